What follows belongs to an exercise in optimizing a design on an open flow for small area, a short achievable clock period and few clock cycles; a production flow would make more cautious choices.
At most, simulation tests tie the RTL to the original design; equivalence was not proved.
Order is by start time. A run may have started before the one above it ended, and the first run may already hold edits.
Not every run is shown, and edits may drop behaviour that the tests do not exercise.
The RTL of runs 5, 6, 17, 18, 21, 22, 28 to 31, 37 to 42, 45 to 57, 70 to 73, 75, 76, 78 to 81 and 90 to 95 was laid out without a check of its function.

<file path="run.sh">
#!/bin/bash
# synth_recipe.tcl (not shown) runs the flow's synth.tcl, then flattens the netlist and writes it again
# the make line also repeats each setting of config.mk as NAME=value (left out here)
make -C /OpenROAD-flow-scripts/flow DESIGN_CONFIG=/design/flow/config.mk WORK_HOME=/design/flow/orfs CLKGATE_MAP_FILE= SYNTH_SCRIPT=/design/flow/synth_recipe.tcl finish
</file>
<file path="config.mk">
export PLATFORM = sky130hd
export DESIGN_NAME = mest_pro
export DESIGN_NICKNAME = mest_pro
export VERILOG_FILES = /design/flow/design.v
export SDC_FILE = /design/flow/constraint.sdc
export NUM_CORES = 4
export LEC_CHECK = 0
export CAP_MARGIN = 20
export CORE_MARGIN = 2
export CORE_UTILIZATION = 40
export SLEW_MARGIN = 20
</file>
<file path="constraint.sdc">
create_clock -name core_clock -period 5.0 [get_ports {clk}]
set_input_delay 1.0000 -clock core_clock [delete_from_list [all_inputs] [get_ports {clk}]]
set_output_delay 1.0000 -clock core_clock [all_outputs]
set_load 0.01 [all_outputs]
</file>
<file path="design.v">
module mest_pro_ctrlr(
    input  clk,
    input  i_reset_n,
    input  i_start,
    input  i_exec_done,
    input  i_end_of_code,
    output o_idle,
    output o_fetch,
    output o_decode,
    output o_execute,
    output o_all_done
);
reg [2-1 :0] current_state;
reg [2-1 :0] next_state;
parameter [2-1 :0] IDLE    = 2'd0;
parameter [2-1 :0] FETCH   = 2'd1;
parameter [2-1 :0] DECODE  = 2'd2;
parameter [2-1 :0] EXECUTE = 2'd3;
assign o_idle      = (current_state == IDLE   );
assign o_fetch     = (current_state == FETCH  );
assign o_decode    = (current_state == DECODE );
assign o_execute   = (current_state == EXECUTE);
assign o_all_done  = i_end_of_code & o_execute;
always @(posedge clk or negedge i_reset_n)
begin
    if(~i_reset_n)
        begin
            current_state <= 'd0;
        end 
    else
        begin
            current_state <= next_state;
        end 
end
always @(*)
begin
    case(current_state)
        IDLE:
            begin
                next_state = i_start ? FETCH : IDLE;
            end
        FETCH:
            begin
                next_state = DECODE;
            end
        DECODE:
            begin
                next_state = EXECUTE;
            end
        EXECUTE:
            begin
                next_state = i_end_of_code   ? IDLE : FETCH;
            end
        default:
            begin
                next_state = IDLE;
            end
    endcase
end
endmodule
module mest_pro_fetch#(
    parameter OP_CODE_SIZE     = 4,
    parameter INSTRUCTION_SIZE = OP_CODE_SIZE + 8 + 8 + 8,
    parameter ROM_DEPTH = 256
)(
    input clk,
    input i_reset_n,
    input idle_state,
    input fetch_state,
    input exec_state,
    input jump,
    input return_pc,
    input [8-1            :0] const_K,
    output reg [INSTRUCTION_SIZE-1  :0] decode_reg,
    output o_req,
    output [$clog2(ROM_DEPTH)-1     :0] o_prog_counter,
    input [INSTRUCTION_SIZE-1 :0] i_instruction
);
wire [INSTRUCTION_SIZE-1 :0] prog_mem_data_out;
reg [$clog2(ROM_DEPTH)-1     :0] prog_counter;
reg [$clog2(ROM_DEPTH)-1     :0] tmp_counter;
always @(posedge clk or negedge i_reset_n)
begin
    if(~i_reset_n)
        begin
            prog_counter <= 'd0;
            tmp_counter  <= 'd0;
        end
    else
        begin
            tmp_counter  <= (exec_state & jump) ? prog_counter : tmp_counter;
            prog_counter <= idle_state               ? 'd0 :
                            fetch_state              ? prog_counter +'d1:
                            (exec_state & jump)      ? const_K  :
                            (exec_state & return_pc) ? tmp_counter  :
                            prog_counter;
        end
end
always @(posedge clk or negedge i_reset_n)
begin
    if(~i_reset_n)
        begin
            decode_reg <= 'd0;
        end
    else
        begin
            decode_reg <= idle_state  ? 'd0 :
                          fetch_state ? prog_mem_data_out:
                          decode_reg;
        end
end
assign prog_mem_data_out = i_instruction;
assign o_req             = fetch_state;
assign o_prog_counter    = prog_counter;
endmodule
module mest_pro_decode
(
    input [28-1 :0] i_decode_reg,
    output [4-1 :0] o_op_code,
    output [8-1 :0] o_const_K,
    output [8-1 :0] o_operand_a,
    output [8-1 :0] o_operand_b
);
assign o_op_code       = i_decode_reg[28-1    : 24];
assign o_const_K       = i_decode_reg[23      : 16];
assign o_operand_a     = i_decode_reg[15      :  8];
assign o_operand_b     = i_decode_reg[7       :  0];
endmodule
module mest_pro_exec(
    input clk,
    input i_reset_n,
    input i_execute,
    input [4-1 :0] i_op_code,
    input [8-1 :0] i_operand1,
    input [8-1 :0] i_operand2,
    output reg o_exec_done,
    output reg [8-1 :0] o_result,
    output reg o_carry,
    output reg o_zero_flag,
    output reg o_jump,
    output reg o_return_pc,
    output reg o_end_of_code
);
reg [9-1 :0] inter_result;
always @(*)
begin
    case(i_op_code)
    'b00000000: begin
        inter_result = i_operand1 + i_operand2;
        o_jump        = 1'd0;
        o_end_of_code = 1'd0;
        o_return_pc   = 1'b0;
    end
    'b00000001: begin
        inter_result = i_operand1 - i_operand2;
        o_jump        = 1'd0;
        o_end_of_code = 1'd0;
        o_return_pc   = 1'b0;
    end
    'b00000010: begin
        inter_result = i_operand1 * i_operand2;
        o_jump        = 1'd0;
        o_end_of_code = 1'd0;
        o_return_pc   = 1'b0;
    end
    'b00000011: begin
        inter_result = i_operand1 & i_operand2;
        o_jump        = 1'd0;
        o_end_of_code = 1'd0;
        o_return_pc   = 1'b0;
    end
    'b00000100: begin
        inter_result = i_operand1 | i_operand2;
        o_jump        = 1'd0;
        o_end_of_code = 1'd0;
        o_return_pc   = 1'b0;
    end
    'b00000101 : begin
        inter_result = i_operand1 >> 1;
        o_jump        = 1'd0;
        o_end_of_code = 1'd0;
        o_return_pc   = 1'b0;
    end
    'b00000110: begin
        inter_result = i_operand1 << 1;
        o_jump        = 1'd0;
        o_end_of_code = 1'd0;
        o_return_pc   = 1'b0;
    end
    'b00000111: begin
        inter_result = ~i_operand1;
        o_jump        = 1'd0;
        o_end_of_code = 1'd0;
        o_return_pc   = 1'b0;
    end
    'b00001000: begin
        o_jump = 1'd1;
        inter_result  = 8'd0;
        o_end_of_code = 1'd0;
        o_return_pc   = 1'b0;
    end
    'b00001001: begin
        o_return_pc = 1'd1;
        inter_result  = 8'd0;
        o_jump        = 1'd0;
        o_end_of_code = 1'd0;
    end  
    'b00001011: begin
        inter_result  = 9'd0;
        o_jump        = 1'd0;
        o_end_of_code = 1'd0;
        o_return_pc   = 1'b0;       
    end
    'b00001111: begin
        o_end_of_code = 1'd1;
        inter_result  = 8'd0;
        o_jump        = 1'd0;
        o_return_pc   = 1'b0;
    end
    default: begin
        inter_result  = 8'd0;
        o_jump        = 1'd0;
        o_end_of_code = 1'd0;
        o_return_pc   = 1'b0;
    end
    endcase
end
always @(posedge clk or negedge i_reset_n)
begin
    if(~i_reset_n)
        begin
            o_result    <= 8'd0;
            o_carry     <= 1'd0;
            o_zero_flag <= 1'd0;
            o_exec_done <= 1'd0;
        end 
    else
        begin
            o_result    <= inter_result[8-1 :0];
            o_carry     <= inter_result[9-1];
            o_zero_flag <= ~(|inter_result);
            o_exec_done <= i_execute;
        end 
end
endmodule
module mest_pro#(
    parameter OP_CODE_SIZE     = 4,
    parameter INSTRUCTION_SIZE = OP_CODE_SIZE + 8 + 8 + 8,
    parameter ROM_DEPTH = 65536
)(
    input clk,
    input i_reset_n,
    input i_start,
    output [$clog2(ROM_DEPTH)-1  :0] o_prog_counter,
    input [INSTRUCTION_SIZE-1    :0] i_instruction,
    output [8-1 :0] o_result,
    output o_valid_result,
    output o_carry,
    output o_zero_flag,
    output o_all_done
);
wire exec_done;
wire end_of_code;
wire idle_state;
wire fetch_state;
wire decode_state;
wire execute_state;
wire [INSTRUCTION_SIZE-1 :0] decode_reg;
wire [4-1 :0] op_code  ; 
wire [8-1 :0] const_K  ; 
wire [8-1 :0] operand_a; 
wire [8-1 :0] operand_b; 
wire jump;
wire return_pc;
assign o_valid_result = exec_done;
mest_pro_ctrlr
u_mest_pro_ctrlr(
    .clk           (clk          ),
    .i_reset_n     (i_reset_n    ),
    .i_start       (i_start      ),
    .i_exec_done   (exec_done    ),
    .i_end_of_code (end_of_code  ),
    .o_idle        (idle_state   ),
    .o_fetch       (fetch_state  ),
    .o_decode      (decode_state ),
    .o_execute     (execute_state),
    .o_all_done    (o_all_done   )
);
mest_pro_fetch#(
    .OP_CODE_SIZE     (OP_CODE_SIZE     ),
    .INSTRUCTION_SIZE (INSTRUCTION_SIZE ),
    .ROM_DEPTH        (ROM_DEPTH        )
)
u_mest_pro_fetch(
    .clk            (clk           ),
    .i_reset_n      (i_reset_n     ),
    .idle_state     (idle_state    ),
    .fetch_state    (fetch_state   ),
    .exec_state     (decode_state  ),
    .jump           (jump          ),
    .return_pc      (return_pc     ),
    .const_K        (const_K       ),
    .decode_reg     (decode_reg    ),
    .o_req          (              ),
    .o_prog_counter (o_prog_counter),
    .i_instruction  (i_instruction )
);
mest_pro_decode
u_mest_pro_decode(
    .i_decode_reg(decode_reg),
    .o_op_code   (op_code   ),
    .o_const_K   (const_K   ),
    .o_operand_a (operand_a ),
    .o_operand_b (operand_b )
);
mest_pro_exec
u_mest_pro_exec(
    .clk           (clk          ),
    .i_reset_n     (i_reset_n    ),
    .i_execute     (execute_state),
    .i_op_code     (op_code      ),
    .i_operand1    (operand_a    ),
    .i_operand2    (operand_b    ),
    .o_exec_done   (exec_done    ),
    .o_result      (o_result     ),
    .o_carry       (o_carry      ),
    .o_zero_flag   (o_zero_flag  ),
    .o_jump        (jump         ),
    .o_return_pc   (return_pc    ),
    .o_end_of_code (end_of_code  )
);
endmodule
</file>
==> run summary, run 1 <==
Layout
• 748 — Nets
• 5.37% — proportion of layout cells with a drive suffix above 1
• 28 — number of flip-flops under the largest register name
• 17.7% — Area Growth Syn to Fin
• 0 — # diodes

Worst hold path
• reg2reg — type of the tightest min-delay check
• 2 — worst hold path cell count
• u_mest_pro_fetch.tmp_counter[10]$_DFFE_PN0P_ — WHS Endpoint
• u_mest_pro_fetch.tmp_counter[10]$_DFFE_PN0P_ — worst min-delay path startpoint

Clock tree
• 0 — Resized Gates After CTS
• yes — CTS tree
• 9 — cts bufs inserted
• 3 — # H-tree levels
• 2 — Max clock buf depth
• 330 ps — clock latency on the worst-skew pair
• 60 ps — post-CTS clock slew at the launch and capture registers of the worst setup and hold paths
• sky130_fd_sc_hd__clkbuf_16 — root buffer cell
• 73 — Sinks on Clock Net
• 0 — post-CTS setup buffers
• 0 — Hold-fix buffers, CTS

Critical path
• 5240 ps — required time of the critical path
• register — kind of start point of the critical path
• 13 — critical path fanouts, max
• reg2reg — type of the setup path with the least slack
• register — type of element capturing the critical path
• u_mest_pro_fetch.decode_reg[9]$_DFFE_PN0P_ — launch point of the worst reg-to-reg path
• 580 ps — R2R setup slack
• 4650 ps — data arrival time of the critical path
• u_mest_pro_exec.o_zero_flag$_DFF_PN0_ — Reg-to-Reg End
• 13 — depth of the worst register-to-register path

Routing
• 4573 — routed via count
• 5 — number of iterations in the first detailed-routing pass
• 0 — number of design rule violations left after detail routing
• 0 — antenna-violating nets left
• 323 — DRC violation total after the first TritonRoute iteration
• 5.41 — vias per inst
• 16.7 um — mean routed wirelength per cell
• 14.1 mm — Final Routed Wirelength

Timing
• 88.3% — fraction of the cycle the final worst path needs
• 38.0% — Slew HR
• 0.226 GHz — peak clock frequency supported by timing
• 0 — Final Setup Violations
• 6.13 ps — clock tree skew after final layout
• 0 — final slew viol count
• 0 — final hold violations
• 4420 ps — crit path time final
• 929 ps — transition time at the pin with the least slew margin
• 0 ps — Setup Total Neg Slack
• no — RSZ-0062 raised after global routing

Synth
• sky130_fd_sc_hd__dfrtp_1 — flip-flop cell with the highest count after synthesis
• sky130_fd_sc_hd__nand2_1 — most frequently used cell type in the post-synthesis netlist
• 33.2% — Seq/Total Area, Yosys
• 100% — asr flop ratio synth
• 629 — Synth Instances
• 0 — number of flops mapped to enable cells by yosys
• sky130_fd_sc_hd__dfrtp_1 (33%), sky130_fd_sc_hd__ha_1 (7.5%), sky130_fd_sc_hd__fa_1 (6.9%) — Area contributors post-synth
• sky130_fd_sc_hd__nand2_1 (99), sky130_fd_sc_hd__dfrtp_1 (73), sky130_fd_sc_hd__nor2_1 (57) — ranking of synthesized cells by instance count
• 3 — number of warning messages in the yosys log
• 8.73 um2 — average cell area after synthesis
• 33.2% — top cell type's share of synthesized area
• 712 — total nets after synthesis
• 5490 um2 — cell area after technology mapping
• 73 — flip-flop and latch count after synthesis
• sky130_fd_sc_hd__dfrtp_1 — library cell occupying the most area in the post-synthesis netlist
• 65 — count of distinct cell types in the synthesized netlist

Global route
• 23.6 mm — global-route wire length before repair
• 4526 — number of global-route vias before repair
• 74 — maximum number of pins on one net before global-route repair
• 0 — antenna violations before repair
• 20.4% — total global routing track utilization
• 0 — overflow left after global routing

Die
• 121 um — Die W
• 41.2% — effective utilization at floorplan
• 13300 um2 — core area
• 121 um — vertical extent of the die
• 59 — number of ports placed on the die boundary
• 42 — count of standard-cell rows
• 14700 um2 — area enclosed by the die boundary

Run
• 0 — Maximum Capacitance Violations

Place
• 0.860 — Final GP Congestion
• 10.0 mm — DP HPWL
• 58 — port buffer count

Status
• timing/DRC/antenna clean — outcome

-- critical path: stages, from the launching register on --
cell and delay [ps]:
sky130_fd_sc_hd__dfrtp_1 610, sky130_fd_sc_hd__nand2_1 140, sky130_fd_sc_hd__fa_1 470, sky130_fd_sc_hd__fa_1 550, sky130_fd_sc_hd__inv_1 50, sky130_fd_sc_hd__fa_1 470, sky130_fd_sc_hd__inv_1 60, sky130_fd_sc_hd__fa_1 540
sky130_fd_sc_hd__inv_1 40, sky130_fd_sc_hd__ha_1 320, sky130_fd_sc_hd__xnor2_1 150, sky130_fd_sc_hd__a221o_1 380, sky130_fd_sc_hd__nor4_1 300, sky130_fd_sc_hd__nor4b_4 230
-- final cells by class --
cell class | instances | area [um2]
sequential | 73 | 1830
clock buffer | 13 | 270
inverter | 45 | 169
clock inverter | 3 | 46.3
fill | 1325 | 6880
tap | 176 | 220
multi-input combinational | 468 | 3280
timing repair buffer | 68 | 653
-- per-layer routing --
| metal | part of all wire (%) | vias up | GRT usage [%] |
|---|---|---|---|
| met4 | 1.7 | 0 | 6.54 |
| met2 | 45 | 134 | 30.5 |
| met3 | 5.3 | 22 | 3.34 |
| li1 | - | 2196 | - |
| met5 | 0 | - | 0 |
| met1 | 48 | 2221 | 30.1 |
-- placed cells by master, fill, tap and decap left out, types with 3 or more instances in the layout --
cell type,n
sky130_fd_sc_hd__o21ai_0,35
sky130_fd_sc_hd__o31ai_1,3
sky130_fd_sc_hd__clkdlybuf4s50_1,57
sky130_fd_sc_hd__inv_1,44
sky130_fd_sc_hd__clkbuf_8,3
sky130_fd_sc_hd__mux2i_1,31
sky130_fd_sc_hd__ha_1,32
sky130_fd_sc_hd__nor2b_1,6
sky130_fd_sc_hd__a21oi_1,36
sky130_fd_sc_hd__nand2_1,99
sky130_fd_sc_hd__nand3b_1,8
sky130_fd_sc_hd__o211ai_1,3
sky130_fd_sc_hd__nand3_1,7
sky130_fd_sc_hd__and3_1,3
sky130_fd_sc_hd__buf_4,11
sky130_fd_sc_hd__nor3_1,5
sky130_fd_sc_hd__a31oi_1,4
sky130_fd_sc_hd__a22o_1,9
sky130_fd_sc_hd__or3_1,3
sky130_fd_sc_hd__a211oi_1,6
sky130_fd_sc_hd__and2_1,17
sky130_fd_sc_hd__nor2_1,57
sky130_fd_sc_hd__fa_1,19
sky130_fd_sc_hd__dfrtp_1,73
sky130_fd_sc_hd__nand2b_1,10
sky130_fd_sc_hd__clkbuf_16,9
sky130_fd_sc_hd__xnor2_1,14
sky130_fd_sc_hd__a21o_1,4
sky130_fd_sc_hd__o22ai_1,4
sky130_fd_sc_hd__xor2_1,9
-- cell families (layout without fill, tap and decap cells) --
group           Yosys count  in the layout  synth area share (%)
mux                      33             33                  6.33
buf+inv                  88            129                  7.08
xor+xnor                 25             25                  4.49
compound gates          126            126                  14.5
flops                    73             73                  33.2
fa+ha+maj                52             52                  14.4
simple gates            232            232                  19.9
-- worst max path at each step --
stage                                                    start  cells past startpoint  slack [ps]                               endpoint
floorplan           u_mest_pro_fetch.decode_reg[9]$_DFFE_PN0P_                     14         790  u_mest_pro_exec.o_zero_flag$_DFF_PN0_
global placement    u_mest_pro_fetch.decode_reg[9]$_DFFE_PN0P_                     13         710  u_mest_pro_exec.o_zero_flag$_DFF_PN0_
detailed placement  u_mest_pro_fetch.decode_reg[9]$_DFFE_PN0P_                     13         590  u_mest_pro_exec.o_zero_flag$_DFF_PN0_
CTS                 u_mest_pro_fetch.decode_reg[9]$_DFFE_PN0P_                     13         560  u_mest_pro_exec.o_zero_flag$_DFF_PN0_
global route        u_mest_pro_fetch.decode_reg[9]$_DFFE_PN0P_                     13         350  u_mest_pro_exec.o_zero_flag$_DFF_PN0_
finish              u_mest_pro_fetch.decode_reg[9]$_DFFE_PN0P_                     13         580  u_mest_pro_exec.o_zero_flag$_DFF_PN0_
-- metrics by stage --
step                      util, %  instances  area, um2  hold slack (ps)  setup slack, ps
after global placement       46.1        830       6150              438              714
after floorplan                 -        629       5490              427              795
after detailed placement     46.1        830       6150              447              588
after global routing         48.4        846       6470              481              355
after CTS                    48.4        846       6470              460              564
final                        48.4        846       6470              454              584
Testbench counts, summed over its fixed seeds: cycles 16,972.
Power of run 1 is not shown: the default activity estimate is doubtful for this run.
==> inputs of run 2 (changes only) <==
==> design.v (replaced) <==
module mest_pro_ctrlr(
    input  clk,
    input  i_reset_n,
    input  i_start,
    input  i_redirect,
    input  i_halt,
    output o_start,
    output reg o_run,
    output reg o_issue,
    output reg o_all_done
);
wire start = i_start & ~o_run & ~o_all_done;
assign o_start = start;
always @(posedge clk or negedge i_reset_n)
begin
    if (~i_reset_n) begin
        o_run      <= 1'b0;
        o_issue    <= 1'b0;
        o_all_done <= 1'b0;
    end else begin
        o_run      <= start | (o_run & ~i_halt);
        o_issue    <= start | (o_run & ~i_halt & ~i_redirect);
        o_all_done <= i_halt;
    end
end
endmodule
module mest_pro_fetch(
    input  clk,
    input  i_reset_n,
    input  i_step,
    input  i_halt,
    input  i_jmp,
    input  i_ret,
    input  [7:0] i_const_K,
    output [15:0] o_prog_counter
);
reg [15:0] pc;
reg [15:0] ret_pc;
always @(posedge clk or negedge i_reset_n)
begin
    if (~i_reset_n) begin
        pc     <= 16'd0;
        ret_pc <= 16'd0;
    end else begin
        if (i_jmp)
            ret_pc <= pc;
        if (i_jmp)
            pc <= {8'd0, i_const_K};
        else if (i_ret)
            pc <= ret_pc;
        else if (i_halt)
            pc <= 16'd0;
        else if (i_step)
            pc <= pc + 16'd1;
    end
end
assign o_prog_counter = pc;
endmodule
module mest_pro_decode(
    input  clk,
    input  i_reset_n,
    input  i_issue,
    input  [27:0] i_instr,
    output reg o_valid,
    output reg [3:0] o_op,
    output reg [7:0] o_a,
    output reg [7:0] o_b
);
always @(posedge clk or negedge i_reset_n)
begin
    if (~i_reset_n)
        o_valid <= 1'b0;
    else
        o_valid <= i_issue;
end
always @(posedge clk)
begin
    o_op <= i_instr[27:24];
    o_a  <= i_instr[15:8];
    o_b  <= i_instr[7:0];
end
endmodule
module mest_pro_exec(
    input  clk,
    input  i_reset_n,
    input  i_valid,
    input  [3:0] i_op,
    input  [7:0] i_a,
    input  [7:0] i_b,
    output reg o_valid_result,
    output reg [7:0] o_result,
    output reg o_carry,
    output reg o_zero_flag
);
reg [8:0] r;
always @(*)
begin
    case (i_op)
    4'd0:    r = {1'b0, i_a} + {1'b0, i_b};
    4'd1:    r = {1'b0, i_a} - {1'b0, i_b};
    4'd2:    r = i_a * i_b;
    4'd3:    r = {1'b0, i_a & i_b};
    4'd4:    r = {1'b0, i_a | i_b};
    4'd5:    r = {2'b0, i_a[7:1]};
    4'd6:    r = {i_a, 1'b0};
    4'd7:    r = ~{1'b0, i_a};
    default: r = 9'd0;
    endcase
end
always @(posedge clk or negedge i_reset_n)
begin
    if (~i_reset_n)
        o_valid_result <= 1'b0;
    else
        o_valid_result <= i_valid;
end
always @(posedge clk)
begin
    o_result    <= r[7:0];
    o_carry     <= r[8];
    o_zero_flag <= (r == 9'd0);
end
endmodule
module mest_pro#(
    parameter OP_CODE_SIZE     = 4,
    parameter INSTRUCTION_SIZE = OP_CODE_SIZE + 8 + 8 + 8,
    parameter ROM_DEPTH = 65536
)(
    input clk,
    input i_reset_n,
    input i_start,
    output [$clog2(ROM_DEPTH)-1  :0] o_prog_counter,
    input [INSTRUCTION_SIZE-1    :0] i_instruction,
    output [8-1 :0] o_result,
    output o_valid_result,
    output o_carry,
    output o_zero_flag,
    output o_all_done
);
wire       issue;       
wire       run;         
wire       start;
wire [3:0] op   = i_instruction[27:24];
wire       is_jmp  = issue & (op == 4'd8);
wire       is_ret  = issue & (op == 4'd9);
wire       is_halt = issue & (op == 4'd15);
wire [3:0] x_op;
wire [7:0] x_a, x_b;
wire       x_valid;
mest_pro_ctrlr u_ctrlr(
    .clk        (clk),
    .i_reset_n  (i_reset_n),
    .i_start    (i_start),
    .i_redirect (is_jmp | is_ret),
    .i_halt     (is_halt),
    .o_start    (start),
    .o_run      (run),
    .o_issue    (issue),
    .o_all_done (o_all_done)
);
mest_pro_fetch u_fetch(
    .clk            (clk),
    .i_reset_n      (i_reset_n),
    .i_step         (run | start),
    .i_halt         (is_halt),
    .i_jmp          (is_jmp),
    .i_ret          (is_ret),
    .i_const_K      (i_instruction[23:16]),
    .o_prog_counter (o_prog_counter)
);
mest_pro_decode u_decode(
    .clk        (clk),
    .i_reset_n  (i_reset_n),
    .i_issue    (issue),
    .i_instr    (i_instruction),
    .o_valid    (x_valid),
    .o_op       (x_op),
    .o_a        (x_a),
    .o_b        (x_b)
);
mest_pro_exec u_exec(
    .clk            (clk),
    .i_reset_n      (i_reset_n),
    .i_valid        (x_valid),
    .i_op           (x_op),
    .i_a            (x_a),
    .i_b            (x_b),
    .o_valid_result (o_valid_result),
    .o_result       (o_result),
    .o_carry        (o_carry),
    .o_zero_flag    (o_zero_flag)
);
endmodule
==> run 2 against run 1 <==
Routed wire length shrank 16%. Highest routed layer unchanged. Still clean on timing, DRC and antenna. Largest cell class unchanged. Critical endpoint is now u_exec.o_zero_flag$_DFF_P_. Design area shrank 12%. Via count is 15% lower. First-iteration DRC count down 8.7%. Maximum frequency about the same.
==> run summary, run 2 <==
Status
• timing/DRC/antenna clean — outcome

Layout
• 67 — Seq cells
• 1530 um2 — Reg area
• 22.2% — Area Growth Syn to Fin
• 11.2% — Signal buf overhead

Timing
• 88.4% — fraction of the cycle the final worst path needs
• 0 — final hold violations
• 4420 ps — crit path time final
• 581 ps — Worst Setup Slack, final

Place
• 691 — number of cells in the design after placement
• 0.912 — Final GP Congestion

Synth
• sky130_fd_sc_hd__dfrtp_1 — library cell occupying the most area in the post-synthesis netlist
• 17.0% — Synth Area in Simple Gates
• sky130_fd_sc_hd__dfrtp_1 (20%), sky130_fd_sc_hd__dfxtp_1 (13%), sky130_fd_sc_hd__fa_1 (8.2%) — Area contributors post-synth
• 9.19 um2 — average cell area after synthesis
• 67 — flip-flop and latch count after synthesis
• 506 — Synth Instances

Critical path
• register — type of element capturing the critical path
• 10 — critical path fanouts, max
• u_decode.o_a[2]$_DFF_P_ — launch point of the worst reg-to-reg path
• 4670 ps — data arrival time of the critical path

Worst hold path
• u_decode.o_valid$_DFF_PN0_ — worst min-delay path startpoint
• u_exec.o_valid_result$_DFF_PN0_ — WHS Endpoint

Die
• 40.9% — effective utilization at floorplan
• 112 um — Die W
• 12500 um2 — area enclosed by the die boundary

Clock tree
• 9 — cts bufs inserted
• 2 — Max clock buf depth
• 3 — # H-tree levels

Global route
• 19.5% — total global routing track utilization
• 19.5 mm — global-route wire length before repair
• 2.99% — GRT met3 Usage

Routing
• 16.8 um — mean routed wirelength per cell
• 5.32 mm — routed length on met2

## run 2: cell count changes after synthesis, sizes merged, moves of 6 or more
cell    before  now
nand2      100   37
dfrtp       73   37
dfxtp        0   30
o21ai       36   17
mux2         1   19
mux2i       31   14
buf         23    9
a21oi       36   25
nor3         6   16
nand3b       8    0
nor2        57   49
and2        18   12
xnor2       14   20
## run 2: worst max-delay path by stage
stage | slack, ps | startpoint | cells past startpoint | end
after floorplan | 920 | u_decode.o_b[4]$_DFF_P_ | 16 | u_exec.o_zero_flag$_DFF_P_
after global placement | 630 | u_decode.o_b[2]$_DFF_P_ | 14 | u_exec.o_zero_flag$_DFF_P_
after detailed placement | 600 | u_decode.o_a[2]$_DFF_P_ | 15 | u_exec.o_zero_flag$_DFF_P_
after CTS | 570 | u_decode.o_a[2]$_DFF_P_ | 15 | u_exec.o_zero_flag$_DFF_P_
after global routing | 360 | u_decode.o_a[2]$_DFF_P_ | 15 | u_exec.o_zero_flag$_DFF_P_
final | 580 | u_decode.o_a[2]$_DFF_P_ | 15 | u_exec.o_zero_flag$_DFF_P_
Testbench counts for the RTL of run 2, summed over its fixed seeds: cycles 6,954.
Power of run 2 is not shown: the default activity estimate is doubtful for this run.
==> inputs of run 3 (changes only) <==
--- a/config.mk
+++ b/config.mk
@@ -5,6 +5,7 @@
 export SDC_FILE = /design/flow/constraint.sdc
 export NUM_CORES = 4
 export LEC_CHECK = 0
+export ABC_CLOCK_PERIOD_IN_PS = 2000
 export CAP_MARGIN = 20
 export CORE_MARGIN = 2
 export CORE_UTILIZATION = 40
==> run 3 against run 2 <==
Register-to-register slack hardly changed. Synthesized cell count unchanged. Highest routed layer unchanged. Still clean. Cell count unchanged. First-iteration DRC count is the same. Maximum frequency is the same. Via count unchanged. Clock-buffer cell count is the same. Hold slack unchanged. Global-route usage stayed put.
==> run summary, run 3 <==
Critical path
• 10 — critical path fanouts, max
• 3 — Bufs and invs on worst path
• reg2reg — type of the setup path with the least slack
• 4670 ps — data arrival time of the critical path

Synth
• sky130_fd_sc_hd__nor2_1 (49), sky130_fd_sc_hd__inv_1 (44), sky130_fd_sc_hd__dfrtp_1 (37), sky130_fd_sc_hd__nand2_1 (37), sky130_fd_sc_hd__dfxtp_1 (30) — ranking of synthesized cells by instance count
• 67 — flip-flop and latch count after synthesis
• 4650 um2 — cell area after technology mapping
• 9.19 um2 — average cell area after synthesis

Layout
• 9 — CLK BUF
• sky130_fd_sc_hd__clkdlybuf4s50_1 (57), sky130_fd_sc_hd__nor2_1 (49), sky130_fd_sc_hd__inv_1 (44), sky130_fd_sc_hd__nand2_1 (37), sky130_fd_sc_hd__dfrtp_1 (37) — commonest cells after routing, fill and taps aside
• 22.2% — Area Growth Syn to Fin
• 638 — Nets
• 2830 um2 — area used by multi-input combinational logic

Timing
• 44.2% — Slew HR
• no — RSZ-0062 raised after global routing
• 0.226 GHz — peak clock frequency supported by timing
• 88.4% — fraction of the cycle the final worst path needs
• 347 ps — worst hold slack after final layout

Routing
• 5.51 — vias per inst
• 11.9 mm — Final Routed Wirelength
• 799 um — Detail Route met3 WL
• 5.59 mm — total routed wire length on the met1 layer

Place
• 691 — number of cells in the design after placement
• 0.912 — Final GP Congestion
• 8.80 mm — DP HPWL

Status
• timing/DRC/antenna clean — outcome

Die
• 39 — count of standard-cell rows

Clock tree
• 70 ps — post-CTS clock slew at the launch and capture registers of the worst setup and hold paths
• sky130_fd_sc_hd__clkbuf_16 — root buffer cell

Run
• 0 — Maximum Capacitance Violations

Global route
• 19.5% — total global routing track utilization
• 29.5% — global-route track usage on met2
• 3753 — number of global-route vias before repair
• 0 — antenna violations before repair

## run 3: cell counts after synthesis
Identical to the previous run, type by type.
## run 3: worst paths after layout
path	cells past startpoint	slack [ps]	endpoint	start
min	0	350	u_exec.o_valid_result$_DFF_PN0_	u_decode.o_valid$_DFF_PN0_
min reg2reg	0	350	u_exec.o_valid_result$_DFF_PN0_	u_decode.o_valid$_DFF_PN0_
max in group asynchronous	1	3690	u_fetch.ret_pc[4]$_DFFE_PN0P_	i_reset_n
max	15	580	u_exec.o_zero_flag$_DFF_P_	u_decode.o_a[2]$_DFF_P_
max reg2reg	15	580	u_exec.o_zero_flag$_DFF_P_	u_decode.o_a[2]$_DFF_P_
min in group asynchronous	1	780	u_fetch.pc[12]$_DFFE_PN0P_	i_reset_n
## run 3: cells by family (layout without fill, tap and decap cells)
family,count (synthesis),count (layout),synth area share (%)
and+or+nand+nor,162,162,17.0
AOI/OAI and AO/OA,94,94,13.6
buffers and inverters,70,128,6.32
DFF,67,67,32.8
adders and majority gates,48,48,16.0
muxes,34,34,8.10
xor gates and xnor gates,31,31,6.13
Power of run 3 is not shown: the default activity estimate is doubtful for this run.
==> inputs of run 4 (changes only) <==
--- a/config.mk
+++ b/config.mk
@@ -5,8 +5,9 @@
 export SDC_FILE = /design/flow/constraint.sdc
 export NUM_CORES = 4
 export LEC_CHECK = 0
-export ABC_CLOCK_PERIOD_IN_PS = 2000
+export ABC_CLOCK_PERIOD_IN_PS = 2500
 export CAP_MARGIN = 20
 export CORE_MARGIN = 2
 export CORE_UTILIZATION = 40
+export SETUP_SLACK_MARGIN = 2.5
 export SLEW_MARGIN = 20
==> run 4 against run 3 <==
Setup slack improved by 370 ps. Area after synthesis did not move. Via count increased by 2.8%. Still clean. Cell count rose by 4.0%. Critical path type unchanged. Critical endpoint unchanged. Maximum frequency up 9.2%. Routed wire length increased by 6.8%.
==> run summary, run 4 <==
Critical path
• register — kind of start point of the critical path
• 570 ps — maximum single-stage delay on the critical path
• sky130_fd_sc_hd__fa_1 — cell with the biggest individual delay on the critical path
• 4 — critical path fanouts, max
• 5230 ps — required time of the critical path
• 14 — depth of the worst register-to-register path

Timing
• 349 ps — worst hold slack after final layout
• yes — RSZ-0062 raised after global routing
• 45.0% — Slew HR

Routing
• 12.7 mm — Final Routed Wirelength
• 5 — number of iterations in the first detailed-routing pass

Place
• 58 — port buffer count

Layout
• sky130_fd_sc_hd__clkdlybuf4s50_1 — most common cell after layout, fill and taps aside
• 67 — Seq cells
• 369 — number of multi-input combinational cells in the layout
• 0 — # diodes
• 25.3% — share of cell area taken by flip-flops and latches
• 26.2% — proportion of layout cells with a drive suffix above 1
• 4.71% — Clock buffers and inverters, area share

Worst hold path
• 0 — worst hold path cell count
• u_decode.o_valid$_DFF_PN0_ — worst min-delay path startpoint

Die
• 59 — number of ports placed on the die boundary

Synth
• 0 — number of flops mapped to enable cells by yosys
• sky130_fd_sc_hd__dfrtp_1 (20%), sky130_fd_sc_hd__dfxtp_1 (13%), sky130_fd_sc_hd__fa_1 (8.2%) — Area contributors post-synth
• 19.9% — top cell type's share of synthesized area
• 4 — number of warning messages in the yosys log
• 585 — total nets after synthesis

Clock tree
• 2 — Max clock buf depth
• yes — CTS tree

Global route
• 20.7% — total global routing track utilization
• 0 — overflow left after global routing
• 20.7 mm — global-route wire length before repair

Status
• timing/DRC/antenna clean — outcome

Run
• 0 — Maximum Capacitance Violations

[run 4: cells by family after synthesis]
logic type / share of synthesized area (%)
simple gates: 17.0
compound gates: 13.6
buf+inv: 6.32
flops: 32.8
fa+ha+maj: 16.0
mux: 8.10
xor+xnor: 6.13
[run 4: worst max path at each step]
stage                                       endpoint               startpoint
final                     u_exec.o_zero_flag$_DFF_P_  u_decode.o_a[1]$_DFF_P_
after global routing      u_exec.o_zero_flag$_DFF_P_  u_decode.o_a[1]$_DFF_P_
after CTS                 u_exec.o_zero_flag$_DFF_P_  u_decode.o_a[1]$_DFF_P_
after detailed placement  u_exec.o_zero_flag$_DFF_P_  u_decode.o_a[3]$_DFF_P_
after global placement    u_exec.o_zero_flag$_DFF_P_  u_decode.o_a[3]$_DFF_P_
after floorplan           u_exec.o_zero_flag$_DFF_P_  u_decode.o_a[1]$_DFF_P_
[run 4: timing repair]
item | CTS | global route
setup buffers | 23 | 9
pin swaps | 29 | 18
endpoints found under the setup margin | 34 | 31
gates resized for setup | 65 | 24
Power of run 4 is not shown: the default activity estimate is doubtful for this run.
==> inputs of run 5 (changes only) <==
--- a/design.v
+++ b/design.v
@@ -9,18 +9,21 @@
     output reg o_issue,
     output reg o_all_done
 );
-wire start = i_start & ~o_run & ~o_all_done;
+reg  halted;
+wire start = i_start & ~o_run & ~halted & ~o_all_done;
 assign o_start = start;
 always @(posedge clk or negedge i_reset_n)
 begin
     if (~i_reset_n) begin
         o_run      <= 1'b0;
         o_issue    <= 1'b0;
+        halted     <= 1'b0;
         o_all_done <= 1'b0;
     end else begin
         o_run      <= start | (o_run & ~i_halt);
         o_issue    <= start | (o_run & ~i_halt & ~i_redirect);
-        o_all_done <= i_halt;
+        halted     <= i_halt;
+        o_all_done <= halted;
     end
 end
 endmodule
@@ -62,10 +65,36 @@
     input  i_issue,
     input  [27:0] i_instr,
     output reg o_valid,
-    output reg [3:0] o_op,
+    output reg o_mul,
+    output reg o_s0,
+    output reg o_s1,
+    output reg o_b8,
+    output reg o_cin,
     output reg [7:0] o_a,
     output reg [7:0] o_b
 );
+wire [3:0] op = i_instr[27:24];
+wire [7:0] a  = i_instr[15:8];
+wire [7:0] b  = i_instr[7:0];
+reg [7:0] x, y;
+reg       y8;
+always @(*)
+begin
+    x  = 8'd0;
+    y  = 8'd0;
+    y8 = 1'b0;
+    case (op)
+    4'd0: begin x = a;        y = b;  end
+    4'd1: begin x = a;        y = ~b; y8 = 1'b1; end
+    4'd2: begin x = a;        y = b;  end
+    4'd3: x = a & b;
+    4'd4: x = a | b;
+    4'd5: x = {1'b0, a[7:1]};
+    4'd6: begin x = {a[6:0], 1'b0}; y8 = a[7]; end
+    4'd7: begin x = ~a;       y8 = 1'b1; end
+    default: ;
+    endcase
+end
 always @(posedge clk or negedge i_reset_n)
 begin
     if (~i_reset_n)
@@ -75,16 +104,24 @@
 end
 always @(posedge clk)
 begin
-    o_op <= i_instr[27:24];
-    o_a  <= i_instr[15:8];
-    o_b  <= i_instr[7:0];
+    o_mul <= (op == 4'd2);
+    o_s0  <= (op == 4'd2) ? b[0] : 1'b1;
+    o_s1  <= (op == 4'd2) & b[1];
+    o_b8  <= y8;
+    o_cin <= (op == 4'd1);
+    o_a   <= x;
+    o_b   <= y;
 end
 endmodule
 module mest_pro_exec(
     input  clk,
     input  i_reset_n,
     input  i_valid,
-    input  [3:0] i_op,
+    input  i_mul,    
+    input  i_s0,     
+    input  i_s1,     
+    input  i_b8,
+    input  i_cin,
     input  [7:0] i_a,
     input  [7:0] i_b,
     output reg o_valid_result,
@@ -92,33 +129,125 @@
     output reg o_carry,
     output reg o_zero_flag
 );
-reg [8:0] r;
-always @(*)
-begin
-    case (i_op)
-    4'd0:    r = {1'b0, i_a} + {1'b0, i_b};
-    4'd1:    r = {1'b0, i_a} - {1'b0, i_b};
-    4'd2:    r = i_a * i_b;
-    4'd3:    r = {1'b0, i_a & i_b};
-    4'd4:    r = {1'b0, i_a | i_b};
-    4'd5:    r = {2'b0, i_a[7:1]};
-    4'd6:    r = {i_a, 1'b0};
-    4'd7:    r = ~{1'b0, i_a};
-    default: r = 9'd0;
-    endcase
-end
+wire p_1 = (i_a[6] & i_s0) ^ ((i_a[5] & i_s1) | (i_b[6] & ~i_mul));
+wire p_2 = (i_a[6] & i_s0) & ((i_a[5] & i_s1) | (i_b[6] & ~i_mul));
+wire p_3 = (i_a[7] & i_s0) ^ ((i_a[6] & i_s1) | (i_b[7] & ~i_mul)) ^ (i_a[5] & i_b[2] & i_mul);
+wire p_4 = ((i_a[7] & i_s0) & ((i_a[6] & i_s1) | (i_b[7] & ~i_mul))) | ((i_a[5] & i_b[2] & i_mul) & ((i_a[7] & i_s0) ^ ((i_a[6] & i_s1) | (i_b[7] & ~i_mul))));
+wire p_5 = (i_a[4] & i_b[3] & i_mul) ^ (i_a[3] & i_b[4] & i_mul);
+wire p_6 = (i_a[4] & i_b[3] & i_mul) & (i_a[3] & i_b[4] & i_mul);
+wire p_7 = ((i_a[7] & i_s1) | i_b8) ^ (i_a[6] & i_b[2] & i_mul) ^ (i_a[5] & i_b[3] & i_mul);
+wire p_8 = (i_a[4] & i_b[4] & i_mul) ^ (i_a[3] & i_b[5] & i_mul);
+wire p_9 = (i_a[4] & i_s0) ^ ((i_a[3] & i_s1) | (i_b[4] & ~i_mul));
+wire p_10 = (i_a[4] & i_s0) & ((i_a[3] & i_s1) | (i_b[4] & ~i_mul));
+wire p_11 = (i_a[5] & i_s0) ^ ((i_a[4] & i_s1) | (i_b[5] & ~i_mul)) ^ (i_a[3] & i_b[2] & i_mul);
+wire p_12 = ((i_a[5] & i_s0) & ((i_a[4] & i_s1) | (i_b[5] & ~i_mul))) | ((i_a[3] & i_b[2] & i_mul) & ((i_a[5] & i_s0) ^ ((i_a[4] & i_s1) | (i_b[5] & ~i_mul))));
+wire p_13 = (i_a[2] & i_b[3] & i_mul) ^ (i_a[1] & i_b[4] & i_mul);
+wire p_14 = (i_a[2] & i_b[3] & i_mul) & (i_a[1] & i_b[4] & i_mul);
+wire p_15 = (i_a[4] & i_b[2] & i_mul) ^ (i_a[3] & i_b[3] & i_mul) ^ (i_a[2] & i_b[4] & i_mul);
+wire p_16 = ((i_a[4] & i_b[2] & i_mul) & (i_a[3] & i_b[3] & i_mul)) | ((i_a[2] & i_b[4] & i_mul) & ((i_a[4] & i_b[2] & i_mul) ^ (i_a[3] & i_b[3] & i_mul)));
+wire p_17 = (i_a[1] & i_b[5] & i_mul) ^ (i_a[0] & i_b[6] & i_mul) ^ p_1;
+wire p_18 = ((i_a[1] & i_b[5] & i_mul) & (i_a[0] & i_b[6] & i_mul)) | (p_1 & ((i_a[1] & i_b[5] & i_mul) ^ (i_a[0] & i_b[6] & i_mul)));
+wire p_19 = (i_a[2] & i_b[5] & i_mul) ^ (i_a[1] & i_b[6] & i_mul) ^ (i_a[0] & i_b[7] & i_mul);
+wire p_20 = ((i_a[2] & i_b[5] & i_mul) & (i_a[1] & i_b[6] & i_mul)) | ((i_a[0] & i_b[7] & i_mul) & ((i_a[2] & i_b[5] & i_mul) ^ (i_a[1] & i_b[6] & i_mul)));
+wire p_21 = p_3 ^ p_5 ^ p_2;
+wire p_22 = (p_3 & p_5) | (p_2 & (p_3 ^ p_5));
+wire p_23 = (i_a[2] & i_b[6] & i_mul) ^ (i_a[1] & i_b[7] & i_mul) ^ p_7;
+wire p_24 = p_8 ^ p_4 ^ p_6;
+wire p_25 = (i_a[3] & i_s0) ^ ((i_a[2] & i_s1) | (i_b[3] & ~i_mul));
+wire p_26 = (i_a[3] & i_s0) & ((i_a[2] & i_s1) | (i_b[3] & ~i_mul));
+wire p_27 = (i_a[2] & i_b[2] & i_mul) ^ (i_a[1] & i_b[3] & i_mul) ^ (i_a[0] & i_b[4] & i_mul);
+wire p_28 = ((i_a[2] & i_b[2] & i_mul) & (i_a[1] & i_b[3] & i_mul)) | ((i_a[0] & i_b[4] & i_mul) & ((i_a[2] & i_b[2] & i_mul) ^ (i_a[1] & i_b[3] & i_mul)));
+wire p_29 = (i_a[0] & i_b[5] & i_mul) ^ p_11 ^ p_13;
+wire p_30 = ((i_a[0] & i_b[5] & i_mul) & p_11) | (p_13 & ((i_a[0] & i_b[5] & i_mul) ^ p_11));
+wire p_31 = p_15 ^ p_17 ^ p_12;
+wire p_32 = (p_15 & p_17) | (p_12 & (p_15 ^ p_17));
+wire p_33 = p_19 ^ p_21 ^ p_16;
+wire p_34 = (p_19 & p_21) | (p_16 & (p_19 ^ p_21));
+wire p_35 = p_23 ^ p_24 ^ p_20;
+reg [25:0] q;
+reg v1;
+always @(posedge clk)
+begin
+    q[0] <= (i_a[0] & i_s0);
+    q[1] <= (i_b[0] & ~i_mul);
+    q[2] <= i_cin;
+    q[3] <= (i_a[1] & i_s0);
+    q[4] <= ((i_a[0] & i_s1) | (i_b[1] & ~i_mul));
+    q[5] <= (i_a[2] & i_s0);
+    q[6] <= ((i_a[1] & i_s1) | (i_b[2] & ~i_mul));
+    q[7] <= (i_a[0] & i_b[2] & i_mul);
+    q[8] <= (i_a[1] & i_b[2] & i_mul);
+    q[9] <= (i_a[0] & i_b[3] & i_mul);
+    q[10] <= p_25;
+    q[11] <= p_9;
+    q[12] <= p_27;
+    q[13] <= p_26;
+    q[14] <= p_10;
+    q[15] <= p_29;
+    q[16] <= p_28;
+    q[17] <= p_14;
+    q[18] <= p_31;
+    q[19] <= p_30;
+    q[20] <= p_18;
+    q[21] <= p_33;
+    q[22] <= p_32;
+    q[23] <= p_22;
+    q[24] <= p_35;
+    q[25] <= p_34;
+end
+wire [8:0] fx, fy;
+wire s_1 = q[0] ^ q[1];
+wire s_2 = q[0] & q[1];
+wire s_3 = q[3] ^ q[4];
+wire s_4 = q[3] & q[4];
+wire s_5 = q[5] ^ q[6] ^ q[7];
+wire s_6 = (q[5] & q[6]) | (q[7] & (q[5] ^ q[6]));
+wire s_7 = q[8] ^ q[9] ^ q[10];
+wire s_8 = (q[8] & q[9]) | (q[10] & (q[8] ^ q[9]));
+wire s_9 = q[11] ^ q[12] ^ q[13];
+wire s_10 = (q[11] & q[12]) | (q[13] & (q[11] ^ q[12]));
+wire s_11 = q[14] ^ q[15] ^ q[16];
+wire s_12 = (q[14] & q[15]) | (q[16] & (q[14] ^ q[15]));
+wire s_13 = q[17] ^ q[18] ^ q[19];
+wire s_14 = (q[17] & q[18]) | (q[19] & (q[17] ^ q[18]));
+wire s_15 = q[20] ^ q[21] ^ q[22];
+wire s_16 = (q[20] & q[21]) | (q[22] & (q[20] ^ q[21]));
+wire s_17 = q[23] ^ q[24] ^ q[25];
+assign fx[0] = q[2];
+assign fx[1] = s_3;
+assign fx[2] = s_5;
+assign fx[3] = s_7;
+assign fx[4] = s_9;
+assign fx[5] = s_11;
+assign fx[6] = s_13;
+assign fx[7] = s_15;
+assign fx[8] = s_17;
+assign fy[0] = s_1;
+assign fy[1] = s_2;
+assign fy[2] = s_4;
+assign fy[3] = s_6;
+assign fy[4] = s_8;
+assign fy[5] = s_10;
+assign fy[6] = s_12;
+assign fy[7] = s_14;
+assign fy[8] = s_16;
+wire [8:0] r = fx + fy;
+wire       zero = ((fx ^ fy) == {fx[7:0] | fy[7:0], 1'b0});
 always @(posedge clk or negedge i_reset_n)
 begin
-    if (~i_reset_n)
+    if (~i_reset_n) begin
+        v1             <= 1'b0;
         o_valid_result <= 1'b0;
-    else
-        o_valid_result <= i_valid;
+    end else begin
+        v1             <= i_valid;
+        o_valid_result <= v1;
+    end
 end
 always @(posedge clk)
 begin
     o_result    <= r[7:0];
     o_carry     <= r[8];
-    o_zero_flag <= (r == 9'd0);
+    o_zero_flag <= zero;
 end
 endmodule
 module mest_pro#(
@@ -144,7 +273,7 @@
 wire       is_jmp  = issue & (op == 4'd8);
 wire       is_ret  = issue & (op == 4'd9);
 wire       is_halt = issue & (op == 4'd15);
-wire [3:0] x_op;
+wire       x_mul, x_s0, x_s1, x_b8, x_cin;
 wire [7:0] x_a, x_b;
 wire       x_valid;
 mest_pro_ctrlr u_ctrlr(
@@ -174,7 +303,11 @@
     .i_issue    (issue),
     .i_instr    (i_instruction),
     .o_valid    (x_valid),
-    .o_op       (x_op),
+    .o_mul      (x_mul),
+    .o_s0       (x_s0),
+    .o_s1       (x_s1),
+    .o_b8       (x_b8),
+    .o_cin      (x_cin),
     .o_a        (x_a),
     .o_b        (x_b)
 );
@@ -182,7 +315,11 @@
     .clk            (clk),
     .i_reset_n      (i_reset_n),
     .i_valid        (x_valid),
-    .i_op           (x_op),
+    .i_mul          (x_mul),
+    .i_s0           (x_s0),
+    .i_s1           (x_s1),
+    .i_b8           (x_b8),
+    .i_cin          (x_cin),
     .i_a            (x_a),
     .i_b            (x_b),
     .o_valid_result (o_valid_result),
--- a/config.mk
+++ b/config.mk
@@ -5,9 +5,7 @@
 export SDC_FILE = /design/flow/constraint.sdc
 export NUM_CORES = 4
 export LEC_CHECK = 0
-export ABC_CLOCK_PERIOD_IN_PS = 2500
 export CAP_MARGIN = 20
 export CORE_MARGIN = 2
 export CORE_UTILIZATION = 40
-export SETUP_SLACK_MARGIN = 2.5
 export SLEW_MARGIN = 20
==> run 5 against run 4 <==
Still clean. Area after synthesis increased by 8.7%. Sequential cell count grew 29. Clock-buffer cell count increased by 4. Clock skew shrank 1.9 ps. Critical endpoint is now u_fetch.pc[15]$_DFFE_PN0P_.
==> run summary, run 5 <==
Critical path
• 2090 ps — R2R setup slack
• 5240 ps — required time of the critical path
• sky130_fd_sc_hd__or4_1 — cell with the biggest individual delay on the critical path
• 850 ps — maximum single-stage delay on the critical path
• u_fetch.pc[15]$_DFFE_PN0P_ — end of the critical path
• input pin — kind of start point of the critical path
• 1 — Bufs and invs on worst path
• i_instruction[27] — Critical Path Source
• in2reg — type of the setup path with the least slack

Routing
• 3721 — routed via count
• met4 — top routing layer in use

Worst hold path
• reg2reg — type of the tightest min-delay check

Synth
• sky130_fd_sc_hd__dfxtp_1 — flip-flop cell with the highest count after synthesis
• 594 — total nets after synthesis
• 56 — count of distinct cell types in the synthesized netlist
• 40.6% — asr flop ratio synth

Place
• 7.73 mm — DP HPWL
• 736 — number of cells in the design after placement
• 0.797 — Final GP Congestion

Clock tree
• 0 — post-CTS setup buffers
• 9 — cts bufs inserted
• 340 ps — clock latency on the worst-skew pair
• 0 — Resized Gates After CTS

Timing
• 6.80 ps — clock tree skew after final layout
• 0 — final slew viol count
• 0 ps — Setup Total Neg Slack
• 0.308 GHz — peak clock frequency supported by timing
• 326 ps — worst hold slack after final layout

Layout
• 20.0% — Area Growth Syn to Fin
• sky130_fd_sc_hd__nand2_1 — most common cell after layout, fill and taps aside

Status
• timing/DRC/antenna clean — outcome

Die
• 116 um — vertical extent of the die
• 116 um — Die W

Global route
• 18.4 mm — global-route wire length before repair

==> run 5: cell types whose count changed in the layout (fill, tap and decap cells not counted), sizes merged, moves of 7 or more <==
cell | previous run | this run
a21oi | 25 | 12
a22oi | 1 | 8
and3 | 3 | 17
buf | 37 | 5
dfxtp | 30 | 57
inv | 45 | 36
mux2 | 19 | 3
mux2i | 14 | 2
nand2 | 37 | 87
nand3 | 7 | 15
nor2 | 49 | 29
nor3 | 16 | 5
o21ai | 17 | 39
==> run 5: area by class of cell <==
| type | instances | area [um2] |
|---|---|---|
| Fill cell | 1159 | 6390 |
| Multi-Input combinational cell | 370 | 2690 |
| Sequential cell | 96 | 2120 |
| Timing Repair Buffer | 62 | 606 |
| Clock buffer | 14 | 275 |
| Tap cell | 172 | 215 |
| Inverter | 36 | 135 |
| Clock inverter | 2 | 35.0 |
==> run 5: kinds of logic after synthesis <==
family,share of synthesized area [%]
xor gates and xnor gates,6.68
AOI/OAI and AO/OA,11.3
buffers and inverters,5.02
adders and majority gates,12.7
and+or+nand+nor,18.8
muxes,3.73
DFF,41.9
Power of run 5 is not shown: the default activity estimate is doubtful for this run.
==> inputs of run 6 (changes only) <==
--- a/config.mk
+++ b/config.mk
@@ -8,4 +8,5 @@
 export CAP_MARGIN = 20
 export CORE_MARGIN = 2
 export CORE_UTILIZATION = 40
+export SETUP_SLACK_MARGIN = 3.2
 export SLEW_MARGIN = 20
==> run 6 against run 5 <==
Still clean. Maximum frequency rose by 51%. Design area rose by 23%. Critical path depth fell by 1. Setup slack improved by 1100 ps. Sequential share of layout area fell by 6.2 points. Cell count rose by 11%. Area after synthesis did not move. Utilization rose by 11 points. First-iteration DRC count rose by 62%. Synthesized cell count did not move. Largest cell class unchanged.
==> run summary, run 6 <==
Layout
• 96 — Seq cells
• 28.7% — share of cell area taken by flip-flops and latches
• 373 — number of multi-input combinational cells in the layout
• 26 — number of flip-flops under the largest register name
• 40.1% — proportion of layout cells with a drive suffix above 1

Timing
• yes — RSZ-0062 raised after global routing
• 932 ps — transition time at the pin with the least slew margin
• 37.9% — Slew HR

Worst hold path
• u_decode.o_cin$_DFF_P_ — worst min-delay path startpoint

Synth
• 522 — Synth Instances
• 6.68% — fraction of synthesized cell area in xor and xnor cells
• 594 — total nets after synthesis
• sky130_fd_sc_hd__dfxtp_1 — library cell occupying the most area in the post-synthesis netlist

Routing
• 5.17 — vias per inst

Die
• 40.6% — effective utilization at floorplan

Critical path
• 5 — critical path fanouts, max
• reg2reg — type of the setup path with the least slack
• 5 — total stage count of the critical path

Global route
• 4238 — number of global-route vias before repair

Clock tree
• 271 — Resized Gates After CTS
• 9 — cts bufs inserted

Status
• timing/DRC/antenna clean — outcome

Place
• 7.68 mm — DP HPWL

## run 6: changes by cell type in the layout (fill, tap and decap cells not counted), sizes merged, moves of 2 or more
cell	change
buf	+117
clkdlybuf4s50	-49
clkdlybuf4s15	+4
dlygate4sd2	+4
bufbuf	+2
dlymetal6s2s	+2
inv	+2
or4	+2
## run 6: worst reg2reg max path: cells and delay by family, from the launching register on
kind	cells	cell delay (ps)
flip-flops	1	370
AND/OR/NAND/NOR	1	140
buffers and inverters	1	130
adder cells (fa/ha/maj)	3	1390
## run 6: routing by layer
metal / vias to the layer above / track usage (%)
li1: 2053 / -
met2: 168 / 32.6
met4: 0 / 7.54
met1: 2073 / 29.8
met3: 30 / 3.79
met5: - / 0
## run 6: through the flow
stage	instance area, um2	hold WS (ps)	utilization [%]	setup slack (ps)	cells
2_1_floorplan	5290	310	-	2880	522
3_3_place_gp	5880	315	47.2	1670	736
3_5_place_dp	5880	312	47.2	1510	736
4_1_cts	7000	328	56.1	2860	819
5_1_grt	7450	346	59.8	2830	836
6_report	7450	337	59.8	2860	836
Power of run 6 is not shown: the default activity estimate is doubtful for this run.
==> inputs of run 7 (changes only) <==
--- a/design.v
+++ b/design.v
@@ -30,7 +30,8 @@
 module mest_pro_fetch(
     input  clk,
     input  i_reset_n,
-    input  i_step,
+    input  i_run,
+    input  i_start,
     input  i_halt,
     input  i_jmp,
     input  i_ret,
@@ -39,6 +40,7 @@
 );
 reg [15:0] pc;
 reg [15:0] ret_pc;
+wire [15:0] pc_inc = pc + 16'd1;
 always @(posedge clk or negedge i_reset_n)
 begin
     if (~i_reset_n) begin
@@ -47,14 +49,16 @@
     end else begin
         if (i_jmp)
             ret_pc <= pc;
-        if (i_jmp)
+        if (~i_run)
+            pc <= {15'd0, i_start};
+        else if (i_jmp)
             pc <= {8'd0, i_const_K};
         else if (i_ret)
             pc <= ret_pc;
         else if (i_halt)
             pc <= 16'd0;
-        else if (i_step)
-            pc <= pc + 16'd1;
+        else
+            pc <= pc_inc;
     end
 end
 assign o_prog_counter = pc;
@@ -290,7 +294,8 @@
 mest_pro_fetch u_fetch(
     .clk            (clk),
     .i_reset_n      (i_reset_n),
-    .i_step         (run | start),
+    .i_run          (run),
+    .i_start        (start),
     .i_halt         (is_halt),
     .i_jmp          (is_jmp),
     .i_ret          (is_ret),
--- a/config.mk
+++ b/config.mk
@@ -7,6 +7,7 @@
 export LEC_CHECK = 0
 export CAP_MARGIN = 20
 export CORE_MARGIN = 2
-export CORE_UTILIZATION = 40
-export SETUP_SLACK_MARGIN = 3.2
+export CORE_UTILIZATION = 60
+export CTS_BUF_LIST = sky130_fd_sc_hd__clkbuf_8
+export SETUP_SLACK_MARGIN = 2.9
 export SLEW_MARGIN = 20
==> run 7 against run 6 <==
Still clean. Global-route usage is 4.4 points higher. Setup slack worse by 21 ps. Sequential cell count did not move. Synthesized cell count down 10%. Utilization rose by 19 points. Clock skew is 11 ps higher. Hold slack gained 1.2 ps. Non-clock buffer count is 50 lower. Design area is 18% lower. First-iteration DRC count fell by 31%. Highest routed layer unchanged.
==> run summary, run 7 <==
Status
• timing/DRC/antenna clean — outcome

Layout
• 660 — post-route non-filler standard cell count
• 625 — Nets
• 6120 um2 — Design Area, Final
• 78.4% — Post-Route Utilization
• 25.4% — Area Growth Syn to Fin

Run
• 0 — Maximum Capacitance Violations

Critical path
• 2400 ps — data arrival time of the critical path
• 5 — depth of the worst register-to-register path
• 2830 ps — R2R setup slack
• 1 — Bufs and invs on worst path
• 4 — critical path fanouts, max
• u_exec.q[21]$_DFF_P_ — Reg-to-Reg End
• u_exec.q[21]$_DFF_P_ — end of the critical path

Global route
• 0 — overflow left after global routing
• 3728 — number of global-route vias before repair

Synth
• sky130_fd_sc_hd__dfxtp_1 — flip-flop cell with the highest count after synthesis
• 40.6% — asr flop ratio synth
• simple AND/OR/NAND/NOR gates — main combinational cell family by area after synthesis
• 23.4% — top cell type's share of synthesized area
• 0 — number of flops mapped to enable cells by yosys
• 7.10% — fraction of synthesized cell area in xor and xnor cells

Timing
• 0.462 GHz — peak clock frequency supported by timing
• 42.5% — Slew HR
• 338 ps — worst hold slack after final layout
• 0 ps — Setup Total Neg Slack
• 17.7 ps — clock tree skew after final layout

Place
• 0.833 — Final GP Congestion

Routing
• 15.9 um — mean routed wirelength per cell
• 3615 — routed via count

Clock tree
• 2 — Max clock buf depth

Worst hold path
• u_exec.q[2]$_DFF_P_ — WHS Endpoint

Die
• 8870 um2 — area enclosed by the die boundary
• 32 — count of standard-cell rows

[run 7: changes by cell type after synthesis, sizes merged, moves of 2 or more]
| cell | previous run | this run |
|---|---|---|
| mux2 | 3 | 19 |
| a22o | 7 | 14 |
| a21oi | 12 | 9 |
| nor2b | 6 | 2 |
| o21a | 0 | 2 |
| o21ai | 39 | 27 |
| buf | 14 | 12 |
| nand2 | 87 | 39 |
| a22oi | 8 | 4 |
| a31oi | 1 | 4 |
| nor2 | 29 | 27 |
[run 7: final cells by class]
type / instances / area (um2) / share of cell area (%)
repair buffers: 93 / 840 / 13.7
well taps: 102 / 128 / 2.09
flip-flops and latches: 96 / 2130 / 34.8
clock inverters: 6 / 67.6 / 1.10
inverters: 35 / 136 / 2.23
multi-input cells: 318 / 2680 / 43.8
clock buffers: 10 / 138 / 2.25
[run 7: repair_timing]
item | in CTS | in global routing
setup endpoints to repair | 92 | 46
pin swaps | 12 | 9
gates resized for setup | 86 | 25
cloned | 2 | 0
buffers inserted | 25 | 4
Testbench counts for the RTL of run 7, summed over its fixed seeds: cycles 7,274.
Power of run 7 is not shown: the default activity estimate is doubtful for this run.
==> inputs of run 8 (changes only) <==
==> flow/run.sh (new file) <==
#!/bin/bash
# Layout: the standard synthesis, then the standard ORFS steps with plain
# buffers (not delay cells) on the ports and free resizing.
set -euo pipefail
bash standard.sh synth > synth.log 2>&1
bash standard.sh BUFFER_PORTS_ARGS="-buffer_cell sky130_fd_sc_hd__buf_2" MATCH_CELL_FOOTPRINT=0 finish > layout.log 2>&1
==> standard.sh (new file) <==
#!/bin/bash
# synth_recipe.tcl (not shown) runs the flow's synth.tcl, then flattens the netlist and writes it again
# the make line also repeats each setting of config.mk as NAME=value (left out here)
make -C /OpenROAD-flow-scripts/flow DESIGN_CONFIG=/design/flow/config.mk WORK_HOME=/design/flow/orfs CLKGATE_MAP_FILE= SYNTH_SCRIPT=/design/flow/synth_recipe.tcl "${@:-finish}"
removed: run.sh
==> run 8 against run 7 <==
Clock-buffer cell count stayed put. Critical path type unchanged. Die area unchanged. Sequential share of layout area is 2.9 points higher.
==> run summary, run 8 <==
Status
• timing/DRC/antenna clean — outcome

Die
• 32 — count of standard-cell rows
• 59 — number of ports placed on the die boundary

Critical path
• 2400 ps — data arrival time of the critical path
• sky130_fd_sc_hd__fa_1 — CP dominant cell by count
• 540 ps — maximum single-stage delay on the critical path
• buf_4, and3_4, fa_1, fa_1, fa_1 — cells along the critical path

Synth
• 23.4% — top cell type's share of synthesized area
• 14.8% — Synth Area in Simple Gates
• sky130_fd_sc_hd__dfxtp_1 (23%), sky130_fd_sc_hd__dfrtp_1 (20%), sky130_fd_sc_hd__fa_1 (7.0%) — Area contributors post-synth
• 0 — number of flops mapped to enable cells by yosys
• 96 — flip-flop and latch count after synthesis
• 540 — total nets after synthesis

Run
• 0 — Maximum Capacitance Violations

Timing
• yes — RSZ-0062 raised after global routing
• 314 ps — worst hold slack after final layout
• 2830 ps — Worst Setup Slack, final
• 0 ps — Setup Total Neg Slack

Routing
• 384 um — Detail Route met3 WL
• 0 — antenna-violating nets left
• 5.63 — vias per inst

Global route
• 0 — overflow left after global routing
• 3595 — number of global-route vias before repair

Layout
• 72.2% — Post-Route Utilization
• 0 — # diodes
• 5640 um2 — Design Area, Final
• 26 — number of flip-flops under the largest register name
• sky130_fd_sc_hd__buf_2 (56), sky130_fd_sc_hd__dfxtp_1 (53), sky130_fd_sc_hd__nand2_1 (38), sky130_fd_sc_hd__dfrtp_1 (38), sky130_fd_sc_hd__inv_1 (32) — commonest cells after routing, fill and taps aside

Place
• 6.89 mm — DP HPWL
• 0.876 — Final GP Congestion
• 58 — port buffer count
• 2230 ps — dpl ws

Clock tree
• 5 — post-CTS setup buffers
• 9 — cts bufs inserted

[run 8: cell counts after synthesis]
Identical to the previous run, type by type.
[run 8: worst paths after layout]
path / start / endpoint / slack [ps] / depth (start not counted)
min in group asynchronous: i_reset_n / u_exec.o_valid_result$_DFF_PN0_ / 750 / 1
setup / recovery: u_decode.o_mul$_DFF_P_ / u_exec.q[21]$_DFF_P_ / 2830 / 5
setup reg to reg: u_decode.o_mul$_DFF_P_ / u_exec.q[21]$_DFF_P_ / 2830 / 5
hold reg to reg: u_decode.o_cin$_DFF_P_ / u_exec.q[2]$_DFF_P_ / 310 / 0
max in group asynchronous: i_reset_n / u_fetch.pc[4]$_DFF_PN0_ / 3660 / 1
hold / removal: u_decode.o_cin$_DFF_P_ / u_exec.q[2]$_DFF_P_ / 310 / 0
[run 8: area by class of cell]
type	count	area (um2)	area share [%]
clock inverters	6	66.3	1.18
clock buffers	10	138	2.44
repair buffers	68	382	6.77
inverters	35	136	2.42
flip-flops and latches	96	2130	37.7
well taps	102	128	2.26
multi-input cells	318	2660	47.2
Power of run 8 is not shown: the default activity estimate is doubtful for this run.
==> inputs of run 9 (changes only) <==
==> flow/run.sh (replaced) <==
#!/bin/bash
# Layout: the standard synthesis, then the standard ORFS steps with plain
# buffers (not delay cells) on the ports and free resizing.
set -euo pipefail
bash standard.sh synth > synth.log 2>&1
bash standard.sh BUFFER_PORTS_ARGS="-buffer_cell sky130_fd_sc_hd__buf_1" MATCH_CELL_FOOTPRINT=0 finish > layout.log 2>&1
==> run 9 against run 8 <==
Highest routed layer unchanged. Maximum frequency rose by 1.5%. Area after synthesis unchanged. Sequential share of layout area increased by 0.14 points. Non-clock buffer count did not move. Still clean. Utilization is 0.14 points lower.
==> run summary, run 9 <==
Status
• timing/DRC/antenna clean — outcome

Critical path
• u_exec.q[21]$_DFF_P_ — end of the critical path
• sky130_fd_sc_hd__fa_1 — CP dominant cell by count
• u_decode.o_mul$_DFF_P_ — launch point of the worst reg-to-reg path
• 2860 ps — R2R setup slack
• reg2reg — type of the setup path with the least slack
• register — type of element capturing the critical path
• u_exec.q[21]$_DFF_P_ — Reg-to-Reg End

Synth
• 4 — number of warning messages in the yosys log
• 0 — number of flops mapped to enable cells by yosys
• sky130_fd_sc_hd__dfxtp_1 (57), sky130_fd_sc_hd__dfrtp_1 (39), sky130_fd_sc_hd__nand2_1 (39) — ranking of synthesized cells by instance count
• 540 — total nets after synthesis
• 44 — count of distinct cell types in the synthesized netlist
• 23.4% — top cell type's share of synthesized area

Worst hold path
• u_exec.q[2]$_DFF_P_ — WHS Endpoint

Die
• 8870 um2 — area enclosed by the die boundary
• 94.2 um — vertical extent of the die

Global route
• 0 — antenna violations before repair
• 33.5% — M1 GR Usage

Layout
• 16.1% — proportion of layout cells with a drive suffix above 1
• 47.3% — multi-input logic portion of the cell area
• 2660 um2 — area used by multi-input combinational logic
• multi-input gates — cell class ranked first by area
• 96 — Seq cells
• 5630 um2 — Design Area, Final

Timing
• 0 ps — Setup Total Neg Slack
• yes — RSZ-0062 raised after global routing
• 14.1 ps — clock tree skew after final layout
• 0 — Final Setup Violations

Clock tree
• 9 — cts bufs inserted
• 350 ps — clock latency on the worst-skew pair
• sky130_fd_sc_hd__clkbuf_8 — root buffer cell

Routing
• 5.54 — vias per inst
• 0 — number of design rule violations left after detail routing

==> run 9: per-stage QoR <==
stage	utilization (%)	std cells	hold WS [ps]
finish	72.1	635	331
global route	72.1	635	353
CTS	71.3	635	332
detailed placement	66.3	611	312
global placement	66.3	611	313
floorplan	-	468	310
==> run 9: worst max-delay path, delay by kind of cell (launching register included) <==
family / cells / cell delay, ps
fa+ha+maj: 3 / 1390
simple gates: 1 / 150
flops: 1 / 360
buf+inv: 1 / 130
==> run 9: what timing repair did <==
| item | 4_1_cts | 5_1_grt |
|---|---|---|
| resized for setup | 25 | 19 |
| pin swaps | 11 | 13 |
| setup buffers | 8 | 0 |
| setup endpoints to repair | 61 | 37 |
| gates cloned | 0 | 0 |
==> run 9: cell families after synthesis <==
logic type | share of synthesized area (%)
adder cells (fa/ha/maj) | 13.1
flip-flops | 43.4
multiplexers | 7.36
AO/OA/AOI/OAI | 9.74
buffers and inverters | 4.46
XOR/XNOR | 7.10
AND/OR/NAND/NOR | 14.8
Power of run 9 is not shown: the default activity estimate is doubtful for this run.
==> inputs of run 10 (changes only) <==
--- a/config.mk
+++ b/config.mk
@@ -9,5 +9,5 @@
 export CORE_MARGIN = 2
 export CORE_UTILIZATION = 60
 export CTS_BUF_LIST = sky130_fd_sc_hd__clkbuf_8
-export SETUP_SLACK_MARGIN = 2.9
+export SETUP_SLACK_MARGIN = 3.0
 export SLEW_MARGIN = 20
==> run 10 against run 9 <==
Cell count increased by 5.4%. Area after synthesis unchanged. Die area did not move. Register-to-register slack is essentially flat. Sequential cell count unchanged. Clock skew is 2.0 ps lower. Clock-buffer cell count increased by 1. Design area up 8.3%. Non-clock buffer count rose by 34. Setup slack better by 8.2 ps. Synthesized cell count unchanged. Critical endpoint unchanged. Via count increased by 5.7%.
==> run summary, run 10 <==
Critical path
• u_exec.q[21]$_DFF_P_ — end of the critical path
• 2370 ps — data arrival time of the critical path
• register — type of element capturing the critical path
• adder cells — family with the most delay on the worst path

Synth
• 540 — total nets after synthesis
• 10.4 um2 — average cell area after synthesis
• sky130_fd_sc_hd__dfxtp_1 — library cell occupying the most area in the post-synthesis netlist
• sky130_fd_sc_hd__dfxtp_1 — most frequently used cell type in the post-synthesis netlist
• 23.4% — top cell type's share of synthesized area
• simple AND/OR/NAND/NOR gates — main combinational cell family by area after synthesis

Clock tree
• 30 — Resized Gates After CTS
• 6 — post-CTS setup buffers
• 350 ps — clock latency on the worst-skew pair
• 2 — Max clock buf depth
• 3 — # H-tree levels

Worst hold path
• reg2reg — type of the tightest min-delay check
• 0 — worst hold path cell count
• u_decode.o_cin$_DFF_P_ — worst min-delay path startpoint

Layout
• 634 — Nets
• 24.9% — Area Growth Syn to Fin
• 26 — number of flip-flops under the largest register name
• sky130_fd_sc_hd__buf_1 — most common cell after layout, fill and taps aside

Timing
• 0.469 GHz — peak clock frequency supported by timing
• 0 — final slew viol count
• yes — RSZ-0062 raised after global routing
• 0 — Final Setup Violations
• 856 ps — transition time at the pin with the least slew margin

Routing
• 4 — number of iterations in the first detailed-routing pass
• 0 — number of design rule violations left after detail routing
• 175 — DRC violation total after the first TritonRoute iteration
• 5.56 — vias per inst

Status
• timing/DRC/antenna clean — outcome

Global route
• met2 — layer with the highest usage after global routing
• 40 — maximum number of pins on one net before global-route repair

-- run 10: cell counts after synthesis --
No cell type changed its count.
-- run 10: area by class of cell --
type,count,area (um2)
Timing Repair Buffer,102,703
Inverter,35,134
Sequential cell,96,2140
Multi-Input combinational cell,318,2750
Clock inverter,6,108
Fill cell,542,1710
Clock buffer,10,138
Tap cell,102,128
-- run 10: worst register-to-register path, stage by stage (launching register included) --
cell,delay [ps]
sky130_fd_sc_hd__dfxtp_1,420
sky130_fd_sc_hd__and3_1,220
sky130_fd_sc_hd__fa_1,440
sky130_fd_sc_hd__fa_1,510
sky130_fd_sc_hd__fa_2,430
-- run 10: through the flow --
| step | setup WS (ps) | instances | utilization (%) |
|---|---|---|---|
| finish | 2870 | 669 | 78.1 |
| global route | 2790 | 669 | 78.1 |
| CTS | 2870 | 636 | 72.8 |
| detailed placement | 1910 | 614 | 67.5 |
| global placement | 2040 | 614 | 67.5 |
| floorplan | 2820 | 468 | - |
Power of run 10 is not shown: the default activity estimate is doubtful for this run.
==> inputs of run 11 (changes only) <==
--- a/config.mk
+++ b/config.mk
@@ -9,5 +9,5 @@
 export CORE_MARGIN = 2
 export CORE_UTILIZATION = 60
 export CTS_BUF_LIST = sky130_fd_sc_hd__clkbuf_8
-export SETUP_SLACK_MARGIN = 3.0
+export SETUP_SLACK_MARGIN = 3.1
 export SLEW_MARGIN = 20
==> run 11 against run 10 <==
Still clean on timing, DRC and antenna. Maximum frequency grew 0.85%. Setup slack gained 18 ps. Register-to-register slack better by 20 ps. Clock-buffer cell count is 1 higher. Cell count up 0.60%. Global-route usage increased by 1.0 points. Critical path type unchanged. Largest cell class unchanged.
==> run summary, run 11 <==
Routing
• 5.49 — vias per inst
• 0 — antenna-violating nets left
• 0 — number of design rule violations left after detail routing
• 4.72 mm — total routed wire length on the met1 layer
• 517 um — Detail Route met3 WL
• 4 — number of iterations in the first detailed-routing pass
• 5.18 mm — routed length on met2

Timing
• yes — RSZ-0062 raised after global routing
• 36.7% — Slew HR
• 0 — final hold violations
• 336 ps — worst hold slack after final layout

Place
• 58 — port buffer count

Status
• timing/DRC/antenna clean — outcome

Die
• 8870 um2 — area enclosed by the die boundary
• 59 — number of ports placed on the die boundary
• 7810 um2 — core area

Global route
• 0 — overflow left after global routing
• 3656 — number of global-route vias before repair

Critical path
• register — kind of start point of the critical path
• inv_4, a22o_1, fa_1, fa_1, fa_2 — cells along the critical path
• 5300 ps — required time of the critical path
• sky130_fd_sc_hd__fa_1 — CP dominant cell by count
• u_decode.o_mul$_DFF_P_ — Critical Path Source
• 2890 ps — R2R setup slack
• u_exec.q[21]$_DFF_P_ — Reg-to-Reg End

Clock tree
• 360 ps — clock latency on the worst-skew pair
• 3 — # H-tree levels
• 9 — cts bufs inserted

Synth
• 23.4% — top cell type's share of synthesized area
• 4 — number of warning messages in the yosys log
• 44 — count of distinct cell types in the synthesized netlist
• 0 — number of flops mapped to enable cells by yosys

Layout
• 28.1% — Area Growth Syn to Fin
• 0 — # diodes

run 11: cell count changes in the layout (fill, tap and decap cells not counted), sizes merged:
cell | previous run | this run
buf | 95 | 87
clkbuf | 17 | 30
bufinv | 3 | 1
clkinv | 1 | 2
run 11: logic make-up (layout without fill, tap and decap cells):
group / after synthesis / in the layout / share of synthesized area [%]
simple gates: 139 / 139 / 14.8
flops: 96 / 96 / 43.4
compound gates: 74 / 74 / 9.74
buf+inv: 54 / 157 / 4.46
fa+ha+maj: 41 / 41 / 13.1
xor+xnor: 38 / 38 / 7.10
mux: 26 / 26 / 7.36
run 11: through the flow:
step	cells	instance area, um2	setup WS, ps
6_report	673	6250	2890
4_1_cts	665	6040	2880
2_1_floorplan	468	5110	2820
3_3_place_gp	613	5320	2000
5_1_grt	673	6250	2850
3_5_place_dp	613	5320	1980
run 11: area by class of cell:
type,instances,area [um2]
multi-input combinational,318,2830
sequential,96,2140
fill,493,1560
timing repair buffer,106,818
clock buffer,11,151
inverter,35,134
tap,102,128
clock inverter,5,47.5
Power of run 11 is not shown: the default activity estimate is doubtful for this run.
==> inputs of run 12 (changes only) <==
==> design.v (replaced) <==
module mest_pro_ctrlr(
    input  clk,
    input  i_reset_n,
    input  i_start,
    input  i_redirect,
    input  i_halt,
    output o_start,
    output reg o_run,
    output reg o_issue,
    output reg o_all_done
);
reg  halted;
wire start = i_start & ~o_run & ~halted & ~o_all_done;
assign o_start = start;
always @(posedge clk or negedge i_reset_n)
begin
    if (~i_reset_n) begin
        o_run      <= 1'b0;
        o_issue    <= 1'b0;
        halted     <= 1'b0;
        o_all_done <= 1'b0;
    end else begin
        o_run      <= start | (o_run & ~i_halt);
        o_issue    <= start | (o_run & ~i_halt & ~i_redirect);
        halted     <= i_halt;
        o_all_done <= halted;
    end
end
endmodule
module mest_pro_fetch(
    input  clk,
    input  i_reset_n,
    input  i_run,
    input  i_start,
    input  i_halt,
    input  i_jmp,
    input  i_ret,
    input  [7:0] i_const_K,
    output [15:0] o_prog_counter
);
reg [15:0] pc;
reg [15:0] ret_pc;
wire [15:0] pc_inc = pc + 16'd1;
always @(posedge clk or negedge i_reset_n)
begin
    if (~i_reset_n) begin
        pc     <= 16'd0;
        ret_pc <= 16'd0;
    end else begin
        if (i_jmp)
            ret_pc <= pc;
        if (~i_run)
            pc <= {15'd0, i_start};
        else if (i_jmp)
            pc <= {8'd0, i_const_K};
        else if (i_ret)
            pc <= ret_pc;
        else if (i_halt)
            pc <= 16'd0;
        else
            pc <= pc_inc;
    end
end
assign o_prog_counter = pc;
endmodule
module mest_pro_decode(
    input  clk,
    input  i_reset_n,
    input  i_issue,
    input  [27:0] i_instr,
    output reg o_valid,
    output reg o_s0,
    output reg o_cin,
    output reg [7:0] o_a,
    output reg [7:1] o_bm,
    output reg [8:0] o_y
);
wire [3:0] op = i_instr[27:24];
wire [7:0] a  = i_instr[15:8];
wire [7:0] b  = i_instr[7:0];
wire       mul = (op == 4'd2);
reg [7:0] x;
reg [8:0] y;
always @(*)
begin
    x = 8'd0;
    y = 9'd0;
    case (op)
    4'd0: begin x = a; y = {1'b0, b}; end
    4'd1: begin x = a; y = ~{1'b0, b}; end
    4'd2: x = a;
    4'd3: x = a & b;
    4'd4: x = a | b;
    4'd5: x = {1'b0, a[7:1]};
    4'd6: begin x = {a[6:0], 1'b0}; y = {a[7], 8'd0}; end
    4'd7: begin x = ~a; y = {1'b1, 8'd0}; end
    default: ;
    endcase
end
always @(posedge clk or negedge i_reset_n)
begin
    if (~i_reset_n)
        o_valid <= 1'b0;
    else
        o_valid <= i_issue;
end
always @(posedge clk)
begin
    o_s0  <= mul ? b[0] : 1'b1;
    o_bm  <= mul ? b[7:1] : 7'd0;
    o_cin <= (op == 4'd1);
    o_a   <= x;
    o_y   <= y;
end
endmodule
module mest_pro_exec(
    input  clk,
    input  i_reset_n,
    input  i_valid,
    input  i_s0,
    input  i_cin,
    input  [7:0] i_a,
    input  [7:1] i_bm,
    input  [8:0] i_y,
    output reg o_valid_result,
    output reg [7:0] o_result,
    output reg o_carry,
    output reg o_zero_flag
);
wire p_1 = (i_a[6] & i_s0) ^ (i_a[4] & i_bm[2]);
wire p_2 = (i_a[6] & i_s0) & (i_a[4] & i_bm[2]);
wire p_3 = (i_a[7] & i_s0) ^ (i_a[5] & i_bm[2]) ^ (i_a[4] & i_bm[3]);
wire p_4 = ((i_a[7] & i_s0) & (i_a[5] & i_bm[2])) | ((i_a[4] & i_bm[3]) & ((i_a[7] & i_s0) ^ (i_a[5] & i_bm[2])));
wire p_5 = (i_a[3] & i_bm[4]) ^ (i_a[2] & i_bm[5]);
wire p_6 = (i_a[3] & i_bm[4]) & (i_a[2] & i_bm[5]);
wire p_7 = (i_a[6] & i_bm[2]) ^ (i_a[5] & i_bm[3]) ^ (i_a[4] & i_bm[4]);
wire p_8 = ((i_a[6] & i_bm[2]) & (i_a[5] & i_bm[3])) | ((i_a[4] & i_bm[4]) & ((i_a[6] & i_bm[2]) ^ (i_a[5] & i_bm[3])));
wire p_9 = (i_a[3] & i_bm[5]) ^ (i_a[2] & i_bm[6]);
wire p_10 = (i_a[3] & i_bm[5]) & (i_a[2] & i_bm[6]);
wire p_11 = (i_a[4] & i_s0) ^ (i_a[2] & i_bm[2]);
wire p_12 = (i_a[4] & i_s0) & (i_a[2] & i_bm[2]);
wire p_13 = (i_a[5] & i_s0) ^ (i_a[3] & i_bm[2]) ^ (i_a[2] & i_bm[3]);
wire p_14 = ((i_a[5] & i_s0) & (i_a[3] & i_bm[2])) | ((i_a[2] & i_bm[3]) & ((i_a[5] & i_s0) ^ (i_a[3] & i_bm[2])));
wire p_15 = (i_a[1] & i_bm[4]) ^ (i_a[0] & i_bm[5]);
wire p_16 = (i_a[1] & i_bm[4]) & (i_a[0] & i_bm[5]);
wire p_17 = (i_a[3] & i_bm[3]) ^ (i_a[2] & i_bm[4]) ^ (i_a[1] & i_bm[5]);
wire p_18 = ((i_a[3] & i_bm[3]) & (i_a[2] & i_bm[4])) | ((i_a[1] & i_bm[5]) & ((i_a[3] & i_bm[3]) ^ (i_a[2] & i_bm[4])));
wire p_19 = (i_a[0] & i_bm[6]) ^ ((i_a[5] & i_bm[1]) | i_y[6]) ^ p_1;
wire p_20 = ((i_a[0] & i_bm[6]) & ((i_a[5] & i_bm[1]) | i_y[6])) | (p_1 & ((i_a[0] & i_bm[6]) ^ ((i_a[5] & i_bm[1]) | i_y[6])));
wire p_21 = (i_a[1] & i_bm[6]) ^ (i_a[0] & i_bm[7]) ^ ((i_a[6] & i_bm[1]) | i_y[7]);
wire p_22 = ((i_a[1] & i_bm[6]) & (i_a[0] & i_bm[7])) | (((i_a[6] & i_bm[1]) | i_y[7]) & ((i_a[1] & i_bm[6]) ^ (i_a[0] & i_bm[7])));
wire p_23 = p_2 ^ p_5 ^ p_3;
wire p_24 = (p_2 & p_5) | (p_3 & (p_2 ^ p_5));
wire p_25 = (i_a[1] & i_bm[7]) ^ ((i_a[7] & i_bm[1]) | i_y[8]) ^ p_6;
wire p_26 = ((i_a[1] & i_bm[7]) & ((i_a[7] & i_bm[1]) | i_y[8])) | (p_6 & ((i_a[1] & i_bm[7]) ^ ((i_a[7] & i_bm[1]) | i_y[8])));
wire p_27 = p_9 ^ p_4 ^ p_7;
wire p_28 = (p_9 & p_4) | (p_7 & (p_9 ^ p_4));
wire p_29 = (i_a[3] & i_s0) ^ (i_a[1] & i_bm[2]);
wire p_30 = (i_a[3] & i_s0) & (i_a[1] & i_bm[2]);
wire p_31 = (i_a[1] & i_bm[3]) ^ (i_a[0] & i_bm[4]) ^ ((i_a[3] & i_bm[1]) | i_y[4]);
wire p_32 = ((i_a[1] & i_bm[3]) & (i_a[0] & i_bm[4])) | (((i_a[3] & i_bm[1]) | i_y[4]) & ((i_a[1] & i_bm[3]) ^ (i_a[0] & i_bm[4])));
wire p_33 = ((i_a[4] & i_bm[1]) | i_y[5]) ^ p_12 ^ p_15;
wire p_34 = (((i_a[4] & i_bm[1]) | i_y[5]) & p_12) | (p_15 & (((i_a[4] & i_bm[1]) | i_y[5]) ^ p_12));
wire p_35 = p_16 ^ p_14 ^ p_17;
wire p_36 = (p_16 & p_14) | (p_17 & (p_16 ^ p_14));
wire p_37 = p_18 ^ p_21 ^ p_20;
wire p_38 = (p_18 & p_21) | (p_20 & (p_18 ^ p_21));
wire p_39 = p_22 ^ p_25 ^ p_24;
wire p_40 = (p_22 & p_25) | (p_24 & (p_22 ^ p_25));
reg [25:0] q;
reg v1;
always @(posedge clk)
begin
    q[0] <= i_y[0];
    q[1] <= i_cin;
    q[2] <= (i_a[0] & i_s0);
    q[3] <= (i_a[1] & i_s0);
    q[4] <= ((i_a[0] & i_bm[1]) | i_y[1]);
    q[5] <= (i_a[2] & i_s0);
    q[6] <= (i_a[0] & i_bm[2]);
    q[7] <= ((i_a[1] & i_bm[1]) | i_y[2]);
    q[8] <= (i_a[0] & i_bm[3]);
    q[9] <= ((i_a[2] & i_bm[1]) | i_y[3]);
    q[10] <= p_29;
    q[11] <= p_30;
    q[12] <= p_11;
    q[13] <= p_31;
    q[14] <= p_32;
    q[15] <= p_13;
    q[16] <= p_33;
    q[17] <= p_34;
    q[18] <= p_19;
    q[19] <= p_35;
    q[20] <= p_36;
    q[21] <= p_23;
    q[22] <= p_37;
    q[23] <= p_27;
    q[24] <= p_38;
    q[25] <= p_39;
end
wire s_1 = q[0] ^ q[1];
wire s_2 = q[0] & q[1];
wire s_3 = q[3] ^ q[4];
wire s_4 = q[3] & q[4];
wire s_5 = q[5] ^ q[6] ^ q[7];
wire s_6 = (q[5] & q[6]) | (q[7] & (q[5] ^ q[6]));
wire s_7 = q[8] ^ q[9] ^ q[10];
wire s_8 = (q[8] & q[9]) | (q[10] & (q[8] ^ q[9]));
wire s_9 = q[11] ^ q[12] ^ q[13];
wire s_10 = (q[11] & q[12]) | (q[13] & (q[11] ^ q[12]));
wire s_11 = q[14] ^ q[15] ^ q[16];
wire s_12 = (q[14] & q[15]) | (q[16] & (q[14] ^ q[15]));
wire s_13 = q[17] ^ q[18] ^ q[19];
wire s_14 = (q[17] & q[18]) | (q[19] & (q[17] ^ q[18]));
wire s_15 = q[20] ^ q[21] ^ q[22];
wire s_16 = (q[20] & q[21]) | (q[22] & (q[20] ^ q[21]));
wire s_17 = q[23] ^ q[24] ^ q[25];
wire s_18 = (q[23] & q[24]) | (q[25] & (q[23] ^ q[24]));
wire [8:0] fx, fy;
assign fx[0] = q[2];
assign fx[1] = s_3;
assign fx[2] = s_5;
assign fx[3] = s_7;
assign fx[4] = s_9;
assign fx[5] = s_11;
assign fx[6] = s_13;
assign fx[7] = s_15;
assign fx[8] = s_17;
assign fy[0] = s_1;
assign fy[1] = s_2;
assign fy[2] = s_4;
assign fy[3] = s_6;
assign fy[4] = s_8;
assign fy[5] = s_10;
assign fy[6] = s_12;
assign fy[7] = s_14;
assign fy[8] = s_16;
wire [8:0] ag = fx & fy;
wire [8:0] ap = fx ^ fy;
wire ag0_1 = ag[1] | (ap[1] & ag[0]);
wire ap0_1 = ap[1] & ap[0];
wire ag0_3 = ag[3] | (ap[3] & ag[2]);
wire ap0_3 = ap[3] & ap[2];
wire ag0_5 = ag[5] | (ap[5] & ag[4]);
wire ap0_5 = ap[5] & ap[4];
wire ag0_7 = ag[7] | (ap[7] & ag[6]);
wire ap0_7 = ap[7] & ap[6];
wire ag1_2 = ag[2] | (ap[2] & ag0_1);
wire ap1_2 = ap[2] & ap0_1;
wire ag1_3 = ag0_3 | (ap0_3 & ag0_1);
wire ap1_3 = ap0_3 & ap0_1;
wire ag1_6 = ag[6] | (ap[6] & ag0_5);
wire ap1_6 = ap[6] & ap0_5;
wire ag1_7 = ag0_7 | (ap0_7 & ag0_5);
wire ap1_7 = ap0_7 & ap0_5;
wire ag2_4 = ag[4] | (ap[4] & ag1_3);
wire ap2_4 = ap[4] & ap1_3;
wire ag2_5 = ag0_5 | (ap0_5 & ag1_3);
wire ap2_5 = ap0_5 & ap1_3;
wire ag2_6 = ag1_6 | (ap1_6 & ag1_3);
wire ap2_6 = ap1_6 & ap1_3;
wire ag2_7 = ag1_7 | (ap1_7 & ag1_3);
wire ap2_7 = ap1_7 & ap1_3;
wire ag3_8 = ag[8] | (ap[8] & ag2_7);
wire ap3_8 = ap[8] & ap2_7;
wire [8:0] rh = {ap[8] ^ ag2_7, ap[7] ^ ag2_6, ap[6] ^ ag2_5, ap[5] ^ ag2_4, ap[4] ^ ag1_3, ap[3] ^ ag1_2, ap[2] ^ ag0_1, ap[1] ^ ag[0], ap[0]};
wire       zh = ((fx ^ fy) == {fx[7:0] | fy[7:0], 1'b0});
wire [8:0] r = rh;
wire       zero = zh;
always @(posedge clk or negedge i_reset_n)
begin
    if (~i_reset_n) begin
        v1             <= 1'b0;
        o_valid_result <= 1'b0;
    end else begin
        v1             <= i_valid;
        o_valid_result <= v1;
    end
end
always @(posedge clk)
begin
    o_result    <= r[7:0];
    o_carry     <= r[8];
    o_zero_flag <= zero;
end
endmodule
module mest_pro#(
    parameter OP_CODE_SIZE     = 4,
    parameter INSTRUCTION_SIZE = OP_CODE_SIZE + 8 + 8 + 8,
    parameter ROM_DEPTH = 65536
)(
    input clk,
    input i_reset_n,
    input i_start,
    output [$clog2(ROM_DEPTH)-1  :0] o_prog_counter,
    input [INSTRUCTION_SIZE-1    :0] i_instruction,
    output [8-1 :0] o_result,
    output o_valid_result,
    output o_carry,
    output o_zero_flag,
    output o_all_done
);
wire       issue;       
wire       run;         
wire       start;
wire [3:0] op   = i_instruction[27:24];
wire       is_jmp  = issue & (op == 4'd8);
wire       is_ret  = issue & (op == 4'd9);
wire       is_halt = issue & (op == 4'd15);
wire       x_s0, x_cin;
wire [7:0] x_a;
wire [7:1] x_bm;
wire [8:0] x_y;
wire       x_valid;
mest_pro_ctrlr u_ctrlr(
    .clk        (clk),
    .i_reset_n  (i_reset_n),
    .i_start    (i_start),
    .i_redirect (is_jmp | is_ret),
    .i_halt     (is_halt),
    .o_start    (start),
    .o_run      (run),
    .o_issue    (issue),
    .o_all_done (o_all_done)
);
mest_pro_fetch u_fetch(
    .clk            (clk),
    .i_reset_n      (i_reset_n),
    .i_run          (run),
    .i_start        (start),
    .i_halt         (is_halt),
    .i_jmp          (is_jmp),
    .i_ret          (is_ret),
    .i_const_K      (i_instruction[23:16]),
    .o_prog_counter (o_prog_counter)
);
mest_pro_decode u_decode(
    .clk        (clk),
    .i_reset_n  (i_reset_n),
    .i_issue    (issue),
    .i_instr    (i_instruction),
    .o_valid    (x_valid),
    .o_s0       (x_s0),
    .o_cin      (x_cin),
    .o_a        (x_a),
    .o_bm       (x_bm),
    .o_y        (x_y)
);
mest_pro_exec u_exec(
    .clk            (clk),
    .i_reset_n      (i_reset_n),
    .i_valid        (x_valid),
    .i_s0           (x_s0),
    .i_cin          (x_cin),
    .i_a            (x_a),
    .i_bm           (x_bm),
    .i_y            (x_y),
    .o_valid_result (o_valid_result),
    .o_result       (o_result),
    .o_carry        (o_carry),
    .o_zero_flag    (o_zero_flag)
);
endmodule
--- a/config.mk
+++ b/config.mk
@@ -9,5 +9,5 @@
 export CORE_MARGIN = 2
 export CORE_UTILIZATION = 60
 export CTS_BUF_LIST = sky130_fd_sc_hd__clkbuf_8
-export SETUP_SLACK_MARGIN = 3.1
+export SETUP_SLACK_MARGIN = 2.9
 export SLEW_MARGIN = 20
==> run 12 against run 11 <==
Cell count increased by 3.3%. Hold slack lost 7.9 ps. Clock skew about the same. Register-to-register slack hardly changed. Design area fell by 8.3%. Critical path depth is 2 higher. First-iteration DRC count grew 4.7%.
==> run summary, run 12 <==
Status
• timing/DRC/antenna clean — outcome

Layout
• 2670 um2 — area used by multi-input combinational logic
• 73 — total of plain and repair buffers excluding clock buffers
• 11.5% — proportion of layout cells with a drive suffix above 1
• 658 — Nets
• 650 — number of filler instances in the final layout
• 2230 um2 — Reg area

Place
• 667 — number of cells in the design after placement

Routing
• met4 — top routing layer in use
• 450 um — Detail Route met3 WL
• 155 — DRC violation total after the first TritonRoute iteration
• 5.27 — vias per inst
• 0 — antenna-violating nets left

Timing
• 0.471 GHz — peak clock frequency supported by timing
• 2120 ps — crit path time final
• 14.9 ps — clock tree skew after final layout
• 0 — final slew viol count
• 328 ps — worst hold slack after final layout

Synth
• 593 — total nets after synthesis
• 43.9% — Seq/Total Area, Yosys
• 9.70 um2 — average cell area after synthesis
• 9.52% — Compound-Gate Fraction of Synth Area

Clock tree
• yes — CTS tree
• 90 ps — post-CTS clock slew at the launch and capture registers of the worst setup and hold paths
• 0 — Hold-fix buffers, CTS

Critical path
• u_exec.o_result[5]$_DFF_P_ — Reg-to-Reg End
• 2880 ps — R2R setup slack
• 2 — critical path fanouts, max
• u_exec.q[6]$_DFF_P_ — launch point of the worst reg-to-reg path

Worst hold path
• reg2reg — type of the tightest min-delay check
• u_exec.q[0]$_DFF_P_ — WHS Endpoint

Global route
• 0 — overflow left after global routing
• 38.2% — global-route track usage on met2

Die
• 61.7% — effective utilization at floorplan

## run 12: how the worst max path moves through the flow
| stage | endpoint | cells past startpoint | slack [ps] | from |
|---|---|---|---|---|
| floorplan | u_fetch.ret_pc[7]$_DFFE_PN0P_ | 6 | 2900 | i_instruction[25] |
| finish | u_exec.o_result[5]$_DFF_P_ | 7 | 2880 | u_exec.q[6]$_DFF_P_ |
| detailed placement | u_fetch.pc[4]$_DFF_PN0_ | 5 | 1650 | i_instruction[26] |
| global placement | u_fetch.pc[3]$_DFF_PN0_ | 5 | 1760 | i_instruction[26] |
| global route | u_exec.o_result[5]$_DFF_P_ | 7 | 2820 | u_exec.q[6]$_DFF_P_ |
| CTS | u_exec.o_zero_flag$_DFF_P_ | 7 | 2870 | u_exec.q[16]$_DFF_P_ |
## run 12: timing repair
item                                    CTS  global route
cloned                                    0             1
pin swaps                                 7            11
resized for setup                        22            17
endpoints found under the setup margin   46            31
buffers inserted                          6             5
Testbench counts for the RTL of run 12, summed over its fixed seeds: cycles 7,274.
Power of run 12 is not shown: the default activity estimate is doubtful for this run.
==> inputs of run 13 (changes only) <==
--- a/config.mk
+++ b/config.mk
@@ -9,5 +9,5 @@
 export CORE_MARGIN = 2
 export CORE_UTILIZATION = 60
 export CTS_BUF_LIST = sky130_fd_sc_hd__clkbuf_8
-export SETUP_SLACK_MARGIN = 2.9
+export SETUP_SLACK_MARGIN = 3.1
 export SLEW_MARGIN = 20
==> run 13 against run 12 <==
Utilization up 7.7 points. Largest cell class unchanged. Cell count rose by 5.8%. Hold slack better by 6.4 ps. Clock skew fell by 1.9 ps. Non-clock buffer count is 38 higher. Still clean. Design area rose by 11%.
==> run summary, run 13 <==
Timing
• 2910 ps — Worst Setup Slack, final
• 948 ps — transition time at the pin with the least slew margin
• 0 ps — Setup Total Neg Slack
• 41.7% — fraction of the cycle the final worst path needs
• 0.479 GHz — peak clock frequency supported by timing
• 13.0 ps — clock tree skew after final layout

Clock tree
• 101 — Sinks on Clock Net
• sky130_fd_sc_hd__clkbuf_8 — root buffer cell
• 90 ps — post-CTS clock slew at the launch and capture registers of the worst setup and hold paths
• 32 — post-CTS setup buffers
• 2 — Max clock buf depth
• 3 — # H-tree levels
• 9 — cts bufs inserted

Layout
• sky130_fd_sc_hd__nand2_1 (78), sky130_fd_sc_hd__dfxtp_1 (54), sky130_fd_sc_hd__buf_4 (43), sky130_fd_sc_hd__buf_1 (35), sky130_fd_sc_hd__and2_1 (33) — commonest cells after routing, fill and taps aside
• 26 — number of flip-flops under the largest register name

Routing
• 712 um — Detail Route met3 WL
• met4 — top routing layer in use
• 15.4 um — mean routed wirelength per cell
• 5 — number of iterations in the first detailed-routing pass
• 11.3 mm — Final Routed Wirelength

Synth
• 46 — count of distinct cell types in the synthesized netlist
• 520 — Synth Instances
• sky130_fd_sc_hd__dfxtp_1 — flip-flop cell with the highest count after synthesis
• 38.6% — asr flop ratio synth
• 24.6% — top cell type's share of synthesized area

Critical path
• 1 — Bufs and invs on worst path

Place
• 7.01 mm — DP HPWL
• 58 — port buffer count
• 0.861 — Final GP Congestion

Global route
• 40 — maximum number of pins on one net before global-route repair
• 0 — antenna violations before repair

Run
• 0 — Maximum Capacitance Violations

Status
• timing/DRC/antenna clean — outcome

Die
• 95.7 um — vertical extent of the die

run 13: logic make-up after synthesis:
group / synth area share (%)
compound gates: 9.52
flops: 43.9
mux: 0.397
xor+xnor: 8.16
fa+ha+maj: 13.2
buf+inv: 5.21
simple gates: 19.5
run 13: final timing paths:
kind                                                  end  cells past startpoint
max in group asynchronous         u_fetch.pc[7]$_DFF_PN0_                      1
min                                   u_exec.q[0]$_DFF_P_                      0
min in group asynchronous  u_fetch.ret_pc[12]$_DFFE_PN0P_                      1
min reg2reg                           u_exec.q[0]$_DFF_P_                      0
max                            u_exec.o_zero_flag$_DFF_P_                      6
max reg2reg                    u_exec.o_zero_flag$_DFF_P_                      6
run 13: layout make-up:
cell class / count / area [um2]
Tap cell: 105 / 131
Timing Repair Buffer: 111 / 800
Sequential cell: 101 / 2240
Multi-Input combinational cell: 365 / 2810
Fill cell: 567 / 1810
Clock inverter: 7 / 106
Inverter: 37 / 143
Clock buffer: 9 / 124
Power of run 13 is not shown: the default activity estimate is doubtful for this run.
==> inputs of run 14 (changes only) <==
--- a/config.mk
+++ b/config.mk
@@ -9,5 +9,5 @@
 export CORE_MARGIN = 2
 export CORE_UTILIZATION = 60
 export CTS_BUF_LIST = sky130_fd_sc_hd__clkbuf_8
-export SETUP_SLACK_MARGIN = 3.1
+export SETUP_SLACK_MARGIN = 2.7
 export SLEW_MARGIN = 20
==> run 14 against run 13 <==
Cell count decreased by 6.5%. Maximum frequency decreased by 7.1%. Clock skew decreased by 4.8 ps. Utilization decreased by 9.4 points. Via count decreased by 7.6%. Design area decreased by 12%. Routed wire length decreased by 13%. Clock-buffer cell count increased by 1. Sequential share of layout area increased by 4.4 points. Register-to-register slack got worse by 160 ps. Synthesized cell count unchanged. Critical endpoint is now u_exec.o_result[5]$_DFF_P_.
==> run summary, run 14 <==
Critical path
• 0 — Bufs and invs on worst path
• 2750 ps — R2R setup slack
• u_exec.o_result[5]$_DFF_P_ — Reg-to-Reg End
• reg2reg — type of the setup path with the least slack
• 610 ps — maximum single-stage delay on the critical path
• u_exec.q[5]$_DFF_P_ — Critical Path Source
• u_exec.o_result[5]$_DFF_P_ — end of the critical path
• 3 — critical path fanouts, max
• fa_2, ha_1, nor2b_2, o21ai_1, nand2b_1, fa_1, xor2_1 — cells along the critical path

Worst hold path
• u_exec.q[0]$_DFF_P_ — WHS Endpoint
• u_decode.o_y[0]$_DFF_P_ — worst min-delay path startpoint

Synth
• 593 — total nets after synthesis
• 4 — number of warning messages in the yosys log
• sky130_fd_sc_hd__dfxtp_1 — library cell occupying the most area in the post-synthesis netlist
• 8.16% — fraction of synthesized cell area in xor and xnor cells
• 38.6% — asr flop ratio synth

Clock tree
• 360 ps — clock latency on the worst-skew pair
• 3 — post-CTS setup buffers
• 2 — Max clock buf depth
• 3 — # H-tree levels

Run
• 0 — Maximum Capacitance Violations

Global route
• 3417 — number of global-route vias before repair
• 40 — maximum number of pins on one net before global-route repair
• 16.3 mm — global-route wire length before repair

Status
• timing/DRC/antenna clean — outcome

Die
• 95.7 um — Die W
• 95.7 um — vertical extent of the die
• 8180 um2 — core area

Routing
• 117 — DRC violation total after the first TritonRoute iteration

Layout
• 0 — # diodes
• 68.4% — Post-Route Utilization
• 650 — Nets

Timing
• 2250 ps — crit path time final
• 0 ps — Setup Total Neg Slack

[run 14: cell counts after synthesis]
Identical to the previous run, type by type.
[run 14: kinds of logic (layout without fill, tap and decap cells)]
family	after synthesis	in the layout
XOR/XNOR	47	47
multiplexers	2	2
AND/OR/NAND/NOR	196	196
flip-flops	101	101
buffers and inverters	56	118
AO/OA/AOI/OAI	76	76
adder cells (fa/ha/maj)	42	42
[run 14: per-layer routing]
| metal | wire length, um | vias to the layer above | GRT usage [%] | share of wire, % |
|---|---|---|---|---|
| met1 | 4770 | 1719 | 32.4 | 49 |
| met3 | 436 | 10 | 4.70 | 4.5 |
| met4 | 104 | 0 | 6.19 | 1.1 |
| li1 | - | 1807 | - | - |
| met2 | 4480 | 92 | 36.5 | 46 |
| met5 | 0 | - | 0 | 0 |
[run 14: final cells by class]
cell class | count | area, um2
clock inverter | 6 | 55.1
multi-input combinational | 363 | 2600
clock buffer | 10 | 138
tap | 105 | 131
sequential | 101 | 2220
timing repair buffer | 65 | 310
fill | 664 | 2580
inverter | 37 | 139
Power of run 14 is not shown: the default activity estimate is doubtful for this run.
==> inputs of run 15 (changes only) <==
--- a/config.mk
+++ b/config.mk
@@ -9,5 +9,5 @@
 export CORE_MARGIN = 2
 export CORE_UTILIZATION = 60
 export CTS_BUF_LIST = sky130_fd_sc_hd__clkbuf_8
-export SETUP_SLACK_MARGIN = 2.7
+export SETUP_SLACK_MARGIN = 2.5
 export SLEW_MARGIN = 20
==> run 15 against run 14 <==
Area after synthesis did not move. Die area did not move. Synthesized cell count did not move. Cell count did not move. Sequential share of layout area rose by 0.25 points. Critical path type unchanged. Highest routed layer unchanged.
==> run summary, run 15 <==
Routing
• 9.71 mm — Final Routed Wirelength
• 96 — DRC violation total after the first TritonRoute iteration
• 0 — number of design rule violations left after detail routing
• 14.1 um — mean routed wirelength per cell
• 3627 — routed via count

Clock tree
• 360 ps — clock latency on the worst-skew pair
• 9 — cts bufs inserted

Layout
• 0 — # diodes
• 5560 um2 — Design Area, Final
• 650 — Nets
• 68.0% — Post-Route Utilization
• sky130_fd_sc_hd__nand2_1 (84), sky130_fd_sc_hd__dfxtp_1 (62), sky130_fd_sc_hd__buf_1 (56), sky130_fd_sc_hd__inv_1 (39), sky130_fd_sc_hd__dfrtp_1 (39) — commonest cells after routing, fill and taps aside
• sky130_fd_sc_hd__nand2_1 — most common cell after layout, fill and taps aside

Timing
• 8.55 ps — clock tree skew after final layout
• 0 — Final Setup Violations
• 57.4% — Slew HR

Critical path
• reg2reg — type of the setup path with the least slack
• u_exec.q[5]$_DFF_P_ — Critical Path Source
• sky130_fd_sc_hd__fa_1 — cell with the biggest individual delay on the critical path
• u_exec.q[5]$_DFF_P_ — launch point of the worst reg-to-reg path

Global route
• 0 — antenna violations before repair
• 4.70% — GRT met3 Usage
• 32.4% — M1 GR Usage
• 16.3 mm — global-route wire length before repair
• 36.5% — global-route track usage on met2

Status
• timing/DRC/antenna clean — outcome

Worst hold path
• u_exec.q[0]$_DFF_P_ — WHS Endpoint

Die
• 8180 um2 — core area
• 9160 um2 — area enclosed by the die boundary

Place
• 5290 um2 — Post-Place Cell Area
• 7.03 mm — DP HPWL

Synth
• sky130_fd_sc_hd__dfxtp_1 (25%), sky130_fd_sc_hd__dfrtp_1 (19%), sky130_fd_sc_hd__fa_1 (7.5%) — Area contributors post-synth
• 101 — flip-flop and latch count after synthesis
• 4 — number of warning messages in the yosys log

## run 15: cell count changes in the layout (fill, tap and decap cells not counted), moves of 2 or more
cell,previous run,this run
sky130_fd_sc_hd__ha_1,21,23
sky130_fd_sc_hd__ha_2,2,0
sky130_fd_sc_hd__o21ai_0,22,24
sky130_fd_sc_hd__o21ai_1,2,0
## run 15: critical path: cells and delay by family (launching register included)
| kind | cells | cell delay [ps] |
|---|---|---|
| fa+ha+maj | 3 | 1280 |
| compound gates | 1 | 180 |
| flops | 1 | 320 |
| xor+xnor | 1 | 170 |
| simple gates | 2 | 250 |
## run 15: area by class of cell
cell class                 instances  area (um2)
tap                              105         131
timing repair buffer              65         310
clock inverter                     6        55.1
inverter                          37         139
sequential                       101        2220
fill                             667        2620
multi-input combinational        363        2570
clock buffer                      10         138
## run 15: what timing repair did
item                       4_1_cts  5_1_grt
setup endpoints to repair       16        0
setup buffers                    3        0
gates resized for setup          3        0
Power of run 15 is not shown: the default activity estimate is doubtful for this run.
==> inputs of run 16 (changes only) <==
--- a/config.mk
+++ b/config.mk
@@ -9,5 +9,7 @@
 export CORE_MARGIN = 2
 export CORE_UTILIZATION = 60
 export CTS_BUF_LIST = sky130_fd_sc_hd__clkbuf_8
-export SETUP_SLACK_MARGIN = 2.5
+export CTS_CLUSTER_DIAMETER = 100
+export CTS_CLUSTER_SIZE = 40
+export SETUP_SLACK_MARGIN = 2.9
 export SLEW_MARGIN = 20
==> run 16 against run 15 <==
Die area is the same. Clock skew grew 6.4 ps. Critical path type unchanged. Synthesized cell count is the same. Still clean on timing, DRC and antenna. Maximum frequency grew 8.4%. Routed wire length grew 4.1%. Utilization grew 2.2 points. Highest routed layer unchanged. Design area grew 3.2%.
==> run summary, run 16 <==
Status
• timing/DRC/antenna clean — outcome

Critical path
• u_exec.q[6]$_DFF_P_ — Critical Path Source
• 500 ps — maximum single-stage delay on the critical path
• 2390 ps — data arrival time of the critical path
• 7 — depth of the worst register-to-register path
• register — kind of start point of the critical path
• sky130_fd_sc_hd__fa_1 — cell with the biggest individual delay on the critical path
• reg2reg — type of the setup path with the least slack
• 5260 ps — required time of the critical path

Synth
• sky130_fd_sc_hd__nand2_1 (84), sky130_fd_sc_hd__dfxtp_1 (62), sky130_fd_sc_hd__dfrtp_1 (39) — ranking of synthesized cells by instance count
• 24.6% — top cell type's share of synthesized area
• 38.6% — asr flop ratio synth
• 9.52% — Compound-Gate Fraction of Synth Area
• 520 — Synth Instances
• 4 — number of warning messages in the yosys log
• sky130_fd_sc_hd__dfxtp_1 (25%), sky130_fd_sc_hd__dfrtp_1 (19%), sky130_fd_sc_hd__fa_1 (7.5%) — Area contributors post-synth
• sky130_fd_sc_hd__dfxtp_1 — library cell occupying the most area in the post-synthesis netlist
• sky130_fd_sc_hd__dfxtp_1 — flip-flop cell with the highest count after synthesis
• 9.70 um2 — average cell area after synthesis

Die
• 95.7 um — Die W
• 59 — number of ports placed on the die boundary

Global route
• 0 — antenna violations before repair
• 16.5 mm — global-route wire length before repair

Clock tree
• yes — CTS tree
• 6 — post-CTS setup buffers
• 90 ps — post-CTS clock slew at the launch and capture registers of the worst setup and hold paths
• sky130_fd_sc_hd__clkbuf_8 — root buffer cell

Routing
• 5.27 — vias per inst
• 5 — number of iterations in the first detailed-routing pass

Place
• 5300 um2 — Post-Place Cell Area
• 667 — number of cells in the design after placement
• 1650 ps — dpl ws

Timing
• 14.9 ps — clock tree skew after final layout
• 2880 ps — Worst Setup Slack, final

-- run 16: routing by layer --
metal | wire (um) | part of all wire (%) | track usage (%) | vias to the layer above
met5 | 0 | 0 | 0 | -
met4 | 103 | 1.0 | 5.71 | 0
met3 | 450 | 4.5 | 4.78 | 11
met2 | 4720 | 47 | 38.2 | 100
met1 | 4820 | 48 | 32.2 | 1735
li1 | - | - | - | 1820
-- run 16: cells by family after synthesis --
| kind of cell | after synthesis |
|---|---|
| AO/OA/AOI/OAI | 76 |
| XOR/XNOR | 47 |
| adder cells (fa/ha/maj) | 42 |
| buffers and inverters | 56 |
| flip-flops | 101 |
| multiplexers | 2 |
| AND/OR/NAND/NOR | 196 |
-- run 16: final cells by class --
cell class	count	area, um2
flip-flops and latches	101	2230
fillers	650	2440
multi-input cells	363	2670
clock inverters	6	31.3
clock buffers	10	138
repair buffers	73	393
inverters	37	139
well taps	105	131
Power of run 16 is not shown: the default activity estimate is doubtful for this run.
## Run 17: large edit since run 16, in outline
design.v: 363 -> 375 lines; modules unchanged: 2
  mest_pro_decode: edited, 50 -> 65 lines, not shown
  mest_pro_exec: edited, 171 -> 164 lines, not shown
  mest_pro: edited, 77 -> 81 lines, not shown
--- a/config.mk
+++ b/config.mk
@@ -5,11 +5,10 @@
 export SDC_FILE = /design/flow/constraint.sdc
 export NUM_CORES = 4
 export LEC_CHECK = 0
+export ABC_AREA = 1
 export CAP_MARGIN = 20
 export CORE_MARGIN = 2
 export CORE_UTILIZATION = 60
 export CTS_BUF_LIST = sky130_fd_sc_hd__clkbuf_8
-export CTS_CLUSTER_DIAMETER = 100
-export CTS_CLUSTER_SIZE = 40
 export SETUP_SLACK_MARGIN = 2.9
 export SLEW_MARGIN = 20
==> run 17 against run 16 <==
Area after synthesis up 8.5%. Synthesized cell count grew 25%. Routed wire length grew 10%. Global-route usage up 0.38 points. Still clean. Non-clock buffer count down 8. Setup slack improved by 24 ps. First-iteration DRC count rose by 42%. Sequential cell count grew 6. Die area rose by 8.1%. Highest routed layer unchanged. Sequential share of layout area down 0.41 points. Maximum frequency is 1.1% higher.
==> run summary, run 17 <==
Routing
• 11.1 mm — Final Routed Wirelength
• 5 — number of iterations in the first detailed-routing pass
• 0 — number of design rule violations left after detail routing

Die
• 99.5 um — vertical extent of the die
• 62.5% — effective utilization at floorplan

Timing
• 0 — final hold violations
• 42.0% — fraction of the cycle the final worst path needs
• 12.1 ps — clock tree skew after final layout

Place
• 0.912 — Final GP Congestion
• 58 — port buffer count

Critical path
• u_exec.q[11]$_DFF_P_ — launch point of the worst reg-to-reg path
• u_exec.o_result[5]$_DFF_P_ — end of the critical path
• sky130_fd_sc_hd__inv_1 — CP dominant cell by count
• u_exec.q[11]$_DFF_P_ — Critical Path Source
• 5250 ps — required time of the critical path

Synth
• 720 — total nets after synthesis
• 20.6% — Synth Area in Simple Gates
• 6.40% — fraction of synthesized cell area in xor and xnor cells
• sky130_fd_sc_hd__dfxtp_1 — flip-flop cell with the highest count after synthesis
• 38 — count of distinct cell types in the synthesized netlist
• 8.45 um2 — average cell area after synthesis

Layout
• 433 — number of multi-input combinational cells in the layout
• 11.0% — Area Growth Syn to Fin
• 38.5% — share of cell area taken by flip-flops and latches
• 69.3% — Post-Route Utilization
• 107 — Seq cells
• 45.3% — multi-input logic portion of the cell area
• multi-input gates — cell class ranked first by area
• 2750 um2 — area used by multi-input combinational logic
• sky130_fd_sc_hd__nand2_1 — most common cell after layout, fill and taps aside
• 65 — total of plain and repair buffers excluding clock buffers
• 98 — number of signal-net inverters in the final layout

Global route
• 0 — overflow left after global routing

Status
• timing/DRC/antenna clean — outcome

run 17: cell count changes in the layout (fill, tap and decap cells not counted), sizes merged, moves of 8 or more:
cell,change
nand3,+12
o211ai,+8
o22ai,+17
xor2,+12
and2,-34
o21ai,+18
nor2b,-9
nand2,+75
nor2,+27
xnor2,-19
inv,+60
run 17: metrics by stage:
step / instances / hold slack [ps] / instance area, um2 / setup slack, ps
after floorplan: 648 / 310 / 5490 / 2900
after detailed placement: 804 / 317 / 5780 / 2340
after global routing: 826 / 345 / 6080 / 2830
final: 826 / 338 / 6080 / 2900
after global placement: 804 / 319 / 5780 / 2420
after CTS: 822 / 339 / 6030 / 2880
run 17: critical path: cells and delay by family (launching register included):
family | cells | cell delay (ps)
adders and majority gates | 3 | 1140
DFF | 1 | 320
xor gates and xnor gates | 1 | 150
buffers and inverters | 2 | 120
AOI/OAI and AO/OA | 1 | 160
and+or+nand+nor | 1 | 90
run 17: what timing repair did:
action	CTS	global route
buffers inserted	3	4
endpoints found under the setup margin	14	13
resized for setup	5	5
pin swaps	3	7
Power of run 17 is not shown: the default activity estimate is doubtful for this run.
==> inputs of run 18 (changes only) <==
--- a/config.mk
+++ b/config.mk
@@ -10,5 +10,5 @@
 export CORE_MARGIN = 2
 export CORE_UTILIZATION = 60
 export CTS_BUF_LIST = sky130_fd_sc_hd__clkbuf_8
-export SETUP_SLACK_MARGIN = 2.9
+export SETUP_SLACK_MARGIN = 3.1
 export SLEW_MARGIN = 20
==> run 18 against run 17 <==
Highest routed layer unchanged. Via count grew 3.5%. Still clean. Register-to-register slack improved by 30 ps. Synthesized cell count did not move. Maximum frequency is 1.4% higher. Routed wire length up 11%. Sequential cell count unchanged.
==> run summary, run 18 <==
Status
• timing/DRC/antenna clean — outcome

Timing
• 2930 ps — Worst Setup Slack, final
• 0 — final hold violations
• 327 ps — worst hold slack after final layout
• 41.4% — fraction of the cycle the final worst path needs

Synth
• 24.9% — top cell type's share of synthesized area
• 4 — number of warning messages in the yosys log
• 648 — Synth Instances
• 0% — mux share of post-synthesis cell area
• 38 — count of distinct cell types in the synthesized netlist
• 42.7% — Seq/Total Area, Yosys
• 20.6% — Synth Area in Simple Gates

Layout
• 850 — post-route non-filler standard cell count
• 27 — number of flip-flops under the largest register name
• 18.5% — proportion of layout cells with a drive suffix above 1
• 696 — number of filler instances in the final layout

Worst hold path
• 0 — worst hold path cell count

Clock tree
• 9 — cts bufs inserted
• 3 — # H-tree levels
• 107 — Sinks on Clock Net

Critical path
• 570 ps — maximum single-stage delay on the critical path
• u_exec.q[5]$_DFF_P_ — launch point of the worst reg-to-reg path
• adder cells — family with the most delay on the worst path
• u_exec.o_result[5]$_DFF_P_ — end of the critical path
• 2930 ps — R2R setup slack

Place
• 8.87 mm — DP HPWL
• 58 — port buffer count

Global route
• 4453 — number of global-route vias before repair
• 0 — overflow left after global routing

Routing
• 5.25 — vias per inst
• 206 — DRC violation total after the first TritonRoute iteration
• 5 — number of iterations in the first detailed-routing pass

Die
• 99.5 um — vertical extent of the die
• 34 — count of standard-cell rows

## run 18: changes by cell type in the layout (fill, tap and decap cells not counted), moves of 4 or more
cell	delta
sky130_fd_sc_hd__buf_1	-22
sky130_fd_sc_hd__buf_4	+19
sky130_fd_sc_hd__clkbuf_2	+18
sky130_fd_sc_hd__buf_6	+6
sky130_fd_sc_hd__dfrtp_1	-5
sky130_fd_sc_hd__dfrtp_2	+5
sky130_fd_sc_hd__nand3_1	-4
sky130_fd_sc_hd__nand3_2	+4
## run 18: repair_timing
action / in CTS / in global routing
pin swaps: 8 / 8
buffers inserted: 20 / 10
endpoints found under the setup margin: 68 / 54
gates resized for setup: 35 / 32
## run 18: layout make-up
| type | instances | area share (%) |
|---|---|---|
| Inverter | 98 | 5.78 |
| Tap cell | 108 | 2.11 |
| Multi-Input combinational cell | 433 | 44.5 |
| Timing Repair Buffer | 88 | 8.03 |
| Clock inverter | 7 | 0.938 |
| Clock buffer | 9 | 1.93 |
| Sequential cell | 107 | 36.7 |
Power of run 18 is not shown: the default activity estimate is doubtful for this run.
==> inputs of run 19 (changes only) <==
==> design.v: back to that of run 7 <==
--- a/config.mk
+++ b/config.mk
@@ -10,5 +10,5 @@
 export CORE_MARGIN = 2
 export CORE_UTILIZATION = 60
 export CTS_BUF_LIST = sky130_fd_sc_hd__clkbuf_8
-export SETUP_SLACK_MARGIN = 3.1
+export SETUP_SLACK_MARGIN = 2.9
 export SLEW_MARGIN = 20
==> run 19 against run 18 <==
Still clean on timing, DRC and antenna. Utilization decreased by 4.4 points. Hold slack better by 36 ps. Clock-buffer cell count unchanged. Maximum frequency down 3.9%. Die area is 8.9% lower. Sequential cell count down 11. Via count is 9.9% lower. Setup slack worse by 83 ps. Clock skew up 4.7 ps. Highest routed layer unchanged.
==> run summary, run 19 <==
Synth
• 23.0% — top cell type's share of synthesized area
• sky130_fd_sc_hd__nand2_1 — most frequently used cell type in the post-synthesis netlist
• 4 — number of warning messages in the yosys log

Layout
• 45.0% — multi-input logic portion of the cell area
• 2510 um2 — area used by multi-input combinational logic
• 9 — CLK BUF
• 771 — post-route non-filler standard cell count
• 90 — number of signal-net inverters in the final layout
• 4.63% — Signal buf overhead

Critical path
• inv_4, a22o_1, fa_1, fa_1, fa_1 — cells along the critical path
• 5240 ps — required time of the critical path
• u_exec.q[21]$_DFF_P_ — end of the critical path
• u_exec.q[21]$_DFF_P_ — Reg-to-Reg End

Worst hold path
• reg2reg — type of the tightest min-delay check

Global route
• 23.8% — total global routing track utilization
• 37.5% — global-route track usage on met2

Clock tree
• yes — CTS tree
• 2 — Max clock buf depth
• 370 ps — clock latency on the worst-skew pair
• 3 — # H-tree levels
• sky130_fd_sc_hd__clkbuf_8 — root buffer cell

Routing
• 4023 — routed via count
• 5.22 — vias per inst
• 13.4 um — mean routed wirelength per cell
• 4.81 mm — total routed wire length on the met1 layer

Die
• 95 um — Die W
• 33 — count of standard-cell rows
• 95 um — vertical extent of the die
• 61.1% — effective utilization at floorplan

Place
• 749 — number of cells in the design after placement

Timing
• yes — RSZ-0062 raised after global routing
• 0 ps — Setup Total Neg Slack
• 0 — final slew viol count

Status
• timing/DRC/antenna clean — outcome

## run 19: changes by cell type after synthesis, sizes merged, moves of 4 or more
cell	change
a21oi	+4
clkbuf	+4
dfxtp	-11
inv	-8
nand2	-7
o22ai	-11
o2bb2ai	+4
xor2	-26
## run 19: logic make-up (layout without fill, tap and decap cells)
| family | Yosys count | in the layout | share of synthesized area, % |
|---|---|---|---|
| adders and majority gates | 41 | 41 | 12.9 |
| xor gates and xnor gates | 15 | 15 | 2.64 |
| and+or+nand+nor | 245 | 246 | 20.7 |
| DFF | 96 | 96 | 42.6 |
| buffers and inverters | 101 | 169 | 8.31 |
| AOI/OAI and AO/OA | 99 | 99 | 12.9 |
## run 19: repair_timing
| action | 4_1_cts | 5_1_grt |
|---|---|---|
| resized for setup | 5 | 16 |
| cloned | 0 | 1 |
| hold buffers | 0 | 0 |
| pin swaps | 1 | 3 |
| endpoints found under the setup margin | 23 | 28 |
| setup buffers | 2 | 3 |
Testbench counts for the RTL of run 19, summed over its fixed seeds: cycles 7,274.
Power of run 19 is not shown: the default activity estimate is doubtful for this run.
==> inputs of run 20 (changes only) <==
--- a/config.mk
+++ b/config.mk
@@ -10,5 +10,5 @@
 export CORE_MARGIN = 2
 export CORE_UTILIZATION = 60
 export CTS_BUF_LIST = sky130_fd_sc_hd__clkbuf_8
-export SETUP_SLACK_MARGIN = 2.9
+export SETUP_SLACK_MARGIN = 3.1
 export SLEW_MARGIN = 20
==> run 20 against run 19 <==
Global-route usage increased by 2.3 points. Register-to-register slack about the same. Sequential share of layout area shrank 3.4 points. Clock-buffer cell count unchanged. Routed wire length increased by 11%. Critical path depth unchanged. Cell count rose by 4.3%. Via count increased by 7.4%. First-iteration DRC count up 67%. Area after synthesis unchanged. Hold slack got worse by 6.4 ps. Synthesized cell count did not move. Critical path type unchanged.
==> run summary, run 20 <==
Status
• timing/DRC/antenna clean — outcome

Clock tree
• 23 — post-CTS setup buffers
• yes — CTS tree
• 2 — Max clock buf depth
• 370 ps — clock latency on the worst-skew pair
• 9 — cts bufs inserted
• sky130_fd_sc_hd__clkbuf_8 — root buffer cell

Worst hold path
• u_decode.o_cin$_DFF_P_ — worst min-delay path startpoint
• 0 — worst hold path cell count

Global route
• 18.2 mm — global-route wire length before repair

Routing
• 286 — DRC violation total after the first TritonRoute iteration
• 0 — antenna-violating nets left

Die
• 95 um — vertical extent of the die
• 33 — count of standard-cell rows
• 61.1% — effective utilization at floorplan
• 95 um — Die W

Place
• 5250 um2 — Post-Place Cell Area
• 7.58 mm — DP HPWL

Critical path
• register — type of element capturing the critical path
• 510 ps — maximum single-stage delay on the critical path
• u_exec.q[21]$_DFF_P_ — Reg-to-Reg End
• sky130_fd_sc_hd__fa_1 — CP dominant cell by count
• 5240 ps — required time of the critical path
• u_decode.o_mul$_DFF_P_ — Critical Path Source
• 5 — depth of the worst register-to-register path
• 2840 ps — R2R setup slack

Timing
• 42.5% — Slew HR
• 862 ps — transition time at the pin with the least slew margin

Synth
• 12.9% — post-synthesis share of cell area spent on full adders, half adders and majority gates
• 597 — Synth Instances
• 96 — flip-flop and latch count after synthesis
• 2.64% — fraction of synthesized cell area in xor and xnor cells
• 669 — total nets after synthesis

Layout
• 0 — # diodes

==> run 20: final cells by class <==
| class | count | area, um2 | area share [%] |
|---|---|---|---|
| clock buffer | 9 | 124 | 2.01 |
| clock inverter | 7 | 68.8 | 1.12 |
| inverter | 90 | 355 | 5.77 |
| multi-input combinational | 402 | 2800 | 45.4 |
| sequential | 96 | 2130 | 34.6 |
| tap | 105 | 131 | 2.13 |
| timing repair buffer | 95 | 554 | 9.00 |
==> run 20: through the flow <==
step / setup WS, ps / utilization (%) / hold slack [ps] / std cells
6_report: 2840 / 75.7 / 356 / 804
3_3_place_gp: 2230 / 64.5 / 334 / 749
5_1_grt: 2790 / 75.7 / 364 / 804
4_1_cts: 2830 / 71.6 / 356 / 790
3_5_place_dp: 2150 / 64.5 / 338 / 749
2_1_floorplan: 2830 / - / 310 / 597
==> run 20: metal layers <==
metal	GRT usage (%)	share of wire, %
met1	34.7	44
met2	42.7	49
met3	4.47	5.3
met4	9.78	2.2
met5	0	0
Power of run 20 is not shown: the default activity estimate is doubtful for this run.
==> inputs of run 21 (changes only) <==
==> design.v (replaced) <==
module mest_pro_ctrlr(
    input  clk,
    input  i_reset_n,
    input  i_start,
    input  i_redirect,
    input  i_halt,
    output o_start,
    output reg o_run,
    output reg o_issue,
    output reg o_all_done
);
reg  halted;
wire start = i_start & ~o_run & ~halted & ~o_all_done;
assign o_start = start;
always @(posedge clk or negedge i_reset_n)
begin
    if (~i_reset_n) begin
        o_run      <= 1'b0;
        o_issue    <= 1'b0;
        halted     <= 1'b0;
        o_all_done <= 1'b0;
    end else begin
        o_run      <= start | (o_run & ~i_halt);
        o_issue    <= start | (o_run & ~i_halt & ~i_redirect);
        halted     <= i_halt;
        o_all_done <= halted;
    end
end
endmodule
module mest_pro_fetch(
    input  clk,
    input  i_reset_n,
    input  i_run,
    input  i_start,
    input  i_jmp,
    input  i_ret,
    input  [7:0] i_const_K,
    output [15:0] o_prog_counter
);
reg [15:0] pc;
reg [15:0] ret_pc;
wire [15:0] pc_inc = pc + 16'd1;
always @(posedge clk or negedge i_reset_n)
begin
    if (~i_reset_n) begin
        pc     <= 16'd0;
        ret_pc <= 16'd0;
    end else begin
        if (i_jmp)
            ret_pc <= pc;
        if (~i_run)
            pc <= {15'd0, i_start};
        else if (i_jmp)
            pc <= {8'd0, i_const_K};
        else if (i_ret)
            pc <= ret_pc;
        else
            pc <= pc_inc;
    end
end
assign o_prog_counter = pc;
endmodule
module mest_pro_decode(
    input  clk,
    input  i_reset_n,
    input  i_issue,
    input  [27:0] i_instr,
    output reg o_valid,
    output reg o_s0,
    output reg o_cin,
    output reg [7:0] o_a,
    output reg [7:1] o_bm,
    output reg [8:0] o_y
);
wire [3:0] op = i_instr[27:24];
wire [7:0] a  = i_instr[15:8];
wire [7:0] b  = i_instr[7:0];
wire       mul = (op == 4'd2);
reg [7:0] x;
reg [8:0] y;
always @(*)
begin
    x = 8'd0;
    y = 9'd0;
    case (op)
    4'd0: begin x = a; y = {1'b0, b}; end
    4'd1: begin x = a; y = ~{1'b0, b}; end
    4'd2: x = a;
    4'd3: x = a & b;
    4'd4: x = a | b;
    4'd5: x = {1'b0, a[7:1]};
    4'd6: begin x = {a[6:0], 1'b0}; y = {a[7], 8'd0}; end
    4'd7: begin x = ~a; y = {1'b1, 8'd0}; end
    default: ;
    endcase
end
always @(posedge clk or negedge i_reset_n)
begin
    if (~i_reset_n)
        o_valid <= 1'b0;
    else
        o_valid <= i_issue;
end
always @(posedge clk)
begin
    o_s0  <= mul ? b[0] : 1'b1;
    o_bm  <= mul ? b[7:1] : 7'd0;
    o_cin <= (op == 4'd1);
    o_a   <= x;
    o_y   <= y;
end
endmodule
module mest_pro_exec(
    input  clk,
    input  i_reset_n,
    input  i_valid,
    input  i_s0,
    input  i_cin,
    input  [7:0] i_a,
    input  [7:1] i_bm,
    input  [8:0] i_y,
    output reg o_valid_result,
    output reg [7:0] o_result,
    output reg o_carry,
    output reg o_zero_flag
);
wire p_1 = (i_a[6] & i_s0) ^ (i_a[4] & i_bm[2]);
wire p_2 = (i_a[6] & i_s0) & (i_a[4] & i_bm[2]);
wire p_3 = (i_a[7] & i_s0) ^ (i_a[5] & i_bm[2]) ^ (i_a[4] & i_bm[3]);
wire p_4 = ((i_a[7] & i_s0) & (i_a[5] & i_bm[2])) | ((i_a[4] & i_bm[3]) & ((i_a[7] & i_s0) ^ (i_a[5] & i_bm[2])));
wire p_5 = (i_a[3] & i_bm[4]) ^ (i_a[2] & i_bm[5]);
wire p_6 = (i_a[3] & i_bm[4]) & (i_a[2] & i_bm[5]);
wire p_7 = (i_a[6] & i_bm[2]) ^ (i_a[5] & i_bm[3]) ^ (i_a[4] & i_bm[4]);
wire p_8 = ((i_a[6] & i_bm[2]) & (i_a[5] & i_bm[3])) | ((i_a[4] & i_bm[4]) & ((i_a[6] & i_bm[2]) ^ (i_a[5] & i_bm[3])));
wire p_9 = (i_a[3] & i_bm[5]) ^ (i_a[2] & i_bm[6]);
wire p_10 = (i_a[3] & i_bm[5]) & (i_a[2] & i_bm[6]);
wire p_11 = (i_a[4] & i_s0) ^ (i_a[2] & i_bm[2]);
wire p_12 = (i_a[4] & i_s0) & (i_a[2] & i_bm[2]);
wire p_13 = (i_a[5] & i_s0) ^ (i_a[3] & i_bm[2]) ^ (i_a[2] & i_bm[3]);
wire p_14 = ((i_a[5] & i_s0) & (i_a[3] & i_bm[2])) | ((i_a[2] & i_bm[3]) & ((i_a[5] & i_s0) ^ (i_a[3] & i_bm[2])));
wire p_15 = (i_a[1] & i_bm[4]) ^ (i_a[0] & i_bm[5]);
wire p_16 = (i_a[1] & i_bm[4]) & (i_a[0] & i_bm[5]);
wire p_17 = (i_a[3] & i_bm[3]) ^ (i_a[2] & i_bm[4]) ^ (i_a[1] & i_bm[5]);
wire p_18 = ((i_a[3] & i_bm[3]) & (i_a[2] & i_bm[4])) | ((i_a[1] & i_bm[5]) & ((i_a[3] & i_bm[3]) ^ (i_a[2] & i_bm[4])));
wire p_19 = (i_a[0] & i_bm[6]) ^ ((i_a[5] & i_bm[1]) | i_y[6]) ^ p_1;
wire p_20 = ((i_a[0] & i_bm[6]) & ((i_a[5] & i_bm[1]) | i_y[6])) | (p_1 & ((i_a[0] & i_bm[6]) ^ ((i_a[5] & i_bm[1]) | i_y[6])));
wire p_21 = (i_a[1] & i_bm[6]) ^ (i_a[0] & i_bm[7]) ^ ((i_a[6] & i_bm[1]) | i_y[7]);
wire p_22 = ((i_a[1] & i_bm[6]) & (i_a[0] & i_bm[7])) | (((i_a[6] & i_bm[1]) | i_y[7]) & ((i_a[1] & i_bm[6]) ^ (i_a[0] & i_bm[7])));
wire p_23 = p_2 ^ p_5 ^ p_3;
wire p_24 = (p_2 & p_5) | (p_3 & (p_2 ^ p_5));
wire p_25 = (i_a[1] & i_bm[7]) ^ ((i_a[7] & i_bm[1]) | i_y[8]) ^ p_6;
wire p_26 = ((i_a[1] & i_bm[7]) & ((i_a[7] & i_bm[1]) | i_y[8])) | (p_6 & ((i_a[1] & i_bm[7]) ^ ((i_a[7] & i_bm[1]) | i_y[8])));
wire p_27 = p_9 ^ p_4 ^ p_7;
wire p_28 = (p_9 & p_4) | (p_7 & (p_9 ^ p_4));
wire p_29 = (i_a[3] & i_s0) ^ (i_a[1] & i_bm[2]);
wire p_30 = (i_a[3] & i_s0) & (i_a[1] & i_bm[2]);
wire p_31 = (i_a[1] & i_bm[3]) ^ (i_a[0] & i_bm[4]) ^ ((i_a[3] & i_bm[1]) | i_y[4]);
wire p_32 = ((i_a[1] & i_bm[3]) & (i_a[0] & i_bm[4])) | (((i_a[3] & i_bm[1]) | i_y[4]) & ((i_a[1] & i_bm[3]) ^ (i_a[0] & i_bm[4])));
wire p_33 = ((i_a[4] & i_bm[1]) | i_y[5]) ^ p_12 ^ p_15;
wire p_34 = (((i_a[4] & i_bm[1]) | i_y[5]) & p_12) | (p_15 & (((i_a[4] & i_bm[1]) | i_y[5]) ^ p_12));
wire p_35 = p_16 ^ p_14 ^ p_17;
wire p_36 = (p_16 & p_14) | (p_17 & (p_16 ^ p_14));
wire p_37 = p_18 ^ p_21 ^ p_20;
wire p_38 = (p_18 & p_21) | (p_20 & (p_18 ^ p_21));
wire p_39 = p_22 ^ p_25 ^ p_24;
wire p_40 = (p_22 & p_25) | (p_24 & (p_22 ^ p_25));
reg [25:0] q;
reg v1;
always @(posedge clk)
begin
    q[0] <= i_y[0];
    q[1] <= i_cin;
    q[2] <= (i_a[0] & i_s0);
    q[3] <= (i_a[1] & i_s0);
    q[4] <= ((i_a[0] & i_bm[1]) | i_y[1]);
    q[5] <= (i_a[2] & i_s0);
    q[6] <= (i_a[0] & i_bm[2]);
    q[7] <= ((i_a[1] & i_bm[1]) | i_y[2]);
    q[8] <= (i_a[0] & i_bm[3]);
    q[9] <= ((i_a[2] & i_bm[1]) | i_y[3]);
    q[10] <= p_29;
    q[11] <= p_30;
    q[12] <= p_11;
    q[13] <= p_31;
    q[14] <= p_32;
    q[15] <= p_13;
    q[16] <= p_33;
    q[17] <= p_34;
    q[18] <= p_19;
    q[19] <= p_35;
    q[20] <= p_36;
    q[21] <= p_23;
    q[22] <= p_37;
    q[23] <= p_27;
    q[24] <= p_38;
    q[25] <= p_39;
end
wire s_1 = q[0] ^ q[1];
wire s_2 = q[0] & q[1];
wire s_3 = q[3] ^ q[4];
wire s_4 = q[3] & q[4];
wire s_5 = q[5] ^ q[6] ^ q[7];
wire s_6 = (q[5] & q[6]) | (q[7] & (q[5] ^ q[6]));
wire s_7 = q[8] ^ q[9] ^ q[10];
wire s_8 = (q[8] & q[9]) | (q[10] & (q[8] ^ q[9]));
wire s_9 = q[11] ^ q[12] ^ q[13];
wire s_10 = (q[11] & q[12]) | (q[13] & (q[11] ^ q[12]));
wire s_11 = q[14] ^ q[15] ^ q[16];
wire s_12 = (q[14] & q[15]) | (q[16] & (q[14] ^ q[15]));
wire s_13 = q[17] ^ q[18] ^ q[19];
wire s_14 = (q[17] & q[18]) | (q[19] & (q[17] ^ q[18]));
wire s_15 = q[20] ^ q[21] ^ q[22];
wire s_16 = (q[20] & q[21]) | (q[22] & (q[20] ^ q[21]));
wire s_17 = q[23] ^ q[24] ^ q[25];
wire s_18 = (q[23] & q[24]) | (q[25] & (q[23] ^ q[24]));
wire [8:0] fx, fy;
assign fx[0] = q[2];
assign fx[1] = s_3;
assign fx[2] = s_5;
assign fx[3] = s_7;
assign fx[4] = s_9;
assign fx[5] = s_11;
assign fx[6] = s_13;
assign fx[7] = s_15;
assign fx[8] = s_17;
assign fy[0] = s_1;
assign fy[1] = s_2;
assign fy[2] = s_4;
assign fy[3] = s_6;
assign fy[4] = s_8;
assign fy[5] = s_10;
assign fy[6] = s_12;
assign fy[7] = s_14;
assign fy[8] = s_16;
wire [8:0] ag = fx & fy;
wire [8:0] ap = fx ^ fy;
wire ag0_1 = ag[1] | (ap[1] & ag[0]);
wire ap0_1 = ap[1] & ap[0];
wire ag0_3 = ag[3] | (ap[3] & ag[2]);
wire ap0_3 = ap[3] & ap[2];
wire ag0_5 = ag[5] | (ap[5] & ag[4]);
wire ap0_5 = ap[5] & ap[4];
wire ag0_7 = ag[7] | (ap[7] & ag[6]);
wire ap0_7 = ap[7] & ap[6];
wire ag1_2 = ag[2] | (ap[2] & ag0_1);
wire ap1_2 = ap[2] & ap0_1;
wire ag1_3 = ag0_3 | (ap0_3 & ag0_1);
wire ap1_3 = ap0_3 & ap0_1;
wire ag1_6 = ag[6] | (ap[6] & ag0_5);
wire ap1_6 = ap[6] & ap0_5;
wire ag1_7 = ag0_7 | (ap0_7 & ag0_5);
wire ap1_7 = ap0_7 & ap0_5;
wire ag2_4 = ag[4] | (ap[4] & ag1_3);
wire ap2_4 = ap[4] & ap1_3;
wire ag2_5 = ag0_5 | (ap0_5 & ag1_3);
wire ap2_5 = ap0_5 & ap1_3;
wire ag2_6 = ag1_6 | (ap1_6 & ag1_3);
wire ap2_6 = ap1_6 & ap1_3;
wire ag2_7 = ag1_7 | (ap1_7 & ag1_3);
wire ap2_7 = ap1_7 & ap1_3;
wire ag3_8 = ag[8] | (ap[8] & ag2_7);
wire ap3_8 = ap[8] & ap2_7;
wire [8:0] rh = {ap[8] ^ ag2_7, ap[7] ^ ag2_6, ap[6] ^ ag2_5, ap[5] ^ ag2_4, ap[4] ^ ag1_3, ap[3] ^ ag1_2, ap[2] ^ ag0_1, ap[1] ^ ag[0], ap[0]};
wire       zh = ((fx ^ fy) == {fx[7:0] | fy[7:0], 1'b0});
wire [8:0] r = rh;
wire       zero = zh;
always @(posedge clk or negedge i_reset_n)
begin
    if (~i_reset_n) begin
        v1             <= 1'b0;
        o_valid_result <= 1'b0;
    end else begin
        v1             <= i_valid;
        o_valid_result <= v1;
    end
end
always @(posedge clk)
begin
    o_result    <= r[7:0];
    o_carry     <= r[8];
    o_zero_flag <= zero;
end
endmodule
module mest_pro#(
    parameter OP_CODE_SIZE     = 4,
    parameter INSTRUCTION_SIZE = OP_CODE_SIZE + 8 + 8 + 8,
    parameter ROM_DEPTH = 65536
)(
    input clk,
    input i_reset_n,
    input i_start,
    output [$clog2(ROM_DEPTH)-1  :0] o_prog_counter,
    input [INSTRUCTION_SIZE-1    :0] i_instruction,
    output [8-1 :0] o_result,
    output o_valid_result,
    output o_carry,
    output o_zero_flag,
    output o_all_done
);
wire       issue;       
wire       run;         
wire       start;
wire [3:0] op   = i_instruction[27:24];
wire       is_jmp  = issue & (op == 4'd8);
wire       is_ret  = issue & (op == 4'd9);
wire       is_halt = issue & (op == 4'd15);
wire       x_s0, x_cin;
wire [7:0] x_a;
wire [7:1] x_bm;
wire [8:0] x_y;
wire       x_valid;
mest_pro_ctrlr u_ctrlr(
    .clk        (clk),
    .i_reset_n  (i_reset_n),
    .i_start    (i_start),
    .i_redirect (is_jmp | is_ret),
    .i_halt     (is_halt),
    .o_start    (start),
    .o_run      (run),
    .o_issue    (issue),
    .o_all_done (o_all_done)
);
mest_pro_fetch u_fetch(
    .clk            (clk),
    .i_reset_n      (i_reset_n),
    .i_run          (run),
    .i_start        (start),
    .i_jmp          (is_jmp),
    .i_ret          (is_ret),
    .i_const_K      (i_instruction[23:16]),
    .o_prog_counter (o_prog_counter)
);
mest_pro_decode u_decode(
    .clk        (clk),
    .i_reset_n  (i_reset_n),
    .i_issue    (issue),
    .i_instr    (i_instruction),
    .o_valid    (x_valid),
    .o_s0       (x_s0),
    .o_cin      (x_cin),
    .o_a        (x_a),
    .o_bm       (x_bm),
    .o_y        (x_y)
);
mest_pro_exec u_exec(
    .clk            (clk),
    .i_reset_n      (i_reset_n),
    .i_valid        (x_valid),
    .i_s0           (x_s0),
    .i_cin          (x_cin),
    .i_a            (x_a),
    .i_bm           (x_bm),
    .i_y            (x_y),
    .o_valid_result (o_valid_result),
    .o_result       (o_result),
    .o_carry        (o_carry),
    .o_zero_flag    (o_zero_flag)
);
endmodule
--- a/config.mk
+++ b/config.mk
@@ -10,5 +10,5 @@
 export CORE_MARGIN = 2
 export CORE_UTILIZATION = 60
 export CTS_BUF_LIST = sky130_fd_sc_hd__clkbuf_8
-export SETUP_SLACK_MARGIN = 3.1
+export SETUP_SLACK_MARGIN = 2.9
 export SLEW_MARGIN = 20
==> run 21 against run 20 <==
Utilization fell by 5.4 points. Clock-buffer cell count did not move. Area after synthesis rose by 4.8%. Critical path depth rose by 3. Hold slack got worse by 22 ps. Global-route usage fell by 3.5 points. Largest cell class unchanged. Highest routed layer unchanged.
==> run summary, run 21 <==
Layout
• 66 — total of plain and repair buffers excluding clock buffers
• multi-input gates — cell class ranked first by area
• 8.91% — proportion of layout cells with a drive suffix above 1
• 413 — number of multi-input combinational cells in the layout
• 823 — post-route non-filler standard cell count
• 693 — number of filler instances in the final layout
• 12.2% — Area Growth Syn to Fin

Synth
• 42.6% — Seq/Total Area, Yosys
• 647 — Synth Instances
• simple AND/OR/NAND/NOR gates — main combinational cell family by area after synthesis
• 38.6% — asr flop ratio synth
• 10.5% — Compound-Gate Fraction of Synth Area
• sky130_fd_sc_hd__dfxtp_1 (24%), sky130_fd_sc_hd__dfrtp_1 (19%), sky130_fd_sc_hd__nand2_1 (11%) — Area contributors post-synth
• 12.8% — post-synthesis share of cell area spent on full adders, half adders and majority gates

Critical path
• 5 — critical path fanouts, max
• sky130_fd_sc_hd__fa_1 — cell with the biggest individual delay on the critical path
• u_exec.o_result[5]$_DFF_P_ — Reg-to-Reg End
• 2960 ps — R2R setup slack
• adder cells — family with the most delay on the worst path

Global route
• 35.5% — global-route track usage on met2
• 17.6 mm — global-route wire length before repair
• 0 — overflow left after global routing

Worst hold path
• reg2reg — type of the tightest min-delay check

Place
• 799 — number of cells in the design after placement
• 5490 um2 — Post-Place Cell Area
• 7.64 mm — DP HPWL

Routing
• 5.01 mm — total routed wire length on the met1 layer
• 4.70 mm — routed length on met2
• 5 — number of iterations in the first detailed-routing pass

Status
• timing/DRC/antenna clean — outcome

Timing
• 874 ps — transition time at the pin with the least slew margin
• yes — RSZ-0062 raised after global routing

Die
• 33 — count of standard-cell rows
• 97.1 um — Die W

## run 21: worst max-delay path by stage
stage | endpoint | slack [ps] | cells past startpoint
final | u_exec.o_result[5]$_DFF_P_ | 2960 | 8
after floorplan | u_exec.o_result[5]$_DFF_P_ | 2930 | 8
after global placement | u_fetch.pc[2]$_DFF_PN0_ | 2630 | 7
after global routing | u_exec.o_result[5]$_DFF_P_ | 2870 | 8
after CTS | u_exec.q[25]$_DFF_P_ | 2880 | 7
after detailed placement | u_fetch.pc[2]$_DFF_PN0_ | 2560 | 7
## run 21: per-stage QoR
stage          hold slack [ps]  utilization (%)  setup WS (ps)
6_report                   334             70.4           2960
4_1_cts                    334             69.0           2880
2_1_floorplan              310                -           2930
3_3_place_gp               318             66.1           2630
5_1_grt                    350             70.4           2870
3_5_place_dp               313             66.1           2560
## run 21: repair_timing
| action | 4_1_cts | 5_1_grt |
|---|---|---|
| cloned | 0 | 0 |
| buffers inserted | 1 | 7 |
| resized for setup | 6 | 26 |
| pin swaps | 1 | 10 |
| endpoints found under the setup margin | 2 | 37 |
Power of run 21 is not shown: the default activity estimate is doubtful for this run.
==> inputs of run 22 (changes only) <==
--- a/config.mk
+++ b/config.mk
@@ -10,5 +10,5 @@
 export CORE_MARGIN = 2
 export CORE_UTILIZATION = 60
 export CTS_BUF_LIST = sky130_fd_sc_hd__clkbuf_8
-export SETUP_SLACK_MARGIN = 2.9
+export SETUP_SLACK_MARGIN = 3.1
 export SLEW_MARGIN = 20
==> run 22 against run 21 <==
Clock skew down 3.7 ps. Sequential cell count unchanged. Critical path type unchanged. Global-route usage grew 1.7 points. Sequential share of layout area down 2.0 points. Non-clock buffer count grew 23. Hold slack improved by 16 ps. Design area is 5.0% higher. Setup slack better by 19 ps. Cell count up 2.8%. Die area did not move. Critical path depth decreased by 1. Area after synthesis unchanged.
==> run summary, run 22 <==
Status
• timing/DRC/antenna clean — outcome

Layout
• sky130_fd_sc_hd__nand2_1 (152), sky130_fd_sc_hd__inv_1 (112), sky130_fd_sc_hd__dfxtp_1 (57), sky130_fd_sc_hd__nor2_1 (56), sky130_fd_sc_hd__o21ai_0 (46) — commonest cells after routing, fill and taps aside
• 809 — Nets
• 89 — total of plain and repair buffers excluding clock buffers

Routing
• 0 — antenna-violating nets left
• 5.11 mm — total routed wire length on the met1 layer
• 5.40 mm — routed length on met2

Die
• 33 — count of standard-cell rows
• 97.1 um — vertical extent of the die
• 97.1 um — Die W

Synth
• 0 — number of flops mapped to enable cells by yosys
• 720 — total nets after synthesis
• 42.6% — Seq/Total Area, Yosys
• 647 — Synth Instances

Critical path
• register — type of element capturing the critical path
• u_exec.q[25]$_DFF_P_ — end of the critical path
• adder cells — family with the most delay on the worst path
• reg2reg — type of the setup path with the least slack
• u_exec.q[25]$_DFF_P_ — Reg-to-Reg End
• u_decode.o_bm[3]$_SDFF_PN0_ — Critical Path Source
• sky130_fd_sc_hd__fa_1 — cell with the biggest individual delay on the critical path
• 2970 ps — R2R setup slack
• sky130_fd_sc_hd__xnor2_1 — CP dominant cell by count
• nand2_1, fa_1, inv_1, fa_2, xnor2_1, xnor2_1, xnor2_1 — cells along the critical path

Timing
• 40.5% — fraction of the cycle the final worst path needs
• 0 — Final Setup Violations
• 0 — final hold violations

Place
• 7.87 mm — DP HPWL
• 799 — number of cells in the design after placement
• 2550 ps — dpl ws

Global route
• 4092 — number of global-route vias before repair

Clock tree
• 25 — post-CTS setup buffers
• 101 — Sinks on Clock Net

Run
• 0 — Maximum Capacitance Violations

run 22: worst min-delay path by stage:
stage / startpoint / end / cells after the start
after floorplan: u_decode.o_y[0]$_DFF_P_ / u_exec.q[0]$_DFF_P_ / 0
after detailed placement: u_decode.o_cin$_DFF_P_ / u_exec.q[1]$_DFF_P_ / 0
final: u_decode.o_cin$_DFF_P_ / u_exec.q[1]$_DFF_P_ / 0
after global placement: u_decode.o_cin$_DFF_P_ / u_exec.q[1]$_DFF_P_ / 0
after global routing: u_exec.v1$_DFF_PN0_ / u_exec.o_valid_result$_DFF_PN0_ / 0
after CTS: u_decode.o_cin$_DFF_P_ / u_exec.q[1]$_DFF_P_ / 0
run 22: cell families after synthesis:
group,count (synthesis),share of synthesized area (%)
compound gates,92,10.5
flops,101,42.6
xor+xnor,18,3.03
fa+ha+maj,42,12.8
simple gates,261,20.7
buf+inv,133,10.3
Power of run 22 is not shown: the default activity estimate is doubtful for this run.
==> inputs of run 23 (changes only) <==
--- a/design.v
+++ b/design.v
@@ -32,6 +32,7 @@
     input  i_reset_n,
     input  i_run,
     input  i_start,
+    input  i_halt,
     input  i_jmp,
     input  i_ret,
     input  [7:0] i_const_K,
@@ -54,6 +55,8 @@
             pc <= {8'd0, i_const_K};
         else if (i_ret)
             pc <= ret_pc;
+        else if (i_halt)
+            pc <= 16'd0;
         else
             pc <= pc_inc;
     end
@@ -325,6 +328,7 @@
     .i_reset_n      (i_reset_n),
     .i_run          (run),
     .i_start        (start),
+    .i_halt         (is_halt),
     .i_jmp          (is_jmp),
     .i_ret          (is_ret),
     .i_const_K      (i_instruction[23:16]),
--- a/config.mk
+++ b/config.mk
@@ -10,5 +10,5 @@
 export CORE_MARGIN = 2
 export CORE_UTILIZATION = 60
 export CTS_BUF_LIST = sky130_fd_sc_hd__clkbuf_8
-export SETUP_SLACK_MARGIN = 3.1
+export SETUP_SLACK_MARGIN = 3.0
 export SLEW_MARGIN = 20
==> run 23 against run 22 <==
Critical path type unchanged. Critical path depth is the same. Register-to-register slack got worse by 30 ps. Setup slack worse by 25 ps.
==> run summary, run 23 <==
Clock tree
• 101 — Sinks on Clock Net
• 3 — # H-tree levels
• 370 ps — clock latency on the worst-skew pair
• 0 — Hold-fix buffers, CTS
• 16 — Resized Gates After CTS

Critical path
• sky130_fd_sc_hd__fa_1 — cell with the biggest individual delay on the critical path
• u_exec.q[25]$_DFF_P_ — end of the critical path
• 2360 ps — data arrival time of the critical path
• register — kind of start point of the critical path
• register — type of element capturing the critical path
• u_exec.q[25]$_DFF_P_ — Reg-to-Reg End

Global route
• 0 — overflow left after global routing
• 3773 — number of global-route vias before repair
• 17.6 mm — global-route wire length before repair
• 25.3% — total global routing track utilization

Synth
• sky130_fd_sc_hd__nand2_1 — most frequently used cell type in the post-synthesis netlist
• 604 — Synth Instances
• 24.5% — top cell type's share of synthesized area
• 38 — count of distinct cell types in the synthesized netlist

Worst hold path
• u_exec.q[1]$_DFF_P_ — WHS Endpoint
• u_decode.o_cin$_DFF_P_ — worst min-delay path startpoint

Layout
• 15.7% — Area Growth Syn to Fin
• 759 — Nets
• 71.5% — Post-Route Utilization
• 38.2% — share of cell area taken by flip-flops and latches
• 676 — number of filler instances in the final layout
• sky130_fd_sc_hd__nand2_1 — most common cell after layout, fill and taps aside
• 7.34% — Signal buf overhead
• 101 — Seq cells
• 93 — number of signal-net inverters in the final layout
• 12.3% — proportion of layout cells with a drive suffix above 1
• 42.6% — multi-input logic portion of the cell area
• 26 — number of flip-flops under the largest register name

Timing
• 0 — final hold violations
• yes — RSZ-0062 raised after global routing
• 2050 ps — crit path time final
• 0 — Final Setup Violations
• 65.9% — Slew HR
• 511 ps — transition time at the pin with the least slew margin
• 0.488 GHz — peak clock frequency supported by timing

Routing
• 0 — antenna-violating nets left
• 4120 — routed via count

Run
• 0 — Maximum Capacitance Violations

Die
• 95.8 um — Die W
• 59 — number of ports placed on the die boundary

Place
• 0.903 — Final GP Congestion
• 5350 um2 — Post-Place Cell Area
• 757 — number of cells in the design after placement

Status
• timing/DRC/antenna clean — outcome

## run 23: worst reg2reg max path, stage by stage, from the launching register on
cell	delay (ps)
sky130_fd_sc_hd__dfxtp_4	410
sky130_fd_sc_hd__nand2_1	90
sky130_fd_sc_hd__fa_1	540
sky130_fd_sc_hd__inv_1	50
sky130_fd_sc_hd__fa_1	420
sky130_fd_sc_hd__xnor2_2	160
sky130_fd_sc_hd__xnor2_1	180
sky130_fd_sc_hd__xnor2_1	130
## run 23: logic make-up after synthesis
group                    count (synthesis)  share of synthesized area [%]
buffers and inverters                  104                           8.41
AND/OR/NAND/NOR                        253                           21.3
flip-flops                             101                           43.9
adder cells (fa/ha/maj)                 42                           13.2
XOR/XNOR                                21                           3.64
AO/OA/AOI/OAI                           83                           9.63
## run 23: layer usage
metal  share of wire, %  routed length, um  vias up  GRT usage (%)
met2                 46               5060      126           39.5
met1                 46               5050     1935           34.1
met5                  0                  0        -              0
met3                5.4                584       17           5.95
met4                1.7                182        0           10.0
li1                   -                  -     2042              -
Testbench counts for the RTL of run 23, summed over its fixed seeds: cycles 7,274.
Power of run 23 is not shown: the default activity estimate is doubtful for this run.
==> inputs of run 24 (changes only) <==
--- a/config.mk
+++ b/config.mk
@@ -10,5 +10,5 @@
 export CORE_MARGIN = 2
 export CORE_UTILIZATION = 60
 export CTS_BUF_LIST = sky130_fd_sc_hd__clkbuf_8
-export SETUP_SLACK_MARGIN = 3.0
+export SETUP_SLACK_MARGIN = 2.95
 export SLEW_MARGIN = 20
==> run 24 against run 23 <==
Still clean. Clock skew shrank 1.7 ps. Via count shrank 1.7%. First-iteration DRC count grew 24%. Design area shrank 2.1%. Maximum frequency shrank 0.96%.
==> run summary, run 24 <==
Synth
• 4 — number of warning messages in the yosys log
• sky130_fd_sc_hd__dfxtp_1 (25%), sky130_fd_sc_hd__dfrtp_1 (19%), sky130_fd_sc_hd__nand2_1 (13%) — Area contributors post-synth
• 43.9% — Seq/Total Area, Yosys
• 5060 um2 — cell area after technology mapping
• 101 — flip-flop and latch count after synthesis
• 21.3% — Synth Area in Simple Gates

Routing
• 13.7 um — mean routed wirelength per cell
• 5.17 — vias per inst
• 10.7 mm — Final Routed Wirelength
• 294 — DRC violation total after the first TritonRoute iteration
• 5 — number of iterations in the first detailed-routing pass
• 513 um — Detail Route met3 WL
• 0 — number of design rule violations left after detail routing

Layout
• sky130_fd_sc_hd__nand2_1 — most common cell after layout, fill and taps aside
• 13.2% — Area Growth Syn to Fin
• multi-input gates — cell class ranked first by area
• 39.0% — share of cell area taken by flip-flops and latches
• 26 — number of flip-flops under the largest register name
• 5730 um2 — Design Area, Final
• 10.0% — proportion of layout cells with a drive suffix above 1
• 93 — number of signal-net inverters in the final layout

Die
• 61.8% — effective utilization at floorplan
• 9180 um2 — area enclosed by the die boundary

Clock tree
• 0 — Hold-fix buffers, CTS
• 3 — # H-tree levels
• 90 ps — post-CTS clock slew at the launch and capture registers of the worst setup and hold paths
• 370 ps — clock latency on the worst-skew pair

Timing
• 0 ps — Setup Total Neg Slack

Global route
• met2 — layer with the highest usage after global routing
• 17.3 mm — global-route wire length before repair
• 38.9% — global-route track usage on met2

Critical path
• register — type of element capturing the critical path
• 570 ps — maximum single-stage delay on the critical path

Status
• timing/DRC/antenna clean — outcome

[run 24: cell count changes in the layout (fill, tap and decap cells not counted), sizes merged]
cell	delta
buf	-12
clkbuf	-1
[run 24: repair_timing]
| item | 4_1_cts | 5_1_grt |
|---|---|---|
| buffers inserted | 2 | 7 |
| hold endpoints to repair | 0 | 0 |
| resized for setup | 11 | 21 |
| pin swaps | 4 | 12 |
| setup endpoints to repair | 24 | 32 |
[run 24: final timing paths]
check	from	end	cells after the start	slack, ps
worst max-delay path	u_exec.q[8]$_DFF_P_	u_exec.o_result[5]$_DFF_P_	8	2930
worst min-delay path	u_decode.o_cin$_DFF_P_	u_exec.q[1]$_DFF_P_	0	340
worst max register to register	u_exec.q[8]$_DFF_P_	u_exec.o_result[5]$_DFF_P_	8	2930
worst min register to register	u_decode.o_cin$_DFF_P_	u_exec.q[1]$_DFF_P_	0	340
max in group asynchronous	i_reset_n	u_fetch.pc[10]$_DFF_PN0_	2	4060
min in group asynchronous	i_reset_n	u_ctrlr.halted$_DFF_PN0_	1	480
Power of run 24 is not shown: the default activity estimate is doubtful for this run.
==> inputs of run 25 (changes only) <==
--- a/config.mk
+++ b/config.mk
@@ -8,7 +8,7 @@
 export ABC_AREA = 1
 export CAP_MARGIN = 20
 export CORE_MARGIN = 2
-export CORE_UTILIZATION = 60
+export CORE_UTILIZATION = 70
 export CTS_BUF_LIST = sky130_fd_sc_hd__clkbuf_8
-export SETUP_SLACK_MARGIN = 2.95
+export SETUP_SLACK_MARGIN = 2.9
 export SLEW_MARGIN = 20
==> run 25 against run 24 <==
Critical path depth is 2 higher. Largest cell class unchanged. First-iteration DRC count shrank 32%. Clock-buffer cell count grew 1. Register-to-register slack hardly changed.
==> run summary, run 25 <==
Place
• 58 — port buffer count
• 7.82 mm — DP HPWL
• 0.911 — Final GP Congestion

Timing
• 2920 ps — Worst Setup Slack, final
• 41.5% — fraction of the cycle the final worst path needs
• 36.7% — Slew HR
• yes — RSZ-0062 raised after global routing
• 0 — final slew viol count
• 324 ps — worst hold slack after final layout

Die
• 7920 um2 — area enclosed by the die boundary
• 59 — number of ports placed on the die boundary
• 96 — tap cell count

Synth
• sky130_fd_sc_hd__nand2_1 — most frequently used cell type in the post-synthesis netlist
• 38.6% — asr flop ratio synth
• 604 — Synth Instances
• 5060 um2 — cell area after technology mapping
• 3.64% — fraction of synthesized cell area in xor and xnor cells
• simple AND/OR/NAND/NOR gates — main combinational cell family by area after synthesis

Layout
• 741 — Nets
• 101 — Seq cells
• 26 — number of flip-flops under the largest register name
• 11.5% — Area Growth Syn to Fin
• 499 — number of filler instances in the final layout
• 93 — number of signal-net inverters in the final layout
• multi-input gates — cell class ranked first by area

Routing
• 11.1 mm — Final Routed Wirelength
• 0 — antenna-violating nets left

Status
• timing/DRC/antenna clean — outcome

Clock tree
• 2 — post-CTS setup buffers
• 3 — # H-tree levels
• 101 — Sinks on Clock Net
• 0 — Hold-fix buffers, CTS

Global route
• 0 — antenna violations before repair

Critical path
• sky130_fd_sc_hd__fa_1 — cell with the biggest individual delay on the critical path

-- run 25: path summary, 6_finish.rpt --
kind | slack [ps] | startpoint | end | depth (start not counted)
min in group asynchronous | 770 | i_reset_n | u_ctrlr.o_all_done$_DFF_PN0_ | 1
setup / recovery | 2920 | u_exec.q[14]$_DFF_P_ | u_exec.o_zero_flag$_DFF_P_ | 10
hold reg to reg | 320 | u_decode.o_y[0]$_DFF_P_ | u_exec.q[0]$_DFF_P_ | 0
max in group asynchronous | 3630 | i_reset_n | u_fetch.pc[11]$_DFF_PN0_ | 1
hold / removal | 320 | u_decode.o_y[0]$_DFF_P_ | u_exec.q[0]$_DFF_P_ | 0
setup reg to reg | 2920 | u_exec.q[14]$_DFF_P_ | u_exec.o_zero_flag$_DFF_P_ | 10
-- run 25: metal layers --
metal / GRT usage (%) / wire length (um) / vias up
met5: 0 / 0 / -
met4: 11.4 / 280 / 0
met3: 5.45 / 725 / 28
met2: 49.2 / 5350 / 163
met1: 40.0 / 4720 / 1956
li1: - / - / 2014
Power of run 25 is not shown: the default activity estimate is doubtful for this run.
==> inputs of run 26 (changes only) <==
--- a/config.mk
+++ b/config.mk
@@ -8,7 +8,7 @@
 export ABC_AREA = 1
 export CAP_MARGIN = 20
 export CORE_MARGIN = 2
-export CORE_UTILIZATION = 70
+export CORE_UTILIZATION = 60
 export CTS_BUF_LIST = sky130_fd_sc_hd__clkbuf_8
-export SETUP_SLACK_MARGIN = 2.9
+export SETUP_SLACK_MARGIN = 2.8
 export SLEW_MARGIN = 20
==> run 26 against run 25 <==
Highest routed layer unchanged. Setup slack worse by 70 ps. Register-to-register slack worse by 70 ps. Critical path depth down 2. Hold slack improved by 22 ps. Clock-buffer cell count is 1 lower.
==> run summary, run 26 <==
Status
• timing/DRC/antenna clean — outcome

Synth
• 24.5% — top cell type's share of synthesized area
• sky130_fd_sc_hd__nand2_1 (176), sky130_fd_sc_hd__inv_1 (87), sky130_fd_sc_hd__dfxtp_1 (62) — ranking of synthesized cells by instance count
• 13.2% — post-synthesis share of cell area spent on full adders, half adders and majority gates
• 38 — count of distinct cell types in the synthesized netlist
• 101 — flip-flop and latch count after synthesis
• 4 — number of warning messages in the yosys log
• 3.64% — fraction of synthesized cell area in xor and xnor cells
• sky130_fd_sc_hd__dfxtp_1 — flip-flop cell with the highest count after synthesis

Clock tree
• 110 ps — post-CTS clock slew at the launch and capture registers of the worst setup and hold paths
• sky130_fd_sc_hd__clkbuf_8 — root buffer cell
• 0 — Hold-fix buffers, CTS
• 4 — Resized Gates After CTS
• yes — CTS tree

Place
• 757 — number of cells in the design after placement

Timing
• 0 — final hold violations
• 0.466 GHz — peak clock frequency supported by timing
• 42.9% — fraction of the cycle the final worst path needs
• yes — RSZ-0062 raised after global routing
• 0 ps — Setup Total Neg Slack
• 0 — final slew viol count
• 2150 ps — crit path time final

Critical path
• register — kind of start point of the critical path
• 2 — Bufs and invs on worst path
• inv_1, fa_1, inv_1, ha_4, a21oi_2, nand2_2, fa_2, xor2_1 — cells along the critical path
• adder cells — family with the most delay on the worst path
• 5260 ps — required time of the critical path

Die
• 9180 um2 — area enclosed by the die boundary
• 59 — number of ports placed on the die boundary

Routing
• 8 — number of iterations in the first detailed-routing pass
• 0 — number of design rule violations left after detail routing

Layout
• sky130_fd_sc_hd__nand2_1 — most common cell after layout, fill and taps aside
• 0 — # diodes

Global route
• met2 — layer with the highest usage after global routing

==> run 26: cell types whose count changed in the layout (fill, tap and decap cells not counted), sizes merged <==
cell / previous run / this run
clkbuf: 12 / 9
buf: 61 / 60
nor2: 39 / 38
clkinv: 0 / 2
clkinvlp: 1 / 0
==> run 26: layout make-up <==
cell class	instances	area (um2)
fill	711	2570
clock buffer	9	124
sequential	101	2220
inverter	93	352
multi-input combinational	399	2440
clock inverter	7	92.6
timing repair buffer	60	234
tap	105	131
==> run 26: layer usage <==
metal	part of all wire, %	up-vias
met5	0	-
met4	2.8	0
met3	3.2	25
met2	52	74
met1	42	1845
li1	-	2002
==> run 26: worst paths after layout <==
kind | endpoint | cells past startpoint
min | u_exec.q[1]$_DFF_P_ | 0
max reg2reg | u_exec.o_result[5]$_DFF_P_ | 8
min in group asynchronous | u_fetch.pc[1]$_DFF_PN0_ | 1
max | u_exec.o_result[5]$_DFF_P_ | 8
max in group asynchronous | u_fetch.ret_pc[6]$_DFFE_PN0P_ | 1
min reg2reg | u_exec.q[1]$_DFF_P_ | 0
Power of run 26 is not shown: the default activity estimate is doubtful for this run.
==> inputs of run 27 (changes only) <==
--- a/config.mk
+++ b/config.mk
@@ -10,5 +10,5 @@
 export CORE_MARGIN = 2
 export CORE_UTILIZATION = 60
 export CTS_BUF_LIST = sky130_fd_sc_hd__clkbuf_8
-export SETUP_SLACK_MARGIN = 2.8
+export SETUP_SLACK_MARGIN = 2.9
 export SLEW_MARGIN = 20
==> run 27 against run 26 <==
Area after synthesis did not move. Via count rose by 1.5%. Critical path depth did not move. Maximum frequency rose by 5.6%. Synthesized cell count did not move. Sequential cell count did not move. Clock-buffer cell count rose by 2. Non-clock buffer count rose by 1. Cell count rose by 0.26%. Still clean. Die area did not move.
==> run summary, run 27 <==
Timing
• 337 ps — worst hold slack after final layout

Layout
• 39.6% — share of cell area taken by flip-flops and latches
• 68.7% — Post-Route Utilization
• 4.32% — Signal buf overhead
• multi-input gates — cell class ranked first by area
• 11 — CLK BUF
• 739 — Nets
• 44.1% — multi-input logic portion of the cell area
• sky130_fd_sc_hd__nand2_1 — most common cell after layout, fill and taps aside
• 2480 um2 — area used by multi-input combinational logic
• 61 — total of plain and repair buffers excluding clock buffers
• 400 — number of multi-input combinational cells in the layout

Place
• 7.81 mm — DP HPWL
• 756 — number of cells in the design after placement

Routing
• 4.91 mm — total routed wire length on the met1 layer
• 6 — number of iterations in the first detailed-routing pass
• met4 — top routing layer in use
• 13.6 um — mean routed wirelength per cell
• 0 — number of design rule violations left after detail routing

Status
• timing/DRC/antenna clean — outcome

Critical path
• adder cells — family with the most delay on the worst path
• 2 — Bufs and invs on worst path
• register — type of element capturing the critical path

Synth
• sky130_fd_sc_hd__nand2_1 — most frequently used cell type in the post-synthesis netlist
• 38 — count of distinct cell types in the synthesized netlist
• 3.64% — fraction of synthesized cell area in xor and xnor cells
• 43.9% — Seq/Total Area, Yosys

Die
• 9180 um2 — area enclosed by the die boundary
• 95.8 um — vertical extent of the die

Global route
• 33.8% — M1 GR Usage

Clock tree
• 3 — # H-tree levels
• 5 — Resized Gates After CTS
• 90 ps — post-CTS clock slew at the launch and capture registers of the worst setup and hold paths

Worst hold path
• reg2reg — type of the tightest min-delay check

run 27: worst register-to-register path, delay by kind of cell, from the launching register on:
kind	cells	cell delay (ps)
buf+inv	2	100
compound gates	1	140
xor+xnor	1	160
simple gates	1	80
fa+ha+maj	3	1140
flops	1	310
run 27: worst paths after layout:
check / cells after the start / end / from
worst max-delay path: 8 / u_exec.o_result[5]$_DFF_P_ / u_exec.q[8]$_DFF_P_
worst min-delay path: 0 / u_exec.q[0]$_DFF_P_ / u_decode.o_y[0]$_DFF_P_
worst max register to register: 8 / u_exec.o_result[5]$_DFF_P_ / u_exec.q[8]$_DFF_P_
worst min register to register: 0 / u_exec.q[0]$_DFF_P_ / u_decode.o_y[0]$_DFF_P_
max in group asynchronous: 1 / u_fetch.pc[14]$_DFF_PN0_ / i_reset_n
min in group asynchronous: 1 / u_ctrlr.o_all_done$_DFF_PN0_ / i_reset_n
Power of run 27 is not shown: the default activity estimate is doubtful for this run.
==> inputs of run 28 (changes only) <==
--- a/design.v
+++ b/design.v
@@ -32,7 +32,6 @@
     input  i_reset_n,
     input  i_run,
     input  i_start,
-    input  i_halt,
     input  i_jmp,
     input  i_ret,
     input  [7:0] i_const_K,
@@ -55,8 +54,6 @@
             pc <= {8'd0, i_const_K};
         else if (i_ret)
             pc <= ret_pc;
-        else if (i_halt)
-            pc <= 16'd0;
         else
             pc <= pc_inc;
     end
@@ -127,76 +124,71 @@
     output reg o_carry,
     output reg o_zero_flag
 );
-wire p_1 = (i_a[6] & i_s0) ^ (i_a[4] & i_bm[2]);
-wire p_2 = (i_a[6] & i_s0) & (i_a[4] & i_bm[2]);
-wire p_3 = (i_a[7] & i_s0) ^ (i_a[5] & i_bm[2]) ^ (i_a[4] & i_bm[3]);
-wire p_4 = ((i_a[7] & i_s0) & (i_a[5] & i_bm[2])) | ((i_a[4] & i_bm[3]) & ((i_a[7] & i_s0) ^ (i_a[5] & i_bm[2])));
-wire p_5 = (i_a[3] & i_bm[4]) ^ (i_a[2] & i_bm[5]);
-wire p_6 = (i_a[3] & i_bm[4]) & (i_a[2] & i_bm[5]);
-wire p_7 = (i_a[6] & i_bm[2]) ^ (i_a[5] & i_bm[3]) ^ (i_a[4] & i_bm[4]);
-wire p_8 = ((i_a[6] & i_bm[2]) & (i_a[5] & i_bm[3])) | ((i_a[4] & i_bm[4]) & ((i_a[6] & i_bm[2]) ^ (i_a[5] & i_bm[3])));
-wire p_9 = (i_a[3] & i_bm[5]) ^ (i_a[2] & i_bm[6]);
-wire p_10 = (i_a[3] & i_bm[5]) & (i_a[2] & i_bm[6]);
-wire p_11 = (i_a[4] & i_s0) ^ (i_a[2] & i_bm[2]);
-wire p_12 = (i_a[4] & i_s0) & (i_a[2] & i_bm[2]);
-wire p_13 = (i_a[5] & i_s0) ^ (i_a[3] & i_bm[2]) ^ (i_a[2] & i_bm[3]);
-wire p_14 = ((i_a[5] & i_s0) & (i_a[3] & i_bm[2])) | ((i_a[2] & i_bm[3]) & ((i_a[5] & i_s0) ^ (i_a[3] & i_bm[2])));
-wire p_15 = (i_a[1] & i_bm[4]) ^ (i_a[0] & i_bm[5]);
-wire p_16 = (i_a[1] & i_bm[4]) & (i_a[0] & i_bm[5]);
-wire p_17 = (i_a[3] & i_bm[3]) ^ (i_a[2] & i_bm[4]) ^ (i_a[1] & i_bm[5]);
-wire p_18 = ((i_a[3] & i_bm[3]) & (i_a[2] & i_bm[4])) | ((i_a[1] & i_bm[5]) & ((i_a[3] & i_bm[3]) ^ (i_a[2] & i_bm[4])));
-wire p_19 = (i_a[0] & i_bm[6]) ^ ((i_a[5] & i_bm[1]) | i_y[6]) ^ p_1;
-wire p_20 = ((i_a[0] & i_bm[6]) & ((i_a[5] & i_bm[1]) | i_y[6])) | (p_1 & ((i_a[0] & i_bm[6]) ^ ((i_a[5] & i_bm[1]) | i_y[6])));
-wire p_21 = (i_a[1] & i_bm[6]) ^ (i_a[0] & i_bm[7]) ^ ((i_a[6] & i_bm[1]) | i_y[7]);
-wire p_22 = ((i_a[1] & i_bm[6]) & (i_a[0] & i_bm[7])) | (((i_a[6] & i_bm[1]) | i_y[7]) & ((i_a[1] & i_bm[6]) ^ (i_a[0] & i_bm[7])));
-wire p_23 = p_2 ^ p_5 ^ p_3;
-wire p_24 = (p_2 & p_5) | (p_3 & (p_2 ^ p_5));
-wire p_25 = (i_a[1] & i_bm[7]) ^ ((i_a[7] & i_bm[1]) | i_y[8]) ^ p_6;
-wire p_26 = ((i_a[1] & i_bm[7]) & ((i_a[7] & i_bm[1]) | i_y[8])) | (p_6 & ((i_a[1] & i_bm[7]) ^ ((i_a[7] & i_bm[1]) | i_y[8])));
-wire p_27 = p_9 ^ p_4 ^ p_7;
-wire p_28 = (p_9 & p_4) | (p_7 & (p_9 ^ p_4));
-wire p_29 = (i_a[3] & i_s0) ^ (i_a[1] & i_bm[2]);
-wire p_30 = (i_a[3] & i_s0) & (i_a[1] & i_bm[2]);
-wire p_31 = (i_a[1] & i_bm[3]) ^ (i_a[0] & i_bm[4]) ^ ((i_a[3] & i_bm[1]) | i_y[4]);
-wire p_32 = ((i_a[1] & i_bm[3]) & (i_a[0] & i_bm[4])) | (((i_a[3] & i_bm[1]) | i_y[4]) & ((i_a[1] & i_bm[3]) ^ (i_a[0] & i_bm[4])));
-wire p_33 = ((i_a[4] & i_bm[1]) | i_y[5]) ^ p_12 ^ p_15;
-wire p_34 = (((i_a[4] & i_bm[1]) | i_y[5]) & p_12) | (p_15 & (((i_a[4] & i_bm[1]) | i_y[5]) ^ p_12));
-wire p_35 = p_16 ^ p_14 ^ p_17;
-wire p_36 = (p_16 & p_14) | (p_17 & (p_16 ^ p_14));
-wire p_37 = p_18 ^ p_21 ^ p_20;
-wire p_38 = (p_18 & p_21) | (p_20 & (p_18 ^ p_21));
-wire p_39 = p_22 ^ p_25 ^ p_24;
-wire p_40 = (p_22 & p_25) | (p_24 & (p_22 ^ p_25));
+wire p_1 = (i_a[3] & i_s0) ^ (i_a[1] & i_bm[2]);
+wire p_2 = (i_a[3] & i_s0) & (i_a[1] & i_bm[2]);
+wire p_3 = (i_a[4] & i_s0) ^ (i_a[2] & i_bm[2]) ^ (i_a[1] & i_bm[3]);
+wire p_4 = ((i_a[4] & i_s0) & (i_a[2] & i_bm[2])) | ((i_a[1] & i_bm[3]) & ((i_a[4] & i_s0) ^ (i_a[2] & i_bm[2])));
+wire p_5 = (i_a[0] & i_bm[4]) ^ ((i_a[3] & i_bm[1]) | i_y[4]);
+wire p_6 = (i_a[0] & i_bm[4]) & ((i_a[3] & i_bm[1]) | i_y[4]);
+wire p_7 = (i_a[5] & i_s0) ^ (i_a[3] & i_bm[2]) ^ (i_a[2] & i_bm[3]);
+wire p_8 = ((i_a[5] & i_s0) & (i_a[3] & i_bm[2])) | ((i_a[2] & i_bm[3]) & ((i_a[5] & i_s0) ^ (i_a[3] & i_bm[2])));
+wire p_9 = (i_a[1] & i_bm[4]) ^ (i_a[0] & i_bm[5]) ^ ((i_a[4] & i_bm[1]) | i_y[5]);
+wire p_10 = ((i_a[1] & i_bm[4]) & (i_a[0] & i_bm[5])) | (((i_a[4] & i_bm[1]) | i_y[5]) & ((i_a[1] & i_bm[4]) ^ (i_a[0] & i_bm[5])));
+wire p_11 = p_6 ^ p_4;
+wire p_12 = p_6 & p_4;
+wire p_13 = (i_a[6] & i_s0) ^ (i_a[4] & i_bm[2]) ^ (i_a[3] & i_bm[3]);
+wire p_14 = ((i_a[6] & i_s0) & (i_a[4] & i_bm[2])) | ((i_a[3] & i_bm[3]) & ((i_a[6] & i_s0) ^ (i_a[4] & i_bm[2])));
+wire p_15 = (i_a[2] & i_bm[4]) ^ (i_a[1] & i_bm[5]) ^ (i_a[0] & i_bm[6]);
+wire p_16 = ((i_a[2] & i_bm[4]) & (i_a[1] & i_bm[5])) | ((i_a[0] & i_bm[6]) & ((i_a[2] & i_bm[4]) ^ (i_a[1] & i_bm[5])));
+wire p_17 = ((i_a[5] & i_bm[1]) | i_y[6]) ^ p_8 ^ p_10;
+wire p_18 = (((i_a[5] & i_bm[1]) | i_y[6]) & p_8) | (p_10 & (((i_a[5] & i_bm[1]) | i_y[6]) ^ p_8));
+wire p_19 = p_13 ^ p_15;
+wire p_20 = p_13 & p_15;
+wire p_21 = (i_a[7] & i_s0) ^ (i_a[5] & i_bm[2]) ^ (i_a[4] & i_bm[3]);
+wire p_22 = ((i_a[7] & i_s0) & (i_a[5] & i_bm[2])) | ((i_a[4] & i_bm[3]) & ((i_a[7] & i_s0) ^ (i_a[5] & i_bm[2])));
+wire p_23 = (i_a[3] & i_bm[4]) ^ (i_a[2] & i_bm[5]) ^ (i_a[1] & i_bm[6]);
+wire p_24 = ((i_a[3] & i_bm[4]) & (i_a[2] & i_bm[5])) | ((i_a[1] & i_bm[6]) & ((i_a[3] & i_bm[4]) ^ (i_a[2] & i_bm[5])));
+wire p_25 = (i_a[0] & i_bm[7]) ^ ((i_a[6] & i_bm[1]) | i_y[7]) ^ p_14;
+wire p_26 = ((i_a[0] & i_bm[7]) & ((i_a[6] & i_bm[1]) | i_y[7])) | (p_14 & ((i_a[0] & i_bm[7]) ^ ((i_a[6] & i_bm[1]) | i_y[7])));
+wire p_27 = p_16 ^ p_21 ^ p_23;
+wire p_28 = (p_16 & p_21) | (p_23 & (p_16 ^ p_21));
+wire p_29 = p_20 ^ p_18;
+wire p_30 = p_20 & p_18;
+wire p_31 = (i_a[6] & i_bm[2]) ^ (i_a[5] & i_bm[3]) ^ (i_a[4] & i_bm[4]);
+wire p_32 = (i_a[3] & i_bm[5]) ^ (i_a[2] & i_bm[6]) ^ (i_a[1] & i_bm[7]);
+wire p_33 = ((i_a[7] & i_bm[1]) | i_y[8]) ^ p_22 ^ p_24;
+wire p_34 = p_31 ^ p_32 ^ p_26;
+wire p_35 = p_33 ^ p_28;
 reg [25:0] q;
 reg v1;
 always @(posedge clk)
 begin
-    q[0] <= i_y[0];
-    q[1] <= i_cin;
-    q[2] <= (i_a[0] & i_s0);
+    q[0] <= (i_a[0] & i_s0);
+    q[1] <= i_y[0];
+    q[2] <= i_cin;
     q[3] <= (i_a[1] & i_s0);
     q[4] <= ((i_a[0] & i_bm[1]) | i_y[1]);
     q[5] <= (i_a[2] & i_s0);
-    q[6] <= (i_a[0] & i_bm[2]);
-    q[7] <= ((i_a[1] & i_bm[1]) | i_y[2]);
+    q[6] <= ((i_a[1] & i_bm[1]) | i_y[2]);
+    q[7] <= (i_a[0] & i_bm[2]);
     q[8] <= (i_a[0] & i_bm[3]);
     q[9] <= ((i_a[2] & i_bm[1]) | i_y[3]);
-    q[10] <= p_29;
-    q[11] <= p_30;
-    q[12] <= p_11;
-    q[13] <= p_31;
-    q[14] <= p_32;
-    q[15] <= p_13;
-    q[16] <= p_33;
-    q[17] <= p_34;
-    q[18] <= p_19;
-    q[19] <= p_35;
-    q[20] <= p_36;
-    q[21] <= p_23;
-    q[22] <= p_37;
-    q[23] <= p_27;
-    q[24] <= p_38;
-    q[25] <= p_39;
+    q[10] <= p_1;
+    q[11] <= p_2;
+    q[12] <= p_3;
+    q[13] <= p_5;
+    q[14] <= p_7;
+    q[15] <= p_9;
+    q[16] <= p_11;
+    q[17] <= p_12;
+    q[18] <= p_17;
+    q[19] <= p_19;
+    q[20] <= p_25;
+    q[21] <= p_27;
+    q[22] <= p_29;
+    q[23] <= p_30;
+    q[24] <= p_34;
+    q[25] <= p_35;
 end
 wire s_1 = q[0] ^ q[1];
 wire s_2 = q[0] & q[1];
@@ -215,26 +207,25 @@
 wire s_15 = q[20] ^ q[21] ^ q[22];
 wire s_16 = (q[20] & q[21]) | (q[22] & (q[20] ^ q[21]));
 wire s_17 = q[23] ^ q[24] ^ q[25];
-wire s_18 = (q[23] & q[24]) | (q[25] & (q[23] ^ q[24]));
 wire [8:0] fx, fy;
 assign fx[0] = q[2];
-assign fx[1] = s_3;
-assign fx[2] = s_5;
-assign fx[3] = s_7;
-assign fx[4] = s_9;
-assign fx[5] = s_11;
-assign fx[6] = s_13;
-assign fx[7] = s_15;
-assign fx[8] = s_17;
+assign fx[1] = s_2;
+assign fx[2] = s_4;
+assign fx[3] = s_6;
+assign fx[4] = s_8;
+assign fx[5] = s_10;
+assign fx[6] = s_12;
+assign fx[7] = s_14;
+assign fx[8] = s_16;
 assign fy[0] = s_1;
-assign fy[1] = s_2;
-assign fy[2] = s_4;
-assign fy[3] = s_6;
-assign fy[4] = s_8;
-assign fy[5] = s_10;
-assign fy[6] = s_12;
-assign fy[7] = s_14;
-assign fy[8] = s_16;
+assign fy[1] = s_3;
+assign fy[2] = s_5;
+assign fy[3] = s_7;
+assign fy[4] = s_9;
+assign fy[5] = s_11;
+assign fy[6] = s_13;
+assign fy[7] = s_15;
+assign fy[8] = s_17;
 wire [8:0] ag = fx & fy;
 wire [8:0] ap = fx ^ fy;
 wire ag0_1 = ag[1] | (ap[1] & ag[0]);
@@ -328,7 +319,6 @@
     .i_reset_n      (i_reset_n),
     .i_run          (run),
     .i_start        (start),
-    .i_halt         (is_halt),
     .i_jmp          (is_jmp),
     .i_ret          (is_ret),
     .i_const_K      (i_instruction[23:16]),
==> run 28 against run 27 <==
Cell count rose by 8.2%. Design area rose by 3.9%. Still clean on timing, DRC and antenna. Routed wire length up 3.0%. Register-to-register slack lost 160 ps. Critical path depth increased by 1. Utilization is 0.78 points lower.
==> run summary, run 28 <==
Status
• timing/DRC/antenna clean — outcome

Worst hold path
• 0 — worst hold path cell count

Synth
• 4 — number of warning messages in the yosys log
• 0% — mux share of post-synthesis cell area
• sky130_fd_sc_hd__nand2_1 — most frequently used cell type in the post-synthesis netlist
• simple AND/OR/NAND/NOR gates — main combinational cell family by area after synthesis
• 38.6% — asr flop ratio synth

Die
• 34 — count of standard-cell rows
• 9510 um2 — area enclosed by the die boundary
• 8590 um2 — core area
• 97.5 um — vertical extent of the die

Timing
• 43.8% — fraction of the cycle the final worst path needs
• 0.457 GHz — peak clock frequency supported by timing
• 362 ps — worst hold slack after final layout
• yes — RSZ-0062 raised after global routing
• 0 — final slew viol count

Layout
• 0 — # diodes
• 801 — Nets

Routing
• 243 — DRC violation total after the first TritonRoute iteration
• 0 — antenna-violating nets left

Place
• 0.923 — Final GP Congestion

Critical path
• 590 ps — maximum single-stage delay on the critical path
• 5260 ps — required time of the critical path
• 3 — critical path fanouts, max
• u_exec.q[5]$_DFF_P_ — Critical Path Source
• 2810 ps — R2R setup slack
• u_exec.o_result[5]$_DFF_P_ — end of the critical path
• 3 — Bufs and invs on worst path
• 2450 ps — data arrival time of the critical path
• inv_2, fa_1, inv_2, ha_4, nand3_2, o211ai_1, inv_1, fa_1, xnor2_1 — cells along the critical path

Global route
• 18.6 mm — global-route wire length before repair

Run
• 0 — Maximum Capacitance Violations

Clock tree
• 5 — Resized Gates After CTS
• 100 ps — post-CTS clock slew at the launch and capture registers of the worst setup and hold paths

==> run 28: cell count changes after synthesis, sizes merged, moves of 6 or more <==
cell   before  now
inv        93  120
nor2       38   65
xor2       11    4
nand3      26   32
a21oi      21   13
o21ai      34   59
==> run 28: layer usage <==
| layer | up-vias | track usage (%) | wire [um] |
|---|---|---|---|
| met5 | - | 0 | 0 |
| met4 | 0 | 7.16 | 147 |
| met3 | 12 | 4.03 | 558 |
| met2 | 108 | 36.2 | 4770 |
| met1 | 1959 | 35.2 | 5380 |
| li1 | 2174 | - | - |
==> run 28: cell type report <==
cell class                 count  area (um2)
clock buffer                   9         124
clock inverter                 7        73.8
fill                         724        2760
inverter                     120         453
multi-input combinational    433        2570
sequential                   101        2230
tap                          108         135
timing repair buffer          62         249
==> run 28: per-stage QoR <==
step           cells  instance area, um2
6_report         840                5840
5_1_grt          840                5840
4_1_cts          837                5760
3_5_place_dp     820                5550
3_3_place_gp     820                5550
2_1_floorplan    666                5270
Power of run 28 is not shown: the default activity estimate is doubtful for this run.
==> inputs of run 29 (changes only) <==
--- a/config.mk
+++ b/config.mk
@@ -10,5 +10,5 @@
 export CORE_MARGIN = 2
 export CORE_UTILIZATION = 60
 export CTS_BUF_LIST = sky130_fd_sc_hd__clkbuf_8
-export SETUP_SLACK_MARGIN = 2.9
+export SETUP_SLACK_MARGIN = 3.05
 export SLEW_MARGIN = 20
==> run 29 against run 28 <==
Synthesized cell count unchanged. Largest cell class unchanged. Utilization up 4.0 points. Critical path depth unchanged. Die area unchanged. Design area up 5.9%. Still clean on timing, DRC and antenna. Via count up 4.7%. Critical endpoint is now u_exec.o_result[4]$_DFF_P_. First-iteration DRC count up 4.9%. Sequential share of layout area down 1.8 points. Setup slack better by 31 ps. Sequential cell count unchanged. Highest routed layer unchanged. Area after synthesis unchanged.
==> run summary, run 29 <==
Status
• timing/DRC/antenna clean — outcome

Place
• 5550 um2 — Post-Place Cell Area
• 58 — port buffer count
• 0.921 — Final GP Congestion

Synth
• 23.7% — top cell type's share of synthesized area
• 4 — number of warning messages in the yosys log
• 740 — total nets after synthesis

Timing
• 2840 ps — Worst Setup Slack, final
• 880 ps — transition time at the pin with the least slew margin

Global route
• 4283 — number of global-route vias before repair
• 0 — overflow left after global routing
• 19.6 mm — global-route wire length before repair

Clock tree
• sky130_fd_sc_hd__clkbuf_8 — root buffer cell
• yes — CTS tree
• 3 — # H-tree levels
• 0 — Hold-fix buffers, CTS
• 9 — cts bufs inserted
• 2 — Max clock buf depth

Layout
• 17.9% — Area Growth Syn to Fin
• sky130_fd_sc_hd__nand2_1 (163), sky130_fd_sc_hd__inv_1 (113), sky130_fd_sc_hd__nor2_1 (62), sky130_fd_sc_hd__o21ai_0 (47), sky130_fd_sc_hd__dfxtp_1 (47) — commonest cells after routing, fill and taps aside
• 6180 um2 — Design Area, Final

Critical path
• 5260 ps — required time of the critical path
• 2 — critical path fanouts, max
• 4 — Bufs and invs on worst path
• u_exec.q[5]$_DFF_P_ — Critical Path Source
• adder cells — family with the most delay on the worst path

Run
• 0 — Maximum Capacitance Violations

Die
• 61.0% — effective utilization at floorplan
• 8590 um2 — core area
• 34 — count of standard-cell rows

Worst hold path
• u_decode.o_cin$_DFF_P_ — worst min-delay path startpoint

Routing
• 13.5 um — mean routed wirelength per cell
• 5.31 mm — routed length on met2
• 5.40 mm — total routed wire length on the met1 layer

run 29: cell counts after synthesis:
Identical to the previous run, type by type.
run 29: worst max-delay path by stage:
stage / slack (ps) / end / cells after the start
4_1_cts: 2840 / u_exec.o_result[4]$_DFF_P_ / 9
3_5_place_dp: 2490 / u_fetch.pc[2]$_DFF_PN0_ / 6
3_3_place_gp: 2580 / u_fetch.pc[2]$_DFF_PN0_ / 7
5_1_grt: 2740 / u_exec.o_result[4]$_DFF_P_ / 10
2_1_floorplan: 2880 / u_exec.o_result[5]$_DFF_P_ / 9
6_report: 2840 / u_exec.o_result[4]$_DFF_P_ / 9
run 29: timing repair:
action                     4_1_cts  5_1_grt
setup endpoints to repair       62       62
setup buffers                   21       10
gates resized for setup         40       44
gates cloned                     0        0
pin swaps                        7       18
run 29: layout make-up:
type	instances	area, um2
Multi-Input combinational cell	433	2660
Sequential cell	101	2260
Clock buffer	9	124
Timing Repair Buffer	89	483
Tap cell	108	135
Inverter	120	455
Clock inverter	7	67.6
Fill cell	719	2410
Power of run 29 is not shown: the default activity estimate is doubtful for this run.
==> run 30: too many edits to list; what changed since run 29 <==
design.v: 353 -> 333 lines; modules unchanged: 4
  mest_pro_exec: edited, 165 -> 145 lines, not shown
--- a/config.mk
+++ b/config.mk
@@ -10,5 +10,5 @@
 export CORE_MARGIN = 2
 export CORE_UTILIZATION = 60
 export CTS_BUF_LIST = sky130_fd_sc_hd__clkbuf_8
-export SETUP_SLACK_MARGIN = 3.05
+export SETUP_SLACK_MARGIN = 2.9
 export SLEW_MARGIN = 20
==> run 30 against run 29 <==
Design area is 10% lower. Hold slack better by 33 ps. Clock skew is 3.9 ps higher. Critical path type unchanged.
==> run summary, run 30 <==
Global route
• 3.85% — GRT met3 Usage
• met2 — layer with the highest usage after global routing
• 33.8% — M1 GR Usage
• 24.5% — total global routing track utilization
• 0 — overflow left after global routing
• 3806 — number of global-route vias before repair

Routing
• 0 — antenna-violating nets left

Place
• 7.31 mm — DP HPWL
• 2540 ps — dpl ws
• 0.849 — Final GP Congestion
• 58 — port buffer count

Critical path
• u_exec.o_result[7]$_DFF_P_ — Reg-to-Reg End
• u_exec.o_result[7]$_DFF_P_ — end of the critical path
• 9 — depth of the worst register-to-register path
• 2830 ps — R2R setup slack
• register — type of element capturing the critical path
• 2430 ps — data arrival time of the critical path
• 570 ps — maximum single-stage delay on the critical path
• register — kind of start point of the critical path
• sky130_fd_sc_hd__fa_1 — cell with the biggest individual delay on the critical path
• adder cells — family with the most delay on the worst path
• 3 — critical path fanouts, max

Synth
• 43.0% — Seq/Total Area, Yosys
• 41.1% — asr flop ratio synth
• 13.4% — post-synthesis share of cell area spent on full adders, half adders and majority gates
• sky130_fd_sc_hd__nand2_1 — most frequently used cell type in the post-synthesis netlist
• 0% — mux share of post-synthesis cell area
• simple AND/OR/NAND/NOR gates — main combinational cell family by area after synthesis
• sky130_fd_sc_hd__dfxtp_1 — flip-flop cell with the highest count after synthesis
• 4 — number of warning messages in the yosys log
• 601 — Synth Instances

Worst hold path
• u_exec.o_valid_result$_DFF_PN0_ — WHS Endpoint

Timing
• 43.5% — fraction of the cycle the final worst path needs
• 872 ps — transition time at the pin with the least slew margin
• 2170 ps — crit path time final
• 0.460 GHz — peak clock frequency supported by timing
• 41.9% — Slew HR
• 10.6 ps — clock tree skew after final layout

Die
• 59 — number of ports placed on the die boundary

Layout
• 20 — number of flip-flops under the largest register name
• 774 — post-route non-filler standard cell count
• 13.9% — Area Growth Syn to Fin
• 71.2% — Post-Route Utilization

Status
• timing/DRC/antenna clean — outcome

Clock tree
• 95 — Sinks on Clock Net
• 90 ps — post-CTS clock slew at the launch and capture registers of the worst setup and hold paths
• yes — CTS tree
• sky130_fd_sc_hd__clkbuf_8 — root buffer cell

Run
• 0 — Maximum Capacitance Violations

==> run 30: layout make-up <==
type | count | area [um2]
inverter | 99 | 374
clock inverter | 6 | 101
sequential | 95 | 2120
fill | 654 | 2250
multi-input combinational | 395 | 2400
clock buffer | 10 | 138
tap | 102 | 128
timing repair buffer | 67 | 289
==> run 30: kinds of logic after synthesis <==
family | Yosys count
compound gates | 83
xor+xnor | 13
fa+ha+maj | 39
buf+inv | 111
flops | 95
simple gates | 260
==> run 30: per-stage QoR <==
| step | hold WS, ps | instance area (um2) |
|---|---|---|
| after global routing | 370 | 5560 |
| final | 362 | 5560 |
| after floorplan | 331 | 4880 |
| after CTS | 366 | 5480 |
| after global placement | 335 | 5150 |
| after detailed placement | 346 | 5150 |
==> run 30: routing by layer <==
metal	up-vias	wire length, um
met2	102	4670
met1	1813	4600
li1	1994	-
met4	0	136
met5	-	0
met3	13	509
Power of run 30 is not shown: the default activity estimate is doubtful for this run.
==> inputs of run 31 (changes only) <==
--- a/config.mk
+++ b/config.mk
@@ -10,5 +10,5 @@
 export CORE_MARGIN = 2
 export CORE_UTILIZATION = 60
 export CTS_BUF_LIST = sky130_fd_sc_hd__clkbuf_8
-export SETUP_SLACK_MARGIN = 2.9
+export SETUP_SLACK_MARGIN = 3.05
 export SLEW_MARGIN = 20
==> run 31 against run 30 <==
Still clean on timing, DRC and antenna. Register-to-register slack improved by 40 ps. Maximum frequency grew 1.9%. Sequential share of layout area decreased by 0.74 points. Setup slack better by 40 ps. Design area grew 2.2%. Sequential cell count unchanged. Global-route usage fell by 0.24 points. Die area is the same. Critical path type unchanged. Highest routed layer unchanged.
==> run summary, run 31 <==
Layout
• 634 — number of filler instances in the final layout
• 42.4% — multi-input logic portion of the cell area
• 9 — CLK BUF
• 16.4% — Area Growth Syn to Fin
• 395 — number of multi-input combinational cells in the layout
• 95 — Seq cells
• 37.4% — share of cell area taken by flip-flops and latches
• 7.20% — Signal buf overhead

Critical path
• sky130_fd_sc_hd__fa_1 — cell with the biggest individual delay on the critical path
• 570 ps — maximum single-stage delay on the critical path
• reg2reg — type of the setup path with the least slack

Synth
• 22.0% — Synth Area in Simple Gates
• 4880 um2 — cell area after technology mapping
• sky130_fd_sc_hd__nand2_1 (149), sky130_fd_sc_hd__inv_1 (98), sky130_fd_sc_hd__nor2_1 (61) — ranking of synthesized cells by instance count
• simple AND/OR/NAND/NOR gates — main combinational cell family by area after synthesis
• 4 — number of warning messages in the yosys log
• 41.1% — asr flop ratio synth
• 0% — mux share of post-synthesis cell area
• 0 — number of flops mapped to enable cells by yosys
• sky130_fd_sc_hd__dfxtp_1 — flip-flop cell with the highest count after synthesis

Status
• timing/DRC/antenna clean — outcome

Clock tree
• 350 ps — clock latency on the worst-skew pair
• 2 — Max clock buf depth
• 16 — post-CTS setup buffers
• 9 — cts bufs inserted

Global route
• 3702 — number of global-route vias before repair
• 34.5% — M1 GR Usage

Routing
• 0 — antenna-violating nets left
• 423 um — Detail Route met3 WL
• 0 — number of design rule violations left after detail routing

Timing
• 0 — Final Setup Violations
• 0.469 GHz — peak clock frequency supported by timing

Die
• 59 — number of ports placed on the die boundary
• 8870 um2 — area enclosed by the die boundary

==> run 31: worst max-delay path: cells and delay by family (launching register included) <==
| family | cells | cell delay, ps |
|---|---|---|
| adder cells (fa/ha/maj) | 3 | 1440 |
| flip-flops | 1 | 330 |
| AND/OR/NAND/NOR | 1 | 130 |
| buffers and inverters | 2 | 100 |
| AO/OA/AOI/OAI | 1 | 50 |
==> run 31: worst paths after layout <==
check	from	endpoint	depth (start not counted)
worst min register to register	u_exec.q[2]$_DFF_P_	u_exec.o_result[2]$_DFF_P_	0
min in group asynchronous	i_reset_n	u_exec.o_valid_result$_DFF_PN0_	1
worst max-delay path	u_exec.q[7]$_DFF_P_	u_exec.o_result[7]$_DFF_P_	7
worst min-delay path	u_exec.q[2]$_DFF_P_	u_exec.o_result[2]$_DFF_P_	0
worst max register to register	u_exec.q[7]$_DFF_P_	u_exec.o_result[7]$_DFF_P_	7
max in group asynchronous	i_reset_n	u_fetch.pc[2]$_DFF_PN0_	1
Power of run 31 is not shown: the default activity estimate is doubtful for this run.
==> inputs of run 32 (changes only) <==
==> design.v: back to that of run 12 <==
--- a/config.mk
+++ b/config.mk
@@ -9,6 +9,6 @@
 export CAP_MARGIN = 20
 export CORE_MARGIN = 2
 export CORE_UTILIZATION = 60
-export CTS_BUF_LIST = sky130_fd_sc_hd__clkbuf_8
-export SETUP_SLACK_MARGIN = 3.05
+export CTS_BUF_LIST = sky130_fd_sc_hd__clkbuf_16
+export SETUP_SLACK_MARGIN = 2.9
 export SLEW_MARGIN = 20
==> run 32 against run 31 <==
Still clean. Routed wire length increased by 7.0%. Cell count decreased by 1.5%. Die area increased by 3.5%. Clock skew decreased by 7.0 ps. Setup slack improved by 100 ps. Non-clock buffer count decreased by 20. Design area increased by 0.51%. Critical path depth increased by 1. Hold slack got worse by 26 ps. Critical path type unchanged.
==> run summary, run 32 <==
Status
• timing/DRC/antenna clean — outcome

Die
• 9180 um2 — area enclosed by the die boundary
• 95.8 um — Die W

Clock tree
• 2 — Max clock buf depth
• yes — CTS tree
• 70 ps — post-CTS clock slew at the launch and capture registers of the worst setup and hold paths

Routing
• 625 um — Detail Route met3 WL
• 5 — number of iterations in the first detailed-routing pass
• 0 — antenna-violating nets left
• 4.94 mm — total routed wire length on the met1 layer
• met4 — top routing layer in use

Global route
• 3746 — number of global-route vias before repair
• 33.9% — M1 GR Usage
• 17.2 mm — global-route wire length before repair

Timing
• 329 ps — worst hold slack after final layout
• 7.91 ps — clock tree skew after final layout

Critical path
• register — type of element capturing the critical path
• 2 — Bufs and invs on worst path
• 2260 ps — data arrival time of the critical path
• 570 ps — maximum single-stage delay on the critical path
• 5230 ps — required time of the critical path

Synth
• 604 — Synth Instances
• 3.64% — fraction of synthesized cell area in xor and xnor cells
• sky130_fd_sc_hd__dfxtp_1 (25%), sky130_fd_sc_hd__dfrtp_1 (19%), sky130_fd_sc_hd__nand2_1 (13%) — Area contributors post-synth
• 38.6% — asr flop ratio synth
• 21.3% — Synth Area in Simple Gates

Layout
• 400 — number of multi-input combinational cells in the layout
• 740 — Nets
• 93 — number of signal-net inverters in the final layout
• 26 — number of flip-flops under the largest register name
• 101 — Seq cells
• 9 — CLK BUF
• 7.44% — proportion of layout cells with a drive suffix above 1
• 39.0% — share of cell area taken by flip-flops and latches

run 32: changes by cell type in the layout (fill, tap and decap cells not counted), sizes merged, moves of 6 or more:
cell   delta
a21oi    +10
buf      -17
dfxtp     +6
ha        +6
inv       -7
nand2    +26
nor2     -23
o21ai    -21
run 32: worst max-delay path by stage:
| stage | endpoint | slack, ps | depth (start not counted) |
|---|---|---|---|
| 2_1_floorplan | u_exec.o_result[5]$_DFF_P_ | 2930 | 8 |
| 3_3_place_gp | u_fetch.pc[8]$_DFF_PN0_ | 2190 | 7 |
| 3_5_place_dp | u_fetch.pc[13]$_DFF_PN0_ | 2120 | 7 |
| 4_1_cts | u_exec.q[25]$_DFF_P_ | 2900 | 7 |
| 5_1_grt | u_fetch.pc[11]$_DFF_PN0_ | 2880 | 8 |
| 6_report | u_exec.o_result[5]$_DFF_P_ | 2970 | 8 |
run 32: timing repair:
item / CTS / global route
buffers inserted: 2 / 2
pin swaps: 3 / 6
setup endpoints to repair: 44 / 19
gates cloned: 1 / 0
resized for setup: 8 / 14
Testbench counts for the RTL of run 32, summed over its fixed seeds: cycles 7,274.
Power of run 32 is not shown: the default activity estimate is doubtful for this run.
==> inputs of run 33 (changes only) <==
--- a/config.mk
+++ b/config.mk
@@ -9,6 +9,7 @@
 export CAP_MARGIN = 20
 export CORE_MARGIN = 2
 export CORE_UTILIZATION = 60
-export CTS_BUF_LIST = sky130_fd_sc_hd__clkbuf_16
+export CTS_BUF_LIST = sky130_fd_sc_hd__clkbuf_8
+export PLACE_DENSITY = 0.75
 export SETUP_SLACK_MARGIN = 2.9
 export SLEW_MARGIN = 20
==> run 33 against run 32 <==
Still clean. Maximum frequency is 1.4% lower. Cell count is 0.13% higher. Design area shrank 0.66%. Via count shrank 1.2%. Routed wire length shrank 2.8%. Setup slack worse by 28 ps. Die area did not move. Critical path type unchanged. Highest routed layer unchanged.
==> run summary, run 33 <==
Synth
• 4 — number of warning messages in the yosys log
• 21.3% — Synth Area in Simple Gates
• 38.6% — asr flop ratio synth
• 0% — mux share of post-synthesis cell area
• 5060 um2 — cell area after technology mapping
• 38 — count of distinct cell types in the synthesized netlist

Critical path
• u_exec.o_result[5]$_DFF_P_ — end of the critical path
• 5240 ps — required time of the critical path

Routing
• 3976 — routed via count
• 10.3 mm — Final Routed Wirelength
• 0 — antenna-violating nets left
• 5.11 — vias per inst

Timing
• 950 ps — transition time at the pin with the least slew margin
• 0 — Final Setup Violations
• 2060 ps — crit path time final
• 41.1% — fraction of the cycle the final worst path needs
• no — RSZ-0062 raised after global routing

Clock tree
• 3 — # H-tree levels
• 0 — Hold-fix buffers, CTS
• 7 — Resized Gates After CTS

Global route
• 17.2 mm — global-route wire length before repair
• 3908 — number of global-route vias before repair
• 24.3% — total global routing track utilization

Place
• 58 — port buffer count
• 7.61 mm — DP HPWL
• 0.883 — Final GP Congestion
• 756 — number of cells in the design after placement

Layout
• 5670 um2 — Design Area, Final
• 4.54% — Signal buf overhead
• 741 — Nets

Die
• 95.8 um — Die W
• 105 — tap cell count

Worst hold path
• reg2reg — type of the tightest min-delay check

Status
• timing/DRC/antenna clean — outcome

-- run 33: cell types whose count changed in the layout (fill, tap and decap cells not counted), sizes merged --
cell / before / now
clkinv: 4 / 3
bufinv: 0 / 1
buf: 60 / 61
-- run 33: metal layers --
metal  up-vias  GRT usage, %  wire [um]
met2        68          46.2       5550
li1       2013             -          -
met1      1887          27.5       4330
met3         8          4.15        281
met4         0          7.86        108
met5         -             0          0
-- run 33: worst max-delay path: stages (launching register included) --
cell,delay (ps)
sky130_fd_sc_hd__dfxtp_1,310
sky130_fd_sc_hd__inv_1,50
sky130_fd_sc_hd__fa_1,550
sky130_fd_sc_hd__inv_1,70
sky130_fd_sc_hd__ha_4,240
sky130_fd_sc_hd__a21oi_2,150
sky130_fd_sc_hd__nand2_2,80
sky130_fd_sc_hd__fa_2,340
sky130_fd_sc_hd__xor2_1,160
Power of run 33 is not shown: the default activity estimate is doubtful for this run.
==> inputs of run 34 (changes only) <==
--- a/config.mk
+++ b/config.mk
@@ -9,7 +9,6 @@
 export CAP_MARGIN = 20
 export CORE_MARGIN = 2
 export CORE_UTILIZATION = 60
-export CTS_BUF_LIST = sky130_fd_sc_hd__clkbuf_8
-export PLACE_DENSITY = 0.75
+export CTS_BUF_LIST = sky130_fd_sc_hd__clkbuf_4 sky130_fd_sc_hd__clkbuf_8
 export SETUP_SLACK_MARGIN = 2.9
 export SLEW_MARGIN = 20
==> run 34 against run 33 <==
Still clean on timing, DRC and antenna. Synthesized cell count is the same. Design area shrank 0.88%. Die area is the same. Via count grew 0.78%. Routed wire length grew 2.7%. Cell count shrank 0.26%.
==> run summary, run 34 <==
Routing
• 5.16 — vias per inst
• 0 — antenna-violating nets left

Place
• 2120 ps — dpl ws
• 7.81 mm — DP HPWL
• 58 — port buffer count

Synth
• sky130_fd_sc_hd__nand2_1 (176), sky130_fd_sc_hd__inv_1 (87), sky130_fd_sc_hd__dfxtp_1 (62) — ranking of synthesized cells by instance count
• 0 — number of flops mapped to enable cells by yosys
• 677 — total nets after synthesis
• 38.6% — asr flop ratio synth
• 38 — count of distinct cell types in the synthesized netlist
• 4 — number of warning messages in the yosys log

Timing
• 975 ps — transition time at the pin with the least slew margin
• 0 — final hold violations
• 0.492 GHz — peak clock frequency supported by timing
• 2970 ps — Worst Setup Slack, final

Global route
• met2 — layer with the highest usage after global routing
• 0 — antenna violations before repair
• 4.46% — GRT met3 Usage
• 0 — overflow left after global routing

Layout
• 7.90% — proportion of layout cells with a drive suffix above 1
• 11.2% — Area Growth Syn to Fin
• 0 — # diodes
• 739 — Nets
• 5620 um2 — Design Area, Final

Worst hold path
• u_exec.q[0]$_DFF_P_ — WHS Endpoint
• reg2reg — type of the tightest min-delay check

Critical path
• u_exec.q[8]$_DFF_P_ — Critical Path Source
• 8 — total stage count of the critical path

Clock tree
• 3 — # H-tree levels
• 9 — cts bufs inserted

Die
• 95.8 um — vertical extent of the die
• 95.8 um — Die W
• 59 — number of ports placed on the die boundary

Status
• timing/DRC/antenna clean — outcome

run 34: cell counts after synthesis:
Identical to the previous run, type by type.
run 34: area by class of cell:
class / count / area, um2
clock buffer: 12 / 159
fill: 693 / 2550
tap: 105 / 131
sequential: 101 / 2230
clock inverter: 4 / 31.3
inverter: 93 / 352
multi-input combinational: 400 / 2480
timing repair buffer: 61 / 243
run 34: logic make-up after synthesis:
| logic type | after synthesis | synth area share (%) |
|---|---|---|
| simple gates | 253 | 21.3 |
| buf+inv | 104 | 8.41 |
| flops | 101 | 43.9 |
| compound gates | 83 | 9.63 |
| fa+ha+maj | 42 | 13.2 |
| xor+xnor | 21 | 3.64 |
run 34: metrics by stage:
step,utilization [%],hold slack (ps)
CTS,68.1,335
global route,68.8,334
detailed placement,65.4,320
floorplan,-,310
finish,68.8,337
global placement,65.4,320
run 34: timing repair:
item / 4_1_cts / 5_1_grt
resized for setup: 5 / 17
setup buffers: 2 / 1
pin swaps: 3 / 5
gates cloned: 1 / 0
endpoints found under the setup margin: 43 / 28
Power of run 34 is not shown: the default activity estimate is doubtful for this run.
==> inputs of run 35 (changes only) <==
--- a/config.mk
+++ b/config.mk
@@ -9,6 +9,7 @@
 export CAP_MARGIN = 20
 export CORE_MARGIN = 2
 export CORE_UTILIZATION = 60
-export CTS_BUF_LIST = sky130_fd_sc_hd__clkbuf_4 sky130_fd_sc_hd__clkbuf_8
+export CTS_BUF_LIST = sky130_fd_sc_hd__clkbuf_8
+export GPL_TIMING_DRIVEN = 1
 export SETUP_SLACK_MARGIN = 2.9
 export SLEW_MARGIN = 20
==> run 35 against run 34 <==
Highest routed layer unchanged. Synthesized cell count unchanged. Via count unchanged. Global-route usage is the same. Cell count stayed put. First-iteration DRC count is the same. Clock-buffer cell count decreased by 1. Non-clock buffer count unchanged. Hold slack unchanged. Design area hardly changed. Sequential share of layout area is essentially flat. Clock skew did not move. Setup slack unchanged.
==> run summary, run 35 <==
Status
• timing/DRC/antenna clean — outcome

Critical path
• u_exec.o_result[5]$_DFF_P_ — Reg-to-Reg End
• register — kind of start point of the critical path
• inv_1, fa_1, inv_2, ha_4, a21oi_2, nand2_2, fa_2, xor2_1 — cells along the critical path
• 2970 ps — R2R setup slack
• reg2reg — type of the setup path with the least slack

Timing
• 40.6% — fraction of the cycle the final worst path needs
• 975 ps — transition time at the pin with the least slew margin
• yes — RSZ-0062 raised after global routing
• 0 — final slew viol count

Worst hold path
• reg2reg — type of the tightest min-delay check
• u_decode.o_y[0]$_DFF_P_ — worst min-delay path startpoint

Synth
• 5060 um2 — cell area after technology mapping
• 21.3% — Synth Area in Simple Gates
• 604 — Synth Instances
• 43.9% — Seq/Total Area, Yosys
• sky130_fd_sc_hd__dfxtp_1 (25%), sky130_fd_sc_hd__dfrtp_1 (19%), sky130_fd_sc_hd__nand2_1 (13%) — Area contributors post-synth
• 0 — number of flops mapped to enable cells by yosys
• 8.37 um2 — average cell area after synthesis

Global route
• 40 — maximum number of pins on one net before global-route repair
• 17.1 mm — global-route wire length before repair
• 24.3% — total global routing track utilization

Clock tree
• 9 — cts bufs inserted
• 3 — # H-tree levels
• 2 — Max clock buf depth
• 90 ps — post-CTS clock slew at the launch and capture registers of the worst setup and hold paths

Routing
• met4 — top routing layer in use
• 5.16 — vias per inst
• 210 — DRC violation total after the first TritonRoute iteration
• 0 — antenna-violating nets left

Layout
• 7.75% — proportion of layout cells with a drive suffix above 1
• 739 — Nets
• 26 — number of flip-flops under the largest register name

Die
• 61.8% — effective utilization at floorplan

## run 35: area by class of cell
class	instances	area, um2	share of cell area [%]
inverters	93	352	6.26
repair buffers	61	243	4.32
multi-input cells	400	2480	44.1
flip-flops and latches	101	2230	39.6
clock buffers	11	151	2.69
well taps	105	131	2.34
clock inverters	5	35.0	0.624
## run 35: what timing repair did
item                                    in CTS  in global routing
resized for setup                            5                 17
endpoints found under the setup margin      43                 28
gates cloned                                 1                  0
pin swaps                                    3                  5
buffers inserted                             2                  1
## run 35: layer usage
metal	global-route usage, %	up-vias
li1	-	2006
met1	33.8	1860
met2	38.5	122
met3	4.46	19
met4	7.86	0
met5	0	-
## run 35: per-stage QoR
stage          hold WS, ps  instance area, um2  instances  utilization [%]
2_1_floorplan          310                5070        604                -
5_1_grt                334                5620        776             68.7
4_1_cts                335                5560        775             68.0
6_report               337                5620        776             68.7
3_3_place_gp           320                5340        756             65.4
3_5_place_dp           320                5340        756             65.4
Power of run 35 is not shown: the default activity estimate is doubtful for this run.
==> inputs of run 36 (changes only) <==
--- a/config.mk
+++ b/config.mk
@@ -10,6 +10,6 @@
 export CORE_MARGIN = 2
 export CORE_UTILIZATION = 60
 export CTS_BUF_LIST = sky130_fd_sc_hd__clkbuf_8
-export GPL_TIMING_DRIVEN = 1
 export SETUP_SLACK_MARGIN = 2.9
 export SLEW_MARGIN = 20
+export TNS_END_PERCENT = 20
==> run 36 against run 35 <==
Hold slack worse by 4.5 ps. Clock-buffer cell count is the same. Setup slack lost 110 ps. Cell count decreased by 0.26%. Largest cell class unchanged. Register-to-register slack got worse by 110 ps. Utilization down 0.73 points. Critical path depth stayed put. Highest routed layer unchanged.
==> run summary, run 36 <==
Status
• timing/DRC/antenna clean — outcome

Critical path
• 2 — Bufs and invs on worst path
• 570 ps — maximum single-stage delay on the critical path
• u_exec.q[8]$_DFF_P_ — launch point of the worst reg-to-reg path
• 8 — depth of the worst register-to-register path

Synth
• 677 — total nets after synthesis
• sky130_fd_sc_hd__nand2_1 — most frequently used cell type in the post-synthesis netlist
• sky130_fd_sc_hd__dfxtp_1 — flip-flop cell with the highest count after synthesis
• 38.6% — asr flop ratio synth

Clock tree
• 9 — cts bufs inserted
• 2 — Resized Gates After CTS
• 3 — # H-tree levels
• 90 ps — post-CTS clock slew at the launch and capture registers of the worst setup and hold paths
• yes — CTS tree
• sky130_fd_sc_hd__clkbuf_8 — root buffer cell

Timing
• 2860 ps — Worst Setup Slack, final
• 42.8% — fraction of the cycle the final worst path needs
• 0 — final slew viol count

Routing
• 4.77 mm — routed length on met2
• 3935 — routed via count
• 10.4 mm — Final Routed Wirelength
• 5 — number of iterations in the first detailed-routing pass
• 0 — antenna-violating nets left

Layout
• 4.10% — Signal buf overhead
• sky130_fd_sc_hd__nand2_1 — most common cell after layout, fill and taps aside
• 698 — number of filler instances in the final layout
• 11 — CLK BUF
• 2440 um2 — area used by multi-input combinational logic

Place
• 2120 ps — dpl ws

Global route
• 40 — maximum number of pins on one net before global-route repair
• 38.1% — global-route track usage on met2
• 33.7% — M1 GR Usage

Worst hold path
• u_decode.o_y[0]$_DFF_P_ — worst min-delay path startpoint

Run
• 0 — Maximum Capacitance Violations

run 36: cell counts after synthesis:
Identical to the previous run, type by type.
run 36: worst max path at each step:
stage	start	to	slack, ps	depth (start not counted)
after CTS	i_instruction[26]	u_decode.o_y[4]$_DFF_P_	2830	6
after global routing	u_decode.o_bm[2]$_SDFF_PN0_	u_exec.q[25]$_DFF_P_	2730	7
final	u_exec.q[8]$_DFF_P_	u_exec.o_result[5]$_DFF_P_	2860	8
after global placement	i_instruction[25]	u_fetch.pc[8]$_DFF_PN0_	2190	7
after floorplan	u_exec.q[8]$_DFF_P_	u_exec.o_result[5]$_DFF_P_	2930	8
after detailed placement	i_instruction[25]	u_fetch.pc[13]$_DFF_PN0_	2120	7
run 36: logic make-up after synthesis:
kind of cell,synth area share [%]
flip-flops,43.9
AND/OR/NAND/NOR,21.3
buffers and inverters,8.41
XOR/XNOR,3.64
adder cells (fa/ha/maj),13.2
AO/OA/AOI/OAI,9.63
Power of run 36 is not shown: the default activity estimate is doubtful for this run.
==> inputs of run 37 (changes only) <==
==> design.v: back to that of run 30 <==
--- a/config.mk
+++ b/config.mk
@@ -10,6 +10,5 @@
 export CORE_MARGIN = 2
 export CORE_UTILIZATION = 60
 export CTS_BUF_LIST = sky130_fd_sc_hd__clkbuf_8
-export SETUP_SLACK_MARGIN = 2.9
+export SETUP_SLACK_MARGIN = 2.95
 export SLEW_MARGIN = 20
-export TNS_END_PERCENT = 20
==> run 37 against run 36 <==
Routed wire length shrank 5.1%. First-iteration DRC count decreased by 44%. Utilization grew 2.5 points. Clock skew up 2.9 ps. Setup slack lost 26 ps. Via count fell by 0.25%.
==> run summary, run 37 <==
Layout
• 20 — number of flip-flops under the largest register name
• 69 — total of plain and repair buffers excluding clock buffers
• 12.9% — Area Growth Syn to Fin
• 776 — post-route non-filler standard cell count
• 11.7% — proportion of layout cells with a drive suffix above 1

Critical path
• 2 — critical path fanouts, max
• u_exec.o_result[7]$_DFF_P_ — Reg-to-Reg End
• 9 — total stage count of the critical path
• 2420 ps — data arrival time of the critical path
• adder cells — family with the most delay on the worst path
• 9 — depth of the worst register-to-register path

Place
• 749 — number of cells in the design after placement
• 7.46 mm — DP HPWL

Timing
• 0 — final hold violations
• 13.0 ps — clock tree skew after final layout
• 0 ps — Setup Total Neg Slack
• 2160 ps — crit path time final
• 41.4% — Slew HR

Routing
• 5.06 — vias per inst
• 12.8 um — mean routed wirelength per cell

Global route
• 17.0 mm — global-route wire length before repair
• met2 — layer with the highest usage after global routing
• 24.2% — total global routing track utilization

Synth
• sky130_fd_sc_hd__nand2_1 — most frequently used cell type in the post-synthesis netlist
• 31 — count of distinct cell types in the synthesized netlist
• 4 — number of warning messages in the yosys log

Die
• 7810 um2 — core area
• 8870 um2 — area enclosed by the die boundary
• 32 — count of standard-cell rows

Status
• timing/DRC/antenna clean — outcome

Clock tree
• 95 — Sinks on Clock Net
• 90 ps — post-CTS clock slew at the launch and capture registers of the worst setup and hold paths
• 2 — Max clock buf depth

Run
• 0 — Maximum Capacitance Violations

==> run 37: changes by cell type in the layout (fill, tap and decap cells not counted), moves of 6 or more <==
cell,delta
sky130_fd_sc_hd__o21ai_0,+16
sky130_fd_sc_hd__buf_4,+8
sky130_fd_sc_hd__ha_1,-8
sky130_fd_sc_hd__nand2_1,-28
sky130_fd_sc_hd__inv_1,+6
sky130_fd_sc_hd__dfxtp_2,+10
sky130_fd_sc_hd__o21ai_2,+7
sky130_fd_sc_hd__a21oi_1,-11
sky130_fd_sc_hd__dfxtp_1,-19
sky130_fd_sc_hd__nor2_1,+24
==> run 37: kinds of logic (layout without fill, tap and decap cells) <==
| family | Yosys count | count (layout) | share of synthesized area, % |
|---|---|---|---|
| AO/OA/AOI/OAI | 83 | 83 | 10.1 |
| XOR/XNOR | 13 | 13 | 2.33 |
| adder cells (fa/ha/maj) | 39 | 39 | 13.4 |
| buffers and inverters | 111 | 184 | 9.23 |
| flip-flops | 95 | 95 | 43.0 |
| AND/OR/NAND/NOR | 260 | 260 | 22.0 |
Power of run 37 is not shown: the default activity estimate is doubtful for this run.
==> inputs of run 38 (changes only) <==
--- a/config.mk
+++ b/config.mk
@@ -8,7 +8,7 @@
 export ABC_AREA = 1
 export CAP_MARGIN = 20
 export CORE_MARGIN = 2
-export CORE_UTILIZATION = 60
+export CORE_UTILIZATION = 70
 export CTS_BUF_LIST = sky130_fd_sc_hd__clkbuf_8
 export SETUP_SLACK_MARGIN = 2.95
 export SLEW_MARGIN = 20
==> run 38 against run 37 <==
Largest cell class unchanged. Highest routed layer unchanged. Global-route usage grew 2.6 points. Sequential cell count is the same. Still clean. Maximum frequency is essentially flat. Critical endpoint unchanged.
==> run summary, run 38 <==
Status
• timing/DRC/antenna clean — outcome

Routing
• 13.0 um — mean routed wirelength per cell
• 4.68 mm — routed length on met2
• 0 — number of design rule violations left after detail routing
• 0 — antenna-violating nets left
• 210 — DRC violation total after the first TritonRoute iteration

Clock tree
• 80 ps — post-CTS clock slew at the launch and capture registers of the worst setup and hold paths
• sky130_fd_sc_hd__clkbuf_8 — root buffer cell
• 95 — Sinks on Clock Net

Die
• 6760 um2 — core area
• 87.5 um — Die W

Synth
• 23.0% — top cell type's share of synthesized area
• simple AND/OR/NAND/NOR gates — main combinational cell family by area after synthesis
• 4 — number of warning messages in the yosys log
• sky130_fd_sc_hd__dfxtp_1 (23%), sky130_fd_sc_hd__dfrtp_1 (20%), sky130_fd_sc_hd__nand2_1 (11%) — Area contributors post-synth
• sky130_fd_sc_hd__dfxtp_1 — library cell occupying the most area in the post-synthesis netlist
• 601 — Synth Instances
• 13.4% — post-synthesis share of cell area spent on full adders, half adders and majority gates

Timing
• 0 — final hold violations
• 2160 ps — crit path time final
• 43.2% — Slew HR

Place
• 58 — port buffer count
• 727 — number of cells in the design after placement

Global route
• 36.5% — M1 GR Usage
• 0 — overflow left after global routing
• 26.8% — total global routing track utilization

Critical path
• 5260 ps — required time of the critical path
• register — type of element capturing the critical path
• u_exec.o_result[7]$_DFF_P_ — Reg-to-Reg End
• u_exec.o_result[7]$_DFF_P_ — end of the critical path
• 3 — Bufs and invs on worst path
• reg2reg — type of the setup path with the least slack

Worst hold path
• u_exec.o_result[1]$_DFF_P_ — WHS Endpoint

Run
• 0 — Maximum Capacitance Violations

## run 38: area by class of cell
class                   count  area, um2  area share (%)
multi-input cells         395       2400            43.6
flip-flops and latches     95       2110            38.5
inverters                  99        374            6.81
repair buffers             69        305            5.56
clock buffers               9        124            2.25
well taps                  80        100            1.82
clock inverters             7       82.6            1.50
## run 38: through the flow
| step | area [um2] | worst slack [ps] | hold slack [ps] | utilization, % |
|---|---|---|---|---|
| finish | 5500 | 2840 | 358 | 81.3 |
| global route | 5500 | 2800 | 366 | 81.3 |
| CTS | 5420 | 2870 | 359 | 80.2 |
| detailed placement | 5150 | 2510 | 339 | 76.3 |
| global placement | 5150 | 2620 | 336 | 76.3 |
| floorplan | 4910 | 2920 | 331 | - |
## run 38: repair_timing
item,in CTS,in global routing
hold buffers,0,0
buffers inserted,5,6
setup endpoints to repair,12,24
resized for setup,11,15
pin swaps,7,14
Power of run 38 is not shown: the default activity estimate is doubtful for this run.
==> inputs of run 39 (changes only) <==
--- a/config.mk
+++ b/config.mk
@@ -8,7 +8,7 @@
 export ABC_AREA = 1
 export CAP_MARGIN = 20
 export CORE_MARGIN = 2
-export CORE_UTILIZATION = 70
+export CORE_UTILIZATION = 50
 export CTS_BUF_LIST = sky130_fd_sc_hd__clkbuf_8
 export SETUP_SLACK_MARGIN = 2.95
 export SLEW_MARGIN = 20
==> run 39 against run 38 <==
Synthesized cell count unchanged. Critical endpoint unchanged. Via count decreased by 2.2%. Routed wire length increased by 1.0%. Clock-buffer cell count up 1. Highest routed layer unchanged. Sequential share of layout area decreased by 0.19 points. Design area grew 0.87%.
==> run summary, run 39 <==
Routing
• 0 — antenna-violating nets left
• 4.87 — vias per inst

Timing
• 0 ps — Setup Total Neg Slack
• 0 — final hold violations
• 0 — final slew viol count
• 2120 ps — crit path time final
• 356 ps — worst hold slack after final layout
• 8.71 ps — clock tree skew after final layout
• 0 — Final Setup Violations

Synth
• 0 — number of flops mapped to enable cells by yosys
• sky130_fd_sc_hd__nand2_1 — most frequently used cell type in the post-synthesis netlist
• 23.0% — top cell type's share of synthesized area
• 601 — Synth Instances
• 8.12 um2 — average cell area after synthesis
• 2.33% — fraction of synthesized cell area in xor and xnor cells
• 95 — flip-flop and latch count after synthesis
• sky130_fd_sc_hd__nand2_1 (149), sky130_fd_sc_hd__inv_1 (98), sky130_fd_sc_hd__nor2_1 (61) — ranking of synthesized cells by instance count

Die
• 103 um — vertical extent of the die
• 103 um — Die W

Critical path
• adder cells — family with the most delay on the worst path
• u_exec.o_result[7]$_DFF_P_ — end of the critical path
• 2880 ps — R2R setup slack
• register — type of element capturing the critical path
• reg2reg — type of the setup path with the least slack
• 2 — critical path fanouts, max

Status
• timing/DRC/antenna clean — outcome

Place
• 780 — number of cells in the design after placement
• 0.830 — Final GP Congestion

Global route
• 3613 — number of global-route vias before repair

Layout
• 20 — number of flip-flops under the largest register name
• 10.4% — proportion of layout cells with a drive suffix above 1
• 57.5% — Post-Route Utilization
• 737 — Nets

Clock tree
• yes — CTS tree

[run 39: per-layer routing]
metal / wire length, um / vias to the layer above
li1: - / 1999
met1: 5010 / 1810
met2: 4370 / 98
met3: 392 / 10
met4: 126 / 0
met5: 0 / -
[run 39: worst register-to-register path, cell delays in order (launching register included)]
cell and delay (ps):
sky130_fd_sc_hd__dfxtp_1 330, sky130_fd_sc_hd__fa_1 570, sky130_fd_sc_hd__inv_2 60, sky130_fd_sc_hd__fa_2 340
sky130_fd_sc_hd__nor2_2 130, sky130_fd_sc_hd__a211oi_2 50, sky130_fd_sc_hd__fa_2 510, sky130_fd_sc_hd__inv_1 30
[run 39: final cells by class]
type,count,area [um2],area share [%]
multi-input combinational,395,2390,43.1
sequential,95,2120,38.3
clock buffer,10,138,2.48
inverter,99,374,6.75
clock inverter,6,67.6,1.22
tap,133,166,3.00
timing repair buffer,67,288,5.19
[run 39: timing repair]
item | CTS | global route
gates resized for setup | 16 | 10
pin swaps | 9 | 2
setup endpoints to repair | 17 | 28
buffers inserted | 7 | 2
Power of run 39 is not shown: the default activity estimate is doubtful for this run.
==> inputs of run 40 (changes only) <==
--- a/config.mk
+++ b/config.mk
@@ -8,7 +8,7 @@
 export ABC_AREA = 1
 export CAP_MARGIN = 20
 export CORE_MARGIN = 2
-export CORE_UTILIZATION = 50
-export CTS_BUF_LIST = sky130_fd_sc_hd__clkbuf_8
-export SETUP_SLACK_MARGIN = 2.95
+export CORE_UTILIZATION = 60
+export CTS_BUF_LIST = sky130_fd_sc_hd__clkbuf_4 sky130_fd_sc_hd__clkbuf_8
+export SETUP_SLACK_MARGIN = 3.0
 export SLEW_MARGIN = 20
==> run 40 against run 39 <==
Cell count down 2.9%. Clock-buffer cell count grew 1. Still clean. Critical path depth rose by 2. Global-route usage up 4.2 points. Sequential cell count unchanged. Critical path type unchanged. Critical endpoint is now u_exec.o_carry$_DFF_P_.
==> run summary, run 40 <==
Timing
• 42.6% — Slew HR
• 0 — Final Setup Violations
• 0 — final hold violations
• 0.465 GHz — peak clock frequency supported by timing
• 2850 ps — Worst Setup Slack, final

Place
• 58 — port buffer count
• 0.844 — Final GP Congestion
• 749 — number of cells in the design after placement
• 2520 ps — dpl ws

Layout
• sky130_fd_sc_hd__nand2_1 (148), sky130_fd_sc_hd__inv_1 (93), sky130_fd_sc_hd__nor2_1 (59), sky130_fd_sc_hd__buf_1 (53), sky130_fd_sc_hd__o21ai_0 (46) — commonest cells after routing, fill and taps aside
• 38.2% — share of cell area taken by flip-flops and latches
• 745 — Nets
• 95 — Seq cells

Clock tree
• 2 — Max clock buf depth
• 90 ps — post-CTS clock slew at the launch and capture registers of the worst setup and hold paths
• 18 — Resized Gates After CTS
• 9 — cts bufs inserted

Die
• 32 — count of standard-cell rows
• 94.2 um — Die W

Synth
• sky130_fd_sc_hd__nand2_1 (149), sky130_fd_sc_hd__inv_1 (98), sky130_fd_sc_hd__nor2_1 (61) — ranking of synthesized cells by instance count
• 4 — number of warning messages in the yosys log
• 31 — count of distinct cell types in the synthesized netlist
• sky130_fd_sc_hd__nand2_1 — most frequently used cell type in the post-synthesis netlist
• sky130_fd_sc_hd__dfxtp_1 — flip-flop cell with the highest count after synthesis
• 671 — total nets after synthesis
• 8.12 um2 — average cell area after synthesis

Routing
• 0 — number of design rule violations left after detail routing
• 3924 — routed via count
• 168 — DRC violation total after the first TritonRoute iteration
• 9.88 mm — Final Routed Wirelength

Status
• timing/DRC/antenna clean — outcome

Critical path
• 2390 ps — data arrival time of the critical path
• 5 — critical path fanouts, max

Global route
• 0 — antenna violations before repair

-- run 40: path summary, 6_finish.rpt --
path                       depth (start not counted)  slack (ps)                  from                               to
max                                                9        2850  u_exec.q[12]$_DFF_P_           u_exec.o_carry$_DFF_P_
min                                                0         360   u_exec.q[2]$_DFF_P_       u_exec.o_result[2]$_DFF_P_
max reg2reg                                        9        2850  u_exec.q[12]$_DFF_P_           u_exec.o_carry$_DFF_P_
min reg2reg                                        0         360   u_exec.q[2]$_DFF_P_       u_exec.o_result[2]$_DFF_P_
max in group asynchronous                          1        3650             i_reset_n          u_fetch.pc[5]$_DFF_PN0_
min in group asynchronous                          1         740             i_reset_n  u_exec.o_valid_result$_DFF_PN0_
-- run 40: cells by family (layout without fill, tap and decap cells) --
family,after synthesis,after routing,share of synthesized area (%)
and+or+nand+nor,260,260,22.0
buffers and inverters,111,190,9.23
DFF,95,95,43.0
AOI/OAI and AO/OA,83,83,10.1
adders and majority gates,39,39,13.4
xor gates and xnor gates,13,13,2.33
Power of run 40 is not shown: the default activity estimate is doubtful for this run.
==> inputs of run 41 (changes only) <==
--- a/design.v
+++ b/design.v
@@ -32,6 +32,7 @@
     input  i_reset_n,
     input  i_run,
     input  i_start,
+    input  i_halt,
     input  i_jmp,
     input  i_ret,
     input  [7:0] i_const_K,
@@ -54,6 +55,8 @@
             pc <= {8'd0, i_const_K};
         else if (i_ret)
             pc <= ret_pc;
+        else if (i_halt)
+            pc <= 16'd0;
         else
             pc <= pc_inc;
     end
@@ -128,71 +131,77 @@
 wire p_2 = (i_y[0] & i_cin) | ((i_a[0] & i_s0) & (i_y[0] ^ i_cin));
 wire p_3 = (i_a[1] & i_s0) ^ ((i_a[0] & i_bm[1]) | i_y[1]) ^ p_2;
 wire p_4 = ((i_a[1] & i_s0) & ((i_a[0] & i_bm[1]) | i_y[1])) | (p_2 & ((i_a[1] & i_s0) ^ ((i_a[0] & i_bm[1]) | i_y[1])));
-wire p_5 = (i_a[2] & i_s0) ^ (i_a[0] & i_bm[2]);
-wire p_6 = (i_a[2] & i_s0) & (i_a[0] & i_bm[2]);
-wire p_7 = ((i_a[1] & i_bm[1]) | i_y[2]) ^ p_5 ^ p_4;
-wire p_8 = (((i_a[1] & i_bm[1]) | i_y[2]) & p_5) | (p_4 & (((i_a[1] & i_bm[1]) | i_y[2]) ^ p_5));
-wire p_9 = (i_a[3] & i_s0) ^ (i_a[1] & i_bm[2]) ^ (i_a[0] & i_bm[3]);
-wire p_10 = ((i_a[3] & i_s0) & (i_a[1] & i_bm[2])) | ((i_a[0] & i_bm[3]) & ((i_a[3] & i_s0) ^ (i_a[1] & i_bm[2])));
-wire p_11 = ((i_a[2] & i_bm[1]) | i_y[3]) ^ p_6;
-wire p_12 = ((i_a[2] & i_bm[1]) | i_y[3]) & p_6;
-wire p_13 = (i_a[4] & i_s0) ^ (i_a[2] & i_bm[2]) ^ (i_a[1] & i_bm[3]);
-wire p_14 = ((i_a[4] & i_s0) & (i_a[2] & i_bm[2])) | ((i_a[1] & i_bm[3]) & ((i_a[4] & i_s0) ^ (i_a[2] & i_bm[2])));
-wire p_15 = (i_a[0] & i_bm[4]) ^ ((i_a[3] & i_bm[1]) | i_y[4]) ^ p_10;
-wire p_16 = ((i_a[0] & i_bm[4]) & ((i_a[3] & i_bm[1]) | i_y[4])) | (p_10 & ((i_a[0] & i_bm[4]) ^ ((i_a[3] & i_bm[1]) | i_y[4])));
-wire p_17 = (i_a[5] & i_s0) ^ (i_a[3] & i_bm[2]) ^ (i_a[2] & i_bm[3]);
-wire p_18 = ((i_a[5] & i_s0) & (i_a[3] & i_bm[2])) | ((i_a[2] & i_bm[3]) & ((i_a[5] & i_s0) ^ (i_a[3] & i_bm[2])));
-wire p_19 = (i_a[1] & i_bm[4]) ^ (i_a[0] & i_bm[5]) ^ ((i_a[4] & i_bm[1]) | i_y[5]);
-wire p_20 = ((i_a[1] & i_bm[4]) & (i_a[0] & i_bm[5])) | (((i_a[4] & i_bm[1]) | i_y[5]) & ((i_a[1] & i_bm[4]) ^ (i_a[0] & i_bm[5])));
-wire p_21 = p_14 ^ p_17;
-wire p_22 = p_14 & p_17;
-wire p_23 = (i_a[6] & i_s0) ^ (i_a[4] & i_bm[2]) ^ (i_a[3] & i_bm[3]);
-wire p_24 = ((i_a[6] & i_s0) & (i_a[4] & i_bm[2])) | ((i_a[3] & i_bm[3]) & ((i_a[6] & i_s0) ^ (i_a[4] & i_bm[2])));
-wire p_25 = (i_a[2] & i_bm[4]) ^ (i_a[1] & i_bm[5]) ^ (i_a[0] & i_bm[6]);
-wire p_26 = ((i_a[2] & i_bm[4]) & (i_a[1] & i_bm[5])) | ((i_a[0] & i_bm[6]) & ((i_a[2] & i_bm[4]) ^ (i_a[1] & i_bm[5])));
-wire p_27 = ((i_a[5] & i_bm[1]) | i_y[6]) ^ p_18 ^ p_20;
-wire p_28 = (((i_a[5] & i_bm[1]) | i_y[6]) & p_18) | (p_20 & (((i_a[5] & i_bm[1]) | i_y[6]) ^ p_18));
-wire p_29 = p_23 ^ p_25;
-wire p_30 = p_23 & p_25;
-wire p_31 = (i_a[7] & i_s0) ^ (i_a[5] & i_bm[2]) ^ (i_a[4] & i_bm[3]);
-wire p_32 = ((i_a[7] & i_s0) & (i_a[5] & i_bm[2])) | ((i_a[4] & i_bm[3]) & ((i_a[7] & i_s0) ^ (i_a[5] & i_bm[2])));
-wire p_33 = (i_a[3] & i_bm[4]) ^ (i_a[2] & i_bm[5]) ^ (i_a[1] & i_bm[6]);
-wire p_34 = ((i_a[3] & i_bm[4]) & (i_a[2] & i_bm[5])) | ((i_a[1] & i_bm[6]) & ((i_a[3] & i_bm[4]) ^ (i_a[2] & i_bm[5])));
-wire p_35 = (i_a[0] & i_bm[7]) ^ ((i_a[6] & i_bm[1]) | i_y[7]) ^ p_24;
-wire p_36 = ((i_a[0] & i_bm[7]) & ((i_a[6] & i_bm[1]) | i_y[7])) | (p_24 & ((i_a[0] & i_bm[7]) ^ ((i_a[6] & i_bm[1]) | i_y[7])));
-wire p_37 = p_26 ^ p_31 ^ p_33;
-wire p_38 = (p_26 & p_31) | (p_33 & (p_26 ^ p_31));
-wire p_39 = p_30 ^ p_28;
-wire p_40 = p_30 & p_28;
-wire p_41 = (i_a[6] & i_bm[2]) ^ (i_a[5] & i_bm[3]) ^ (i_a[4] & i_bm[4]);
-wire p_42 = (i_a[3] & i_bm[5]) ^ (i_a[2] & i_bm[6]) ^ (i_a[1] & i_bm[7]);
-wire p_43 = ((i_a[7] & i_bm[1]) | i_y[8]) ^ p_32 ^ p_34;
-wire p_44 = p_41 ^ p_42 ^ p_36;
-wire p_45 = p_43 ^ p_38 ^ p_40;
-reg [19:0] q;
+wire p_5 = (i_a[2] & i_s0) ^ (i_a[0] & i_bm[2]) ^ ((i_a[1] & i_bm[1]) | i_y[2]);
+wire p_6 = ((i_a[2] & i_s0) & (i_a[0] & i_bm[2])) | (((i_a[1] & i_bm[1]) | i_y[2]) & ((i_a[2] & i_s0) ^ (i_a[0] & i_bm[2])));
+wire p_7 = p_5 ^ p_4;
+wire p_8 = p_5 & p_4;
+wire p_9 = (i_a[6] & i_s0) ^ (i_a[4] & i_bm[2]);
+wire p_10 = (i_a[6] & i_s0) & (i_a[4] & i_bm[2]);
+wire p_11 = (i_a[7] & i_s0) ^ (i_a[5] & i_bm[2]) ^ (i_a[4] & i_bm[3]);
+wire p_12 = ((i_a[7] & i_s0) & (i_a[5] & i_bm[2])) | ((i_a[4] & i_bm[3]) & ((i_a[7] & i_s0) ^ (i_a[5] & i_bm[2])));
+wire p_13 = (i_a[3] & i_bm[4]) ^ (i_a[2] & i_bm[5]);
+wire p_14 = (i_a[3] & i_bm[4]) & (i_a[2] & i_bm[5]);
+wire p_15 = (i_a[6] & i_bm[2]) ^ (i_a[5] & i_bm[3]) ^ (i_a[4] & i_bm[4]);
+wire p_16 = ((i_a[6] & i_bm[2]) & (i_a[5] & i_bm[3])) | ((i_a[4] & i_bm[4]) & ((i_a[6] & i_bm[2]) ^ (i_a[5] & i_bm[3])));
+wire p_17 = (i_a[3] & i_bm[5]) ^ (i_a[2] & i_bm[6]);
+wire p_18 = (i_a[3] & i_bm[5]) & (i_a[2] & i_bm[6]);
+wire p_19 = (i_a[3] & i_s0) ^ (i_a[1] & i_bm[2]) ^ (i_a[0] & i_bm[3]);
+wire p_20 = ((i_a[3] & i_s0) & (i_a[1] & i_bm[2])) | ((i_a[0] & i_bm[3]) & ((i_a[3] & i_s0) ^ (i_a[1] & i_bm[2])));
+wire p_21 = (i_a[4] & i_s0) ^ (i_a[2] & i_bm[2]) ^ (i_a[1] & i_bm[3]);
+wire p_22 = ((i_a[4] & i_s0) & (i_a[2] & i_bm[2])) | ((i_a[1] & i_bm[3]) & ((i_a[4] & i_s0) ^ (i_a[2] & i_bm[2])));
+wire p_23 = (i_a[5] & i_s0) ^ (i_a[3] & i_bm[2]) ^ (i_a[2] & i_bm[3]);
+wire p_24 = ((i_a[5] & i_s0) & (i_a[3] & i_bm[2])) | ((i_a[2] & i_bm[3]) & ((i_a[5] & i_s0) ^ (i_a[3] & i_bm[2])));
+wire p_25 = (i_a[1] & i_bm[4]) ^ (i_a[0] & i_bm[5]);
+wire p_26 = (i_a[1] & i_bm[4]) & (i_a[0] & i_bm[5]);
+wire p_27 = (i_a[3] & i_bm[3]) ^ (i_a[2] & i_bm[4]) ^ (i_a[1] & i_bm[5]);
+wire p_28 = ((i_a[3] & i_bm[3]) & (i_a[2] & i_bm[4])) | ((i_a[1] & i_bm[5]) & ((i_a[3] & i_bm[3]) ^ (i_a[2] & i_bm[4])));
+wire p_29 = (i_a[0] & i_bm[6]) ^ ((i_a[5] & i_bm[1]) | i_y[6]) ^ p_9;
+wire p_30 = ((i_a[0] & i_bm[6]) & ((i_a[5] & i_bm[1]) | i_y[6])) | (p_9 & ((i_a[0] & i_bm[6]) ^ ((i_a[5] & i_bm[1]) | i_y[6])));
+wire p_31 = (i_a[1] & i_bm[6]) ^ (i_a[0] & i_bm[7]) ^ ((i_a[6] & i_bm[1]) | i_y[7]);
+wire p_32 = ((i_a[1] & i_bm[6]) & (i_a[0] & i_bm[7])) | (((i_a[6] & i_bm[1]) | i_y[7]) & ((i_a[1] & i_bm[6]) ^ (i_a[0] & i_bm[7])));
+wire p_33 = p_10 ^ p_13 ^ p_11;
+wire p_34 = (p_10 & p_13) | (p_11 & (p_10 ^ p_13));
+wire p_35 = (i_a[1] & i_bm[7]) ^ ((i_a[7] & i_bm[1]) | i_y[8]) ^ p_14;
+wire p_36 = ((i_a[1] & i_bm[7]) & ((i_a[7] & i_bm[1]) | i_y[8])) | (p_14 & ((i_a[1] & i_bm[7]) ^ ((i_a[7] & i_bm[1]) | i_y[8])));
+wire p_37 = p_17 ^ p_12 ^ p_15;
+wire p_38 = (p_17 & p_12) | (p_15 & (p_17 ^ p_12));
+wire p_39 = ((i_a[2] & i_bm[1]) | i_y[3]) ^ p_6;
+wire p_40 = ((i_a[2] & i_bm[1]) | i_y[3]) & p_6;
+wire p_41 = (i_a[0] & i_bm[4]) ^ ((i_a[3] & i_bm[1]) | i_y[4]) ^ p_20;
+wire p_42 = ((i_a[0] & i_bm[4]) & ((i_a[3] & i_bm[1]) | i_y[4])) | (p_20 & ((i_a[0] & i_bm[4]) ^ ((i_a[3] & i_bm[1]) | i_y[4])));
+wire p_43 = ((i_a[4] & i_bm[1]) | i_y[5]) ^ p_25 ^ p_22;
+wire p_44 = (((i_a[4] & i_bm[1]) | i_y[5]) & p_25) | (p_22 & (((i_a[4] & i_bm[1]) | i_y[5]) ^ p_25));
+wire p_45 = p_26 ^ p_24 ^ p_27;
+wire p_46 = (p_26 & p_24) | (p_27 & (p_26 ^ p_24));
+wire p_47 = p_28 ^ p_31 ^ p_30;
+wire p_48 = (p_28 & p_31) | (p_30 & (p_28 ^ p_31));
+wire p_49 = p_32 ^ p_35 ^ p_34;
+wire p_50 = (p_32 & p_35) | (p_34 & (p_32 ^ p_35));
+reg [20:0] q;
 reg v1;
 always @(posedge clk)
 begin
     q[0] <= p_1;
     q[1] <= p_3;
     q[2] <= p_7;
-    q[3] <= p_11;
-    q[4] <= p_9;
-    q[5] <= p_8;
-    q[6] <= p_12;
-    q[7] <= p_13;
-    q[8] <= p_15;
-    q[9] <= p_19;
-    q[10] <= p_16;
-    q[11] <= p_21;
-    q[12] <= p_22;
-    q[13] <= p_27;
-    q[14] <= p_29;
-    q[15] <= p_35;
-    q[16] <= p_37;
-    q[17] <= p_39;
-    q[18] <= p_44;
-    q[19] <= p_45;
+    q[3] <= p_19;
+    q[4] <= p_8;
+    q[5] <= p_39;
+    q[6] <= p_21;
+    q[7] <= p_41;
+    q[8] <= p_40;
+    q[9] <= p_23;
+    q[10] <= p_43;
+    q[11] <= p_42;
+    q[12] <= p_29;
+    q[13] <= p_45;
+    q[14] <= p_44;
+    q[15] <= p_33;
+    q[16] <= p_47;
+    q[17] <= p_46;
+    q[18] <= p_37;
+    q[19] <= p_49;
+    q[20] <= p_48;
 end
 wire s_1 = q[3] ^ q[4];
 wire s_2 = q[3] & q[4];
@@ -204,20 +213,21 @@
 wire s_8 = (q[12] & q[13]) | (q[14] & (q[12] ^ q[13]));
 wire s_9 = q[15] ^ q[16] ^ q[17];
 wire s_10 = (q[15] & q[16]) | (q[17] & (q[15] ^ q[16]));
-wire s_11 = q[18] ^ q[19];
+wire s_11 = q[18] ^ q[19] ^ q[20];
+wire s_12 = (q[18] & q[19]) | (q[20] & (q[18] ^ q[19]));
 wire [5:0] fx, fy;
 assign fx[0] = q[5];
-assign fx[1] = s_2;
-assign fx[2] = s_4;
-assign fx[3] = s_6;
-assign fx[4] = s_8;
-assign fx[5] = s_10;
+assign fx[1] = s_3;
+assign fx[2] = s_5;
+assign fx[3] = s_7;
+assign fx[4] = s_9;
+assign fx[5] = s_11;
 assign fy[0] = s_1;
-assign fy[1] = s_3;
-assign fy[2] = s_5;
-assign fy[3] = s_7;
-assign fy[4] = s_9;
-assign fy[5] = s_11;
+assign fy[1] = s_2;
+assign fy[2] = s_4;
+assign fy[3] = s_6;
+assign fy[4] = s_8;
+assign fy[5] = s_10;
 wire [5:0] ag = fx & fy;
 wire [5:0] ap = fx ^ fy;
 wire ag0_1 = ag[1] | (ap[1] & ag[0]);
@@ -299,6 +309,7 @@
     .i_reset_n      (i_reset_n),
     .i_run          (run),
     .i_start        (start),
+    .i_halt         (is_halt),
     .i_jmp          (is_jmp),
     .i_ret          (is_ret),
     .i_const_K      (i_instruction[23:16]),
--- a/config.mk
+++ b/config.mk
@@ -9,6 +9,6 @@
 export CAP_MARGIN = 20
 export CORE_MARGIN = 2
 export CORE_UTILIZATION = 60
-export CTS_BUF_LIST = sky130_fd_sc_hd__clkbuf_4 sky130_fd_sc_hd__clkbuf_8
-export SETUP_SLACK_MARGIN = 3.0
+export CTS_BUF_LIST = sky130_fd_sc_hd__clkbuf_8
+export SETUP_SLACK_MARGIN = 2.9
 export SLEW_MARGIN = 20
==> run 41 against run 40 <==
Still clean. First-iteration DRC count is 58% higher. Clock skew is 4.9 ps lower. Sequential share of layout area is 0.83 points higher. Synthesized cell count is 5.3% lower. Critical path type unchanged.
==> run summary, run 41 <==
Synth
• 96 — flip-flop and latch count after synthesis
• sky130_fd_sc_hd__dfxtp_1 — flip-flop cell with the highest count after synthesis
• 0 — number of flops mapped to enable cells by yosys
• 44.0% — Seq/Total Area, Yosys
• 4820 um2 — cell area after technology mapping
• 569 — Synth Instances
• 639 — total nets after synthesis

Layout
• 701 — Nets
• 80 — number of signal-net inverters in the final layout
• 44.0% — multi-input logic portion of the cell area
• 647 — number of filler instances in the final layout
• 2120 um2 — Reg area
• 96 — Seq cells
• 2400 um2 — area used by multi-input combinational logic
• 9 — CLK BUF

Routing
• 5 — number of iterations in the first detailed-routing pass
• 512 um — Detail Route met3 WL

Place
• 5110 um2 — Post-Place Cell Area
• 58 — port buffer count
• 7.12 mm — DP HPWL
• 718 — number of cells in the design after placement
• 0.806 — Final GP Congestion

Critical path
• 8 — depth of the worst register-to-register path
• adder cells — family with the most delay on the worst path
• register — kind of start point of the critical path
• 2780 ps — R2R setup slack
• register — type of element capturing the critical path
• u_exec.o_result[7]$_DFF_P_ — Reg-to-Reg End
• u_exec.o_result[7]$_DFF_P_ — end of the critical path
• 2 — critical path fanouts, max

Worst hold path
• u_exec.v1$_DFF_PN0_ — WHS Endpoint
• u_decode.o_valid$_DFF_PN0_ — worst min-delay path startpoint
• 0 — worst hold path cell count

Timing
• 864 ps — transition time at the pin with the least slew margin
• 0.450 GHz — peak clock frequency supported by timing
• 42.4% — Slew HR
• 0 ps — Setup Total Neg Slack

Clock tree
• 4 — Resized Gates After CTS
• 9 — cts bufs inserted
• sky130_fd_sc_hd__clkbuf_8 — root buffer cell
• yes — CTS tree

Global route
• 37.2% — global-route track usage on met2
• 3.14% — GRT met3 Usage
• met2 — layer with the highest usage after global routing
• 3630 — number of global-route vias before repair
• 0 — overflow left after global routing

Die
• 93.6 um — vertical extent of the die

Status
• timing/DRC/antenna clean — outcome

Run
• 0 — Maximum Capacitance Violations

==> run 41: cell types whose count changed after synthesis, moves of 4 or more <==
cell,previous run,this run
sky130_fd_sc_hd__nor3_1,4,0
sky130_fd_sc_hd__inv_2,1,6
sky130_fd_sc_hd__o21ai_2,7,0
sky130_fd_sc_hd__o21ai_0,46,30
sky130_fd_sc_hd__nand3_1,29,21
sky130_fd_sc_hd__inv_1,98,73
sky130_fd_sc_hd__nand2_1,149,180
sky130_fd_sc_hd__nor2_1,61,32
==> run 41: logic make-up (layout without fill, tap and decap cells) <==
| group | after synthesis | count (layout) | synth area share [%] |
|---|---|---|---|
| flip-flops | 96 | 96 | 44.0 |
| AND/OR/NAND/NOR | 257 | 258 | 23.6 |
| adder cells (fa/ha/maj) | 39 | 39 | 13.6 |
| XOR/XNOR | 18 | 18 | 3.27 |
| buffers and inverters | 91 | 157 | 7.43 |
| AO/OA/AOI/OAI | 68 | 68 | 8.21 |
Power of run 41 is not shown: the default activity estimate is doubtful for this run.
==> inputs of run 42 (changes only) <==
--- a/config.mk
+++ b/config.mk
@@ -10,5 +10,5 @@
 export CORE_MARGIN = 2
 export CORE_UTILIZATION = 60
 export CTS_BUF_LIST = sky130_fd_sc_hd__clkbuf_8
-export SETUP_SLACK_MARGIN = 2.9
+export SETUP_SLACK_MARGIN = 2.95
 export SLEW_MARGIN = 20
==> run 42 against run 41 <==
Largest cell class unchanged. Maximum frequency is 0.58% higher. Sequential cell count stayed put. Still clean on timing, DRC and antenna. Critical endpoint unchanged. Non-clock buffer count is 8 higher.
==> run summary, run 42 <==
Status
• timing/DRC/antenna clean — outcome

Synth
• 0% — mux share of post-synthesis cell area
• 569 — Synth Instances
• sky130_fd_sc_hd__nand2_1 — most frequently used cell type in the post-synthesis netlist
• 41 — count of distinct cell types in the synthesized netlist
• 44.0% — Seq/Total Area, Yosys
• 639 — total nets after synthesis

Critical path
• 3 — Bufs and invs on worst path
• register — type of element capturing the critical path
• inv_2, fa_1, inv_2, fa_2, a21o_1, a21oi_2, fa_2, inv_1 — cells along the critical path
• 570 ps — maximum single-stage delay on the critical path
• u_exec.q[8]$_DFF_P_ — Critical Path Source
• register — kind of start point of the critical path

Timing
• 0.453 GHz — peak clock frequency supported by timing
• yes — RSZ-0062 raised after global routing
• 969 ps — transition time at the pin with the least slew margin
• 2790 ps — Worst Setup Slack, final

Layout
• 709 — Nets
• 39.2% — share of cell area taken by flip-flops and latches
• 3.55% — Clock buffers and inverters, area share

Place
• 58 — port buffer count
• 5110 um2 — Post-Place Cell Area
• 0.799 — Final GP Congestion

Worst hold path
• 0 — worst hold path cell count

Routing
• 4.68 mm — total routed wire length on the met1 layer
• 4 — number of iterations in the first detailed-routing pass
• 4.44 mm — routed length on met2
• met4 — top routing layer in use
• 579 um — Detail Route met3 WL

Clock tree
• 360 ps — clock latency on the worst-skew pair
• 9 — cts bufs inserted

Global route
• 24.2% — total global routing track utilization
• 3607 — number of global-route vias before repair

Run
• 0 — Maximum Capacitance Violations

-- run 42: cell count changes in the layout (fill, tap and decap cells not counted), sizes merged --
| cell | previous run | this run |
|---|---|---|
| buf | 60 | 67 |
| clkbuf | 10 | 14 |
| bufinv | 3 | 0 |
| clkinv | 1 | 3 |
| inv | 82 | 80 |
-- run 42: repair_timing --
item                                    4_1_cts  5_1_grt
pin swaps                                     1        7
endpoints found under the hold margin         0        0
gates cloned                                  1        0
endpoints found under the setup margin       13       19
gates resized for setup                       8       19
buffers inserted                              3        8
-- run 42: cell families (layout without fill, tap and decap cells) --
group / Yosys count / after routing
xor gates and xnor gates: 18 / 18
adders and majority gates: 39 / 39
AOI/OAI and AO/OA: 68 / 68
buffers and inverters: 91 / 165
and+or+nand+nor: 257 / 258
DFF: 96 / 96
-- run 42: per-layer routing --
metal,GRT usage (%),vias up
met3,5.48,14
met1,34.0,1782
li1,-,1910
met5,0,-
met4,7.25,0
met2,37.6,102
Power of run 42 is not shown: the default activity estimate is doubtful for this run.
--- run 43: outline of the changes from run 42 ---
design.v: 344 -> 340 lines; modules unchanged: 4
  mest_pro_exec: edited, 152 -> 148 lines, shown in part
==> module mest_pro_exec as of run 43, first 35 of 148 lines <==
module mest_pro_exec(
    input  clk,
    input  i_reset_n,
    input  i_valid,
    input  i_s0,
    input  i_cin,
    input  [7:0] i_a,
    input  [7:1] i_bm,
    input  [8:0] i_y,
    output reg o_valid_result,
    output reg [7:0] o_result,
    output reg o_carry,
    output reg o_zero_flag
);
wire p_1 = i_y[0] ^ i_cin ^ (i_a[0] & i_s0);
wire p_2 = (i_y[0] & i_cin) | ((i_a[0] & i_s0) & (i_y[0] ^ i_cin));
wire p_3 = (i_a[1] & i_s0) ^ ((i_a[0] & i_bm[1]) | i_y[1]) ^ p_2;
wire p_4 = ((i_a[1] & i_s0) & ((i_a[0] & i_bm[1]) | i_y[1])) | (p_2 & ((i_a[1] & i_s0) ^ ((i_a[0] & i_bm[1]) | i_y[1])));
wire p_5 = (i_a[2] & i_s0) ^ (i_a[0] & i_bm[2]) ^ ((i_a[1] & i_bm[1]) | i_y[2]);
wire p_6 = ((i_a[2] & i_s0) & (i_a[0] & i_bm[2])) | (((i_a[1] & i_bm[1]) | i_y[2]) & ((i_a[2] & i_s0) ^ (i_a[0] & i_bm[2])));
wire p_7 = p_5 ^ p_4;
wire p_8 = p_5 & p_4;
wire p_9 = (i_a[3] & i_s0) ^ (i_a[1] & i_bm[2]) ^ (i_a[0] & i_bm[3]);
wire p_10 = ((i_a[3] & i_s0) & (i_a[1] & i_bm[2])) | ((i_a[0] & i_bm[3]) & ((i_a[3] & i_s0) ^ (i_a[1] & i_bm[2])));
wire p_11 = ((i_a[2] & i_bm[1]) | i_y[3]) ^ p_6 ^ p_9;
wire p_12 = (((i_a[2] & i_bm[1]) | i_y[3]) & p_6) | (p_9 & (((i_a[2] & i_bm[1]) | i_y[3]) ^ p_6));
wire p_13 = p_11 ^ p_8;
wire p_14 = p_11 & p_8;
wire p_15 = (i_a[4] & i_s0) ^ (i_a[2] & i_bm[2]) ^ (i_a[1] & i_bm[3]);
wire p_16 = ((i_a[4] & i_s0) & (i_a[2] & i_bm[2])) | ((i_a[1] & i_bm[3]) & ((i_a[4] & i_s0) ^ (i_a[2] & i_bm[2])));
wire p_17 = (i_a[5] & i_s0) ^ (i_a[3] & i_bm[2]);
wire p_18 = (i_a[5] & i_s0) & (i_a[3] & i_bm[2]);
wire p_19 = (i_a[6] & i_s0) ^ (i_a[4] & i_bm[2]) ^ (i_a[3] & i_bm[3]);
wire p_20 = ((i_a[6] & i_s0) & (i_a[4] & i_bm[2])) | ((i_a[3] & i_bm[3]) & ((i_a[6] & i_s0) ^ (i_a[4] & i_bm[2])));
wire p_21 = (i_a[7] & i_s0) ^ (i_a[5] & i_bm[2]) ^ (i_a[4] & i_bm[3]);
==> run 43 against run 42 <==
Sequential cell count shrank 2. Clock-buffer cell count shrank 3. Global-route usage grew 0.46 points. Area after synthesis shrank 0.94%. Largest cell class unchanged. Register-to-register slack gained 150 ps. Via count shrank 2.1%. Hold slack is essentially flat. Critical path type unchanged. Cell count is the same. Critical path depth shrank 2. Synthesized cell count grew 1.1%.
==> run summary, run 43 <==
Global route
• 4.19% — GRT met3 Usage
• 40 — maximum number of pins on one net before global-route repair
• 3593 — number of global-route vias before repair
• 24.6% — total global routing track utilization
• 35.8% — M1 GR Usage
• 16.8 mm — global-route wire length before repair
• 0 — overflow left after global routing

Timing
• 0 ps — Setup Total Neg Slack
• 43.1% — Slew HR
• 355 ps — worst hold slack after final layout
• 0 — Final Setup Violations
• yes — RSZ-0062 raised after global routing
• 853 ps — transition time at the pin with the least slew margin
• 2940 ps — Worst Setup Slack, final

Die
• 61.7% — effective utilization at floorplan
• 7730 um2 — core area

Routing
• 0 — number of design rule violations left after detail routing
• 391 um — Detail Route met3 WL
• met4 — top routing layer in use
• 4.43 mm — routed length on met2

Clock tree
• sky130_fd_sc_hd__clkbuf_8 — root buffer cell
• 2 — Max clock buf depth

Status
• timing/DRC/antenna clean — outcome

Synth
• sky130_fd_sc_hd__dfxtp_1 (23%), sky130_fd_sc_hd__dfrtp_1 (20%), sky130_fd_sc_hd__nand2_1 (13%) — Area contributors post-synth
• 0% — mux share of post-synthesis cell area
• 31 — count of distinct cell types in the synthesized netlist
• 43.5% — Seq/Total Area, Yosys
• 3.12% — fraction of synthesized cell area in xor and xnor cells
• simple AND/OR/NAND/NOR gates — main combinational cell family by area after synthesis

Worst hold path
• reg2reg — type of the tightest min-delay check

Critical path
• 2 — critical path fanouts, max
• u_exec.q[9]$_DFF_P_ — launch point of the worst reg-to-reg path
• sky130_fd_sc_hd__fa_1 — cell with the biggest individual delay on the critical path

Place
• 0.846 — Final GP Congestion

## run 43: cell types whose count changed after synthesis, sizes merged, moves of 2 or more
| cell | delta |
|---|---|
| inv | +16 |
| nand2 | -12 |
| o21ai | +10 |
| nand3 | +5 |
| nor3 | +3 |
| o21bai | -3 |
| dfxtp | -2 |
| nand3b | -2 |
| o21a | -2 |
| xnor2 | -2 |
## run 43: critical path: cells and delay by family (launching register included)
| kind | cells | cell delay (ps) |
|---|---|---|
| xor gates and xnor gates | 1 | 170 |
| adders and majority gates | 3 | 1330 |
| DFF | 1 | 320 |
| buffers and inverters | 2 | 110 |
## run 43: cell type report
class	instances	area, um2
Clock buffer	9	124
Sequential cell	94	2100
Clock inverter	7	96.3
Inverter	95	362
Timing Repair Buffer	64	294
Fill cell	663	2310
Tap cell	102	128
Multi-Input combinational cell	375	2310
## run 43: logic make-up after synthesis
group / count (synthesis)
AO/OA/AOI/OAI: 71
XOR/XNOR: 17
adder cells (fa/ha/maj): 38
buffers and inverters: 106
flip-flops: 94
AND/OR/NAND/NOR: 249
Testbench counts for the RTL of run 43, summed over its fixed seeds: cycles 7,274.
Power of run 43 is not shown: the default activity estimate is doubtful for this run.
==> inputs of run 44 (changes only) <==
--- a/config.mk
+++ b/config.mk
@@ -10,5 +10,5 @@
 export CORE_MARGIN = 2
 export CORE_UTILIZATION = 60
 export CTS_BUF_LIST = sky130_fd_sc_hd__clkbuf_8
-export SETUP_SLACK_MARGIN = 2.95
+export SETUP_SLACK_MARGIN = 2.9
 export SLEW_MARGIN = 20
==> run 44 against run 43 <==
Still clean on timing, DRC and antenna. First-iteration DRC count shrank 19%. Setup slack gained 4.8 ps. Routed wire length shrank 0.77%. Highest routed layer unchanged.
==> run summary, run 44 <==
Die
• 7730 um2 — core area
• 32 — count of standard-cell rows
• 59 — number of ports placed on the die boundary

Clock tree
• 0 — Hold-fix buffers, CTS
• 9 — cts bufs inserted
• 94 — Sinks on Clock Net

Critical path
• u_decode.o_s0$_SDFF_PN1_ — launch point of the worst reg-to-reg path
• 8 — depth of the worst register-to-register path
• 6 — critical path fanouts, max
• u_decode.o_s0$_SDFF_PN1_ — Critical Path Source

Timing
• 43.4% — Slew HR
• 0 ps — Setup Total Neg Slack
• 41.1% — fraction of the cycle the final worst path needs
• 0 — Final Setup Violations

Routing
• 420 um — Detail Route met3 WL
• 4.35 mm — routed length on met2
• 0 — antenna-violating nets left
• 7 — number of iterations in the first detailed-routing pass

Status
• timing/DRC/antenna clean — outcome

Worst hold path
• u_exec.v1$_DFF_PN0_ — WHS Endpoint
• u_decode.o_valid$_DFF_PN0_ — worst min-delay path startpoint

Layout
• 5290 um2 — Design Area, Final
• 19 — number of flip-flops under the largest register name
• 680 — number of filler instances in the final layout
• 742 — post-route non-filler standard cell count

Synth
• 43.5% — Seq/Total Area, Yosys
• 575 — Synth Instances
• 4770 um2 — cell area after technology mapping
• 41.5% — asr flop ratio synth

Place
• 0.829 — Final GP Congestion
• 58 — port buffer count
• 5050 um2 — Post-Place Cell Area

Global route
• 23.9% — total global routing track utilization
• 16.4 mm — global-route wire length before repair

[run 44: cell counts after synthesis]
Identical to the previous run, type by type.
[run 44: timing repair]
item                       4_1_cts  5_1_grt
setup endpoints to repair        7       23
setup buffers                    0        2
pin swaps                        0        3
gates resized for setup          5       13
[run 44: final cells by class]
| type | instances | area, um2 | area share [%] |
|---|---|---|---|
| multi-input combinational | 375 | 2300 | 43.4 |
| clock inverter | 6 | 37.5 | 0.710 |
| timing repair buffer | 60 | 235 | 4.45 |
| tap | 102 | 128 | 2.41 |
| sequential | 94 | 2090 | 39.6 |
| clock buffer | 10 | 138 | 2.60 |
| inverter | 95 | 362 | 6.84 |
[run 44: critical path, delay by kind of cell, from the launching register on]
family / cells / cell delay (ps)
adders and majority gates: 2 / 870
xor gates and xnor gates: 3 / 500
DFF: 1 / 390
buffers and inverters: 2 / 110
and+or+nand+nor: 1 / 80
[run 44: cells by family after synthesis]
family          synth area share [%]
simple gates                    22.5
buf+inv                         8.86
flops                           43.5
compound gates                  8.58
fa+ha+maj                       13.4
xor+xnor                        3.12
Power of run 44 is not shown: the default activity estimate is doubtful for this run.
==> inputs of run 45 (changes only) <==
--- a/design.v
+++ b/design.v
@@ -32,7 +32,6 @@
     input  i_reset_n,
     input  i_run,
     input  i_start,
-    input  i_halt,
     input  i_jmp,
     input  i_ret,
     input  [7:0] i_const_K,
@@ -55,8 +54,6 @@
             pc <= {8'd0, i_const_K};
         else if (i_ret)
             pc <= ret_pc;
-        else if (i_halt)
-            pc <= 16'd0;
         else
             pc <= pc_inc;
     end
@@ -79,6 +76,7 @@
 wire [7:0] a  = i_instr[15:8];
 wire [7:0] b  = i_instr[7:0];
 wire       mul = (op == 4'd2);
+wire       shl = (op == 4'd6);
 reg [7:0] x;
 reg [8:0] y;
 always @(*)
@@ -92,7 +90,7 @@
     4'd3: x = a & b;
     4'd4: x = a | b;
     4'd5: x = {1'b0, a[7:1]};
-    4'd6: begin x = {a[6:0], 1'b0}; y = {a[7], 8'd0}; end
+    4'd6: x = a;
     4'd7: begin x = ~a; y = {1'b1, 8'd0}; end
     default: ;
     endcase
@@ -106,8 +104,8 @@
 end
 always @(posedge clk)
 begin
-    o_s0  <= mul ? b[0] : 1'b1;
-    o_bm  <= mul ? b[7:1] : 7'd0;
+    o_s0  <= mul ? b[0] : ~shl;
+    o_bm  <= mul ? b[7:1] : {6'd0, shl};
     o_cin <= (op == 4'd1);
     o_a   <= x;
     o_y   <= y;
@@ -305,7 +303,6 @@
     .i_reset_n      (i_reset_n),
     .i_run          (run),
     .i_start        (start),
-    .i_halt         (is_halt),
     .i_jmp          (is_jmp),
     .i_ret          (is_ret),
     .i_const_K      (i_instruction[23:16]),
==> run 45 against run 44 <==
Sequential share of layout area down 1.0 points. Critical path type unchanged. Synthesized cell count up 4.0%. Utilization up 1.9 points. Hold slack improved by 2.5 ps.
==> run summary, run 45 <==
Critical path
• u_exec.q[17]$_DFF_P_ — Reg-to-Reg End
• sky130_fd_sc_hd__fa_1 — cell with the biggest individual delay on the critical path
• register — type of element capturing the critical path
• adder cells — family with the most delay on the worst path
• reg2reg — type of the setup path with the least slack
• 5250 ps — required time of the critical path
• register — kind of start point of the critical path

Layout
• 4.01% — Clock buffers and inverters, area share
• 733 — Nets
• sky130_fd_sc_hd__nand2_1 (154), sky130_fd_sc_hd__inv_1 (93), sky130_fd_sc_hd__buf_1 (55), sky130_fd_sc_hd__nor2_1 (52), sky130_fd_sc_hd__dfxtp_1 (50) — commonest cells after routing, fill and taps aside
• 12 — CLK BUF
• multi-input gates — cell class ranked first by area

Place
• 0.898 — Final GP Congestion
• 58 — port buffer count

Worst hold path
• 0 — worst hold path cell count
• u_exec.o_valid_result$_DFF_PN0_ — WHS Endpoint

Synth
• 13.4% — post-synthesis share of cell area spent on full adders, half adders and majority gates
• 94 — flip-flop and latch count after synthesis
• sky130_fd_sc_hd__nand2_1 (156), sky130_fd_sc_hd__inv_1 (95), sky130_fd_sc_hd__dfxtp_1 (55) — ranking of synthesized cells by instance count
• simple AND/OR/NAND/NOR gates — main combinational cell family by area after synthesis
• 41.5% — asr flop ratio synth
• 32 — count of distinct cell types in the synthesized netlist

Timing
• 42.0% — fraction of the cycle the final worst path needs
• 2100 ps — crit path time final
• 0 — Final Setup Violations
• 0.476 GHz — peak clock frequency supported by timing

Die
• 32 — count of standard-cell rows
• 8700 um2 — area enclosed by the die boundary
• 93.3 um — Die W

Routing
• 5 — number of iterations in the first detailed-routing pass
• 3951 — routed via count

Clock tree
• 3 — # H-tree levels
• 90 ps — post-CTS clock slew at the launch and capture registers of the worst setup and hold paths

Status
• timing/DRC/antenna clean — outcome

[run 45: changes by cell type in the layout (fill, tap and decap cells not counted), moves of 4 or more]
cell	previous run	this run
sky130_fd_sc_hd__inv_1	89	93
sky130_fd_sc_hd__o21ai_2	4	0
sky130_fd_sc_hd__nor2_1	32	52
sky130_fd_sc_hd__buf_4	2	9
sky130_fd_sc_hd__o21ai_0	26	44
sky130_fd_sc_hd__o211ai_1	6	2
sky130_fd_sc_hd__dfxtp_2	5	1
sky130_fd_sc_hd__nand2_1	169	154
[run 45: what timing repair did]
item / CTS / global route
pin swaps: 5 / 5
setup buffers: 5 / 4
hold buffers: 0 / 0
endpoints found under the setup margin: 35 / 25
gates resized for setup: 17 / 8
endpoints found under the hold margin: 0 / 0
[run 45: per-layer routing]
layer  vias up  share of wire, %  GRT usage [%]
li1       1980                 -              -
met1      1813                47           35.2
met2       142                45           37.5
met3        16               6.5           4.59
met4         0               1.7           9.07
met5         -                 0              0
Power of run 45 is not shown: the default activity estimate is doubtful for this run.
==> inputs of run 46 (changes only) <==
--- a/config.mk
+++ b/config.mk
@@ -10,5 +10,5 @@
 export CORE_MARGIN = 2
 export CORE_UTILIZATION = 60
 export CTS_BUF_LIST = sky130_fd_sc_hd__clkbuf_8
-export SETUP_SLACK_MARGIN = 2.9
+export SETUP_SLACK_MARGIN = 2.95
 export SLEW_MARGIN = 20
==> run 46 against run 45 <==
Maximum frequency up 1.8%. Clock-buffer cell count is 1 lower. Utilization increased by 0.47 points. Via count down 1.6%. Still clean on timing, DRC and antenna. Critical endpoint unchanged. Largest cell class unchanged. Synthesized cell count stayed put. Routed wire length is 0.17% higher. Sequential share of layout area shrank 0.12 points. Area after synthesis is the same. Cell count grew 0.13%. Die area stayed put. Critical path depth unchanged.
==> run summary, run 46 <==
Timing
• 41.6% — Slew HR
• 2060 ps — crit path time final

Synth
• 667 — total nets after synthesis
• 32 — count of distinct cell types in the synthesized netlist
• sky130_fd_sc_hd__dfxtp_1 — library cell occupying the most area in the post-synthesis netlist
• sky130_fd_sc_hd__dfxtp_1 — flip-flop cell with the highest count after synthesis
• 8.00 um2 — average cell area after synthesis
• 4 — number of warning messages in the yosys log
• 94 — flip-flop and latch count after synthesis
• sky130_fd_sc_hd__nand2_1 — most frequently used cell type in the post-synthesis netlist
• 2.38% — fraction of synthesized cell area in xor and xnor cells

Place
• 5070 um2 — Post-Place Cell Area
• 1920 ps — dpl ws
• 746 — number of cells in the design after placement

Layout
• 10.9% — proportion of layout cells with a drive suffix above 1
• 772 — post-route non-filler standard cell count
• 2100 um2 — Reg area
• 2340 um2 — area used by multi-input combinational logic
• 734 — Nets
• 19 — number of flip-flops under the largest register name

Worst hold path
• reg2reg — type of the tightest min-delay check

Status
• timing/DRC/antenna clean — outcome

Global route
• 0 — overflow left after global routing
• 40 — maximum number of pins on one net before global-route repair
• 35.8% — M1 GR Usage
• 3621 — number of global-route vias before repair
• 16.8 mm — global-route wire length before repair

Clock tree
• yes — CTS tree
• 360 ps — clock latency on the worst-skew pair
• 94 — Sinks on Clock Net

Routing
• 5 — number of iterations in the first detailed-routing pass

Die
• 32 — count of standard-cell rows
• 93.3 um — vertical extent of the die

Critical path
• 2 — critical path fanouts, max

## run 46: cell counts after synthesis
Identical to the previous run, type by type.
## run 46: final cells by class
cell class	count	area share (%)
Inverter	97	6.72
Tap cell	102	2.33
Multi-Input combinational cell	394	42.8
Clock buffer	11	2.77
Clock inverter	5	1.05
Timing Repair Buffer	69	5.90
Sequential cell	94	38.4
## run 46: worst paths after layout
kind	slack [ps]	end	start	cells past startpoint
setup / recovery	2940	u_exec.q[17]$_DFF_P_	u_decode.o_a[4]$_DFF_P_	10
hold / removal	350	u_exec.v1$_DFF_PN0_	u_decode.o_valid$_DFF_PN0_	0
setup reg to reg	2940	u_exec.q[17]$_DFF_P_	u_decode.o_a[4]$_DFF_P_	10
hold reg to reg	350	u_exec.v1$_DFF_PN0_	u_decode.o_valid$_DFF_PN0_	0
max in group asynchronous	3650	u_fetch.pc[2]$_DFF_PN0_	i_reset_n	1
min in group asynchronous	750	u_fetch.ret_pc[12]$_DFFE_PN0P_	i_reset_n	1
Power of run 46 is not shown: the default activity estimate is doubtful for this run.
## Run 47: large edit since run 46, in outline
design.v: 337 -> 338 lines; modules unchanged: 1
  mest_pro_fetch: edited, 33 -> 36 lines
  mest_pro_decode: edited, 51 -> 50 lines, not shown
  mest_pro_exec: edited, 148 -> 146 lines, not shown
  mest_pro: edited, 76 -> 77 lines
==> module mest_pro_fetch, changes in run 47 <==
@@ -3,6 +3,7 @@
     input  i_reset_n,
     input  i_run,
     input  i_start,
+    input  i_halt,
     input  i_jmp,
     input  i_ret,
     input  [7:0] i_const_K,
@@ -25,6 +26,8 @@
             pc <= {8'd0, i_const_K};
         else if (i_ret)
             pc <= ret_pc;
+        else if (i_halt)
+            pc <= 16'd0;
         else
             pc <= pc_inc;
     end
==> module mest_pro, changes in run 47 <==
@@ -42,6 +42,7 @@
     .i_reset_n      (i_reset_n),
     .i_run          (run),
     .i_start        (start),
+    .i_halt         (is_halt),
     .i_jmp          (is_jmp),
     .i_ret          (is_ret),
     .i_const_K      (i_instruction[23:16]),
--- a/config.mk
+++ b/config.mk
@@ -10,5 +10,5 @@
 export CORE_MARGIN = 2
 export CORE_UTILIZATION = 60
 export CTS_BUF_LIST = sky130_fd_sc_hd__clkbuf_8
-export SETUP_SLACK_MARGIN = 2.95
+export SETUP_SLACK_MARGIN = 2.9
 export SLEW_MARGIN = 20
==> run 47 against run 46 <==
Highest routed layer unchanged. Clock-buffer cell count shrank 2. Via count is 3.5% lower. Hold slack better by 4.1 ps. Sequential share of layout area grew 0.49 points. Routed wire length is 6.7% lower.
==> run summary, run 47 <==
Status
• timing/DRC/antenna clean — outcome

Die
• 32 — count of standard-cell rows
• 92.1 um — vertical extent of the die
• 8480 um2 — area enclosed by the die boundary
• 59 — number of ports placed on the die boundary

Critical path
• u_exec.q[4]$_DFF_P_ — Reg-to-Reg End
• u_decode.o_a[0]$_DFF_P_ — launch point of the worst reg-to-reg path
• 6 — depth of the worst register-to-register path
• sky130_fd_sc_hd__fa_1 — CP dominant cell by count
• 5240 ps — required time of the critical path

Layout
• sky130_fd_sc_hd__nand2_1 (168), sky130_fd_sc_hd__inv_1 (76), sky130_fd_sc_hd__buf_1 (57), sky130_fd_sc_hd__dfxtp_1 (45), sky130_fd_sc_hd__dfrtp_1 (39) — commonest cells after routing, fill and taps aside
• 17 — number of flip-flops under the largest register name
• 2290 um2 — area used by multi-input combinational logic

Global route
• 23.8% — total global routing track utilization
• 3572 — number of global-route vias before repair
• 16.0 mm — global-route wire length before repair
• 39.3% — global-route track usage on met2
• 0 — overflow left after global routing

Routing
• 4.35 mm — total routed wire length on the met1 layer
• 9.34 mm — Final Routed Wirelength
• 0 — antenna-violating nets left
• 488 um — Detail Route met3 WL

Synth
• sky130_fd_sc_hd__dfxtp_1 — flip-flop cell with the highest count after synthesis
• 0% — mux share of post-synthesis cell area
• 9.08% — Compound-Gate Fraction of Synth Area
• 628 — total nets after synthesis

Place
• 0.838 — Final GP Congestion
• 7.05 mm — DP HPWL

Worst hold path
• reg2reg — type of the tightest min-delay check

Timing
• yes — RSZ-0062 raised after global routing
• 2200 ps — crit path time final
• 0.454 GHz — peak clock frequency supported by timing

Run
• 0 — Maximum Capacitance Violations

Clock tree
• 90 ps — post-CTS clock slew at the launch and capture registers of the worst setup and hold paths

==> run 47: cell type report <==
cell class,count,share of cell area [%]
inverters,85,6.02
well taps,102,2.41
clock buffers,9,2.34
multi-input cells,372,43.2
repair buffers,69,6.21
flip-flops and latches,92,38.9
clock inverters,7,0.921
==> run 47: worst max-delay path by stage <==
| stage | from | endpoint | slack (ps) | cells past startpoint |
|---|---|---|---|---|
| after floorplan | u_decode.o_a[0]$_DFF_P_ | u_exec.q[4]$_DFF_P_ | 2790 | 7 |
| after global placement | i_instruction[25] | u_fetch.ret_pc[12]$_DFFE_PN0P_ | 2610 | 7 |
| after detailed placement | u_decode.o_a[1]$_DFF_P_ | u_exec.q[4]$_DFF_P_ | 2560 | 6 |
| after CTS | u_decode.o_a[0]$_DFF_P_ | u_exec.q[4]$_DFF_P_ | 2790 | 6 |
| after global routing | u_decode.o_a[0]$_DFF_P_ | u_exec.q[4]$_DFF_P_ | 2730 | 8 |
| final | u_decode.o_a[0]$_DFF_P_ | u_exec.q[4]$_DFF_P_ | 2800 | 6 |
Power of run 47 is not shown: the default activity estimate is doubtful for this run.
==> inputs of run 48 (changes only) <==
--- a/config.mk
+++ b/config.mk
@@ -10,5 +10,5 @@
 export CORE_MARGIN = 2
 export CORE_UTILIZATION = 60
 export CTS_BUF_LIST = sky130_fd_sc_hd__clkbuf_8
-export SETUP_SLACK_MARGIN = 2.9
+export SETUP_SLACK_MARGIN = 2.95
 export SLEW_MARGIN = 20
==> run 48 against run 47 <==
Sequential cell count did not move. Via count down 0.11%. Maximum frequency down 0.70%. Design area up 2.1%. Clock-buffer cell count unchanged.
==> run summary, run 48 <==
Synth
• 33 — count of distinct cell types in the synthesized netlist
• 22.6% — Synth Area in Simple Gates
• 4660 um2 — cell area after technology mapping
• sky130_fd_sc_hd__dfxtp_1 — flip-flop cell with the highest count after synthesis
• sky130_fd_sc_hd__dfxtp_1 — library cell occupying the most area in the post-synthesis netlist
• 0 — number of flops mapped to enable cells by yosys
• 43.7% — Seq/Total Area, Yosys
• 4 — number of warning messages in the yosys log
• 559 — Synth Instances
• 22.8% — top cell type's share of synthesized area
• 0% — mux share of post-synthesis cell area
• 92 — flip-flop and latch count after synthesis

Clock tree
• yes — CTS tree
• 360 ps — clock latency on the worst-skew pair

Die
• 92.1 um — vertical extent of the die

Routing
• 222 — DRC violation total after the first TritonRoute iteration
• 4.47 mm — total routed wire length on the met1 layer

Layout
• 702 — Nets
• 2340 um2 — area used by multi-input combinational logic
• 73 — total of plain and repair buffers excluding clock buffers
• 2070 um2 — Reg area
• 3.19% — Clock buffers and inverters, area share
• 5410 um2 — Design Area, Final

Critical path
• register — type of element capturing the critical path
• sky130_fd_sc_hd__fa_1 — cell with the biggest individual delay on the critical path
• sky130_fd_sc_hd__fa_1 — CP dominant cell by count

Place
• 0.838 — Final GP Congestion
• 2560 ps — dpl ws

Worst hold path
• reg2reg — type of the tightest min-delay check

Timing
• 356 ps — worst hold slack after final layout
• 0 ps — Setup Total Neg Slack
• 17.5 ps — clock tree skew after final layout
• 44.4% — fraction of the cycle the final worst path needs

Status
• timing/DRC/antenna clean — outcome

==> run 48: worst paths after layout <==
kind | startpoint | endpoint | slack (ps) | depth (start not counted)
max | u_decode.o_a[0]$_DFF_P_ | u_exec.q[4]$_DFF_P_ | 2780 | 6
min | u_exec.q[1]$_DFF_P_ | u_exec.o_result[1]$_DFF_P_ | 360 | 0
max reg2reg | u_decode.o_a[0]$_DFF_P_ | u_exec.q[4]$_DFF_P_ | 2780 | 6
min reg2reg | u_exec.q[1]$_DFF_P_ | u_exec.o_result[1]$_DFF_P_ | 360 | 0
max in group asynchronous | i_reset_n | u_fetch.pc[14]$_DFF_PN0_ | 4040 | 2
min in group asynchronous | i_reset_n | u_exec.o_valid_result$_DFF_PN0_ | 510 | 1
==> run 48: repair_timing <==
| action | CTS | global route |
|---|---|---|
| resized for setup | 35 | 20 |
| buffers inserted | 9 | 5 |
| hold buffers | 0 | 0 |
| pin swaps | 13 | 14 |
| endpoints found under the setup margin | 9 | 32 |
Power of run 48 is not shown: the default activity estimate is doubtful for this run.
==> inputs of run 49 (changes only) <==
--- a/design.v
+++ b/design.v
@@ -32,7 +32,6 @@
     input  i_reset_n,
     input  i_run,
     input  i_start,
-    input  i_halt,
     input  i_jmp,
     input  i_ret,
     input  [7:0] i_const_K,
@@ -55,8 +54,6 @@
             pc <= {8'd0, i_const_K};
         else if (i_ret)
             pc <= ret_pc;
-        else if (i_halt)
-            pc <= 16'd0;
         else
             pc <= pc_inc;
     end
@@ -79,6 +76,7 @@
 wire [7:0] a  = i_instr[15:8];
 wire [7:0] b  = i_instr[7:0];
 wire       mul = (op == 4'd2);
+wire       shl = (op == 4'd6);
 reg [7:0] x;
 reg [8:0] y;
 always @(*)
@@ -92,7 +90,7 @@
     4'd3: x = a & b;
     4'd4: x = a | b;
     4'd5: x = {1'b0, a[7:1]};
-    4'd6: begin x = {a[6:0], 1'b0}; y = {a[7], 8'd0}; end
+    4'd6: x = a;
     4'd7: begin x = ~a; y = {1'b1, 8'd0}; end
     default: ;
     endcase
@@ -106,8 +104,8 @@
 end
 always @(posedge clk)
 begin
-    o_s0  <= mul ? b[0] : 1'b1;
-    o_bm  <= mul ? b[7:1] : 7'd0;
+    o_s0  <= mul ? b[0] : ~shl;
+    o_bm  <= mul ? b[7:1] : {6'd0, shl};
     o_cin <= (op == 4'd1);
     o_a   <= x;
     o_y   <= y;
@@ -303,7 +301,6 @@
     .i_reset_n      (i_reset_n),
     .i_run          (run),
     .i_start        (start),
-    .i_halt         (is_halt),
     .i_jmp          (is_jmp),
     .i_ret          (is_ret),
     .i_const_K      (i_instruction[23:16]),
==> run 49 against run 48 <==
Via count up 0.56%. Register-to-register slack is essentially flat. Highest routed layer unchanged. Sequential share of layout area decreased by 0.76 points. Global-route usage up 0.29 points. Utilization rose by 0.59 points. Still clean. Setup slack got worse by 13 ps. Synthesized cell count rose by 2.1%. Sequential cell count unchanged.
==> run summary, run 49 <==
Clock tree
• 350 ps — clock latency on the worst-skew pair
• sky130_fd_sc_hd__clkbuf_8 — root buffer cell
• 0 — Hold-fix buffers, CTS
• 100 ps — post-CTS clock slew at the launch and capture registers of the worst setup and hold paths
• 3 — # H-tree levels
• 9 — cts bufs inserted

Critical path
• u_decode.o_a[1]$_DFF_P_ — launch point of the worst reg-to-reg path
• 8 — depth of the worst register-to-register path
• register — type of element capturing the critical path
• 2490 ps — data arrival time of the critical path
• nand2_4, fa_2, inv_2, fa_2, inv_2, fa_1, inv_2, ha_4 — cells along the critical path
• 2770 ps — R2R setup slack
• sky130_fd_sc_hd__fa_2 — cell with the biggest individual delay on the critical path
• reg2reg — type of the setup path with the least slack

Global route
• met2 — layer with the highest usage after global routing
• 28.3% — M1 GR Usage

Routing
• 5.05 — vias per inst
• met4 — top routing layer in use
• 4.19 mm — total routed wire length on the met1 layer
• 290 um — Detail Route met3 WL
• 9.75 mm — Final Routed Wirelength
• 5.18 mm — routed length on met2

Worst hold path
• reg2reg — type of the tightest min-delay check

Synth
• 0 — number of flops mapped to enable cells by yosys
• sky130_fd_sc_hd__dfxtp_1 — library cell occupying the most area in the post-synthesis netlist
• 22.3% — top cell type's share of synthesized area
• 640 — total nets after synthesis

Timing
• 357 ps — worst hold slack after final layout
• yes — RSZ-0062 raised after global routing

Die
• 93.0 um — Die W

Layout
• 17 — number of flip-flops under the largest register name
• sky130_fd_sc_hd__nand2_1 (121), sky130_fd_sc_hd__inv_1 (76), sky130_fd_sc_hd__buf_1 (57), sky130_fd_sc_hd__nor2_1 (43), sky130_fd_sc_hd__dfxtp_1 (43) — commonest cells after routing, fill and taps aside

Place
• 720 — number of cells in the design after placement

Status
• timing/DRC/antenna clean — outcome

run 49: logic make-up (layout without fill, tap and decap cells):
group / count (synthesis) / after routing / synth area share (%)
AOI/OAI and AO/OA: 83 / 83 / 10.1
xor gates and xnor gates: 12 / 12 / 2.21
adders and majority gates: 38 / 38 / 13.6
buffers and inverters: 107 / 180 / 9.27
DFF: 92 / 92 / 42.9
muxes: 2 / 2 / 0.632
and+or+nand+nor: 237 / 237 / 21.3
run 49: cell type report:
type,count,share of cell area (%)
Multi-Input combinational cell,372,44.1
Sequential cell,92,37.4
Inverter,96,6.58
Timing Repair Buffer,68,5.74
Tap cell,102,2.31
Clock buffer,9,2.25
Clock inverter,7,1.59
run 49: stage by stage:
stage / setup slack [ps] / cell area, um2
2_1_floorplan: 2790 / 4790
5_1_grt: 2710 / 5510
3_3_place_gp: 2230 / 5040
4_1_cts: 2780 / 5440
6_report: 2770 / 5510
3_5_place_dp: 2180 / 5040
run 49: timing repair:
item                       in CTS  in global routing
setup endpoints to repair      26                 19
pin swaps                      12                 18
gates resized for setup        39                 24
setup buffers                   9                  1
Power of run 49 is not shown: the default activity estimate is doubtful for this run.
==> inputs of run 50 (changes only) <==
--- a/config.mk
+++ b/config.mk
@@ -10,5 +10,5 @@
 export CORE_MARGIN = 2
 export CORE_UTILIZATION = 60
 export CTS_BUF_LIST = sky130_fd_sc_hd__clkbuf_8
-export SETUP_SLACK_MARGIN = 2.95
+export SETUP_SLACK_MARGIN = 2.9
 export SLEW_MARGIN = 20
==> run 50 against run 49 <==
Non-clock buffer count decreased by 1. Synthesized cell count is the same. Sequential share of layout area up 0.52 points. Cell count down 0.13%. Setup slack better by 28 ps. Critical path depth fell by 2. Register-to-register slack improved by 30 ps. Via count shrank 0.74%. Global-route usage shrank 0.30 points. Routed wire length down 0.26%. Area after synthesis unchanged.
==> run summary, run 50 <==
Global route
• 45.3% — global-route track usage on met2
• 0 — antenna violations before repair
• met2 — layer with the highest usage after global routing
• 3796 — number of global-route vias before repair

Synth
• sky130_fd_sc_hd__dfxtp_1 (22%), sky130_fd_sc_hd__dfrtp_1 (21%), sky130_fd_sc_hd__nand2_1 (10%) — Area contributors post-synth
• 0.632% — mux share of post-synthesis cell area
• sky130_fd_sc_hd__nand2_1 (132), sky130_fd_sc_hd__inv_1 (90), sky130_fd_sc_hd__dfxtp_1 (53) — ranking of synthesized cells by instance count
• 42.4% — asr flop ratio synth
• sky130_fd_sc_hd__dfxtp_1 — library cell occupying the most area in the post-synthesis netlist

Place
• 720 — number of cells in the design after placement
• 5040 um2 — Post-Place Cell Area
• 58 — port buffer count

Clock tree
• 2 — Max clock buf depth
• yes — CTS tree
• 3 — # H-tree levels
• 0 — Hold-fix buffers, CTS

Critical path
• 5260 ps — required time of the critical path
• register — kind of start point of the critical path
• nand2_4, fa_2, fa_1, fa_1, inv_2, ha_4 — cells along the critical path
• 2460 ps — data arrival time of the critical path
• reg2reg — type of the setup path with the least slack

Layout
• 70.7% — Post-Route Utilization
• 0 — # diodes
• 665 — number of filler instances in the final layout
• 707 — Nets
• 5440 um2 — Design Area, Final

Timing
• 41.2% — Slew HR

Die
• 59 — number of ports placed on the die boundary
• 7690 um2 — core area

Routing
• 162 — DRC violation total after the first TritonRoute iteration
• 3740 — routed via count
• 4.16 mm — total routed wire length on the met1 layer

Worst hold path
• reg2reg — type of the tightest min-delay check

Status
• timing/DRC/antenna clean — outcome

## run 50: worst max-delay path: cells and delay by family (launching register included)
family	cells	cell delay, ps
buffers and inverters	1	50
flip-flops	1	380
AND/OR/NAND/NOR	1	50
adder cells (fa/ha/maj)	4	1630
## run 50: cell type report
type	instances	area [um2]	share of cell area (%)
well taps	102	128	2.35
inverters	96	363	6.68
clock inverters	7	87.6	1.61
clock buffers	9	124	2.28
flip-flops and latches	92	2060	38.0
repair buffers	67	302	5.55
multi-input cells	372	2370	43.6
## run 50: worst paths after layout
check | to | slack (ps) | cells past startpoint
setup / recovery | u_exec.q[4]$_DFF_P_ | 2800 | 6
hold / removal | u_exec.o_result[0]$_DFF_P_ | 360 | 0
setup reg to reg | u_exec.q[4]$_DFF_P_ | 2800 | 6
hold reg to reg | u_exec.o_result[0]$_DFF_P_ | 360 | 0
max in group asynchronous | u_fetch.ret_pc[3]$_DFFE_PN0P_ | 3690 | 1
min in group asynchronous | u_ctrlr.halted$_DFF_PN0_ | 760 | 1
Power of run 50 is not shown: the default activity estimate is doubtful for this run.
==> inputs of run 51 (changes only) <==
--- a/design.v
+++ b/design.v
@@ -32,6 +32,7 @@
     input  i_reset_n,
     input  i_run,
     input  i_start,
+    input  i_halt,
     input  i_jmp,
     input  i_ret,
     input  [7:0] i_const_K,
@@ -54,6 +55,8 @@
             pc <= {8'd0, i_const_K};
         else if (i_ret)
             pc <= ret_pc;
+        else if (i_halt)
+            pc <= 16'd0;
         else
             pc <= pc_inc;
     end
@@ -76,7 +79,6 @@
 wire [7:0] a  = i_instr[15:8];
 wire [7:0] b  = i_instr[7:0];
 wire       mul = (op == 4'd2);
-wire       shl = (op == 4'd6);
 reg [7:0] x;
 reg [8:0] y;
 always @(*)
@@ -90,7 +92,7 @@
     4'd3: x = a & b;
     4'd4: x = a | b;
     4'd5: x = {1'b0, a[7:1]};
-    4'd6: x = a;
+    4'd6: begin x = {a[6:0], 1'b0}; y = {a[7], 8'd0}; end
     4'd7: begin x = ~a; y = {1'b1, 8'd0}; end
     default: ;
     endcase
@@ -104,8 +106,8 @@
 end
 always @(posedge clk)
 begin
-    o_s0  <= mul ? b[0] : ~shl;
-    o_bm  <= mul ? b[7:1] : {6'd0, shl};
+    o_s0  <= mul ? b[0] : 1'b1;
+    o_bm  <= mul ? b[7:1] : 7'd0;
     o_cin <= (op == 4'd1);
     o_a   <= x;
     o_y   <= y;
@@ -141,53 +143,46 @@
 wire p_14 = p_11 & p_8;
 wire p_15 = (i_a[4] & i_s0) ^ (i_a[2] & i_bm[2]) ^ (i_a[1] & i_bm[3]);
 wire p_16 = ((i_a[4] & i_s0) & (i_a[2] & i_bm[2])) | ((i_a[1] & i_bm[3]) & ((i_a[4] & i_s0) ^ (i_a[2] & i_bm[2])));
-wire p_17 = (i_a[0] & i_bm[4]) ^ ((i_a[3] & i_bm[1]) | i_y[4]) ^ p_10;
-wire p_18 = ((i_a[0] & i_bm[4]) & ((i_a[3] & i_bm[1]) | i_y[4])) | (p_10 & ((i_a[0] & i_bm[4]) ^ ((i_a[3] & i_bm[1]) | i_y[4])));
-wire p_19 = p_15 ^ p_17 ^ p_12;
-wire p_20 = (p_15 & p_17) | (p_12 & (p_15 ^ p_17));
-wire p_21 = p_14 ^ p_19;
-wire p_22 = p_14 & p_19;
-wire p_23 = (i_a[5] & i_s0) ^ (i_a[3] & i_bm[2]);
-wire p_24 = (i_a[5] & i_s0) & (i_a[3] & i_bm[2]);
-wire p_25 = (i_a[2] & i_bm[3]) ^ (i_a[1] & i_bm[4]) ^ (i_a[0] & i_bm[5]);
-wire p_26 = ((i_a[2] & i_bm[3]) & (i_a[1] & i_bm[4])) | ((i_a[0] & i_bm[5]) & ((i_a[2] & i_bm[3]) ^ (i_a[1] & i_bm[4])));
-wire p_27 = ((i_a[4] & i_bm[1]) | i_y[5]) ^ p_23;
-wire p_28 = ((i_a[4] & i_bm[1]) | i_y[5]) & p_23;
-wire p_29 = (i_a[6] & i_s0) ^ (i_a[4] & i_bm[2]) ^ (i_a[3] & i_bm[3]);
-wire p_30 = ((i_a[6] & i_s0) & (i_a[4] & i_bm[2])) | ((i_a[3] & i_bm[3]) & ((i_a[6] & i_s0) ^ (i_a[4] & i_bm[2])));
+wire p_17 = (i_a[5] & i_s0) ^ (i_a[3] & i_bm[2]);
+wire p_18 = (i_a[5] & i_s0) & (i_a[3] & i_bm[2]);
+wire p_19 = (i_a[6] & i_s0) ^ (i_a[4] & i_bm[2]) ^ (i_a[3] & i_bm[3]);
+wire p_20 = ((i_a[6] & i_s0) & (i_a[4] & i_bm[2])) | ((i_a[3] & i_bm[3]) & ((i_a[6] & i_s0) ^ (i_a[4] & i_bm[2])));
+wire p_21 = (i_a[7] & i_s0) ^ (i_a[5] & i_bm[2]) ^ (i_a[4] & i_bm[3]);
+wire p_22 = ((i_a[7] & i_s0) & (i_a[5] & i_bm[2])) | ((i_a[4] & i_bm[3]) & ((i_a[7] & i_s0) ^ (i_a[5] & i_bm[2])));
+wire p_23 = (i_a[3] & i_bm[4]) ^ (i_a[2] & i_bm[5]);
+wire p_24 = (i_a[3] & i_bm[4]) & (i_a[2] & i_bm[5]);
+wire p_25 = (i_a[0] & i_bm[4]) ^ ((i_a[3] & i_bm[1]) | i_y[4]) ^ p_10;
+wire p_26 = ((i_a[0] & i_bm[4]) & ((i_a[3] & i_bm[1]) | i_y[4])) | (p_10 & ((i_a[0] & i_bm[4]) ^ ((i_a[3] & i_bm[1]) | i_y[4])));
+wire p_27 = (i_a[2] & i_bm[3]) ^ (i_a[1] & i_bm[4]) ^ (i_a[0] & i_bm[5]);
+wire p_28 = ((i_a[2] & i_bm[3]) & (i_a[1] & i_bm[4])) | ((i_a[0] & i_bm[5]) & ((i_a[2] & i_bm[3]) ^ (i_a[1] & i_bm[4])));
+wire p_29 = ((i_a[4] & i_bm[1]) | i_y[5]) ^ p_17;
+wire p_30 = ((i_a[4] & i_bm[1]) | i_y[5]) & p_17;
 wire p_31 = (i_a[2] & i_bm[4]) ^ (i_a[1] & i_bm[5]) ^ (i_a[0] & i_bm[6]);
 wire p_32 = ((i_a[2] & i_bm[4]) & (i_a[1] & i_bm[5])) | ((i_a[0] & i_bm[6]) & ((i_a[2] & i_bm[4]) ^ (i_a[1] & i_bm[5])));
-wire p_33 = (i_a[7] & i_s0) ^ (i_a[5] & i_bm[2]) ^ (i_a[4] & i_bm[3]);
-wire p_34 = ((i_a[7] & i_s0) & (i_a[5] & i_bm[2])) | ((i_a[4] & i_bm[3]) & ((i_a[7] & i_s0) ^ (i_a[5] & i_bm[2])));
-wire p_35 = (i_a[3] & i_bm[4]) ^ (i_a[2] & i_bm[5]) ^ (i_a[1] & i_bm[6]);
-wire p_36 = ((i_a[3] & i_bm[4]) & (i_a[2] & i_bm[5])) | ((i_a[1] & i_bm[6]) & ((i_a[3] & i_bm[4]) ^ (i_a[2] & i_bm[5])));
-wire p_37 = (i_a[6] & i_bm[2]) ^ (i_a[5] & i_bm[3]) ^ (i_a[4] & i_bm[4]);
-wire p_38 = ((i_a[6] & i_bm[2]) & (i_a[5] & i_bm[3])) | ((i_a[4] & i_bm[4]) & ((i_a[6] & i_bm[2]) ^ (i_a[5] & i_bm[3])));
-wire p_39 = (i_a[3] & i_bm[5]) ^ (i_a[2] & i_bm[6]);
-wire p_40 = (i_a[3] & i_bm[5]) & (i_a[2] & i_bm[6]);
-wire p_41 = p_16 ^ p_25 ^ p_27;
-wire p_42 = (p_16 & p_25) | (p_27 & (p_16 ^ p_25));
-wire p_43 = ((i_a[5] & i_bm[1]) | i_y[6]) ^ p_24 ^ p_26;
-wire p_44 = (((i_a[5] & i_bm[1]) | i_y[6]) & p_24) | (p_26 & (((i_a[5] & i_bm[1]) | i_y[6]) ^ p_24));
-wire p_45 = p_29 ^ p_31;
-wire p_46 = p_29 & p_31;
-wire p_47 = (i_a[0] & i_bm[7]) ^ ((i_a[6] & i_bm[1]) | i_y[7]) ^ p_30;
-wire p_48 = ((i_a[0] & i_bm[7]) & ((i_a[6] & i_bm[1]) | i_y[7])) | (p_30 & ((i_a[0] & i_bm[7]) ^ ((i_a[6] & i_bm[1]) | i_y[7])));
-wire p_49 = p_32 ^ p_33 ^ p_35;
-wire p_50 = (p_32 & p_33) | (p_35 & (p_32 ^ p_33));
-wire p_51 = (i_a[1] & i_bm[7]) ^ ((i_a[7] & i_bm[1]) | i_y[8]) ^ p_39;
-wire p_52 = ((i_a[1] & i_bm[7]) & ((i_a[7] & i_bm[1]) | i_y[8])) | (p_39 & ((i_a[1] & i_bm[7]) ^ ((i_a[7] & i_bm[1]) | i_y[8])));
-wire p_53 = p_34 ^ p_36 ^ p_37;
-wire p_54 = (p_34 & p_36) | (p_37 & (p_34 ^ p_36));
-wire p_55 = p_18 ^ p_41;
-wire p_56 = p_18 & p_41;
-wire p_57 = p_28 ^ p_45 ^ p_43;
-wire p_58 = (p_28 & p_45) | (p_43 & (p_28 ^ p_45));
-wire p_59 = p_46 ^ p_44 ^ p_47;
-wire p_60 = (p_46 & p_44) | (p_47 & (p_46 ^ p_44));
-wire p_61 = p_51 ^ p_48 ^ p_50;
-wire p_62 = (p_51 & p_48) | (p_50 & (p_51 ^ p_48));
-reg [16:0] q;
+wire p_33 = ((i_a[5] & i_bm[1]) | i_y[6]) ^ p_18 ^ p_19;
+wire p_34 = (((i_a[5] & i_bm[1]) | i_y[6]) & p_18) | (p_19 & (((i_a[5] & i_bm[1]) | i_y[6]) ^ p_18));
+wire p_35 = (i_a[1] & i_bm[6]) ^ (i_a[0] & i_bm[7]) ^ ((i_a[6] & i_bm[1]) | i_y[7]);
+wire p_36 = ((i_a[1] & i_bm[6]) & (i_a[0] & i_bm[7])) | (((i_a[6] & i_bm[1]) | i_y[7]) & ((i_a[1] & i_bm[6]) ^ (i_a[0] & i_bm[7])));
+wire p_37 = p_23 ^ p_20 ^ p_21;
+wire p_38 = (p_23 & p_20) | (p_21 & (p_23 ^ p_20));
+wire p_39 = p_15 ^ p_25;
+wire p_40 = p_15 & p_25;
+wire p_41 = p_16 ^ p_27 ^ p_29;
+wire p_42 = (p_16 & p_27) | (p_29 & (p_16 ^ p_27));
+wire p_43 = p_28 ^ p_31 ^ p_30;
+wire p_44 = (p_28 & p_31) | (p_30 & (p_28 ^ p_31));
+wire p_45 = p_32 ^ p_35 ^ p_34;
+wire p_46 = (p_32 & p_35) | (p_34 & (p_32 ^ p_35));
+wire p_47 = (i_a[6] & i_bm[2]) ^ (i_a[5] & i_bm[3]);
+wire p_48 = (i_a[4] & i_bm[4]) ^ (i_a[3] & i_bm[5]);
+wire p_49 = (i_a[2] & i_bm[6]) ^ (i_a[1] & i_bm[7]);
+wire p_50 = ((i_a[7] & i_bm[1]) | i_y[8]) ^ p_24;
+wire p_51 = p_47 ^ p_48;
+wire p_52 = p_49 ^ p_22;
+wire p_53 = p_50 ^ p_51;
+wire p_54 = p_36 ^ p_52;
+wire p_55 = p_53 ^ p_54;
+reg [18:0] q;
 reg v1;
 always @(posedge clk)
 begin
@@ -195,39 +190,45 @@
     q[1] <= p_3;
     q[2] <= p_7;
     q[3] <= p_13;
-    q[4] <= p_21;
-    q[5] <= p_20;
-    q[6] <= p_22;
-    q[7] <= p_55;
-    q[8] <= p_42;
-    q[9] <= p_57;
-    q[10] <= p_56;
-    q[11] <= p_49;
-    q[12] <= p_59;
-    q[13] <= p_58;
-    q[14] <= p_53;
-    q[15] <= p_61;
-    q[16] <= p_60;
+    q[4] <= p_12;
+    q[5] <= p_14;
+    q[6] <= p_39;
+    q[7] <= p_26;
+    q[8] <= p_41;
+    q[9] <= p_40;
+    q[10] <= p_33;
+    q[11] <= p_43;
+    q[12] <= p_42;
+    q[13] <= p_37;
+    q[14] <= p_45;
+    q[15] <= p_44;
+    q[16] <= p_38;
+    q[17] <= p_55;
+    q[18] <= p_46;
 end
-wire s_1 = q[5] ^ q[6];
-wire s_2 = q[5] & q[6];
-wire s_3 = q[8] ^ q[9] ^ q[10];
-wire s_4 = (q[8] & q[9]) | (q[10] & (q[8] ^ q[9]));
-wire s_5 = q[11] ^ q[12] ^ q[13];
-wire s_6 = (q[11] & q[12]) | (q[13] & (q[11] ^ q[12]));
-wire s_7 = q[14] ^ q[15] ^ q[16];
-wire s_8 = (q[14] & q[15]) | (q[16] & (q[14] ^ q[15]));
-wire [3:0] fx, fy;
-assign fx[0] = q[7];
+wire s_1 = q[4] ^ q[5];
+wire s_2 = q[4] & q[5];
+wire s_3 = q[7] ^ q[8] ^ q[9];
+wire s_4 = (q[7] & q[8]) | (q[9] & (q[7] ^ q[8]));
+wire s_5 = q[10] ^ q[11] ^ q[12];
+wire s_6 = (q[10] & q[11]) | (q[12] & (q[10] ^ q[11]));
+wire s_7 = q[13] ^ q[14] ^ q[15];
+wire s_8 = (q[13] & q[14]) | (q[15] & (q[13] ^ q[14]));
+wire s_9 = q[16] ^ q[17] ^ q[18];
+wire s_10 = (q[16] & q[17]) | (q[18] & (q[16] ^ q[17]));
+wire [4:0] fx, fy;
+assign fx[0] = q[6];
 assign fx[1] = s_3;
 assign fx[2] = s_5;
 assign fx[3] = s_7;
+assign fx[4] = s_9;
 assign fy[0] = s_1;
 assign fy[1] = s_2;
 assign fy[2] = s_4;
 assign fy[3] = s_6;
-wire [3:0] ag = fx & fy;
-wire [3:0] ap = fx ^ fy;
+assign fy[4] = s_8;
+wire [4:0] ag = fx & fy;
+wire [4:0] ap = fx ^ fy;
 wire ag0_1 = ag[1] | (ap[1] & ag[0]);
 wire ap0_1 = ap[1] & ap[0];
 wire ag0_3 = ag[3] | (ap[3] & ag[2]);
@@ -236,10 +237,12 @@
 wire ap1_2 = ap[2] & ap0_1;
 wire ag1_3 = ag0_3 | (ap0_3 & ag0_1);
 wire ap1_3 = ap0_3 & ap0_1;
-wire [3:0] rh = {ap[3] ^ ag1_2, ap[2] ^ ag0_1, ap[1] ^ ag[0], ap[0]};
-wire       zh = ((fx ^ fy) == {fx[2:0] | fy[2:0], 1'b0});
-wire [8:0] r = {rh, {q[4], q[3], q[2], q[1], q[0]}};
-wire       zero = zh & ~(|{q[4], q[3], q[2], q[1], q[0]});
+wire ag2_4 = ag[4] | (ap[4] & ag1_3);
+wire ap2_4 = ap[4] & ap1_3;
+wire [4:0] rh = {ap[4] ^ ag1_3, ap[3] ^ ag1_2, ap[2] ^ ag0_1, ap[1] ^ ag[0], ap[0]};
+wire       zh = ((fx ^ fy) == {fx[3:0] | fy[3:0], 1'b0});
+wire [8:0] r = {rh, {q[3], q[2], q[1], q[0]}};
+wire       zero = zh & ~(|{q[3], q[2], q[1], q[0]});
 always @(posedge clk or negedge i_reset_n)
 begin
     if (~i_reset_n) begin
@@ -301,6 +304,7 @@
     .i_reset_n      (i_reset_n),
     .i_run          (run),
     .i_start        (start),
+    .i_halt         (is_halt),
     .i_jmp          (is_jmp),
     .i_ret          (is_ret),
     .i_const_K      (i_instruction[23:16]),
--- a/config.mk
+++ b/config.mk
@@ -10,5 +10,5 @@
 export CORE_MARGIN = 2
 export CORE_UTILIZATION = 60
 export CTS_BUF_LIST = sky130_fd_sc_hd__clkbuf_8
-export SETUP_SLACK_MARGIN = 2.9
+export SETUP_SLACK_MARGIN = 2.95
 export SLEW_MARGIN = 20
==> run 51 against run 50 <==
Clock skew rose by 8.3 ps. Design area fell by 0.58%. Die area rose by 0.51%. Sequential share of layout area rose by 0.73 points. Clock-buffer cell count did not move. Register-to-register slack improved by 240 ps. Critical endpoint is now o_prog_counter[7].
==> run summary, run 51 <==
Timing
• 0 ps — Setup Total Neg Slack
• 36.6% — Slew HR
• no — RSZ-0062 raised after global routing

Die
• 59 — number of ports placed on the die boundary
• 93.2 um — Die W
• 7730 um2 — core area
• 61.8% — effective utilization at floorplan

Synth
• 4780 um2 — cell area after technology mapping
• 23.0% — top cell type's share of synthesized area
• sky130_fd_sc_hd__nand2_1 (189), sky130_fd_sc_hd__inv_1 (91), sky130_fd_sc_hd__dfxtp_1 (55) — ranking of synthesized cells by instance count
• 41.5% — asr flop ratio synth
• 587 — Synth Instances
• 4 — number of warning messages in the yosys log

Critical path
• 4000 ps — required time of the critical path
• 5 — critical path fanouts, max
• reg2out — type of the setup path with the least slack
• u_exec.q[14]$_DFF_P_ — Reg-to-Reg End

Layout
• 0 — # diodes
• sky130_fd_sc_hd__nand2_1 — most common cell after layout, fill and taps aside

Routing
• 4.37 mm — routed length on met2
• met4 — top routing layer in use
• 0 — number of design rule violations left after detail routing
• 5.06 — vias per inst
• 178 — DRC violation total after the first TritonRoute iteration

Clock tree
• yes — CTS tree
• 0 — Hold-fix buffers, CTS

Place
• 7.19 mm — DP HPWL

Worst hold path
• reg2reg — type of the tightest min-delay check
• 0 — worst hold path cell count

Global route
• 0 — overflow left after global routing
• 0 — antenna violations before repair
• 40 — maximum number of pins on one net before global-route repair
• met2 — layer with the highest usage after global routing

Status
• timing/DRC/antenna clean — outcome

## run 51: cell type report
class | count | area (um2)
Tap cell | 102 | 128
Sequential cell | 94 | 2090
Fill cell | 658 | 2320
Clock buffer | 9 | 124
Clock inverter | 7 | 63.8
Multi-Input combinational cell | 388 | 2350
Inverter | 96 | 365
Timing Repair Buffer | 64 | 278
## run 51: metrics by stage
step	setup WS, ps	util (%)	hold slack (ps)	cells	instance area (um2)
floorplan	2970	-	331	587	4780
global placement	2450	65.7	333	737	5080
detailed placement	2350	65.7	337	737	5080
CTS	2960	68.3	355	753	5280
global route	2950	69.9	360	760	5400
finish	3010	69.9	357	760	5400
## run 51: cell families (layout without fill, tap and decap cells)
group	count (synthesis)	in the layout	share of synthesized area, %
compound gates	70	70	8.59
xor+xnor	15	15	2.75
fa+ha+maj	38	38	13.4
buf+inv	106	176	8.51
flops	94	94	43.5
simple gates	264	265	23.3
## run 51: timing repair
item,CTS,global route
setup endpoints to repair,23,30
hold endpoints to repair,0,0
pin swaps,0,3
setup buffers,0,6
cloned,0,1
gates resized for setup,4,22
Power of run 51 is not shown: the default activity estimate is doubtful for this run.
==> inputs of run 52 (changes only) <==
--- a/config.mk
+++ b/config.mk
@@ -10,5 +10,5 @@
 export CORE_MARGIN = 2
 export CORE_UTILIZATION = 60
 export CTS_BUF_LIST = sky130_fd_sc_hd__clkbuf_8
-export SETUP_SLACK_MARGIN = 2.95
+export SETUP_SLACK_MARGIN = 2.9
 export SLEW_MARGIN = 20
==> run 52 against run 51 <==
Design area down 1.0%. Setup slack worse by 28 ps. Synthesized cell count unchanged. Die area unchanged. Sequential cell count unchanged. Maximum frequency down 1.4%. Utilization down 0.71 points. Clock skew down 1.5 ps. Critical endpoint is now o_prog_counter[5]. Highest routed layer unchanged. Still clean on timing, DRC and antenna. Area after synthesis unchanged.
==> run summary, run 52 <==
Timing
• 0 ps — Setup Total Neg Slack
• 36.6% — Slew HR
• 0 — final hold violations
• yes — RSZ-0062 raised after global routing
• 2020 ps — crit path time final
• 40.4% — fraction of the cycle the final worst path needs

Critical path
• 1 — Bufs and invs on worst path
• 470 ps — maximum single-stage delay on the critical path
• o_prog_counter[5] — end of the critical path
• sky130_fd_sc_hd__dfrtp_1 — cell with the biggest individual delay on the critical path

Die
• 93.2 um — Die W
• 102 — tap cell count
• 59 — number of ports placed on the die boundary

Routing
• 4 — number of iterations in the first detailed-routing pass
• 5.07 — vias per inst

Status
• timing/DRC/antenna clean — outcome

Synth
• 8.14 um2 — average cell area after synthesis
• sky130_fd_sc_hd__dfxtp_1 — library cell occupying the most area in the post-synthesis netlist
• 34 — count of distinct cell types in the synthesized netlist
• sky130_fd_sc_hd__dfxtp_1 — flip-flop cell with the highest count after synthesis
• 2.75% — fraction of synthesized cell area in xor and xnor cells
• 41.5% — asr flop ratio synth

Layout
• 60 — total of plain and repair buffers excluding clock buffers
• 657 — number of filler instances in the final layout
• sky130_fd_sc_hd__nand2_1 (189), sky130_fd_sc_hd__inv_1 (91), sky130_fd_sc_hd__buf_1 (57), sky130_fd_sc_hd__dfxtp_1 (51), sky130_fd_sc_hd__dfrtp_1 (39) — commonest cells after routing, fill and taps aside
• 3.51% — Clock buffers and inverters, area share
• multi-input gates — cell class ranked first by area
• 9 — CLK BUF
• 0 — # diodes

Global route
• 34.2% — M1 GR Usage
• met2 — layer with the highest usage after global routing
• 3616 — number of global-route vias before repair
• 37.2% — global-route track usage on met2
• 40 — maximum number of pins on one net before global-route repair

## run 52: routing by layer
layer / wire [um] / part of all wire, % / vias up
li1: - / - / 1940
met1: 4680 / 48 / 1765
met2: 4310 / 45 / 113
met3: 575 / 5.9 / 12
met4: 102 / 1.1 / 0
met5: 0 / 0 / -
## run 52: per-stage QoR
| stage | hold WS (ps) | utilization (%) | instances | area, um2 |
|---|---|---|---|---|
| finish | 358 | 69.2 | 756 | 5350 |
| global route | 360 | 69.2 | 756 | 5350 |
| CTS | 355 | 68.3 | 753 | 5280 |
| detailed placement | 337 | 65.7 | 737 | 5080 |
| global placement | 333 | 65.7 | 737 | 5080 |
| floorplan | 331 | - | 587 | 4780 |
## run 52: repair_timing
| action | 4_1_cts | 5_1_grt |
|---|---|---|
| cloned | 0 | 1 |
| endpoints found under the setup margin | 13 | 14 |
| hold buffers | 0 | 0 |
| resized for setup | 2 | 11 |
| buffers inserted | 0 | 2 |
| pin swaps | 0 | 1 |
Power of run 52 is not shown: the default activity estimate is doubtful for this run.
==> inputs of run 53 (changes only) <==
--- a/config.mk
+++ b/config.mk
@@ -10,5 +10,5 @@
 export CORE_MARGIN = 2
 export CORE_UTILIZATION = 60
 export CTS_BUF_LIST = sky130_fd_sc_hd__clkbuf_8
-export SETUP_SLACK_MARGIN = 2.9
+export SETUP_SLACK_MARGIN = 2.85
 export SLEW_MARGIN = 20
==> run 53 against run 52 <==
Area after synthesis is the same. Clock-buffer cell count unchanged. Critical endpoint is now u_decode.o_y[3]$_DFF_P_. Critical path depth rose by 5. Maximum frequency is 2.8% lower. Highest routed layer unchanged. Register-to-register slack lost 50 ps. Hold slack worse by 0.68 ps. Setup slack lost 58 ps. Design area decreased by 0.33%. Critical path type is now in2reg. Via count is 0.16% lower.
==> run summary, run 53 <==
Synth
• 43.5% — Seq/Total Area, Yosys
• 41.5% — asr flop ratio synth
• 34 — count of distinct cell types in the synthesized netlist
• 23.0% — top cell type's share of synthesized area
• sky130_fd_sc_hd__nand2_1 — most frequently used cell type in the post-synthesis netlist
• 94 — flip-flop and latch count after synthesis
• 4 — number of warning messages in the yosys log

Layout
• 43.7% — multi-input logic portion of the cell area
• 2080 um2 — Reg area
• 2330 um2 — area used by multi-input combinational logic
• 4.62% — Signal buf overhead
• 19 — number of flip-flops under the largest register name
• 11.6% — Area Growth Syn to Fin
• 69.0% — Post-Route Utilization
• sky130_fd_sc_hd__nand2_1 — most common cell after layout, fill and taps aside

Die
• 61.8% — effective utilization at floorplan

Timing
• 0 — final slew viol count
• 968 ps — transition time at the pin with the least slew margin
• 357 ps — worst hold slack after final layout

Routing
• 212 — DRC violation total after the first TritonRoute iteration
• met4 — top routing layer in use
• 4.28 mm — routed length on met2
• 0 — number of design rule violations left after detail routing

Worst hold path
• u_exec.v1$_DFF_PN0_ — worst min-delay path startpoint

Clock tree
• sky130_fd_sc_hd__clkbuf_8 — root buffer cell
• 2 — Max clock buf depth
• yes — CTS tree
• 94 — Sinks on Clock Net

Critical path
• u_decode.o_y[3]$_DFF_P_ — end of the critical path
• 5280 ps — required time of the critical path
• in2reg — type of the setup path with the least slack
• input pin — kind of start point of the critical path

Place
• 737 — number of cells in the design after placement

Status
• timing/DRC/antenna clean — outcome

-- run 53: changes by cell type in the layout (fill, tap and decap cells not counted) --
cell	change
sky130_fd_sc_hd__dfxtp_1	+2
sky130_fd_sc_hd__fa_1	+1
sky130_fd_sc_hd__fa_2	-1
sky130_fd_sc_hd__inv_4	-1
sky130_fd_sc_hd__nor4_1	+1
sky130_fd_sc_hd__nand3_2	-1
sky130_fd_sc_hd__dfxtp_2	-2
sky130_fd_sc_hd__clkinv_2	+1
sky130_fd_sc_hd__nor4_2	-1
sky130_fd_sc_hd__nand3_1	+1
-- run 53: logic make-up after synthesis --
kind of cell | after synthesis
AND/OR/NAND/NOR | 264
buffers and inverters | 106
flip-flops | 94
AO/OA/AOI/OAI | 70
adder cells (fa/ha/maj) | 38
XOR/XNOR | 15
-- run 53: critical path, delay by kind of cell --
kind | cells | cell delay [ps]
AND/OR/NAND/NOR | 2 | 470
AO/OA/AOI/OAI | 1 | 240
buffers and inverters | 3 | 650
Power of run 53 is not shown: the default activity estimate is doubtful for this run.
==> inputs of run 54 (changes only) <==
--- a/config.mk
+++ b/config.mk
@@ -10,5 +10,5 @@
 export CORE_MARGIN = 2
 export CORE_UTILIZATION = 60
 export CTS_BUF_LIST = sky130_fd_sc_hd__clkbuf_8
-export SETUP_SLACK_MARGIN = 2.85
+export SETUP_SLACK_MARGIN = 3.0
 export SLEW_MARGIN = 20
==> run 54 against run 53 <==
Still clean. Die area unchanged. Non-clock buffer count grew 11. Clock-buffer cell count is 2 higher. Global-route usage increased by 0.26 points. First-iteration DRC count is 28% lower. Clock skew is essentially flat. Utilization grew 2.5 points. Synthesized cell count stayed put. Sequential cell count unchanged. Maximum frequency grew 3.6%. Sequential share of layout area shrank 0.79 points. Critical endpoint is now u_fetch.pc[0]$_DFF_PN0_.
==> run summary, run 54 <==
Timing
• 660 ps — transition time at the pin with the least slew margin
• 0 ps — Setup Total Neg Slack
• 55.8% — Slew HR
• 353 ps — worst hold slack after final layout
• 2010 ps — crit path time final
• 2990 ps — Worst Setup Slack, final

Layout
• sky130_fd_sc_hd__nand2_1 (189), sky130_fd_sc_hd__inv_1 (89), sky130_fd_sc_hd__buf_1 (55), sky130_fd_sc_hd__dfxtp_1 (45), sky130_fd_sc_hd__o21ai_0 (35) — commonest cells after routing, fill and taps aside
• 94 — Seq cells
• 2110 um2 — Reg area
• 5520 um2 — Design Area, Final
• 11 — CLK BUF
• 15.6% — Area Growth Syn to Fin
• 728 — Nets
• 2350 um2 — area used by multi-input combinational logic
• 0 — # diodes

Synth
• sky130_fd_sc_hd__dfxtp_1 — flip-flop cell with the highest count after synthesis
• 0% — mux share of post-synthesis cell area
• 8.59% — Compound-Gate Fraction of Synth Area
• 0 — number of flops mapped to enable cells by yosys
• 2.75% — fraction of synthesized cell area in xor and xnor cells
• 8.14 um2 — average cell area after synthesis

Critical path
• register — type of element capturing the critical path
• 330 ps — maximum single-stage delay on the critical path
• 2260 ps — data arrival time of the critical path

Global route
• 0 — antenna violations before repair
• met2 — layer with the highest usage after global routing

Place
• 5080 um2 — Post-Place Cell Area
• 7.13 mm — DP HPWL
• 0.852 — Final GP Congestion

Clock tree
• 94 — Sinks on Clock Net
• sky130_fd_sc_hd__clkbuf_8 — root buffer cell

Routing
• 3893 — routed via count
• 0 — number of design rule violations left after detail routing

Status
• timing/DRC/antenna clean — outcome

## run 54: changes by cell type in the layout (fill, tap and decap cells not counted), sizes merged
cell	delta
clkinv	-2
clkinvlp	-2
clkbuf	+4
bufinv	+2
buf	+9
nand4	-1
## run 54: worst min-delay path by stage
stage | startpoint | to | slack, ps | cells after the start
3_3_place_gp | u_decode.o_valid$_DFF_PN0_ | u_exec.v1$_DFF_PN0_ | 330 | 0
4_1_cts | u_exec.v1$_DFF_PN0_ | u_exec.o_valid_result$_DFF_PN0_ | 360 | 0
3_5_place_dp | u_exec.v1$_DFF_PN0_ | u_exec.o_valid_result$_DFF_PN0_ | 340 | 0
5_1_grt | u_exec.q[2]$_DFF_P_ | u_exec.o_result[2]$_DFF_P_ | 370 | 0
2_1_floorplan | u_exec.q[3]$_DFF_P_ | u_exec.o_result[3]$_DFF_P_ | 330 | 0
6_report | u_exec.v1$_DFF_PN0_ | u_exec.o_valid_result$_DFF_PN0_ | 350 | 0
Power of run 54 is not shown: the default activity estimate is doubtful for this run.
==> inputs of run 55 (changes only) <==
==> flow/run.sh (replaced) <==
#!/bin/bash
# Layout: the standard synthesis, then the standard ORFS steps with plain
# buffers (not delay cells) on the ports and free resizing.
set -euo pipefail
bash standard.sh synth > synth.log 2>&1
bash standard.sh BUFFER_PORTS_ARGS="-buffer_cell sky130_fd_sc_hd__buf_1" MATCH_CELL_FOOTPRINT=0 CTS_ARGS="-sink_clustering_enable -repair_clock_nets -buf_list sky130_fd_sc_hd__clkbuf_8 -dont_use_dummy_load" finish > layout.log 2>&1
--- a/config.mk
+++ b/config.mk
@@ -10,5 +10,5 @@
 export CORE_MARGIN = 2
 export CORE_UTILIZATION = 60
 export CTS_BUF_LIST = sky130_fd_sc_hd__clkbuf_8
-export SETUP_SLACK_MARGIN = 3.0
+export SETUP_SLACK_MARGIN = 2.95
 export SLEW_MARGIN = 20
==> run 55 against run 54 <==
Still clean on timing, DRC and antenna. Clock skew grew 20 ps. Hold slack lost 18 ps. Area after synthesis is the same. Design area shrank 3.4%. Clock-buffer cell count shrank 2. Critical endpoint is now o_prog_counter[7].
==> run summary, run 55 <==
Status
• timing/DRC/antenna clean — outcome

Layout
• 5340 um2 — Design Area, Final
• 96 — number of signal-net inverters in the final layout
• 19 — number of flip-flops under the largest register name
• 388 — number of multi-input combinational cells in the layout
• multi-input gates — cell class ranked first by area
• 669 — number of filler instances in the final layout
• 11.7% — Area Growth Syn to Fin
• 7.53% — proportion of layout cells with a drive suffix above 1

Synth
• sky130_fd_sc_hd__nand2_1 (189), sky130_fd_sc_hd__inv_1 (91), sky130_fd_sc_hd__dfxtp_1 (55) — ranking of synthesized cells by instance count
• 43.5% — Seq/Total Area, Yosys
• 8.14 um2 — average cell area after synthesis
• sky130_fd_sc_hd__dfxtp_1 — library cell occupying the most area in the post-synthesis netlist
• 4 — number of warning messages in the yosys log
• 94 — flip-flop and latch count after synthesis

Critical path
• reg2out — type of the setup path with the least slack
• 3040 ps — R2R setup slack
• buf_1 — cells along the critical path
• 1 — Bufs and invs on worst path
• register — kind of start point of the critical path
• 5 — depth of the worst register-to-register path

Timing
• 1970 ps — crit path time final
• 0 — final slew viol count
• 3030 ps — Worst Setup Slack, final
• 0 — Final Setup Violations

Clock tree
• 360 ps — clock latency on the worst-skew pair
• 3 — Resized Gates After CTS
• 100 ps — post-CTS clock slew at the launch and capture registers of the worst setup and hold paths

Routing
• 217 — DRC violation total after the first TritonRoute iteration
• 4.62 mm — total routed wire length on the met1 layer

Global route
• met2 — layer with the highest usage after global routing
• 0 — overflow left after global routing

Place
• 7.19 mm — DP HPWL

Die
• 7730 um2 — core area

-- run 55: cell counts after synthesis --
No cell type changed its count.
-- run 55: how the worst max path moves through the flow --
stage / from / slack (ps) / endpoint
final: u_fetch.pc[7]$_DFF_PN0_ / 3030 / o_prog_counter[7]
after global routing: u_decode.o_bm[2]$_SDFF_PN0_ / 2950 / u_exec.q[14]$_DFF_P_
after CTS: u_decode.o_s0$_SDFF_PN1_ / 2960 / u_exec.q[14]$_DFF_P_
after detailed placement: i_instruction[27] / 2350 / u_fetch.pc[2]$_DFF_PN0_
after global placement: i_instruction[27] / 2450 / u_fetch.pc[0]$_DFF_PN0_
after floorplan: u_exec.q[7]$_DFF_P_ / 2970 / u_exec.o_result[7]$_DFF_P_
-- run 55: cell families after synthesis --
group | count (synthesis) | synth area share [%]
simple gates | 264 | 23.3
compound gates | 70 | 8.59
buf+inv | 106 | 8.51
fa+ha+maj | 38 | 13.4
xor+xnor | 15 | 2.75
flops | 94 | 43.5
Power of run 55 is not shown: the default activity estimate is doubtful for this run.
==> inputs of run 56 (changes only) <==
--- a/design.v
+++ b/design.v
@@ -79,6 +79,7 @@
 wire [7:0] a  = i_instr[15:8];
 wire [7:0] b  = i_instr[7:0];
 wire       mul = (op == 4'd2);
+wire       shl = (op == 4'd6);
 reg [7:0] x;
 reg [8:0] y;
 always @(*)
@@ -92,7 +93,7 @@
     4'd3: x = a & b;
     4'd4: x = a | b;
     4'd5: x = {1'b0, a[7:1]};
-    4'd6: begin x = {a[6:0], 1'b0}; y = {a[7], 8'd0}; end
+    4'd6: x = a;
     4'd7: begin x = ~a; y = {1'b1, 8'd0}; end
     default: ;
     endcase
@@ -106,8 +107,8 @@
 end
 always @(posedge clk)
 begin
-    o_s0  <= mul ? b[0] : 1'b1;
-    o_bm  <= mul ? b[7:1] : 7'd0;
+    o_s0  <= mul ? b[0] : ~shl;
+    o_bm  <= mul ? b[7:1] : {6'd0, shl};
     o_cin <= (op == 4'd1);
     o_a   <= x;
     o_y   <= y;
==> flow/run.sh (replaced) <==
#!/bin/bash
# Layout: the standard synthesis, then the standard ORFS steps with plain
# buffers (not delay cells) on the ports and free resizing.
set -euo pipefail
bash standard.sh synth > synth.log 2>&1
bash standard.sh BUFFER_PORTS_ARGS="-buffer_cell sky130_fd_sc_hd__buf_1" MATCH_CELL_FOOTPRINT=0  finish > layout.log 2>&1
--- a/config.mk
+++ b/config.mk
@@ -10,5 +10,5 @@
 export CORE_MARGIN = 2
 export CORE_UTILIZATION = 60
 export CTS_BUF_LIST = sky130_fd_sc_hd__clkbuf_8
-export SETUP_SLACK_MARGIN = 2.95
+export SETUP_SLACK_MARGIN = 2.9
 export SLEW_MARGIN = 20
==> run 56 against run 55 <==
Still clean. Sequential cell count unchanged. Setup slack lost 51 ps. Global-route usage up 0.58 points. Clock-buffer cell count is the same. Synthesized cell count is 1.9% lower. Highest routed layer unchanged.
==> run summary, run 56 <==
Status
• timing/DRC/antenna clean — outcome

Synth
• 41.5% — asr flop ratio synth
• 645 — total nets after synthesis
• sky130_fd_sc_hd__dfxtp_1 (23%), sky130_fd_sc_hd__dfrtp_1 (21%), sky130_fd_sc_hd__nand2_1 (14%) — Area contributors post-synth
• 43.9% — Seq/Total Area, Yosys
• 8.21 um2 — average cell area after synthesis
• 0 — number of flops mapped to enable cells by yosys
• sky130_fd_sc_hd__nand2_1 (180), sky130_fd_sc_hd__inv_1 (89), sky130_fd_sc_hd__dfxtp_1 (55) — ranking of synthesized cells by instance count
• 4730 um2 — cell area after technology mapping

Routing
• 0 — number of design rule violations left after detail routing
• met4 — top routing layer in use
• 0 — antenna-violating nets left

Place
• 0.857 — Final GP Congestion
• 7.18 mm — DP HPWL

Clock tree
• 360 ps — clock latency on the worst-skew pair
• 2 — Resized Gates After CTS

Global route
• 16.4 mm — global-route wire length before repair
• 40 — maximum number of pins on one net before global-route repair
• 24.4% — total global routing track utilization

Timing
• 0.495 GHz — peak clock frequency supported by timing
• 2020 ps — crit path time final
• 14.0 ps — clock tree skew after final layout

Layout
• 662 — number of filler instances in the final layout
• 2260 um2 — area used by multi-input combinational logic
• 0 — # diodes

Critical path
• 4000 ps — required time of the critical path
• buf_1 — cells along the critical path
• 3010 ps — R2R setup slack
• sky130_fd_sc_hd__dfrtp_1 — cell with the biggest individual delay on the critical path
• reg2out — type of the setup path with the least slack
• u_exec.q[3]$_DFF_P_ — Reg-to-Reg End

Run
• 0 — Maximum Capacitance Violations

Die
• 32 — count of standard-cell rows
• 59 — number of ports placed on the die boundary

run 56: layout make-up:
| class | count | share of cell area, % |
|---|---|---|
| inverter | 91 | 6.63 |
| timing repair buffer | 58 | 4.19 |
| tap | 102 | 2.44 |
| sequential | 94 | 39.8 |
| clock inverter | 7 | 1.41 |
| multi-input combinational | 382 | 43.2 |
| clock buffer | 9 | 2.37 |
run 56: cell families (layout without fill, tap and decap cells):
kind of cell               count (synthesis)  count (layout)  synth area share [%]
AOI/OAI and AO/OA                         72              72                  8.52
xor gates and xnor gates                  14              14                  2.59
adders and majority gates                 38              38                  13.5
buffers and inverters                    100             165                  8.57
DFF                                       94              94                  43.9
and+or+nand+nor                          258             258                  22.9
run 56: stage by stage:
step	area, um2	hold slack [ps]	setup WS [ps]	util (%)
after floorplan	4730	331	2970	-
after global placement	5020	336	2700	65.3
after detailed placement	5020	338	2670	65.3
after CTS	5220	354	2910	67.9
after global routing	5230	365	2910	68.1
final	5230	353	2980	68.1
Power of run 56 is not shown: the default activity estimate is doubtful for this run.
==> inputs of run 57 (changes only) <==
--- a/config.mk
+++ b/config.mk
@@ -10,5 +10,5 @@
 export CORE_MARGIN = 2
 export CORE_UTILIZATION = 60
 export CTS_BUF_LIST = sky130_fd_sc_hd__clkbuf_8
-export SETUP_SLACK_MARGIN = 2.9
+export SETUP_SLACK_MARGIN = 2.95
 export SLEW_MARGIN = 20
==> run 57 against run 56 <==
Design area increased by 1.3%. Via count increased by 1.4%. Routed wire length increased by 1.6%. Clock skew decreased by 0.60 ps. Sequential cell count unchanged. Highest routed layer unchanged. Sequential share of layout area decreased by 0.41 points. Maximum frequency increased by 1.7%.
==> run summary, run 57 <==
Status
• timing/DRC/antenna clean — outcome

Clock tree
• sky130_fd_sc_hd__clkbuf_8 — root buffer cell
• 3 — # H-tree levels

Timing
• 352 ps — worst hold slack after final layout
• 0 — final hold violations
• 13.4 ps — clock tree skew after final layout

Routing
• 12.8 um — mean routed wirelength per cell
• 5.01 — vias per inst
• 361 um — Detail Route met3 WL
• 5 — number of iterations in the first detailed-routing pass
• 182 — DRC violation total after the first TritonRoute iteration

Global route
• 33.9% — M1 GR Usage
• 40 — maximum number of pins on one net before global-route repair

Synth
• 41.5% — asr flop ratio synth
• 0 — number of flops mapped to enable cells by yosys
• 2.59% — fraction of synthesized cell area in xor and xnor cells
• 8.52% — Compound-Gate Fraction of Synth Area
• simple AND/OR/NAND/NOR gates — main combinational cell family by area after synthesis
• 8.21 um2 — average cell area after synthesis
• sky130_fd_sc_hd__dfxtp_1 — flip-flop cell with the highest count after synthesis
• 34 — count of distinct cell types in the synthesized netlist

Layout
• multi-input gates — cell class ranked first by area
• 39.4% — share of cell area taken by flip-flops and latches
• 0 — # diodes
• 748 — post-route non-filler standard cell count
• 43.1% — multi-input logic portion of the cell area

Die
• 59 — number of ports placed on the die boundary
• 32 — count of standard-cell rows

Critical path
• register — type of element capturing the critical path

Place
• 5020 um2 — Post-Place Cell Area
• 0.857 — Final GP Congestion
• 58 — port buffer count

Worst hold path
• reg2reg — type of the tightest min-delay check
• 0 — worst hold path cell count

run 57: cell counts after synthesis:
No cell type changed its count.
run 57: worst max-delay path: stages, from the launching register on:
cell	delay, ps
sky130_fd_sc_hd__dfxtp_2	440
sky130_fd_sc_hd__nand2_1	110
sky130_fd_sc_hd__fa_1	560
sky130_fd_sc_hd__inv_1	50
sky130_fd_sc_hd__fa_1	430
sky130_fd_sc_hd__ha_1	290
run 57: worst max-delay path by stage:
stage                                        from                          to  slack [ps]  depth (start not counted)
after floorplan               u_exec.q[7]$_DFF_P_  u_exec.o_result[7]$_DFF_P_        2970                          6
after global placement          i_instruction[27]     u_fetch.pc[7]$_DFF_PN0_        2700                          9
after detailed placement        i_instruction[27]     u_fetch.pc[7]$_DFF_PN0_        2670                          9
after CTS                 u_decode.o_a[1]$_DFF_P_         u_exec.q[3]$_DFF_P_        2910                          5
after global routing            i_instruction[25]     u_decode.o_a[3]$_DFF_P_        2870                          7
final                       u_decode.o_s0$_DFF_P_         u_exec.q[3]$_DFF_P_        3010                          5
Power of run 57 is not shown: the default activity estimate is doubtful for this run.
==> inputs of run 58 (changes only) <==
--- a/design.v
+++ b/design.v
@@ -40,7 +40,20 @@
 );
 reg [15:0] pc;
 reg [15:0] ret_pc;
-wire [15:0] pc_inc = pc + 16'd1;
+wire [3:0]  g  = {&pc[11:8], &pc[7:4], &pc[3:0], 1'b1};
+wire [3:0]  gc = {g[3] & g[2] & g[1], g[2] & g[1], g[1], 1'b1};
+reg  [15:0] cy;
+integer i;
+always @(*)
+begin
+    for (i = 0; i < 4; i = i + 1) begin
+        cy[4*i]   = gc[i];
+        cy[4*i+1] = gc[i] & pc[4*i];
+        cy[4*i+2] = gc[i] & pc[4*i] & pc[4*i+1];
+        cy[4*i+3] = gc[i] & pc[4*i] & pc[4*i+1] & pc[4*i+2];
+    end
+end
+wire [15:0] pc_inc = pc ^ cy;
 always @(posedge clk or negedge i_reset_n)
 begin
     if (~i_reset_n) begin
==> flow/run.sh (replaced) <==
#!/bin/bash
# Layout: the standard synthesis, then the standard ORFS steps with plain
# buffers (not delay cells) on the ports and free resizing.
set -euo pipefail
bash standard.sh synth > synth.log 2>&1
bash standard.sh BUFFER_PORTS_ARGS="-buffer_cell sky130_fd_sc_hd__buf_1" MATCH_CELL_FOOTPRINT=0 CTS_ARGS="-sink_clustering_enable -repair_clock_nets -buf_list sky130_fd_sc_hd__clkbuf_8 -dont_use_dummy_load" finish > layout.log 2>&1
--- a/config.mk
+++ b/config.mk
@@ -10,5 +10,5 @@
 export CORE_MARGIN = 2
 export CORE_UTILIZATION = 60
 export CTS_BUF_LIST = sky130_fd_sc_hd__clkbuf_8
-export SETUP_SLACK_MARGIN = 2.95
+export SETUP_SLACK_MARGIN = 2.9
 export SLEW_MARGIN = 20
==> run 58 against run 57 <==
Register-to-register slack lost 20 ps. Clock-buffer cell count is the same. Sequential share of layout area grew 1.0 points. Area after synthesis shrank 1.3%. Non-clock buffer count is the same. Design area shrank 2.8%. Die area shrank 1.3%. Critical path depth shrank 3. Hold slack gained 4.2 ps. Critical endpoint is now o_prog_counter[1]. Highest routed layer unchanged.
==> run summary, run 58 <==
Status
• timing/DRC/antenna clean — outcome

Synth
• 548 — Synth Instances
• 627 — total nets after synthesis
• sky130_fd_sc_hd__dfxtp_1 (24%), sky130_fd_sc_hd__dfrtp_1 (21%), sky130_fd_sc_hd__nand2_1 (16%) — Area contributors post-synth
• 41.5% — asr flop ratio synth
• 94 — flip-flop and latch count after synthesis

Timing
• no — RSZ-0062 raised after global routing
• 0 — final hold violations
• 871 ps — transition time at the pin with the least slew margin

Clock tree
• sky130_fd_sc_hd__clkbuf_8 — root buffer cell
• 94 — Sinks on Clock Net
• 350 ps — clock latency on the worst-skew pair

Layout
• 0 — # diodes
• 359 — number of multi-input combinational cells in the layout
• 10.4% — Area Growth Syn to Fin
• 9 — CLK BUF
• 675 — number of filler instances in the final layout
• 2220 um2 — area used by multi-input combinational logic
• 5.25% — Signal buf overhead

Worst hold path
• u_exec.q[0]$_DFF_P_ — worst min-delay path startpoint

Critical path
• sky130_fd_sc_hd__dfrtp_1 — cell with the biggest individual delay on the critical path
• 1020 ps — data arrival time of the critical path
• reg2out — type of the setup path with the least slack

Place
• 6.58 mm — DP HPWL
• 4950 um2 — Post-Place Cell Area
• 0.845 — Final GP Congestion

Routing
• 3553 — routed via count
• 507 um — Detail Route met3 WL
• 0 — number of design rule violations left after detail routing
• 12.4 um — mean routed wirelength per cell

Global route
• 0 — antenna violations before repair
• 40 — maximum number of pins on one net before global-route repair
• 0 — overflow left after global routing

Run
• 0 — Maximum Capacitance Violations

==> run 58: logic make-up after synthesis <==
group	after synthesis
AND/OR/NAND/NOR	246
buffers and inverters	96
flip-flops	94
AO/OA/AOI/OAI	54
adder cells (fa/ha/maj)	48
XOR/XNOR	10
==> run 58: per-layer routing <==
metal / vias up / track usage, %
met5: - / 0
met1: 1643 / 32.9
met4: 0 / 8.46
li1: 1799 / -
met2: 104 / 37.0
met3: 7 / 3.53
==> run 58: what timing repair did <==
item,CTS,global route
hold buffers,0,0
endpoints found under the setup margin,27,37
buffers inserted,0,5
hold endpoints to repair,0,0
resized for setup,1,10
gates cloned,1,0
pin swaps,1,1
==> run 58: metrics by stage <==
| stage | hold slack [ps] | util (%) |
|---|---|---|
| 6_report | 356 | 67.4 |
| 5_1_grt | 360 | 67.4 |
| 4_1_cts | 359 | 66.5 |
| 3_5_place_dp | 338 | 64.7 |
| 3_3_place_gp | 336 | 64.7 |
| 2_1_floorplan | 331 | - |
Testbench counts for the RTL of run 58, summed over its fixed seeds: cycles 7,274.
Power of run 58 is not shown: the default activity estimate is doubtful for this run.
==> inputs of run 59 (changes only) <==
==> flow/run.sh (replaced) <==
#!/bin/bash
# Layout: the standard synthesis, then the standard ORFS steps with plain
# buffers (not delay cells) on the ports and free resizing.
set -euo pipefail
bash standard.sh synth > synth.log 2>&1
bash standard.sh BUFFER_PORTS_ARGS="-buffer_cell sky130_fd_sc_hd__buf_1" MATCH_CELL_FOOTPRINT=0 CTS_ARGS="-sink_clustering_enable -repair_clock_nets -buf_list sky130_fd_sc_hd__clkbuf_8 -dont_use_dummy_load -sink_clustering_size 30 -sink_clustering_max_diameter 200" finish > layout.log 2>&1
--- a/config.mk
+++ b/config.mk
@@ -10,5 +10,5 @@
 export CORE_MARGIN = 2
 export CORE_UTILIZATION = 60
 export CTS_BUF_LIST = sky130_fd_sc_hd__clkbuf_8
-export SETUP_SLACK_MARGIN = 2.9
+export SETUP_SLACK_MARGIN = 2.95
 export SLEW_MARGIN = 20
==> run 59 against run 58 <==
Register-to-register slack improved by 50 ps. Die area did not move. Design area rose by 0.66%. Critical path depth did not move. Clock skew barely moved. Global-route usage rose by 0.071 points. First-iteration DRC count rose by 16%. Largest cell class unchanged.
==> run summary, run 59 <==
Clock tree
• 2 — post-CTS setup buffers
• 3 — # H-tree levels
• 0 — Hold-fix buffers, CTS
• sky130_fd_sc_hd__clkbuf_8 — root buffer cell

Synth
• 548 — Synth Instances
• sky130_fd_sc_hd__dfxtp_1 — library cell occupying the most area in the post-synthesis netlist
• 627 — total nets after synthesis
• 1.88% — fraction of synthesized cell area in xor and xnor cells
• 4670 um2 — cell area after technology mapping
• 0 — number of flops mapped to enable cells by yosys

Layout
• 5180 um2 — Design Area, Final
• 0 — # diodes
• 2090 um2 — Reg area
• 7.82% — proportion of layout cells with a drive suffix above 1

Timing
• 357 ps — worst hold slack after final layout
• 19.9 ps — clock tree skew after final layout
• 862 ps — transition time at the pin with the least slew margin
• 0 — final slew viol count
• 42.6% — Slew HR
• 0 — Final Setup Violations

Run
• 0 — Maximum Capacitance Violations

Global route
• 3528 — number of global-route vias before repair
• 37.1% — global-route track usage on met2
• 23.5% — total global routing track utilization
• met2 — layer with the highest usage after global routing

Place
• 4950 um2 — Post-Place Cell Area
• 6.58 mm — DP HPWL

Die
• 92.2 um — Die W
• 7650 um2 — core area
• 32 — count of standard-cell rows
• 8500 um2 — area enclosed by the die boundary
• 61.0% — effective utilization at floorplan

Status
• timing/DRC/antenna clean — outcome

Critical path
• register — kind of start point of the critical path

==> run 59: final timing paths <==
check / start / to / slack [ps] / cells after the start
worst max-delay path: u_fetch.pc[1]$_DFF_PN0_ / o_prog_counter[1] / 2980 / 2
worst min-delay path: u_exec.q[3]$_DFF_P_ / u_exec.o_result[3]$_DFF_P_ / 360 / 0
worst max register to register: u_exec.q[9]$_DFF_P_ / u_exec.o_result[6]$_DFF_P_ / 3040 / 7
worst min register to register: u_exec.q[3]$_DFF_P_ / u_exec.o_result[3]$_DFF_P_ / 360 / 0
max in group asynchronous: i_reset_n / u_fetch.pc[12]$_DFF_PN0_ / 3690 / 1
min in group asynchronous: i_reset_n / u_exec.v1$_DFF_PN0_ / 750 / 1
==> run 59: area by class of cell <==
cell class	count	area share, %
flip-flops and latches	94	40.2
clock buffers	9	2.39
repair buffers	66	5.69
inverters	86	6.27
well taps	102	2.46
multi-input cells	359	43.0
Power of run 59 is not shown: the default activity estimate is doubtful for this run.
==> inputs of run 60 (changes only) <==
==> flow/run.sh (replaced) <==
#!/bin/bash
# Layout: the standard synthesis, then the standard ORFS steps with plain
# buffers (not delay cells) on the ports and free resizing.
set -euo pipefail
bash standard.sh synth > synth.log 2>&1
bash standard.sh BUFFER_PORTS_ARGS="-buffer_cell sky130_fd_sc_hd__buf_1" MATCH_CELL_FOOTPRINT=0 CTS_ARGS="-sink_clustering_enable -repair_clock_nets -buf_list sky130_fd_sc_hd__clkbuf_16 -dont_use_dummy_load -sink_clustering_size 50 -sink_clustering_max_diameter 300" finish > layout.log 2>&1
==> run 60 against run 59 <==
Still clean on timing, DRC and antenna. Sequential cell count is the same. Hold slack lost 2.1 ps. Clock-buffer cell count is the same. Design area grew 2.1%. Setup slack gained 31 ps. First-iteration DRC count shrank 12%. Highest routed layer unchanged.
==> run summary, run 60 <==
Synth
• 94 — flip-flop and latch count after synthesis
• 548 — Synth Instances
• 23.6% — top cell type's share of synthesized area
• sky130_fd_sc_hd__dfxtp_1 (24%), sky130_fd_sc_hd__dfrtp_1 (21%), sky130_fd_sc_hd__nand2_1 (16%) — Area contributors post-synth

Clock tree
• 0 — Hold-fix buffers, CTS
• 330 ps — clock latency on the worst-skew pair
• sky130_fd_sc_hd__clkbuf_16 — root buffer cell
• 70 ps — post-CTS clock slew at the launch and capture registers of the worst setup and hold paths

Place
• 6.58 mm — DP HPWL
• 0.845 — Final GP Congestion

Die
• 8500 um2 — area enclosed by the die boundary
• 61.0% — effective utilization at floorplan
• 32 — count of standard-cell rows

Routing
• 5.02 — vias per inst

Critical path
• u_exec.q[9]$_DFF_P_ — launch point of the worst reg-to-reg path
• 7 — depth of the worst register-to-register path
• flip-flops — family with the most delay on the worst path
• 3040 ps — R2R setup slack
• u_fetch.pc[1]$_DFF_PN0_ — Critical Path Source
• 990 ps — data arrival time of the critical path
• sky130_fd_sc_hd__dfrtp_1 — cell with the biggest individual delay on the critical path

Layout
• 716 — post-route non-filler standard cell count
• 0 — # diodes
• 69.2% — Post-Route Utilization
• 13.5% — Area Growth Syn to Fin
• 5290 um2 — Design Area, Final
• 8.14% — proportion of layout cells with a drive suffix above 1

Timing
• 1990 ps — crit path time final
• 0 — Final Setup Violations
• 0.503 GHz — peak clock frequency supported by timing
• 43.0% — Slew HR

Global route
• 3548 — number of global-route vias before repair

Status
• timing/DRC/antenna clean — outcome

Worst hold path
• u_exec.q[3]$_DFF_P_ — worst min-delay path startpoint

==> run 60: cell counts after synthesis <==
No cell type changed its count.
==> run 60: routing by layer <==
metal / global-route usage, % / share of wire [%] / vias to the layer above
met4: 7.46 / 1.1 / 0
met1: 33.2 / 49 / 1678
met5: 0 / 0 / -
li1: - / - / 1809
met3: 3.62 / 5.6 / 10
met2: 37.4 / 45 / 97
==> run 60: final cells by class <==
| cell class | instances | share of cell area [%] |
|---|---|---|
| multi-input combinational | 359 | 42.2 |
| tap | 102 | 2.41 |
| clock buffer | 9 | 4.25 |
| timing repair buffer | 66 | 5.58 |
| sequential | 94 | 39.4 |
| inverter | 86 | 6.15 |
==> run 60: cells by family after synthesis <==
kind of cell             after synthesis  synth area share [%]
adder cells (fa/ha/maj)               48                  16.4
XOR/XNOR                              10                  1.88
AND/OR/NAND/NOR                      246                  22.4
buffers and inverters                 96                  8.37
AO/OA/AOI/OAI                         54                  6.46
flip-flops                            94                  44.5
Power of run 60 is not shown: the default activity estimate is doubtful for this run.
==> inputs of run 61 (changes only) <==
==> flow/run.sh (replaced) <==
#!/bin/bash
# Layout: the standard synthesis, then the standard ORFS steps with plain
# buffers (not delay cells) on the ports and free resizing.
set -euo pipefail
bash standard.sh synth > synth.log 2>&1
bash standard.sh BUFFER_PORTS_ARGS="-buffer_cell sky130_fd_sc_hd__buf_1" MATCH_CELL_FOOTPRINT=0 CTS_ARGS="-sink_clustering_enable -repair_clock_nets -buf_list sky130_fd_sc_hd__clkbuf_8 -dont_use_dummy_load" finish > layout.log 2>&1
==> run 61 against run 60 <==
Via count decreased by 0.81%. Largest cell class unchanged. Global-route usage barely moved. Routed wire length decreased by 1.2%. Cell count unchanged. First-iteration DRC count up 14%. Synthesized cell count is the same. Non-clock buffer count unchanged. Clock skew up 4.5 ps. Maximum frequency is 1.5% lower. Sequential share of layout area up 0.78 points.
==> run summary, run 61 <==
Status
• timing/DRC/antenna clean — outcome

Place
• 58 — port buffer count
• 0.845 — Final GP Congestion
• 2400 ps — dpl ws

Timing
• 0 — final hold violations
• 0.495 GHz — peak clock frequency supported by timing
• 0 — final slew viol count
• 40.4% — fraction of the cycle the final worst path needs

Clock tree
• 3 — # H-tree levels
• 2 — post-CTS setup buffers
• yes — CTS tree
• 94 — Sinks on Clock Net

Die
• 8500 um2 — area enclosed by the die boundary
• 59 — number of ports placed on the die boundary
• 61.0% — effective utilization at floorplan
• 92.2 um — vertical extent of the die

Critical path
• 3 — critical path fanouts, max
• 1020 ps — data arrival time of the critical path
• reg2out — type of the setup path with the least slack
• u_exec.q[9]$_DFF_P_ — launch point of the worst reg-to-reg path
• register — kind of start point of the critical path

Synth
• sky130_fd_sc_hd__dfxtp_1 — library cell occupying the most area in the post-synthesis netlist
• 0 — number of flops mapped to enable cells by yosys
• 23.6% — top cell type's share of synthesized area
• 35 — count of distinct cell types in the synthesized netlist
• 16.4% — post-synthesis share of cell area spent on full adders, half adders and majority gates
• 4670 um2 — cell area after technology mapping
• 1.88% — fraction of synthesized cell area in xor and xnor cells

Routing
• 4.98 — vias per inst
• 12.5 um — mean routed wirelength per cell
• 165 — DRC violation total after the first TritonRoute iteration

Layout
• 695 — Nets
• sky130_fd_sc_hd__nand2_1 — most common cell after layout, fill and taps aside
• 2090 um2 — Reg area

run 61: cell count changes in the layout (fill, tap and decap cells not counted):
cell                        change
sky130_fd_sc_hd__dfxtp_2        +1
sky130_fd_sc_hd__dfxtp_4        -1
sky130_fd_sc_hd__ha_2           -2
sky130_fd_sc_hd__clkbuf_16      -9
sky130_fd_sc_hd__ha_1           +2
sky130_fd_sc_hd__clkbuf_8       +9
run 61: per-layer routing:
metal	share of wire [%]	vias to the layer above	GRT usage [%]
li1	-	1805	-
met1	49	1653	33.0
met2	43	95	37.1
met3	5.7	12	3.53
met4	1.5	0	8.46
met5	0	-	0
run 61: area by class of cell:
type                            count  share of cell area (%)
Timing Repair Buffer               66                    5.69
Multi-Input combinational cell    359                    43.0
Clock buffer                        9                    2.39
Tap cell                          102                    2.46
Inverter                           86                    6.27
Sequential cell                    94                    40.2
run 61: critical path: stages (launching register included):
cell                      delay [ps]
sky130_fd_sc_hd__dfrtp_1         410
sky130_fd_sc_hd__buf_4           140
sky130_fd_sc_hd__buf_1           120
Power of run 61 is not shown: the default activity estimate is doubtful for this run.
==> inputs of run 62 (changes only) <==
--- a/config.mk
+++ b/config.mk
@@ -5,7 +5,6 @@
 export SDC_FILE = /design/flow/constraint.sdc
 export NUM_CORES = 4
 export LEC_CHECK = 0
-export ABC_AREA = 1
 export CAP_MARGIN = 20
 export CORE_MARGIN = 2
 export CORE_UTILIZATION = 60
==> run 62 against run 61 <==
Still clean on timing, DRC and antenna. Hold slack worse by 14 ps. Setup slack improved by 3.6 ps. Maximum frequency grew 0.18%. Global-route usage decreased by 1.4 points. Area after synthesis is 0.78% lower. Largest cell class unchanged.
==> run summary, run 62 <==
Routing
• 342 um — Detail Route met3 WL
• 5.20 — vias per inst
• 8.77 mm — Final Routed Wirelength
• 4 — number of iterations in the first detailed-routing pass

Layout
• 11.4% — Area Growth Syn to Fin
• 2330 um2 — area used by multi-input combinational logic
• 11.5% — proportion of layout cells with a drive suffix above 1

Timing
• 2010 ps — crit path time final
• 40.3% — fraction of the cycle the final worst path needs
• yes — RSZ-0062 raised after global routing
• 28.3 ps — clock tree skew after final layout
• 343 ps — worst hold slack after final layout

Global route
• 22.0% — total global routing track utilization
• 0 — antenna violations before repair
• 0 — overflow left after global routing
• 3061 — number of global-route vias before repair
• 14.6 mm — global-route wire length before repair

Status
• timing/DRC/antenna clean — outcome

Place
• 0.813 — Final GP Congestion

Clock tree
• 3 — # H-tree levels
• 360 ps — clock latency on the worst-skew pair
• 16 — Resized Gates After CTS

Die
• 8430 um2 — area enclosed by the die boundary
• 32 — count of standard-cell rows
• 60.9% — effective utilization at floorplan

Synth
• sky130_fd_sc_hd__dfxtp_1 (55), sky130_fd_sc_hd__inv_1 (44), sky130_fd_sc_hd__dfrtp_1 (39) — ranking of synthesized cells by instance count
• 94 — flip-flop and latch count after synthesis
• 4 — number of warning messages in the yosys log
• sky130_fd_sc_hd__dfxtp_1 — flip-flop cell with the highest count after synthesis
• 502 — total nets after synthesis
• 41.5% — asr flop ratio synth

Worst hold path
• reg2reg — type of the tightest min-delay check
• u_exec.q[3]$_DFF_P_ — worst min-delay path startpoint
• u_exec.o_result[3]$_DFF_P_ — WHS Endpoint

==> run 62: cell types whose count changed in the layout (fill, tap and decap cells not counted), moves of 8 or more <==
cell and delta:
sky130_fd_sc_hd__nand2_1 -165, sky130_fd_sc_hd__inv_1 -36, sky130_fd_sc_hd__xnor2_1 +18, sky130_fd_sc_hd__and2_1 +17, sky130_fd_sc_hd__nand2b_1 +12, sky130_fd_sc_hd__o21ai_0 -12, sky130_fd_sc_hd__mux2_4 +10, sky130_fd_sc_hd__mux2i_1 +8
==> run 62: cell type report <==
type / count / area share, %
clock buffer: 9 / 2.40
inverter: 44 / 3.20
multi-input combinational: 268 / 45.2
sequential: 94 / 40.5
tap: 102 / 2.48
timing repair buffer: 64 / 6.21
==> run 62: logic make-up after synthesis <==
kind of cell / after synthesis / synth area share [%]
adder cells (fa/ha/maj): 48 / 16.5
AND/OR/NAND/NOR: 104 / 11.2
buffers and inverters: 61 / 6.00
flip-flops: 94 / 44.9
AO/OA/AOI/OAI: 62 / 9.00
multiplexers: 24 / 6.43
XOR/XNOR: 30 / 5.97
Power of run 62 is not shown: the default activity estimate is doubtful for this run.
==> inputs of run 63 (changes only) <==
--- a/config.mk
+++ b/config.mk
@@ -5,9 +5,10 @@
 export SDC_FILE = /design/flow/constraint.sdc
 export NUM_CORES = 4
 export LEC_CHECK = 0
+export ABC_AREA = 1
 export CAP_MARGIN = 20
 export CORE_MARGIN = 2
-export CORE_UTILIZATION = 60
+export CORE_UTILIZATION = 70
 export CTS_BUF_LIST = sky130_fd_sc_hd__clkbuf_8
 export SETUP_SLACK_MARGIN = 2.95
 export SLEW_MARGIN = 20
==> run 63 against run 62 <==
Via count up 21%. Routed wire length up 6.1%. Register-to-register slack about the same. First-iteration DRC count up 75%. Area after synthesis up 0.78%. Largest cell class unchanged. Global-route usage up 5.2 points. Sequential cell count unchanged.
==> run summary, run 63 <==
Status
• timing/DRC/antenna clean — outcome

Clock tree
• sky130_fd_sc_hd__clkbuf_8 — root buffer cell
• 350 ps — clock latency on the worst-skew pair
• 80 ps — post-CTS clock slew at the launch and capture registers of the worst setup and hold paths

Synth
• 16.4% — post-synthesis share of cell area spent on full adders, half adders and majority gates
• sky130_fd_sc_hd__nand2_1 — most frequently used cell type in the post-synthesis netlist
• 6.46% — Compound-Gate Fraction of Synth Area
• 94 — flip-flop and latch count after synthesis
• 4670 um2 — cell area after technology mapping
• 0 — number of flops mapped to enable cells by yosys
• 23.6% — top cell type's share of synthesized area

Global route
• met2 — layer with the highest usage after global routing
• 45.2% — global-route track usage on met2
• 0 — antenna violations before repair
• 3.46% — GRT met3 Usage
• 40 — maximum number of pins on one net before global-route repair

Timing
• 0 ps — Setup Total Neg Slack
• 0 — final hold violations
• 36.5% — Slew HR

Die
• 29 — count of standard-cell rows
• 59 — number of ports placed on the die boundary

Routing
• 231 — DRC violation total after the first TritonRoute iteration
• 5 — number of iterations in the first detailed-routing pass
• 0 — number of design rule violations left after detail routing

Critical path
• sky130_fd_sc_hd__dfrtp_1 — cell with the biggest individual delay on the critical path
• reg2out — type of the setup path with the least slack
• flip-flops — family with the most delay on the worst path
• 980 ps — data arrival time of the critical path
• buf_1 — cells along the critical path
• output pin — type of element capturing the critical path

Layout
• 5160 um2 — Design Area, Final
• 691 — Nets
• 80.8% — Post-Route Utilization

Place
• 6.93 mm — DP HPWL

run 63: per-layer routing:
layer	part of all wire [%]	vias to the layer above
li1	-	1797
met1	45	1724
met2	49	117
met3	5.2	13
met4	1.4	0
met5	0	-
run 63: worst paths after layout:
path | cells after the start | endpoint | slack, ps
max in group asynchronous | 1 | u_fetch.pc[9]$_DFF_PN0_ | 3600
hold / removal | 0 | u_exec.o_result[2]$_DFF_P_ | 340
setup reg to reg | 6 | u_exec.q[3]$_DFF_P_ | 3020
setup / recovery | 1 | o_prog_counter[11] | 3020
min in group asynchronous | 1 | u_exec.o_valid_result$_DFF_PN0_ | 780
hold reg to reg | 0 | u_exec.o_result[2]$_DFF_P_ | 340
run 63: what timing repair did:
item                       in CTS  in global routing
resized for setup               4                 26
setup endpoints to repair      35                 36
cloned                          1                  0
pin swaps                       1                  6
buffers inserted                3                  1
run 63: layout make-up:
type                    count  area [um2]
clock buffers               9         124
flip-flops and latches     94        2090
inverters                  86         325
repair buffers             62         251
fillers                   435        1230
well taps                  77        96.3
multi-input cells         359        2270
Power of run 63 is not shown: the default activity estimate is doubtful for this run.
==> inputs of run 64 (changes only) <==
--- a/config.mk
+++ b/config.mk
@@ -8,7 +8,7 @@
 export ABC_AREA = 1
 export CAP_MARGIN = 20
 export CORE_MARGIN = 2
-export CORE_UTILIZATION = 70
+export CORE_UTILIZATION = 60
 export CTS_BUF_LIST = sky130_fd_sc_hd__clkbuf_8
-export SETUP_SLACK_MARGIN = 2.95
+export SETUP_SLACK_MARGIN = 2.97
 export SLEW_MARGIN = 20
==> run 64 against run 63 <==
Design area increased by 0.73%. Hold slack improved by 20 ps. Clock-buffer cell count unchanged. Critical path depth increased by 1. Sequential cell count unchanged. Largest cell class unchanged. Highest routed layer unchanged.
==> run summary, run 64 <==
Status
• timing/DRC/antenna clean — outcome

Place
• 58 — port buffer count

Critical path
• u_exec.o_result[6]$_DFF_P_ — Reg-to-Reg End
• 7 — depth of the worst register-to-register path
• 3050 ps — R2R setup slack
• 2 — Bufs and invs on worst path
• register — kind of start point of the critical path
• flip-flops — family with the most delay on the worst path
• output pin — type of element capturing the critical path
• u_exec.q[9]$_DFF_P_ — launch point of the worst reg-to-reg path
• sky130_fd_sc_hd__dfrtp_1 — cell with the biggest individual delay on the critical path
• 2 — total stage count of the critical path

Run
• 0 — Maximum Capacitance Violations

Synth
• 41.5% — asr flop ratio synth
• 4670 um2 — cell area after technology mapping
• sky130_fd_sc_hd__nand2_1 — most frequently used cell type in the post-synthesis netlist
• 0 — number of flops mapped to enable cells by yosys
• sky130_fd_sc_hd__dfxtp_1 — flip-flop cell with the highest count after synthesis

Routing
• 140 — DRC violation total after the first TritonRoute iteration
• 0 — number of design rule violations left after detail routing

Timing
• 0 — Final Setup Violations
• 0 — final hold violations
• 2980 ps — Worst Setup Slack, final
• 21.1 ps — clock tree skew after final layout

Global route
• met2 — layer with the highest usage after global routing
• 40 — maximum number of pins on one net before global-route repair
• 3528 — number of global-route vias before repair

Clock tree
• 2 — Max clock buf depth

Worst hold path
• u_exec.q[3]$_DFF_P_ — worst min-delay path startpoint
• 0 — worst hold path cell count

Layout
• 11.4% — Area Growth Syn to Fin
• 695 — Nets

Die
• 32 — count of standard-cell rows
• 59 — number of ports placed on the die boundary

run 64: cell counts after synthesis:
No cell type changed its count.
run 64: area by class of cell:
cell class / count / area (um2)
sequential: 94 / 2090
fill: 668 / 2450
multi-input combinational: 359 / 2230
clock buffer: 9 / 124
tap: 102 / 128
inverter: 86 / 325
timing repair buffer: 66 / 295
run 64: cell families (layout without fill, tap and decap cells):
kind of cell    Yosys count  after routing  synth area share, %
xor+xnor                 10             10                 1.88
simple gates            246            247                 22.4
buf+inv                  96            161                 8.37
fa+ha+maj                48             48                 16.4
compound gates           54             54                 6.46
flops                    94             94                 44.5
run 64: metal layers:
metal	wire length (um)	vias to the layer above
li1	-	1806
met1	4430	1673
met2	3920	108
met3	493	12
met4	133	0
met5	0	-
run 64: through the flow:
stage | utilization [%] | area, um2
2_1_floorplan | - | 4670
3_3_place_gp | 64.7 | 4950
3_5_place_dp | 64.7 | 4950
4_1_cts | 66.7 | 5100
5_1_grt | 67.9 | 5200
6_report | 67.9 | 5200
Power of run 64 is not shown: the default activity estimate is doubtful for this run.
==> inputs of run 65 (changes only) <==
--- a/config.mk
+++ b/config.mk
@@ -10,5 +10,5 @@
 export CORE_MARGIN = 2
 export CORE_UTILIZATION = 60
 export CTS_BUF_LIST = sky130_fd_sc_hd__clkbuf_8
-export SETUP_SLACK_MARGIN = 2.97
+export SETUP_SLACK_MARGIN = 2.92
 export SLEW_MARGIN = 20
==> run 65 against run 64 <==
Hold slack is essentially flat. Maximum frequency grew 0.16%. Global-route usage shrank 0.071 points. Clock-buffer cell count is the same. Critical endpoint is now o_prog_counter[1]. Non-clock buffer count shrank 3. Sequential share of layout area grew 0.11 points. Design area shrank 0.70%. Largest cell class unchanged. Synthesized cell count is the same. Die area is the same. Critical path depth is the same. Critical path type unchanged. Clock skew shrank 1.7 ps. Area after synthesis is the same.
==> run summary, run 65 <==
Die
• 92.2 um — Die W

Synth
• 4 — number of warning messages in the yosys log
• sky130_fd_sc_hd__dfxtp_1 (24%), sky130_fd_sc_hd__dfrtp_1 (21%), sky130_fd_sc_hd__nand2_1 (16%) — Area contributors post-synth
• sky130_fd_sc_hd__dfxtp_1 — library cell occupying the most area in the post-synthesis netlist

Routing
• 12.5 um — mean routed wirelength per cell
• 0 — antenna-violating nets left
• 541 um — Detail Route met3 WL

Clock tree
• yes — CTS tree
• 2 — Max clock buf depth
• 94 — Sinks on Clock Net
• 90 ps — post-CTS clock slew at the launch and capture registers of the worst setup and hold paths

Critical path
• 1020 ps — data arrival time of the critical path
• output pin — type of element capturing the critical path
• u_exec.q[9]$_DFF_P_ — launch point of the worst reg-to-reg path
• 410 ps — maximum single-stage delay on the critical path
• register — kind of start point of the critical path

Timing
• 42.5% — Slew HR
• 2980 ps — Worst Setup Slack, final

Place
• 6.58 mm — DP HPWL

Global route
• 0 — antenna violations before repair
• met2 — layer with the highest usage after global routing

Layout
• 673 — number of filler instances in the final layout

Status
• timing/DRC/antenna clean — outcome

[run 65: cell counts after synthesis]
Identical to the previous run, type by type.
[run 65: cell type report]
type / instances / area [um2] / share of cell area [%]
Clock buffer: 9 / 124 / 2.40
Inverter: 86 / 325 / 6.30
Multi-Input combinational cell: 359 / 2230 / 43.2
Sequential cell: 94 / 2090 / 40.4
Tap cell: 102 / 128 / 2.47
Timing Repair Buffer: 63 / 270 / 5.24
[run 65: what timing repair did]
item,4_1_cts,5_1_grt
endpoints found under the setup margin,30,42
resized for setup,1,14
gates cloned,1,0
buffers inserted,0,5
pin swaps,1,2
[run 65: logic make-up after synthesis]
logic type / count (synthesis) / synth area share [%]
adder cells (fa/ha/maj): 48 / 16.4
XOR/XNOR: 10 / 1.88
flip-flops: 94 / 44.5
AO/OA/AOI/OAI: 54 / 6.46
AND/OR/NAND/NOR: 246 / 22.4
buffers and inverters: 96 / 8.37
Power of run 65 is not shown: the default activity estimate is doubtful for this run.
==> inputs of run 66 (changes only) <==
--- a/config.mk
+++ b/config.mk
@@ -8,7 +8,7 @@
 export ABC_AREA = 1
 export CAP_MARGIN = 20
 export CORE_MARGIN = 2
-export CORE_UTILIZATION = 60
+export CORE_UTILIZATION = 40
 export CTS_BUF_LIST = sky130_fd_sc_hd__clkbuf_8
-export SETUP_SLACK_MARGIN = 2.92
+export SETUP_SLACK_MARGIN = 2.95
 export SLEW_MARGIN = 20
==> run 66 against run 65 <==
Still clean on timing, DRC and antenna. Global-route usage down 7.7 points. Area after synthesis unchanged. Utilization down 21 points. Via count down 1.5%. Sequential share of layout area down 0.52 points. Routed wire length up 3.5%. Register-to-register slack about the same. Clock skew up 4.7 ps. Non-clock buffer count up 1. Critical path type unchanged. Critical endpoint is now o_prog_counter[10]. Highest routed layer unchanged.
==> run summary, run 66 <==
Critical path
• 1010 ps — data arrival time of the critical path
• output pin — type of element capturing the critical path
• flip-flops — family with the most delay on the worst path
• reg2out — type of the setup path with the least slack
• 3040 ps — R2R setup slack
• buf_1 — cells along the critical path

Timing
• 41.6% — Slew HR
• 2010 ps — crit path time final
• 0 — Final Setup Violations

Clock tree
• 9 — cts bufs inserted
• 94 — Sinks on Clock Net
• sky130_fd_sc_hd__clkbuf_8 — root buffer cell
• 80 ps — post-CTS clock slew at the launch and capture registers of the worst setup and hold paths

Layout
• 8.33% — proportion of layout cells with a drive suffix above 1
• 2260 um2 — area used by multi-input combinational logic
• multi-input gates — cell class ranked first by area
• 46.0% — Post-Route Utilization
• 64 — total of plain and repair buffers excluding clock buffers
• 693 — Nets
• 9 — CLK BUF

Routing
• 4.69 — vias per inst
• 5 — number of iterations in the first detailed-routing pass
• 4.38 mm — total routed wire length on the met1 layer
• met4 — top routing layer in use

Status
• timing/DRC/antenna clean — outcome

Synth
• simple AND/OR/NAND/NOR gates — main combinational cell family by area after synthesis
• 35 — count of distinct cell types in the synthesized netlist
• 44.5% — Seq/Total Area, Yosys
• 22.4% — Synth Area in Simple Gates
• 548 — Synth Instances
• sky130_fd_sc_hd__dfxtp_1 — library cell occupying the most area in the post-synthesis netlist
• 16.4% — post-synthesis share of cell area spent on full adders, half adders and majority gates

Place
• 58 — port buffer count
• 2450 ps — dpl ws

==> run 66: cell counts after synthesis <==
Identical to the previous run, type by type.
==> run 66: metrics by stage <==
step | instances | hold WS [ps]
5_1_grt | 755 | 368
6_report | 755 | 356
3_3_place_gp | 739 | 335
4_1_cts | 749 | 359
3_5_place_dp | 739 | 343
2_1_floorplan | 548 | 331
==> run 66: how the worst max path moves through the flow <==
stage	start	slack (ps)	cells past startpoint	to
after floorplan	u_decode.o_s0$_DFF_P_	2990	6	u_exec.q[14]$_DFF_P_
after global placement	i_instruction[27]	2500	8	u_fetch.ret_pc[0]$_DFFE_PN0P_
after detailed placement	i_instruction[27]	2450	8	u_fetch.ret_pc[3]$_DFFE_PN0P_
after CTS	i_instruction[24]	2940	6	u_decode.o_a[2]$_DFF_P_
after global routing	u_fetch.pc[10]$_DFF_PN0_	2940	1	o_prog_counter[10]
final	u_fetch.pc[10]$_DFF_PN0_	2990	1	o_prog_counter[10]
Power of run 66 is not shown: the default activity estimate is doubtful for this run.
==> inputs of run 67 (changes only) <==
--- a/config.mk
+++ b/config.mk
@@ -8,7 +8,7 @@
 export ABC_AREA = 1
 export CAP_MARGIN = 20
 export CORE_MARGIN = 2
-export CORE_UTILIZATION = 40
+export CORE_UTILIZATION = 50
 export CTS_BUF_LIST = sky130_fd_sc_hd__clkbuf_8
-export SETUP_SLACK_MARGIN = 2.95
+export SETUP_SLACK_MARGIN = 3.0
 export SLEW_MARGIN = 20
==> run 67 against run 66 <==
Setup slack got worse by 12 ps. Hold slack got worse by 2.1 ps. Non-clock buffer count increased by 3. Clock skew increased by 6.8 ps. Register-to-register slack improved by 40 ps. Cell count decreased by 3.8%. Utilization increased by 11 points. Sequential cell count unchanged. Critical path depth increased by 1. Area after synthesis unchanged. Synthesized cell count unchanged.
==> run summary, run 67 <==
Status
• timing/DRC/antenna clean — outcome

Routing
• 4.57 mm — total routed wire length on the met1 layer
• 132 — DRC violation total after the first TritonRoute iteration
• 9.16 mm — Final Routed Wirelength
• 4 — number of iterations in the first detailed-routing pass

Critical path
• sky130_fd_sc_hd__buf_6 — CP dominant cell by count
• 1020 ps — data arrival time of the critical path
• 4000 ps — required time of the critical path
• 2 — total stage count of the critical path
• 3 — critical path fanouts, max

Timing
• yes — RSZ-0062 raised after global routing
• 354 ps — worst hold slack after final layout
• 0 ps — Setup Total Neg Slack
• 2980 ps — Worst Setup Slack, final

Die
• 10100 um2 — area enclosed by the die boundary

Synth
• 41.5% — asr flop ratio synth
• sky130_fd_sc_hd__nand2_1 — most frequently used cell type in the post-synthesis netlist
• 6.46% — Compound-Gate Fraction of Synth Area
• 4 — number of warning messages in the yosys log
• 8.51 um2 — average cell area after synthesis

Clock tree
• 94 — Sinks on Clock Net
• 100 ps — post-CTS clock slew at the launch and capture registers of the worst setup and hold paths
• 2 — Max clock buf depth

Global route
• 30.8% — global-route track usage on met2
• met2 — layer with the highest usage after global routing
• 40 — maximum number of pins on one net before global-route repair
• 2.57% — GRT met3 Usage

Layout
• sky130_fd_sc_hd__nand2_1 — most common cell after layout, fill and taps aside
• 57.4% — Post-Route Utilization
• 0 — # diodes
• 696 — Nets

Place
• 6.87 mm — DP HPWL
• 58 — port buffer count
• 707 — number of cells in the design after placement

[run 67: cell types whose count changed in the layout (fill, tap and decap cells not counted), moves of 2 or more]
| cell | before | now |
|---|---|---|
| sky130_fd_sc_hd__ha_4 | 2 | 0 |
| sky130_fd_sc_hd__a21oi_1 | 13 | 15 |
| sky130_fd_sc_hd__a21oi_2 | 2 | 0 |
| sky130_fd_sc_hd__inv_2 | 3 | 5 |
| sky130_fd_sc_hd__buf_1 | 57 | 53 |
| sky130_fd_sc_hd__inv_1 | 80 | 78 |
| sky130_fd_sc_hd__buf_6 | 0 | 2 |
| sky130_fd_sc_hd__ha_1 | 22 | 24 |
| sky130_fd_sc_hd__nor2_1 | 19 | 17 |
| sky130_fd_sc_hd__clkbuf_2 | 0 | 3 |
[run 67: final cells by class]
cell class | count | area [um2]
clock buffer | 9 | 124
fill | 862 | 3900
inverter | 86 | 325
multi-input combinational | 359 | 2250
sequential | 94 | 2100
tap | 111 | 139
timing repair buffer | 67 | 314
Power of run 67 is not shown: the default activity estimate is doubtful for this run.
==> inputs of run 68 (changes only) <==
--- a/config.mk
+++ b/config.mk
@@ -8,7 +8,7 @@
 export ABC_AREA = 1
 export CAP_MARGIN = 20
 export CORE_MARGIN = 2
-export CORE_UTILIZATION = 50
+export CORE_UTILIZATION = 45
 export CTS_BUF_LIST = sky130_fd_sc_hd__clkbuf_8
-export SETUP_SLACK_MARGIN = 3.0
+export SETUP_SLACK_MARGIN = 2.95
 export SLEW_MARGIN = 20
==> run 68 against run 67 <==
Sequential cell count stayed put. Sequential share of layout area up 0.057 points. Design area down 0.62%. Register-to-register slack worse by 60 ps. Utilization down 6.1 points.
==> run summary, run 68 <==
Place
• 6.92 mm — DP HPWL

Clock tree
• 9 — cts bufs inserted
• 3 — # H-tree levels

Timing
• yes — RSZ-0062 raised after global routing
• 0 — final slew viol count
• 2010 ps — crit path time final
• 0 — final hold violations
• 2990 ps — Worst Setup Slack, final

Layout
• 2230 um2 — area used by multi-input combinational logic
• 0 — # diodes
• 1046 — number of filler instances in the final layout
• 51.3% — Post-Route Utilization
• 2090 um2 — Reg area

Routing
• 0 — antenna-violating nets left
• 0 — number of design rule violations left after detail routing
• 9.26 mm — Final Routed Wirelength
• 4.74 — vias per inst
• 4.40 mm — total routed wire length on the met1 layer

Synth
• sky130_fd_sc_hd__nand2_1 (195), sky130_fd_sc_hd__inv_1 (82), sky130_fd_sc_hd__dfxtp_1 (55) — ranking of synthesized cells by instance count
• 627 — total nets after synthesis
• sky130_fd_sc_hd__dfxtp_1 (24%), sky130_fd_sc_hd__dfrtp_1 (21%), sky130_fd_sc_hd__nand2_1 (16%) — Area contributors post-synth
• 23.6% — top cell type's share of synthesized area
• sky130_fd_sc_hd__dfxtp_1 — flip-flop cell with the highest count after synthesis

Die
• 106 um — Die W
• 37 — count of standard-cell rows
• 106 um — vertical extent of the die

Critical path
• 1010 ps — data arrival time of the critical path
• 3020 ps — R2R setup slack
• u_fetch.pc[0]$_DFF_PN0_ — Critical Path Source
• flip-flops — family with the most delay on the worst path
• 410 ps — maximum single-stage delay on the critical path
• o_prog_counter[0] — end of the critical path

Status
• timing/DRC/antenna clean — outcome

Worst hold path
• u_exec.v1$_DFF_PN0_ — WHS Endpoint

==> run 68: cell types whose count changed in the layout (fill, tap and decap cells not counted), sizes merged <==
| cell | change |
|---|---|
| clkbuf | -2 |
==> run 68: final cells by class <==
cell class | instances | area share [%]
Sequential cell | 94 | 40.0
Timing Repair Buffer | 65 | 5.47
Tap cell | 136 | 3.26
Multi-Input combinational cell | 359 | 42.7
Inverter | 86 | 6.23
Clock buffer | 9 | 2.37
==> run 68: repair_timing <==
item / 4_1_cts / 5_1_grt
resized for setup: 2 / 15
cloned: 1 / 0
endpoints found under the setup margin: 28 / 47
buffers inserted: 0 / 7
pin swaps: 1 / 2
hold buffers: 0 / 0
==> run 68: cell families (layout without fill, tap and decap cells) <==
kind of cell	after synthesis	count (layout)	share of synthesized area (%)
adders and majority gates	48	48	16.4
DFF	94	94	44.5
xor gates and xnor gates	10	10	1.88
AOI/OAI and AO/OA	54	54	6.46
buffers and inverters	96	160	8.37
and+or+nand+nor	246	247	22.4
Power of run 68 is not shown: the default activity estimate is doubtful for this run.
==> inputs of run 69 (changes only) <==
--- a/config.mk
+++ b/config.mk
@@ -6,9 +6,9 @@
 export NUM_CORES = 4
 export LEC_CHECK = 0
 export ABC_AREA = 1
-export CAP_MARGIN = 20
+export CAP_MARGIN = 0
 export CORE_MARGIN = 2
-export CORE_UTILIZATION = 45
+export CORE_UTILIZATION = 50
 export CTS_BUF_LIST = sky130_fd_sc_hd__clkbuf_8
 export SETUP_SLACK_MARGIN = 2.95
-export SLEW_MARGIN = 20
+export SLEW_MARGIN = 0
==> run 69 against run 68 <==
Die area fell by 9.6%. Global-route usage grew 1.5 points. Via count is 0.45% higher. Non-clock buffer count unchanged. Clock skew up 11 ps. Critical path depth fell by 1. Routed wire length down 2.5%. Maximum frequency increased by 1.7%. Sequential cell count unchanged.
==> run summary, run 69 <==
Run
• 0 — Maximum Capacitance Violations

Die
• 101 um — Die W

Critical path
• o_prog_counter[11] — end of the critical path
• 3030 ps — R2R setup slack
• reg2out — type of the setup path with the least slack
• 1 — total stage count of the critical path
• flip-flops — family with the most delay on the worst path
• output pin — type of element capturing the critical path

Timing
• 0 ps — Setup Total Neg Slack
• 0 — Final Setup Violations
• 0 — final slew viol count

Routing
• 138 — DRC violation total after the first TritonRoute iteration
• 0 — number of design rule violations left after detail routing

Status
• timing/DRC/antenna clean — outcome

Worst hold path
• reg2reg — type of the tightest min-delay check

Clock tree
• 4 — Resized Gates After CTS
• sky130_fd_sc_hd__clkbuf_8 — root buffer cell
• 100 ps — post-CTS clock slew at the launch and capture registers of the worst setup and hold paths
• 94 — Sinks on Clock Net
• 2 — Max clock buf depth

Synth
• sky130_fd_sc_hd__nand2_1 (195), sky130_fd_sc_hd__inv_1 (82), sky130_fd_sc_hd__dfxtp_1 (55) — ranking of synthesized cells by instance count
• sky130_fd_sc_hd__dfxtp_1 — library cell occupying the most area in the post-synthesis netlist
• sky130_fd_sc_hd__nand2_1 — most frequently used cell type in the post-synthesis netlist
• 4 — number of warning messages in the yosys log
• 41.5% — asr flop ratio synth

Layout
• 694 — Nets
• 724 — post-route non-filler standard cell count
• 19 — number of flip-flops under the largest register name

Place
• 4960 um2 — Post-Place Cell Area
• 6.80 mm — DP HPWL
• 58 — port buffer count

Global route
• 40 — maximum number of pins on one net before global-route repair
• 0 — antenna violations before repair
• 19.4% — total global routing track utilization

## run 69: cell count changes in the layout (fill, tap and decap cells not counted)
cell / before / now
sky130_fd_sc_hd__dfrtp_1: 38 / 39
sky130_fd_sc_hd__buf_4: 6 / 5
sky130_fd_sc_hd__clkbuf_2: 1 / 3
sky130_fd_sc_hd__dfrtp_2: 1 / 0
sky130_fd_sc_hd__buf_12: 1 / 2
sky130_fd_sc_hd__buf_2: 1 / 0
sky130_fd_sc_hd__buf_1: 56 / 55
## run 69: layout make-up
class | count | area [um2] | share of cell area, %
timing repair buffer | 65 | 299 | 5.75
multi-input combinational | 359 | 2230 | 42.8
sequential | 94 | 2090 | 40.1
tap | 111 | 139 | 2.67
clock buffer | 9 | 124 | 2.38
inverter | 86 | 325 | 6.25
## run 69: routing by layer
layer,up-vias,track usage [%],wire (um)
met5,-,0,0
met4,0,6.85,106
met3,8,2.64,359
met2,82,30.7,4010
met1,1674,27.5,4550
li1,1802,-,-
Power of run 69 is not shown: the default activity estimate is doubtful for this run.
==> inputs of run 70 (changes only) <==
--- a/design.v
+++ b/design.v
@@ -85,8 +85,8 @@
     output reg o_s0,
     output reg o_cin,
     output reg [7:0] o_a,
-    output reg [7:1] o_bm,
-    output reg [8:0] o_y
+    output reg o_m,
+    output reg [8:0] o_w
 );
 wire [3:0] op = i_instr[27:24];
 wire [7:0] a  = i_instr[15:8];
@@ -121,10 +121,10 @@
 always @(posedge clk)
 begin
     o_s0  <= mul ? b[0] : ~shl;
-    o_bm  <= mul ? b[7:1] : {6'd0, shl};
+    o_m   <= mul | shl;
     o_cin <= (op == 4'd1);
     o_a   <= x;
-    o_y   <= y;
+    o_w   <= mul ? {1'b0, b} : shl ? 9'd2 : y;
 end
 endmodule
 module mest_pro_exec(
@@ -134,63 +134,63 @@
     input  i_s0,
     input  i_cin,
     input  [7:0] i_a,
-    input  [7:1] i_bm,
-    input  [8:0] i_y,
+    input  i_m,           
+    input  [8:0] i_w,     
     output reg o_valid_result,
     output reg [7:0] o_result,
     output reg o_carry,
     output reg o_zero_flag
 );
-wire p_1 = i_y[0] ^ i_cin ^ (i_a[0] & i_s0);
-wire p_2 = (i_y[0] & i_cin) | ((i_a[0] & i_s0) & (i_y[0] ^ i_cin));
-wire p_3 = (i_a[1] & i_s0) ^ ((i_a[0] & i_bm[1]) | i_y[1]) ^ p_2;
-wire p_4 = ((i_a[1] & i_s0) & ((i_a[0] & i_bm[1]) | i_y[1])) | (p_2 & ((i_a[1] & i_s0) ^ ((i_a[0] & i_bm[1]) | i_y[1])));
-wire p_5 = (i_a[2] & i_s0) ^ (i_a[0] & i_bm[2]) ^ ((i_a[1] & i_bm[1]) | i_y[2]);
-wire p_6 = ((i_a[2] & i_s0) & (i_a[0] & i_bm[2])) | (((i_a[1] & i_bm[1]) | i_y[2]) & ((i_a[2] & i_s0) ^ (i_a[0] & i_bm[2])));
+wire p_1 = i_cin ^ (i_a[0] & i_s0) ^ (i_w[0] & ~i_m);
+wire p_2 = (i_cin & (i_a[0] & i_s0)) | ((i_w[0] & ~i_m) & (i_cin ^ (i_a[0] & i_s0)));
+wire p_3 = (i_a[1] & i_s0) ^ (i_m ? (i_a[0] & i_w[1]) : i_w[1]) ^ p_2;
+wire p_4 = ((i_a[1] & i_s0) & (i_m ? (i_a[0] & i_w[1]) : i_w[1])) | (p_2 & ((i_a[1] & i_s0) ^ (i_m ? (i_a[0] & i_w[1]) : i_w[1])));
+wire p_5 = (i_a[2] & i_s0) ^ (i_a[0] & i_w[2] & i_m) ^ (i_m ? (i_a[1] & i_w[1]) : i_w[2]);
+wire p_6 = ((i_a[2] & i_s0) & (i_a[0] & i_w[2] & i_m)) | ((i_m ? (i_a[1] & i_w[1]) : i_w[2]) & ((i_a[2] & i_s0) ^ (i_a[0] & i_w[2] & i_m)));
 wire p_7 = p_5 ^ p_4;
 wire p_8 = p_5 & p_4;
-wire p_9 = (i_a[3] & i_s0) ^ (i_a[1] & i_bm[2]) ^ (i_a[0] & i_bm[3]);
-wire p_10 = ((i_a[3] & i_s0) & (i_a[1] & i_bm[2])) | ((i_a[0] & i_bm[3]) & ((i_a[3] & i_s0) ^ (i_a[1] & i_bm[2])));
-wire p_11 = ((i_a[2] & i_bm[1]) | i_y[3]) ^ p_6 ^ p_9;
-wire p_12 = (((i_a[2] & i_bm[1]) | i_y[3]) & p_6) | (p_9 & (((i_a[2] & i_bm[1]) | i_y[3]) ^ p_6));
-wire p_13 = p_11 ^ p_8;
-wire p_14 = p_11 & p_8;
-wire p_15 = (i_a[4] & i_s0) ^ (i_a[2] & i_bm[2]) ^ (i_a[1] & i_bm[3]);
-wire p_16 = ((i_a[4] & i_s0) & (i_a[2] & i_bm[2])) | ((i_a[1] & i_bm[3]) & ((i_a[4] & i_s0) ^ (i_a[2] & i_bm[2])));
-wire p_17 = (i_a[5] & i_s0) ^ (i_a[3] & i_bm[2]);
-wire p_18 = (i_a[5] & i_s0) & (i_a[3] & i_bm[2]);
-wire p_19 = (i_a[6] & i_s0) ^ (i_a[4] & i_bm[2]) ^ (i_a[3] & i_bm[3]);
-wire p_20 = ((i_a[6] & i_s0) & (i_a[4] & i_bm[2])) | ((i_a[3] & i_bm[3]) & ((i_a[6] & i_s0) ^ (i_a[4] & i_bm[2])));
-wire p_21 = (i_a[7] & i_s0) ^ (i_a[5] & i_bm[2]) ^ (i_a[4] & i_bm[3]);
-wire p_22 = ((i_a[7] & i_s0) & (i_a[5] & i_bm[2])) | ((i_a[4] & i_bm[3]) & ((i_a[7] & i_s0) ^ (i_a[5] & i_bm[2])));
-wire p_23 = (i_a[3] & i_bm[4]) ^ (i_a[2] & i_bm[5]);
-wire p_24 = (i_a[3] & i_bm[4]) & (i_a[2] & i_bm[5]);
-wire p_25 = (i_a[0] & i_bm[4]) ^ ((i_a[3] & i_bm[1]) | i_y[4]) ^ p_10;
-wire p_26 = ((i_a[0] & i_bm[4]) & ((i_a[3] & i_bm[1]) | i_y[4])) | (p_10 & ((i_a[0] & i_bm[4]) ^ ((i_a[3] & i_bm[1]) | i_y[4])));
-wire p_27 = (i_a[2] & i_bm[3]) ^ (i_a[1] & i_bm[4]) ^ (i_a[0] & i_bm[5]);
-wire p_28 = ((i_a[2] & i_bm[3]) & (i_a[1] & i_bm[4])) | ((i_a[0] & i_bm[5]) & ((i_a[2] & i_bm[3]) ^ (i_a[1] & i_bm[4])));
-wire p_29 = ((i_a[4] & i_bm[1]) | i_y[5]) ^ p_17;
-wire p_30 = ((i_a[4] & i_bm[1]) | i_y[5]) & p_17;
-wire p_31 = (i_a[2] & i_bm[4]) ^ (i_a[1] & i_bm[5]) ^ (i_a[0] & i_bm[6]);
-wire p_32 = ((i_a[2] & i_bm[4]) & (i_a[1] & i_bm[5])) | ((i_a[0] & i_bm[6]) & ((i_a[2] & i_bm[4]) ^ (i_a[1] & i_bm[5])));
-wire p_33 = ((i_a[5] & i_bm[1]) | i_y[6]) ^ p_18 ^ p_19;
-wire p_34 = (((i_a[5] & i_bm[1]) | i_y[6]) & p_18) | (p_19 & (((i_a[5] & i_bm[1]) | i_y[6]) ^ p_18));
-wire p_35 = (i_a[1] & i_bm[6]) ^ (i_a[0] & i_bm[7]) ^ ((i_a[6] & i_bm[1]) | i_y[7]);
-wire p_36 = ((i_a[1] & i_bm[6]) & (i_a[0] & i_bm[7])) | (((i_a[6] & i_bm[1]) | i_y[7]) & ((i_a[1] & i_bm[6]) ^ (i_a[0] & i_bm[7])));
+wire p_9 = (i_a[3] & i_s0) ^ (i_a[1] & i_w[2] & i_m) ^ (i_a[0] & i_w[3] & i_m);
+wire p_10 = ((i_a[3] & i_s0) & (i_a[1] & i_w[2] & i_m)) | ((i_a[0] & i_w[3] & i_m) & ((i_a[3] & i_s0) ^ (i_a[1] & i_w[2] & i_m)));
+wire p_11 = (i_m ? (i_a[2] & i_w[1]) : i_w[3]) ^ p_6 ^ p_9;
+wire p_12 = ((i_m ? (i_a[2] & i_w[1]) : i_w[3]) & p_6) | (p_9 & ((i_m ? (i_a[2] & i_w[1]) : i_w[3]) ^ p_6));
+wire p_13 = p_8 ^ p_11;
+wire p_14 = p_8 & p_11;
+wire p_15 = (i_a[4] & i_s0) ^ (i_a[2] & i_w[2] & i_m) ^ (i_a[1] & i_w[3] & i_m);
+wire p_16 = ((i_a[4] & i_s0) & (i_a[2] & i_w[2] & i_m)) | ((i_a[1] & i_w[3] & i_m) & ((i_a[4] & i_s0) ^ (i_a[2] & i_w[2] & i_m)));
+wire p_17 = (i_a[5] & i_s0) ^ (i_a[3] & i_w[2] & i_m);
+wire p_18 = (i_a[5] & i_s0) & (i_a[3] & i_w[2] & i_m);
+wire p_19 = (i_a[6] & i_s0) ^ (i_a[4] & i_w[2] & i_m) ^ (i_a[3] & i_w[3] & i_m);
+wire p_20 = ((i_a[6] & i_s0) & (i_a[4] & i_w[2] & i_m)) | ((i_a[3] & i_w[3] & i_m) & ((i_a[6] & i_s0) ^ (i_a[4] & i_w[2] & i_m)));
+wire p_21 = (i_a[7] & i_s0) ^ (i_a[5] & i_w[2] & i_m) ^ (i_a[4] & i_w[3] & i_m);
+wire p_22 = ((i_a[7] & i_s0) & (i_a[5] & i_w[2] & i_m)) | ((i_a[4] & i_w[3] & i_m) & ((i_a[7] & i_s0) ^ (i_a[5] & i_w[2] & i_m)));
+wire p_23 = (i_a[3] & i_w[4] & i_m) ^ (i_a[2] & i_w[5] & i_m);
+wire p_24 = (i_a[3] & i_w[4] & i_m) & (i_a[2] & i_w[5] & i_m);
+wire p_25 = (i_a[0] & i_w[4] & i_m) ^ (i_m ? (i_a[3] & i_w[1]) : i_w[4]) ^ p_10;
+wire p_26 = ((i_a[0] & i_w[4] & i_m) & (i_m ? (i_a[3] & i_w[1]) : i_w[4])) | (p_10 & ((i_a[0] & i_w[4] & i_m) ^ (i_m ? (i_a[3] & i_w[1]) : i_w[4])));
+wire p_27 = (i_a[2] & i_w[3] & i_m) ^ (i_a[1] & i_w[4] & i_m) ^ (i_a[0] & i_w[5] & i_m);
+wire p_28 = ((i_a[2] & i_w[3] & i_m) & (i_a[1] & i_w[4] & i_m)) | ((i_a[0] & i_w[5] & i_m) & ((i_a[2] & i_w[3] & i_m) ^ (i_a[1] & i_w[4] & i_m)));
+wire p_29 = (i_m ? (i_a[4] & i_w[1]) : i_w[5]) ^ p_17;
+wire p_30 = (i_m ? (i_a[4] & i_w[1]) : i_w[5]) & p_17;
+wire p_31 = (i_a[2] & i_w[4] & i_m) ^ (i_a[1] & i_w[5] & i_m) ^ (i_a[0] & i_w[6] & i_m);
+wire p_32 = ((i_a[2] & i_w[4] & i_m) & (i_a[1] & i_w[5] & i_m)) | ((i_a[0] & i_w[6] & i_m) & ((i_a[2] & i_w[4] & i_m) ^ (i_a[1] & i_w[5] & i_m)));
+wire p_33 = (i_m ? (i_a[5] & i_w[1]) : i_w[6]) ^ p_18 ^ p_19;
+wire p_34 = ((i_m ? (i_a[5] & i_w[1]) : i_w[6]) & p_18) | (p_19 & ((i_m ? (i_a[5] & i_w[1]) : i_w[6]) ^ p_18));
+wire p_35 = (i_a[1] & i_w[6] & i_m) ^ (i_a[0] & i_w[7] & i_m) ^ (i_m ? (i_a[6] & i_w[1]) : i_w[7]);
+wire p_36 = ((i_a[1] & i_w[6] & i_m) & (i_a[0] & i_w[7] & i_m)) | ((i_m ? (i_a[6] & i_w[1]) : i_w[7]) & ((i_a[1] & i_w[6] & i_m) ^ (i_a[0] & i_w[7] & i_m)));
 wire p_37 = p_23 ^ p_20 ^ p_21;
 wire p_38 = (p_23 & p_20) | (p_21 & (p_23 ^ p_20));
-wire p_39 = p_15 ^ p_25;
-wire p_40 = p_15 & p_25;
+wire p_39 = p_15 ^ p_12;
+wire p_40 = p_15 & p_12;
 wire p_41 = p_16 ^ p_27 ^ p_29;
 wire p_42 = (p_16 & p_27) | (p_29 & (p_16 ^ p_27));
 wire p_43 = p_28 ^ p_31 ^ p_30;
 wire p_44 = (p_28 & p_31) | (p_30 & (p_28 ^ p_31));
 wire p_45 = p_32 ^ p_35 ^ p_34;
 wire p_46 = (p_32 & p_35) | (p_34 & (p_32 ^ p_35));
-wire p_47 = (i_a[6] & i_bm[2]) ^ (i_a[5] & i_bm[3]);
-wire p_48 = (i_a[4] & i_bm[4]) ^ (i_a[3] & i_bm[5]);
-wire p_49 = (i_a[2] & i_bm[6]) ^ (i_a[1] & i_bm[7]);
-wire p_50 = ((i_a[7] & i_bm[1]) | i_y[8]) ^ p_24;
+wire p_47 = (i_a[6] & i_w[2] & i_m) ^ (i_a[5] & i_w[3] & i_m);
+wire p_48 = (i_a[4] & i_w[4] & i_m) ^ (i_a[3] & i_w[5] & i_m);
+wire p_49 = (i_a[2] & i_w[6] & i_m) ^ (i_a[1] & i_w[7] & i_m);
+wire p_50 = (i_m ? (i_a[7] & i_w[1]) : i_w[8]) ^ p_24;
 wire p_51 = p_47 ^ p_48;
 wire p_52 = p_49 ^ p_22;
 wire p_53 = p_50 ^ p_51;
@@ -204,7 +204,7 @@
     q[1] <= p_3;
     q[2] <= p_7;
     q[3] <= p_13;
-    q[4] <= p_12;
+    q[4] <= p_25;
     q[5] <= p_14;
     q[6] <= p_39;
     q[7] <= p_26;
@@ -299,8 +299,8 @@
 wire       is_halt = issue & (op == 4'd15);
 wire       x_s0, x_cin;
 wire [7:0] x_a;
-wire [7:1] x_bm;
-wire [8:0] x_y;
+wire       x_m;
+wire [8:0] x_w;
 wire       x_valid;
 mest_pro_ctrlr u_ctrlr(
     .clk        (clk),
@@ -333,8 +333,8 @@
     .o_s0       (x_s0),
     .o_cin      (x_cin),
     .o_a        (x_a),
-    .o_bm       (x_bm),
-    .o_y        (x_y)
+    .o_m        (x_m),
+    .o_w        (x_w)
 );
 mest_pro_exec u_exec(
     .clk            (clk),
@@ -343,8 +343,8 @@
     .i_s0           (x_s0),
     .i_cin          (x_cin),
     .i_a            (x_a),
-    .i_bm           (x_bm),
-    .i_y            (x_y),
+    .i_m            (x_m),
+    .i_w            (x_w),
     .o_valid_result (o_valid_result),
     .o_result       (o_result),
     .o_carry        (o_carry),
--- a/config.mk
+++ b/config.mk
@@ -6,9 +6,9 @@
 export NUM_CORES = 4
 export LEC_CHECK = 0
 export ABC_AREA = 1
-export CAP_MARGIN = 0
+export CAP_MARGIN = 20
 export CORE_MARGIN = 2
-export CORE_UTILIZATION = 50
+export CORE_UTILIZATION = 60
 export CTS_BUF_LIST = sky130_fd_sc_hd__clkbuf_8
 export SETUP_SLACK_MARGIN = 2.95
-export SLEW_MARGIN = 0
+export SLEW_MARGIN = 20
==> run 70 against run 69 <==
Still clean on timing, DRC and antenna. Utilization increased by 15 points. Area after synthesis decreased by 2.7%. Sequential cell count decreased by 6. Synthesized cell count decreased by 1.8%. Hold slack about the same. Die area decreased by 18%. Sequential share of layout area decreased by 2.4 points. Critical endpoint is now u_exec.q[3]$_DFF_P_. Largest cell class unchanged. Highest routed layer unchanged.
==> run summary, run 70 <==
Critical path
• sky130_fd_sc_hd__fa_1 — cell with the biggest individual delay on the critical path
• 7 — critical path fanouts, max
• register — type of element capturing the critical path
• 2930 ps — R2R setup slack
• 500 ps — maximum single-stage delay on the critical path
• buf_6, nand2_4, nor2_1, fa_1, inv_1, fa_1, inv_1, ha_1 — cells along the critical path
• u_decode.o_m$_DFF_P_ — Critical Path Source

Global route
• 16.0 mm — global-route wire length before repair
• 0 — antenna violations before repair
• met2 — layer with the highest usage after global routing
• 3520 — number of global-route vias before repair

Synth
• sky130_fd_sc_hd__nand2_1 — most frequently used cell type in the post-synthesis netlist
• 8.44 um2 — average cell area after synthesis
• 4540 um2 — cell area after technology mapping
• 0 — number of flops mapped to enable cells by yosys
• 4 — number of warning messages in the yosys log
• 7.66% — Compound-Gate Fraction of Synth Area
• 21.6% — top cell type's share of synthesized area

Timing
• 69.9% — Slew HR
• 2070 ps — crit path time final
• yes — RSZ-0062 raised after global routing

Place
• 6.87 mm — DP HPWL
• 4850 um2 — Post-Place Cell Area
• 0.886 — Final GP Congestion

Status
• timing/DRC/antenna clean — outcome

Worst hold path
• reg2reg — type of the tightest min-delay check

Routing
• 4.46 mm — total routed wire length on the met1 layer
• 13.0 um — mean routed wirelength per cell

Clock tree
• 2 — Max clock buf depth
• 3 — # H-tree levels

Layout
• 14.7% — Area Growth Syn to Fin
• sky130_fd_sc_hd__nand2_1 — most common cell after layout, fill and taps aside
• 88 — Seq cells

Die
• 91.0 um — vertical extent of the die

-- run 70: repair_timing --
item / CTS / global route
cloned: 0 / 1
gates resized for setup: 13 / 21
setup endpoints to repair: 26 / 34
hold buffers: 0 / 0
pin swaps: 3 / 5
buffers inserted: 4 / 11
-- run 70: worst min path at each step --
stage / slack, ps / to / cells after the start / startpoint
finish: 350 / u_exec.o_result[3]$_DFF_P_ / 0 / u_exec.q[3]$_DFF_P_
global route: 370 / u_exec.o_result[1]$_DFF_P_ / 0 / u_exec.q[1]$_DFF_P_
CTS: 350 / u_exec.o_result[3]$_DFF_P_ / 0 / u_exec.q[3]$_DFF_P_
detailed placement: 340 / u_exec.o_result[3]$_DFF_P_ / 0 / u_exec.q[3]$_DFF_P_
global placement: 340 / u_exec.o_result[3]$_DFF_P_ / 0 / u_exec.q[3]$_DFF_P_
floorplan: 330 / u_exec.o_valid_result$_DFF_PN0_ / 0 / u_exec.v1$_DFF_PN0_
Power of run 70 is not shown: the default activity estimate is doubtful for this run.
==> inputs of run 71 (changes only) <==
--- a/config.mk
+++ b/config.mk
@@ -8,7 +8,7 @@
 export ABC_AREA = 1
 export CAP_MARGIN = 20
 export CORE_MARGIN = 2
-export CORE_UTILIZATION = 60
+export CORE_UTILIZATION = 50
 export CTS_BUF_LIST = sky130_fd_sc_hd__clkbuf_8
 export SETUP_SLACK_MARGIN = 2.95
 export SLEW_MARGIN = 20
==> run 71 against run 70 <==
Still clean on timing, DRC and antenna. Synthesized cell count unchanged. Via count down 3.4%. Routed wire length down 2.8%. Sequential share of layout area up 0.24 points. Utilization down 12 points. Hold slack worse by 7.4 ps. Cell count up 0.56%. Clock-buffer cell count unchanged. Maximum frequency up 1.4%. Largest cell class unchanged.
==> run summary, run 71 <==
Status
• timing/DRC/antenna clean — outcome

Critical path
• 3 — Bufs and invs on worst path
• u_decode.o_m$_DFF_P_ — Critical Path Source
• register — kind of start point of the critical path
• 2960 ps — R2R setup slack
• register — type of element capturing the critical path
• sky130_fd_sc_hd__fa_1 — cell with the biggest individual delay on the critical path
• 2280 ps — data arrival time of the critical path
• u_decode.o_m$_DFF_P_ — launch point of the worst reg-to-reg path
• buf_6, nand2_4, nor2_4, fa_1, inv_1, fa_1, inv_1, ha_1 — cells along the critical path

Routing
• 4.33 mm — total routed wire length on the met1 layer
• met4 — top routing layer in use
• 5 — number of iterations in the first detailed-routing pass
• 179 — DRC violation total after the first TritonRoute iteration
• 0 — antenna-violating nets left

Synth
• sky130_fd_sc_hd__dfxtp_1 — flip-flop cell with the highest count after synthesis
• 0 — number of flops mapped to enable cells by yosys
• simple AND/OR/NAND/NOR gates — main combinational cell family by area after synthesis
• 16.9% — post-synthesis share of cell area spent on full adders, half adders and majority gates
• 21.6% — top cell type's share of synthesized area

Layout
• 0 — # diodes
• 9.54% — proportion of layout cells with a drive suffix above 1
• sky130_fd_sc_hd__nand2_1 — most common cell after layout, fill and taps aside
• 59.2% — Post-Route Utilization

Timing
• 2040 ps — crit path time final
• 0 — Final Setup Violations
• 347 ps — worst hold slack after final layout
• 40.9% — fraction of the cycle the final worst path needs

Global route
• 19.7% — total global routing track utilization
• 0 — overflow left after global routing

Die
• 99.3 um — vertical extent of the die
• 8760 um2 — core area
• 9860 um2 — area enclosed by the die boundary

Clock tree
• 3 — # H-tree levels

run 71: changes by cell type in the layout (fill, tap and decap cells not counted), moves of 2 or more:
cell	previous run	this run
sky130_fd_sc_hd__nor2_1	30	26
sky130_fd_sc_hd__fa_1	19	17
sky130_fd_sc_hd__dfxtp_4	1	3
sky130_fd_sc_hd__fa_2	3	5
sky130_fd_sc_hd__nand2_2	5	3
sky130_fd_sc_hd__buf_4	14	10
sky130_fd_sc_hd__nor2_2	1	4
run 71: cell families (layout without fill, tap and decap cells):
group                    after synthesis  in the layout
AND/OR/NAND/NOR                      242            242
buffers and inverters                 96            166
flip-flops                            88             88
AO/OA/AOI/OAI                         52             52
adder cells (fa/ha/maj)               48             48
XOR/XNOR                              12             12
run 71: area by class of cell:
type,instances,area [um2]
clock buffer,9,124
multi-input combinational,354,2290
fill,828,3570
timing repair buffer,70,327
inverter,87,339
sequential,88,1970
tap,108,135
run 71: repair_timing:
action                     in CTS  in global routing
setup endpoints to repair      30                 22
buffers inserted                7                  5
hold buffers                    0                  0
pin swaps                       2                  3
resized for setup              27                 14
Power of run 71 is not shown: the default activity estimate is doubtful for this run.
==> inputs of run 72 (changes only) <==
--- a/config.mk
+++ b/config.mk
@@ -10,5 +10,5 @@
 export CORE_MARGIN = 2
 export CORE_UTILIZATION = 50
 export CTS_BUF_LIST = sky130_fd_sc_hd__clkbuf_8
-export SETUP_SLACK_MARGIN = 2.95
+export SETUP_SLACK_MARGIN = 2.9
 export SLEW_MARGIN = 20
==> run 72 against run 71 <==
Design area is 1.7% lower. Critical path depth fell by 1. First-iteration DRC count up 6.1%. Setup slack worse by 31 ps. Hold slack improved by 9.1 ps. Clock-buffer cell count unchanged. Sequential share of layout area grew 0.52 points. Via count decreased by 0.48%. Routed wire length down 0.93%.
==> run summary, run 72 <==
Routing
• 12.6 um — mean routed wirelength per cell
• 5.01 — vias per inst
• 8.94 mm — Final Routed Wirelength
• 190 — DRC violation total after the first TritonRoute iteration

Synth
• 21.9% — Synth Area in Simple Gates
• 4 — number of warning messages in the yosys log
• sky130_fd_sc_hd__nand2_1 (168), sky130_fd_sc_hd__inv_1 (83), sky130_fd_sc_hd__dfxtp_1 (49) — ranking of synthesized cells by instance count
• 34 — count of distinct cell types in the synthesized netlist
• 44.3% — asr flop ratio synth
• simple AND/OR/NAND/NOR gates — main combinational cell family by area after synthesis
• 4540 um2 — cell area after technology mapping

Critical path
• 2920 ps — R2R setup slack
• sky130_fd_sc_hd__fa_1 — cell with the biggest individual delay on the critical path
• reg2reg — type of the setup path with the least slack
• 2360 ps — data arrival time of the critical path
• 5 — critical path fanouts, max

Die
• 59 — number of ports placed on the die boundary
• 51.8% — effective utilization at floorplan
• 99.3 um — vertical extent of the die
• 99.3 um — Die W

Timing
• 0 — final slew viol count
• 0.482 GHz — peak clock frequency supported by timing

Global route
• met2 — layer with the highest usage after global routing
• 3421 — number of global-route vias before repair
• 0 — overflow left after global routing

Clock tree
• 80 ps — post-CTS clock slew at the launch and capture registers of the worst setup and hold paths
• 2 — Max clock buf depth
• 350 ps — clock latency on the worst-skew pair
• sky130_fd_sc_hd__clkbuf_8 — root buffer cell

Place
• 0.866 — Final GP Congestion
• 4860 um2 — Post-Place Cell Area

Status
• timing/DRC/antenna clean — outcome

Layout
• 0 — # diodes
• sky130_fd_sc_hd__nand2_1 — most common cell after layout, fill and taps aside

==> run 72: cell count changes in the layout (fill, tap and decap cells not counted), sizes merged <==
| cell | previous run | this run |
|---|---|---|
| buf | 68 | 63 |
| clkbuf | 11 | 10 |
==> run 72: metal layers <==
metal / vias up / routed length [um]
li1: 1812 / -
met1: 1637 / 4370
met2: 94 / 4000
met3: 14 / 400
met4: 0 / 170
met5: - / 0
==> run 72: cell type report <==
cell class	count	area (um2)
sequential	88	1960
multi-input combinational	354	2260
timing repair buffer	64	280
tap	108	135
clock buffer	9	124
fill	821	3660
inverter	87	334
==> run 72: path summary, 6_finish.rpt <==
check / endpoint / depth (start not counted)
min: u_exec.o_result[2]$_DFF_P_ / 0
min reg2reg: u_exec.o_result[2]$_DFF_P_ / 0
max: u_exec.q[14]$_DFF_P_ / 7
min in group asynchronous: u_fetch.ret_pc[1]$_DFFE_PN0P_ / 1
max in group asynchronous: u_fetch.ret_pc[15]$_DFFE_PN0P_ / 1
max reg2reg: u_exec.q[14]$_DFF_P_ / 7
Power of run 72 is not shown: the default activity estimate is doubtful for this run.
==> inputs of run 73 (changes only) <==
--- a/config.mk
+++ b/config.mk
@@ -10,5 +10,5 @@
 export CORE_MARGIN = 2
 export CORE_UTILIZATION = 50
 export CTS_BUF_LIST = sky130_fd_sc_hd__clkbuf_8
-export SETUP_SLACK_MARGIN = 2.9
+export SETUP_SLACK_MARGIN = 3.0
 export SLEW_MARGIN = 20
==> run 73 against run 72 <==
Still clean on timing, DRC and antenna. Non-clock buffer count rose by 11. Via count up 1.2%. Hold slack worse by 4.1 ps. Sequential cell count unchanged. Die area unchanged. Cell count is 1.5% higher. Clock skew rose by 0.75 ps.
==> run summary, run 73 <==
Routing
• 0 — number of design rule violations left after detail routing
• 9.41 mm — Final Routed Wirelength
• 147 — DRC violation total after the first TritonRoute iteration

Die
• 51.8% — effective utilization at floorplan

Timing
• 0.490 GHz — peak clock frequency supported by timing
• 352 ps — worst hold slack after final layout
• 0 — Final Setup Violations
• yes — RSZ-0062 raised after global routing
• 40.9% — fraction of the cycle the final worst path needs

Layout
• 10.9% — proportion of layout cells with a drive suffix above 1
• 19 — number of flip-flops under the largest register name
• sky130_fd_sc_hd__nand2_1 — most common cell after layout, fill and taps aside
• 721 — post-route non-filler standard cell count

Place
• 695 — number of cells in the design after placement
• 0.866 — Final GP Congestion
• 6.95 mm — DP HPWL

Synth
• sky130_fd_sc_hd__nand2_1 — most frequently used cell type in the post-synthesis netlist
• sky130_fd_sc_hd__nand2_1 (168), sky130_fd_sc_hd__inv_1 (83), sky130_fd_sc_hd__dfxtp_1 (49) — ranking of synthesized cells by instance count
• 4540 um2 — cell area after technology mapping
• 21.6% — top cell type's share of synthesized area
• sky130_fd_sc_hd__dfxtp_1 — flip-flop cell with the highest count after synthesis

Global route
• 15.9 mm — global-route wire length before repair
• 0 — antenna violations before repair

Status
• timing/DRC/antenna clean — outcome

Critical path
• u_exec.q[3]$_DFF_P_ — end of the critical path
• reg2reg — type of the setup path with the least slack
• u_exec.q[3]$_DFF_P_ — Reg-to-Reg End
• adder cells — family with the most delay on the worst path
• 8 — depth of the worst register-to-register path
• sky130_fd_sc_hd__fa_1 — cell with the biggest individual delay on the critical path
• 6 — critical path fanouts, max

Run
• 0 — Maximum Capacitance Violations

Worst hold path
• reg2reg — type of the tightest min-delay check

Clock tree
• 88 — Sinks on Clock Net

==> run 73: cell count changes in the layout (fill, tap and decap cells not counted), moves of 3 or more <==
cell and delta:
sky130_fd_sc_hd__buf_4 +10, sky130_fd_sc_hd__nand2_1 -4, sky130_fd_sc_hd__buf_1 -3, sky130_fd_sc_hd__inv_1 -3
sky130_fd_sc_hd__inv_2 +3
==> run 73: stage by stage <==
stage               worst slack [ps]  cell area [um2]  utilization, %
finish                          2960             5240            59.8
global route                    2880             5240            59.8
floorplan                       2990             4570               -
global placement                2380             4870            55.6
CTS                             2940             5090            58.1
detailed placement              2290             4870            55.6
==> run 73: routing by layer <==
metal  wire length [um]  up-vias  part of all wire [%]
met5                  0        -                     0
met4                195        0                   2.1
met3                502       19                   5.3
met2               4290       98                    46
met1               4430     1642                    47
li1                   -     1842                     -
==> run 73: cell type report <==
type	instances	area share, %
Sequential cell	88	37.6
Clock buffer	9	2.36
Multi-Input combinational cell	354	43.8
Tap cell	108	2.58
Inverter	87	6.61
Timing Repair Buffer	75	7.06
Power of run 73 is not shown: the default activity estimate is doubtful for this run.
==> inputs of run 74 (changes only) <==
==> design.v: back to that of run 58 <==
--- a/config.mk
+++ b/config.mk
@@ -10,5 +10,5 @@
 export CORE_MARGIN = 2
 export CORE_UTILIZATION = 50
 export CTS_BUF_LIST = sky130_fd_sc_hd__clkbuf_8
-export SETUP_SLACK_MARGIN = 3.0
+export SETUP_SLACK_MARGIN = 2.95
 export SLEW_MARGIN = 20
==> run 74 against run 73 <==
Via count fell by 1.3%. Register-to-register slack better by 70 ps. Sequential share of layout area up 2.6 points. Global-route usage down 0.74 points. Cell count increased by 0.42%. Synthesized cell count is 1.9% higher. Clock-buffer cell count unchanged. Routed wire length is 4.1% lower. Non-clock buffer count shrank 10. Area after synthesis is 2.8% higher. Hold slack better by 2.8 ps. Highest routed layer unchanged.
==> run summary, run 74 <==
Die
• 101 um — vertical extent of the die
• 35 — count of standard-cell rows
• 59 — number of ports placed on the die boundary

Critical path
• u_exec.q[14]$_DFF_P_ — Reg-to-Reg End
• reg2out — type of the setup path with the least slack
• o_prog_counter[11] — end of the critical path
• 1 — total stage count of the critical path
• 4000 ps — required time of the critical path
• 980 ps — data arrival time of the critical path
• 5 — depth of the worst register-to-register path
• u_fetch.pc[11]$_DFF_PN0_ — Critical Path Source

Routing
• 0 — antenna-violating nets left
• 12.5 um — mean routed wirelength per cell

Timing
• 355 ps — worst hold slack after final layout
• 25.9 ps — clock tree skew after final layout
• 0.505 GHz — peak clock frequency supported by timing
• 1980 ps — crit path time final
• 0 — final slew viol count
• no — RSZ-0062 raised after global routing

Clock tree
• 350 ps — clock latency on the worst-skew pair
• 94 — Sinks on Clock Net

Synth
• 44.5% — Seq/Total Area, Yosys
• 22.4% — Synth Area in Simple Gates
• 6.46% — Compound-Gate Fraction of Synth Area
• 35 — count of distinct cell types in the synthesized netlist

Global route
• 0 — overflow left after global routing

Layout
• sky130_fd_sc_hd__nand2_1 — most common cell after layout, fill and taps aside
• sky130_fd_sc_hd__nand2_1 (195), sky130_fd_sc_hd__inv_1 (80), sky130_fd_sc_hd__buf_1 (55), sky130_fd_sc_hd__dfxtp_1 (47), sky130_fd_sc_hd__dfrtp_1 (39) — commonest cells after routing, fill and taps aside
• 724 — post-route non-filler standard cell count
• 0 — # diodes

Worst hold path
• reg2reg — type of the tightest min-delay check
• u_exec.v1$_DFF_PN0_ — worst min-delay path startpoint

Status
• timing/DRC/antenna clean — outcome

Place
• 6.80 mm — DP HPWL

run 74: cell types whose count changed after synthesis, sizes merged, moves of 7 or more:
cell	before	now
nand2	169	198
nand3	25	15
nor2	32	24
o2111ai	7	0
o21ai	13	23
o2bb2ai	7	0
run 74: repair_timing:
| action | 4_1_cts | 5_1_grt |
|---|---|---|
| hold buffers | 0 | 0 |
| setup endpoints to repair | 31 | 36 |
| gates resized for setup | 4 | 13 |
| gates cloned | 1 | 0 |
| pin swaps | 1 | 4 |
| buffers inserted | 0 | 7 |
run 74: layout make-up:
| cell class | instances | area (um2) | area share (%) |
|---|---|---|---|
| timing repair buffer | 65 | 299 | 5.75 |
| inverter | 86 | 325 | 6.25 |
| clock buffer | 9 | 124 | 2.38 |
| sequential | 94 | 2090 | 40.1 |
| multi-input combinational | 359 | 2230 | 42.8 |
| tap | 111 | 139 | 2.67 |
run 74: per-layer routing:
layer  GRT usage, %  share of wire (%)  vias up
met2           30.7                 44       78
met1           27.5                 50     1666
met5              0                  0        -
met3           2.64                3.9        8
li1               -                  -     1802
met4           6.85                1.2        0
Testbench counts for the RTL of run 74, summed over its fixed seeds: cycles 7,274.
Power of run 74 is not shown: the default activity estimate is doubtful for this run.
==> inputs of run 75 (changes only) <==
--- a/design.v
+++ b/design.v
@@ -196,7 +196,8 @@
 wire p_53 = p_50 ^ p_51;
 wire p_54 = p_36 ^ p_52;
 wire p_55 = p_53 ^ p_54;
-reg [18:0] q;
+wire p_56 = p_38 ^ p_55;
+reg [17:0] q;
 reg v1;
 always @(posedge clk)
 begin
@@ -216,9 +217,8 @@
     q[13] <= p_37;
     q[14] <= p_45;
     q[15] <= p_44;
-    q[16] <= p_38;
-    q[17] <= p_55;
-    q[18] <= p_46;
+    q[16] <= p_56;
+    q[17] <= p_46;
 end
 wire s_1 = q[4] ^ q[5];
 wire s_2 = q[4] & q[5];
@@ -228,8 +228,8 @@
 wire s_6 = (q[10] & q[11]) | (q[12] & (q[10] ^ q[11]));
 wire s_7 = q[13] ^ q[14] ^ q[15];
 wire s_8 = (q[13] & q[14]) | (q[15] & (q[13] ^ q[14]));
-wire s_9 = q[16] ^ q[17] ^ q[18];
-wire s_10 = (q[16] & q[17]) | (q[18] & (q[16] ^ q[17]));
+wire s_9 = q[16] ^ q[17];
+wire s_10 = q[16] & q[17];
 wire [4:0] fx, fy;
 assign fx[0] = q[6];
 assign fx[1] = s_3;
==> run 75 against run 74 <==
Critical path depth up 5. Utilization increased by 0.79 points. Global-route usage is 0.073 points higher. Design area down 2.5%. Sequential cell count is 1 lower. Critical endpoint is now u_exec.q[3]$_DFF_P_. Hold slack barely moved. Non-clock buffer count down 5. Routed wire length is 1.5% higher.
==> run summary, run 75 <==
Clock tree
• 350 ps — clock latency on the worst-skew pair
• 3 — # H-tree levels
• yes — CTS tree
• 9 — cts bufs inserted
• sky130_fd_sc_hd__clkbuf_8 — root buffer cell
• 0 — Hold-fix buffers, CTS

Die
• 34 — count of standard-cell rows

Timing
• yes — RSZ-0062 raised after global routing
• 2000 ps — crit path time final
• 42.4% — Slew HR
• 0 ps — Setup Total Neg Slack
• 865 ps — transition time at the pin with the least slew margin

Routing
• 9.15 mm — Final Routed Wirelength

Critical path
• 6 — depth of the worst register-to-register path
• u_decode.o_s0$_DFF_P_ — launch point of the worst reg-to-reg path
• 5210 ps — required time of the critical path
• 550 ps — maximum single-stage delay on the critical path
• u_exec.q[3]$_DFF_P_ — Reg-to-Reg End

Layout
• multi-input gates — cell class ranked first by area
• 0 — # diodes
• 42.3% — multi-input logic portion of the cell area
• sky130_fd_sc_hd__nand2_1 (151), sky130_fd_sc_hd__inv_1 (92), sky130_fd_sc_hd__buf_1 (55), sky130_fd_sc_hd__dfxtp_1 (48), sky130_fd_sc_hd__dfrtp_1 (39) — commonest cells after routing, fill and taps aside
• 2070 um2 — Reg area
• 822 — number of filler instances in the final layout
• 60 — total of plain and repair buffers excluding clock buffers
• 10.5% — Area Growth Syn to Fin

Synth
• 4 — number of warning messages in the yosys log
• 38 — count of distinct cell types in the synthesized netlist
• sky130_fd_sc_hd__dfxtp_1 — library cell occupying the most area in the post-synthesis netlist
• sky130_fd_sc_hd__dfxtp_1 (24%), sky130_fd_sc_hd__dfrtp_1 (21%), sky130_fd_sc_hd__nand2_1 (13%) — Area contributors post-synth
• 16.7% — post-synthesis share of cell area spent on full adders, half adders and majority gates
• simple AND/OR/NAND/NOR gates — main combinational cell family by area after synthesis

Status
• timing/DRC/antenna clean — outcome

Place
• 0.882 — Final GP Congestion

[run 75: changes by cell type after synthesis, sizes merged, moves of 3 or more]
cell | before | now
a21oi | 15 | 11
xor2 | 5 | 2
inv | 84 | 96
o22ai | 7 | 12
o21ai | 23 | 30
nand2 | 198 | 156
nor2 | 24 | 32
[run 75: kinds of logic after synthesis]
group / count (synthesis)
flip-flops: 93
AO/OA/AOI/OAI: 68
XOR/XNOR: 9
AND/OR/NAND/NOR: 209
adder cells (fa/ha/maj): 48
buffers and inverters: 107
[run 75: stage by stage]
stage	instance area [um2]	utilization, %
2_1_floorplan	4590	-
3_3_place_gp	4880	55.4
3_5_place_dp	4880	55.4
4_1_cts	5010	56.9
5_1_grt	5070	57.6
6_report	5070	57.6
[run 75: critical path: cells and delay by family (launching register included)]
family / cells / cell delay (ps)
buffers and inverters: 2 / 200
adders and majority gates: 3 / 1260
and+or+nand+nor: 1 / 50
DFF: 1 / 360
Power of run 75 is not shown: the default activity estimate is doubtful for this run.
==> inputs of run 76 (changes only) <==
--- a/config.mk
+++ b/config.mk
@@ -8,7 +8,7 @@
 export ABC_AREA = 1
 export CAP_MARGIN = 20
 export CORE_MARGIN = 2
-export CORE_UTILIZATION = 50
+export CORE_UTILIZATION = 60
 export CTS_BUF_LIST = sky130_fd_sc_hd__clkbuf_8
 export SETUP_SLACK_MARGIN = 2.95
 export SLEW_MARGIN = 20
==> run 76 against run 75 <==
Still clean on timing, DRC and antenna. Cell count is 1.6% lower. Synthesized cell count unchanged. Die area is 16% lower. Maximum frequency grew 0.72%. Routed wire length shrank 7.1%. Largest cell class unchanged. Highest routed layer unchanged.
==> run summary, run 76 <==
Status
• timing/DRC/antenna clean — outcome

Synth
• 534 — Synth Instances
• sky130_fd_sc_hd__dfxtp_1 — flip-flop cell with the highest count after synthesis
• 38 — count of distinct cell types in the synthesized netlist

Layout
• 7.77% — proportion of layout cells with a drive suffix above 1
• 2080 um2 — Reg area
• 97 — number of signal-net inverters in the final layout
• 59 — total of plain and repair buffers excluding clock buffers
• 655 — number of filler instances in the final layout
• 41.1% — share of cell area taken by flip-flops and latches

Die
• 99 — tap cell count

Timing
• 938 ps — transition time at the pin with the least slew margin
• yes — RSZ-0062 raised after global routing
• 1990 ps — crit path time final
• 0 — final hold violations
• 3010 ps — Worst Setup Slack, final

Worst hold path
• u_exec.o_result[1]$_DFF_P_ — WHS Endpoint
• reg2reg — type of the tightest min-delay check
• u_exec.q[1]$_DFF_P_ — worst min-delay path startpoint

Global route
• 31.2% — M1 GR Usage
• 40 — maximum number of pins on one net before global-route repair
• 0 — antenna violations before repair

Critical path
• u_fetch.ret_pc[11]$_DFFE_PN0P_ — end of the critical path
• register — type of element capturing the critical path
• i_instruction[25] — Critical Path Source
• 1 — Bufs and invs on worst path
• simple AND/OR/NAND/NOR gates — family with the most delay on the worst path

Routing
• met4 — top routing layer in use
• 12.3 um — mean routed wirelength per cell
• 5.00 — vias per inst

Clock tree
• yes — CTS tree
• 0 — Hold-fix buffers, CTS
• 3 — # H-tree levels
• 9 — cts bufs inserted

## run 76: cell count changes in the layout (fill, tap and decap cells not counted), sizes merged
cell / change
clkbuf: -1
nand2: -1
## run 76: cell families (layout without fill, tap and decap cells)
kind of cell	after synthesis	after routing	share of synthesized area, %
xor gates and xnor gates	9	9	1.72
buffers and inverters	107	165	9.34
DFF	93	93	44.8
adders and majority gates	48	48	16.7
and+or+nand+nor	209	209	18.7
AOI/OAI and AO/OA	68	68	8.80
## run 76: through the flow
stage	area [um2]	utilization [%]	hold slack, ps	cells
after CTS	5000	68.2	355	690
after detailed placement	4870	66.4	339	681
after floorplan	4590	-	331	534
after global placement	4870	66.4	337	681
final	5060	69.1	354	691
after global routing	5060	69.1	366	691
## run 76: repair_timing
| item | 4_1_cts | 5_1_grt |
|---|---|---|
| pin swaps | 0 | 6 |
| setup endpoints to repair | 2 | 22 |
| gates resized for setup | 2 | 27 |
| setup buffers | 0 | 1 |
Power of run 76 is not shown: the default activity estimate is doubtful for this run.
==> inputs of run 77 (changes only) <==
--- a/design.v
+++ b/design.v
@@ -54,6 +54,7 @@
     end
 end
 wire [15:0] pc_inc = pc ^ cy;
+wire [15:0] pc_seq = i_run ? pc_inc : {15'd0, i_start};
 always @(posedge clk or negedge i_reset_n)
 begin
     if (~i_reset_n) begin
@@ -62,16 +63,14 @@
     end else begin
         if (i_jmp)
             ret_pc <= pc;
-        if (~i_run)
-            pc <= {15'd0, i_start};
-        else if (i_jmp)
+        if (i_jmp)
             pc <= {8'd0, i_const_K};
         else if (i_ret)
             pc <= ret_pc;
         else if (i_halt)
             pc <= 16'd0;
         else
-            pc <= pc_inc;
+            pc <= pc_seq;
     end
 end
 assign o_prog_counter = pc;
--- a/config.mk
+++ b/config.mk
@@ -8,7 +8,7 @@
 export ABC_AREA = 1
 export CAP_MARGIN = 20
 export CORE_MARGIN = 2
-export CORE_UTILIZATION = 60
+export CORE_UTILIZATION = 50
 export CTS_BUF_LIST = sky130_fd_sc_hd__clkbuf_8
 export SETUP_SLACK_MARGIN = 2.95
 export SLEW_MARGIN = 20
==> run 77 against run 76 <==
Still clean. Sequential cell count unchanged. Setup slack got worse by 3.4 ps. First-iteration DRC count decreased by 31%. Clock-buffer cell count unchanged. Utilization decreased by 12 points. Routed wire length about the same. Synthesized cell count decreased by 4.3%.
==> run summary, run 77 <==
Clock tree
• 0 — post-CTS setup buffers
• 3 — # H-tree levels
• 2 — Max clock buf depth

Layout
• 41.6% — multi-input logic portion of the cell area
• sky130_fd_sc_hd__nand2_1 (148), sky130_fd_sc_hd__inv_1 (86), sky130_fd_sc_hd__buf_1 (57), sky130_fd_sc_hd__dfxtp_1 (46), sky130_fd_sc_hd__dfrtp_1 (39) — commonest cells after routing, fill and taps aside
• sky130_fd_sc_hd__nand2_1 — most common cell after layout, fill and taps aside
• 4.54% — Signal buf overhead
• 2080 um2 — area used by multi-input combinational logic
• 314 — number of multi-input combinational cells in the layout
• 2070 um2 — Reg area
• 59 — total of plain and repair buffers excluding clock buffers
• 93 — Seq cells

Global route
• 0 — overflow left after global routing
• 40 — maximum number of pins on one net before global-route repair
• 2.67% — GRT met3 Usage
• 26.4% — M1 GR Usage

Place
• 58 — port buffer count
• 6.35 mm — DP HPWL
• 4830 um2 — Post-Place Cell Area
• 667 — number of cells in the design after placement

Die
• 108 — tap cell count
• 59 — number of ports placed on the die boundary
• 9880 um2 — area enclosed by the die boundary

Critical path
• 5220 ps — required time of the critical path
• sky130_fd_sc_hd__fa_1 — cell with the biggest individual delay on the critical path
• sky130_fd_sc_hd__fa_1 — CP dominant cell by count
• buf_4, nand2_1, inv_1, fa_1, fa_1, ha_1 — cells along the critical path

Timing
• 355 ps — worst hold slack after final layout
• 0.502 GHz — peak clock frequency supported by timing
• yes — RSZ-0062 raised after global routing

Synth
• 511 — Synth Instances
• 4 — number of warning messages in the yosys log
• sky130_fd_sc_hd__dfxtp_1 — flip-flop cell with the highest count after synthesis

Status
• timing/DRC/antenna clean — outcome

[run 77: cells by family after synthesis]
| group | after synthesis |
|---|---|
| flip-flops | 93 |
| AO/OA/AOI/OAI | 65 |
| adder cells (fa/ha/maj) | 48 |
| AND/OR/NAND/NOR | 192 |
| XOR/XNOR | 9 |
| buffers and inverters | 104 |
[run 77: path summary, 6_finish.rpt]
kind / from / end / slack (ps) / depth (start not counted)
max in group asynchronous: i_reset_n / u_fetch.ret_pc[7]$_DFFE_PN0P_ / 3690 / 1
hold reg to reg: u_exec.q[1]$_DFF_P_ / u_exec.o_result[1]$_DFF_P_ / 350 / 0
setup reg to reg: u_decode.o_s0$_DFF_P_ / u_exec.q[3]$_DFF_P_ / 3010 / 6
min in group asynchronous: i_reset_n / u_fetch.ret_pc[6]$_DFFE_PN0P_ / 750 / 1
hold / removal: u_exec.q[1]$_DFF_P_ / u_exec.o_result[1]$_DFF_P_ / 350 / 0
setup / recovery: u_decode.o_s0$_DFF_P_ / u_exec.q[3]$_DFF_P_ / 3010 / 6
Testbench counts for the RTL of run 77, summed over its fixed seeds: cycles 7,274.
Power of run 77 is not shown: the default activity estimate is doubtful for this run.
==> inputs of run 78 (changes only) <==
--- a/design.v
+++ b/design.v
@@ -54,7 +54,6 @@
     end
 end
 wire [15:0] pc_inc = pc ^ cy;
-wire [15:0] pc_seq = i_run ? pc_inc : {15'd0, i_start};
 always @(posedge clk or negedge i_reset_n)
 begin
     if (~i_reset_n) begin
@@ -63,14 +62,16 @@
     end else begin
         if (i_jmp)
             ret_pc <= pc;
-        if (i_jmp)
+        if (~i_run)
+            pc <= {15'd0, i_start};
+        else if (i_jmp)
             pc <= {8'd0, i_const_K};
         else if (i_ret)
             pc <= ret_pc;
         else if (i_halt)
             pc <= 16'd0;
         else
-            pc <= pc_seq;
+            pc <= pc_inc;
     end
 end
 assign o_prog_counter = pc;
--- a/config.mk
+++ b/config.mk
@@ -10,5 +10,5 @@
 export CORE_MARGIN = 2
 export CORE_UTILIZATION = 50
 export CTS_BUF_LIST = sky130_fd_sc_hd__clkbuf_8
-export SETUP_SLACK_MARGIN = 2.95
+export SETUP_SLACK_MARGIN = 2.9
 export SLEW_MARGIN = 20
==> run 78 against run 77 <==
Sequential cell count unchanged. Clock-buffer cell count unchanged. Still clean on timing, DRC and antenna. First-iteration DRC count increased by 54%. Sequential share of layout area is 0.58 points lower. Design area up 1.1%. Global-route usage grew 0.78 points. Area after synthesis grew 0.96%. Cell count is 3.5% higher. Setup slack worse by 42 ps. Via count grew 3.0%. Hold slack got worse by 7.7 ps.
==> run summary, run 78 <==
Synth
• 4590 um2 — cell area after technology mapping
• simple AND/OR/NAND/NOR gates — main combinational cell family by area after synthesis
• sky130_fd_sc_hd__nand2_1 — most frequently used cell type in the post-synthesis netlist
• 0 — number of flops mapped to enable cells by yosys
• 0% — mux share of post-synthesis cell area
• 38 — count of distinct cell types in the synthesized netlist
• 8.80% — Compound-Gate Fraction of Synth Area

Routing
• 4.65 mm — total routed wire length on the met1 layer
• 3.99 mm — routed length on met2
• 0 — number of design rule violations left after detail routing

Critical path
• 5200 ps — required time of the critical path
• input pin — kind of start point of the critical path
• 2240 ps — data arrival time of the critical path
• 440 ps — maximum single-stage delay on the critical path
• simple AND/OR/NAND/NOR gates — family with the most delay on the worst path

Die
• 99.8 um — Die W
• 8810 um2 — core area

Global route
• 0 — overflow left after global routing

Place
• 58 — port buffer count

Worst hold path
• u_exec.o_result[2]$_DFF_P_ — WHS Endpoint

Clock tree
• 0 — Resized Gates After CTS

Status
• timing/DRC/antenna clean — outcome

Timing
• 2030 ps — crit path time final

[run 78: area by class of cell]
class                      instances  area [um2]  share of cell area (%)
clock buffer                       9         124                    2.46
inverter                          97         364                    7.22
multi-input combinational        335        2130                    42.3
timing repair buffer              59         226                    4.49
tap                              108         135                    2.68
sequential                        93        2060                    40.9
[run 78: how the worst max path moves through the flow]
stage | start | slack [ps] | depth (start not counted) | to
2_1_floorplan | u_decode.o_s0$_DFF_P_ | 2970 | 8 | u_exec.q[14]$_DFF_P_
3_3_place_gp | i_instruction[24] | 2690 | 6 | u_decode.o_a[6]$_DFF_P_
3_5_place_dp | i_instruction[27] | 2620 | 8 | u_fetch.pc[7]$_DFF_PN0_
4_1_cts | u_decode.o_s0$_DFF_P_ | 2910 | 7 | u_exec.q[14]$_DFF_P_
5_1_grt | u_decode.o_a[2]$_DFF_P_ | 2820 | 11 | u_exec.q[16]$_DFF_P_
6_report | i_instruction[25] | 2970 | 5 | u_fetch.ret_pc[11]$_DFFE_PN0P_
Power of run 78 is not shown: the default activity estimate is doubtful for this run.
==> inputs of run 79 (changes only) <==
--- a/config.mk
+++ b/config.mk
@@ -10,5 +10,5 @@
 export CORE_MARGIN = 2
 export CORE_UTILIZATION = 50
 export CTS_BUF_LIST = sky130_fd_sc_hd__clkbuf_8
-export SETUP_SLACK_MARGIN = 2.9
+export SETUP_SLACK_MARGIN = 3.0
 export SLEW_MARGIN = 20
==> run 79 against run 78 <==
Sequential cell count is the same. Routed wire length increased by 0.64%. Design area grew 4.0%. Clock-buffer cell count is the same. Clock skew is 6.9 ps higher. Maximum frequency increased by 3.7%. First-iteration DRC count shrank 17%. Largest cell class unchanged. Highest routed layer unchanged.
==> run summary, run 79 <==
Clock tree
• 2 — Max clock buf depth
• 80 ps — post-CTS clock slew at the launch and capture registers of the worst setup and hold paths
• 0 — Hold-fix buffers, CTS
• yes — CTS tree
• 93 — Sinks on Clock Net

Routing
• met4 — top routing layer in use
• 0 — number of design rule violations left after detail routing
• 4.90 — vias per inst
• 9.22 mm — Final Routed Wirelength

Layout
• sky130_fd_sc_hd__nand2_1 — most common cell after layout, fill and taps aside
• 14.2% — Area Growth Syn to Fin
• sky130_fd_sc_hd__nand2_1 (148), sky130_fd_sc_hd__inv_1 (87), sky130_fd_sc_hd__buf_1 (53), sky130_fd_sc_hd__dfxtp_1 (44), sky130_fd_sc_hd__dfrtp_1 (39) — commonest cells after routing, fill and taps aside

Place
• 0.874 — Final GP Congestion
• 690 — number of cells in the design after placement
• 4880 um2 — Post-Place Cell Area

Synth
• 38 — count of distinct cell types in the synthesized netlist
• sky130_fd_sc_hd__dfxtp_1 — library cell occupying the most area in the post-synthesis netlist
• 44.8% — Seq/Total Area, Yosys
• 4590 um2 — cell area after technology mapping

Timing
• 0.510 GHz — peak clock frequency supported by timing
• 36.0% — Slew HR
• yes — RSZ-0062 raised after global routing
• 32.5 ps — clock tree skew after final layout

Status
• timing/DRC/antenna clean — outcome

Critical path
• 6 — critical path fanouts, max
• register — type of element capturing the critical path
• sky130_fd_sc_hd__fa_1 — cell with the biggest individual delay on the critical path
• u_decode.o_s0$_DFF_P_ — Critical Path Source

Worst hold path
• reg2reg — type of the tightest min-delay check
• u_exec.q[1]$_DFF_P_ — worst min-delay path startpoint

Global route
• 40 — maximum number of pins on one net before global-route repair
• 28.1% — M1 GR Usage
• 0 — antenna violations before repair

Die
• 52.2% — effective utilization at floorplan

[run 79: kinds of logic (layout without fill, tap and decap cells)]
group | count (synthesis) | in the layout | share of synthesized area, %
DFF | 93 | 93 | 44.8
buffers and inverters | 107 | 178 | 9.34
xor gates and xnor gates | 9 | 9 | 1.72
adders and majority gates | 48 | 48 | 16.7
AOI/OAI and AO/OA | 68 | 68 | 8.80
and+or+nand+nor | 209 | 210 | 18.7
[run 79: stage by stage]
step                hold slack, ps  util (%)
floorplan                      331         -
finish                         353      59.6
global route                   361      59.6
global placement               341      55.4
detailed placement             340      55.4
CTS                            355      57.4
[run 79: cell type report]
| class | count | area [um2] | share of cell area, % |
|---|---|---|---|
| Tap cell | 108 | 135 | 2.58 |
| Timing Repair Buffer | 72 | 342 | 6.51 |
| Multi-Input combinational cell | 335 | 2200 | 41.9 |
| Inverter | 97 | 364 | 6.94 |
| Clock buffer | 9 | 124 | 2.36 |
| Sequential cell | 93 | 2080 | 39.7 |
Power of run 79 is not shown: the default activity estimate is doubtful for this run.
==> inputs of run 80 (changes only) <==
--- a/config.mk
+++ b/config.mk
@@ -8,7 +8,7 @@
 export ABC_AREA = 1
 export CAP_MARGIN = 20
 export CORE_MARGIN = 2
-export CORE_UTILIZATION = 50
+export CORE_UTILIZATION = 45
 export CTS_BUF_LIST = sky130_fd_sc_hd__clkbuf_8
-export SETUP_SLACK_MARGIN = 3.0
+export SETUP_SLACK_MARGIN = 2.97
 export SLEW_MARGIN = 20
==> run 80 against run 79 <==
Still clean on timing, DRC and antenna. Global-route usage down 2.0 points. Via count is 1.0% lower. Routed wire length shrank 1.1%. Setup slack better by 9.7 ps. Clock-buffer cell count did not move. Register-to-register slack hardly changed. Maximum frequency up 0.50%. Design area fell by 1.4%. Sequential cell count did not move. Critical path type unchanged. Highest routed layer unchanged.
==> run summary, run 80 <==
Synth
• sky130_fd_sc_hd__nand2_1 (153), sky130_fd_sc_hd__inv_1 (94), sky130_fd_sc_hd__dfxtp_1 (54) — ranking of synthesized cells by instance count
• 44.8% — Seq/Total Area, Yosys
• sky130_fd_sc_hd__dfxtp_1 — library cell occupying the most area in the post-synthesis netlist
• 8.60 um2 — average cell area after synthesis
• sky130_fd_sc_hd__dfxtp_1 (24%), sky130_fd_sc_hd__dfrtp_1 (21%), sky130_fd_sc_hd__nand2_1 (13%) — Area contributors post-synth

Status
• timing/DRC/antenna clean — outcome

Layout
• sky130_fd_sc_hd__nand2_1 — most common cell after layout, fill and taps aside
• 41.7% — multi-input logic portion of the cell area
• 335 — number of multi-input combinational cells in the layout

Critical path
• 5210 ps — required time of the critical path
• reg2reg — type of the setup path with the least slack
• nand2_1, inv_1, fa_1, inv_1, fa_2, inv_2, fa_1 — cells along the critical path

Place
• 58 — port buffer count

Routing
• 4.06 mm — routed length on met2
• 4.43 mm — total routed wire length on the met1 layer
• 12.5 um — mean routed wirelength per cell

Timing
• 0 — final hold violations
• 864 ps — transition time at the pin with the least slew margin
• 0 ps — Setup Total Neg Slack

Global route
• 15.9 mm — global-route wire length before repair
• 3.24% — GRT met3 Usage

Clock tree
• 340 ps — clock latency on the worst-skew pair

Die
• 105 um — Die W

==> run 80: worst max path at each step <==
stage,startpoint,end
final,u_decode.o_s0$_DFF_P_,u_exec.q[14]$_DFF_P_
after global routing,i_instruction[25],u_fetch.pc[8]$_DFF_PN0_
after CTS,i_instruction[27],u_fetch.pc[7]$_DFF_PN0_
after detailed placement,i_instruction[27],u_fetch.pc[7]$_DFF_PN0_
after global placement,i_instruction[24],u_decode.o_a[1]$_DFF_P_
after floorplan,u_decode.o_s0$_DFF_P_,u_exec.q[14]$_DFF_P_
==> run 80: cells by family after synthesis <==
family / synth area share (%)
AND/OR/NAND/NOR: 18.7
AO/OA/AOI/OAI: 8.80
adder cells (fa/ha/maj): 16.7
flip-flops: 44.8
buffers and inverters: 9.34
XOR/XNOR: 1.72
==> run 80: through the flow <==
stage	utilization [%]	hold slack, ps	cells
2_1_floorplan	-	331	534
3_3_place_gp	50.0	336	715
3_5_place_dp	50.0	338	715
4_1_cts	51.4	357	724
5_1_grt	52.7	367	731
6_report	52.7	354	731
Power of run 80 is not shown: the default activity estimate is doubtful for this run.
==> inputs of run 81 (changes only) <==
--- a/config.mk
+++ b/config.mk
@@ -8,7 +8,7 @@
 export ABC_AREA = 1
 export CAP_MARGIN = 20
 export CORE_MARGIN = 2
-export CORE_UTILIZATION = 45
+export CORE_UTILIZATION = 60
 export CTS_BUF_LIST = sky130_fd_sc_hd__clkbuf_8
-export SETUP_SLACK_MARGIN = 2.97
+export SETUP_SLACK_MARGIN = 3.0
 export SLEW_MARGIN = 20
==> run 81 against run 80 <==
First-iteration DRC count up 3.6%. Die area down 24%. Sequential cell count unchanged. Hold slack better by 2.0 ps. Clock skew down 6.4 ps. Setup slack worse by 92 ps. Maximum frequency down 4.5%.
==> run summary, run 81 <==
Status
• timing/DRC/antenna clean — outcome

Synth
• sky130_fd_sc_hd__dfxtp_1 (24%), sky130_fd_sc_hd__dfrtp_1 (21%), sky130_fd_sc_hd__nand2_1 (13%) — Area contributors post-synth
• 38 — count of distinct cell types in the synthesized netlist
• 613 — total nets after synthesis
• simple AND/OR/NAND/NOR gates — main combinational cell family by area after synthesis

Routing
• 0 — number of design rule violations left after detail routing
• 145 — DRC violation total after the first TritonRoute iteration
• 3535 — routed via count
• 4.45 mm — total routed wire length on the met1 layer
• 0 — antenna-violating nets left
• 4 — number of iterations in the first detailed-routing pass
• 9.33 mm — Final Routed Wirelength

Timing
• 2040 ps — crit path time final
• 0 — final slew viol count
• 37.9% — Slew HR

Run
• 0 — Maximum Capacitance Violations

Layout
• 2080 um2 — Reg area
• 587 — number of filler instances in the final layout
• 9 — CLK BUF

Clock tree
• 9 — cts bufs inserted
• 93 — Sinks on Clock Net
• 3 — # H-tree levels
• 1 — post-CTS setup buffers

Die
• 7330 um2 — core area
• 99 — tap cell count

Critical path
• 2960 ps — R2R setup slack
• 5220 ps — required time of the critical path
• adder cells — family with the most delay on the worst path
• u_decode.o_bm[3]$_SDFF_PN0_ — Critical Path Source
• register — kind of start point of the critical path

Global route
• 23.2% — total global routing track utilization
• 0 — overflow left after global routing

Worst hold path
• reg2reg — type of the tightest min-delay check

Place
• 2610 ps — dpl ws

==> run 81: per-stage QoR <==
step | instances | hold slack (ps)
after global routing | 700 | 363
after detailed placement | 681 | 336
after floorplan | 534 | 331
after global placement | 681 | 337
final | 700 | 356
after CTS | 691 | 353
==> run 81: worst min-delay path by stage <==
stage,startpoint,to,slack (ps),cells past startpoint
final,u_exec.q[0]$_DFF_P_,u_exec.o_result[0]$_DFF_P_,360,0
after global routing,u_decode.o_valid$_DFF_PN0_,u_exec.v1$_DFF_PN0_,360,0
after CTS,u_decode.o_valid$_DFF_PN0_,u_exec.v1$_DFF_PN0_,350,0
after detailed placement,u_exec.q[0]$_DFF_P_,u_exec.o_result[0]$_DFF_P_,340,0
after global placement,u_exec.q[0]$_DFF_P_,u_exec.o_result[0]$_DFF_P_,340,0
after floorplan,u_exec.q[3]$_DFF_P_,u_exec.o_result[3]$_DFF_P_,330,0
Power of run 81 is not shown: the default activity estimate is doubtful for this run.
==> inputs of run 82 (changes only) <==
--- a/design.v
+++ b/design.v
@@ -54,6 +54,7 @@
     end
 end
 wire [15:0] pc_inc = pc ^ cy;
+wire [15:0] pc_seq = i_run ? pc_inc : {15'd0, i_start};
 always @(posedge clk or negedge i_reset_n)
 begin
     if (~i_reset_n) begin
@@ -62,16 +63,14 @@
     end else begin
         if (i_jmp)
             ret_pc <= pc;
-        if (~i_run)
-            pc <= {15'd0, i_start};
-        else if (i_jmp)
+        if (i_jmp)
             pc <= {8'd0, i_const_K};
         else if (i_ret)
             pc <= ret_pc;
         else if (i_halt)
             pc <= 16'd0;
         else
-            pc <= pc_inc;
+            pc <= pc_seq;
     end
 end
 assign o_prog_counter = pc;
--- a/config.mk
+++ b/config.mk
@@ -10,5 +10,5 @@
 export CORE_MARGIN = 2
 export CORE_UTILIZATION = 60
 export CTS_BUF_LIST = sky130_fd_sc_hd__clkbuf_8
-export SETUP_SLACK_MARGIN = 3.0
+export SETUP_SLACK_MARGIN = 2.95
 export SLEW_MARGIN = 20
==> run 82 against run 81 <==
Via count down 4.0%. Cell count fell by 4.6%. Hold slack worse by 12 ps. Setup slack better by 67 ps. First-iteration DRC count rose by 12%. Synthesized cell count decreased by 4.3%. Sequential share of layout area up 1.8 points. Register-to-register slack better by 70 ps. Global-route usage shrank 0.31 points. Area after synthesis is 0.95% lower.
==> run summary, run 82 <==
Clock tree
• 350 ps — clock latency on the worst-skew pair
• 0 — Hold-fix buffers, CTS
• 9 — cts bufs inserted
• 90 ps — post-CTS clock slew at the launch and capture registers of the worst setup and hold paths
• 3 — # H-tree levels

Global route
• met2 — layer with the highest usage after global routing
• 22.9% — total global routing track utilization

Layout
• 4.53% — Signal buf overhead
• 2090 um2 — area used by multi-input combinational logic
• 41.5% — share of cell area taken by flip-flops and latches
• 655 — number of filler instances in the final layout
• 41.8% — multi-input logic portion of the cell area
• 650 — Nets
• 94 — number of signal-net inverters in the final layout

Critical path
• 3020 ps — R2R setup slack
• 2260 ps — data arrival time of the critical path

Die
• 91.1 um — Die W
• 8290 um2 — area enclosed by the die boundary
• 59 — number of ports placed on the die boundary
• 99 — tap cell count
• 7290 um2 — core area
• 91.1 um — vertical extent of the die

Worst hold path
• reg2reg — type of the tightest min-delay check

Synth
• 17.9% — Synth Area in Simple Gates
• 38 — count of distinct cell types in the synthesized netlist
• 4550 um2 — cell area after technology mapping
• 23.8% — top cell type's share of synthesized area
• 4 — number of warning messages in the yosys log
• 1.73% — fraction of synthesized cell area in xor and xnor cells

Run
• 0 — Maximum Capacitance Violations

Place
• 4820 um2 — Post-Place Cell Area

Timing
• 0.506 GHz — peak clock frequency supported by timing
• 26.2 ps — clock tree skew after final layout

Status
• timing/DRC/antenna clean — outcome

[run 82: worst max path at each step]
stage,end,cells after the start,slack [ps],from
after global routing,u_exec.q[16]$_DFF_P_,11,2940,u_decode.o_bm[2]$_SDFF_PN0_
final,u_exec.o_result[6]$_DFF_P_,7,3020,u_exec.q[9]$_DFF_P_
after floorplan,u_exec.q[14]$_DFF_P_,8,2970,u_decode.o_s0$_DFF_P_
after global placement,u_decode.o_a[0]$_DFF_P_,6,2780,i_instruction[24]
after CTS,u_exec.q[16]$_DFF_P_,10,2950,u_decode.o_a[4]$_DFF_P_
after detailed placement,u_fetch.pc[7]$_DFF_PN0_,7,2680,i_instruction[25]
[run 82: worst max-delay path: stages, from the launching register on]
cell and delay, ps:
sky130_fd_sc_hd__dfxtp_1 310, sky130_fd_sc_hd__inv_1 50, sky130_fd_sc_hd__fa_1 570, sky130_fd_sc_hd__inv_2 60, sky130_fd_sc_hd__fa_2 390, sky130_fd_sc_hd__inv_2 70, sky130_fd_sc_hd__fa_1 410, sky130_fd_sc_hd__inv_1 70
Testbench counts for the RTL of run 82, summed over its fixed seeds: cycles 7,274.
Power of run 82 is not shown: the default activity estimate is doubtful for this run.
==> inputs of run 83 (changes only) <==
==> flow/run.sh (replaced) <==
#!/bin/bash
# Layout: the standard synthesis, then the standard ORFS steps with plain
# buffers (not delay cells) on the ports and free resizing.
set -euo pipefail
bash standard.sh synth > synth.log 2>&1
bash standard.sh BUFFER_PORTS_ARGS="-buffer_cell sky130_fd_sc_hd__buf_1" MATCH_CELL_FOOTPRINT=0 CTS_ARGS="-sink_clustering_enable -repair_clock_nets -buf_list sky130_fd_sc_hd__clkbuf_4 sky130_fd_sc_hd__clkbuf_8 -dont_use_dummy_load" finish > layout.log 2>&1
==> run 83 against run 82 <==
The flow now stops in clock tree synthesis (4_1_cts). Synthesized cell count unchanged. Area after synthesis unchanged.
==> run summary, run 83 <==
Synth
• sky130_fd_sc_hd__nand2_1 — most frequently used cell type in the post-synthesis netlist
• 45.2% — Seq/Total Area, Yosys
• 38 — count of distinct cell types in the synthesized netlist
• 511 — Synth Instances
• 23.8% — top cell type's share of synthesized area
• 590 — total nets after synthesis
• sky130_fd_sc_hd__nand2_1 (148), sky130_fd_sc_hd__inv_1 (88), sky130_fd_sc_hd__dfxtp_1 (54) — ranking of synthesized cells by instance count
• 4 — number of warning messages in the yosys log
• sky130_fd_sc_hd__dfxtp_1 — flip-flop cell with the highest count after synthesis
• 8.90 um2 — average cell area after synthesis
• 41.9% — asr flop ratio synth
• sky130_fd_sc_hd__dfxtp_1 — library cell occupying the most area in the post-synthesis netlist
• 93 — flip-flop and latch count after synthesis
• sky130_fd_sc_hd__dfxtp_1 (24%), sky130_fd_sc_hd__dfrtp_1 (21%), sky130_fd_sc_hd__nand2_1 (12%) — Area contributors post-synth
• 4550 um2 — cell area after technology mapping
• 0 — number of flops mapped to enable cells by yosys

Place
• 6.37 mm — DP HPWL
• 0.845 — Final GP Congestion
• 58 — port buffer count

Die
• 91.1 um — vertical extent of the die
• 91.1 um — Die W
• 62.4% — effective utilization at floorplan
• 31 — count of standard-cell rows
• 59 — number of ports placed on the die boundary

Status
• aborted with a tool error — outcome
• clock tree synthesis (4_1_cts) — last stage the flow got to
• [ERROR STA-0564] clock_tree_synthesis positional arguments not supported. — Log Error

run 83: cell counts after synthesis:
No cell type changed its count.
run 83: how the worst min path moves through the flow:
| stage | start | to | slack, ps | depth (start not counted) |
|---|---|---|---|---|
| 3_3_place_gp | u_exec.q[0]$_DFF_P_ | u_exec.o_result[0]$_DFF_P_ | 340 | 0 |
| 2_1_floorplan | u_exec.q[3]$_DFF_P_ | u_exec.o_result[3]$_DFF_P_ | 330 | 0 |
| 3_5_place_dp | u_exec.v1$_DFF_PN0_ | u_exec.o_valid_result$_DFF_PN0_ | 340 | 0 |
run 83: stage by stage:
step | cell area (um2) | cells | util, % | setup slack, ps
3_5_place_dp | 4820 | 658 | 66.1 | 2680
3_3_place_gp | 4820 | 658 | 66.1 | 2780
2_1_floorplan | 4550 | 511 | - | 2970
run 83: logic make-up after synthesis:
family | count (synthesis) | share of synthesized area [%]
simple gates | 192 | 17.9
buf+inv | 104 | 9.54
flops | 93 | 45.2
compound gates | 65 | 8.80
fa+ha+maj | 48 | 16.8
xor+xnor | 9 | 1.73
==> inputs of run 84 (changes only) <==
==> flow/run.sh (replaced) <==
#!/bin/bash
# Layout: the standard synthesis, then the standard ORFS steps with plain
# buffers (not delay cells) on the ports and free resizing.
set -euo pipefail
bash standard.sh synth > synth.log 2>&1
bash standard.sh BUFFER_PORTS_ARGS="-buffer_cell sky130_fd_sc_hd__buf_1" MATCH_CELL_FOOTPRINT=0 CTS_ARGS="-sink_clustering_enable -repair_clock_nets -buf_list sky130_fd_sc_hd__clkbuf_8 -dont_use_dummy_load" finish > layout.log 2>&1
--- a/config.mk
+++ b/config.mk
@@ -8,7 +8,7 @@
 export ABC_AREA = 1
 export CAP_MARGIN = 20
 export CORE_MARGIN = 2
-export CORE_UTILIZATION = 60
+export CORE_UTILIZATION = 45
 export CTS_BUF_LIST = sky130_fd_sc_hd__clkbuf_8
-export SETUP_SLACK_MARGIN = 2.95
+export SETUP_SLACK_MARGIN = 2.97
 export SLEW_MARGIN = 20
==> run 84 against run 83 <==
The run now finishes clean. Synthesized cell count unchanged. Area after synthesis unchanged.
==> run summary, run 84 <==
Status
• timing/DRC/antenna clean — outcome

Layout
• sky130_fd_sc_hd__nand2_1 — most common cell after layout, fill and taps aside
• 943 — number of filler instances in the final layout
• 2070 um2 — Reg area
• 8.06% — proportion of layout cells with a drive suffix above 1
• 5050 um2 — Design Area, Final
• sky130_fd_sc_hd__nand2_1 (148), sky130_fd_sc_hd__inv_1 (86), sky130_fd_sc_hd__buf_1 (57), sky130_fd_sc_hd__dfxtp_1 (46), sky130_fd_sc_hd__dfrtp_1 (39) — commonest cells after routing, fill and taps aside

Place
• 2750 ps — dpl ws
• 6.27 mm — DP HPWL

Clock tree
• 0 — Hold-fix buffers, CTS
• 2 — Max clock buf depth
• 80 ps — post-CTS clock slew at the launch and capture registers of the worst setup and hold paths

Synth
• 8.90 um2 — average cell area after synthesis
• 93 — flip-flop and latch count after synthesis
• 590 — total nets after synthesis
• 511 — Synth Instances
• sky130_fd_sc_hd__dfxtp_1 (24%), sky130_fd_sc_hd__dfrtp_1 (21%), sky130_fd_sc_hd__nand2_1 (12%) — Area contributors post-synth
• sky130_fd_sc_hd__dfxtp_1 — library cell occupying the most area in the post-synthesis netlist

Critical path
• u_exec.q[16]$_DFF_P_ — end of the critical path
• u_decode.o_s0$_DFF_P_ — Critical Path Source
• u_exec.q[16]$_DFF_P_ — Reg-to-Reg End
• register — type of element capturing the critical path

Timing
• 351 ps — worst hold slack after final layout
• 43.8% — Slew HR
• 1980 ps — crit path time final
• 0 — final hold violations
• 0 — Final Setup Violations

Routing
• 8.43 mm — Final Routed Wirelength
• 4.72 — vias per inst
• 0 — number of design rule violations left after detail routing

Die
• 59 — number of ports placed on the die boundary
• 36 — count of standard-cell rows

Global route
• 0 — antenna violations before repair

Worst hold path
• u_exec.v1$_DFF_PN0_ — WHS Endpoint

==> run 84: cell counts after synthesis <==
Identical to the previous run, type by type.
==> run 84: metal layers <==
layer	up-vias	track usage, %	wire length, um
li1	1704	-	-
met1	1522	22.5	4150
met2	84	26.1	3770
met3	10	2.56	364
met4	0	6.85	143
met5	-	0	0
==> run 84: timing repair <==
| item | 4_1_cts | 5_1_grt |
|---|---|---|
| pin swaps | 0 | 1 |
| endpoints found under the hold margin | 0 | 0 |
| gates resized for setup | 3 | 16 |
| endpoints found under the setup margin | 4 | 15 |
| setup buffers | 0 | 3 |
==> run 84: cells by family after synthesis <==
group	count (synthesis)	synth area share (%)
AND/OR/NAND/NOR	192	17.9
flip-flops	93	45.2
AO/OA/AOI/OAI	65	8.80
adder cells (fa/ha/maj)	48	16.8
buffers and inverters	104	9.54
XOR/XNOR	9	1.73
==> run 84: area by class of cell <==
cell class	count	area share, %
well taps	133	3.29
multi-input cells	314	41.4
flip-flops and latches	93	40.9
inverters	94	7.10
clock buffers	9	2.45
repair buffers	61	4.78
Power of run 84 is not shown: the default activity estimate is doubtful for this run.
==> inputs of run 85 (changes only) <==
--- a/config.mk
+++ b/config.mk
@@ -8,7 +8,7 @@
 export ABC_AREA = 1
 export CAP_MARGIN = 20
 export CORE_MARGIN = 2
-export CORE_UTILIZATION = 45
+export CORE_UTILIZATION = 60
 export CTS_BUF_LIST = sky130_fd_sc_hd__clkbuf_8
 export SETUP_SLACK_MARGIN = 2.97
 export SLEW_MARGIN = 20
==> run 85 against run 84 <==
Global-route usage increased by 5.6 points. Critical path depth fell by 5. Cell count decreased by 5.0%. Synthesized cell count is the same. First-iteration DRC count decreased by 7.1%. Area after synthesis stayed put.
==> run summary, run 85 <==
Critical path
• u_decode.o_s0$_DFF_P_ — Critical Path Source
• adder cells — family with the most delay on the worst path
• buf_4, nand2_1, inv_1, fa_1, fa_1, ha_1 — cells along the critical path
• 3020 ps — R2R setup slack
• 2190 ps — data arrival time of the critical path
• 5210 ps — required time of the critical path

Die
• 31 — count of standard-cell rows
• 62.4% — effective utilization at floorplan

Synth
• 23.8% — top cell type's share of synthesized area
• 0 — number of flops mapped to enable cells by yosys
• 590 — total nets after synthesis
• sky130_fd_sc_hd__nand2_1 — most frequently used cell type in the post-synthesis netlist
• 511 — Synth Instances
• 93 — flip-flop and latch count after synthesis

Global route
• 0 — antenna violations before repair
• 3311 — number of global-route vias before repair
• 40 — maximum number of pins on one net before global-route repair
• 22.1% — total global routing track utilization

Layout
• 651 — Nets
• 68.7% — Post-Route Utilization
• sky130_fd_sc_hd__nand2_1 (148), sky130_fd_sc_hd__inv_1 (86), sky130_fd_sc_hd__buf_1 (57), sky130_fd_sc_hd__dfxtp_1 (44), sky130_fd_sc_hd__dfrtp_1 (39) — commonest cells after routing, fill and taps aside
• 5010 um2 — Design Area, Final

Routing
• 3360 — routed via count
• 5.02 — vias per inst

Timing
• 358 ps — worst hold slack after final layout
• 28.8 ps — clock tree skew after final layout
• 449 ps — transition time at the pin with the least slew margin
• 0 ps — Setup Total Neg Slack

Status
• timing/DRC/antenna clean — outcome

Place
• 658 — number of cells in the design after placement
• 2740 ps — dpl ws

Worst hold path
• reg2reg — type of the tightest min-delay check
• 0 — worst hold path cell count

Clock tree
• 340 ps — clock latency on the worst-skew pair

==> run 85: cell counts after synthesis <==
No cell type changed its count.
==> run 85: cells by family (layout without fill, tap and decap cells) <==
group	count (synthesis)	after routing	synth area share (%)
buffers and inverters	104	163	9.54
flip-flops	93	93	45.2
AO/OA/AOI/OAI	65	65	8.80
adder cells (fa/ha/maj)	48	48	16.8
XOR/XNOR	9	9	1.73
AND/OR/NAND/NOR	192	192	17.9
==> run 85: area by class of cell <==
type	instances	area [um2]	area share [%]
sequential	93	2070	41.4
inverter	94	359	7.17
timing repair buffer	60	246	4.92
clock buffer	9	124	2.47
multi-input combinational	314	2080	41.6
tap	99	124	2.47
==> run 85: routing by layer <==
| metal | global-route usage [%] | wire length (um) |
|---|---|---|
| met1 | 30.1 | 4020 |
| met2 | 36.8 | 4010 |
| met3 | 3.40 | 297 |
| met4 | 6.44 | 77 |
| met5 | 0 | 0 |
==> run 85: repair_timing <==
action                     in CTS  in global routing
setup buffers                   0                  1
resized for setup               3                 18
pin swaps                       0                  2
gates cloned                    0                  0
setup endpoints to repair       3                 16
Power of run 85 is not shown: the default activity estimate is doubtful for this run.
==> inputs of run 86 (changes only) <==
--- a/config.mk
+++ b/config.mk
@@ -10,5 +10,5 @@
 export CORE_MARGIN = 2
 export CORE_UTILIZATION = 60
 export CTS_BUF_LIST = sky130_fd_sc_hd__clkbuf_8
-export SETUP_SLACK_MARGIN = 2.97
+export SETUP_SLACK_MARGIN = 3.0
 export SLEW_MARGIN = 20
==> run 86 against run 85 <==
Clock skew increased by 2.2 ps. Routed wire length increased by 0.30%. Cell count increased by 0.15%. Utilization increased by 0.31 points. Maximum frequency increased by 0.81%. Via count decreased by 1.2%. Critical endpoint is now u_exec.q[16]$_DFF_P_. Largest cell class unchanged.
==> run summary, run 86 <==
Synth
• 8.80% — Compound-Gate Fraction of Synth Area
• sky130_fd_sc_hd__dfxtp_1 — library cell occupying the most area in the post-synthesis netlist
• 38 — count of distinct cell types in the synthesized netlist
• 23.8% — top cell type's share of synthesized area
• 0 — number of flops mapped to enable cells by yosys
• 93 — flip-flop and latch count after synthesis
• simple AND/OR/NAND/NOR gates — main combinational cell family by area after synthesis
• 4550 um2 — cell area after technology mapping
• sky130_fd_sc_hd__nand2_1 (148), sky130_fd_sc_hd__inv_1 (88), sky130_fd_sc_hd__dfxtp_1 (54) — ranking of synthesized cells by instance count
• 8.90 um2 — average cell area after synthesis

Layout
• 652 — Nets
• 10.6% — Area Growth Syn to Fin
• 8.58% — proportion of layout cells with a drive suffix above 1
• 41.6% — multi-input logic portion of the cell area

Global route
• 3348 — number of global-route vias before repair
• 22.4% — total global routing track utilization

Place
• 2730 ps — dpl ws
• 0.853 — Final GP Congestion
• 4820 um2 — Post-Place Cell Area

Timing
• 0 — final slew viol count
• 0 — final hold violations
• 0 ps — Setup Total Neg Slack
• 855 ps — transition time at the pin with the least slew margin
• 43.0% — Slew HR
• yes — RSZ-0062 raised after global routing

Routing
• met4 — top routing layer in use
• 4.96 — vias per inst

Die
• 59 — number of ports placed on the die boundary
• 91.1 um — Die W
• 99 — tap cell count

Status
• timing/DRC/antenna clean — outcome

Run
• 0 — Maximum Capacitance Violations

Worst hold path
• reg2reg — type of the tightest min-delay check

Clock tree
• 93 — Sinks on Clock Net

==> run 86: repair_timing <==
action / CTS / global route
resized for setup: 11 / 14
pin swaps: 0 / 5
endpoints found under the setup margin: 5 / 14
hold buffers: 0 / 0
buffers inserted: 1 / 2
==> run 86: path summary, 6_finish.rpt <==
kind / startpoint / to / slack (ps) / cells after the start
min in group asynchronous: i_reset_n / u_fetch.pc[4]$_DFF_PN0_ / 760 / 1
max: u_decode.o_s0$_DFF_P_ / u_exec.q[16]$_DFF_P_ / 3040 / 10
max in group asynchronous: i_reset_n / u_fetch.ret_pc[7]$_DFFE_PN0P_ / 3670 / 1
min reg2reg: u_exec.q[0]$_DFF_P_ / u_exec.o_result[0]$_DFF_P_ / 350 / 0
max reg2reg: u_decode.o_s0$_DFF_P_ / u_exec.q[16]$_DFF_P_ / 3040 / 10
min: u_exec.q[0]$_DFF_P_ / u_exec.o_result[0]$_DFF_P_ / 350 / 0
Power of run 86 is not shown: the default activity estimate is doubtful for this run.
==> inputs of run 87 (changes only) <==
--- a/config.mk
+++ b/config.mk
@@ -8,7 +8,7 @@
 export ABC_AREA = 1
 export CAP_MARGIN = 20
 export CORE_MARGIN = 2
-export CORE_UTILIZATION = 60
+export CORE_UTILIZATION = 55
 export CTS_BUF_LIST = sky130_fd_sc_hd__clkbuf_8
-export SETUP_SLACK_MARGIN = 3.0
+export SETUP_SLACK_MARGIN = 2.93
 export SLEW_MARGIN = 20
==> run 87 against run 86 <==
Still clean. Hold slack better by 1.1 ps. Maximum frequency is 0.72% lower. Sequential share of layout area is 0.15 points higher. Critical path depth is 4 lower. Synthesized cell count stayed put. Clock-buffer cell count stayed put.
==> run summary, run 87 <==
Clock tree
• 2 — Resized Gates After CTS
• 0 — post-CTS setup buffers
• 2 — Max clock buf depth
• 93 — Sinks on Clock Net

Die
• 33 — count of standard-cell rows
• 59 — number of ports placed on the die boundary
• 9020 um2 — area enclosed by the die boundary
• 95.0 um — Die W

Synth
• 590 — total nets after synthesis
• sky130_fd_sc_hd__nand2_1 (148), sky130_fd_sc_hd__inv_1 (88), sky130_fd_sc_hd__dfxtp_1 (54) — ranking of synthesized cells by instance count
• 41.9% — asr flop ratio synth

Layout
• 18 — number of flip-flops under the largest register name
• 7.91% — proportion of layout cells with a drive suffix above 1
• sky130_fd_sc_hd__nand2_1 — most common cell after layout, fill and taps aside

Critical path
• u_exec.q[3]$_DFF_P_ — Reg-to-Reg End
• u_decode.o_s0$_DFF_P_ — launch point of the worst reg-to-reg path
• 2190 ps — data arrival time of the critical path
• 6 — depth of the worst register-to-register path
• 5 — critical path fanouts, max

Place
• 664 — number of cells in the design after placement
• 2700 ps — dpl ws

Timing
• 0 — final hold violations
• 23.8 ps — clock tree skew after final layout

Routing
• 89 — DRC violation total after the first TritonRoute iteration
• 3331 — routed via count
• 4.20 mm — total routed wire length on the met1 layer

Status
• timing/DRC/antenna clean — outcome

Worst hold path
• u_exec.o_valid_result$_DFF_PN0_ — WHS Endpoint

Global route
• 33.7% — global-route track usage on met2
• 40 — maximum number of pins on one net before global-route repair
• 14.5 mm — global-route wire length before repair
• 0 — overflow left after global routing
• 3180 — number of global-route vias before repair
• 20.9% — total global routing track utilization

[run 87: cell counts after synthesis]
No cell type changed its count.
[run 87: final cells by class]
type	instances	area (um2)	area share (%)
multi-input combinational	314	2090	41.7
sequential	93	2070	41.5
inverter	94	359	7.18
timing repair buffer	59	226	4.53
tap	105	131	2.63
clock buffer	9	124	2.48
[run 87: worst max-delay path, stage by stage (launching register included)]
cell	delay, ps
sky130_fd_sc_hd__dfxtp_4	360
sky130_fd_sc_hd__buf_4	150
sky130_fd_sc_hd__nand2_1	50
sky130_fd_sc_hd__inv_1	50
sky130_fd_sc_hd__fa_1	540
sky130_fd_sc_hd__fa_1	410
sky130_fd_sc_hd__ha_1	300
[run 87: kinds of logic (layout without fill, tap and decap cells)]
kind of cell	count (synthesis)	after routing	share of synthesized area [%]
simple gates	192	192	17.9
buf+inv	104	162	9.54
flops	93	93	45.2
compound gates	65	65	8.80
fa+ha+maj	48	48	16.8
xor+xnor	9	9	1.73
Power of run 87 is not shown: the default activity estimate is doubtful for this run.
==> inputs of run 88 (changes only) <==
==> config.mk (replaced) <==
export PLATFORM = sky130hd
export DESIGN_NAME = mest_pro
export DESIGN_NICKNAME = mest_pro
export VERILOG_FILES = /design/flow/design.v
export SDC_FILE = /design/flow/constraint.sdc
export NUM_CORES = 4
export LEC_CHECK = 0
export CAP_MARGIN = 20
export CORE_MARGIN = 2
export CORE_UTILIZATION = 60
export CTS_BUF_LIST = sky130_fd_sc_hd__clkbuf_8
export SETUP_SLACK_MARGIN = 2.95
export SLEW_MARGIN = 20
==> run 88 against run 87 <==
Setup slack worse by 180 ps. Non-clock buffer count up 8. Via count down 10%. Register-to-register slack worse by 180 ps. Synthesized cell count down 22%. Cell count down 17%. Area after synthesis up 0.69%. Critical path type unchanged.
==> run summary, run 88 <==
Status
• timing/DRC/antenna clean — outcome

Synth
• 41.9% — asr flop ratio synth
• 9.23% — Compound-Gate Fraction of Synth Area
• 23.6% — top cell type's share of synthesized area
• 4580 um2 — cell area after technology mapping
• 45 — count of distinct cell types in the synthesized netlist
• sky130_fd_sc_hd__dfxtp_1 (54), sky130_fd_sc_hd__inv_1 (43), sky130_fd_sc_hd__dfrtp_1 (39) — ranking of synthesized cells by instance count
• 0 — number of flops mapped to enable cells by yosys

Timing
• 481 ps — transition time at the pin with the least slew margin
• 17.9 ps — clock tree skew after final layout
• 2160 ps — crit path time final

Layout
• 560 — post-route non-filler standard cell count
• 5100 um2 — Design Area, Final
• 18 — number of flip-flops under the largest register name
• 69.6% — Post-Route Utilization

Global route
• 40 — maximum number of pins on one net before global-route repair
• 0 — overflow left after global routing
• met2 — layer with the highest usage after global routing
• 3081 — number of global-route vias before repair

Routing
• 261 um — Detail Route met3 WL
• 5.34 — vias per inst
• 3.58 mm — total routed wire length on the met1 layer

Critical path
• 2840 ps — R2R setup slack
• register — type of element capturing the critical path
• u_exec.q[16]$_DFF_P_ — end of the critical path
• 2390 ps — data arrival time of the critical path
• register — kind of start point of the critical path

Clock tree
• 3 — # H-tree levels
• 340 ps — clock latency on the worst-skew pair
• yes — CTS tree
• 7 — post-CTS setup buffers

Worst hold path
• 0 — worst hold path cell count

Place
• 6.18 mm — DP HPWL

Die
• 7330 um2 — core area

run 88: cell types whose count changed in the layout (fill, tap and decap cells not counted), moves of 6 or more:
cell	previous run	this run
sky130_fd_sc_hd__inv_1	85	43
sky130_fd_sc_hd__nand3_1	11	3
sky130_fd_sc_hd__o22ai_1	16	9
sky130_fd_sc_hd__a21oi_1	14	8
sky130_fd_sc_hd__and2_1	0	15
sky130_fd_sc_hd__o2bb2ai_1	0	6
sky130_fd_sc_hd__a22o_1	1	15
sky130_fd_sc_hd__mux2_2	0	16
sky130_fd_sc_hd__a21o_1	3	11
sky130_fd_sc_hd__nand2_1	148	27
sky130_fd_sc_hd__mux2i_1	0	14
sky130_fd_sc_hd__o21ai_0	21	3
sky130_fd_sc_hd__xnor2_1	6	18
run 88: cell type report:
cell class                      instances  area (um2)  area share (%)
Timing Repair Buffer                   67         318            6.23
Tap cell                               99         124            2.43
Sequential cell                        93        2070            40.6
Inverter                               43         161            3.16
Multi-Input combinational cell        249        2300            45.1
Clock buffer                            9         124            2.43
Power of run 88 is not shown: the default activity estimate is doubtful for this run.
==> inputs of run 89 (changes only) <==
--- a/config.mk
+++ b/config.mk
@@ -5,9 +5,10 @@
 export SDC_FILE = /design/flow/constraint.sdc
 export NUM_CORES = 4
 export LEC_CHECK = 0
+export ABC_AREA = 1
 export CAP_MARGIN = 20
 export CORE_MARGIN = 2
-export CORE_UTILIZATION = 60
+export CORE_UTILIZATION = 55
 export CTS_BUF_LIST = sky130_fd_sc_hd__clkbuf_8
 export SETUP_SLACK_MARGIN = 2.95
 export SLEW_MARGIN = 20
==> run 89 against run 88 <==
Sequential cell count did not move. Clock-buffer cell count did not move. Setup slack improved by 180 ps. First-iteration DRC count fell by 6.0%. Synthesized cell count rose by 28%. Critical endpoint is now u_exec.q[3]$_DFF_P_. Area after synthesis fell by 0.68%. Still clean on timing, DRC and antenna. Routed wire length rose by 1.4%. Maximum frequency rose by 8.9%. Die area rose by 8.0%. Hold slack improved by 3.8 ps.
==> run summary, run 89 <==
Synth
• sky130_fd_sc_hd__dfxtp_1 (24%), sky130_fd_sc_hd__dfrtp_1 (21%), sky130_fd_sc_hd__nand2_1 (12%) — Area contributors post-synth
• 511 — Synth Instances
• sky130_fd_sc_hd__nand2_1 — most frequently used cell type in the post-synthesis netlist
• 16.8% — post-synthesis share of cell area spent on full adders, half adders and majority gates
• sky130_fd_sc_hd__nand2_1 (148), sky130_fd_sc_hd__inv_1 (88), sky130_fd_sc_hd__dfxtp_1 (54) — ranking of synthesized cells by instance count
• 38 — count of distinct cell types in the synthesized netlist

Routing
• 0 — number of design rule violations left after detail routing
• 12.7 um — mean routed wirelength per cell

Layout
• 4.81% — Signal buf overhead
• 314 — number of multi-input combinational cells in the layout
• 41.3% — share of cell area taken by flip-flops and latches
• 676 — post-route non-filler standard cell count
• 5020 um2 — Design Area, Final

Die
• 95.0 um — Die W
• 9020 um2 — area enclosed by the die boundary
• 55.9% — effective utilization at floorplan
• 8130 um2 — core area
• 105 — tap cell count

Timing
• 0.505 GHz — peak clock frequency supported by timing
• yes — RSZ-0062 raised after global routing
• 1980 ps — crit path time final
• 42.7% — Slew HR

Critical path
• 5210 ps — required time of the critical path
• sky130_fd_sc_hd__fa_1 — CP dominant cell by count
• sky130_fd_sc_hd__fa_1 — cell with the biggest individual delay on the critical path
• 540 ps — maximum single-stage delay on the critical path
• register — kind of start point of the critical path
• u_exec.q[3]$_DFF_P_ — Reg-to-Reg End

Clock tree
• 93 — Sinks on Clock Net
• 90 ps — post-CTS clock slew at the launch and capture registers of the worst setup and hold paths

Place
• 0.866 — Final GP Congestion

Worst hold path
• reg2reg — type of the tightest min-delay check
• u_exec.v1$_DFF_PN0_ — worst min-delay path startpoint

Status
• timing/DRC/antenna clean — outcome

run 89: cell types whose count changed after synthesis, moves of 7 or more:
| cell | delta |
|---|---|
| sky130_fd_sc_hd__mux2i_1 | -14 |
| sky130_fd_sc_hd__nand2_1 | +121 |
| sky130_fd_sc_hd__xnor2_1 | -13 |
| sky130_fd_sc_hd__a21o_1 | -8 |
| sky130_fd_sc_hd__o22ai_1 | +7 |
| sky130_fd_sc_hd__mux2_2 | -16 |
| sky130_fd_sc_hd__and2_1 | -17 |
| sky130_fd_sc_hd__inv_1 | +45 |
| sky130_fd_sc_hd__a22o_1 | -14 |
| sky130_fd_sc_hd__nand3_1 | +9 |
| sky130_fd_sc_hd__o21ai_0 | +18 |
run 89: per-layer routing:
metal  GRT usage [%]  part of all wire (%)  vias to the layer above
met1            29.2                    49                     1551
met4            6.04                   1.1                        0
met3            3.27                   3.5                        8
li1                -                     -                     1706
met2            33.7                    46                       59
met5               0                     0                        -
Power of run 89 is not shown: the default activity estimate is doubtful for this run.
==> inputs of run 90 (changes only) <==
--- a/design.v
+++ b/design.v
@@ -92,24 +92,16 @@
 wire [7:0] b  = i_instr[7:0];
 wire       mul = (op == 4'd2);
 wire       shl = (op == 4'd6);
-reg [7:0] x;
-reg [8:0] y;
-always @(*)
-begin
-    x = 8'd0;
-    y = 9'd0;
-    case (op)
-    4'd0: begin x = a; y = {1'b0, b}; end
-    4'd1: begin x = a; y = ~{1'b0, b}; end
-    4'd2: x = a;
-    4'd3: x = a & b;
-    4'd4: x = a | b;
-    4'd5: x = {1'b0, a[7:1]};
-    4'd6: x = a;
-    4'd7: begin x = ~a; y = {1'b1, 8'd0}; end
-    default: ;
-    endcase
-end
+wire       op_pass = (op == 4'd0) | (op == 4'd1) | (op == 4'd2) | (op == 4'd6);
+wire       op_and  = (op == 4'd3);
+wire       op_or   = (op == 4'd4);
+wire       op_shr  = (op == 4'd5);
+wire       op_not  = (op == 4'd7);
+wire       op_add  = (op == 4'd0);
+wire       op_sub  = (op == 4'd1);
+wire [7:0] x = ({8{op_pass}} & a) | ({8{op_and}} & (a & b)) | ({8{op_or}} & (a | b)) |
+               ({8{op_shr}} & {1'b0, a[7:1]}) | ({8{op_not}} & ~a);
+wire [8:0] y = {op_sub | op_not, ({8{op_add}} & b) | ({8{op_sub}} & ~b)};
 always @(posedge clk or negedge i_reset_n)
 begin
     if (~i_reset_n)
--- a/config.mk
+++ b/config.mk
@@ -8,7 +8,7 @@
 export ABC_AREA = 1
 export CAP_MARGIN = 20
 export CORE_MARGIN = 2
-export CORE_UTILIZATION = 55
+export CORE_UTILIZATION = 60
 export CTS_BUF_LIST = sky130_fd_sc_hd__clkbuf_8
 export SETUP_SLACK_MARGIN = 2.95
 export SLEW_MARGIN = 20
==> run 90 against run 89 <==
Still clean on timing, DRC and antenna. Cell count increased by 2.5%. Setup slack better by 23 ps. Design area is 1.6% higher. Register-to-register slack gained 20 ps. Sequential cell count stayed put. Critical path type unchanged. Highest routed layer unchanged.
==> run summary, run 90 <==
Timing
• 352 ps — worst hold slack after final layout
• 44.1% — Slew HR
• 0 — final slew viol count
• 839 ps — transition time at the pin with the least slew margin
• 3040 ps — Worst Setup Slack, final
• 0 — final hold violations

Routing
• 0 — number of design rule violations left after detail routing
• 4 — number of iterations in the first detailed-routing pass

Die
• 91.5 um — vertical extent of the die
• 91.5 um — Die W

Global route
• 22.2% — total global routing track utilization
• 0 — antenna violations before repair

Clock tree
• sky130_fd_sc_hd__clkbuf_8 — root buffer cell
• 340 ps — clock latency on the worst-skew pair
• 9 — cts bufs inserted
• 3 — # H-tree levels
• 0 — Hold-fix buffers, CTS
• 80 ps — post-CTS clock slew at the launch and capture registers of the worst setup and hold paths
• 9 — Resized Gates After CTS

Critical path
• 3 — Bufs and invs on worst path
• 3040 ps — R2R setup slack
• reg2reg — type of the setup path with the least slack
• 7 — depth of the worst register-to-register path
• u_decode.o_s0$_DFF_P_ — launch point of the worst reg-to-reg path
• 5210 ps — required time of the critical path

Synth
• 0% — mux share of post-synthesis cell area
• sky130_fd_sc_hd__nand2_1 (166), sky130_fd_sc_hd__inv_1 (84), sky130_fd_sc_hd__dfxtp_1 (54) — ranking of synthesized cells by instance count

Layout
• sky130_fd_sc_hd__nand2_1 (166), sky130_fd_sc_hd__inv_1 (80), sky130_fd_sc_hd__buf_1 (55), sky130_fd_sc_hd__dfxtp_1 (45), sky130_fd_sc_hd__dfrtp_1 (39) — commonest cells after routing, fill and taps aside
• 693 — post-route non-filler standard cell count
• 18 — number of flip-flops under the largest register name
• 89 — number of signal-net inverters in the final layout

Place
• 2280 ps — dpl ws

Status
• timing/DRC/antenna clean — outcome

Worst hold path
• u_exec.o_result[1]$_DFF_P_ — WHS Endpoint

run 90: cell count changes after synthesis, sizes merged, moves of 2 or more:
cell	delta
a21oi	-4
clkinv	-2
inv	-5
nand2	+17
nand3	+12
nor2	+6
nor4	-2
o211ai	+4
o21ai	+8
o221ai	-4
o22ai	-13
run 90: worst max path at each step:
stage                                  from                         end  slack [ps]
floorplan             u_decode.o_s0$_DFF_P_        u_exec.q[14]$_DFF_P_        2970
global placement          i_instruction[26]     u_fetch.pc[1]$_DFF_PN0_        2390
detailed placement        i_instruction[26]     u_fetch.pc[5]$_DFF_PN0_        2280
CTS                     u_exec.q[7]$_DFF_P_  u_exec.o_result[6]$_DFF_P_        2970
global route        u_decode.o_a[4]$_DFF_P_        u_exec.q[16]$_DFF_P_        2890
finish                u_decode.o_s0$_DFF_P_        u_exec.q[14]$_DFF_P_        3040
run 90: routing by layer:
metal,routed length [um],track usage [%]
met5,0,0
met1,4210,30.6
met4,78,7.20
met3,352,3.57
met2,4060,36.0
Power of run 90 is not shown: the default activity estimate is doubtful for this run.
==> inputs of run 91 (changes only) <==
--- a/config.mk
+++ b/config.mk
@@ -8,7 +8,7 @@
 export ABC_AREA = 1
 export CAP_MARGIN = 20
 export CORE_MARGIN = 2
-export CORE_UTILIZATION = 60
+export CORE_UTILIZATION = 55
 export CTS_BUF_LIST = sky130_fd_sc_hd__clkbuf_8
 export SETUP_SLACK_MARGIN = 2.95
 export SLEW_MARGIN = 20
==> run 91 against run 90 <==
Register-to-register slack lost 20 ps. Utilization shrank 7.3 points. Via count shrank 0.52%. Clock skew shrank 5.3 ps. Synthesized cell count is the same. First-iteration DRC count grew 14%. Critical path depth grew 1. Sequential cell count is the same. Global-route usage shrank 0.84 points. Non-clock buffer count shrank 2. Maximum frequency shrank 1.2%. Critical endpoint is now u_fetch.pc[2]$_DFF_PN0_. Largest cell class unchanged.
==> run summary, run 91 <==
Status
• timing/DRC/antenna clean — outcome

Critical path
• 2180 ps — data arrival time of the critical path
• register — type of element capturing the critical path
• i_instruction[25] — Critical Path Source

Die
• 9110 um2 — area enclosed by the die boundary
• 56.2% — effective utilization at floorplan

Timing
• 1980 ps — crit path time final

Routing
• 3.97 mm — routed length on met2
• 488 um — Detail Route met3 WL
• 0 — number of design rule violations left after detail routing

Synth
• 0 — number of flops mapped to enable cells by yosys
• 44.7% — Seq/Total Area, Yosys
• 531 — Synth Instances
• sky130_fd_sc_hd__dfxtp_1 (24%), sky130_fd_sc_hd__dfrtp_1 (21%), sky130_fd_sc_hd__nand2_1 (14%) — Area contributors post-synth
• 8.66 um2 — average cell area after synthesis
• 4600 um2 — cell area after technology mapping

Layout
• 2070 um2 — Reg area
• 0 — # diodes

Global route
• 3.32% — GRT met3 Usage
• 15.0 mm — global-route wire length before repair

Worst hold path
• reg2reg — type of the tightest min-delay check

Place
• 58 — port buffer count
• 0.827 — Final GP Congestion

run 91: cell counts after synthesis:
No cell type changed its count.
run 91: cell type report:
cell class	instances	share of cell area (%)
multi-input cells	340	42.6
flip-flops and latches	93	40.7
inverters	87	6.61
repair buffers	61	4.82
well taps	105	2.58
clock buffers	9	2.43
repair inverters	2	0.295
run 91: what timing repair did:
action                     4_1_cts  5_1_grt
buffers inserted                 2        1
hold buffers                     0        0
hold endpoints to repair         0        0
gates resized for setup          6       25
setup endpoints to repair       26       49
cloned                           1        1
pin swaps                        0        2
run 91: kinds of logic (layout without fill, tap and decap cells):
family                   count (synthesis)  after routing  share of synthesized area [%]
AND/OR/NAND/NOR                        228            228                           20.4
XOR/XNOR                                 9              9                           1.71
buffers and inverters                   98            159                           9.22
adder cells (fa/ha/maj)                 48             48                           16.7
flip-flops                              93             93                           44.7
AO/OA/AOI/OAI                           55             55                           7.29
run 91: critical path: cells and delay by family:
family                 cells  cell delay [ps]
AO/OA/AOI/OAI              1               80
buffers and inverters      3              560
AND/OR/NAND/NOR            4              530
Power of run 91 is not shown: the default activity estimate is doubtful for this run.
==> inputs of run 92 (changes only) <==
--- a/design.v
+++ b/design.v
@@ -92,16 +92,24 @@
 wire [7:0] b  = i_instr[7:0];
 wire       mul = (op == 4'd2);
 wire       shl = (op == 4'd6);
-wire       op_pass = (op == 4'd0) | (op == 4'd1) | (op == 4'd2) | (op == 4'd6);
-wire       op_and  = (op == 4'd3);
-wire       op_or   = (op == 4'd4);
-wire       op_shr  = (op == 4'd5);
-wire       op_not  = (op == 4'd7);
-wire       op_add  = (op == 4'd0);
-wire       op_sub  = (op == 4'd1);
-wire [7:0] x = ({8{op_pass}} & a) | ({8{op_and}} & (a & b)) | ({8{op_or}} & (a | b)) |
-               ({8{op_shr}} & {1'b0, a[7:1]}) | ({8{op_not}} & ~a);
-wire [8:0] y = {op_sub | op_not, ({8{op_add}} & b) | ({8{op_sub}} & ~b)};
+reg [7:0] x;
+reg [8:0] y;
+always @(*)
+begin
+    x = 8'd0;
+    y = 9'd0;
+    case (op)
+    4'd0: begin x = a; y = {1'b0, b}; end
+    4'd1: begin x = a; y = ~{1'b0, b}; end
+    4'd2: x = a;
+    4'd3: x = a & b;
+    4'd4: x = a | b;
+    4'd5: x = {1'b0, a[7:1]};
+    4'd6: x = a;
+    4'd7: begin x = ~a; y = {1'b1, 8'd0}; end
+    default: ;
+    endcase
+end
 always @(posedge clk or negedge i_reset_n)
 begin
     if (~i_reset_n)
@@ -148,47 +156,53 @@
 wire p_14 = p_11 & p_8;
 wire p_15 = (i_a[4] & i_s0) ^ (i_a[2] & i_bm[2]) ^ (i_a[1] & i_bm[3]);
 wire p_16 = ((i_a[4] & i_s0) & (i_a[2] & i_bm[2])) | ((i_a[1] & i_bm[3]) & ((i_a[4] & i_s0) ^ (i_a[2] & i_bm[2])));
-wire p_17 = (i_a[5] & i_s0) ^ (i_a[3] & i_bm[2]);
-wire p_18 = (i_a[5] & i_s0) & (i_a[3] & i_bm[2]);
-wire p_19 = (i_a[6] & i_s0) ^ (i_a[4] & i_bm[2]) ^ (i_a[3] & i_bm[3]);
-wire p_20 = ((i_a[6] & i_s0) & (i_a[4] & i_bm[2])) | ((i_a[3] & i_bm[3]) & ((i_a[6] & i_s0) ^ (i_a[4] & i_bm[2])));
-wire p_21 = (i_a[7] & i_s0) ^ (i_a[5] & i_bm[2]) ^ (i_a[4] & i_bm[3]);
-wire p_22 = ((i_a[7] & i_s0) & (i_a[5] & i_bm[2])) | ((i_a[4] & i_bm[3]) & ((i_a[7] & i_s0) ^ (i_a[5] & i_bm[2])));
-wire p_23 = (i_a[3] & i_bm[4]) ^ (i_a[2] & i_bm[5]);
-wire p_24 = (i_a[3] & i_bm[4]) & (i_a[2] & i_bm[5]);
-wire p_25 = (i_a[0] & i_bm[4]) ^ ((i_a[3] & i_bm[1]) | i_y[4]) ^ p_10;
-wire p_26 = ((i_a[0] & i_bm[4]) & ((i_a[3] & i_bm[1]) | i_y[4])) | (p_10 & ((i_a[0] & i_bm[4]) ^ ((i_a[3] & i_bm[1]) | i_y[4])));
-wire p_27 = (i_a[2] & i_bm[3]) ^ (i_a[1] & i_bm[4]) ^ (i_a[0] & i_bm[5]);
-wire p_28 = ((i_a[2] & i_bm[3]) & (i_a[1] & i_bm[4])) | ((i_a[0] & i_bm[5]) & ((i_a[2] & i_bm[3]) ^ (i_a[1] & i_bm[4])));
-wire p_29 = ((i_a[4] & i_bm[1]) | i_y[5]) ^ p_17;
-wire p_30 = ((i_a[4] & i_bm[1]) | i_y[5]) & p_17;
+wire p_17 = (i_a[0] & i_bm[4]) ^ ((i_a[3] & i_bm[1]) | i_y[4]) ^ p_10;
+wire p_18 = ((i_a[0] & i_bm[4]) & ((i_a[3] & i_bm[1]) | i_y[4])) | (p_10 & ((i_a[0] & i_bm[4]) ^ ((i_a[3] & i_bm[1]) | i_y[4])));
+wire p_19 = p_15 ^ p_17 ^ p_12;
+wire p_20 = (p_15 & p_17) | (p_12 & (p_15 ^ p_17));
+wire p_21 = p_14 ^ p_19;
+wire p_22 = p_14 & p_19;
+wire p_23 = (i_a[5] & i_s0) ^ (i_a[3] & i_bm[2]);
+wire p_24 = (i_a[5] & i_s0) & (i_a[3] & i_bm[2]);
+wire p_25 = (i_a[2] & i_bm[3]) ^ (i_a[1] & i_bm[4]) ^ (i_a[0] & i_bm[5]);
+wire p_26 = ((i_a[2] & i_bm[3]) & (i_a[1] & i_bm[4])) | ((i_a[0] & i_bm[5]) & ((i_a[2] & i_bm[3]) ^ (i_a[1] & i_bm[4])));
+wire p_27 = ((i_a[4] & i_bm[1]) | i_y[5]) ^ p_23;
+wire p_28 = ((i_a[4] & i_bm[1]) | i_y[5]) & p_23;
+wire p_29 = (i_a[6] & i_s0) ^ (i_a[4] & i_bm[2]) ^ (i_a[3] & i_bm[3]);
+wire p_30 = ((i_a[6] & i_s0) & (i_a[4] & i_bm[2])) | ((i_a[3] & i_bm[3]) & ((i_a[6] & i_s0) ^ (i_a[4] & i_bm[2])));
 wire p_31 = (i_a[2] & i_bm[4]) ^ (i_a[1] & i_bm[5]) ^ (i_a[0] & i_bm[6]);
 wire p_32 = ((i_a[2] & i_bm[4]) & (i_a[1] & i_bm[5])) | ((i_a[0] & i_bm[6]) & ((i_a[2] & i_bm[4]) ^ (i_a[1] & i_bm[5])));
-wire p_33 = ((i_a[5] & i_bm[1]) | i_y[6]) ^ p_18 ^ p_19;
-wire p_34 = (((i_a[5] & i_bm[1]) | i_y[6]) & p_18) | (p_19 & (((i_a[5] & i_bm[1]) | i_y[6]) ^ p_18));
-wire p_35 = (i_a[1] & i_bm[6]) ^ (i_a[0] & i_bm[7]) ^ ((i_a[6] & i_bm[1]) | i_y[7]);
-wire p_36 = ((i_a[1] & i_bm[6]) & (i_a[0] & i_bm[7])) | (((i_a[6] & i_bm[1]) | i_y[7]) & ((i_a[1] & i_bm[6]) ^ (i_a[0] & i_bm[7])));
-wire p_37 = p_23 ^ p_20 ^ p_21;
-wire p_38 = (p_23 & p_20) | (p_21 & (p_23 ^ p_20));
-wire p_39 = p_15 ^ p_25;
-wire p_40 = p_15 & p_25;
-wire p_41 = p_16 ^ p_27 ^ p_29;
-wire p_42 = (p_16 & p_27) | (p_29 & (p_16 ^ p_27));
-wire p_43 = p_28 ^ p_31 ^ p_30;
-wire p_44 = (p_28 & p_31) | (p_30 & (p_28 ^ p_31));
-wire p_45 = p_32 ^ p_35 ^ p_34;
-wire p_46 = (p_32 & p_35) | (p_34 & (p_32 ^ p_35));
-wire p_47 = (i_a[6] & i_bm[2]) ^ (i_a[5] & i_bm[3]);
-wire p_48 = (i_a[4] & i_bm[4]) ^ (i_a[3] & i_bm[5]);
-wire p_49 = (i_a[2] & i_bm[6]) ^ (i_a[1] & i_bm[7]);
-wire p_50 = ((i_a[7] & i_bm[1]) | i_y[8]) ^ p_24;
-wire p_51 = p_47 ^ p_48;
-wire p_52 = p_49 ^ p_22;
-wire p_53 = p_50 ^ p_51;
-wire p_54 = p_36 ^ p_52;
-wire p_55 = p_53 ^ p_54;
-wire p_56 = p_38 ^ p_55;
-reg [17:0] q;
+wire p_33 = (i_a[7] & i_s0) ^ (i_a[5] & i_bm[2]) ^ (i_a[4] & i_bm[3]);
+wire p_34 = ((i_a[7] & i_s0) & (i_a[5] & i_bm[2])) | ((i_a[4] & i_bm[3]) & ((i_a[7] & i_s0) ^ (i_a[5] & i_bm[2])));
+wire p_35 = (i_a[3] & i_bm[4]) ^ (i_a[2] & i_bm[5]) ^ (i_a[1] & i_bm[6]);
+wire p_36 = ((i_a[3] & i_bm[4]) & (i_a[2] & i_bm[5])) | ((i_a[1] & i_bm[6]) & ((i_a[3] & i_bm[4]) ^ (i_a[2] & i_bm[5])));
+wire p_37 = p_16 ^ p_25 ^ p_27;
+wire p_38 = (p_16 & p_25) | (p_27 & (p_16 ^ p_25));
+wire p_39 = ((i_a[5] & i_bm[1]) | i_y[6]) ^ p_24 ^ p_26;
+wire p_40 = (((i_a[5] & i_bm[1]) | i_y[6]) & p_24) | (p_26 & (((i_a[5] & i_bm[1]) | i_y[6]) ^ p_24));
+wire p_41 = p_29 ^ p_31;
+wire p_42 = p_29 & p_31;
+wire p_43 = (i_a[0] & i_bm[7]) ^ ((i_a[6] & i_bm[1]) | i_y[7]) ^ p_30;
+wire p_44 = ((i_a[0] & i_bm[7]) & ((i_a[6] & i_bm[1]) | i_y[7])) | (p_30 & ((i_a[0] & i_bm[7]) ^ ((i_a[6] & i_bm[1]) | i_y[7])));
+wire p_45 = p_32 ^ p_33 ^ p_35;
+wire p_46 = (p_32 & p_33) | (p_35 & (p_32 ^ p_33));
+wire p_47 = p_18 ^ p_37;
+wire p_48 = p_18 & p_37;
+wire p_49 = p_28 ^ p_41 ^ p_39;
+wire p_50 = (p_28 & p_41) | (p_39 & (p_28 ^ p_41));
+wire p_51 = p_42 ^ p_40 ^ p_43;
+wire p_52 = (p_42 & p_40) | (p_43 & (p_42 ^ p_40));
+wire p_53 = (i_a[6] & i_bm[2]) ^ (i_a[5] & i_bm[3]);
+wire p_54 = (i_a[4] & i_bm[4]) ^ (i_a[3] & i_bm[5]);
+wire p_55 = (i_a[2] & i_bm[6]) ^ (i_a[1] & i_bm[7]);
+wire p_56 = ((i_a[7] & i_bm[1]) | i_y[8]) ^ p_53;
+wire p_57 = p_54 ^ p_55;
+wire p_58 = p_34 ^ p_36;
+wire p_59 = p_56 ^ p_57;
+wire p_60 = p_58 ^ p_59;
+wire p_61 = p_44 ^ p_60;
+wire p_62 = p_46 ^ p_61;
+reg [15:0] q;
 reg v1;
 always @(posedge clk)
 begin
@@ -196,44 +210,38 @@
     q[1] <= p_3;
     q[2] <= p_7;
     q[3] <= p_13;
-    q[4] <= p_12;
-    q[5] <= p_14;
-    q[6] <= p_39;
-    q[7] <= p_26;
-    q[8] <= p_41;
-    q[9] <= p_40;
-    q[10] <= p_33;
-    q[11] <= p_43;
-    q[12] <= p_42;
-    q[13] <= p_37;
-    q[14] <= p_45;
-    q[15] <= p_44;
-    q[16] <= p_56;
-    q[17] <= p_46;
+    q[4] <= p_21;
+    q[5] <= p_20;
+    q[6] <= p_22;
+    q[7] <= p_47;
+    q[8] <= p_38;
+    q[9] <= p_49;
+    q[10] <= p_48;
+    q[11] <= p_45;
+    q[12] <= p_51;
+    q[13] <= p_50;
+    q[14] <= p_62;
+    q[15] <= p_52;
 end
-wire s_1 = q[4] ^ q[5];
-wire s_2 = q[4] & q[5];
-wire s_3 = q[7] ^ q[8] ^ q[9];
-wire s_4 = (q[7] & q[8]) | (q[9] & (q[7] ^ q[8]));
-wire s_5 = q[10] ^ q[11] ^ q[12];
-wire s_6 = (q[10] & q[11]) | (q[12] & (q[10] ^ q[11]));
-wire s_7 = q[13] ^ q[14] ^ q[15];
-wire s_8 = (q[13] & q[14]) | (q[15] & (q[13] ^ q[14]));
-wire s_9 = q[16] ^ q[17];
-wire s_10 = q[16] & q[17];
-wire [4:0] fx, fy;
-assign fx[0] = q[6];
+wire s_1 = q[5] ^ q[6];
+wire s_2 = q[5] & q[6];
+wire s_3 = q[8] ^ q[9] ^ q[10];
+wire s_4 = (q[8] & q[9]) | (q[10] & (q[8] ^ q[9]));
+wire s_5 = q[11] ^ q[12] ^ q[13];
+wire s_6 = (q[11] & q[12]) | (q[13] & (q[11] ^ q[12]));
+wire s_7 = q[14] ^ q[15];
+wire s_8 = q[14] & q[15];
+wire [3:0] fx, fy;
+assign fx[0] = q[7];
 assign fx[1] = s_3;
 assign fx[2] = s_5;
 assign fx[3] = s_7;
-assign fx[4] = s_9;
 assign fy[0] = s_1;
 assign fy[1] = s_2;
 assign fy[2] = s_4;
 assign fy[3] = s_6;
-assign fy[4] = s_8;
-wire [4:0] ag = fx & fy;
-wire [4:0] ap = fx ^ fy;
+wire [3:0] ag = fx & fy;
+wire [3:0] ap = fx ^ fy;
 wire ag0_1 = ag[1] | (ap[1] & ag[0]);
 wire ap0_1 = ap[1] & ap[0];
 wire ag0_3 = ag[3] | (ap[3] & ag[2]);
@@ -242,12 +250,10 @@
 wire ap1_2 = ap[2] & ap0_1;
 wire ag1_3 = ag0_3 | (ap0_3 & ag0_1);
 wire ap1_3 = ap0_3 & ap0_1;
-wire ag2_4 = ag[4] | (ap[4] & ag1_3);
-wire ap2_4 = ap[4] & ap1_3;
-wire [4:0] rh = {ap[4] ^ ag1_3, ap[3] ^ ag1_2, ap[2] ^ ag0_1, ap[1] ^ ag[0], ap[0]};
-wire       zh = ((fx ^ fy) == {fx[3:0] | fy[3:0], 1'b0});
-wire [8:0] r = {rh, {q[3], q[2], q[1], q[0]}};
-wire       zero = zh & ~(|{q[3], q[2], q[1], q[0]});
+wire [3:0] rh = {ap[3] ^ ag1_2, ap[2] ^ ag0_1, ap[1] ^ ag[0], ap[0]};
+wire       zh = ((fx ^ fy) == {fx[2:0] | fy[2:0], 1'b0});
+wire [8:0] r = {rh, {q[4], q[3], q[2], q[1], q[0]}};
+wire       zero = zh & ~(|{q[4], q[3], q[2], q[1], q[0]});
 always @(posedge clk or negedge i_reset_n)
 begin
     if (~i_reset_n) begin
==> run 92 against run 91 <==
Still clean on timing, DRC and antenna. Area after synthesis fell by 2.7%. Sequential cell count shrank 2. Critical path depth decreased by 2. Clock skew is 11 ps higher. Largest cell class unchanged.
==> run summary, run 92 <==
Worst hold path
• u_exec.q[3]$_DFF_P_ — worst min-delay path startpoint
• 0 — worst hold path cell count

Clock tree
• 360 ps — clock latency on the worst-skew pair
• 70 ps — post-CTS clock slew at the launch and capture registers of the worst setup and hold paths
• yes — CTS tree
• 0 — Hold-fix buffers, CTS

Routing
• 0 — number of design rule violations left after detail routing
• 5 — number of iterations in the first detailed-routing pass
• 13.3 um — mean routed wirelength per cell
• 3483 — routed via count

Critical path
• 2840 ps — R2R setup slack
• 7 — critical path fanouts, max
• 6 — depth of the worst register-to-register path
• u_decode.o_a[3]$_DFF_P_ — Critical Path Source
• 6 — total stage count of the critical path
• 5220 ps — required time of the critical path

Status
• timing/DRC/antenna clean — outcome

Synth
• 42.9% — asr flop ratio synth
• 0 — number of flops mapped to enable cells by yosys
• 4480 um2 — cell area after technology mapping
• 591 — total nets after synthesis

Die
• 94.2 um — Die W
• 94.2 um — vertical extent of the die
• 7810 um2 — core area
• 57.3% — effective utilization at floorplan

Timing
• 2840 ps — Worst Setup Slack, final
• 0 — final slew viol count
• 0 — Final Setup Violations
• 2160 ps — crit path time final
• 0 ps — Setup Total Neg Slack

Global route
• 3405 — number of global-route vias before repair
• 15.5 mm — global-route wire length before repair

Place
• 2650 ps — dpl ws

Layout
• 5050 um2 — Design Area, Final

## run 92: cell count changes after synthesis, sizes merged, moves of 4 or more
cell	before	now
nand3	26	30
a21oi	10	5
inv	87	81
nand2	169	154
o2111ai	0	7
## run 92: layer usage
metal / GRT usage (%) / vias up / wire length, um
met2: 34.9 / 92 / 4130
met3: 3.93 / 12 / 479
li1: - / 1733 / -
met4: 8.94 / 0 / 149
met1: 31.1 / 1646 / 4330
met5: 0 / - / 0
## run 92: cell type report
type,count,share of cell area (%)
Clock buffer,9,2.45
Timing Repair Buffer,66,5.59
Sequential cell,91,40.4
Inverter,82,6.19
Multi-Input combinational cell,331,42.8
Tap cell,102,2.52
## run 92: metrics by stage
stage,std cells,hold WS [ps]
finish,681,351
global placement,665,335
global route,681,365
detailed placement,665,340
CTS,680,352
floorplan,513,331
## run 92: kinds of logic after synthesis
kind of cell	count (synthesis)	share of synthesized area, %
buffers and inverters	91	8.08
and+or+nand+nor	218	20.6
AOI/OAI and AO/OA	59	7.91
xor gates and xnor gates	7	1.37
adders and majority gates	47	17.0
DFF	91	45.1
Power of run 92 is not shown: the default activity estimate is doubtful for this run.
==> inputs of run 93 (changes only) <==
--- a/config.mk
+++ b/config.mk
@@ -8,7 +8,7 @@
 export ABC_AREA = 1
 export CAP_MARGIN = 20
 export CORE_MARGIN = 2
-export CORE_UTILIZATION = 55
+export CORE_UTILIZATION = 60
 export CTS_BUF_LIST = sky130_fd_sc_hd__clkbuf_8
 export SETUP_SLACK_MARGIN = 2.95
 export SLEW_MARGIN = 20
==> run 93 against run 92 <==
Still clean. Design area barely moved. Utilization rose by 4.9 points. Clock skew fell by 12 ps. Clock-buffer cell count did not move. Global-route usage rose by 0.92 points. Sequential cell count did not move. Die area fell by 8.0%. Via count rose by 0.98%. Cell count rose by 0.15%. Setup slack barely moved.
==> run summary, run 93 <==
Timing
• 0 — final hold violations
• yes — RSZ-0062 raised after global routing
• 0.463 GHz — peak clock frequency supported by timing
• 352 ps — worst hold slack after final layout

Routing
• 231 — DRC violation total after the first TritonRoute iteration
• met4 — top routing layer in use
• 3517 — routed via count

Layout
• 605 — number of filler instances in the final layout
• 682 — post-route non-filler standard cell count

Die
• 8170 um2 — area enclosed by the die boundary
• 7250 um2 — core area

Synth
• sky130_fd_sc_hd__dfxtp_1 — flip-flop cell with the highest count after synthesis
• 45.1% — Seq/Total Area, Yosys
• 0% — mux share of post-synthesis cell area
• 8.72 um2 — average cell area after synthesis
• simple AND/OR/NAND/NOR gates — main combinational cell family by area after synthesis
• 36 — count of distinct cell types in the synthesized netlist
• 4 — number of warning messages in the yosys log
• 91 — flip-flop and latch count after synthesis

Global route
• 40 — maximum number of pins on one net before global-route repair
• 32.3% — M1 GR Usage
• met2 — layer with the highest usage after global routing
• 4.59% — GRT met3 Usage

Clock tree
• 3 — # H-tree levels
• 2 — Max clock buf depth
• 9 — cts bufs inserted
• sky130_fd_sc_hd__clkbuf_8 — root buffer cell
• 350 ps — clock latency on the worst-skew pair

Place
• 58 — port buffer count

Run
• 0 — Maximum Capacitance Violations

Status
• timing/DRC/antenna clean — outcome

Critical path
• u_decode.o_a[3]$_DFF_P_ — Critical Path Source
• reg2reg — type of the setup path with the least slack
• sky130_fd_sc_hd__fa_1 — cell with the biggest individual delay on the critical path

[run 93: cell counts after synthesis]
Identical to the previous run, type by type.
[run 93: what timing repair did]
item / 4_1_cts / 5_1_grt
buffers inserted: 5 / 5
hold buffers: 0 / 0
gates resized for setup: 14 / 12
pin swaps: 2 / 1
endpoints found under the setup margin: 6 / 10
[run 93: cell type report]
cell class,instances,area share [%]
clock buffers,9,2.45
inverters,82,6.14
multi-input cells,331,42.0
flip-flops and latches,91,40.6
well taps,99,2.45
repair buffers,70,6.37
[run 93: final timing paths]
check,endpoint,slack [ps],depth (start not counted)
worst max-delay path,u_exec.q[4]$_DFF_P_,2840,6
worst min-delay path,u_exec.o_result[4]$_DFF_P_,350,0
worst max register to register,u_exec.q[4]$_DFF_P_,2840,6
worst min register to register,u_exec.o_result[4]$_DFF_P_,350,0
max in group asynchronous,u_fetch.ret_pc[4]$_DFFE_PN0P_,4050,2
min in group asynchronous,u_exec.v1$_DFF_PN0_,500,1
Power of run 93 is not shown: the default activity estimate is doubtful for this run.
==> inputs of run 94 (changes only) <==
--- a/design.v
+++ b/design.v
@@ -156,53 +156,48 @@
 wire p_14 = p_11 & p_8;
 wire p_15 = (i_a[4] & i_s0) ^ (i_a[2] & i_bm[2]) ^ (i_a[1] & i_bm[3]);
 wire p_16 = ((i_a[4] & i_s0) & (i_a[2] & i_bm[2])) | ((i_a[1] & i_bm[3]) & ((i_a[4] & i_s0) ^ (i_a[2] & i_bm[2])));
-wire p_17 = (i_a[0] & i_bm[4]) ^ ((i_a[3] & i_bm[1]) | i_y[4]) ^ p_10;
-wire p_18 = ((i_a[0] & i_bm[4]) & ((i_a[3] & i_bm[1]) | i_y[4])) | (p_10 & ((i_a[0] & i_bm[4]) ^ ((i_a[3] & i_bm[1]) | i_y[4])));
-wire p_19 = p_15 ^ p_17 ^ p_12;
-wire p_20 = (p_15 & p_17) | (p_12 & (p_15 ^ p_17));
-wire p_21 = p_14 ^ p_19;
-wire p_22 = p_14 & p_19;
-wire p_23 = (i_a[5] & i_s0) ^ (i_a[3] & i_bm[2]);
-wire p_24 = (i_a[5] & i_s0) & (i_a[3] & i_bm[2]);
-wire p_25 = (i_a[2] & i_bm[3]) ^ (i_a[1] & i_bm[4]) ^ (i_a[0] & i_bm[5]);
-wire p_26 = ((i_a[2] & i_bm[3]) & (i_a[1] & i_bm[4])) | ((i_a[0] & i_bm[5]) & ((i_a[2] & i_bm[3]) ^ (i_a[1] & i_bm[4])));
-wire p_27 = ((i_a[4] & i_bm[1]) | i_y[5]) ^ p_23;
-wire p_28 = ((i_a[4] & i_bm[1]) | i_y[5]) & p_23;
-wire p_29 = (i_a[6] & i_s0) ^ (i_a[4] & i_bm[2]) ^ (i_a[3] & i_bm[3]);
-wire p_30 = ((i_a[6] & i_s0) & (i_a[4] & i_bm[2])) | ((i_a[3] & i_bm[3]) & ((i_a[6] & i_s0) ^ (i_a[4] & i_bm[2])));
+wire p_17 = (i_a[5] & i_s0) ^ (i_a[3] & i_bm[2]);
+wire p_18 = (i_a[5] & i_s0) & (i_a[3] & i_bm[2]);
+wire p_19 = (i_a[6] & i_s0) ^ (i_a[4] & i_bm[2]) ^ (i_a[3] & i_bm[3]);
+wire p_20 = ((i_a[6] & i_s0) & (i_a[4] & i_bm[2])) | ((i_a[3] & i_bm[3]) & ((i_a[6] & i_s0) ^ (i_a[4] & i_bm[2])));
+wire p_21 = (i_a[7] & i_s0) ^ (i_a[5] & i_bm[2]) ^ (i_a[4] & i_bm[3]);
+wire p_22 = ((i_a[7] & i_s0) & (i_a[5] & i_bm[2])) | ((i_a[4] & i_bm[3]) & ((i_a[7] & i_s0) ^ (i_a[5] & i_bm[2])));
+wire p_23 = (i_a[3] & i_bm[4]) ^ (i_a[2] & i_bm[5]);
+wire p_24 = (i_a[3] & i_bm[4]) & (i_a[2] & i_bm[5]);
+wire p_25 = (i_a[0] & i_bm[4]) ^ ((i_a[3] & i_bm[1]) | i_y[4]) ^ p_10;
+wire p_26 = ((i_a[0] & i_bm[4]) & ((i_a[3] & i_bm[1]) | i_y[4])) | (p_10 & ((i_a[0] & i_bm[4]) ^ ((i_a[3] & i_bm[1]) | i_y[4])));
+wire p_27 = (i_a[2] & i_bm[3]) ^ (i_a[1] & i_bm[4]) ^ (i_a[0] & i_bm[5]);
+wire p_28 = ((i_a[2] & i_bm[3]) & (i_a[1] & i_bm[4])) | ((i_a[0] & i_bm[5]) & ((i_a[2] & i_bm[3]) ^ (i_a[1] & i_bm[4])));
+wire p_29 = ((i_a[4] & i_bm[1]) | i_y[5]) ^ p_17;
+wire p_30 = ((i_a[4] & i_bm[1]) | i_y[5]) & p_17;
 wire p_31 = (i_a[2] & i_bm[4]) ^ (i_a[1] & i_bm[5]) ^ (i_a[0] & i_bm[6]);
 wire p_32 = ((i_a[2] & i_bm[4]) & (i_a[1] & i_bm[5])) | ((i_a[0] & i_bm[6]) & ((i_a[2] & i_bm[4]) ^ (i_a[1] & i_bm[5])));
-wire p_33 = (i_a[7] & i_s0) ^ (i_a[5] & i_bm[2]) ^ (i_a[4] & i_bm[3]);
-wire p_34 = ((i_a[7] & i_s0) & (i_a[5] & i_bm[2])) | ((i_a[4] & i_bm[3]) & ((i_a[7] & i_s0) ^ (i_a[5] & i_bm[2])));
-wire p_35 = (i_a[3] & i_bm[4]) ^ (i_a[2] & i_bm[5]) ^ (i_a[1] & i_bm[6]);
-wire p_36 = ((i_a[3] & i_bm[4]) & (i_a[2] & i_bm[5])) | ((i_a[1] & i_bm[6]) & ((i_a[3] & i_bm[4]) ^ (i_a[2] & i_bm[5])));
-wire p_37 = p_16 ^ p_25 ^ p_27;
-wire p_38 = (p_16 & p_25) | (p_27 & (p_16 ^ p_25));
-wire p_39 = ((i_a[5] & i_bm[1]) | i_y[6]) ^ p_24 ^ p_26;
-wire p_40 = (((i_a[5] & i_bm[1]) | i_y[6]) & p_24) | (p_26 & (((i_a[5] & i_bm[1]) | i_y[6]) ^ p_24));
-wire p_41 = p_29 ^ p_31;
-wire p_42 = p_29 & p_31;
-wire p_43 = (i_a[0] & i_bm[7]) ^ ((i_a[6] & i_bm[1]) | i_y[7]) ^ p_30;
-wire p_44 = ((i_a[0] & i_bm[7]) & ((i_a[6] & i_bm[1]) | i_y[7])) | (p_30 & ((i_a[0] & i_bm[7]) ^ ((i_a[6] & i_bm[1]) | i_y[7])));
-wire p_45 = p_32 ^ p_33 ^ p_35;
-wire p_46 = (p_32 & p_33) | (p_35 & (p_32 ^ p_33));
-wire p_47 = p_18 ^ p_37;
-wire p_48 = p_18 & p_37;
-wire p_49 = p_28 ^ p_41 ^ p_39;
-wire p_50 = (p_28 & p_41) | (p_39 & (p_28 ^ p_41));
-wire p_51 = p_42 ^ p_40 ^ p_43;
-wire p_52 = (p_42 & p_40) | (p_43 & (p_42 ^ p_40));
-wire p_53 = (i_a[6] & i_bm[2]) ^ (i_a[5] & i_bm[3]);
-wire p_54 = (i_a[4] & i_bm[4]) ^ (i_a[3] & i_bm[5]);
-wire p_55 = (i_a[2] & i_bm[6]) ^ (i_a[1] & i_bm[7]);
-wire p_56 = ((i_a[7] & i_bm[1]) | i_y[8]) ^ p_53;
-wire p_57 = p_54 ^ p_55;
-wire p_58 = p_34 ^ p_36;
-wire p_59 = p_56 ^ p_57;
-wire p_60 = p_58 ^ p_59;
-wire p_61 = p_44 ^ p_60;
-wire p_62 = p_46 ^ p_61;
-reg [15:0] q;
+wire p_33 = ((i_a[5] & i_bm[1]) | i_y[6]) ^ p_18 ^ p_19;
+wire p_34 = (((i_a[5] & i_bm[1]) | i_y[6]) & p_18) | (p_19 & (((i_a[5] & i_bm[1]) | i_y[6]) ^ p_18));
+wire p_35 = (i_a[1] & i_bm[6]) ^ (i_a[0] & i_bm[7]) ^ ((i_a[6] & i_bm[1]) | i_y[7]);
+wire p_36 = ((i_a[1] & i_bm[6]) & (i_a[0] & i_bm[7])) | (((i_a[6] & i_bm[1]) | i_y[7]) & ((i_a[1] & i_bm[6]) ^ (i_a[0] & i_bm[7])));
+wire p_37 = p_23 ^ p_20 ^ p_21;
+wire p_38 = (p_23 & p_20) | (p_21 & (p_23 ^ p_20));
+wire p_39 = p_15 ^ p_25;
+wire p_40 = p_15 & p_25;
+wire p_41 = p_16 ^ p_27 ^ p_29;
+wire p_42 = (p_16 & p_27) | (p_29 & (p_16 ^ p_27));
+wire p_43 = p_28 ^ p_31 ^ p_30;
+wire p_44 = (p_28 & p_31) | (p_30 & (p_28 ^ p_31));
+wire p_45 = p_32 ^ p_35 ^ p_34;
+wire p_46 = (p_32 & p_35) | (p_34 & (p_32 ^ p_35));
+wire p_47 = (i_a[6] & i_bm[2]) ^ (i_a[5] & i_bm[3]);
+wire p_48 = (i_a[4] & i_bm[4]) ^ (i_a[3] & i_bm[5]);
+wire p_49 = (i_a[2] & i_bm[6]) ^ (i_a[1] & i_bm[7]);
+wire p_50 = ((i_a[7] & i_bm[1]) | i_y[8]) ^ p_24;
+wire p_51 = p_47 ^ p_48;
+wire p_52 = p_49 ^ p_22;
+wire p_53 = p_50 ^ p_51;
+wire p_54 = p_36 ^ p_52;
+wire p_55 = p_53 ^ p_54;
+wire p_56 = p_38 ^ p_55;
+wire p_57 = p_56 ^ p_46;
+reg [16:0] q;
 reg v1;
 always @(posedge clk)
 begin
@@ -210,38 +205,41 @@
     q[1] <= p_3;
     q[2] <= p_7;
     q[3] <= p_13;
-    q[4] <= p_21;
-    q[5] <= p_20;
-    q[6] <= p_22;
-    q[7] <= p_47;
-    q[8] <= p_38;
-    q[9] <= p_49;
-    q[10] <= p_48;
-    q[11] <= p_45;
-    q[12] <= p_51;
-    q[13] <= p_50;
-    q[14] <= p_62;
-    q[15] <= p_52;
+    q[4] <= p_12;
+    q[5] <= p_14;
+    q[6] <= p_39;
+    q[7] <= p_26;
+    q[8] <= p_41;
+    q[9] <= p_40;
+    q[10] <= p_33;
+    q[11] <= p_43;
+    q[12] <= p_42;
+    q[13] <= p_37;
+    q[14] <= p_45;
+    q[15] <= p_44;
+    q[16] <= p_57;
 end
-wire s_1 = q[5] ^ q[6];
-wire s_2 = q[5] & q[6];
-wire s_3 = q[8] ^ q[9] ^ q[10];
-wire s_4 = (q[8] & q[9]) | (q[10] & (q[8] ^ q[9]));
-wire s_5 = q[11] ^ q[12] ^ q[13];
-wire s_6 = (q[11] & q[12]) | (q[13] & (q[11] ^ q[12]));
-wire s_7 = q[14] ^ q[15];
-wire s_8 = q[14] & q[15];
-wire [3:0] fx, fy;
-assign fx[0] = q[7];
+wire s_1 = q[4] ^ q[5];
+wire s_2 = q[4] & q[5];
+wire s_3 = q[7] ^ q[8] ^ q[9];
+wire s_4 = (q[7] & q[8]) | (q[9] & (q[7] ^ q[8]));
+wire s_5 = q[10] ^ q[11] ^ q[12];
+wire s_6 = (q[10] & q[11]) | (q[12] & (q[10] ^ q[11]));
+wire s_7 = q[13] ^ q[14] ^ q[15];
+wire s_8 = (q[13] & q[14]) | (q[15] & (q[13] ^ q[14]));
+wire [4:0] fx, fy;
+assign fx[0] = q[6];
 assign fx[1] = s_3;
 assign fx[2] = s_5;
 assign fx[3] = s_7;
+assign fx[4] = q[16];
 assign fy[0] = s_1;
 assign fy[1] = s_2;
 assign fy[2] = s_4;
 assign fy[3] = s_6;
-wire [3:0] ag = fx & fy;
-wire [3:0] ap = fx ^ fy;
+assign fy[4] = s_8;
+wire [4:0] ag = fx & fy;
+wire [4:0] ap = fx ^ fy;
 wire ag0_1 = ag[1] | (ap[1] & ag[0]);
 wire ap0_1 = ap[1] & ap[0];
 wire ag0_3 = ag[3] | (ap[3] & ag[2]);
@@ -250,10 +248,12 @@
 wire ap1_2 = ap[2] & ap0_1;
 wire ag1_3 = ag0_3 | (ap0_3 & ag0_1);
 wire ap1_3 = ap0_3 & ap0_1;
-wire [3:0] rh = {ap[3] ^ ag1_2, ap[2] ^ ag0_1, ap[1] ^ ag[0], ap[0]};
-wire       zh = ((fx ^ fy) == {fx[2:0] | fy[2:0], 1'b0});
-wire [8:0] r = {rh, {q[4], q[3], q[2], q[1], q[0]}};
-wire       zero = zh & ~(|{q[4], q[3], q[2], q[1], q[0]});
+wire ag2_4 = ag[4] | (ap[4] & ag1_3);
+wire ap2_4 = ap[4] & ap1_3;
+wire [4:0] rh = {ap[4] ^ ag1_3, ap[3] ^ ag1_2, ap[2] ^ ag0_1, ap[1] ^ ag[0], ap[0]};
+wire       zh = ((fx ^ fy) == {fx[3:0] | fy[3:0], 1'b0});
+wire [8:0] r = {rh, {q[3], q[2], q[1], q[0]}};
+wire       zero = zh & ~(|{q[3], q[2], q[1], q[0]});
 always @(posedge clk or negedge i_reset_n)
 begin
     if (~i_reset_n) begin
--- a/config.mk
+++ b/config.mk
@@ -8,7 +8,7 @@
 export ABC_AREA = 1
 export CAP_MARGIN = 20
 export CORE_MARGIN = 2
-export CORE_UTILIZATION = 60
+export CORE_UTILIZATION = 55
 export CTS_BUF_LIST = sky130_fd_sc_hd__clkbuf_8
 export SETUP_SLACK_MARGIN = 2.95
 export SLEW_MARGIN = 20
==> run 94 against run 93 <==
Setup slack got worse by 160 ps. Synthesized cell count increased by 2.3%. Maximum frequency decreased by 7.0%. Via count increased by 1.1%. Critical endpoint is now u_exec.q[16]$_DFF_P_. Highest routed layer unchanged.
==> run summary, run 94 <==
Status
• timing/DRC/antenna clean — outcome

Global route
• 36.3% — global-route track usage on met2
• 3438 — number of global-route vias before repair
• 23.2% — total global routing track utilization
• 0 — antenna violations before repair

Layout
• 66 — total of plain and repair buffers excluding clock buffers
• multi-input gates — cell class ranked first by area
• 40.7% — share of cell area taken by flip-flops and latches
• 0 — # diodes
• sky130_fd_sc_hd__nand2_1 — most common cell after layout, fill and taps aside
• 674 — Nets
• 92 — Seq cells
• 5.54% — Signal buf overhead

Critical path
• u_exec.q[16]$_DFF_P_ — Reg-to-Reg End
• 13 — total stage count of the critical path
• register — type of element capturing the critical path
• 2680 ps — R2R setup slack
• reg2reg — type of the setup path with the least slack
• u_decode.o_a[3]$_DFF_P_ — launch point of the worst reg-to-reg path

Timing
• 939 ps — transition time at the pin with the least slew margin
• 0 — final slew viol count
• 37.4% — Slew HR

Synth
• 33 — count of distinct cell types in the synthesized netlist
• 16.9% — post-synthesis share of cell area spent on full adders, half adders and majority gates
• 45.1% — Seq/Total Area, Yosys
• sky130_fd_sc_hd__dfxtp_1 — flip-flop cell with the highest count after synthesis

Worst hold path
• 0 — worst hold path cell count

Clock tree
• yes — CTS tree
• 92 — Sinks on Clock Net

Place
• 2460 ps — dpl ws
• 6.75 mm — DP HPWL
• 4840 um2 — Post-Place Cell Area

Routing
• 9.36 mm — Final Routed Wirelength

Die
• 94.6 um — vertical extent of the die

==> run 94: what timing repair did <==
| item | in CTS | in global routing |
|---|---|---|
| endpoints found under the setup margin | 34 | 23 |
| setup buffers | 5 | 3 |
| resized for setup | 6 | 9 |
| cloned | 1 | 0 |
| pin swaps | 2 | 6 |
==> run 94: cells by family (layout without fill, tap and decap cells) <==
family | count (synthesis) | after routing
and+or+nand+nor | 229 | 230
buffers and inverters | 91 | 158
xor gates and xnor gates | 7 | 7
AOI/OAI and AO/OA | 58 | 58
DFF | 92 | 92
adders and majority gates | 48 | 48
==> run 94: per-layer routing <==
metal | wire length [um] | vias up
li1 | - | 1773
met1 | 4440 | 1677
met2 | 4330 | 98
met3 | 468 | 8
met4 | 117 | 0
met5 | 0 | -
==> run 94: worst register-to-register path: cells and delay by family, from the launching register on <==
| family | cells | cell delay (ps) |
|---|---|---|
| buffers and inverters | 2 | 100 |
| DFF | 1 | 360 |
| and+or+nand+nor | 8 | 520 |
| adders and majority gates | 3 | 1240 |
Power of run 94 is not shown: the default activity estimate is doubtful for this run.
==> inputs of run 95 (changes only) <==
--- a/config.mk
+++ b/config.mk
@@ -8,7 +8,7 @@
 export ABC_AREA = 1
 export CAP_MARGIN = 20
 export CORE_MARGIN = 2
-export CORE_UTILIZATION = 55
+export CORE_UTILIZATION = 60
 export CTS_BUF_LIST = sky130_fd_sc_hd__clkbuf_8
 export SETUP_SLACK_MARGIN = 2.95
 export SLEW_MARGIN = 20
==> run 95 against run 94 <==
Routed wire length shrank 6.2%. Area after synthesis unchanged. Sequential share of layout area decreased by 0.055 points. Clock skew fell by 14 ps. Clock-buffer cell count did not move. Utilization up 6.9 points. Global-route usage up 0.30 points. Cell count is 1.1% lower. Hold slack lost 4.5 ps. Design area is essentially flat. Maximum frequency decreased by 4.7%. Largest cell class unchanged. Critical path type unchanged.
==> run summary, run 95 <==
Critical path
• 2670 ps — data arrival time of the critical path
• adder cells — family with the most delay on the worst path
• 2 — critical path fanouts, max
• 2 — Bufs and invs on worst path
• nand2_2, fa_1, inv_2, fa_2, fa_2, inv_2, nand3_2, nand2_2, nand2_2, nand2_2, nand3_2, nand3_1, nand2_1 — cells along the critical path

Synth
• sky130_fd_sc_hd__nand2_1 (162), sky130_fd_sc_hd__inv_1 (78), sky130_fd_sc_hd__dfxtp_1 (53) — ranking of synthesized cells by instance count
• sky130_fd_sc_hd__dfxtp_1 (23%), sky130_fd_sc_hd__dfrtp_1 (22%), sky130_fd_sc_hd__nand2_1 (13%) — Area contributors post-synth
• 0 — number of flops mapped to enable cells by yosys
• 23.5% — top cell type's share of synthesized area
• 525 — Synth Instances
• simple AND/OR/NAND/NOR gates — main combinational cell family by area after synthesis

Status
• timing/DRC/antenna clean — outcome

Routing
• 12.7 um — mean routed wirelength per cell
• 3.94 mm — routed length on met2
• 3517 — routed via count
• met4 — top routing layer in use
• 0 — antenna-violating nets left

Layout
• 9.64% — proportion of layout cells with a drive suffix above 1
• 2180 um2 — area used by multi-input combinational logic
• 0 — # diodes
• 17 — number of flip-flops under the largest register name
• 690 — post-route non-filler standard cell count

Timing
• 15.1 ps — clock tree skew after final layout
• 948 ps — transition time at the pin with the least slew margin
• yes — RSZ-0062 raised after global routing
• 0 — final slew viol count
• 0 — Final Setup Violations

Die
• 7290 um2 — core area
• 59 — number of ports placed on the die boundary
• 99 — tap cell count

Place
• 674 — number of cells in the design after placement
• 0.826 — Final GP Congestion
• 6.36 mm — DP HPWL

Global route
• 32.7% — M1 GR Usage

[run 95: cell types whose count changed in the layout (fill, tap and decap cells not counted), sizes merged]
cell  change
buf       -2
[run 95: path summary, 6_finish.rpt]
kind	end	depth (start not counted)	slack [ps]	startpoint
max	u_exec.q[16]$_DFF_P_	13	2560	u_decode.o_a[3]$_DFF_P_
min	u_exec.o_result[2]$_DFF_P_	0	350	u_exec.q[2]$_DFF_P_
max reg2reg	u_exec.q[16]$_DFF_P_	13	2560	u_decode.o_a[3]$_DFF_P_
min reg2reg	u_exec.o_result[2]$_DFF_P_	0	350	u_exec.q[2]$_DFF_P_
max in group asynchronous	u_fetch.ret_pc[6]$_DFFE_PN0P_	1	3620	i_reset_n
min in group asynchronous	u_ctrlr.o_all_done$_DFF_PN0_	1	780	i_reset_n
[run 95: timing repair]
action | 4_1_cts | 5_1_grt
buffers inserted | 4 | 2
gates resized for setup | 5 | 17
cloned | 1 | 0
pin swaps | 2 | 7
setup endpoints to repair | 23 | 31
Power of run 95 is not shown: the default activity estimate is doubtful for this run.

separate check: timing with driven ports:
How much do the figures lean on ideal ports? The routed layouts below were timed once more, with nothing changed but the port constraints.
Step 1 sets driving cells, clkbuf_16 on the clock port and buf_2 on the other inputs (assumed; they add their load-dependent delay and slew).
Step 2 times the ports against the registers' clock, not the clock port: input delays grow and output delays shrink by t, the midpoint of the rising clock arrivals with the driver on.
a / b / c = no drivers / after step 1 / after step 2; a / b = the first two.
| run | t, ns | slack for setup (ns) | worst slew at a driven data input, ns | cell pins on the clock port's net |
|---|---|---|---|---|
| run 1 | 0.366 | 0.584 / 0.584 / 0.584 | 0.04 | 1 |
| run 2 | 0.362 | 0.581 / 0.581 / 0.581 | 0.03 | 1 |
| run 3 | 0.362 | 0.581 / 0.581 / 0.581 | 0.03 | 1 |
| run 4 | 0.357 | 0.952 / 0.952 / 0.952 | 0.04 | 1 |
| run 5 | 0.380 | 1.757 / 1.746 / 1.366 | 0.05 | 1 |
| run 6 | 0.383 | 2.855 / 2.855 / 2.586 | 0.07 | 1 |
| run 7 | 0.388 | 2.834 / 2.834 / 2.558 | 0.03 | 1 |
| run 8 | 0.377 | 2.828 / 2.828 / 2.625 | 0.03 | 1 |
| run 9 | 0.377 | 2.860 / 2.860 / 2.635 | 0.03 | 1 |
| run 10 | 0.382 | 2.869 / 2.869 / 2.609 | 0.03 | 1 |
| run 11 | 0.388 | 2.887 / 2.887 / 2.667 | 0.05 | 1 |
| run 12 | 0.393 | 2.875 / 2.875 / 2.630 | 0.04 | 1 |
| run 13 | 0.383 | 2.913 / 2.913 / 2.621 | 0.05 | 1 |
| run 14 | 0.388 | 2.754 / 2.754 / 2.449 | 0.03 | 1 |
| run 15 | 0.387 | 2.697 / 2.697 / 2.393 | 0.03 | 1 |
| run 16 | 0.393 | 2.875 / 2.875 / 2.630 | 0.04 | 1 |
| run 17 | 0.391 | 2.899 / 2.899 / 2.686 | 0.03 | 1 |
| run 18 | 0.388 | 2.928 / 2.928 / 2.673 | 0.04 | 1 |
| run 19 | 0.387 | 2.845 / 2.845 / 2.603 | 0.03 | 1 |
| run 20 | 0.386 | 2.841 / 2.841 / 2.791 | 0.03 | 1 |
| run 21 | 0.378 | 2.955 / 2.955 / 2.690 | 0.04 | 1 |
| run 22 | 0.397 | 2.975 / 2.975 / 2.827 | 0.03 | 1 |
| run 23 | 0.399 | 2.950 / 2.950 / 2.705 | 0.04 | 1 |
| run 24 | 0.399 | 2.930 / 2.930 / 2.653 | 0.04 | 1 |
| run 25 | 0.378 | 2.924 / 2.924 / 2.602 | 0.03 | 1 |
| run 26 | 0.393 | 2.853 / 2.853 / 2.574 | 0.05 | 1 |
| run 27 | 0.378 | 2.968 / 2.935 / 2.615 | 0.04 | 1 |
| run 28 | 0.391 | 2.810 / 2.810 / 2.612 | 0.04 | 1 |
| run 29 | 0.391 | 2.841 / 2.841 / 2.808 | 0.04 | 1 |
| run 30 | 0.379 | 2.826 / 2.826 / 2.660 | 0.03 | 1 |
| run 31 | 0.375 | 2.866 / 2.866 / 2.786 | 0.03 | 1 |
| run 32 | 0.372 | 2.971 / 2.947 / 2.620 | 0.04 | 1 |
| run 33 | 0.383 | 2.943 / 2.942 / 2.700 | 0.03 | 1 |
| run 34 | 0.378 | 2.968 / 2.935 / 2.615 | 0.04 | 1 |
| run 35 | 0.378 | 2.968 / 2.935 / 2.615 | 0.04 | 1 |
| run 36 | 0.380 | 2.862 / 2.862 / 2.535 | 0.04 | 1 |
| run 37 | 0.377 | 2.837 / 2.837 / 2.684 | 0.03 | 1 |
| run 38 | 0.382 | 2.838 / 2.838 / 2.602 | 0.03 | 1 |
| run 39 | 0.382 | 2.883 / 2.883 / 2.615 | 0.03 | 1 |
| run 40 | 0.388 | 2.850 / 2.850 / 2.748 | 0.03 | 1 |
| run 41 | 0.378 | 2.778 / 2.778 / 2.664 | 0.03 | 1 |
| run 42 | 0.393 | 2.791 / 2.791 / 2.680 | 0.04 | 1 |
| run 43 | 0.370 | 2.943 / 2.943 / 2.716 | 0.03 | 1 |
| run 44 | 0.374 | 2.947 / 2.947 / 2.709 | 0.04 | 1 |
| run 45 | 0.372 | 2.901 / 2.901 / 2.700 | 0.03 | 1 |
| run 46 | 0.382 | 2.939 / 2.939 / 2.725 | 0.04 | 1 |
| run 47 | 0.382 | 2.797 / 2.797 / 2.689 | 0.03 | 1 |
| run 48 | 0.381 | 2.782 / 2.782 / 2.699 | 0.03 | 1 |
| run 49 | 0.380 | 2.769 / 2.769 / 2.745 | 0.04 | 1 |
| run 50 | 0.383 | 2.796 / 2.796 / 2.700 | 0.04 | 1 |
| run 51 | 0.393 | 3.007 / 2.975 / 2.714 | 0.03 | 1 |
| run 52 | 0.394 | 2.979 / 2.947 / 2.637 | 0.03 | 1 |
| run 53 | 0.391 | 2.920 / 2.932 / 2.541 | 0.03 | 1 |
| run 54 | 0.384 | 2.993 / 3.001 / 2.617 | 0.03 | 1 |
| run 55 | 0.376 | 3.029 / 2.998 / 2.721 | 0.03 | 1 |
| run 56 | 0.390 | 2.979 / 2.944 / 2.667 | 0.03 | 1 |
| run 57 | 0.392 | 3.012 / 2.981 / 2.669 | 0.04 | 1 |
| run 58 | 0.372 | 2.981 / 2.948 / 2.620 | 0.03 | 1 |
| run 59 | 0.372 | 2.981 / 2.948 / 2.729 | 0.03 | 1 |
| run 60 | 0.358 | 3.012 / 2.976 / 2.732 | 0.03 | 1 |
| run 61 | 0.372 | 2.981 / 2.948 / 2.729 | 0.03 | 1 |
| run 62 | 0.373 | 2.985 / 2.987 / 2.614 | 0.04 | 1 |
| run 63 | 0.369 | 3.017 / 2.982 / 2.665 | 0.04 | 1 |
| run 64 | 0.372 | 2.979 / 2.946 / 2.725 | 0.03 | 1 |
| run 65 | 0.371 | 2.982 / 2.949 / 2.624 | 0.03 | 1 |
| run 66 | 0.374 | 2.994 / 2.963 / 2.655 | 0.03 | 1 |
| run 67 | 0.371 | 2.982 / 2.950 / 2.781 | 0.04 | 1 |
| run 68 | 0.374 | 2.988 / 2.954 / 2.678 | 0.03 | 1 |
| run 69 | 0.370 | 3.022 / 2.989 / 2.725 | 0.03 | 1 |
| run 70 | 0.367 | 2.926 / 2.926 / 2.680 | 0.03 | 1 |
| run 71 | 0.365 | 2.956 / 2.956 / 2.650 | 0.03 | 1 |
| run 72 | 0.371 | 2.924 / 2.924 / 2.609 | 0.03 | 1 |
| run 73 | 0.382 | 2.957 / 2.957 / 2.737 | 0.03 | 1 |
| run 74 | 0.370 | 3.022 / 2.989 / 2.725 | 0.03 | 1 |
| run 75 | 0.367 | 2.997 / 2.997 / 2.653 | 0.04 | 1 |
| run 76 | 0.364 | 3.011 / 3.022 / 2.660 | 0.03 | 1 |
| run 77 | 0.372 | 3.008 / 3.008 / 2.705 | 0.03 | 1 |
| run 78 | 0.369 | 2.966 / 2.972 / 2.607 | 0.04 | 1 |
| run 79 | 0.373 | 3.040 / 3.024 / 2.710 | 0.04 | 1 |
| run 80 | 0.360 | 3.049 / 3.045 / 2.698 | 0.03 | 1 |
| run 81 | 0.368 | 2.957 / 2.957 / 2.637 | 0.03 | 1 |
| run 82 | 0.368 | 3.025 / 3.024 / 2.722 | 0.03 | 1 |
| run 84 | 0.363 | 3.015 / 3.015 / 2.758 | 0.03 | 1 |
| run 85 | 0.364 | 3.021 / 3.018 / 2.694 | 0.03 | 1 |
| run 86 | 0.366 | 3.037 / 3.033 / 2.733 | 0.04 | 1 |
| run 87 | 0.363 | 3.022 / 3.015 / 2.702 | 0.03 | 1 |
| run 88 | 0.368 | 2.842 / 2.842 / 2.692 | 0.04 | 1 |
| run 89 | 0.363 | 3.019 / 3.019 / 2.723 | 0.03 | 1 |
| run 90 | 0.354 | 3.042 / 3.040 / 2.709 | 0.03 | 1 |
| run 91 | 0.365 | 3.018 / 3.021 / 2.662 | 0.04 | 1 |
| run 92 | 0.383 | 2.840 / 2.840 / 2.767 | 0.04 | 1 |
| run 93 | 0.378 | 2.840 / 2.840 / 2.668 | 0.03 | 1 |
| run 94 | 0.368 | 2.677 / 2.677 / 2.677 | 0.03 | 1 |
| run 95 | 0.364 | 2.562 / 2.562 / 2.562 | 0.04 | 1 |
After both steps every run listed still meets setup and hold. The setup slack of run 5, which loses most, moves by -0.011 ns with the drivers and by -0.391 ns with both steps.
